This design comes from an exercise in tuning for small area on the open sky130 flow, not from production work.
Where RTL was checked, it was by simulation tests only, not by an equivalence proof against the original.
Runs are listed by start time; runs that overlapped did not see each other's results, and the first one shown may already differ from the original design.
Some runs may be left out. An edit can pass the tests and still lose a function that they never use.
The RTL of runs 1 to 5, 7 to 9 and 15 was laid out without a check of its function.

--- constraint.sdc ---
create_clock -name core_clock -period 8.5 [get_ports {clock}]
set_input_delay 1.7000 -clock core_clock [delete_from_list [all_inputs] [get_ports {clock}]]
set_output_delay 1.7000 -clock core_clock [all_outputs]
set_load 0.01 [all_outputs]
--- config.mk ---
export PLATFORM = sky130hd
export DESIGN_NAME = MulRawFN
export DESIGN_NICKNAME = MulRawFN
export VERILOG_FILES = /design/flow/design.v
export SDC_FILE = /design/flow/constraint.sdc
export NUM_CORES = 4
export LEC_CHECK = 0
export CAP_MARGIN = 20
export CORE_MARGIN = 2
export CORE_UTILIZATION = 40
export SLEW_MARGIN = 20
--- design.v ---
module MulFullRawFN(
  input         clock,
  input         io_a_isNaN,
  input         io_a_isInf,
  input         io_a_isZero,
  input  [8:0]  io_a_exp,
  input  [22:0] io_a_sig,
  input         io_b_isNaN,
  input         io_b_isInf,
  input         io_b_isZero,
  input  [8:0]  io_b_exp,
  input  [22:0] io_b_sig,
  output        io_invalidExc,
  output        io_rawOut_isNaN,
  output        io_rawOut_isInf,
  output        io_rawOut_isZero,
  output [8:0]  io_rawOut_exp,
  output [47:0] io_rawOut_sig
);
  wire  notSigNaN_invalidExc = io_a_isInf & io_b_isZero | io_a_isZero & io_b_isInf;  
  wire  notNaN_isZeroOut = io_a_isZero | io_b_isZero;  
  wire [8:0] _common_expOut_T_1 = io_a_exp + io_b_exp;  
  wire [23:0] _common_sigOut_T = {1'h1,io_a_sig};  
  wire [23:0] _common_sigOut_T_1 = {1'h1,io_b_sig};  
  reg [8:0] common_expOut_reg;  
  reg [47:0] common_sigOut_reg;  
  reg  invalidExc_reg;
  reg  isNaN_reg;
  reg  isInf_reg;
  reg  isZero_reg;
  wire  _io_invalidExc_T_11 = io_a_isNaN & ~io_a_isInf & ~io_a_isZero & io_a_exp == 9'h1ff & ~io_a_sig[22] & io_a_sig[21
    :0] != 22'h0;  
  wire  _io_invalidExc_T_23 = io_b_isNaN & ~io_b_isInf & ~io_b_isZero & io_b_exp == 9'h1ff & ~io_b_sig[22] & io_b_sig[21
    :0] != 22'h0;  
  wire [8:0] _io_rawOut_exp_T_1 = common_expOut_reg + 9'h1;  
  wire [48:0] _io_rawOut_sig_T = {common_sigOut_reg, 1'h0};  
  wire [49:0] _io_rawOut_sig_T_1 = {common_sigOut_reg, 2'h0};  
  wire [8:0] _GEN_0 = common_sigOut_reg[47] ? _io_rawOut_exp_T_1 : common_expOut_reg;  
  wire [49:0] _GEN_1 = common_sigOut_reg[47] ? {{1'd0}, _io_rawOut_sig_T} : _io_rawOut_sig_T_1;  
  wire [49:0] _GEN_3 = isZero_reg ? 50'h0 : _GEN_1;  
  assign io_invalidExc = invalidExc_reg;  
  assign io_rawOut_isNaN = isNaN_reg;  
  assign io_rawOut_isInf = isInf_reg;  
  assign io_rawOut_isZero = isZero_reg;  
  assign io_rawOut_exp = isZero_reg ? 9'h0 : _GEN_0;  
  assign io_rawOut_sig = _GEN_3[47:0];
  always @(posedge clock) begin
    common_expOut_reg <= _common_expOut_T_1 - 9'hff;  
    common_sigOut_reg <= _common_sigOut_T * _common_sigOut_T_1;  
    invalidExc_reg <= _io_invalidExc_T_11 | _io_invalidExc_T_23 | notSigNaN_invalidExc;
    isNaN_reg <= io_a_isNaN | io_b_isNaN;
    isInf_reg <= io_a_isInf | io_b_isInf;
    isZero_reg <= notNaN_isZeroOut;
  end
endmodule
module MulRawFN(
  input         clock,
  input         reset,
  input         io_a_isNaN,
  input         io_a_isInf,
  input         io_a_isZero,
  input  [8:0]  io_a_exp,
  input  [22:0] io_a_sig,
  input         io_b_isNaN,
  input         io_b_isInf,
  input         io_b_isZero,
  input  [8:0]  io_b_exp,
  input  [22:0] io_b_sig,
  output        io_invalidExc,
  output        io_rawOut_isNaN,
  output        io_rawOut_isInf,
  output        io_rawOut_isZero,
  output [8:0]  io_rawOut_exp,
  output [22:0] io_rawOut_sig
);
  wire  mulFullRaw_clock;  
  wire  mulFullRaw_io_a_isNaN;  
  wire  mulFullRaw_io_a_isInf;  
  wire  mulFullRaw_io_a_isZero;  
  wire [8:0] mulFullRaw_io_a_exp;  
  wire [22:0] mulFullRaw_io_a_sig;  
  wire  mulFullRaw_io_b_isNaN;  
  wire  mulFullRaw_io_b_isInf;  
  wire  mulFullRaw_io_b_isZero;  
  wire [8:0] mulFullRaw_io_b_exp;  
  wire [22:0] mulFullRaw_io_b_sig;  
  wire  mulFullRaw_io_invalidExc;  
  wire  mulFullRaw_io_rawOut_isNaN;  
  wire  mulFullRaw_io_rawOut_isInf;  
  wire  mulFullRaw_io_rawOut_isZero;  
  wire [8:0] mulFullRaw_io_rawOut_exp;  
  wire [47:0] mulFullRaw_io_rawOut_sig;  
  wire  guardBit = mulFullRaw_io_rawOut_sig[24];  
  wire  roundBit = mulFullRaw_io_rawOut_sig[23];  
  wire  stickyBit = |mulFullRaw_io_rawOut_sig[22:0];  
  wire  leastSigBitOfResult = mulFullRaw_io_rawOut_sig[25];  
  wire  roundUp = guardBit & (roundBit | stickyBit | ~roundBit & ~stickyBit & leastSigBitOfResult);  
  wire [22:0] preRoundSig = mulFullRaw_io_rawOut_sig[47:25];  
  wire [22:0] _io_rawOut_sig_T_1 = preRoundSig + 23'h1;  
  wire  roundCarry = roundUp & (&preRoundSig);
  MulFullRawFN mulFullRaw (  
    .clock(mulFullRaw_clock),
    .io_a_isNaN(mulFullRaw_io_a_isNaN),
    .io_a_isInf(mulFullRaw_io_a_isInf),
    .io_a_isZero(mulFullRaw_io_a_isZero),
    .io_a_exp(mulFullRaw_io_a_exp),
    .io_a_sig(mulFullRaw_io_a_sig),
    .io_b_isNaN(mulFullRaw_io_b_isNaN),
    .io_b_isInf(mulFullRaw_io_b_isInf),
    .io_b_isZero(mulFullRaw_io_b_isZero),
    .io_b_exp(mulFullRaw_io_b_exp),
    .io_b_sig(mulFullRaw_io_b_sig),
    .io_invalidExc(mulFullRaw_io_invalidExc),
    .io_rawOut_isNaN(mulFullRaw_io_rawOut_isNaN),
    .io_rawOut_isInf(mulFullRaw_io_rawOut_isInf),
    .io_rawOut_isZero(mulFullRaw_io_rawOut_isZero),
    .io_rawOut_exp(mulFullRaw_io_rawOut_exp),
    .io_rawOut_sig(mulFullRaw_io_rawOut_sig)
  );
  assign io_invalidExc = mulFullRaw_io_invalidExc;  
  assign io_rawOut_isNaN = mulFullRaw_io_rawOut_isNaN;  
  assign io_rawOut_isInf = mulFullRaw_io_rawOut_isInf;  
  assign io_rawOut_isZero = mulFullRaw_io_rawOut_isZero;  
  assign io_rawOut_exp = mulFullRaw_io_rawOut_exp + {8'h0, roundCarry};  
  assign io_rawOut_sig = roundUp ? _io_rawOut_sig_T_1 : preRoundSig;  
  assign mulFullRaw_clock = clock;
  assign mulFullRaw_io_a_isNaN = io_a_isNaN;  
  assign mulFullRaw_io_a_isInf = io_a_isInf;  
  assign mulFullRaw_io_a_isZero = io_a_isZero;  
  assign mulFullRaw_io_a_exp = io_a_exp;  
  assign mulFullRaw_io_a_sig = io_a_sig;  
  assign mulFullRaw_io_b_isNaN = io_b_isNaN;  
  assign mulFullRaw_io_b_isInf = io_b_isInf;  
  assign mulFullRaw_io_b_isZero = io_b_isZero;  
  assign mulFullRaw_io_b_exp = io_b_exp;  
  assign mulFullRaw_io_b_sig = io_b_sig;  
endmodule
--- run.sh ---
#!/bin/bash
# synth_recipe.tcl (not shown) runs the flow's synth.tcl, then flattens the netlist and writes it again
# the make line also repeats each setting of config.mk as NAME=value (left out here)
make -C /OpenROAD-flow-scripts/flow DESIGN_CONFIG=/design/flow/config.mk WORK_HOME=/design/flow/orfs CLKGATE_MAP_FILE= SYNTH_SCRIPT=/design/flow/synth_recipe.tcl finish
==> out/summary.txt, run 1 <==
outcome - finished clean
CP max stage delay - 600 ps
# hold bufs at CTS - 0
cell mode on critical path - fa_1
Hold Path Sink - mulFullRaw.isNaN_reg
layout cell share with drive strength beyond 1 - 7.55%
Die X - 238 um
GRT met3 Usage - 2.66%
DP Cell Count - 3,368
buffers inserted by post-CTS timing repair - 0
All-Layer GR Usage - 22.6%
Crit-path slowest cell - fa_1
chip height - 238 um
Slew headroom - 33.0%
vias in the first global route - 18.7k
Layout area overhead - 15.9%
Worst Tran Pin Value - 996 ps
CTS tree - yes
H-tree depth - 3
via count - 17.2k
Core Util, Final - 47.0%
Worst Setup SP - io_a_sig[15]
worst min path class - primary input to flop
FMAX - 122 MHz
# rows - 85
# DRC - 0
PortBufs - 106
Layout Cells excl Fill - 3,384
WP data arrival - 8420 ps
met2 track demand over resource - 38.6%
RSZ-0062 raised after global routing - false
Hold Slack - 1990 ps
Yosys top cell area share - 44.1%
post-synthesis sequential area ratio - 5.57%
Clock transition at path regs - 50 ps
pin count of the biggest net entering global routing - 46
Cells after Synth - 2,520
Startpoint Class - primary input
Antenna Cells - 0
number of I/O pins - 108
most common cell in the netlist - inv_1
max FFs per register - 48
Most used DFF post-synth - dfxtp_1
top post-synthesis cells by area - fa_1 (44%), ha_1 (11%), inv_1 (10%)
critical-path maximum fanout - 16
distinct cell type count after synthesis - 67
DP Area - 25,100 um2
NumNets Final - 3,430
Post-Route WL - 61,500 um
Overflow after GRT - 0
clk buf depth - 2
Commonest cells post-synth - inv_1 (586), fa_1 (483), nand2_1 (343)
Synth area leader - fa_1
initial core utilization - 40.6%
post-route cell area - 25,400 um2
# clock sinks - 61
GRT busiest layer - met2
Worst setup EP type - flop
routed len/inst - 18.2 um
WS Path Type - primary input to flop
Core ar. - 54,000 um2
part of the cycle the worst path needs - 96.6%
#FFs+latches synth - 61
met1 GRT Util - 31.2%
CP required - 8710 ps
Min-Delay Path Depth - 2
antenna violations before repair - 0
mapped cell area - 21,900 um2
fin. max-slew vios - 0
Setup Viol. Count Final - 0
1st-iter DRT viols - 924
crit path cell chain - clkdlybuf4s50_1 > buf_12 > buf_4 > nand2_1 > fa_1 > fa_1 > inv_1 > fa_1 > fa_1 > fa_1 > fa_1 > inv_1 > fa_1 > inv_1 > ha_1 > a21oi_1 > o21ai_0 > a22o_1 > a211oi_1 > or3_4 > o211ai_1 > xor2_1
Clk Tree Root Cell - clkbuf_16
maxcap violations - 0
Post-synth EDFFs - 0
first-pass GRT wire length - 101,000 um
Async SR Flop Fraction - 0%
Hold Crit Start - io_a_isNaN
via density per instance - 5.07
min cycle time layout - 8210 ps
FILL cells - 5,189
syn avg cell area - 8.70 um2
Warnings, synthesis - 1
drt first pass iters - 5
ANT nets after route - 0
Fin. Hold Viols - 0
gpl congestion - 0.900
cts bufs inserted - 9
Die Footprint - 56,700 um2
HPWL Detailed - 52,300 um
==> worst max-delay path by stage <==
stage,to,slack [ps],depth (start not counted)
floorplan,mulFullRaw.common_sigOut_reg[45],590,23
global placement,mulFullRaw.common_sigOut_reg[47],-30,24
detailed placement,mulFullRaw.common_sigOut_reg[47],-80,24
CTS,mulFullRaw.common_sigOut_reg[47],260,24
global route,mulFullRaw.common_sigOut_reg[40],10,27
finish,mulFullRaw.common_sigOut_reg[37],290,22
==> critical path: cells and delay by family <==
kind            cells  cell delay (ps)
fa+ha+maj           8             3950
compound gates      5             1150
xor+xnor            1              150
buf+inv             6             1090
simple gates        2              380
==> metal layers <==
layer | up-vias | wire (um)
met3 | 70 | 3570
met2 | 530 | 29800
met5 | - | 0
li1 | 7809 | -
met1 | 8744 | 27200
met4 | 0 | 1010
==> placed cells by master (no fill, tap or decap), drive strengths merged, types with 3 or more instances in the layout <==
cell           count
a2111oi            3
mux2i             13
nand3             28
or3                5
nand2            343
o21a               4
ha               192
a211oi             6
o21bai            10
nor4              19
clkbuf            11
nor2              99
a31oi              8
o21ai             23
xnor2             51
nand4b             3
a211o              5
a21o              25
clkinvlp           4
or4                4
clkdlybuf4s50    106
and3               6
o31ai              4
o211ai             5
xor2              36
nor3              12
inv              586
nand4             16
or2                5
fa               483
buf              167
a21oi             64
clkinv             3
and2             245
dfxtp             61
==> cell families after synthesis <==
family / count (synthesis) / synth area share, %
flops: 61 / 5.57
buf+inv: 710 / 12.2
mux: 13 / 0.594
fa+ha+maj: 675 / 55.1
compound gates: 180 / 5.53
xor+xnor: 87 / 3.48
simple gates: 794 / 17.6
==> cell type report <==
| class | instances | area, um2 | share of cell area, % |
|---|---|---|---|
| repair buffers | 273 | 2770 | 10.9 |
| flip-flops and latches | 61 | 1220 | 4.81 |
| clock buffers | 11 | 243 | 0.956 |
| well taps | 696 | 871 | 3.43 |
| multi-input cells | 1749 | 18000 | 71.0 |
| inverters | 589 | 2210 | 8.70 |
| clock inverters | 5 | 60.1 | 0.236 |
==> stage by stage <==
step / setup slack [ps] / TNS [ps]
6_report: 286 / 0
5_1_grt: 13.5 / 0
4_1_cts: 257 / 0
3_5_place_dp: -78.2 / -287
3_3_place_gp: -27.8 / -60.8
2_1_floorplan: 590 / 0
==> repair_timing <==
item | 4_1_cts | 5_1_grt
endpoints found under the hold margin | 0 | 0
gates resized for setup | 0 | 1
setup endpoints to repair | 0 | 2
Power of run 1 is left out: the tool's default activity adds up to more than one toggle a clock period on the data nets, which glitch-free logic cannot reach.
==> run 2: changes to the inputs <==
==> design.v (replaced) <==
module MulRawFN(
  input         clock,
  input         reset,
  input         io_a_isNaN,
  input         io_a_isInf,
  input         io_a_isZero,
  input  [8:0]  io_a_exp,
  input  [22:0] io_a_sig,
  input         io_b_isNaN,
  input         io_b_isInf,
  input         io_b_isZero,
  input  [8:0]  io_b_exp,
  input  [22:0] io_b_sig,
  output        io_invalidExc,
  output        io_rawOut_isNaN,
  output        io_rawOut_isInf,
  output        io_rawOut_isZero,
  output [8:0]  io_rawOut_exp,
  output [22:0] io_rawOut_sig
);
  wire sNaN_a = io_a_isNaN & ~io_a_isInf & ~io_a_isZero & (io_a_exp == 9'h1ff) & ~io_a_sig[22] & (io_a_sig[21:0] != 22'h0);
  wire sNaN_b = io_b_isNaN & ~io_b_isInf & ~io_b_isZero & (io_b_exp == 9'h1ff) & ~io_b_sig[22] & (io_b_sig[21:0] != 22'h0);
  wire [47:0] prod = {1'b1, io_a_sig} * {1'b1, io_b_sig};
  reg        invalidExc_reg, isNaN_reg, isInf_reg, isZero_reg;
  reg [8:0]  exp_reg;
  reg [25:0] prodHi_reg;   
  reg        stickyLo_reg;  
  always @(posedge clock) begin
    invalidExc_reg <= sNaN_a | sNaN_b | (io_a_isInf & io_b_isZero) | (io_a_isZero & io_b_isInf);
    isNaN_reg <= io_a_isNaN | io_b_isNaN;
    isInf_reg <= io_a_isInf | io_b_isInf;
    isZero_reg <= io_a_isZero | io_b_isZero;
    exp_reg <= io_a_exp + io_b_exp + 9'h101;
    prodHi_reg <= prod[47:22];
    stickyLo_reg <= |prod[21:0];
  end
  wire top = prodHi_reg[25];
  wire [22:0] preF = top ? prodHi_reg[24:2] : prodHi_reg[23:1];
  wire g    = top ? prodHi_reg[1] : prodHi_reg[0];
  wire rest = top ? (prodHi_reg[0] | stickyLo_reg) : stickyLo_reg;
  wire roundUp = g & (rest | preF[0]);
  wire [23:0] F = {1'b0, preF} + {23'h0, roundUp};
  wire [8:0] E = exp_reg + {8'h0, top | F[23]};
  assign io_invalidExc = invalidExc_reg;
  assign io_rawOut_isNaN = isNaN_reg;
  assign io_rawOut_isInf = isInf_reg;
  assign io_rawOut_isZero = isZero_reg;
  assign io_rawOut_exp = isZero_reg ? 9'h0 : E;
  assign io_rawOut_sig = isZero_reg ? 23'h0 : F[22:0];
endmodule
==> run 2 against run 1 <==
Compared with the run above: still clean on timing, DRC and antenna; cell count grew 1.1%; core utilization grew 1.6 points; routed wire length shrank 0.14%; fmax shrank 1.4%; synthesized area shrank 2.2%; worst hold slack gained 19 ps; via count grew 0.50%; global-route usage shrank 0.29 points.
==> out/summary.txt, run 2 <==
FMAX - 120 MHz (-1.4%)
post-synthesis mux area share - 0.636% (+0.043 points)
distinct cell type count after synthesis - 68 (+1.5%)
post-synthesis adder-cell area fraction - 56.3% (+1.2 points)
largest family of logic cells by synthesized area - adder cells
Clk Tree Root Cell - clkbuf_16
Critical Path Stages - 25 (+14%)
layout cell share with drive strength beyond 1 - 11.1% (+3.5 points)
post-synthesis sequential area ratio - 3.74% (-1.8 points)
Layout area overhead - 19.7%
Compound-Gate Fraction of Synth Area - 6.14% (+0.61 points)
CTS tree - yes
Die X - 235 um (-1.1%)
Setup Total Neg Slack - 0 ps (unchanged)
multi-input logic area - 18,000 um2 (about the same)
Post-Route WL - 61,400 um (-0.14%)
NumNets Final - 3,476 (+1.3%)
#FFs+latches synth - 40 (-34%)
Crit-path slowest cell - fa_1
WP data arrival - 8540 ps (+120 ps)
Die Footprint - 55,400 um2 (-2.2%)
Slew headroom - 35.8% (+2.8 points)
# DRC - 0 (unchanged)
syn avg cell area - 8.63 um2 (-0.80%)
via count - 17.2k (+0.50%)
first-pass GRT wire length - 98,300 um (-2.6%)
Post-synth EDFFs - 0 (unchanged)
Yosys top cell area share - 45.1% (+1.0 points)
H-tree depth - 2 (-1)
Worst setup EP type - flop
Fin. Hold Viols - 0 (unchanged)
post-synthesis simple-gate area fraction - 17.8% (+0.26 points)
Synth area leader - fa_1
drt first pass iters - 5 (unchanged)
ANT nets after route - 0 (unchanged)
CP Buf/Inv Count - 8 (+2)
pin count of the biggest net entering global routing - 50 (+8.7%)
top post-synthesis cells by area - fa_1 (45%), ha_1 (11%), inv_1 (11%)
Layout Cells excl Fill - 3,421 (+1.1%)
FILL cells - 5,042 (-2.8%)
# hold bufs at CTS - 0 (unchanged)
# clock sinks - 40 (-34%)
most common cell after layout, fill and taps aside - inv_1
clk buf depth - 2 (unchanged)
min cycle time layout - 8330 ps (+116 ps)
xor-xnor portion of the synthesized cell area - 2.62% (-0.86 points)
most frequent cells in the layout - inv_1 (600), fa_1 (481), nand2_1 (300), and2_1 (253), buf_4 (206)
most common cell in the netlist - inv_1
CP max stage delay - 580 ps (-20 ps)
DP Cell Count - 3,395 (+0.80%)
mapped cell area - 21,400 um2 (-2.2%)
maxcap violations - 0 (unchanged)
Clock transition at path regs - 60 ps (about the same)
# rows - 84 (-1.2%)
gpl congestion - 0.910 (+1.1%)
critical-path maximum fanout - 20 (+4)
chip height - 235 um (-1.1%)
cts bufs inserted - 5 (-4)
sequential standard cell area - 802 um2 (-34%)
Cells after Synth - 2,484 (-1.4%)
vias in the first global route - 18.6k (-0.85%)
via density per instance - 5.04 (-0.59%)
HPWL Detailed - 52,400 um (+0.28%)
routed len/inst - 18.0 um (-1.2%)
Warnings, synthesis - 1 (unchanged)
Overflow after GRT - 0 (unchanged)
Worst Tran Pin Value - 954 ps (-42.3 ps)
critical path's top delay family - adder cells
Commonest cells post-synth - inv_1 (601), fa_1 (483), nand2_1 (300)
WS Path Type - primary input to flop
Most used DFF post-synth - dfxtp_1
fin. max-slew vios - 0 (unchanged)
Hold Slack - 2010 ps (+19.0 ps)
cell mode on critical path - fa_1
antenna violations before repair - 3 (+3)
number of I/O pins - 108 (unchanged)
Core ar. - 52,800 um2 (-2.3%)
initial core utilization - 40.6% (+0.053 points)
Core Util, Final - 48.6% (+1.6 points)
worst min path class - primary input to flop
PortBufs - 106 (unchanged)
CP required - 8710 ps (about the same)
outcome - finished clean
max FFs per register - 26 (-46%)
Setup Viol. Count Final - 0 (unchanged)
part of the cycle the worst path needs - 98.0% (+1.4 points)
Min-Delay Path Depth - 2 (unchanged)
All-Layer GR Usage - 22.3% (-0.29 points)
1st-iter DRT viols - 1,157 (+25%)
Async SR Flop Fraction - 0% (unchanged)
Startpoint Class - primary input
run 2: cell count changes after synthesis, moves of 6 or more:
cell	change
nand2_1	-43
dfxtp_1	-21
nor2_1	-16
o21ai_0	+16
inv_1	+15
xnor2_1	-12
nor2b_1	+11
xor2_1	-11
and2_1	+8
nand4_1	+6
nor4_1	-6
run 2: area by class of cell:
type / count / share of cell area, %
Clock buffer: 5 / 0.488
Inverter: 605 / 8.88
Sequential cell: 40 / 3.13
Multi-Input combinational cell: 1720 / 70.3
Clock inverter: 2 / 0.234
Tap cell: 688 / 3.36
Timing Repair Buffer: 357 / 13.6
Antenna cell: 4 / 0.0390
run 2: cell families (layout without fill, tap and decap cells):
| group | after synthesis | after routing |
|---|---|---|
| other | 0 | 4 |
| AND/OR/NAND/NOR | 764 | 764 |
| XOR/XNOR | 64 | 64 |
| multiplexers | 13 | 13 |
| buffers and inverters | 724 | 969 |
| adder cells (fa/ha/maj) | 675 | 675 |
| flip-flops | 40 | 40 |
| AO/OA/AOI/OAI | 204 | 204 |
run 2: repair_timing:
action | in CTS | in global routing
setup endpoints to repair | 10 | 12
gates cloned | 0 | 2
pin swaps | 0 | 8
gates resized for setup | 8 | 41
setup buffers | 1 | 12
run 2: final timing paths:
path	startpoint	to	slack (ps)
min	io_a_isNaN	isNaN_reg	2010
max	io_a_sig[12]	prodHi_reg[21]	170
run 2: per-stage QoR:
stage / instance area, um2 / setup slack, ps
after floorplan: 21400 / 467
after global placement: 25100 / -493
after detailed placement: 25100 / -541
after CTS: 25300 / 10.3
after global routing: 25600 / -11.5
final: 25700 / 169
run 2: metal layers:
layer  wire [um]  part of all wire [%]  vias up  global-route usage (%)
met5           0                     0        -                       0
met4        1370                   2.2        0                    6.00
met3        3880                   6.3       71                    3.10
met2       29300                    48      553                    37.8
met1       26900                    44     8712                    30.1
li1            -                     -     7902                       -
Power of run 2 is left out for the same reason.
--- run 3: outline of the changes from run 2 ---
design.v: 50 -> 3084 lines; modules unchanged: 0
  FA: new, 4 lines
  HA: new, 4 lines
  MulRawFN: edited, 50 -> 3076 lines, shown in part
==> module FA as of run 3 <==
module FA(input a, input b, input ci, output s, output co);
  assign s = a ^ b ^ ci;
  assign co = (a & b) | (a & ci) | (b & ci);
endmodule
==> module HA as of run 3 <==
module HA(input a, input b, output s, output co);
  assign s = a ^ b;
  assign co = a & b;
endmodule
==> module MulRawFN, changes in run 3, first 122 of 3061 lines <==
@@ -18,27 +18,3053 @@
   output [8:0]  io_rawOut_exp,
   output [22:0] io_rawOut_sig
 );
+  wire [23:0] A = {1'b1, io_a_sig};
+  wire [23:0] B = {1'b1, io_b_sig};
+  wire pp1;
+  wire pp2;
+  wire pp3;
+  wire pp4;
+  wire pp5;
+  wire pp6;
+  wire pp7;
+  wire pp8;
+  wire pp9;
+  wire pp10;
+  wire pp11;
+  wire pp12;
+  wire pp13;
+  wire pp14;
+  wire pp15;
+  wire pp16;
+  wire pp17;
+  wire pp18;
+  wire pp19;
+  wire pp20;
+  wire pp21;
+  wire pp22;
+  wire pp23;
+  wire pp24;
+  wire pp25;
+  wire pp26;
+  wire pp27;
+  wire pp28;
+  wire pp29;
+  wire pp30;
+  wire pp31;
+  wire pp32;
+  wire pp33;
+  wire pp34;
+  wire pp35;
+  wire pp36;
+  wire pp37;
+  wire pp38;
+  wire pp39;
+  wire pp40;
+  wire pp41;
+  wire pp42;
+  wire pp43;
+  wire pp44;
+  wire pp45;
+  wire pp46;
+  wire pp47;
+  wire pp48;
+  wire pp49;
+  wire pp50;
+  wire pp51;
+  wire pp52;
+  wire pp53;
+  wire pp54;
+  wire pp55;
+  wire pp56;
+  wire pp57;
+  wire pp58;
+  wire pp59;
+  wire pp60;
+  wire pp61;
+  wire pp62;
+  wire pp63;
+  wire pp64;
+  wire pp65;
+  wire pp66;
+  wire pp67;
+  wire pp68;
+  wire pp69;
+  wire pp70;
+  wire pp71;
+  wire pp72;
+  wire pp73;
+  wire pp74;
+  wire pp75;
+  wire pp76;
+  wire pp77;
+  wire pp78;
+  wire pp79;
+  wire pp80;
+  wire pp81;
+  wire pp82;
+  wire pp83;
+  wire pp84;
+  wire pp85;
+  wire pp86;
+  wire pp87;
+  wire pp88;
+  wire pp89;
+  wire pp90;
+  wire pp91;
+  wire pp92;
+  wire pp93;
+  wire pp94;
+  wire pp95;
+  wire pp96;
+  wire pp97;
+  wire pp98;
+  wire pp99;
+  wire pp100;
+  wire pp101;
+  wire pp102;
+  wire pp103;
+  wire pp104;
+  wire pp105;
+  wire pp106;
+  wire pp107;
+  wire pp108;
+  wire pp109;
+  wire pp110;
+  wire pp111;
+  wire pp112;
+  wire pp113;
+  wire pp114;
+  wire pp115;
+  wire pp116;
--- a/config.mk
+++ b/config.mk
@@ -9,3 +9,5 @@
 export CORE_MARGIN = 2
 export CORE_UTILIZATION = 40
 export SLEW_MARGIN = 20
+export SYNTH_HIERARCHICAL = 1
+export SYNTH_MINIMUM_KEEP_SIZE = 0
==> run 3 against run 2 <==
Compared with the run above: die area decreased by 18%; count of clock-buffer cells in the layout unchanged; critical path type unchanged; fmax increased by 0.13%; still clean on timing, DRC and antenna; synthesized cell count fell by 27%; first-iteration DRC count decreased by 11%; routed wire length down 12%; setup slack better by 11 ps; flip-flop and latch count unchanged; cell area is 18% lower; synthesized area shrank 19%; non-clock buffer count down 41.
==> out/summary.txt, run 3 <==
outcome - finished clean
min cycle time layout - 8320 ps (-11.1 ps)
max FFs per register - 26 (unchanged)
PortBufs - 106 (unchanged)
Hold Slack - 2000 ps (-9.31 ps)
most common cell in the netlist - nand2_1
Slew headroom - 28.1% (-7.7 points)
first-pass GRT wire length - 85,900 um (-13%)
Compound-Gate Fraction of Synth Area - 5.13% (-1.0 points)
fin. max-slew vios - 0 (unchanged)
post-synthesis mux area share - 0.302% (-0.33 points)
chip height - 213 um (-9.7%)
Commonest cells post-synth - nand2_1 (565), fa_1 (506), inv_1 (168)
worst min path class - primary input to flop
Fin. Hold Viols - 0 (unchanged)
initial core utilization - 40.5% (-0.11 points)
Async SR Flop Fraction - 0% (unchanged)
Setup Viol. Count Final - 0 (unchanged)
drt first pass iters - 5 (unchanged)
Overflow after GRT - 0 (unchanged)
FMAX - 120 MHz (+0.13%)
number of I/O pins - 108 (unchanged)
critical-path maximum fanout - 8 (-60%)
gpl congestion - 0.928 (+2.0%)
maxcap violations - 0 (unchanged)
HPWL Detailed - 45,600 um (-13%)
Startpoint Class - primary input
Synth area leader - fa_1
antenna violations before repair - 1 (-2)
Layout area overhead - 20.6%
Clock transition at path regs - 70 ps (about the same)
cts bufs inserted - 5 (unchanged)
Post-Route WL - 54,100 um (-12%)
Yosys top cell area share - 58.2% (+13 points)
Worst setup EP type - flop
syn avg cell area - 9.54 um2 (+11%)
distinct cell type count after synthesis - 64 (-5.9%)
Die X - 213 um (-9.7%)
post-synthesis sequential area ratio - 4.60% (+0.86 points)
#FFs+latches synth - 40 (unchanged)
routed len/inst - 20.8 um (+16%)
NumNets Final - 2,680 (-23%)
Post-synth EDFFs - 0 (unchanged)
ANT nets after route - 0 (unchanged)
post-synthesis adder-cell area fraction - 64.5% (+8.2 points)
# clock sinks - 40 (unchanged)
mapped cell area - 17,400 um2 (-19%)
# DRC - 0 (unchanged)
1st-iter DRT viols - 1,031 (-11%)
via density per instance - 5.34 (+6.1%)
xor-xnor portion of the synthesized cell area - 2.46% (-0.15 points)
Clk Tree Root Cell - clkbuf_16
# rows - 76 (-9.5%)
WP data arrival - 8490 ps (-50 ps)
via count - 13.9k (-19%)
Worst Tran Pin Value - 1070 ps (+115 ps)
FILL cells - 4,048 (-20%)
clk buf depth - 2 (unchanged)
All-Layer GR Usage - 25.1% (+2.8 points)
post-synthesis simple-gate area fraction - 16.4% (-1.4 points)
CP required - 8670 ps (-40 ps)
pin count of the biggest net entering global routing - 48 (-4.0%)
H-tree depth - 2 (unchanged)
WS Path Type - primary input to flop
Most used DFF post-synth - dfxtp_1
Core ar. - 43,000 um2 (-19%)
top post-synthesis cells by area - fa_1 (58%), nand2_1 (12%), ha_1 (6.3%)
most frequent cells in the layout - nand2_1 (565), fa_1 (473), inv_1 (168), buf_4 (157), clkdlybuf4s50_1 (91)
largest family of logic cells by synthesized area - adder cells
most common cell after layout, fill and taps aside - nand2_1
Die Footprint - 45,200 um2 (-18%)
Warnings, synthesis - 7 (+6)
layout cell share with drive strength beyond 1 - 14.3% (+3.2 points)
Cells after Synth - 1,825 (-27%)
CTS tree - yes
part of the cycle the worst path needs - 97.9% (-0.13 points)
Min-Delay Path Depth - 2 (unchanged)
vias in the first global route - 15.8k (-15%)
run 3: changes by cell type in the layout (fill, tap and decap cells not counted), moves of 13 or more:
cell	previous run	this run
nand4_1	22	9
inv_1	600	168
buf_12	39	23
ha_1	190	87
a21oi_1	58	37
and2_1	253	3
nand2_1	300	565
o21ai_0	34	20
buf_4	206	157
nor2_1	80	55
fa_2	2	33
buf_6	3	28
xnor2_1	39	21
run 3: final cells by class:
cell class                 count  area [um2]  share of cell area, %
multi-input combinational   1483       15600                   74.2
inverter                     168         631                   3.00
clock buffer                   5         125                  0.596
tap                          585         732                   3.48
clock inverter                 2        60.1                  0.286
antenna                        1        2.50                 0.0119
timing repair buffer         316        3060                   14.6
sequential                    40         802                   3.82
run 3: final timing paths:
kind	from	endpoint	slack [ps]
min	io_a_isNaN	isNaN_reg	2000
max	io_a_sig[15]	prodHi_reg[23]	180
run 3: critical path: stages:
cell	delay, ps
clkdlybuf4s50_1	510
buf_12	150
buf_6	140
buf_4	160
nand2_1	80
fa_1	580
fa_1	460
fa_1	420
fa_1	470
fa_1	400
fa_1	460
fa_1	490
inv_1	40
ha_1	310
a21oi_2	150
o21ai_2	80
a221oi_2	330
o21ai_1	120
a31oi_2	150
buf_4	160
buf_4	120
o31ai_2	70
o41a_1	420
fa_2	350
xor2_1	160
run 3: layer usage:
| metal | vias up | track usage, % | part of all wire, % |
|---|---|---|---|
| met5 | - | 0 | 0 |
| met4 | 0 | 7.67 | 3.6 |
| met3 | 137 | 6.12 | 9.2 |
| met2 | 666 | 43.5 | 50 |
| met1 | 7151 | 31.0 | 37 |
| li1 | 5942 | - | - |
run 3: Yosys stat by module (local to each module, per instance):
module / flip-flops and latches / copies in the design / area (um2) / cells inside
MulRawFN: 40 / 1 / 7740 / 1342
FA: 0 / 483 / 20.0 / 1
run 3: logic make-up (layout without fill, tap and decap cells):
kind of cell             Yosys count  after routing
AND/OR/NAND/NOR                  706            706
adder cells (fa/ha/maj)          594            594
buffers and inverters            302            491
AO/OA/AOI/OAI                    129            129
XOR/XNOR                          49             49
flip-flops                        40             40
multiplexers                       5              5
other                              0              1
run 3: timing repair:
item                                   4_1_cts  5_1_grt
setup endpoints to repair                   12       11
resized for setup                           19       79
pin swaps                                    2       18
hold buffers                                 0        0
buffers inserted                             1       14
endpoints found under the hold margin        0        0
run 3: through the flow:
stage,utilization [%],worst slack [ps],cell area [um2],setup TNS [ps],std cells
after floorplan,-,297,17400,0,1825
final,48.9,180,21000,0,2600
after CTS,48.0,31.4,20600,0,2587
after detailed placement,47.4,-585,20400,-6400,2579
after global routing,48.9,-14.9,21000,-16.2,2600
after global placement,47.4,-527,20400,-5360,2579
Power of run 3 is left out for the same reason.
==> run 4: changes to the inputs <==
==> design.v (replaced) <==
module FA(input a, input b, input ci, output s, output co);
  assign s = a ^ b ^ ci;
  assign co = (a & b) | (a & ci) | (b & ci);
endmodule
module HA(input a, input b, output s, output co);
  assign s = a ^ b;
  assign co = a & b;
endmodule
module BPP(input one, input two, input neg, input a1, input a0, output pp);
  assign pp = ((one & a1) | (two & a0)) ^ neg;
endmodule
module MulRawFN(
  input         clock,
  input         reset,
  input         io_a_isNaN,
  input         io_a_isInf,
  input         io_a_isZero,
  input  [8:0]  io_a_exp,
  input  [22:0] io_a_sig,
  input         io_b_isNaN,
  input         io_b_isInf,
  input         io_b_isZero,
  input  [8:0]  io_b_exp,
  input  [22:0] io_b_sig,
  output        io_invalidExc,
  output        io_rawOut_isNaN,
  output        io_rawOut_isInf,
  output        io_rawOut_isZero,
  output [8:0]  io_rawOut_exp,
  output [22:0] io_rawOut_sig
);
  wire [23:0] A = {1'b1, io_a_sig};
  wire [23:0] B = {1'b1, io_b_sig};
  wire neg0, one0, two0;
  wire pp1;
  wire pp2;
  wire pp3;
  wire pp4;
  wire pp5;
  wire pp6;
  wire pp7;
  wire pp8;
  wire pp9;
  wire pp10;
  wire pp11;
  wire pp12;
  wire pp13;
  wire pp14;
  wire pp15;
  wire pp16;
  wire pp17;
  wire pp18;
  wire pp19;
  wire pp20;
  wire pp21;
  wire pp22;
  wire pp23;
  wire pp24;
  wire pp25;
  wire sn26;
  wire neg1, one1, two1;
  wire pp27;
  wire pp28;
  wire pp29;
  wire pp30;
  wire pp31;
  wire pp32;
  wire pp33;
  wire pp34;
  wire pp35;
  wire pp36;
  wire pp37;
  wire pp38;
  wire pp39;
  wire pp40;
  wire pp41;
  wire pp42;
  wire pp43;
  wire pp44;
  wire pp45;
  wire pp46;
  wire pp47;
  wire pp48;
  wire pp49;
  wire pp50;
  wire pp51;
  wire sn52;
  wire neg2, one2, two2;
  wire pp53;
  wire pp54;
  wire pp55;
  wire pp56;
  wire pp57;
  wire pp58;
  wire pp59;
  wire pp60;
  wire pp61;
  wire pp62;
  wire pp63;
  wire pp64;
  wire pp65;
  wire pp66;
  wire pp67;
  wire pp68;
  wire pp69;
  wire pp70;
  wire pp71;
  wire pp72;
  wire pp73;
  wire pp74;
  wire pp75;
  wire pp76;
  wire pp77;
  wire sn78;
  wire neg3, one3, two3;
  wire pp79;
  wire pp80;
  wire pp81;
  wire pp82;
  wire pp83;
  wire pp84;
  wire pp85;
  wire pp86;
  wire pp87;
  wire pp88;
  wire pp89;
  wire pp90;
  wire pp91;
  wire pp92;
  wire pp93;
  wire pp94;
  wire pp95;
  wire pp96;
  wire pp97;
  wire pp98;
  wire pp99;
  wire pp100;
  wire pp101;
  wire pp102;
  wire pp103;
  wire sn104;
  wire neg4, one4, two4;
  wire pp105;
  wire pp106;
  wire pp107;
  wire pp108;
  wire pp109;
  wire pp110;
  wire pp111;
  wire pp112;
  wire pp113;
  wire pp114;
  wire pp115;
  wire pp116;
  wire pp117;
  wire pp118;
  wire pp119;
  wire pp120;
  wire pp121;
  wire pp122;
  wire pp123;
  wire pp124;
  wire pp125;
  wire pp126;
  wire pp127;
  wire pp128;
  wire pp129;
  wire sn130;
  wire neg5, one5, two5;
  wire pp131;
  wire pp132;
  wire pp133;
  wire pp134;
  wire pp135;
  wire pp136;
  wire pp137;
  wire pp138;
  wire pp139;
  wire pp140;
  wire pp141;
  wire pp142;
  wire pp143;
  wire pp144;
  wire pp145;
  wire pp146;
  wire pp147;
  wire pp148;
  wire pp149;
  wire pp150;
  wire pp151;
  wire pp152;
  wire pp153;
  wire pp154;
  wire pp155;
  wire sn156;
  wire neg6, one6, two6;
  wire pp157;
  wire pp158;
  wire pp159;
  wire pp160;
  wire pp161;
  wire pp162;
  wire pp163;
  wire pp164;
  wire pp165;
  wire pp166;
  wire pp167;
  wire pp168;
  wire pp169;
  wire pp170;
  wire pp171;
  wire pp172;
  wire pp173;
  wire pp174;
  wire pp175;
  wire pp176;
  wire pp177;
  wire pp178;
  wire pp179;
  wire pp180;
  wire pp181;
  wire sn182;
  wire neg7, one7, two7;
  wire pp183;
  wire pp184;
  wire pp185;
  wire pp186;
  wire pp187;
  wire pp188;
  wire pp189;
  wire pp190;
  wire pp191;
  wire pp192;
  wire pp193;
  wire pp194;
  wire pp195;
  wire pp196;
  wire pp197;
  wire pp198;
  wire pp199;
  wire pp200;
  wire pp201;
  wire pp202;
  wire pp203;
  wire pp204;
  wire pp205;
  wire pp206;
  wire pp207;
  wire sn208;
  wire neg8, one8, two8;
  wire pp209;
  wire pp210;
  wire pp211;
  wire pp212;
  wire pp213;
  wire pp214;
  wire pp215;
  wire pp216;
  wire pp217;
  wire pp218;
  wire pp219;
  wire pp220;
  wire pp221;
  wire pp222;
  wire pp223;
  wire pp224;
  wire pp225;
  wire pp226;
  wire pp227;
  wire pp228;
  wire pp229;
  wire pp230;
  wire pp231;
  wire pp232;
  wire pp233;
  wire sn234;
  wire neg9, one9, two9;
  wire pp235;
  wire pp236;
  wire pp237;
  wire pp238;
  wire pp239;
  wire pp240;
  wire pp241;
  wire pp242;
  wire pp243;
  wire pp244;
  wire pp245;
  wire pp246;
  wire pp247;
  wire pp248;
  wire pp249;
  wire pp250;
  wire pp251;
  wire pp252;
  wire pp253;
  wire pp254;
  wire pp255;
  wire pp256;
  wire pp257;
  wire pp258;
  wire pp259;
  wire sn260;
  wire neg10, one10, two10;
  wire pp261;
  wire pp262;
  wire pp263;
  wire pp264;
  wire pp265;
  wire pp266;
  wire pp267;
  wire pp268;
  wire pp269;
  wire pp270;
  wire pp271;
  wire pp272;
  wire pp273;
  wire pp274;
  wire pp275;
  wire pp276;
  wire pp277;
  wire pp278;
  wire pp279;
  wire pp280;
  wire pp281;
  wire pp282;
  wire pp283;
  wire pp284;
  wire pp285;
  wire sn286;
  wire neg11, one11, two11;
  wire pp287;
  wire pp288;
  wire pp289;
  wire pp290;
  wire pp291;
  wire pp292;
  wire pp293;
  wire pp294;
  wire pp295;
  wire pp296;
  wire pp297;
  wire pp298;
  wire pp299;
  wire pp300;
  wire pp301;
  wire pp302;
  wire pp303;
  wire pp304;
  wire pp305;
  wire pp306;
  wire pp307;
  wire pp308;
  wire pp309;
  wire pp310;
  wire pp311;
  wire sn312;
  wire s313;
  wire c314;
  wire s315;
  wire c316;
  wire s317;
  wire c318;
  wire s319;
  wire c320;
  wire s321;
  wire c322;
  wire s323;
  wire c324;
  wire s325;
  wire c326;
  wire s327;
  wire c328;
  wire s329;
  wire c330;
  wire s331;
  wire c332;
  wire s333;
  wire c334;
  wire s335;
  wire c336;
  wire s337;
  wire c338;
  wire s339;
  wire c340;
  wire s341;
  wire c342;
  wire s343;
  wire c344;
  wire s345;
  wire c346;
  wire s347;
  wire c348;
  wire s349;
  wire c350;
  wire s351;
  wire c352;
  wire s353;
  wire c354;
  wire s355;
  wire c356;
  wire s357;
  wire c358;
  wire s359;
  wire c360;
  wire s361;
  wire c362;
  wire s363;
  wire c364;
  wire s365;
  wire c366;
  wire s367;
  wire c368;
  wire s369;
  wire c370;
  wire s371;
  wire c372;
  wire s373;
  wire c374;
  wire s375;
  wire c376;
  wire s377;
  wire c378;
  wire s379;
  wire c380;
  wire s381;
  wire c382;
  wire s383;
  wire c384;
  wire s385;
  wire c386;
  wire s387;
  wire c388;
  wire s389;
  wire c390;
  wire s391;
  wire c392;
  wire s393;
  wire c394;
  wire s395;
  wire c396;
  wire s397;
  wire c398;
  wire s399;
  wire c400;
  wire s401;
  wire c402;
  wire s403;
  wire c404;
  wire s405;
  wire c406;
  wire s407;
  wire c408;
  wire s409;
  wire c410;
  wire s411;
  wire c412;
  wire s413;
  wire c414;
  wire s415;
  wire c416;
  wire s417;
  wire c418;
  wire s419;
  wire c420;
  wire s421;
  wire c422;
  wire s423;
  wire c424;
  wire s425;
  wire c426;
  wire s427;
  wire c428;
  wire s429;
  wire c430;
  wire s431;
  wire c432;
  wire s433;
  wire c434;
  wire s435;
  wire c436;
  wire s437;
  wire c438;
  wire s439;
  wire c440;
  wire s441;
  wire c442;
  wire s443;
  wire c444;
  wire s445;
  wire c446;
  wire s447;
  wire c448;
  wire s449;
  wire c450;
  wire s451;
  wire c452;
  wire s453;
  wire c454;
  wire s455;
  wire c456;
  wire s457;
  wire c458;
  wire s459;
  wire c460;
  wire s461;
  wire c462;
  wire s463;
  wire c464;
  wire s465;
  wire c466;
  wire s467;
  wire c468;
  wire s469;
  wire c470;
  wire s471;
  wire c472;
  wire s473;
  wire c474;
  wire s475;
  wire c476;
  wire s477;
  wire c478;
  wire s479;
  wire c480;
  wire s481;
  wire c482;
  wire s483;
  wire c484;
  wire s485;
  wire c486;
  wire s487;
  wire c488;
  wire s489;
  wire c490;
  wire s491;
  wire c492;
  wire s493;
  wire c494;
  wire s495;
  wire c496;
  wire s497;
  wire c498;
  wire s499;
  wire c500;
  wire s501;
  wire c502;
  wire s503;
  wire c504;
  wire s505;
  wire c506;
  wire s507;
  wire c508;
  wire s509;
  wire c510;
  wire s511;
  wire c512;
  wire s513;
  wire c514;
  wire s515;
  wire c516;
  wire s517;
  wire c518;
  wire s519;
  wire c520;
  wire s521;
  wire c522;
  wire s523;
  wire c524;
  wire s525;
  wire c526;
  wire s527;
  wire c528;
  wire s529;
  wire c530;
  wire s531;
  wire c532;
  wire s533;
  wire c534;
  wire s535;
  wire c536;
  wire s537;
  wire c538;
  wire s539;
  wire c540;
  wire s541;
  wire c542;
  wire s543;
  wire c544;
  wire s545;
  wire c546;
  wire s547;
  wire c548;
  wire s549;
  wire c550;
  wire s551;
  wire c552;
  wire s553;
  wire c554;
  wire s555;
  wire c556;
  wire s557;
  wire c558;
  wire s559;
  wire c560;
  wire s561;
  wire c562;
  wire s563;
  wire c564;
  wire s565;
  wire c566;
  wire s567;
  wire c568;
  wire s569;
  wire c570;
  wire s571;
  wire c572;
  wire s573;
  wire c574;
  wire s575;
  wire c576;
  wire s577;
  wire c578;
  wire s579;
  wire c580;
  wire s581;
  wire c582;
  wire s583;
  wire c584;
  wire s585;
  wire c586;
  wire s587;
  wire c588;
  wire s589;
  wire c590;
  wire s591;
  wire c592;
  wire s593;
  wire c594;
  wire s595;
  wire c596;
  wire s597;
  wire c598;
  wire s599;
  wire c600;
  wire s601;
  wire c602;
  wire s603;
  wire c604;
  wire s605;
  wire c606;
  wire s607;
  wire c608;
  wire s609;
  wire c610;
  wire s611;
  wire c612;
  wire s613;
  wire c614;
  wire s615;
  wire c616;
  wire s617;
  wire c618;
  wire s619;
  wire c620;
  wire s621;
  wire c622;
  wire s623;
  wire c624;
  wire s625;
  wire c626;
  wire s627;
  wire c628;
  wire s629;
  wire c630;
  wire s631;
  wire c632;
  wire s633;
  wire c634;
  wire s635;
  wire c636;
  wire s637;
  wire c638;
  wire s639;
  wire c640;
  wire s641;
  wire c642;
  wire s643;
  wire c644;
  wire s645;
  wire c646;
  wire s647;
  wire c648;
  wire s649;
  wire c650;
  wire s651;
  wire c652;
  wire s653;
  wire c654;
  wire s655;
  wire c656;
  wire s657;
  wire c658;
  wire s659;
  wire c660;
  wire s661;
  wire c662;
  wire s663;
  wire c664;
  wire s665;
  wire c666;
  wire s667;
  wire c668;
  wire s669;
  wire c670;
  wire s671;
  wire c672;
  wire s673;
  wire c674;
  wire s675;
  wire c676;
  wire s677;
  wire c678;
  wire s679;
  wire c680;
  wire s681;
  wire c682;
  wire s683;
  wire c684;
  wire s685;
  wire c686;
  wire s687;
  wire c688;
  wire s689;
  wire c690;
  wire s691;
  wire c692;
  wire s693;
  wire c694;
  wire s695;
  wire c696;
  wire s697;
  wire c698;
  wire s699;
  wire c700;
  wire s701;
  wire c702;
  wire s703;
  wire c704;
  wire s705;
  wire c706;
  wire s707;
  wire c708;
  wire s709;
  wire c710;
  wire s711;
  wire c712;
  wire s713;
  wire c714;
  wire s715;
  wire c716;
  wire s717;
  wire c718;
  wire s719;
  wire c720;
  wire s721;
  wire c722;
  wire s723;
  wire c724;
  wire s725;
  wire c726;
  wire s727;
  wire c728;
  wire s729;
  wire c730;
  wire s731;
  wire c732;
  wire s733;
  wire c734;
  wire s735;
  wire c736;
  wire s737;
  wire c738;
  wire s739;
  wire c740;
  wire s741;
  wire c742;
  wire s743;
  wire c744;
  wire s745;
  wire c746;
  wire s747;
  wire c748;
  wire s749;
  wire c750;
  wire s751;
  wire c752;
  wire s753;
  wire c754;
  wire s755;
  wire c756;
  wire s757;
  wire c758;
  wire s759;
  wire c760;
  wire s761;
  wire c762;
  wire s763;
  wire c764;
  wire s765;
  wire c766;
  wire s767;
  wire c768;
  wire s769;
  wire c770;
  wire s771;
  wire c772;
  wire s773;
  wire c774;
  wire s775;
  wire c776;
  wire s777;
  wire c778;
  wire s779;
  wire c780;
  wire s781;
  wire c782;
  wire s783;
  wire c784;
  wire s785;
  wire c786;
  wire s787;
  wire c788;
  wire s789;
  wire c790;
  wire s791;
  wire c792;
  wire s793;
  wire c794;
  wire s795;
  wire c796;
  wire s797;
  wire c798;
  wire s799;
  wire c800;
  wire s801;
  wire c802;
  wire s803;
  wire c804;
  wire s805;
  wire c806;
  wire s807;
  wire c808;
  wire s809;
  wire c810;
  wire s811;
  wire c812;
  wire s813;
  wire c814;
  wire s815;
  wire c816;
  wire s817;
  wire c818;
  wire s819;
  wire c820;
  wire s821;
  wire c822;
  wire s823;
  wire c824;
  wire s825;
  wire c826;
  wire s827;
  wire c828;
  wire s829;
  wire c830;
  wire s831;
  wire c832;
  wire s833;
  wire c834;
  wire s835;
  wire c836;
  wire s837;
  wire c838;
  wire s839;
  wire c840;
  wire s841;
  wire c842;
  wire s843;
  wire c844;
  wire s845;
  wire c846;
  wire s847;
  wire c848;
  wire s849;
  wire c850;
  wire s851;
  wire c852;
  wire s853;
  wire c854;
  wire s855;
  wire c856;
  wire s857;
  wire c858;
  wire s859;
  wire c860;
  wire s861;
  wire c862;
  wire s863;
  wire c864;
  wire s865;
  wire c866;
  wire s867;
  wire c868;
  wire s869;
  wire c870;
  wire s871;
  wire c872;
  wire s873;
  wire c874;
  wire s875;
  wire c876;
  wire s877;
  wire c878;
  wire s879;
  wire c880;
  wire s881;
  wire c882;
  wire s883;
  wire c884;
  wire s885;
  wire c886;
  wire s887;
  wire c888;
  wire s889;
  wire c890;
  wire s891;
  wire c892;
  wire s893;
  wire c894;
  wire s895;
  wire c896;
  wire s897;
  wire c898;
  wire s899;
  wire c900;
  wire s901;
  wire c902;
  wire s903;
  wire c904;
  wire [47:0] R0, R1, P;
  wire [47:0] gen, prp;
  wire [47:0] C;
  wire G905;
  wire G906;
  wire P907;
  wire G908;
  wire P909;
  wire G910;
  wire P911;
  wire G912;
  wire P913;
  wire G914;
  wire P915;
  wire G916;
  wire P917;
  wire G918;
  wire P919;
  wire G920;
  wire P921;
  wire G922;
  wire P923;
  wire G924;
  wire P925;
  wire G926;
  wire P927;
  wire G928;
  wire P929;
  wire G930;
  wire P931;
  wire G932;
  wire P933;
  wire G934;
  wire P935;
  wire G936;
  wire P937;
  wire G938;
  wire P939;
  wire G940;
  wire P941;
  wire G942;
  wire P943;
  wire G944;
  wire P945;
  wire G946;
  wire P947;
  wire G948;
  wire P949;
  wire G950;
  wire P951;
  wire G952;
  wire G953;
  wire P954;
  wire G955;
  wire P956;
  wire G957;
  wire P958;
  wire G959;
  wire P960;
  wire G961;
  wire P962;
  wire G963;
  wire P964;
  wire G965;
  wire P966;
  wire G967;
  wire P968;
  wire G969;
  wire P970;
  wire G971;
  wire P972;
  wire G973;
  wire P974;
  wire G975;
  wire G976;
  wire P977;
  wire G978;
  wire P979;
  wire G980;
  wire P981;
  wire G982;
  wire P983;
  wire G984;
  wire P985;
  wire G986;
  wire G987;
  wire P988;
  wire G989;
  wire P990;
  wire G991;
  wire G992;
  wire G993;
  wire G994;
  wire G995;
  wire G996;
  wire G997;
  wire G998;
  wire G999;
  wire G1000;
  wire G1001;
  wire G1002;
  wire G1003;
  wire G1004;
  wire G1005;
  wire G1006;
  wire G1007;
  wire G1008;
  wire G1009;
  wire G1010;
  wire G1011;
  wire G1012;
  wire G1013;
  wire G1014;
  wire G1015;
  wire G1016;
  wire G1017;
  wire G1018;
  wire G1019;
  wire G1020;
  wire G1021;
  wire G1022;
  wire G1023;
  wire G1024;
  wire G1025;
  wire G1026;
  wire G1027;
  wire G1028;
  wire G1029;
  wire G1030;
  wire G1031;
  wire G1032;
  wire G1033;
  assign neg0 = B[1];
  assign one0 = B[0] ^ 1'b0;
  assign two0 = (B[1] & ~B[0] & ~1'b0) | (~B[1] & B[0] & 1'b0);
  assign pp1 = ((one0 & A[0]) | (two0 & 1'b0)) ^ neg0;
  BPP u_bpp0_1 (.one(one0), .two(two0), .neg(neg0), .a1(A[1]), .a0(A[0]), .pp(pp2));
  BPP u_bpp0_2 (.one(one0), .two(two0), .neg(neg0), .a1(A[2]), .a0(A[1]), .pp(pp3));
  BPP u_bpp0_3 (.one(one0), .two(two0), .neg(neg0), .a1(A[3]), .a0(A[2]), .pp(pp4));
  BPP u_bpp0_4 (.one(one0), .two(two0), .neg(neg0), .a1(A[4]), .a0(A[3]), .pp(pp5));
  BPP u_bpp0_5 (.one(one0), .two(two0), .neg(neg0), .a1(A[5]), .a0(A[4]), .pp(pp6));
  BPP u_bpp0_6 (.one(one0), .two(two0), .neg(neg0), .a1(A[6]), .a0(A[5]), .pp(pp7));
  BPP u_bpp0_7 (.one(one0), .two(two0), .neg(neg0), .a1(A[7]), .a0(A[6]), .pp(pp8));
  BPP u_bpp0_8 (.one(one0), .two(two0), .neg(neg0), .a1(A[8]), .a0(A[7]), .pp(pp9));
  BPP u_bpp0_9 (.one(one0), .two(two0), .neg(neg0), .a1(A[9]), .a0(A[8]), .pp(pp10));
  BPP u_bpp0_10 (.one(one0), .two(two0), .neg(neg0), .a1(A[10]), .a0(A[9]), .pp(pp11));
  BPP u_bpp0_11 (.one(one0), .two(two0), .neg(neg0), .a1(A[11]), .a0(A[10]), .pp(pp12));
  BPP u_bpp0_12 (.one(one0), .two(two0), .neg(neg0), .a1(A[12]), .a0(A[11]), .pp(pp13));
  BPP u_bpp0_13 (.one(one0), .two(two0), .neg(neg0), .a1(A[13]), .a0(A[12]), .pp(pp14));
  BPP u_bpp0_14 (.one(one0), .two(two0), .neg(neg0), .a1(A[14]), .a0(A[13]), .pp(pp15));
  BPP u_bpp0_15 (.one(one0), .two(two0), .neg(neg0), .a1(A[15]), .a0(A[14]), .pp(pp16));
  BPP u_bpp0_16 (.one(one0), .two(two0), .neg(neg0), .a1(A[16]), .a0(A[15]), .pp(pp17));
  BPP u_bpp0_17 (.one(one0), .two(two0), .neg(neg0), .a1(A[17]), .a0(A[16]), .pp(pp18));
  BPP u_bpp0_18 (.one(one0), .two(two0), .neg(neg0), .a1(A[18]), .a0(A[17]), .pp(pp19));
  BPP u_bpp0_19 (.one(one0), .two(two0), .neg(neg0), .a1(A[19]), .a0(A[18]), .pp(pp20));
  BPP u_bpp0_20 (.one(one0), .two(two0), .neg(neg0), .a1(A[20]), .a0(A[19]), .pp(pp21));
  BPP u_bpp0_21 (.one(one0), .two(two0), .neg(neg0), .a1(A[21]), .a0(A[20]), .pp(pp22));
  BPP u_bpp0_22 (.one(one0), .two(two0), .neg(neg0), .a1(A[22]), .a0(A[21]), .pp(pp23));
  assign pp24 = ((one0 & A[23]) | (two0 & A[22])) ^ neg0;
  assign pp25 = ((one0 & 1'b0) | (two0 & A[23])) ^ neg0;
  assign sn26 = ~neg0;
  assign neg1 = B[3];
  assign one1 = B[2] ^ B[1];
  assign two1 = (B[3] & ~B[2] & ~B[1]) | (~B[3] & B[2] & B[1]);
  assign pp27 = ((one1 & A[0]) | (two1 & 1'b0)) ^ neg1;
  BPP u_bpp1_1 (.one(one1), .two(two1), .neg(neg1), .a1(A[1]), .a0(A[0]), .pp(pp28));
  BPP u_bpp1_2 (.one(one1), .two(two1), .neg(neg1), .a1(A[2]), .a0(A[1]), .pp(pp29));
  BPP u_bpp1_3 (.one(one1), .two(two1), .neg(neg1), .a1(A[3]), .a0(A[2]), .pp(pp30));
  BPP u_bpp1_4 (.one(one1), .two(two1), .neg(neg1), .a1(A[4]), .a0(A[3]), .pp(pp31));
  BPP u_bpp1_5 (.one(one1), .two(two1), .neg(neg1), .a1(A[5]), .a0(A[4]), .pp(pp32));
  BPP u_bpp1_6 (.one(one1), .two(two1), .neg(neg1), .a1(A[6]), .a0(A[5]), .pp(pp33));
  BPP u_bpp1_7 (.one(one1), .two(two1), .neg(neg1), .a1(A[7]), .a0(A[6]), .pp(pp34));
  BPP u_bpp1_8 (.one(one1), .two(two1), .neg(neg1), .a1(A[8]), .a0(A[7]), .pp(pp35));
  BPP u_bpp1_9 (.one(one1), .two(two1), .neg(neg1), .a1(A[9]), .a0(A[8]), .pp(pp36));
  BPP u_bpp1_10 (.one(one1), .two(two1), .neg(neg1), .a1(A[10]), .a0(A[9]), .pp(pp37));
  BPP u_bpp1_11 (.one(one1), .two(two1), .neg(neg1), .a1(A[11]), .a0(A[10]), .pp(pp38));
  BPP u_bpp1_12 (.one(one1), .two(two1), .neg(neg1), .a1(A[12]), .a0(A[11]), .pp(pp39));
  BPP u_bpp1_13 (.one(one1), .two(two1), .neg(neg1), .a1(A[13]), .a0(A[12]), .pp(pp40));
  BPP u_bpp1_14 (.one(one1), .two(two1), .neg(neg1), .a1(A[14]), .a0(A[13]), .pp(pp41));
  BPP u_bpp1_15 (.one(one1), .two(two1), .neg(neg1), .a1(A[15]), .a0(A[14]), .pp(pp42));
  BPP u_bpp1_16 (.one(one1), .two(two1), .neg(neg1), .a1(A[16]), .a0(A[15]), .pp(pp43));
  BPP u_bpp1_17 (.one(one1), .two(two1), .neg(neg1), .a1(A[17]), .a0(A[16]), .pp(pp44));
  BPP u_bpp1_18 (.one(one1), .two(two1), .neg(neg1), .a1(A[18]), .a0(A[17]), .pp(pp45));
  BPP u_bpp1_19 (.one(one1), .two(two1), .neg(neg1), .a1(A[19]), .a0(A[18]), .pp(pp46));
  BPP u_bpp1_20 (.one(one1), .two(two1), .neg(neg1), .a1(A[20]), .a0(A[19]), .pp(pp47));
  BPP u_bpp1_21 (.one(one1), .two(two1), .neg(neg1), .a1(A[21]), .a0(A[20]), .pp(pp48));
  BPP u_bpp1_22 (.one(one1), .two(two1), .neg(neg1), .a1(A[22]), .a0(A[21]), .pp(pp49));
  assign pp50 = ((one1 & A[23]) | (two1 & A[22])) ^ neg1;
  assign pp51 = ((one1 & 1'b0) | (two1 & A[23])) ^ neg1;
  assign sn52 = ~neg1;
  assign neg2 = B[5];
  assign one2 = B[4] ^ B[3];
  assign two2 = (B[5] & ~B[4] & ~B[3]) | (~B[5] & B[4] & B[3]);
  assign pp53 = ((one2 & A[0]) | (two2 & 1'b0)) ^ neg2;
  BPP u_bpp2_1 (.one(one2), .two(two2), .neg(neg2), .a1(A[1]), .a0(A[0]), .pp(pp54));
  BPP u_bpp2_2 (.one(one2), .two(two2), .neg(neg2), .a1(A[2]), .a0(A[1]), .pp(pp55));
  BPP u_bpp2_3 (.one(one2), .two(two2), .neg(neg2), .a1(A[3]), .a0(A[2]), .pp(pp56));
  BPP u_bpp2_4 (.one(one2), .two(two2), .neg(neg2), .a1(A[4]), .a0(A[3]), .pp(pp57));
  BPP u_bpp2_5 (.one(one2), .two(two2), .neg(neg2), .a1(A[5]), .a0(A[4]), .pp(pp58));
  BPP u_bpp2_6 (.one(one2), .two(two2), .neg(neg2), .a1(A[6]), .a0(A[5]), .pp(pp59));
  BPP u_bpp2_7 (.one(one2), .two(two2), .neg(neg2), .a1(A[7]), .a0(A[6]), .pp(pp60));
  BPP u_bpp2_8 (.one(one2), .two(two2), .neg(neg2), .a1(A[8]), .a0(A[7]), .pp(pp61));
  BPP u_bpp2_9 (.one(one2), .two(two2), .neg(neg2), .a1(A[9]), .a0(A[8]), .pp(pp62));
  BPP u_bpp2_10 (.one(one2), .two(two2), .neg(neg2), .a1(A[10]), .a0(A[9]), .pp(pp63));
  BPP u_bpp2_11 (.one(one2), .two(two2), .neg(neg2), .a1(A[11]), .a0(A[10]), .pp(pp64));
  BPP u_bpp2_12 (.one(one2), .two(two2), .neg(neg2), .a1(A[12]), .a0(A[11]), .pp(pp65));
  BPP u_bpp2_13 (.one(one2), .two(two2), .neg(neg2), .a1(A[13]), .a0(A[12]), .pp(pp66));
  BPP u_bpp2_14 (.one(one2), .two(two2), .neg(neg2), .a1(A[14]), .a0(A[13]), .pp(pp67));
  BPP u_bpp2_15 (.one(one2), .two(two2), .neg(neg2), .a1(A[15]), .a0(A[14]), .pp(pp68));
  BPP u_bpp2_16 (.one(one2), .two(two2), .neg(neg2), .a1(A[16]), .a0(A[15]), .pp(pp69));
  BPP u_bpp2_17 (.one(one2), .two(two2), .neg(neg2), .a1(A[17]), .a0(A[16]), .pp(pp70));
  BPP u_bpp2_18 (.one(one2), .two(two2), .neg(neg2), .a1(A[18]), .a0(A[17]), .pp(pp71));
  BPP u_bpp2_19 (.one(one2), .two(two2), .neg(neg2), .a1(A[19]), .a0(A[18]), .pp(pp72));
  BPP u_bpp2_20 (.one(one2), .two(two2), .neg(neg2), .a1(A[20]), .a0(A[19]), .pp(pp73));
  BPP u_bpp2_21 (.one(one2), .two(two2), .neg(neg2), .a1(A[21]), .a0(A[20]), .pp(pp74));
  BPP u_bpp2_22 (.one(one2), .two(two2), .neg(neg2), .a1(A[22]), .a0(A[21]), .pp(pp75));
  assign pp76 = ((one2 & A[23]) | (two2 & A[22])) ^ neg2;
  assign pp77 = ((one2 & 1'b0) | (two2 & A[23])) ^ neg2;
  assign sn78 = ~neg2;
  assign neg3 = B[7];
  assign one3 = B[6] ^ B[5];
  assign two3 = (B[7] & ~B[6] & ~B[5]) | (~B[7] & B[6] & B[5]);
  assign pp79 = ((one3 & A[0]) | (two3 & 1'b0)) ^ neg3;
  BPP u_bpp3_1 (.one(one3), .two(two3), .neg(neg3), .a1(A[1]), .a0(A[0]), .pp(pp80));
  BPP u_bpp3_2 (.one(one3), .two(two3), .neg(neg3), .a1(A[2]), .a0(A[1]), .pp(pp81));
  BPP u_bpp3_3 (.one(one3), .two(two3), .neg(neg3), .a1(A[3]), .a0(A[2]), .pp(pp82));
  BPP u_bpp3_4 (.one(one3), .two(two3), .neg(neg3), .a1(A[4]), .a0(A[3]), .pp(pp83));
  BPP u_bpp3_5 (.one(one3), .two(two3), .neg(neg3), .a1(A[5]), .a0(A[4]), .pp(pp84));
  BPP u_bpp3_6 (.one(one3), .two(two3), .neg(neg3), .a1(A[6]), .a0(A[5]), .pp(pp85));
  BPP u_bpp3_7 (.one(one3), .two(two3), .neg(neg3), .a1(A[7]), .a0(A[6]), .pp(pp86));
  BPP u_bpp3_8 (.one(one3), .two(two3), .neg(neg3), .a1(A[8]), .a0(A[7]), .pp(pp87));
  BPP u_bpp3_9 (.one(one3), .two(two3), .neg(neg3), .a1(A[9]), .a0(A[8]), .pp(pp88));
  BPP u_bpp3_10 (.one(one3), .two(two3), .neg(neg3), .a1(A[10]), .a0(A[9]), .pp(pp89));
  BPP u_bpp3_11 (.one(one3), .two(two3), .neg(neg3), .a1(A[11]), .a0(A[10]), .pp(pp90));
  BPP u_bpp3_12 (.one(one3), .two(two3), .neg(neg3), .a1(A[12]), .a0(A[11]), .pp(pp91));
  BPP u_bpp3_13 (.one(one3), .two(two3), .neg(neg3), .a1(A[13]), .a0(A[12]), .pp(pp92));
  BPP u_bpp3_14 (.one(one3), .two(two3), .neg(neg3), .a1(A[14]), .a0(A[13]), .pp(pp93));
  BPP u_bpp3_15 (.one(one3), .two(two3), .neg(neg3), .a1(A[15]), .a0(A[14]), .pp(pp94));
  BPP u_bpp3_16 (.one(one3), .two(two3), .neg(neg3), .a1(A[16]), .a0(A[15]), .pp(pp95));
  BPP u_bpp3_17 (.one(one3), .two(two3), .neg(neg3), .a1(A[17]), .a0(A[16]), .pp(pp96));
  BPP u_bpp3_18 (.one(one3), .two(two3), .neg(neg3), .a1(A[18]), .a0(A[17]), .pp(pp97));
  BPP u_bpp3_19 (.one(one3), .two(two3), .neg(neg3), .a1(A[19]), .a0(A[18]), .pp(pp98));
  BPP u_bpp3_20 (.one(one3), .two(two3), .neg(neg3), .a1(A[20]), .a0(A[19]), .pp(pp99));
  BPP u_bpp3_21 (.one(one3), .two(two3), .neg(neg3), .a1(A[21]), .a0(A[20]), .pp(pp100));
  BPP u_bpp3_22 (.one(one3), .two(two3), .neg(neg3), .a1(A[22]), .a0(A[21]), .pp(pp101));
  assign pp102 = ((one3 & A[23]) | (two3 & A[22])) ^ neg3;
  assign pp103 = ((one3 & 1'b0) | (two3 & A[23])) ^ neg3;
  assign sn104 = ~neg3;
  assign neg4 = B[9];
  assign one4 = B[8] ^ B[7];
  assign two4 = (B[9] & ~B[8] & ~B[7]) | (~B[9] & B[8] & B[7]);
  assign pp105 = ((one4 & A[0]) | (two4 & 1'b0)) ^ neg4;
  BPP u_bpp4_1 (.one(one4), .two(two4), .neg(neg4), .a1(A[1]), .a0(A[0]), .pp(pp106));
  BPP u_bpp4_2 (.one(one4), .two(two4), .neg(neg4), .a1(A[2]), .a0(A[1]), .pp(pp107));
  BPP u_bpp4_3 (.one(one4), .two(two4), .neg(neg4), .a1(A[3]), .a0(A[2]), .pp(pp108));
  BPP u_bpp4_4 (.one(one4), .two(two4), .neg(neg4), .a1(A[4]), .a0(A[3]), .pp(pp109));
  BPP u_bpp4_5 (.one(one4), .two(two4), .neg(neg4), .a1(A[5]), .a0(A[4]), .pp(pp110));
  BPP u_bpp4_6 (.one(one4), .two(two4), .neg(neg4), .a1(A[6]), .a0(A[5]), .pp(pp111));
  BPP u_bpp4_7 (.one(one4), .two(two4), .neg(neg4), .a1(A[7]), .a0(A[6]), .pp(pp112));
  BPP u_bpp4_8 (.one(one4), .two(two4), .neg(neg4), .a1(A[8]), .a0(A[7]), .pp(pp113));
  BPP u_bpp4_9 (.one(one4), .two(two4), .neg(neg4), .a1(A[9]), .a0(A[8]), .pp(pp114));
  BPP u_bpp4_10 (.one(one4), .two(two4), .neg(neg4), .a1(A[10]), .a0(A[9]), .pp(pp115));
  BPP u_bpp4_11 (.one(one4), .two(two4), .neg(neg4), .a1(A[11]), .a0(A[10]), .pp(pp116));
  BPP u_bpp4_12 (.one(one4), .two(two4), .neg(neg4), .a1(A[12]), .a0(A[11]), .pp(pp117));
  BPP u_bpp4_13 (.one(one4), .two(two4), .neg(neg4), .a1(A[13]), .a0(A[12]), .pp(pp118));
  BPP u_bpp4_14 (.one(one4), .two(two4), .neg(neg4), .a1(A[14]), .a0(A[13]), .pp(pp119));
  BPP u_bpp4_15 (.one(one4), .two(two4), .neg(neg4), .a1(A[15]), .a0(A[14]), .pp(pp120));
  BPP u_bpp4_16 (.one(one4), .two(two4), .neg(neg4), .a1(A[16]), .a0(A[15]), .pp(pp121));
  BPP u_bpp4_17 (.one(one4), .two(two4), .neg(neg4), .a1(A[17]), .a0(A[16]), .pp(pp122));
  BPP u_bpp4_18 (.one(one4), .two(two4), .neg(neg4), .a1(A[18]), .a0(A[17]), .pp(pp123));
  BPP u_bpp4_19 (.one(one4), .two(two4), .neg(neg4), .a1(A[19]), .a0(A[18]), .pp(pp124));
  BPP u_bpp4_20 (.one(one4), .two(two4), .neg(neg4), .a1(A[20]), .a0(A[19]), .pp(pp125));
  BPP u_bpp4_21 (.one(one4), .two(two4), .neg(neg4), .a1(A[21]), .a0(A[20]), .pp(pp126));
  BPP u_bpp4_22 (.one(one4), .two(two4), .neg(neg4), .a1(A[22]), .a0(A[21]), .pp(pp127));
  assign pp128 = ((one4 & A[23]) | (two4 & A[22])) ^ neg4;
  assign pp129 = ((one4 & 1'b0) | (two4 & A[23])) ^ neg4;
  assign sn130 = ~neg4;
  assign neg5 = B[11];
  assign one5 = B[10] ^ B[9];
  assign two5 = (B[11] & ~B[10] & ~B[9]) | (~B[11] & B[10] & B[9]);
  assign pp131 = ((one5 & A[0]) | (two5 & 1'b0)) ^ neg5;
  BPP u_bpp5_1 (.one(one5), .two(two5), .neg(neg5), .a1(A[1]), .a0(A[0]), .pp(pp132));
  BPP u_bpp5_2 (.one(one5), .two(two5), .neg(neg5), .a1(A[2]), .a0(A[1]), .pp(pp133));
  BPP u_bpp5_3 (.one(one5), .two(two5), .neg(neg5), .a1(A[3]), .a0(A[2]), .pp(pp134));
  BPP u_bpp5_4 (.one(one5), .two(two5), .neg(neg5), .a1(A[4]), .a0(A[3]), .pp(pp135));
  BPP u_bpp5_5 (.one(one5), .two(two5), .neg(neg5), .a1(A[5]), .a0(A[4]), .pp(pp136));
  BPP u_bpp5_6 (.one(one5), .two(two5), .neg(neg5), .a1(A[6]), .a0(A[5]), .pp(pp137));
  BPP u_bpp5_7 (.one(one5), .two(two5), .neg(neg5), .a1(A[7]), .a0(A[6]), .pp(pp138));
  BPP u_bpp5_8 (.one(one5), .two(two5), .neg(neg5), .a1(A[8]), .a0(A[7]), .pp(pp139));
  BPP u_bpp5_9 (.one(one5), .two(two5), .neg(neg5), .a1(A[9]), .a0(A[8]), .pp(pp140));
  BPP u_bpp5_10 (.one(one5), .two(two5), .neg(neg5), .a1(A[10]), .a0(A[9]), .pp(pp141));
  BPP u_bpp5_11 (.one(one5), .two(two5), .neg(neg5), .a1(A[11]), .a0(A[10]), .pp(pp142));
  BPP u_bpp5_12 (.one(one5), .two(two5), .neg(neg5), .a1(A[12]), .a0(A[11]), .pp(pp143));
  BPP u_bpp5_13 (.one(one5), .two(two5), .neg(neg5), .a1(A[13]), .a0(A[12]), .pp(pp144));
  BPP u_bpp5_14 (.one(one5), .two(two5), .neg(neg5), .a1(A[14]), .a0(A[13]), .pp(pp145));
  BPP u_bpp5_15 (.one(one5), .two(two5), .neg(neg5), .a1(A[15]), .a0(A[14]), .pp(pp146));
  BPP u_bpp5_16 (.one(one5), .two(two5), .neg(neg5), .a1(A[16]), .a0(A[15]), .pp(pp147));
  BPP u_bpp5_17 (.one(one5), .two(two5), .neg(neg5), .a1(A[17]), .a0(A[16]), .pp(pp148));
  BPP u_bpp5_18 (.one(one5), .two(two5), .neg(neg5), .a1(A[18]), .a0(A[17]), .pp(pp149));
  BPP u_bpp5_19 (.one(one5), .two(two5), .neg(neg5), .a1(A[19]), .a0(A[18]), .pp(pp150));
  BPP u_bpp5_20 (.one(one5), .two(two5), .neg(neg5), .a1(A[20]), .a0(A[19]), .pp(pp151));
  BPP u_bpp5_21 (.one(one5), .two(two5), .neg(neg5), .a1(A[21]), .a0(A[20]), .pp(pp152));
  BPP u_bpp5_22 (.one(one5), .two(two5), .neg(neg5), .a1(A[22]), .a0(A[21]), .pp(pp153));
  assign pp154 = ((one5 & A[23]) | (two5 & A[22])) ^ neg5;
  assign pp155 = ((one5 & 1'b0) | (two5 & A[23])) ^ neg5;
  assign sn156 = ~neg5;
  assign neg6 = B[13];
  assign one6 = B[12] ^ B[11];
  assign two6 = (B[13] & ~B[12] & ~B[11]) | (~B[13] & B[12] & B[11]);
  assign pp157 = ((one6 & A[0]) | (two6 & 1'b0)) ^ neg6;
  BPP u_bpp6_1 (.one(one6), .two(two6), .neg(neg6), .a1(A[1]), .a0(A[0]), .pp(pp158));
  BPP u_bpp6_2 (.one(one6), .two(two6), .neg(neg6), .a1(A[2]), .a0(A[1]), .pp(pp159));
  BPP u_bpp6_3 (.one(one6), .two(two6), .neg(neg6), .a1(A[3]), .a0(A[2]), .pp(pp160));
  BPP u_bpp6_4 (.one(one6), .two(two6), .neg(neg6), .a1(A[4]), .a0(A[3]), .pp(pp161));
  BPP u_bpp6_5 (.one(one6), .two(two6), .neg(neg6), .a1(A[5]), .a0(A[4]), .pp(pp162));
  BPP u_bpp6_6 (.one(one6), .two(two6), .neg(neg6), .a1(A[6]), .a0(A[5]), .pp(pp163));
  BPP u_bpp6_7 (.one(one6), .two(two6), .neg(neg6), .a1(A[7]), .a0(A[6]), .pp(pp164));
  BPP u_bpp6_8 (.one(one6), .two(two6), .neg(neg6), .a1(A[8]), .a0(A[7]), .pp(pp165));
  BPP u_bpp6_9 (.one(one6), .two(two6), .neg(neg6), .a1(A[9]), .a0(A[8]), .pp(pp166));
  BPP u_bpp6_10 (.one(one6), .two(two6), .neg(neg6), .a1(A[10]), .a0(A[9]), .pp(pp167));
  BPP u_bpp6_11 (.one(one6), .two(two6), .neg(neg6), .a1(A[11]), .a0(A[10]), .pp(pp168));
  BPP u_bpp6_12 (.one(one6), .two(two6), .neg(neg6), .a1(A[12]), .a0(A[11]), .pp(pp169));
  BPP u_bpp6_13 (.one(one6), .two(two6), .neg(neg6), .a1(A[13]), .a0(A[12]), .pp(pp170));
  BPP u_bpp6_14 (.one(one6), .two(two6), .neg(neg6), .a1(A[14]), .a0(A[13]), .pp(pp171));
  BPP u_bpp6_15 (.one(one6), .two(two6), .neg(neg6), .a1(A[15]), .a0(A[14]), .pp(pp172));
  BPP u_bpp6_16 (.one(one6), .two(two6), .neg(neg6), .a1(A[16]), .a0(A[15]), .pp(pp173));
  BPP u_bpp6_17 (.one(one6), .two(two6), .neg(neg6), .a1(A[17]), .a0(A[16]), .pp(pp174));
  BPP u_bpp6_18 (.one(one6), .two(two6), .neg(neg6), .a1(A[18]), .a0(A[17]), .pp(pp175));
  BPP u_bpp6_19 (.one(one6), .two(two6), .neg(neg6), .a1(A[19]), .a0(A[18]), .pp(pp176));
  BPP u_bpp6_20 (.one(one6), .two(two6), .neg(neg6), .a1(A[20]), .a0(A[19]), .pp(pp177));
  BPP u_bpp6_21 (.one(one6), .two(two6), .neg(neg6), .a1(A[21]), .a0(A[20]), .pp(pp178));
  BPP u_bpp6_22 (.one(one6), .two(two6), .neg(neg6), .a1(A[22]), .a0(A[21]), .pp(pp179));
  assign pp180 = ((one6 & A[23]) | (two6 & A[22])) ^ neg6;
  assign pp181 = ((one6 & 1'b0) | (two6 & A[23])) ^ neg6;
  assign sn182 = ~neg6;
  assign neg7 = B[15];
  assign one7 = B[14] ^ B[13];
  assign two7 = (B[15] & ~B[14] & ~B[13]) | (~B[15] & B[14] & B[13]);
  assign pp183 = ((one7 & A[0]) | (two7 & 1'b0)) ^ neg7;
  BPP u_bpp7_1 (.one(one7), .two(two7), .neg(neg7), .a1(A[1]), .a0(A[0]), .pp(pp184));
  BPP u_bpp7_2 (.one(one7), .two(two7), .neg(neg7), .a1(A[2]), .a0(A[1]), .pp(pp185));
  BPP u_bpp7_3 (.one(one7), .two(two7), .neg(neg7), .a1(A[3]), .a0(A[2]), .pp(pp186));
  BPP u_bpp7_4 (.one(one7), .two(two7), .neg(neg7), .a1(A[4]), .a0(A[3]), .pp(pp187));
  BPP u_bpp7_5 (.one(one7), .two(two7), .neg(neg7), .a1(A[5]), .a0(A[4]), .pp(pp188));
  BPP u_bpp7_6 (.one(one7), .two(two7), .neg(neg7), .a1(A[6]), .a0(A[5]), .pp(pp189));
  BPP u_bpp7_7 (.one(one7), .two(two7), .neg(neg7), .a1(A[7]), .a0(A[6]), .pp(pp190));
  BPP u_bpp7_8 (.one(one7), .two(two7), .neg(neg7), .a1(A[8]), .a0(A[7]), .pp(pp191));
  BPP u_bpp7_9 (.one(one7), .two(two7), .neg(neg7), .a1(A[9]), .a0(A[8]), .pp(pp192));
  BPP u_bpp7_10 (.one(one7), .two(two7), .neg(neg7), .a1(A[10]), .a0(A[9]), .pp(pp193));
  BPP u_bpp7_11 (.one(one7), .two(two7), .neg(neg7), .a1(A[11]), .a0(A[10]), .pp(pp194));
  BPP u_bpp7_12 (.one(one7), .two(two7), .neg(neg7), .a1(A[12]), .a0(A[11]), .pp(pp195));
  BPP u_bpp7_13 (.one(one7), .two(two7), .neg(neg7), .a1(A[13]), .a0(A[12]), .pp(pp196));
  BPP u_bpp7_14 (.one(one7), .two(two7), .neg(neg7), .a1(A[14]), .a0(A[13]), .pp(pp197));
  BPP u_bpp7_15 (.one(one7), .two(two7), .neg(neg7), .a1(A[15]), .a0(A[14]), .pp(pp198));
  BPP u_bpp7_16 (.one(one7), .two(two7), .neg(neg7), .a1(A[16]), .a0(A[15]), .pp(pp199));
  BPP u_bpp7_17 (.one(one7), .two(two7), .neg(neg7), .a1(A[17]), .a0(A[16]), .pp(pp200));
  BPP u_bpp7_18 (.one(one7), .two(two7), .neg(neg7), .a1(A[18]), .a0(A[17]), .pp(pp201));
  BPP u_bpp7_19 (.one(one7), .two(two7), .neg(neg7), .a1(A[19]), .a0(A[18]), .pp(pp202));
  BPP u_bpp7_20 (.one(one7), .two(two7), .neg(neg7), .a1(A[20]), .a0(A[19]), .pp(pp203));
  BPP u_bpp7_21 (.one(one7), .two(two7), .neg(neg7), .a1(A[21]), .a0(A[20]), .pp(pp204));
  BPP u_bpp7_22 (.one(one7), .two(two7), .neg(neg7), .a1(A[22]), .a0(A[21]), .pp(pp205));
  assign pp206 = ((one7 & A[23]) | (two7 & A[22])) ^ neg7;
  assign pp207 = ((one7 & 1'b0) | (two7 & A[23])) ^ neg7;
  assign sn208 = ~neg7;
  assign neg8 = B[17];
  assign one8 = B[16] ^ B[15];
  assign two8 = (B[17] & ~B[16] & ~B[15]) | (~B[17] & B[16] & B[15]);
  assign pp209 = ((one8 & A[0]) | (two8 & 1'b0)) ^ neg8;
  BPP u_bpp8_1 (.one(one8), .two(two8), .neg(neg8), .a1(A[1]), .a0(A[0]), .pp(pp210));
  BPP u_bpp8_2 (.one(one8), .two(two8), .neg(neg8), .a1(A[2]), .a0(A[1]), .pp(pp211));
  BPP u_bpp8_3 (.one(one8), .two(two8), .neg(neg8), .a1(A[3]), .a0(A[2]), .pp(pp212));
  BPP u_bpp8_4 (.one(one8), .two(two8), .neg(neg8), .a1(A[4]), .a0(A[3]), .pp(pp213));
  BPP u_bpp8_5 (.one(one8), .two(two8), .neg(neg8), .a1(A[5]), .a0(A[4]), .pp(pp214));
  BPP u_bpp8_6 (.one(one8), .two(two8), .neg(neg8), .a1(A[6]), .a0(A[5]), .pp(pp215));
  BPP u_bpp8_7 (.one(one8), .two(two8), .neg(neg8), .a1(A[7]), .a0(A[6]), .pp(pp216));
  BPP u_bpp8_8 (.one(one8), .two(two8), .neg(neg8), .a1(A[8]), .a0(A[7]), .pp(pp217));
  BPP u_bpp8_9 (.one(one8), .two(two8), .neg(neg8), .a1(A[9]), .a0(A[8]), .pp(pp218));
  BPP u_bpp8_10 (.one(one8), .two(two8), .neg(neg8), .a1(A[10]), .a0(A[9]), .pp(pp219));
  BPP u_bpp8_11 (.one(one8), .two(two8), .neg(neg8), .a1(A[11]), .a0(A[10]), .pp(pp220));
  BPP u_bpp8_12 (.one(one8), .two(two8), .neg(neg8), .a1(A[12]), .a0(A[11]), .pp(pp221));
  BPP u_bpp8_13 (.one(one8), .two(two8), .neg(neg8), .a1(A[13]), .a0(A[12]), .pp(pp222));
  BPP u_bpp8_14 (.one(one8), .two(two8), .neg(neg8), .a1(A[14]), .a0(A[13]), .pp(pp223));
  BPP u_bpp8_15 (.one(one8), .two(two8), .neg(neg8), .a1(A[15]), .a0(A[14]), .pp(pp224));
  BPP u_bpp8_16 (.one(one8), .two(two8), .neg(neg8), .a1(A[16]), .a0(A[15]), .pp(pp225));
  BPP u_bpp8_17 (.one(one8), .two(two8), .neg(neg8), .a1(A[17]), .a0(A[16]), .pp(pp226));
  BPP u_bpp8_18 (.one(one8), .two(two8), .neg(neg8), .a1(A[18]), .a0(A[17]), .pp(pp227));
  BPP u_bpp8_19 (.one(one8), .two(two8), .neg(neg8), .a1(A[19]), .a0(A[18]), .pp(pp228));
  BPP u_bpp8_20 (.one(one8), .two(two8), .neg(neg8), .a1(A[20]), .a0(A[19]), .pp(pp229));
  BPP u_bpp8_21 (.one(one8), .two(two8), .neg(neg8), .a1(A[21]), .a0(A[20]), .pp(pp230));
  BPP u_bpp8_22 (.one(one8), .two(two8), .neg(neg8), .a1(A[22]), .a0(A[21]), .pp(pp231));
  assign pp232 = ((one8 & A[23]) | (two8 & A[22])) ^ neg8;
  assign pp233 = ((one8 & 1'b0) | (two8 & A[23])) ^ neg8;
  assign sn234 = ~neg8;
  assign neg9 = B[19];
  assign one9 = B[18] ^ B[17];
  assign two9 = (B[19] & ~B[18] & ~B[17]) | (~B[19] & B[18] & B[17]);
  assign pp235 = ((one9 & A[0]) | (two9 & 1'b0)) ^ neg9;
  BPP u_bpp9_1 (.one(one9), .two(two9), .neg(neg9), .a1(A[1]), .a0(A[0]), .pp(pp236));
  BPP u_bpp9_2 (.one(one9), .two(two9), .neg(neg9), .a1(A[2]), .a0(A[1]), .pp(pp237));
  BPP u_bpp9_3 (.one(one9), .two(two9), .neg(neg9), .a1(A[3]), .a0(A[2]), .pp(pp238));
  BPP u_bpp9_4 (.one(one9), .two(two9), .neg(neg9), .a1(A[4]), .a0(A[3]), .pp(pp239));
  BPP u_bpp9_5 (.one(one9), .two(two9), .neg(neg9), .a1(A[5]), .a0(A[4]), .pp(pp240));
  BPP u_bpp9_6 (.one(one9), .two(two9), .neg(neg9), .a1(A[6]), .a0(A[5]), .pp(pp241));
  BPP u_bpp9_7 (.one(one9), .two(two9), .neg(neg9), .a1(A[7]), .a0(A[6]), .pp(pp242));
  BPP u_bpp9_8 (.one(one9), .two(two9), .neg(neg9), .a1(A[8]), .a0(A[7]), .pp(pp243));
  BPP u_bpp9_9 (.one(one9), .two(two9), .neg(neg9), .a1(A[9]), .a0(A[8]), .pp(pp244));
  BPP u_bpp9_10 (.one(one9), .two(two9), .neg(neg9), .a1(A[10]), .a0(A[9]), .pp(pp245));
  BPP u_bpp9_11 (.one(one9), .two(two9), .neg(neg9), .a1(A[11]), .a0(A[10]), .pp(pp246));
  BPP u_bpp9_12 (.one(one9), .two(two9), .neg(neg9), .a1(A[12]), .a0(A[11]), .pp(pp247));
  BPP u_bpp9_13 (.one(one9), .two(two9), .neg(neg9), .a1(A[13]), .a0(A[12]), .pp(pp248));
  BPP u_bpp9_14 (.one(one9), .two(two9), .neg(neg9), .a1(A[14]), .a0(A[13]), .pp(pp249));
  BPP u_bpp9_15 (.one(one9), .two(two9), .neg(neg9), .a1(A[15]), .a0(A[14]), .pp(pp250));
  BPP u_bpp9_16 (.one(one9), .two(two9), .neg(neg9), .a1(A[16]), .a0(A[15]), .pp(pp251));
  BPP u_bpp9_17 (.one(one9), .two(two9), .neg(neg9), .a1(A[17]), .a0(A[16]), .pp(pp252));
  BPP u_bpp9_18 (.one(one9), .two(two9), .neg(neg9), .a1(A[18]), .a0(A[17]), .pp(pp253));
  BPP u_bpp9_19 (.one(one9), .two(two9), .neg(neg9), .a1(A[19]), .a0(A[18]), .pp(pp254));
  BPP u_bpp9_20 (.one(one9), .two(two9), .neg(neg9), .a1(A[20]), .a0(A[19]), .pp(pp255));
  BPP u_bpp9_21 (.one(one9), .two(two9), .neg(neg9), .a1(A[21]), .a0(A[20]), .pp(pp256));
  BPP u_bpp9_22 (.one(one9), .two(two9), .neg(neg9), .a1(A[22]), .a0(A[21]), .pp(pp257));
  assign pp258 = ((one9 & A[23]) | (two9 & A[22])) ^ neg9;
  assign pp259 = ((one9 & 1'b0) | (two9 & A[23])) ^ neg9;
  assign sn260 = ~neg9;
  assign neg10 = B[21];
  assign one10 = B[20] ^ B[19];
  assign two10 = (B[21] & ~B[20] & ~B[19]) | (~B[21] & B[20] & B[19]);
  assign pp261 = ((one10 & A[0]) | (two10 & 1'b0)) ^ neg10;
  BPP u_bpp10_1 (.one(one10), .two(two10), .neg(neg10), .a1(A[1]), .a0(A[0]), .pp(pp262));
  BPP u_bpp10_2 (.one(one10), .two(two10), .neg(neg10), .a1(A[2]), .a0(A[1]), .pp(pp263));
  BPP u_bpp10_3 (.one(one10), .two(two10), .neg(neg10), .a1(A[3]), .a0(A[2]), .pp(pp264));
  BPP u_bpp10_4 (.one(one10), .two(two10), .neg(neg10), .a1(A[4]), .a0(A[3]), .pp(pp265));
  BPP u_bpp10_5 (.one(one10), .two(two10), .neg(neg10), .a1(A[5]), .a0(A[4]), .pp(pp266));
  BPP u_bpp10_6 (.one(one10), .two(two10), .neg(neg10), .a1(A[6]), .a0(A[5]), .pp(pp267));
  BPP u_bpp10_7 (.one(one10), .two(two10), .neg(neg10), .a1(A[7]), .a0(A[6]), .pp(pp268));
  BPP u_bpp10_8 (.one(one10), .two(two10), .neg(neg10), .a1(A[8]), .a0(A[7]), .pp(pp269));
  BPP u_bpp10_9 (.one(one10), .two(two10), .neg(neg10), .a1(A[9]), .a0(A[8]), .pp(pp270));
  BPP u_bpp10_10 (.one(one10), .two(two10), .neg(neg10), .a1(A[10]), .a0(A[9]), .pp(pp271));
  BPP u_bpp10_11 (.one(one10), .two(two10), .neg(neg10), .a1(A[11]), .a0(A[10]), .pp(pp272));
  BPP u_bpp10_12 (.one(one10), .two(two10), .neg(neg10), .a1(A[12]), .a0(A[11]), .pp(pp273));
  BPP u_bpp10_13 (.one(one10), .two(two10), .neg(neg10), .a1(A[13]), .a0(A[12]), .pp(pp274));
  BPP u_bpp10_14 (.one(one10), .two(two10), .neg(neg10), .a1(A[14]), .a0(A[13]), .pp(pp275));
  BPP u_bpp10_15 (.one(one10), .two(two10), .neg(neg10), .a1(A[15]), .a0(A[14]), .pp(pp276));
  BPP u_bpp10_16 (.one(one10), .two(two10), .neg(neg10), .a1(A[16]), .a0(A[15]), .pp(pp277));
  BPP u_bpp10_17 (.one(one10), .two(two10), .neg(neg10), .a1(A[17]), .a0(A[16]), .pp(pp278));
  BPP u_bpp10_18 (.one(one10), .two(two10), .neg(neg10), .a1(A[18]), .a0(A[17]), .pp(pp279));
  BPP u_bpp10_19 (.one(one10), .two(two10), .neg(neg10), .a1(A[19]), .a0(A[18]), .pp(pp280));
  BPP u_bpp10_20 (.one(one10), .two(two10), .neg(neg10), .a1(A[20]), .a0(A[19]), .pp(pp281));
  BPP u_bpp10_21 (.one(one10), .two(two10), .neg(neg10), .a1(A[21]), .a0(A[20]), .pp(pp282));
  BPP u_bpp10_22 (.one(one10), .two(two10), .neg(neg10), .a1(A[22]), .a0(A[21]), .pp(pp283));
  assign pp284 = ((one10 & A[23]) | (two10 & A[22])) ^ neg10;
  assign pp285 = ((one10 & 1'b0) | (two10 & A[23])) ^ neg10;
  assign sn286 = ~neg10;
  assign neg11 = B[23];
  assign one11 = B[22] ^ B[21];
  assign two11 = (B[23] & ~B[22] & ~B[21]) | (~B[23] & B[22] & B[21]);
  assign pp287 = ((one11 & A[0]) | (two11 & 1'b0)) ^ neg11;
  BPP u_bpp11_1 (.one(one11), .two(two11), .neg(neg11), .a1(A[1]), .a0(A[0]), .pp(pp288));
  BPP u_bpp11_2 (.one(one11), .two(two11), .neg(neg11), .a1(A[2]), .a0(A[1]), .pp(pp289));
  BPP u_bpp11_3 (.one(one11), .two(two11), .neg(neg11), .a1(A[3]), .a0(A[2]), .pp(pp290));
  BPP u_bpp11_4 (.one(one11), .two(two11), .neg(neg11), .a1(A[4]), .a0(A[3]), .pp(pp291));
  BPP u_bpp11_5 (.one(one11), .two(two11), .neg(neg11), .a1(A[5]), .a0(A[4]), .pp(pp292));
  BPP u_bpp11_6 (.one(one11), .two(two11), .neg(neg11), .a1(A[6]), .a0(A[5]), .pp(pp293));
  BPP u_bpp11_7 (.one(one11), .two(two11), .neg(neg11), .a1(A[7]), .a0(A[6]), .pp(pp294));
  BPP u_bpp11_8 (.one(one11), .two(two11), .neg(neg11), .a1(A[8]), .a0(A[7]), .pp(pp295));
  BPP u_bpp11_9 (.one(one11), .two(two11), .neg(neg11), .a1(A[9]), .a0(A[8]), .pp(pp296));
  BPP u_bpp11_10 (.one(one11), .two(two11), .neg(neg11), .a1(A[10]), .a0(A[9]), .pp(pp297));
  BPP u_bpp11_11 (.one(one11), .two(two11), .neg(neg11), .a1(A[11]), .a0(A[10]), .pp(pp298));
  BPP u_bpp11_12 (.one(one11), .two(two11), .neg(neg11), .a1(A[12]), .a0(A[11]), .pp(pp299));
  BPP u_bpp11_13 (.one(one11), .two(two11), .neg(neg11), .a1(A[13]), .a0(A[12]), .pp(pp300));
  BPP u_bpp11_14 (.one(one11), .two(two11), .neg(neg11), .a1(A[14]), .a0(A[13]), .pp(pp301));
  BPP u_bpp11_15 (.one(one11), .two(two11), .neg(neg11), .a1(A[15]), .a0(A[14]), .pp(pp302));
  BPP u_bpp11_16 (.one(one11), .two(two11), .neg(neg11), .a1(A[16]), .a0(A[15]), .pp(pp303));
  BPP u_bpp11_17 (.one(one11), .two(two11), .neg(neg11), .a1(A[17]), .a0(A[16]), .pp(pp304));
  BPP u_bpp11_18 (.one(one11), .two(two11), .neg(neg11), .a1(A[18]), .a0(A[17]), .pp(pp305));
  BPP u_bpp11_19 (.one(one11), .two(two11), .neg(neg11), .a1(A[19]), .a0(A[18]), .pp(pp306));
  BPP u_bpp11_20 (.one(one11), .two(two11), .neg(neg11), .a1(A[20]), .a0(A[19]), .pp(pp307));
  BPP u_bpp11_21 (.one(one11), .two(two11), .neg(neg11), .a1(A[21]), .a0(A[20]), .pp(pp308));
  BPP u_bpp11_22 (.one(one11), .two(two11), .neg(neg11), .a1(A[22]), .a0(A[21]), .pp(pp309));
  assign pp310 = ((one11 & A[23]) | (two11 & A[22])) ^ neg11;
  assign pp311 = ((one11 & 1'b0) | (two11 & A[23])) ^ neg11;
  assign sn312 = ~neg11;
  HA u_ha1 (.a(neg1), .b(pp3), .s(s313), .co(c314));
  HA u_ha2 (.a(pp4), .b(pp28), .s(s315), .co(c316));
  FA u_fa1 (.a(neg2), .b(pp5), .ci(pp29), .s(s317), .co(c318));
  HA u_ha3 (.a(pp53), .b(c316), .s(s319), .co(c320));
  FA u_fa2 (.a(pp6), .b(pp30), .ci(pp54), .s(s321), .co(c322));
  HA u_ha4 (.a(c318), .b(c320), .s(s323), .co(c324));
  FA u_fa3 (.a(neg3), .b(pp7), .ci(pp31), .s(s325), .co(c326));
  FA u_fa4 (.a(pp55), .b(pp79), .ci(c322), .s(s327), .co(c328));
  HA u_ha5 (.a(s325), .b(c324), .s(s329), .co(c330));
  FA u_fa5 (.a(pp8), .b(pp32), .ci(pp56), .s(s331), .co(c332));
  FA u_fa6 (.a(pp80), .b(c326), .ci(s331), .s(s333), .co(c334));
  HA u_ha6 (.a(c328), .b(c330), .s(s335), .co(c336));
  FA u_fa7 (.a(neg4), .b(pp9), .ci(pp33), .s(s337), .co(c338));
  FA u_fa8 (.a(pp57), .b(pp81), .ci(pp105), .s(s339), .co(c340));
  FA u_fa9 (.a(c332), .b(s337), .ci(s339), .s(s341), .co(c342));
  HA u_ha7 (.a(c334), .b(s341), .s(s343), .co(c344));
  FA u_fa10 (.a(pp10), .b(pp34), .ci(pp58), .s(s345), .co(c346));
  FA u_fa11 (.a(pp82), .b(pp106), .ci(c338), .s(s347), .co(c348));
  FA u_fa12 (.a(c340), .b(s345), .ci(c342), .s(s349), .co(c350));
  HA u_ha8 (.a(s347), .b(c344), .s(s351), .co(c352));
  FA u_fa13 (.a(neg5), .b(pp11), .ci(pp35), .s(s353), .co(c354));
  FA u_fa14 (.a(pp59), .b(pp83), .ci(pp107), .s(s355), .co(c356));
  FA u_fa15 (.a(pp131), .b(c346), .ci(s353), .s(s357), .co(c358));
  FA u_fa16 (.a(s355), .b(c348), .ci(s357), .s(s359), .co(c360));
  HA u_ha9 (.a(c350), .b(c352), .s(s361), .co(c362));
  FA u_fa17 (.a(pp12), .b(pp36), .ci(pp60), .s(s363), .co(c364));
  FA u_fa18 (.a(pp84), .b(pp108), .ci(pp132), .s(s365), .co(c366));
  FA u_fa19 (.a(c354), .b(c356), .ci(s363), .s(s367), .co(c368));
  FA u_fa20 (.a(s365), .b(c358), .ci(s367), .s(s369), .co(c370));
  HA u_ha10 (.a(c360), .b(s369), .s(s371), .co(c372));
  FA u_fa21 (.a(neg6), .b(pp13), .ci(pp37), .s(s373), .co(c374));
  FA u_fa22 (.a(pp61), .b(pp85), .ci(pp109), .s(s375), .co(c376));
  FA u_fa23 (.a(pp133), .b(pp157), .ci(c364), .s(s377), .co(c378));
  FA u_fa24 (.a(c366), .b(s373), .ci(s375), .s(s379), .co(c380));
  FA u_fa25 (.a(c368), .b(s377), .ci(s379), .s(s381), .co(c382));
  HA u_ha11 (.a(c370), .b(s381), .s(s383), .co(c384));
  FA u_fa26 (.a(pp14), .b(pp38), .ci(pp62), .s(s385), .co(c386));
  FA u_fa27 (.a(pp86), .b(pp110), .ci(pp134), .s(s387), .co(c388));
  FA u_fa28 (.a(pp158), .b(c374), .ci(c376), .s(s389), .co(c390));
  FA u_fa29 (.a(s385), .b(s387), .ci(c378), .s(s391), .co(c392));
  FA u_fa30 (.a(c380), .b(s389), .ci(s391), .s(s393), .co(c394));
  HA u_ha12 (.a(c382), .b(c384), .s(s395), .co(c396));
  FA u_fa31 (.a(neg7), .b(pp15), .ci(pp39), .s(s397), .co(c398));
  FA u_fa32 (.a(pp63), .b(pp87), .ci(pp111), .s(s399), .co(c400));
  FA u_fa33 (.a(pp135), .b(pp159), .ci(pp183), .s(s401), .co(c402));
  FA u_fa34 (.a(c386), .b(c388), .ci(s397), .s(s403), .co(c404));
  FA u_fa35 (.a(s399), .b(s401), .ci(c390), .s(s405), .co(c406));
  FA u_fa36 (.a(s403), .b(c392), .ci(s405), .s(s407), .co(c408));
  HA u_ha13 (.a(c394), .b(s407), .s(s409), .co(c410));
  FA u_fa37 (.a(pp16), .b(pp40), .ci(pp64), .s(s411), .co(c412));
  FA u_fa38 (.a(pp88), .b(pp112), .ci(pp136), .s(s413), .co(c414));
  FA u_fa39 (.a(pp160), .b(pp184), .ci(c398), .s(s415), .co(c416));
  FA u_fa40 (.a(c400), .b(c402), .ci(s411), .s(s417), .co(c418));
  FA u_fa41 (.a(s413), .b(c404), .ci(s415), .s(s419), .co(c420));
  FA u_fa42 (.a(s417), .b(c406), .ci(s419), .s(s421), .co(c422));
  HA u_ha14 (.a(c408), .b(s421), .s(s423), .co(c424));
  FA u_fa43 (.a(neg8), .b(pp17), .ci(pp41), .s(s425), .co(c426));
  FA u_fa44 (.a(pp65), .b(pp89), .ci(pp113), .s(s427), .co(c428));
  FA u_fa45 (.a(pp137), .b(pp161), .ci(pp185), .s(s429), .co(c430));
  FA u_fa46 (.a(pp209), .b(c412), .ci(c414), .s(s431), .co(c432));
  FA u_fa47 (.a(s425), .b(s427), .ci(s429), .s(s433), .co(c434));
  FA u_fa48 (.a(c416), .b(c418), .ci(s431), .s(s435), .co(c436));
  FA u_fa49 (.a(s433), .b(c420), .ci(s435), .s(s437), .co(c438));
  HA u_ha15 (.a(c422), .b(s437), .s(s439), .co(c440));
  FA u_fa50 (.a(pp18), .b(pp42), .ci(pp66), .s(s441), .co(c442));
  FA u_fa51 (.a(pp90), .b(pp114), .ci(pp138), .s(s443), .co(c444));
  FA u_fa52 (.a(pp162), .b(pp186), .ci(pp210), .s(s445), .co(c446));
  FA u_fa53 (.a(c426), .b(c428), .ci(c430), .s(s447), .co(c448));
  FA u_fa54 (.a(s441), .b(s443), .ci(s445), .s(s449), .co(c450));
  FA u_fa55 (.a(c432), .b(c434), .ci(s447), .s(s451), .co(c452));
  FA u_fa56 (.a(s449), .b(c436), .ci(s451), .s(s453), .co(c454));
  HA u_ha16 (.a(c438), .b(s453), .s(s455), .co(c456));
  FA u_fa57 (.a(neg9), .b(pp19), .ci(pp43), .s(s457), .co(c458));
  FA u_fa58 (.a(pp67), .b(pp91), .ci(pp115), .s(s459), .co(c460));
  FA u_fa59 (.a(pp139), .b(pp163), .ci(pp187), .s(s461), .co(c462));
  FA u_fa60 (.a(pp211), .b(pp235), .ci(c442), .s(s463), .co(c464));
  FA u_fa61 (.a(c444), .b(c446), .ci(s457), .s(s465), .co(c466));
  FA u_fa62 (.a(s459), .b(s461), .ci(c448), .s(s467), .co(c468));
  FA u_fa63 (.a(c450), .b(s463), .ci(s465), .s(s469), .co(c470));
  FA u_fa64 (.a(c452), .b(s467), .ci(s469), .s(s471), .co(c472));
  HA u_ha17 (.a(c454), .b(s471), .s(s473), .co(c474));
  FA u_fa65 (.a(pp20), .b(pp44), .ci(pp68), .s(s475), .co(c476));
  FA u_fa66 (.a(pp92), .b(pp116), .ci(pp140), .s(s477), .co(c478));
  FA u_fa67 (.a(pp164), .b(pp188), .ci(pp212), .s(s479), .co(c480));
  FA u_fa68 (.a(pp236), .b(c458), .ci(c460), .s(s481), .co(c482));
  FA u_fa69 (.a(c462), .b(s475), .ci(s477), .s(s483), .co(c484));
  FA u_fa70 (.a(s479), .b(c464), .ci(c466), .s(s485), .co(c486));
  FA u_fa71 (.a(s481), .b(s483), .ci(c468), .s(s487), .co(c488));
  FA u_fa72 (.a(c470), .b(s485), .ci(s487), .s(s489), .co(c490));
  HA u_ha18 (.a(c472), .b(c474), .s(s491), .co(c492));
  FA u_fa73 (.a(neg10), .b(pp21), .ci(pp45), .s(s493), .co(c494));
  FA u_fa74 (.a(pp69), .b(pp93), .ci(pp117), .s(s495), .co(c496));
  FA u_fa75 (.a(pp141), .b(pp165), .ci(pp189), .s(s497), .co(c498));
  FA u_fa76 (.a(pp213), .b(pp237), .ci(pp261), .s(s499), .co(c500));
  FA u_fa77 (.a(c476), .b(c478), .ci(c480), .s(s501), .co(c502));
  FA u_fa78 (.a(s493), .b(s495), .ci(s497), .s(s503), .co(c504));
  FA u_fa79 (.a(s499), .b(c482), .ci(c484), .s(s505), .co(c506));
  FA u_fa80 (.a(s501), .b(s503), .ci(c486), .s(s507), .co(c508));
  FA u_fa81 (.a(s505), .b(c488), .ci(s507), .s(s509), .co(c510));
  HA u_ha19 (.a(c490), .b(s509), .s(s511), .co(c512));
  FA u_fa82 (.a(pp22), .b(pp46), .ci(pp70), .s(s513), .co(c514));
  FA u_fa83 (.a(pp94), .b(pp118), .ci(pp142), .s(s515), .co(c516));
  FA u_fa84 (.a(pp166), .b(pp190), .ci(pp214), .s(s517), .co(c518));
  FA u_fa85 (.a(pp238), .b(pp262), .ci(c494), .s(s519), .co(c520));
  FA u_fa86 (.a(c496), .b(c498), .ci(c500), .s(s521), .co(c522));
  FA u_fa87 (.a(s513), .b(s515), .ci(s517), .s(s523), .co(c524));
  FA u_fa88 (.a(c502), .b(c504), .ci(s519), .s(s525), .co(c526));
  FA u_fa89 (.a(s521), .b(s523), .ci(c506), .s(s527), .co(c528));
  FA u_fa90 (.a(s525), .b(c508), .ci(s527), .s(s529), .co(c530));
  HA u_ha20 (.a(c510), .b(s529), .s(s531), .co(c532));
  FA u_fa91 (.a(neg11), .b(pp23), .ci(pp47), .s(s533), .co(c534));
  FA u_fa92 (.a(pp71), .b(pp95), .ci(pp119), .s(s535), .co(c536));
  FA u_fa93 (.a(pp143), .b(pp167), .ci(pp191), .s(s537), .co(c538));
  FA u_fa94 (.a(pp215), .b(pp239), .ci(pp263), .s(s539), .co(c540));
  FA u_fa95 (.a(pp287), .b(c514), .ci(c516), .s(s541), .co(c542));
  FA u_fa96 (.a(c518), .b(s533), .ci(s535), .s(s543), .co(c544));
  FA u_fa97 (.a(s537), .b(s539), .ci(c520), .s(s545), .co(c546));
  FA u_fa98 (.a(c522), .b(c524), .ci(s541), .s(s547), .co(c548));
  FA u_fa99 (.a(s543), .b(c526), .ci(s545), .s(s549), .co(c550));
  FA u_fa100 (.a(s547), .b(c528), .ci(s549), .s(s551), .co(c552));
  HA u_ha21 (.a(c530), .b(s551), .s(s553), .co(c554));
  FA u_fa101 (.a(pp24), .b(pp48), .ci(pp72), .s(s555), .co(c556));
  FA u_fa102 (.a(pp96), .b(pp120), .ci(pp144), .s(s557), .co(c558));
  FA u_fa103 (.a(pp168), .b(pp192), .ci(pp216), .s(s559), .co(c560));
  FA u_fa104 (.a(pp240), .b(pp264), .ci(pp288), .s(s561), .co(c562));
  FA u_fa105 (.a(c534), .b(c536), .ci(c538), .s(s563), .co(c564));
  FA u_fa106 (.a(c540), .b(s555), .ci(s557), .s(s565), .co(c566));
  FA u_fa107 (.a(s559), .b(s561), .ci(c542), .s(s567), .co(c568));
  FA u_fa108 (.a(c544), .b(s563), .ci(s565), .s(s569), .co(c570));
  FA u_fa109 (.a(c546), .b(c548), .ci(s567), .s(s571), .co(c572));
  FA u_fa110 (.a(s569), .b(c550), .ci(s571), .s(s573), .co(c574));
  HA u_ha22 (.a(c552), .b(s573), .s(s575), .co(c576));
  FA u_fa111 (.a(A[0]), .b(pp25), .ci(pp49), .s(s577), .co(c578));
  FA u_fa112 (.a(pp73), .b(pp97), .ci(pp121), .s(s579), .co(c580));
  FA u_fa113 (.a(pp145), .b(pp169), .ci(pp193), .s(s581), .co(c582));
  FA u_fa114 (.a(pp217), .b(pp241), .ci(pp265), .s(s583), .co(c584));
  FA u_fa115 (.a(pp289), .b(c556), .ci(c558), .s(s585), .co(c586));
  FA u_fa116 (.a(c560), .b(c562), .ci(s577), .s(s587), .co(c588));
  FA u_fa117 (.a(s579), .b(s581), .ci(s583), .s(s589), .co(c590));
  FA u_fa118 (.a(c564), .b(c566), .ci(s585), .s(s591), .co(c592));
  FA u_fa119 (.a(s587), .b(s589), .ci(c568), .s(s593), .co(c594));
  FA u_fa120 (.a(c570), .b(s591), .ci(c572), .s(s595), .co(c596));
  FA u_fa121 (.a(s593), .b(c574), .ci(s595), .s(s597), .co(c598));
  FA u_fa122 (.a(neg0), .b(A[1]), .ci(pp50), .s(s599), .co(c600));
  FA u_fa123 (.a(pp74), .b(pp98), .ci(pp122), .s(s601), .co(c602));
  FA u_fa124 (.a(pp146), .b(pp170), .ci(pp194), .s(s603), .co(c604));
  FA u_fa125 (.a(pp218), .b(pp242), .ci(pp266), .s(s605), .co(c606));
  FA u_fa126 (.a(pp290), .b(c578), .ci(c580), .s(s607), .co(c608));
  FA u_fa127 (.a(c582), .b(c584), .ci(s599), .s(s609), .co(c610));
  FA u_fa128 (.a(s601), .b(s603), .ci(s605), .s(s611), .co(c612));
  FA u_fa129 (.a(c586), .b(c588), .ci(c590), .s(s613), .co(c614));
  FA u_fa130 (.a(s607), .b(s609), .ci(s611), .s(s615), .co(c616));
  FA u_fa131 (.a(c592), .b(s613), .ci(s615), .s(s617), .co(c618));
  FA u_fa132 (.a(c594), .b(s617), .ci(c596), .s(s619), .co(c620));
  FA u_fa133 (.a(neg0), .b(A[2]), .ci(pp51), .s(s621), .co(c622));
  FA u_fa134 (.a(pp75), .b(pp99), .ci(pp123), .s(s623), .co(c624));
  FA u_fa135 (.a(pp147), .b(pp171), .ci(pp195), .s(s625), .co(c626));
  FA u_fa136 (.a(pp219), .b(pp243), .ci(pp267), .s(s627), .co(c628));
  FA u_fa137 (.a(pp291), .b(c600), .ci(c602), .s(s629), .co(c630));
  FA u_fa138 (.a(c604), .b(c606), .ci(s621), .s(s631), .co(c632));
  FA u_fa139 (.a(s623), .b(s625), .ci(s627), .s(s633), .co(c634));
  FA u_fa140 (.a(c608), .b(c610), .ci(c612), .s(s635), .co(c636));
  FA u_fa141 (.a(s629), .b(s631), .ci(s633), .s(s637), .co(c638));
  FA u_fa142 (.a(c614), .b(c616), .ci(s635), .s(s639), .co(c640));
  FA u_fa143 (.a(s637), .b(c618), .ci(s639), .s(s641), .co(c642));
  FA u_fa144 (.a(A[3]), .b(sn26), .ci(sn52), .s(s643), .co(c644));
  FA u_fa145 (.a(pp76), .b(pp100), .ci(pp124), .s(s645), .co(c646));
  FA u_fa146 (.a(pp148), .b(pp172), .ci(pp196), .s(s647), .co(c648));
  FA u_fa147 (.a(pp220), .b(pp244), .ci(pp268), .s(s649), .co(c650));
  FA u_fa148 (.a(pp292), .b(s643), .ci(c622), .s(s651), .co(c652));
  FA u_fa149 (.a(c624), .b(c626), .ci(c628), .s(s653), .co(c654));
  FA u_fa150 (.a(s645), .b(s647), .ci(s649), .s(s655), .co(c656));
  FA u_fa151 (.a(c630), .b(c632), .ci(c634), .s(s657), .co(c658));
  FA u_fa152 (.a(s651), .b(s653), .ci(s655), .s(s659), .co(c660));
  FA u_fa153 (.a(c636), .b(c638), .ci(s657), .s(s661), .co(c662));
  FA u_fa154 (.a(s659), .b(c640), .ci(s661), .s(s663), .co(c664));
  assign s665 = ~(A[4] ^ pp77);
  assign c666 = A[4] | pp77;
  FA u_fa155 (.a(pp101), .b(pp125), .ci(pp149), .s(s667), .co(c668));
  FA u_fa156 (.a(pp173), .b(pp197), .ci(pp221), .s(s669), .co(c670));
  FA u_fa157 (.a(pp245), .b(pp269), .ci(pp293), .s(s671), .co(c672));
  FA u_fa158 (.a(c644), .b(s665), .ci(c646), .s(s673), .co(c674));
  FA u_fa159 (.a(c648), .b(c650), .ci(s667), .s(s675), .co(c676));
  FA u_fa160 (.a(s669), .b(s671), .ci(c652), .s(s677), .co(c678));
  FA u_fa161 (.a(c654), .b(c656), .ci(s673), .s(s679), .co(c680));
  FA u_fa162 (.a(s675), .b(c658), .ci(s677), .s(s681), .co(c682));
  FA u_fa163 (.a(c660), .b(s679), .ci(c662), .s(s683), .co(c684));
  HA u_ha23 (.a(s681), .b(c664), .s(s685), .co(c686));
  FA u_fa164 (.a(A[5]), .b(sn78), .ci(pp102), .s(s687), .co(c688));
  FA u_fa165 (.a(pp126), .b(pp150), .ci(pp174), .s(s689), .co(c690));
  FA u_fa166 (.a(pp198), .b(pp222), .ci(pp246), .s(s691), .co(c692));
  FA u_fa167 (.a(pp270), .b(pp294), .ci(c666), .s(s693), .co(c694));
  FA u_fa168 (.a(c668), .b(c670), .ci(c672), .s(s695), .co(c696));
  FA u_fa169 (.a(s687), .b(s689), .ci(s691), .s(s697), .co(c698));
  FA u_fa170 (.a(s693), .b(c674), .ci(c676), .s(s699), .co(c700));
  FA u_fa171 (.a(s695), .b(s697), .ci(c678), .s(s701), .co(c702));
  FA u_fa172 (.a(c680), .b(s699), .ci(c682), .s(s703), .co(c704));
  FA u_fa173 (.a(s701), .b(c684), .ci(s703), .s(s705), .co(c706));
  assign s707 = ~(A[6] ^ pp103);
  assign c708 = A[6] | pp103;
  FA u_fa174 (.a(pp127), .b(pp151), .ci(pp175), .s(s709), .co(c710));
  FA u_fa175 (.a(pp199), .b(pp223), .ci(pp247), .s(s711), .co(c712));
  FA u_fa176 (.a(pp271), .b(pp295), .ci(s707), .s(s713), .co(c714));
  FA u_fa177 (.a(c688), .b(c690), .ci(c692), .s(s715), .co(c716));
  FA u_fa178 (.a(s709), .b(s711), .ci(c694), .s(s717), .co(c718));
  FA u_fa179 (.a(s713), .b(c696), .ci(c698), .s(s719), .co(c720));
  FA u_fa180 (.a(s715), .b(s717), .ci(c700), .s(s721), .co(c722));
  FA u_fa181 (.a(s719), .b(c702), .ci(s721), .s(s723), .co(c724));
  HA u_ha24 (.a(c704), .b(s723), .s(s725), .co(c726));
  FA u_fa182 (.a(A[7]), .b(sn104), .ci(pp128), .s(s727), .co(c728));
  FA u_fa183 (.a(pp152), .b(pp176), .ci(pp200), .s(s729), .co(c730));
  FA u_fa184 (.a(pp224), .b(pp248), .ci(pp272), .s(s731), .co(c732));
  FA u_fa185 (.a(pp296), .b(c708), .ci(c710), .s(s733), .co(c734));
  FA u_fa186 (.a(c712), .b(s727), .ci(s729), .s(s735), .co(c736));
  FA u_fa187 (.a(s731), .b(c714), .ci(c716), .s(s737), .co(c738));
  FA u_fa188 (.a(s733), .b(s735), .ci(c718), .s(s739), .co(c740));
  FA u_fa189 (.a(c720), .b(s737), .ci(s739), .s(s741), .co(c742));
  FA u_fa190 (.a(c722), .b(s741), .ci(c724), .s(s743), .co(c744));
  assign s745 = ~(A[8] ^ pp129);
  assign c746 = A[8] | pp129;
  FA u_fa191 (.a(pp153), .b(pp177), .ci(pp201), .s(s747), .co(c748));
  FA u_fa192 (.a(pp225), .b(pp249), .ci(pp273), .s(s749), .co(c750));
  FA u_fa193 (.a(pp297), .b(s745), .ci(c728), .s(s751), .co(c752));
  FA u_fa194 (.a(c730), .b(c732), .ci(s747), .s(s753), .co(c754));
  FA u_fa195 (.a(s749), .b(c734), .ci(c736), .s(s755), .co(c756));
  FA u_fa196 (.a(s751), .b(s753), .ci(c738), .s(s757), .co(c758));
  FA u_fa197 (.a(s755), .b(c740), .ci(s757), .s(s759), .co(c760));
  HA u_ha25 (.a(c742), .b(s759), .s(s761), .co(c762));
  FA u_fa198 (.a(A[9]), .b(sn130), .ci(pp154), .s(s763), .co(c764));
  FA u_fa199 (.a(pp178), .b(pp202), .ci(pp226), .s(s765), .co(c766));
  FA u_fa200 (.a(pp250), .b(pp274), .ci(pp298), .s(s767), .co(c768));
  FA u_fa201 (.a(c746), .b(c748), .ci(c750), .s(s769), .co(c770));
  FA u_fa202 (.a(s763), .b(s765), .ci(s767), .s(s771), .co(c772));
  FA u_fa203 (.a(c752), .b(c754), .ci(s769), .s(s773), .co(c774));
  FA u_fa204 (.a(s771), .b(c756), .ci(s773), .s(s775), .co(c776));
  FA u_fa205 (.a(c758), .b(s775), .ci(c760), .s(s777), .co(c778));
  assign s779 = ~(A[10] ^ pp155);
  assign c780 = A[10] | pp155;
  FA u_fa206 (.a(pp179), .b(pp203), .ci(pp227), .s(s781), .co(c782));
  FA u_fa207 (.a(pp251), .b(pp275), .ci(pp299), .s(s783), .co(c784));
  FA u_fa208 (.a(s779), .b(c764), .ci(c766), .s(s785), .co(c786));
  FA u_fa209 (.a(c768), .b(s781), .ci(s783), .s(s787), .co(c788));
  FA u_fa210 (.a(c770), .b(c772), .ci(s785), .s(s789), .co(c790));
  FA u_fa211 (.a(s787), .b(c774), .ci(s789), .s(s791), .co(c792));
  HA u_ha26 (.a(c776), .b(s791), .s(s793), .co(c794));
  FA u_fa212 (.a(A[11]), .b(sn156), .ci(pp180), .s(s795), .co(c796));
  FA u_fa213 (.a(pp204), .b(pp228), .ci(pp252), .s(s797), .co(c798));
  FA u_fa214 (.a(pp276), .b(pp300), .ci(c780), .s(s799), .co(c800));
  FA u_fa215 (.a(c782), .b(c784), .ci(s795), .s(s801), .co(c802));
  FA u_fa216 (.a(s797), .b(s799), .ci(c786), .s(s803), .co(c804));
  FA u_fa217 (.a(c788), .b(s801), .ci(c790), .s(s805), .co(c806));
  FA u_fa218 (.a(s803), .b(c792), .ci(s805), .s(s807), .co(c808));
  assign s809 = ~(A[12] ^ pp181);
  assign c810 = A[12] | pp181;
  FA u_fa219 (.a(pp205), .b(pp229), .ci(pp253), .s(s811), .co(c812));
  FA u_fa220 (.a(pp277), .b(pp301), .ci(s809), .s(s813), .co(c814));
  FA u_fa221 (.a(c796), .b(c798), .ci(s811), .s(s815), .co(c816));
  FA u_fa222 (.a(c800), .b(s813), .ci(c802), .s(s817), .co(c818));
  FA u_fa223 (.a(s815), .b(c804), .ci(s817), .s(s819), .co(c820));
  HA u_ha27 (.a(c806), .b(s819), .s(s821), .co(c822));
  FA u_fa224 (.a(A[13]), .b(sn182), .ci(pp206), .s(s823), .co(c824));
  FA u_fa225 (.a(pp230), .b(pp254), .ci(pp278), .s(s825), .co(c826));
  FA u_fa226 (.a(pp302), .b(c810), .ci(c812), .s(s827), .co(c828));
  FA u_fa227 (.a(s823), .b(s825), .ci(c814), .s(s829), .co(c830));
  FA u_fa228 (.a(c816), .b(s827), .ci(s829), .s(s831), .co(c832));
  FA u_fa229 (.a(c818), .b(s831), .ci(c820), .s(s833), .co(c834));
  assign s835 = ~(A[14] ^ pp207);
  assign c836 = A[14] | pp207;
  FA u_fa230 (.a(pp231), .b(pp255), .ci(pp279), .s(s837), .co(c838));
  FA u_fa231 (.a(pp303), .b(s835), .ci(c824), .s(s839), .co(c840));
  FA u_fa232 (.a(c826), .b(s837), .ci(c828), .s(s841), .co(c842));
  FA u_fa233 (.a(s839), .b(c830), .ci(s841), .s(s843), .co(c844));
  HA u_ha28 (.a(c832), .b(s843), .s(s845), .co(c846));
  FA u_fa234 (.a(A[15]), .b(sn208), .ci(pp232), .s(s847), .co(c848));
  FA u_fa235 (.a(pp256), .b(pp280), .ci(pp304), .s(s849), .co(c850));
  FA u_fa236 (.a(c836), .b(c838), .ci(s847), .s(s851), .co(c852));
  FA u_fa237 (.a(s849), .b(c840), .ci(s851), .s(s853), .co(c854));
  FA u_fa238 (.a(c842), .b(s853), .ci(c844), .s(s855), .co(c856));
  assign s857 = ~(A[16] ^ pp233);
  assign c858 = A[16] | pp233;
  FA u_fa239 (.a(pp257), .b(pp281), .ci(pp305), .s(s859), .co(c860));
  FA u_fa240 (.a(s857), .b(c848), .ci(c850), .s(s861), .co(c862));
  FA u_fa241 (.a(s859), .b(c852), .ci(s861), .s(s863), .co(c864));
  HA u_ha29 (.a(c854), .b(s863), .s(s865), .co(c866));
  FA u_fa242 (.a(A[17]), .b(sn234), .ci(pp258), .s(s867), .co(c868));
  FA u_fa243 (.a(pp282), .b(pp306), .ci(c858), .s(s869), .co(c870));
  FA u_fa244 (.a(c860), .b(s867), .ci(s869), .s(s871), .co(c872));
  FA u_fa245 (.a(c862), .b(s871), .ci(c864), .s(s873), .co(c874));
  assign s875 = ~(A[18] ^ pp259);
  assign c876 = A[18] | pp259;
  FA u_fa246 (.a(pp283), .b(pp307), .ci(s875), .s(s877), .co(c878));
  FA u_fa247 (.a(c868), .b(c870), .ci(s877), .s(s879), .co(c880));
  HA u_ha30 (.a(c872), .b(s879), .s(s881), .co(c882));
  FA u_fa248 (.a(A[19]), .b(sn260), .ci(pp284), .s(s883), .co(c884));
  FA u_fa249 (.a(pp308), .b(c876), .ci(s883), .s(s885), .co(c886));
  FA u_fa250 (.a(c878), .b(s885), .ci(c880), .s(s887), .co(c888));
  assign s889 = ~(A[20] ^ pp285);
  assign c890 = A[20] | pp285;
  FA u_fa251 (.a(pp309), .b(s889), .ci(c884), .s(s891), .co(c892));
  HA u_ha31 (.a(c886), .b(s891), .s(s893), .co(c894));
  FA u_fa252 (.a(A[21]), .b(sn286), .ci(pp310), .s(s895), .co(c896));
  FA u_fa253 (.a(c890), .b(s895), .ci(c892), .s(s897), .co(c898));
  assign s899 = ~(A[22] ^ pp311);
  assign c900 = A[22] | pp311;
  HA u_ha32 (.a(s899), .b(c896), .s(s901), .co(c902));
  assign s903 = ~(sn312 ^ c900);
  assign c904 = sn312 | c900;
  assign R0 = {c902, c898, c894, c888, c882, c874, c866, c856, c846, c834, c822, c808, c794, c778, c762, c744, c726, c706, c686, s683, c642, c620, c598, c576, c554, c532, c512, c492, s489, c456, c440, c424, c410, c396, s393, c372, c362, s359, s349, c336, s333, s327, s321, s317, c314, pp27, pp2, pp1};
  assign R1 = {s903, s901, s897, s893, s887, s881, s873, s865, s855, s845, s833, s821, s807, s793, s777, s761, s743, s725, s705, s685, s663, s641, s619, s597, s575, s553, s531, s511, s491, s473, s455, s439, s423, s409, s395, s383, s371, s361, s351, s343, s335, s329, s323, s319, s315, s313, 1'b0, neg0};
  assign gen = R0 & R1;
  assign prp = R0 ^ R1;
  assign G905 = gen[1] | (prp[1] & gen[0]);
  assign G906 = gen[3] | (prp[3] & gen[2]);
  assign P907 = prp[3] & prp[2];
  assign G908 = gen[5] | (prp[5] & gen[4]);
  assign P909 = prp[5] & prp[4];
  assign G910 = gen[7] | (prp[7] & gen[6]);
  assign P911 = prp[7] & prp[6];
  assign G912 = gen[9] | (prp[9] & gen[8]);
  assign P913 = prp[9] & prp[8];
  assign G914 = gen[11] | (prp[11] & gen[10]);
  assign P915 = prp[11] & prp[10];
  assign G916 = gen[13] | (prp[13] & gen[12]);
  assign P917 = prp[13] & prp[12];
  assign G918 = gen[15] | (prp[15] & gen[14]);
  assign P919 = prp[15] & prp[14];
  assign G920 = gen[17] | (prp[17] & gen[16]);
  assign P921 = prp[17] & prp[16];
  assign G922 = gen[19] | (prp[19] & gen[18]);
  assign P923 = prp[19] & prp[18];
  assign G924 = gen[21] | (prp[21] & gen[20]);
  assign P925 = prp[21] & prp[20];
  assign G926 = gen[23] | (prp[23] & gen[22]);
  assign P927 = prp[23] & prp[22];
  assign G928 = gen[25] | (prp[25] & gen[24]);
  assign P929 = prp[25] & prp[24];
  assign G930 = gen[27] | (prp[27] & gen[26]);
  assign P931 = prp[27] & prp[26];
  assign G932 = gen[29] | (prp[29] & gen[28]);
  assign P933 = prp[29] & prp[28];
  assign G934 = gen[31] | (prp[31] & gen[30]);
  assign P935 = prp[31] & prp[30];
  assign G936 = gen[33] | (prp[33] & gen[32]);
  assign P937 = prp[33] & prp[32];
  assign G938 = gen[35] | (prp[35] & gen[34]);
  assign P939 = prp[35] & prp[34];
  assign G940 = gen[37] | (prp[37] & gen[36]);
  assign P941 = prp[37] & prp[36];
  assign G942 = gen[39] | (prp[39] & gen[38]);
  assign P943 = prp[39] & prp[38];
  assign G944 = gen[41] | (prp[41] & gen[40]);
  assign P945 = prp[41] & prp[40];
  assign G946 = gen[43] | (prp[43] & gen[42]);
  assign P947 = prp[43] & prp[42];
  assign G948 = gen[45] | (prp[45] & gen[44]);
  assign P949 = prp[45] & prp[44];
  assign G950 = gen[47] | (prp[47] & gen[46]);
  assign P951 = prp[47] & prp[46];
  assign G952 = G906 | (P907 & G905);
  assign G953 = G910 | (P911 & G908);
  assign P954 = P911 & P909;
  assign G955 = G914 | (P915 & G912);
  assign P956 = P915 & P913;
  assign G957 = G918 | (P919 & G916);
  assign P958 = P919 & P917;
  assign G959 = G922 | (P923 & G920);
  assign P960 = P923 & P921;
  assign G961 = G926 | (P927 & G924);
  assign P962 = P927 & P925;
  assign G963 = G930 | (P931 & G928);
  assign P964 = P931 & P929;
  assign G965 = G934 | (P935 & G932);
  assign P966 = P935 & P933;
  assign G967 = G938 | (P939 & G936);
  assign P968 = P939 & P937;
  assign G969 = G942 | (P943 & G940);
  assign P970 = P943 & P941;
  assign G971 = G946 | (P947 & G944);
  assign P972 = P947 & P945;
  assign G973 = G950 | (P951 & G948);
  assign P974 = P951 & P949;
  assign G975 = G953 | (P954 & G952);
  assign G976 = G957 | (P958 & G955);
  assign P977 = P958 & P956;
  assign G978 = G961 | (P962 & G959);
  assign P979 = P962 & P960;
  assign G980 = G965 | (P966 & G963);
  assign P981 = P966 & P964;
  assign G982 = G969 | (P970 & G967);
  assign P983 = P970 & P968;
  assign G984 = G973 | (P974 & G971);
  assign P985 = P974 & P972;
  assign G986 = G976 | (P977 & G975);
  assign G987 = G980 | (P981 & G978);
  assign P988 = P981 & P979;
  assign G989 = G984 | (P985 & G982);
  assign P990 = P985 & P983;
  assign G991 = G987 | (P988 & G986);
  assign G992 = G989 | (P990 & G991);
  assign G993 = G978 | (P979 & G986);
  assign G994 = G982 | (P983 & G991);
  assign G995 = G955 | (P956 & G975);
  assign G996 = G959 | (P960 & G986);
  assign G997 = G963 | (P964 & G993);
  assign G998 = G967 | (P968 & G991);
  assign G999 = G971 | (P972 & G994);
  assign G1000 = G908 | (P909 & G952);
  assign G1001 = G912 | (P913 & G975);
  assign G1002 = G916 | (P917 & G995);
  assign G1003 = G920 | (P921 & G986);
  assign G1004 = G924 | (P925 & G996);
  assign G1005 = G928 | (P929 & G993);
  assign G1006 = G932 | (P933 & G997);
  assign G1007 = G936 | (P937 & G991);
  assign G1008 = G940 | (P941 & G998);
  assign G1009 = G944 | (P945 & G994);
  assign G1010 = G948 | (P949 & G999);
  assign G1011 = gen[2] | (prp[2] & G905);
  assign G1012 = gen[4] | (prp[4] & G952);
  assign G1013 = gen[6] | (prp[6] & G1000);
  assign G1014 = gen[8] | (prp[8] & G975);
  assign G1015 = gen[10] | (prp[10] & G1001);
  assign G1016 = gen[12] | (prp[12] & G995);
  assign G1017 = gen[14] | (prp[14] & G1002);
  assign G1018 = gen[16] | (prp[16] & G986);
  assign G1019 = gen[18] | (prp[18] & G1003);
  assign G1020 = gen[20] | (prp[20] & G996);
  assign G1021 = gen[22] | (prp[22] & G1004);
  assign G1022 = gen[24] | (prp[24] & G993);
  assign G1023 = gen[26] | (prp[26] & G1005);
  assign G1024 = gen[28] | (prp[28] & G997);
  assign G1025 = gen[30] | (prp[30] & G1006);
  assign G1026 = gen[32] | (prp[32] & G991);
  assign G1027 = gen[34] | (prp[34] & G1007);
  assign G1028 = gen[36] | (prp[36] & G998);
  assign G1029 = gen[38] | (prp[38] & G1008);
  assign G1030 = gen[40] | (prp[40] & G994);
  assign G1031 = gen[42] | (prp[42] & G1009);
  assign G1032 = gen[44] | (prp[44] & G999);
  assign G1033 = gen[46] | (prp[46] & G1010);
  assign C[0] = 1'b0;
  assign C[1] = gen[0];
  assign C[2] = G905;
  assign C[3] = G1011;
  assign C[4] = G952;
  assign C[5] = G1012;
  assign C[6] = G1000;
  assign C[7] = G1013;
  assign C[8] = G975;
  assign C[9] = G1014;
  assign C[10] = G1001;
  assign C[11] = G1015;
  assign C[12] = G995;
  assign C[13] = G1016;
  assign C[14] = G1002;
  assign C[15] = G1017;
  assign C[16] = G986;
  assign C[17] = G1018;
  assign C[18] = G1003;
  assign C[19] = G1019;
  assign C[20] = G996;
  assign C[21] = G1020;
  assign C[22] = G1004;
  assign C[23] = G1021;
  assign C[24] = G993;
  assign C[25] = G1022;
  assign C[26] = G1005;
  assign C[27] = G1023;
  assign C[28] = G997;
  assign C[29] = G1024;
  assign C[30] = G1006;
  assign C[31] = G1025;
  assign C[32] = G991;
  assign C[33] = G1026;
  assign C[34] = G1007;
  assign C[35] = G1027;
  assign C[36] = G998;
  assign C[37] = G1028;
  assign C[38] = G1008;
  assign C[39] = G1029;
  assign C[40] = G994;
  assign C[41] = G1030;
  assign C[42] = G1009;
  assign C[43] = G1031;
  assign C[44] = G999;
  assign C[45] = G1032;
  assign C[46] = G1010;
  assign C[47] = G1033;
  assign P = prp ^ C;
  wire sNaN_a = io_a_isNaN & ~io_a_isInf & ~io_a_isZero & (io_a_exp == 9'h1ff) & ~io_a_sig[22] & (io_a_sig[21:0] != 22'h0);
  wire sNaN_b = io_b_isNaN & ~io_b_isInf & ~io_b_isZero & (io_b_exp == 9'h1ff) & ~io_b_sig[22] & (io_b_sig[21:0] != 22'h0);
  reg        invalidExc_reg, isNaN_reg, isInf_reg, isZero_reg;
  reg [8:0]  exp_reg;
  reg [25:0] prodHi_reg;
  reg        stickyLo_reg;
  always @(posedge clock) begin
    invalidExc_reg <= sNaN_a | sNaN_b | (io_a_isInf & io_b_isZero) | (io_a_isZero & io_b_isInf);
    isNaN_reg <= io_a_isNaN | io_b_isNaN;
    isInf_reg <= io_a_isInf | io_b_isInf;
    isZero_reg <= io_a_isZero | io_b_isZero;
    exp_reg <= io_a_exp + io_b_exp + 9'h101;
    prodHi_reg <= P[47:22];
    stickyLo_reg <= |P[21:0];
  end
  wire top = prodHi_reg[25];
  wire [22:0] preF = top ? prodHi_reg[24:2] : prodHi_reg[23:1];
  wire gb   = top ? prodHi_reg[1] : prodHi_reg[0];
  wire rest = top ? (prodHi_reg[0] | stickyLo_reg) : stickyLo_reg;
  wire roundUp = gb & (rest | preF[0]);
  wire [23:0] F = {1'b0, preF} + {23'h0, roundUp};
  wire [8:0] E = exp_reg + {8'h0, top | F[23]};
  assign io_invalidExc = invalidExc_reg;
  assign io_rawOut_isNaN = isNaN_reg;
  assign io_rawOut_isInf = isInf_reg;
  assign io_rawOut_isZero = isZero_reg;
  assign io_rawOut_exp = isZero_reg ? 9'h0 : E;
  assign io_rawOut_sig = isZero_reg ? 23'h0 : F[22:0];
endmodule
==> run 4 against run 3 <==
Compared with the run above: fmax is 1.8% higher; sequential share of layout area is 0.16 points higher; setup slack better by 150 ps; synthesized area is 3.3% lower; via count is 1.7% lower; first-iteration DRC count is 2.7% lower; global-route usage is 0.12 points lower; cell area is 3.9% lower; flip-flop and latch count stayed put; synthesized cell count is 14% lower; cell count is 9.6% lower; largest cell class unchanged; still clean; worst hold slack better by 10 ps.
==> out/summary.txt, run 4 <==
post-synthesis mux area share - 0.624% (+0.32 points)
1st-iter DRT viols - 1,003 (-2.7%)
Setup Viol. Count Final - 0 (unchanged)
HPWL Detailed - 42,600 um (-6.6%)
Core ar. - 41,800 um2 (-2.8%)
crit path cell chain - clkdlybuf4s50_1 > nand2b_1 > o21ai_2 > buf_12 > a22oi_2 > xnor2_1 > fa_1 > fa_1 > fa_1 > fa_1 > fa_1 > fa_1 > ha_1 > nand4_1 > nor3_1 > a221oi_1 > nand2_1 > a32oi_1 > buf_4 > a31oi_1 > a211o_1 > fa_1 > xnor2_1 > xnor2_1
Worst Setup SP - io_b_sig[14]
routed len/inst - 22.9 um (+10%)
Post-synth EDFFs - 0 (unchanged)
Hold Crit Start - io_a_isNaN
via density per instance - 5.81 (+8.7%)
Fin. Hold Viols - 0 (unchanged)
NumNets Final - 2,266 (-15%)
H-tree depth - 2 (unchanged)
RSZ-0062 raised after global routing - false
DP Cell Count - 2,340 (-9.3%)
number of I/O pins - 108 (unchanged)
gpl congestion - 0.918 (-1.0%)
cts bufs inserted - 5 (unchanged)
Yosys top cell area share - 32.9% (-25 points)
CP required - 8710 ps (+40 ps)
PortBufs - 106 (unchanged)
Core Util, Final - 48.3% (-0.55 points)
DP Area - 20,000 um2 (-2.0%)
mapped cell area - 16,800 um2 (-3.3%)
most frequent cells in the layout - xnor2_1 (299), fa_1 (277), a22oi_2 (264), ha_1 (109), buf_4 (95)
Die Footprint - 43,700 um2 (-3.3%)
Overflow after GRT - 0 (unchanged)
Layout Cells excl Fill - 2,350 (-9.6%)
# hold bufs at CTS - 0 (unchanged)
critical path's top delay family - adder cells
Die X - 209 um (-1.6%)
CP max stage delay - 580 ps (about the same)
maxcap violations - 0 (unchanged)
layout cell share with drive strength beyond 1 - 25.1% (+11 points)
post-synthesis simple-gate area fraction - 7.43% (-9.0 points)
Slew headroom - 28.2% (+0.15 points)
Setup Total Neg Slack - 0 ps (unchanged)
antenna violations before repair - 5 (+4)
sequential standard cell area - 802 um2 (unchanged)
Crit-path slowest cell - clkdlybuf4s50_1
# DRC - 0 (unchanged)
distinct cell type count after synthesis - 58 (-9.4%)
Worst setup EP type - flop
ANT nets after route - 0 (unchanged)
Synth area leader - fa_1
vias in the first global route - 14.3k (-9.6%)
post-route cell area - 20,200 um2 (-3.9%)
Clock transition at path regs - 60 ps (about the same)
post-synthesis adder-cell area fraction - 41.0% (-23 points)
via count - 13.7k (-1.7%)
FILL cells - 3,828 (-5.4%)
fin. max-slew vios - 0 (unchanged)
pin count of the biggest net entering global routing - 46 (-4.2%)
clk buf depth - 2 (unchanged)
WS Path Type - primary input to flop
chip height - 209 um (-1.6%)
Layout area overhead - 19.9%
#FFs+latches synth - 40 (unchanged)
max FFs per register - 26 (unchanged)
top post-synthesis cells by area - fa_1 (33%), a22oi_2 (20%), xnor2_1 (16%)
most common cell after layout, fill and taps aside - xnor2_1
Post-Route WL - 53,900 um (-0.40%)
most common cell in the netlist - xnor2_1
WP data arrival - 8380 ps (-110 ps)
initial core utilization - 40.3% (-0.20 points)
FMAX - 122 MHz (+1.8%)
multi-input logic area - 15,800 um2 (+1.5%)
post-synthesis sequential area ratio - 4.76% (+0.16 points)
min cycle time layout - 8170 ps (-147 ps)
largest family of logic cells by synthesized area - adder cells
CP Buf/Inv Count - 3 (-4)
Warnings, synthesis - 7 (unchanged)
xor-xnor portion of the synthesized cell area - 17.5% (+15 points)
drt first pass iters - 5 (unchanged)
critical-path maximum fanout - 14 (+6)
All-Layer GR Usage - 25.0% (-0.12 points)
Clk Tree Root Cell - clkbuf_16
Worst Tran Pin Value - 1070 ps (-2.19 ps)
Async SR Flop Fraction - 0% (unchanged)
worst min path class - primary input to flop
Commonest cells post-synth - xnor2_1 (299), fa_1 (277), a22oi_2 (264)
first-pass GRT wire length - 84,700 um (-1.3%)
Compound-Gate Fraction of Synth Area - 26.1% (+21 points)
Cells after Synth - 1,572 (-14%)
cell mode on critical path - fa_1
# clock sinks - 40 (unchanged)
Startpoint Class - primary input
outcome - finished clean
CTS tree - yes
part of the cycle the worst path needs - 96.1% (-1.7 points)
Most used DFF post-synth - dfxtp_1
syn avg cell area - 10.7 um2 (+12%)
# rows - 75 (-1.3%)
==> run 4: cell count changes after synthesis, moves of 87 or more <==
cell	change
nand2_1	-507
a22oi_2	+264
inv_1	-87
xnor2_1	+278
fa_1	-229
clkbuf_1	-108
==> run 4: path summary, 6_finish.rpt <==
check              to  cells after the start
max    prodHi_reg[25]                     24
min         isNaN_reg                      2
==> run 4: modules after synthesis (local to each module, per instance) <==
module,copies in the design,cells,area (um2),flops+latches
FA,253,1,20.0,0
HA,32,1,12.5,0
BPP,264,2,21.3,0
MulRawFN,1,759,5750,40
==> run 4: area by class of cell <==
class	instances	share of cell area, %
multi-input cells	1445	78.4
clock inverters	3	0.229
flip-flops and latches	40	3.97
well taps	539	3.34
inverters	81	1.51
diodes	2	0.0248
repair buffers	235	11.9
clock buffers	5	0.620
==> run 4: per-stage QoR <==
step                worst slack, ps  hold WS (ps)
floorplan                      9.24          1800
global placement               27.4          2300
detailed placement             19.6          2300
CTS                             293          2000
global route                   3.96          2020
finish                          327          2010
==> run 4: cells by family (layout without fill, tap and decap cells) <==
logic type	Yosys count	count (layout)
other cells	1	25
fa+ha+maj	386	386
compound gates	439	439
flops	40	40
mux	10	10
buf+inv	109	324
simple gates	250	250
xor+xnor	337	337
==> run 4: metal layers <==
metal / global-route usage [%] / vias up / part of all wire (%)
li1: - / 6077 / -
met1: 35.9 / 6968 / 45
met2: 40.4 / 548 / 46
met3: 2.96 / 60 / 7.0
met4: 5.39 / 0 / 2.0
met5: 0 / - / 0
==> run 4: repair_timing <==
| action | in CTS | in global routing |
|---|---|---|
| endpoints found under the hold margin | 0 | 0 |
| buffers inserted | 0 | 0 |
| setup endpoints to repair | 0 | 2 |
| gates resized for setup | 0 | 4 |
Power of run 4 is left out for the same reason.
==> run 5: changes to the inputs <==
==> config.mk (replaced) <==
export PLATFORM = sky130hd
export DESIGN_NAME = MulRawFN
export DESIGN_NICKNAME = MulRawFN
export VERILOG_FILES = /design/flow/design.v
export SDC_FILE = /design/flow/constraint.sdc
export NUM_CORES = 4
export LEC_CHECK = 0
export CAP_MARGIN = 0
export CORE_MARGIN = 2
export CORE_UTILIZATION = 60
export SLEW_MARGIN = 0
export SYNTH_HIERARCHICAL = 1
export SYNTH_MINIMUM_KEEP_SIZE = 0
==> run 5 against run 4 <==
Compared with the run above: routed wire length about the same; die area fell by 33%; non-clock buffer count rose by 8; synthesized area is the same; via count grew 2.7%; first-iteration DRC count increased by 26%; global-route usage up 12 points; largest cell class unchanged; worst hold slack worse by 12 ps; fmax grew 0.68%; cell area down 0.66%; setup slack improved by 55 ps.
==> out/summary.txt, run 5 <==
#FFs+latches synth - 40 (unchanged)
Core ar. - 27,700 um2 (-34%)
chip height - 172 um (-18%)
Startpoint Class - primary input
FILL cells - 2,110 (-45%)
Min-Delay Path Depth - 2 (unchanged)
outcome - finished clean
cell mode on critical path - fa_1
most common cell in the netlist - xnor2_1
part of the cycle the worst path needs - 95.5% (-0.65 points)
fin. max-slew vios - 0 (unchanged)
WS Path Type - primary input to flop
critical-path maximum fanout - 14 (unchanged)
Critical Path Stages - 24 (unchanged)
Post-Route WL - 53,900 um (about the same)
CP Buf/Inv Count - 3 (unchanged)
worst min path class - primary input to flop
pin count of the biggest net entering global routing - 46 (unchanged)
antenna violations before repair - 5 (unchanged)
post-place setup slack - -232 ps (-252 ps)
CTS tree - yes
Die Footprint - 29,400 um2 (-33%)
Fin. Hold Viols - 0 (unchanged)
top post-synthesis cells by area - fa_1 (33%), a22oi_2 (20%), xnor2_1 (16%)
WP data arrival - 8320 ps (-60 ps)
1st-iter DRT viols - 1,260 (+26%)
crit path cell chain - clkdlybuf4s50_1 > nand2b_1 > o21ai_2 > buf_12 > buf_4 > a22oi_2 > xnor2_1 > fa_1 > fa_1 > fa_1 > fa_1 > fa_1 > fa_1 > ha_1 > nand4_1 > nor3_1 > a221oi_1 > nand2_1 > a32oi_2 > a31oi_1 > a211o_1 > fa_1 > xnor2_1 > xnor2_1
Overflow after GRT - 0 (unchanged)
gpl congestion - 0.933 (+1.5%)
CP max stage delay - 520 ps (-60 ps)
ANT nets after route - 0 (unchanged)
Worst setup EP type - flop
All-Layer GR Usage - 37.3% (+12 points)
Crit-path slowest cell - fa_1
# clock sinks - 40 (unchanged)
worst setup margin - 382 ps (+54.9 ps)
Clock transition at path regs - 60 ps (about the same)
# DRC - 0 (unchanged)
min cycle time layout - 8120 ps (-54.9 ps)
RSZ-0062 raised after global routing - false
HPWL Detailed - 41,300 um (-3.2%)
DP Area - 19,800 um2 (-1.1%)
FMAX - 123 MHz (+0.68%)
maxcap violations - 0 (unchanged)
most common cell after layout, fill and taps aside - xnor2_1
PortBufs - 106 (unchanged)
distinct cell type count after synthesis - 58 (unchanged)
Worst Tran Pin Value - 1170 ps (+101 ps)
NumNets Final - 2,274 (+0.35%)
vias in the first global route - 14.2k (-0.33%)
via density per instance - 6.38 (+9.9%)
DP Cell Count - 2,181 (-6.8%)
drt first pass iters - 5 (unchanged)
Slew headroom - 22.1% (-6.2 points)
CP required - 8710 ps (about the same)
Most used DFF post-synth - dfxtp_1
Clk Tree Root Cell - clkbuf_16
max FFs per register - 26 (unchanged)
Setup Viol. Count Final - 0 (unchanged)
Warnings, synthesis - 7 (unchanged)
initial core utilization - 60.8% (+20 points)
Layout Cells excl Fill - 2,197 (-6.5%)
syn avg cell area - 10.7 um2 (unchanged)
Async SR Flop Fraction - 0% (unchanged)
# rows - 61 (-19%)
Cells after Synth - 1,572 (unchanged)
cts bufs inserted - 5 (unchanged)
via count - 14.0k (+2.7%)
Commonest cells post-synth - xnor2_1 (299), fa_1 (277), a22oi_2 (264)
most frequent cells in the layout - xnor2_1 (298), fa_1 (275), a22oi_2 (264), ha_1 (109), buf_4 (103)
critical path's top delay family - adder cells
Layout area overhead - 19.1%
number of I/O pins - 108 (unchanged)
layout cell share with drive strength beyond 1 - 25.5% (+0.38 points)
H-tree depth - 2 (unchanged)
Post-synth EDFFs - 0 (unchanged)
Yosys top cell area share - 32.9% (unchanged)
first-pass GRT wire length - 82,700 um (-2.4%)
clk buf depth - 2 (unchanged)
Synth area leader - fa_1
Die X - 172 um (-18%)
mapped cell area - 16,800 um2 (unchanged)
# hold bufs at CTS - 0 (unchanged)
post-route cell area - 20,000 um2 (-0.66%)
routed len/inst - 24.5 um (+7.0%)
post-synthesis sequential area ratio - 4.76% (unchanged)
==> run 5: cell counts after synthesis <==
No cell type changed its count.
==> run 5: area by class of cell <==
class | count | area [um2] | share of cell area [%]
inverters | 81 | 304 | 1.52
multi-input cells | 1445 | 15900 | 79.1
flip-flops and latches | 40 | 801 | 3.99
clock inverters | 3 | 23.8 | 0.119
diodes | 2 | 5.00 | 0.0250
clock buffers | 5 | 125 | 0.624
well taps | 378 | 473 | 2.36
repair buffers | 243 | 2450 | 12.2
==> run 5: modules after synthesis, one instance, submodules excluded <==
module / area [um2] / cells inside
MulRawFN: 5750 / 759
FA: 20.0 / 1
HA: 12.5 / 1
BPP: 21.3 / 2
==> run 5: worst paths after layout <==
path / start / endpoint / slack (ps)
max: io_b_sig[10] / prodHi_reg[25] / 380
min: io_b_isNaN / isNaN_reg / 2000
==> run 5: what timing repair did <==
item,CTS,global route
endpoints found under the setup margin,0,11
buffers inserted,0,5
resized for setup,0,12
==> run 5: cells by family after synthesis <==
| group | count (synthesis) | synth area share, % |
|---|---|---|
| compound gates | 439 | 26.1 |
| mux | 10 | 0.624 |
| other cells | 1 | 0.0223 |
| fa+ha+maj | 386 | 41.0 |
| xor+xnor | 337 | 17.5 |
| simple gates | 250 | 7.43 |
| flops | 40 | 4.76 |
| buf+inv | 109 | 2.50 |
==> run 5: per-stage QoR <==
| stage | setup TNS, ps | hold WS (ps) | util, % |
|---|---|---|---|
| 2_1_floorplan | 0 | 1800 | - |
| 3_3_place_gp | -149 | 2290 | 71.4 |
| 3_5_place_dp | -426 | 2290 | 71.4 |
| 4_1_cts | 0 | 1990 | 71.9 |
| 5_1_grt | 0 | 2020 | 72.3 |
| 6_report | 0 | 2000 | 72.4 |
==> run 5: per-layer routing <==
metal  part of all wire (%)  vias up  GRT usage [%]
li1                       -     6093              -
met1                     41     7053           52.6
met2                     45      780           57.4
met3                     11       95           9.16
met4                    3.2        2           10.3
met5                  0.024        -              0
Power of run 5 is left out for the same reason.
## Run 6: large edit since run 5, in outline
design.v: 1947 -> 2473 lines; modules unchanged: 2
  AO22: new, 3 lines
  MulRawFN: edited, 1936 -> 2462 lines, shown in part
  removed: BPP
==> module AO22 as of run 6 <==
module AO22(input a1, input b1, input a2, input b2, output y);
  assign y = (a1 & b1) | (a2 & b2);
endmodule
==> module MulRawFN, changes in run 6, first 127 of 4105 lines <==
@@ -23,1887 +23,2413 @@
   wire neg0, one0, two0;
   wire pp1;
   wire pp2;
-  wire pp3;
+  wire m3;
   wire pp4;
-  wire pp5;
+  wire m5;
   wire pp6;
-  wire pp7;
+  wire m7;
   wire pp8;
-  wire pp9;
+  wire m9;
   wire pp10;
-  wire pp11;
+  wire m11;
   wire pp12;
-  wire pp13;
+  wire m13;
   wire pp14;
-  wire pp15;
+  wire m15;
   wire pp16;
-  wire pp17;
+  wire m17;
   wire pp18;
-  wire pp19;
+  wire m19;
   wire pp20;
-  wire pp21;
+  wire m21;
   wire pp22;
-  wire pp23;
+  wire m23;
   wire pp24;
-  wire pp25;
-  wire sn26;
-  wire neg1, one1, two1;
-  wire pp27;
+  wire m25;
+  wire pp26;
+  wire m27;
   wire pp28;
-  wire pp29;
+  wire m29;
   wire pp30;
-  wire pp31;
+  wire m31;
   wire pp32;
-  wire pp33;
+  wire m33;
   wire pp34;
-  wire pp35;
+  wire m35;
   wire pp36;
-  wire pp37;
+  wire m37;
   wire pp38;
-  wire pp39;
+  wire m39;
   wire pp40;
-  wire pp41;
+  wire m41;
   wire pp42;
-  wire pp43;
+  wire m43;
   wire pp44;
-  wire pp45;
+  wire m45;
   wire pp46;
   wire pp47;
-  wire pp48;
+  wire sn48;
+  wire neg1, one1, two1;
   wire pp49;
   wire pp50;
-  wire pp51;
-  wire sn52;
-  wire neg2, one2, two2;
-  wire pp53;
+  wire m51;
+  wire pp52;
+  wire m53;
   wire pp54;
-  wire pp55;
+  wire m55;
   wire pp56;
-  wire pp57;
+  wire m57;
   wire pp58;
-  wire pp59;
+  wire m59;
   wire pp60;
-  wire pp61;
+  wire m61;
   wire pp62;
-  wire pp63;
+  wire m63;
   wire pp64;
-  wire pp65;
+  wire m65;
   wire pp66;
-  wire pp67;
+  wire m67;
   wire pp68;
-  wire pp69;
+  wire m69;
   wire pp70;
-  wire pp71;
+  wire m71;
   wire pp72;
-  wire pp73;
+  wire m73;
   wire pp74;
-  wire pp75;
+  wire m75;
   wire pp76;
-  wire pp77;
-  wire sn78;
-  wire neg3, one3, two3;
-  wire pp79;
+  wire m77;
+  wire pp78;
+  wire m79;
   wire pp80;
--- a/config.mk
+++ b/config.mk
@@ -5,9 +5,9 @@
 export SDC_FILE = /design/flow/constraint.sdc
 export NUM_CORES = 4
 export LEC_CHECK = 0
-export CAP_MARGIN = 0
+export CAP_MARGIN = 20
 export CORE_MARGIN = 2
-export CORE_UTILIZATION = 60
-export SLEW_MARGIN = 0
+export CORE_UTILIZATION = 40
+export SLEW_MARGIN = 20
 export SYNTH_HIERARCHICAL = 1
 export SYNTH_MINIMUM_KEEP_SIZE = 0
==> run 6 against run 5 <==
Compared with the run above: via count fell by 3.1%; fmax down 0.64%; setup slack got worse by 52 ps; count of clock-buffer cells in the layout unchanged; cell count rose by 6.7%; routed wire length shrank 3.0%; sequential share of layout area up 0.26 points; largest cell class unchanged; highest routed layer is now met4.
==> out/summary.txt, run 6 <==
Worst Setup SP - io_b_sig[10]
pin count of the biggest net entering global routing - 34 (-26%)
Setup Viol. Count Final - 0 (unchanged)
vias in the first global route - 14.1k (-0.63%)
Warnings, synthesis - 7 (unchanged)
first-pass GRT wire length - 82,100 um (-0.74%)
most frequent cells in the layout - xor2_1 (277), fa_1 (276), a22o_1 (266), buf_4 (164), ha_1 (110)
Die X - 203 um (+18%)
top post-synthesis cells by area - fa_1 (35%), xor2_1 (15%), a22o_1 (15%)
WP data arrival - 8320 ps (about the same)
Slew headroom - 30.5% (+8.4 points)
worst min path class - primary input to flop
via density per instance - 5.80 (-9.2%)
Layout area overhead - 18.9%
number of I/O pins - 108 (unchanged)
uppermost layer routed - met4
post-CTS resize count - 0 (unchanged)
Antenna Cells - 0 (-2)
NumNets Final - 2,283 (+0.40%)
layout cell share with drive strength beyond 1 - 11.7% (-14 points)
chip height - 203 um (+18%)
Synth area leader - fa_1
Hold Crit Start - io_b_isNaN
met3 WL - 4160 um (-28%)
Core ar. - 38,800 um2 (+40%)
Worst setup EP type - flop
antenna violations before repair - 0 (-5)
# clock sinks - 40 (unchanged)
outcome - finished clean
#FFs+latches synth - 40 (unchanged)
# DRC - 0 (unchanged)
CP required - 8650 ps (-60 ps)
Worst Tran Pin Value - 1040 ps (-126 ps)
Most used DFF post-synth - dfxtp_1
Clk Tree Root Cell - clkbuf_16
WS Path Type - primary input to flop
CTS tree - yes
Startpoint Class - primary input
HPWL Detailed - 42,800 um (+3.8%)
Post-Route WL - 52,300 um (-3.0%)
Commonest cells post-synth - xor2_1 (278), fa_1 (276), a22o_1 (266)
gpl congestion - 0.918 (-1.6%)
most common cell in the netlist - xor2_1
maxcap violations - 0 (unchanged)
buffers inserted by post-CTS timing repair - 0 (unchanged)
max FFs per register - 26 (unchanged)
syn avg cell area - 9.92 um2 (-7.4%)
# hold bufs at CTS - 0 (unchanged)
routed len/inst - 22.3 um (-9.0%)
drt first pass iters - 5 (unchanged)
ANT nets after route - 0 (unchanged)
part of the cycle the worst path needs - 96.1% (+0.62 points)
wl on met1 - 23,600 um (+6.0%)
PortBufs - 106 (unchanged)
cts bufs inserted - 5 (unchanged)
Overflow after GRT - 0 (unchanged)
# rows - 72 (+18%)
All-Layer GR Usage - 25.7% (-12 points)
via count - 13.6k (-3.1%)
post-synthesis sequential area ratio - 5.06% (+0.30 points)
Setup Total Neg Slack - 0 ps (unchanged)
Post-synth EDFFs - 0 (unchanged)
RSZ-0062 raised after global routing - false
Clock transition at path regs - 60 ps (about the same)
distinct cell type count after synthesis - 66 (+14%)
Die Footprint - 41,200 um2 (+40%)
min cycle time layout - 8170 ps (+52.3 ps)
clk buf depth - 2 (unchanged)
H-tree depth - 2 (unchanged)
mapped cell area - 15,800 um2 (-5.9%)
1st-iter DRT viols - 1,073 (-15%)
FMAX - 122 MHz (-0.64%)
Fin. Hold Viols - 0 (unchanged)
fin. max-slew vios - 0 (unchanged)
WL met2 - 23,100 um (-4.2%)
Cells after Synth - 1,597 (+1.6%)
initial core utilization - 40.8% (-20 points)
most common cell after layout, fill and taps aside - xor2_1
Yosys top cell area share - 34.9% (+1.9 points)
Async SR Flop Fraction - 0% (unchanged)
critical-path maximum fanout - 6 (-8)
run 6: cell count changes after synthesis, moves of 8 or more:
cell,delta
a22o_1,+265
a22oi_2,-264
buf_1,+8
clkbuf_1,+23
inv_1,+26
nand2_1,-12
o21ai_0,-11
xnor2_1,-263
xor2_1,+240
run 6: worst paths after layout:
check,cells past startpoint,to,slack [ps]
worst min-delay path,2,isNaN_reg,2020
worst max-delay path,24,prodHi_reg[16],330
run 6: final cells by class:
cell class	count	area, um2
clock buffers	5	125
clock inverters	3	42.5
fillers	3653	20000
inverters	107	402
multi-input cells	1394	14400
flip-flops and latches	40	802
well taps	518	648
repair buffers	277	2380
run 6: metal layers:
metal	vias up	global-route usage, %
met2	591	40.7
met4	0	6.65
li1	6121	-
met5	-	0
met3	73	3.56
met1	6804	36.9
run 6: critical path, stage by stage:
cell	delay, ps
clkdlybuf4s50_1	480
nand2b_1	190
o21ai_1	210
buf_4	190
a22o_1	140
xor2_1	250
fa_1	540
fa_1	470
fa_1	440
fa_1	530
fa_1	420
ha_1	290
ha_1	310
nand4_1	200
nor3_1	300
nand4_1	130
buf_4	180
nand2_1	60
nor3_1	50
buf_4	140
o21a_1	190
o21ai_1	260
a31o_2	210
fa_1	420
run 6: per-module statistics from Yosys (local to each module, per instance):
module / flip-flops and latches / times used / cells inside
AO22: 0 / 264 / 1
FA: 0 / 252 / 1
HA: 0 / 32 / 1
MulRawFN: 40 / 1 / 1049
run 6: stage by stage:
stage / cell area, um2 / cells / util [%] / hold WS (ps) / setup slack [ps]
floorplan: 15800 / 1597 / - / 1800 / 212
global placement: 18700 / 2336 / 48.0 / 2300 / -136
detailed placement: 18700 / 2336 / 48.0 / 2310 / -158
CTS: 18800 / 2344 / 48.5 / 2020 / 112
global route: 18800 / 2344 / 48.5 / 2010 / 7.97
finish: 18800 / 2344 / 48.5 / 2020 / 330
run 6: cell families (layout without fill, tap and decap cells):
| kind of cell | count (synthesis) | after routing | share of synthesized area (%) |
|---|---|---|---|
| flops | 40 | 40 | 5.06 |
| simple gates | 249 | 249 | 8.10 |
| buf+inv | 163 | 392 | 3.92 |
| fa+ha+maj | 386 | 386 | 43.6 |
| compound gates | 440 | 440 | 21.6 |
| xor+xnor | 314 | 314 | 17.4 |
| mux | 5 | 5 | 0.340 |
Power of run 6 is left out for the same reason.
==> run 7: changes to the inputs <==
--- a/design.v
+++ b/design.v
@@ -1210,9 +1210,9 @@
   wire c1165;
   wire s1166;
   wire c1167;
-  wire [47:0] R0, R1, P;
+  wire [47:0] R0, R1;
   wire [47:0] gen, prp;
-  wire [47:0] C;
+  wire [47:0] P;
   wire G1168;
   wire G1169;
   wire P1170;
@@ -1235,36 +1235,37 @@
   wire G1187;
   wire P1188;
   wire G1189;
-  wire P1190;
-  wire G1191;
-  wire P1192;
-  wire G1193;
-  wire P1194;
-  wire G1195;
-  wire P1196;
-  wire G1197;
-  wire P1198;
+  wire G1190;
+  wire P1191;
+  wire G1192;
+  wire P1193;
+  wire G1194;
+  wire P1195;
+  wire G1196;
+  wire P1197;
+  wire G1198;
   wire G1199;
   wire P1200;
   wire G1201;
-  wire P1202;
+  wire G1202;
   wire G1203;
-  wire P1204;
+  wire G1204;
   wire G1205;
-  wire P1206;
+  wire G1206;
   wire G1207;
-  wire P1208;
+  wire G1208;
   wire G1209;
-  wire P1210;
+  wire G1210;
   wire G1211;
-  wire P1212;
+  wire G1212;
   wire G1213;
-  wire P1214;
+  wire G1214;
   wire G1215;
   wire G1216;
-  wire P1217;
+  wire G1217;
   wire G1218;
-  wire P1219;
+  wire [21:0] orA;
+  wire G1219;
   wire G1220;
   wire P1221;
   wire G1222;
@@ -1284,27 +1285,27 @@
   wire G1236;
   wire P1237;
   wire G1238;
-  wire G1239;
-  wire P1240;
-  wire G1241;
-  wire P1242;
-  wire G1243;
-  wire P1244;
+  wire P1239;
+  wire G1240;
+  wire P1241;
+  wire G1242;
+  wire P1243;
+  wire G1244;
   wire G1245;
   wire P1246;
   wire G1247;
   wire P1248;
   wire G1249;
-  wire G1250;
-  wire P1251;
-  wire G1252;
-  wire P1253;
-  wire G1254;
+  wire P1250;
+  wire G1251;
+  wire P1252;
+  wire G1253;
+  wire P1254;
   wire G1255;
   wire G1256;
-  wire G1257;
+  wire P1257;
   wire G1258;
-  wire G1259;
+  wire P1259;
   wire G1260;
   wire G1261;
   wire G1262;
@@ -1328,20 +1329,7 @@
   wire G1280;
   wire G1281;
   wire G1282;
-  wire G1283;
-  wire G1284;
-  wire G1285;
-  wire G1286;
-  wire G1287;
-  wire G1288;
-  wire G1289;
-  wire G1290;
-  wire G1291;
-  wire G1292;
-  wire G1293;
-  wire G1294;
-  wire G1295;
-  wire G1296;
+  wire [47:0] C;
   assign neg0 = B[1];
   assign one0 = B[0] ^ 1'b0;
   assign two0 = (B[1] & ~B[0] & ~1'b0) | (~B[1] & B[0] & 1'b0);
@@ -2285,165 +2273,154 @@
   assign P1186 = prp[19] & prp[18];
   assign G1187 = gen[21] | (prp[21] & gen[20]);
   assign P1188 = prp[21] & prp[20];
-  assign G1189 = gen[23] | (prp[23] & gen[22]);
-  assign P1190 = prp[23] & prp[22];
-  assign G1191 = gen[25] | (prp[25] & gen[24]);
-  assign P1192 = prp[25] & prp[24];
-  assign G1193 = gen[27] | (prp[27] & gen[26]);
-  assign P1194 = prp[27] & prp[26];
-  assign G1195 = gen[29] | (prp[29] & gen[28]);
-  assign P1196 = prp[29] & prp[28];
-  assign G1197 = gen[31] | (prp[31] & gen[30]);
-  assign P1198 = prp[31] & prp[30];
-  assign G1199 = gen[33] | (prp[33] & gen[32]);
-  assign P1200 = prp[33] & prp[32];
-  assign G1201 = gen[35] | (prp[35] & gen[34]);
-  assign P1202 = prp[35] & prp[34];
-  assign G1203 = gen[37] | (prp[37] & gen[36]);
-  assign P1204 = prp[37] & prp[36];
-  assign G1205 = gen[39] | (prp[39] & gen[38]);
-  assign P1206 = prp[39] & prp[38];
-  assign G1207 = gen[41] | (prp[41] & gen[40]);
-  assign P1208 = prp[41] & prp[40];
-  assign G1209 = gen[43] | (prp[43] & gen[42]);
-  assign P1210 = prp[43] & prp[42];
-  assign G1211 = gen[45] | (prp[45] & gen[44]);
-  assign P1212 = prp[45] & prp[44];
-  assign G1213 = gen[47] | (prp[47] & gen[46]);
-  assign P1214 = prp[47] & prp[46];
-  assign G1215 = G1169 | (P1170 & G1168);
-  assign G1216 = G1173 | (P1174 & G1171);
-  assign P1217 = P1174 & P1172;
-  assign G1218 = G1177 | (P1178 & G1175);
-  assign P1219 = P1178 & P1176;
-  assign G1220 = G1181 | (P1182 & G1179);
-  assign P1221 = P1182 & P1180;
-  assign G1222 = G1185 | (P1186 & G1183);
-  assign P1223 = P1186 & P1184;
-  assign G1224 = G1189 | (P1190 & G1187);
-  assign P1225 = P1190 & P1188;
-  assign G1226 = G1193 | (P1194 & G1191);
-  assign P1227 = P1194 & P1192;
-  assign G1228 = G1197 | (P1198 & G1195);
-  assign P1229 = P1198 & P1196;
-  assign G1230 = G1201 | (P1202 & G1199);
-  assign P1231 = P1202 & P1200;
-  assign G1232 = G1205 | (P1206 & G1203);
-  assign P1233 = P1206 & P1204;
-  assign G1234 = G1209 | (P1210 & G1207);
-  assign P1235 = P1210 & P1208;
-  assign G1236 = G1213 | (P1214 & G1211);
-  assign P1237 = P1214 & P1212;
-  assign G1238 = G1216 | (P1217 & G1215);
-  assign G1239 = G1220 | (P1221 & G1218);
-  assign P1240 = P1221 & P1219;
-  assign G1241 = G1224 | (P1225 & G1222);
-  assign P1242 = P1225 & P1223;
-  assign G1243 = G1228 | (P1229 & G1226);
-  assign P1244 = P1229 & P1227;
-  assign G1245 = G1232 | (P1233 & G1230);
-  assign P1246 = P1233 & P1231;
-  assign G1247 = G1236 | (P1237 & G1234);
-  assign P1248 = P1237 & P1235;
-  assign G1249 = G1239 | (P1240 & G1238);
-  assign G1250 = G1243 | (P1244 & G1241);
-  assign P1251 = P1244 & P1242;
-  assign G1252 = G1247 | (P1248 & G1245);
-  assign P1253 = P1248 & P1246;
-  assign G1254 = G1250 | (P1251 & G1249);
-  assign G1255 = G1252 | (P1253 & G1254);
-  assign G1256 = G1241 | (P1242 & G1249);
-  assign G1257 = G1245 | (P1246 & G1254);
-  assign G1258 = G1218 | (P1219 & G1238);
-  assign G1259 = G1222 | (P1223 & G1249);
-  assign G1260 = G1226 | (P1227 & G1256);
-  assign G1261 = G1230 | (P1231 & G1254);
-  assign G1262 = G1234 | (P1235 & G1257);
-  assign G1263 = G1171 | (P1172 & G1215);
-  assign G1264 = G1175 | (P1176 & G1238);
-  assign G1265 = G1179 | (P1180 & G1258);
-  assign G1266 = G1183 | (P1184 & G1249);
-  assign G1267 = G1187 | (P1188 & G1259);
-  assign G1268 = G1191 | (P1192 & G1256);
-  assign G1269 = G1195 | (P1196 & G1260);
-  assign G1270 = G1199 | (P1200 & G1254);
-  assign G1271 = G1203 | (P1204 & G1261);
-  assign G1272 = G1207 | (P1208 & G1257);
-  assign G1273 = G1211 | (P1212 & G1262);
-  assign G1274 = gen[2] | (prp[2] & G1168);
-  assign G1275 = gen[4] | (prp[4] & G1215);
-  assign G1276 = gen[6] | (prp[6] & G1263);
-  assign G1277 = gen[8] | (prp[8] & G1238);
-  assign G1278 = gen[10] | (prp[10] & G1264);
-  assign G1279 = gen[12] | (prp[12] & G1258);
-  assign G1280 = gen[14] | (prp[14] & G1265);
-  assign G1281 = gen[16] | (prp[16] & G1249);
-  assign G1282 = gen[18] | (prp[18] & G1266);
-  assign G1283 = gen[20] | (prp[20] & G1259);
-  assign G1284 = gen[22] | (prp[22] & G1267);
-  assign G1285 = gen[24] | (prp[24] & G1256);
-  assign G1286 = gen[26] | (prp[26] & G1268);
-  assign G1287 = gen[28] | (prp[28] & G1260);
-  assign G1288 = gen[30] | (prp[30] & G1269);
-  assign G1289 = gen[32] | (prp[32] & G1254);
-  assign G1290 = gen[34] | (prp[34] & G1270);
-  assign G1291 = gen[36] | (prp[36] & G1261);
-  assign G1292 = gen[38] | (prp[38] & G1271);
-  assign G1293 = gen[40] | (prp[40] & G1257);
-  assign G1294 = gen[42] | (prp[42] & G1272);
-  assign G1295 = gen[44] | (prp[44] & G1262);
-  assign G1296 = gen[46] | (prp[46] & G1273);
-  assign C[0] = 1'b0;
-  assign C[1] = gen[0];
-  assign C[2] = G1168;
-  assign C[3] = G1274;
-  assign C[4] = G1215;
-  assign C[5] = G1275;
-  assign C[6] = G1263;
-  assign C[7] = G1276;
-  assign C[8] = G1238;
-  assign C[9] = G1277;
-  assign C[10] = G1264;
-  assign C[11] = G1278;
-  assign C[12] = G1258;
-  assign C[13] = G1279;
-  assign C[14] = G1265;
-  assign C[15] = G1280;
-  assign C[16] = G1249;
-  assign C[17] = G1281;
-  assign C[18] = G1266;
-  assign C[19] = G1282;
-  assign C[20] = G1259;
-  assign C[21] = G1283;
-  assign C[22] = G1267;
-  assign C[23] = G1284;
-  assign C[24] = G1256;
-  assign C[25] = G1285;
-  assign C[26] = G1268;
-  assign C[27] = G1286;
-  assign C[28] = G1260;
-  assign C[29] = G1287;
-  assign C[30] = G1269;
-  assign C[31] = G1288;
-  assign C[32] = G1254;
-  assign C[33] = G1289;
-  assign C[34] = G1270;
-  assign C[35] = G1290;
-  assign C[36] = G1261;
-  assign C[37] = G1291;
-  assign C[38] = G1271;
-  assign C[39] = G1292;
-  assign C[40] = G1257;
-  assign C[41] = G1293;
-  assign C[42] = G1272;
-  assign C[43] = G1294;
-  assign C[44] = G1262;
-  assign C[45] = G1295;
-  assign C[46] = G1273;
-  assign C[47] = G1296;
-  assign P = prp ^ C;
+  assign G1189 = G1169 | (P1170 & G1168);
+  assign G1190 = G1173 | (P1174 & G1171);
+  assign P1191 = P1174 & P1172;
+  assign G1192 = G1177 | (P1178 & G1175);
+  assign P1193 = P1178 & P1176;
+  assign G1194 = G1181 | (P1182 & G1179);
+  assign P1195 = P1182 & P1180;
+  assign G1196 = G1185 | (P1186 & G1183);
+  assign P1197 = P1186 & P1184;
+  assign G1198 = G1190 | (P1191 & G1189);
+  assign G1199 = G1194 | (P1195 & G1192);
+  assign P1200 = P1195 & P1193;
+  assign G1201 = G1199 | (P1200 & G1198);
+  assign G1202 = G1192 | (P1193 & G1198);
+  assign G1203 = G1196 | (P1197 & G1201);
+  assign G1204 = G1171 | (P1172 & G1189);
+  assign G1205 = G1175 | (P1176 & G1198);
+  assign G1206 = G1179 | (P1180 & G1202);
+  assign G1207 = G1183 | (P1184 & G1201);
+  assign G1208 = G1187 | (P1188 & G1203);
+  assign G1209 = gen[2] | (prp[2] & G1168);
+  assign G1210 = gen[4] | (prp[4] & G1189);
+  assign G1211 = gen[6] | (prp[6] & G1204);
+  assign G1212 = gen[8] | (prp[8] & G1198);
+  assign G1213 = gen[10] | (prp[10] & G1205);
+  assign G1214 = gen[12] | (prp[12] & G1202);
+  assign G1215 = gen[14] | (prp[14] & G1206);
+  assign G1216 = gen[16] | (prp[16] & G1201);
+  assign G1217 = gen[18] | (prp[18] & G1207);
+  assign G1218 = gen[20] | (prp[20] & G1203);
+  assign orA[0] = A[0];
+  assign orA[1] = orA[0] | A[1];
+  assign orA[2] = orA[1] | A[2];
+  assign orA[3] = orA[2] | A[3];
+  assign orA[4] = orA[3] | A[4];
+  assign orA[5] = orA[4] | A[5];
+  assign orA[6] = orA[5] | A[6];
+  assign orA[7] = orA[6] | A[7];
+  assign orA[8] = orA[7] | A[8];
+  assign orA[9] = orA[8] | A[9];
+  assign orA[10] = orA[9] | A[10];
+  assign orA[11] = orA[10] | A[11];
+  assign orA[12] = orA[11] | A[12];
+  assign orA[13] = orA[12] | A[13];
+  assign orA[14] = orA[13] | A[14];
+  assign orA[15] = orA[14] | A[15];
+  assign orA[16] = orA[15] | A[16];
+  assign orA[17] = orA[16] | A[17];
+  assign orA[18] = orA[17] | A[18];
+  assign orA[19] = orA[18] | A[19];
+  assign orA[20] = orA[19] | A[20];
+  assign orA[21] = orA[20] | A[21];
+  wire stickyLo = (B[0] & orA[21]) | (B[1] & orA[20]) | (B[2] & orA[19]) | (B[3] & orA[18]) | (B[4] & orA[17]) | (B[5] & orA[16]) | (B[6] & orA[15]) | (B[7] & orA[14]) | (B[8] & orA[13]) | (B[9] & orA[12]) | (B[10] & orA[11]) | (B[11] & orA[10]) | (B[12] & orA[9]) | (B[13] & orA[8]) | (B[14] & orA[7]) | (B[15] & orA[6]) | (B[16] & orA[5]) | (B[17] & orA[4]) | (B[18] & orA[3]) | (B[19] & orA[2]) | (B[20] & orA[1]) | (B[21] & orA[0]);
+  assign P[21:0] = 22'b0;
+  assign G1219 = gen[22] | (prp[22] & G1208);
+  assign G1220 = gen[24] | (prp[24] & gen[23]);
+  assign P1221 = prp[24] & prp[23];
+  assign G1222 = gen[26] | (prp[26] & gen[25]);
+  assign P1223 = prp[26] & prp[25];
+  assign G1224 = gen[28] | (prp[28] & gen[27]);
+  assign P1225 = prp[28] & prp[27];
+  assign G1226 = gen[30] | (prp[30] & gen[29]);
+  assign P1227 = prp[30] & prp[29];
+  assign G1228 = gen[32] | (prp[32] & gen[31]);
+  assign P1229 = prp[32] & prp[31];
+  assign G1230 = gen[34] | (prp[34] & gen[33]);
+  assign P1231 = prp[34] & prp[33];
+  assign G1232 = gen[36] | (prp[36] & gen[35]);
+  assign P1233 = prp[36] & prp[35];
+  assign G1234 = gen[38] | (prp[38] & gen[37]);
+  assign P1235 = prp[38] & prp[37];
+  assign G1236 = gen[40] | (prp[40] & gen[39]);
+  assign P1237 = prp[40] & prp[39];
+  assign G1238 = gen[42] | (prp[42] & gen[41]);
+  assign P1239 = prp[42] & prp[41];
+  assign G1240 = gen[44] | (prp[44] & gen[43]);
+  assign P1241 = prp[44] & prp[43];
+  assign G1242 = gen[46] | (prp[46] & gen[45]);
+  assign P1243 = prp[46] & prp[45];
+  assign G1244 = G1220 | (P1221 & G1219);
+  assign G1245 = G1224 | (P1225 & G1222);
+  assign P1246 = P1225 & P1223;
+  assign G1247 = G1228 | (P1229 & G1226);
+  assign P1248 = P1229 & P1227;
+  assign G1249 = G1232 | (P1233 & G1230);
+  assign P1250 = P1233 & P1231;
+  assign G1251 = G1236 | (P1237 & G1234);
+  assign P1252 = P1237 & P1235;
+  assign G1253 = G1240 | (P1241 & G1238);
+  assign P1254 = P1241 & P1239;
+  assign G1255 = G1245 | (P1246 & G1244);
+  assign G1256 = G1249 | (P1250 & G1247);
+  assign P1257 = P1250 & P1248;
+  assign G1258 = G1253 | (P1254 & G1251);
+  assign P1259 = P1254 & P1252;
+  assign G1260 = G1256 | (P1257 & G1255);
+  assign G1261 = G1258 | (P1259 & G1260);
+  assign G1262 = G1247 | (P1248 & G1255);
+  assign G1263 = G1251 | (P1252 & G1260);
+  assign G1264 = G1222 | (P1223 & G1244);
+  assign G1265 = G1226 | (P1227 & G1255);
+  assign G1266 = G1230 | (P1231 & G1262);
+  assign G1267 = G1234 | (P1235 & G1260);
+  assign G1268 = G1238 | (P1239 & G1263);
+  assign G1269 = G1242 | (P1243 & G1261);
+  assign G1270 = gen[23] | (prp[23] & G1219);
+  assign G1271 = gen[25] | (prp[25] & G1244);
+  assign G1272 = gen[27] | (prp[27] & G1264);
+  assign G1273 = gen[29] | (prp[29] & G1255);
+  assign G1274 = gen[31] | (prp[31] & G1265);
+  assign G1275 = gen[33] | (prp[33] & G1262);
+  assign G1276 = gen[35] | (prp[35] & G1266);
+  assign G1277 = gen[37] | (prp[37] & G1260);
+  assign G1278 = gen[39] | (prp[39] & G1267);
+  assign G1279 = gen[41] | (prp[41] & G1263);
+  assign G1280 = gen[43] | (prp[43] & G1268);
+  assign G1281 = gen[45] | (prp[45] & G1261);
+  assign G1282 = gen[47] | (prp[47] & G1269);
+  assign C[22] = G1208;
+  assign C[23] = G1219;
+  assign C[24] = G1270;
+  assign C[25] = G1244;
+  assign C[26] = G1271;
+  assign C[27] = G1264;
+  assign C[28] = G1272;
+  assign C[29] = G1255;
+  assign C[30] = G1273;
+  assign C[31] = G1265;
+  assign C[32] = G1274;
+  assign C[33] = G1262;
+  assign C[34] = G1275;
+  assign C[35] = G1266;
+  assign C[36] = G1276;
+  assign C[37] = G1260;
+  assign C[38] = G1277;
+  assign C[39] = G1267;
+  assign C[40] = G1278;
+  assign C[41] = G1263;
+  assign C[42] = G1279;
+  assign C[43] = G1268;
+  assign C[44] = G1280;
+  assign C[45] = G1261;
+  assign C[46] = G1281;
+  assign C[47] = G1269;
+  assign P[47:22] = prp[47:22] ^ C[47:22];
   wire sNaN_a = io_a_isNaN & ~io_a_isInf & ~io_a_isZero & (io_a_exp == 9'h1ff) & ~io_a_sig[22] & (io_a_sig[21:0] != 22'h0);
   wire sNaN_b = io_b_isNaN & ~io_b_isInf & ~io_b_isZero & (io_b_exp == 9'h1ff) & ~io_b_sig[22] & (io_b_sig[21:0] != 22'h0);
+  wire isZero = io_a_isZero | io_b_isZero;
   reg        invalidExc_reg, isNaN_reg, isInf_reg, isZero_reg;
   reg [8:0]  exp_reg;
   reg [25:0] prodHi_reg;
@@ -2452,22 +2429,92 @@
     invalidExc_reg <= sNaN_a | sNaN_b | (io_a_isInf & io_b_isZero) | (io_a_isZero & io_b_isInf);
     isNaN_reg <= io_a_isNaN | io_b_isNaN;
     isInf_reg <= io_a_isInf | io_b_isInf;
-    isZero_reg <= io_a_isZero | io_b_isZero;
-    exp_reg <= io_a_exp + io_b_exp + 9'h101;
+    isZero_reg <= isZero;
+    exp_reg <= isZero ? 9'h0 : io_a_exp + io_b_exp + 9'h101;
     prodHi_reg <= P[47:22];
-    stickyLo_reg <= |P[21:0];
+    stickyLo_reg <= stickyLo;
   end
   wire top = prodHi_reg[25];
-  wire [22:0] preF = top ? prodHi_reg[24:2] : prodHi_reg[23:1];
-  wire gb   = top ? prodHi_reg[1] : prodHi_reg[0];
-  wire rest = top ? (prodHi_reg[0] | stickyLo_reg) : stickyLo_reg;
+  wire sT = top & ~isZero_reg;
+  wire sN = ~top & ~isZero_reg;
+  wire [22:0] preF;
+  wire gb;
+  wire [23:0] c;
+  wire [22:0] F;
+  AO22 u_mx0 (.a1(sT), .b1(prodHi_reg[2]), .a2(sN), .b2(prodHi_reg[1]), .y(preF[0]));
+  AO22 u_mx1 (.a1(sT), .b1(prodHi_reg[3]), .a2(sN), .b2(prodHi_reg[2]), .y(preF[1]));
+  AO22 u_mx2 (.a1(sT), .b1(prodHi_reg[4]), .a2(sN), .b2(prodHi_reg[3]), .y(preF[2]));
+  AO22 u_mx3 (.a1(sT), .b1(prodHi_reg[5]), .a2(sN), .b2(prodHi_reg[4]), .y(preF[3]));
+  AO22 u_mx4 (.a1(sT), .b1(prodHi_reg[6]), .a2(sN), .b2(prodHi_reg[5]), .y(preF[4]));
+  AO22 u_mx5 (.a1(sT), .b1(prodHi_reg[7]), .a2(sN), .b2(prodHi_reg[6]), .y(preF[5]));
+  AO22 u_mx6 (.a1(sT), .b1(prodHi_reg[8]), .a2(sN), .b2(prodHi_reg[7]), .y(preF[6]));
+  AO22 u_mx7 (.a1(sT), .b1(prodHi_reg[9]), .a2(sN), .b2(prodHi_reg[8]), .y(preF[7]));
+  AO22 u_mx8 (.a1(sT), .b1(prodHi_reg[10]), .a2(sN), .b2(prodHi_reg[9]), .y(preF[8]));
+  AO22 u_mx9 (.a1(sT), .b1(prodHi_reg[11]), .a2(sN), .b2(prodHi_reg[10]), .y(preF[9]));
+  AO22 u_mx10 (.a1(sT), .b1(prodHi_reg[12]), .a2(sN), .b2(prodHi_reg[11]), .y(preF[10]));
+  AO22 u_mx11 (.a1(sT), .b1(prodHi_reg[13]), .a2(sN), .b2(prodHi_reg[12]), .y(preF[11]));
+  AO22 u_mx12 (.a1(sT), .b1(prodHi_reg[14]), .a2(sN), .b2(prodHi_reg[13]), .y(preF[12]));
+  AO22 u_mx13 (.a1(sT), .b1(prodHi_reg[15]), .a2(sN), .b2(prodHi_reg[14]), .y(preF[13]));
+  AO22 u_mx14 (.a1(sT), .b1(prodHi_reg[16]), .a2(sN), .b2(prodHi_reg[15]), .y(preF[14]));
+  AO22 u_mx15 (.a1(sT), .b1(prodHi_reg[17]), .a2(sN), .b2(prodHi_reg[16]), .y(preF[15]));
+  AO22 u_mx16 (.a1(sT), .b1(prodHi_reg[18]), .a2(sN), .b2(prodHi_reg[17]), .y(preF[16]));
+  AO22 u_mx17 (.a1(sT), .b1(prodHi_reg[19]), .a2(sN), .b2(prodHi_reg[18]), .y(preF[17]));
+  AO22 u_mx18 (.a1(sT), .b1(prodHi_reg[20]), .a2(sN), .b2(prodHi_reg[19]), .y(preF[18]));
+  AO22 u_mx19 (.a1(sT), .b1(prodHi_reg[21]), .a2(sN), .b2(prodHi_reg[20]), .y(preF[19]));
+  AO22 u_mx20 (.a1(sT), .b1(prodHi_reg[22]), .a2(sN), .b2(prodHi_reg[21]), .y(preF[20]));
+  AO22 u_mx21 (.a1(sT), .b1(prodHi_reg[23]), .a2(sN), .b2(prodHi_reg[22]), .y(preF[21]));
+  AO22 u_mx22 (.a1(sT), .b1(prodHi_reg[24]), .a2(sN), .b2(prodHi_reg[23]), .y(preF[22]));
+  AO22 u_mxg (.a1(sT), .b1(prodHi_reg[1]), .a2(sN), .b2(prodHi_reg[0]), .y(gb));
+  wire rest = (top & prodHi_reg[0]) | stickyLo_reg;
   wire roundUp = gb & (rest | preF[0]);
-  wire [23:0] F = {1'b0, preF} + {23'h0, roundUp};
-  wire [8:0] E = exp_reg + {8'h0, top | F[23]};
+  wire cb0 = roundUp;
+  HA u_inc0 (.a(preF[0]), .b(cb0), .s(F[0]), .co(c[1]));
+  HA u_inc1 (.a(preF[1]), .b(c[1]), .s(F[1]), .co(c[2]));
+  HA u_inc2 (.a(preF[2]), .b(c[2]), .s(F[2]), .co(c[3]));
+  HA u_inc3 (.a(preF[3]), .b(c[3]), .s(F[3]), .co(c[4]));
+  HA u_inc4 (.a(preF[4]), .b(c[4]), .s(F[4]), .co(c[5]));
+  assign F[5] = preF[5] ^ c[5];
+  wire ao0 = preF[0] & preF[1] & preF[2] & preF[3] & preF[4] & preF[5];
+  wire cb1 = (cb0 & ao0);
+  HA u_inc6 (.a(preF[6]), .b(cb1), .s(F[6]), .co(c[7]));
+  HA u_inc7 (.a(preF[7]), .b(c[7]), .s(F[7]), .co(c[8]));
+  HA u_inc8 (.a(preF[8]), .b(c[8]), .s(F[8]), .co(c[9]));
+  HA u_inc9 (.a(preF[9]), .b(c[9]), .s(F[9]), .co(c[10]));
+  HA u_inc10 (.a(preF[10]), .b(c[10]), .s(F[10]), .co(c[11]));
+  assign F[11] = preF[11] ^ c[11];
+  wire ao1 = preF[6] & preF[7] & preF[8] & preF[9] & preF[10] & preF[11];
+  wire cb2 = (cb1 & ao1);
+  HA u_inc12 (.a(preF[12]), .b(cb2), .s(F[12]), .co(c[13]));
+  HA u_inc13 (.a(preF[13]), .b(c[13]), .s(F[13]), .co(c[14]));
+  HA u_inc14 (.a(preF[14]), .b(c[14]), .s(F[14]), .co(c[15]));
+  HA u_inc15 (.a(preF[15]), .b(c[15]), .s(F[15]), .co(c[16]));
+  HA u_inc16 (.a(preF[16]), .b(c[16]), .s(F[16]), .co(c[17]));
+  assign F[17] = preF[17] ^ c[17];
+  wire ao2 = preF[12] & preF[13] & preF[14] & preF[15] & preF[16] & preF[17];
+  wire cb3 = (cb2 & ao2);
+  HA u_inc18 (.a(preF[18]), .b(cb3), .s(F[18]), .co(c[19]));
+  HA u_inc19 (.a(preF[19]), .b(c[19]), .s(F[19]), .co(c[20]));
+  HA u_inc20 (.a(preF[20]), .b(c[20]), .s(F[20]), .co(c[21]));
+  HA u_inc21 (.a(preF[21]), .b(c[21]), .s(F[21]), .co(c[22]));
+  assign F[22] = preF[22] ^ c[22];
+  wire ao3 = preF[18] & preF[19] & preF[20] & preF[21] & preF[22];
+  wire inc = sT | (cb3 & ao3);
+  wire [9:0] ce;
+  wire [8:0] E;
+  assign ce[0] = inc;
+  HA u_einc0 (.a(exp_reg[0]), .b(ce[0]), .s(E[0]), .co(ce[1]));
+  HA u_einc1 (.a(exp_reg[1]), .b(ce[1]), .s(E[1]), .co(ce[2]));
+  HA u_einc2 (.a(exp_reg[2]), .b(ce[2]), .s(E[2]), .co(ce[3]));
+  HA u_einc3 (.a(exp_reg[3]), .b(ce[3]), .s(E[3]), .co(ce[4]));
+  HA u_einc4 (.a(exp_reg[4]), .b(ce[4]), .s(E[4]), .co(ce[5]));
+  HA u_einc5 (.a(exp_reg[5]), .b(ce[5]), .s(E[5]), .co(ce[6]));
+  HA u_einc6 (.a(exp_reg[6]), .b(ce[6]), .s(E[6]), .co(ce[7]));
+  HA u_einc7 (.a(exp_reg[7]), .b(ce[7]), .s(E[7]), .co(ce[8]));
+  assign E[8] = exp_reg[8] ^ ce[8];
   assign io_invalidExc = invalidExc_reg;
   assign io_rawOut_isNaN = isNaN_reg;
   assign io_rawOut_isInf = isInf_reg;
   assign io_rawOut_isZero = isZero_reg;
-  assign io_rawOut_exp = isZero_reg ? 9'h0 : E;
-  assign io_rawOut_sig = isZero_reg ? 23'h0 : F[22:0];
+  assign io_rawOut_exp = E;
+  assign io_rawOut_sig = F;
 endmodule
==> run 7 against run 6 <==
Compared with the run above: count of clock-buffer cells in the layout up 1; flip-flop and latch count did not move; routed wire length decreased by 0.24%; cell area rose by 0.11%; sequential share of layout area about the same; non-clock buffer count rose by 48; synthesized cell count fell by 11%; cell count fell by 7.2%; still clean; worst hold slack lost 13 ps.
==> out/summary.txt, run 7 <==
maxcap violations - 0 (unchanged)
part of the cycle the worst path needs - 97.7% (+1.6 points)
post-synthesis sequential area ratio - 5.37% (+0.31 points)
All-Layer GR Usage - 27.3% (+1.6 points)
post-route cell area - 18,800 um2 (+0.11%)
mapped cell area - 14,900 um2 (-5.8%)
WP data arrival - 8480 ps (+160 ps)
via count - 12.9k (-4.7%)
WS Path Type - primary input to flop
drt first pass iters - 7 (+2)
Synth area leader - fa_1
# rows - 70 (-2.8%)
Post-synth EDFFs - 0 (unchanged)
Warnings, synthesis - 7 (unchanged)
Setup Viol. Count Final - 0 (unchanged)
gpl congestion - 0.952 (+3.7%)
first-pass GRT wire length - 80,300 um (-2.2%)
top post-synthesis cells by area - fa_1 (36%), a22o_1 (17%), xor2_1 (16%)
most common cell after layout, fill and taps aside - a22o_1
# clock sinks - 40 (unchanged)
Overflow after GRT - 0 (unchanged)
DP Area - 18,100 um2 (-3.2%)
Die Footprint - 38,800 um2 (-5.7%)
Commonest cells post-synth - a22o_1 (288), xor2_1 (268), fa_1 (266)
Clk Tree Root Cell - clkbuf_16
chip height - 197 um (-2.9%)
worst min path class - primary input to flop
distinct cell type count after synthesis - 48 (-27%)
Worst Setup SP - io_b_sig[16]
max FFs per register - 26 (unchanged)
CP required - 8680 ps (+30 ps)
CTS tree - yes
post-place setup slack - -1120 ps (-964 ps)
Worst setup EP type - flop
FMAX - 120 MHz (-1.6%)
Worst Tran Pin Value - 717 ps (-324 ps)
worst setup margin - 195 ps (-136 ps)
Core Util, Final - 51.4% (+2.9 points)
# DRC - 0 (unchanged)
number of I/O pins - 108 (unchanged)
1st-iter DRT viols - 1,072 (-0.093%)
initial core utilization - 40.6% (-0.15 points)
worst setup path end - prodHi_reg[24]
Core ar. - 36,700 um2 (-5.5%)
# hold bufs at CTS - 0 (unchanged)
RSZ-0062 raised after global routing - true
CP max stage delay - 580 ps (+40 ps)
Fin. Hold Viols - 0 (unchanged)
Startpoint Class - primary input
routed len/inst - 24.0 um (+7.5%)
Die X - 197 um (-2.9%)
NumNets Final - 2,175 (-4.7%)
vias in the first global route - 13.7k (-3.0%)
Most used DFF post-synth - dfxtp_1
H-tree depth - 2 (unchanged)
Clock transition at path regs - 60 ps (about the same)
min cycle time layout - 8310 ps (+136 ps)
Yosys top cell area share - 35.7% (+0.82 points)
Post-Route WL - 52,200 um (-0.24%)
outcome - finished clean
Crit-path slowest cell - fa_1
ANT nets after route - 0 (unchanged)
cts bufs inserted - 5 (unchanged)
clk buf depth - 2 (unchanged)
via density per instance - 5.95 (+2.6%)
most frequent cells in the layout - a22o_1 (287), fa_1 (247), xor2_1 (243), buf_4 (197), ha_1 (124)
PortBufs - 106 (unchanged)
HPWL Detailed - 42,000 um (-1.9%)
#FFs+latches synth - 40 (unchanged)
FILL cells - 3,311 (-9.4%)
critical-path maximum fanout - 4 (-2)
layout cell share with drive strength beyond 1 - 19.6% (+7.9 points)
pin count of the biggest net entering global routing - 28 (-18%)
antenna violations before repair - 2 (+2)
syn avg cell area - 10.5 um2 (+5.5%)
most common cell in the netlist - a22o_1
Slew headroom - 52.0% (+22 points)
Async SR Flop Fraction - 0% (unchanged)
Layout area overhead - 26.4%
fin. max-slew vios - 0 (unchanged)
Cells after Synth - 1,426 (-11%)
[run 7: per-stage QoR]
step | hold slack, ps | cells | TNS [ps]
final | 2010 | 2176 | 0
after global routing | 2010 | 2176 | -254
after CTS | 2000 | 2169 | 0
after detailed placement | 2300 | 2154 | -18220
after global placement | 2300 | 2154 | -15160
after floorplan | 1800 | 1426 | 0
[run 7: worst min path at each step]
stage	slack, ps	cells after the start	from	endpoint
global route	2010	2	io_b_isNaN	isNaN_reg
detailed placement	2300	2	io_b_isNaN	isNaN_reg
CTS	2000	2	io_b_isNaN	isNaN_reg
floorplan	1800	1	io_b_isInf	isInf_reg
global placement	2300	2	io_b_isNaN	isNaN_reg
finish	2010	2	io_b_isNaN	isNaN_reg
[run 7: what timing repair did]
| item | 4_1_cts | 5_1_grt |
|---|---|---|
| gates cloned | 0 | 0 |
| endpoints found under the setup margin | 22 | 18 |
| gates resized for setup | 75 | 55 |
| pin swaps | 32 | 39 |
| buffers inserted | 9 | 6 |
[run 7: logic make-up (layout without fill, tap and decap cells)]
logic type / after synthesis / count (layout) / synth area share (%)
simple gates: 161 / 161 / 5.49
xor+xnor: 288 / 288 / 16.9
flops: 40 / 40 / 5.37
other cells: 0 / 1 / 0
mux: 2 / 2 / 0.134
compound gates: 411 / 411 / 22.2
buf+inv: 127 / 408 / 3.20
fa+ha+maj: 397 / 397 / 46.7
[run 7: cell type report]
class	count	area [um2]	area share [%]
flip-flops and latches	40	801	4.25
inverters	75	282	1.49
clock inverters	2	35.0	0.186
repair buffers	325	2830	15.0
clock buffers	6	129	0.684
diodes	1	2.50	0.0133
multi-input cells	1259	14200	75.2
well taps	468	586	3.11
[run 7: worst max-delay path: cells and delay by family]
kind | cells | cell delay [ps]
adders and majority gates | 9 | 3270
xor gates and xnor gates | 2 | 340
AOI/OAI and AO/OA | 9 | 1840
and+or+nand+nor | 3 | 450
buffers and inverters | 3 | 860
[run 7: modules after synthesis, one instance, submodules excluded]
module	flip-flops and latches	area (um2)	copies in the design	cells inside
AO22	0	8.76	288	1
FA	0	20.0	252	1
HA	0	12.5	59	1
MulRawFN	40	6610	1	827
[run 7: routing by layer]
metal	global-route usage, %	vias to the layer above	wire, um	part of all wire, %
li1	-	5680	-	-
met1	35.9	6584	21400	41
met2	43.4	567	24100	46
met3	7.09	113	4640	8.9
met4	9.83	2	2030	3.9
met5	0	-	13	0.025
Power of run 7 is not shown: the default activity estimate is doubtful for this run.
==> run 8: changes to the inputs <==
--- a/design.v
+++ b/design.v
@@ -1236,54 +1236,54 @@
   wire P1188;
   wire G1189;
   wire G1190;
-  wire P1191;
-  wire G1192;
-  wire P1193;
-  wire G1194;
-  wire P1195;
-  wire G1196;
-  wire P1197;
-  wire G1198;
+  wire G1191;
+  wire P1192;
+  wire G1193;
+  wire P1194;
+  wire G1195;
+  wire P1196;
+  wire G1197;
+  wire P1198;
   wire G1199;
   wire P1200;
   wire G1201;
-  wire G1202;
+  wire P1202;
   wire G1203;
-  wire G1204;
+  wire P1204;
   wire G1205;
-  wire G1206;
+  wire P1206;
   wire G1207;
   wire G1208;
   wire G1209;
   wire G1210;
   wire G1211;
-  wire G1212;
+  wire P1212;
   wire G1213;
-  wire G1214;
+  wire P1214;
   wire G1215;
-  wire G1216;
+  wire P1216;
   wire G1217;
-  wire G1218;
-  wire [21:0] orA;
+  wire P1218;
   wire G1219;
-  wire G1220;
-  wire P1221;
-  wire G1222;
-  wire P1223;
+  wire P1220;
+  wire G1221;
+  wire P1222;
+  wire G1223;
   wire G1224;
-  wire P1225;
+  wire G1225;
   wire G1226;
-  wire P1227;
+  wire G1227;
   wire G1228;
-  wire P1229;
+  wire G1229;
   wire G1230;
-  wire P1231;
+  wire G1231;
   wire G1232;
-  wire P1233;
+  wire G1233;
   wire G1234;
-  wire P1235;
+  wire G1235;
   wire G1236;
-  wire P1237;
+  wire [21:0] orA;
+  wire G1237;
   wire G1238;
   wire P1239;
   wire G1240;
@@ -1291,44 +1291,92 @@
   wire G1242;
   wire P1243;
   wire G1244;
-  wire G1245;
-  wire P1246;
-  wire G1247;
-  wire P1248;
-  wire G1249;
-  wire P1250;
-  wire G1251;
-  wire P1252;
-  wire G1253;
-  wire P1254;
-  wire G1255;
+  wire P1245;
+  wire G1246;
+  wire P1247;
+  wire G1248;
+  wire P1249;
+  wire G1250;
+  wire P1251;
+  wire G1252;
+  wire P1253;
+  wire G1254;
+  wire P1255;
   wire G1256;
   wire P1257;
   wire G1258;
   wire P1259;
   wire G1260;
-  wire G1261;
+  wire P1261;
   wire G1262;
   wire G1263;
   wire G1264;
-  wire G1265;
+  wire P1265;
   wire G1266;
-  wire G1267;
+  wire P1267;
   wire G1268;
-  wire G1269;
+  wire P1269;
   wire G1270;
-  wire G1271;
+  wire P1271;
   wire G1272;
-  wire G1273;
+  wire P1273;
   wire G1274;
-  wire G1275;
+  wire P1275;
   wire G1276;
-  wire G1277;
+  wire P1277;
   wire G1278;
-  wire G1279;
+  wire P1279;
   wire G1280;
-  wire G1281;
+  wire P1281;
   wire G1282;
+  wire P1283;
+  wire G1284;
+  wire P1285;
+  wire G1286;
+  wire G1287;
+  wire G1288;
+  wire G1289;
+  wire G1290;
+  wire P1291;
+  wire G1292;
+  wire P1293;
+  wire G1294;
+  wire P1295;
+  wire G1296;
+  wire P1297;
+  wire G1298;
+  wire P1299;
+  wire G1300;
+  wire P1301;
+  wire G1302;
+  wire P1303;
+  wire G1304;
+  wire P1305;
+  wire G1306;
+  wire G1307;
+  wire G1308;
+  wire G1309;
+  wire G1310;
+  wire G1311;
+  wire G1312;
+  wire G1313;
+  wire G1314;
+  wire P1315;
+  wire G1316;
+  wire P1317;
+  wire G1318;
+  wire P1319;
+  wire G1320;
+  wire G1321;
+  wire G1322;
+  wire G1323;
+  wire G1324;
+  wire G1325;
+  wire G1326;
+  wire G1327;
+  wire G1328;
+  wire G1329;
+  wire G1330;
   wire [47:0] C;
   assign neg0 = B[1];
   assign one0 = B[0] ^ 1'b0;
@@ -2273,36 +2321,54 @@
   assign P1186 = prp[19] & prp[18];
   assign G1187 = gen[21] | (prp[21] & gen[20]);
   assign P1188 = prp[21] & prp[20];
-  assign G1189 = G1169 | (P1170 & G1168);
-  assign G1190 = G1173 | (P1174 & G1171);
-  assign P1191 = P1174 & P1172;
-  assign G1192 = G1177 | (P1178 & G1175);
-  assign P1193 = P1178 & P1176;
-  assign G1194 = G1181 | (P1182 & G1179);
-  assign P1195 = P1182 & P1180;
-  assign G1196 = G1185 | (P1186 & G1183);
-  assign P1197 = P1186 & P1184;
-  assign G1198 = G1190 | (P1191 & G1189);
-  assign G1199 = G1194 | (P1195 & G1192);
-  assign P1200 = P1195 & P1193;
-  assign G1201 = G1199 | (P1200 & G1198);
-  assign G1202 = G1192 | (P1193 & G1198);
-  assign G1203 = G1196 | (P1197 & G1201);
-  assign G1204 = G1171 | (P1172 & G1189);
-  assign G1205 = G1175 | (P1176 & G1198);
-  assign G1206 = G1179 | (P1180 & G1202);
-  assign G1207 = G1183 | (P1184 & G1201);
-  assign G1208 = G1187 | (P1188 & G1203);
-  assign G1209 = gen[2] | (prp[2] & G1168);
-  assign G1210 = gen[4] | (prp[4] & G1189);
-  assign G1211 = gen[6] | (prp[6] & G1204);
-  assign G1212 = gen[8] | (prp[8] & G1198);
-  assign G1213 = gen[10] | (prp[10] & G1205);
-  assign G1214 = gen[12] | (prp[12] & G1202);
-  assign G1215 = gen[14] | (prp[14] & G1206);
-  assign G1216 = gen[16] | (prp[16] & G1201);
-  assign G1217 = gen[18] | (prp[18] & G1207);
-  assign G1218 = gen[20] | (prp[20] & G1203);
+  assign G1189 = gen[2] | (prp[2] & G1168);
+  assign G1190 = G1169 | (P1170 & G1168);
+  assign G1191 = gen[6] | (prp[6] & G1171);
+  assign P1192 = prp[6] & P1172;
+  assign G1193 = G1173 | (P1174 & G1171);
+  assign P1194 = P1174 & P1172;
+  assign G1195 = gen[10] | (prp[10] & G1175);
+  assign P1196 = prp[10] & P1176;
+  assign G1197 = G1177 | (P1178 & G1175);
+  assign P1198 = P1178 & P1176;
+  assign G1199 = gen[14] | (prp[14] & G1179);
+  assign P1200 = prp[14] & P1180;
+  assign G1201 = G1181 | (P1182 & G1179);
+  assign P1202 = P1182 & P1180;
+  assign G1203 = gen[18] | (prp[18] & G1183);
+  assign P1204 = prp[18] & P1184;
+  assign G1205 = G1185 | (P1186 & G1183);
+  assign P1206 = P1186 & P1184;
+  assign G1207 = gen[4] | (prp[4] & G1190);
+  assign G1208 = G1171 | (P1172 & G1190);
+  assign G1209 = G1191 | (P1192 & G1190);
+  assign G1210 = G1193 | (P1194 & G1190);
+  assign G1211 = gen[12] | (prp[12] & G1197);
+  assign P1212 = prp[12] & P1198;
+  assign G1213 = G1179 | (P1180 & G1197);
+  assign P1214 = P1180 & P1198;
+  assign G1215 = G1199 | (P1200 & G1197);
+  assign P1216 = P1200 & P1198;
+  assign G1217 = G1201 | (P1202 & G1197);
+  assign P1218 = P1202 & P1198;
+  assign G1219 = gen[20] | (prp[20] & G1205);
+  assign P1220 = prp[20] & P1206;
+  assign G1221 = G1187 | (P1188 & G1205);
+  assign P1222 = P1188 & P1206;
+  assign G1223 = gen[8] | (prp[8] & G1210);
+  assign G1224 = G1175 | (P1176 & G1210);
+  assign G1225 = G1195 | (P1196 & G1210);
+  assign G1226 = G1197 | (P1198 & G1210);
+  assign G1227 = G1211 | (P1212 & G1210);
+  assign G1228 = G1213 | (P1214 & G1210);
+  assign G1229 = G1215 | (P1216 & G1210);
+  assign G1230 = G1217 | (P1218 & G1210);
+  assign G1231 = gen[16] | (prp[16] & G1230);
+  assign G1232 = G1183 | (P1184 & G1230);
+  assign G1233 = G1203 | (P1204 & G1230);
+  assign G1234 = G1205 | (P1206 & G1230);
+  assign G1235 = G1219 | (P1220 & G1230);
+  assign G1236 = G1221 | (P1222 & G1230);
   assign orA[0] = A[0];
   assign orA[1] = orA[0] | A[1];
   assign orA[2] = orA[1] | A[2];
@@ -2327,96 +2393,126 @@
   assign orA[21] = orA[20] | A[21];
   wire stickyLo = (B[0] & orA[21]) | (B[1] & orA[20]) | (B[2] & orA[19]) | (B[3] & orA[18]) | (B[4] & orA[17]) | (B[5] & orA[16]) | (B[6] & orA[15]) | (B[7] & orA[14]) | (B[8] & orA[13]) | (B[9] & orA[12]) | (B[10] & orA[11]) | (B[11] & orA[10]) | (B[12] & orA[9]) | (B[13] & orA[8]) | (B[14] & orA[7]) | (B[15] & orA[6]) | (B[16] & orA[5]) | (B[17] & orA[4]) | (B[18] & orA[3]) | (B[19] & orA[2]) | (B[20] & orA[1]) | (B[21] & orA[0]);
   assign P[21:0] = 22'b0;
-  assign G1219 = gen[22] | (prp[22] & G1208);
-  assign G1220 = gen[24] | (prp[24] & gen[23]);
-  assign P1221 = prp[24] & prp[23];
-  assign G1222 = gen[26] | (prp[26] & gen[25]);
-  assign P1223 = prp[26] & prp[25];
-  assign G1224 = gen[28] | (prp[28] & gen[27]);
-  assign P1225 = prp[28] & prp[27];
-  assign G1226 = gen[30] | (prp[30] & gen[29]);
-  assign P1227 = prp[30] & prp[29];
-  assign G1228 = gen[32] | (prp[32] & gen[31]);
-  assign P1229 = prp[32] & prp[31];
-  assign G1230 = gen[34] | (prp[34] & gen[33]);
-  assign P1231 = prp[34] & prp[33];
-  assign G1232 = gen[36] | (prp[36] & gen[35]);
-  assign P1233 = prp[36] & prp[35];
-  assign G1234 = gen[38] | (prp[38] & gen[37]);
-  assign P1235 = prp[38] & prp[37];
-  assign G1236 = gen[40] | (prp[40] & gen[39]);
-  assign P1237 = prp[40] & prp[39];
-  assign G1238 = gen[42] | (prp[42] & gen[41]);
-  assign P1239 = prp[42] & prp[41];
-  assign G1240 = gen[44] | (prp[44] & gen[43]);
-  assign P1241 = prp[44] & prp[43];
-  assign G1242 = gen[46] | (prp[46] & gen[45]);
-  assign P1243 = prp[46] & prp[45];
-  assign G1244 = G1220 | (P1221 & G1219);
-  assign G1245 = G1224 | (P1225 & G1222);
-  assign P1246 = P1225 & P1223;
-  assign G1247 = G1228 | (P1229 & G1226);
-  assign P1248 = P1229 & P1227;
-  assign G1249 = G1232 | (P1233 & G1230);
-  assign P1250 = P1233 & P1231;
-  assign G1251 = G1236 | (P1237 & G1234);
-  assign P1252 = P1237 & P1235;
-  assign G1253 = G1240 | (P1241 & G1238);
-  assign P1254 = P1241 & P1239;
-  assign G1255 = G1245 | (P1246 & G1244);
-  assign G1256 = G1249 | (P1250 & G1247);
-  assign P1257 = P1250 & P1248;
-  assign G1258 = G1253 | (P1254 & G1251);
-  assign P1259 = P1254 & P1252;
-  assign G1260 = G1256 | (P1257 & G1255);
-  assign G1261 = G1258 | (P1259 & G1260);
-  assign G1262 = G1247 | (P1248 & G1255);
-  assign G1263 = G1251 | (P1252 & G1260);
-  assign G1264 = G1222 | (P1223 & G1244);
-  assign G1265 = G1226 | (P1227 & G1255);
-  assign G1266 = G1230 | (P1231 & G1262);
-  assign G1267 = G1234 | (P1235 & G1260);
-  assign G1268 = G1238 | (P1239 & G1263);
-  assign G1269 = G1242 | (P1243 & G1261);
-  assign G1270 = gen[23] | (prp[23] & G1219);
-  assign G1271 = gen[25] | (prp[25] & G1244);
-  assign G1272 = gen[27] | (prp[27] & G1264);
-  assign G1273 = gen[29] | (prp[29] & G1255);
-  assign G1274 = gen[31] | (prp[31] & G1265);
-  assign G1275 = gen[33] | (prp[33] & G1262);
-  assign G1276 = gen[35] | (prp[35] & G1266);
-  assign G1277 = gen[37] | (prp[37] & G1260);
-  assign G1278 = gen[39] | (prp[39] & G1267);
-  assign G1279 = gen[41] | (prp[41] & G1263);
-  assign G1280 = gen[43] | (prp[43] & G1268);
-  assign G1281 = gen[45] | (prp[45] & G1261);
-  assign G1282 = gen[47] | (prp[47] & G1269);
-  assign C[22] = G1208;
-  assign C[23] = G1219;
-  assign C[24] = G1270;
-  assign C[25] = G1244;
-  assign C[26] = G1271;
-  assign C[27] = G1264;
-  assign C[28] = G1272;
-  assign C[29] = G1255;
-  assign C[30] = G1273;
-  assign C[31] = G1265;
-  assign C[32] = G1274;
-  assign C[33] = G1262;
-  assign C[34] = G1275;
-  assign C[35] = G1266;
-  assign C[36] = G1276;
-  assign C[37] = G1260;
-  assign C[38] = G1277;
-  assign C[39] = G1267;
-  assign C[40] = G1278;
-  assign C[41] = G1263;
-  assign C[42] = G1279;
-  assign C[43] = G1268;
-  assign C[44] = G1280;
-  assign C[45] = G1261;
-  assign C[46] = G1281;
-  assign C[47] = G1269;
+  assign G1237 = gen[22] | (prp[22] & G1236);
+  assign G1238 = gen[24] | (prp[24] & gen[23]);
+  assign P1239 = prp[24] & prp[23];
+  assign G1240 = gen[26] | (prp[26] & gen[25]);
+  assign P1241 = prp[26] & prp[25];
+  assign G1242 = gen[28] | (prp[28] & gen[27]);
+  assign P1243 = prp[28] & prp[27];
+  assign G1244 = gen[30] | (prp[30] & gen[29]);
+  assign P1245 = prp[30] & prp[29];
+  assign G1246 = gen[32] | (prp[32] & gen[31]);
+  assign P1247 = prp[32] & prp[31];
+  assign G1248 = gen[34] | (prp[34] & gen[33]);
+  assign P1249 = prp[34] & prp[33];
+  assign G1250 = gen[36] | (prp[36] & gen[35]);
+  assign P1251 = prp[36] & prp[35];
+  assign G1252 = gen[38] | (prp[38] & gen[37]);
+  assign P1253 = prp[38] & prp[37];
+  assign G1254 = gen[40] | (prp[40] & gen[39]);
+  assign P1255 = prp[40] & prp[39];
+  assign G1256 = gen[42] | (prp[42] & gen[41]);
+  assign P1257 = prp[42] & prp[41];
+  assign G1258 = gen[44] | (prp[44] & gen[43]);
+  assign P1259 = prp[44] & prp[43];
+  assign G1260 = gen[46] | (prp[46] & gen[45]);
+  assign P1261 = prp[46] & prp[45];
+  assign G1262 = gen[23] | (prp[23] & G1237);
+  assign G1263 = G1238 | (P1239 & G1237);
+  assign G1264 = gen[27] | (prp[27] & G1240);
+  assign P1265 = prp[27] & P1241;
+  assign G1266 = G1242 | (P1243 & G1240);
+  assign P1267 = P1243 & P1241;
+  assign G1268 = gen[31] | (prp[31] & G1244);
+  assign P1269 = prp[31] & P1245;
+  assign G1270 = G1246 | (P1247 & G1244);
+  assign P1271 = P1247 & P1245;
+  assign G1272 = gen[35] | (prp[35] & G1248);
+  assign P1273 = prp[35] & P1249;
+  assign G1274 = G1250 | (P1251 & G1248);
+  assign P1275 = P1251 & P1249;
+  assign G1276 = gen[39] | (prp[39] & G1252);
+  assign P1277 = prp[39] & P1253;
+  assign G1278 = G1254 | (P1255 & G1252);
+  assign P1279 = P1255 & P1253;
+  assign G1280 = gen[43] | (prp[43] & G1256);
+  assign P1281 = prp[43] & P1257;
+  assign G1282 = G1258 | (P1259 & G1256);
+  assign P1283 = P1259 & P1257;
+  assign G1284 = gen[47] | (prp[47] & G1260);
+  assign P1285 = prp[47] & P1261;
+  assign G1286 = gen[25] | (prp[25] & G1263);
+  assign G1287 = G1240 | (P1241 & G1263);
+  assign G1288 = G1264 | (P1265 & G1263);
+  assign G1289 = G1266 | (P1267 & G1263);
+  assign G1290 = gen[33] | (prp[33] & G1270);
+  assign P1291 = prp[33] & P1271;
+  assign G1292 = G1248 | (P1249 & G1270);
+  assign P1293 = P1249 & P1271;
+  assign G1294 = G1272 | (P1273 & G1270);
+  assign P1295 = P1273 & P1271;
+  assign G1296 = G1274 | (P1275 & G1270);
+  assign P1297 = P1275 & P1271;
+  assign G1298 = gen[41] | (prp[41] & G1278);
+  assign P1299 = prp[41] & P1279;
+  assign G1300 = G1256 | (P1257 & G1278);
+  assign P1301 = P1257 & P1279;
+  assign G1302 = G1280 | (P1281 & G1278);
+  assign P1303 = P1281 & P1279;
+  assign G1304 = G1282 | (P1283 & G1278);
+  assign P1305 = P1283 & P1279;
+  assign G1306 = gen[29] | (prp[29] & G1289);
+  assign G1307 = G1244 | (P1245 & G1289);
+  assign G1308 = G1268 | (P1269 & G1289);
+  assign G1309 = G1270 | (P1271 & G1289);
+  assign G1310 = G1290 | (P1291 & G1289);
+  assign G1311 = G1292 | (P1293 & G1289);
+  assign G1312 = G1294 | (P1295 & G1289);
+  assign G1313 = G1296 | (P1297 & G1289);
+  assign G1314 = gen[45] | (prp[45] & G1304);
+  assign P1315 = prp[45] & P1305;
+  assign G1316 = G1260 | (P1261 & G1304);
+  assign P1317 = P1261 & P1305;
+  assign G1318 = G1284 | (P1285 & G1304);
+  assign P1319 = P1285 & P1305;
+  assign G1320 = gen[37] | (prp[37] & G1313);
+  assign G1321 = G1252 | (P1253 & G1313);
+  assign G1322 = G1276 | (P1277 & G1313);
+  assign G1323 = G1278 | (P1279 & G1313);
+  assign G1324 = G1298 | (P1299 & G1313);
+  assign G1325 = G1300 | (P1301 & G1313);
+  assign G1326 = G1302 | (P1303 & G1313);
+  assign G1327 = G1304 | (P1305 & G1313);
+  assign G1328 = G1314 | (P1315 & G1313);
+  assign G1329 = G1316 | (P1317 & G1313);
+  assign G1330 = G1318 | (P1319 & G1313);
+  assign C[22] = G1236;
+  assign C[23] = G1237;
+  assign C[24] = G1262;
+  assign C[25] = G1263;
+  assign C[26] = G1286;
+  assign C[27] = G1287;
+  assign C[28] = G1288;
+  assign C[29] = G1289;
+  assign C[30] = G1306;
+  assign C[31] = G1307;
+  assign C[32] = G1308;
+  assign C[33] = G1309;
+  assign C[34] = G1310;
+  assign C[35] = G1311;
+  assign C[36] = G1312;
+  assign C[37] = G1313;
+  assign C[38] = G1320;
+  assign C[39] = G1321;
+  assign C[40] = G1322;
+  assign C[41] = G1323;
+  assign C[42] = G1324;
+  assign C[43] = G1325;
+  assign C[44] = G1326;
+  assign C[45] = G1327;
+  assign C[46] = G1328;
+  assign C[47] = G1329;
   assign P[47:22] = prp[47:22] ^ C[47:22];
   wire sNaN_a = io_a_isNaN & ~io_a_isInf & ~io_a_isZero & (io_a_exp == 9'h1ff) & ~io_a_sig[22] & (io_a_sig[21:0] != 22'h0);
   wire sNaN_b = io_b_isNaN & ~io_b_isInf & ~io_b_isZero & (io_b_exp == 9'h1ff) & ~io_b_sig[22] & (io_b_sig[21:0] != 22'h0);
==> run 8 against run 7 <==
Compared with the run above: non-clock buffer count up 9; critical endpoint is now prodHi_reg[16]; flip-flop and latch count unchanged; synthesized area up 0.17%; critical path depth up 2; first-iteration DRC count up 6.0%; count of clock-buffer cells in the layout down 1; cell count up 1.7%; global-route usage up 0.28 points; routed wire length up 1.8%; critical path type unchanged; cell area down 0.97%.
==> out/summary.txt, run 8 <==
Hold Crit Start - io_a_isNaN
number of I/O pins - 108 (unchanged)
min cycle time layout - 8260 ps (-46.5 ps)
# rows - 70 (unchanged)
Commonest cells post-synth - a22o_1 (289), xor2_1 (266), fa_1 (258)
via count - 13.2k (+2.2%)
pin count of the biggest net entering global routing - 26 (-7.1%)
most common cell in the netlist - a22o_1
max FFs per register - 26 (unchanged)
layout cell share with drive strength beyond 1 - 17.4% (-2.1 points)
Overflow after GRT - 0 (unchanged)
#FFs+latches synth - 40 (unchanged)
post-place setup slack - -778 ps (+345 ps)
FMAX - 121 MHz (+0.56%)
# clock sinks - 40 (unchanged)
WS Path Type - primary input to flop
critical-path maximum fanout - 7 (+3)
via density per instance - 5.98 (+0.58%)
H-tree depth - 2 (unchanged)
part of the cycle the worst path needs - 97.2% (-0.55 points)
worst min path class - primary input to flop
Hold Slack - 2020 ps (+13.0 ps)
Worst Tran Pin Value - 847 ps (+130 ps)
Slew headroom - 43.0% (-9.0 points)
gpl congestion - 0.947 (-0.57%)
Most used DFF post-synth - dfxtp_1
Worst setup EP type - flop
clk buf depth - 2 (unchanged)
distinct cell type count after synthesis - 51 (+6.3%)
worst setup margin - 241 ps (+46.5 ps)
CP required - 8680 ps (about the same)
Layout area overhead - 25.0%
Die X - 197 um (about the same)
Core Util, Final - 50.9% (-0.50 points)
Startpoint Class - primary input
NumNets Final - 2,203 (+1.3%)
# DRC - 0 (unchanged)
All-Layer GR Usage - 27.5% (+0.28 points)
FILL cells - 3,388 (+2.3%)
PortBufs - 106 (unchanged)
most frequent cells in the layout - a22o_1 (289), xor2_1 (254), fa_1 (245), buf_4 (215), ha_1 (130)
Async SR Flop Fraction - 0% (unchanged)
WP data arrival - 8430 ps (-50 ps)
Setup Total Neg Slack - 0 ps (unchanged)
mapped cell area - 14,900 um2 (+0.17%)
drt first pass iters - 5 (-2)
Core ar. - 36,700 um2 (unchanged)
vias in the first global route - 13.9k (+1.2%)
Hold Path Sink - isNaN_reg
1st-iter DRT viols - 1,136 (+6.0%)
ANT nets after route - 0 (unchanged)
Setup Viol. Count Final - 0 (unchanged)
Cells after Synth - 1,456 (+2.1%)
routed len/inst - 24.0 um (+0.13%)
initial core utilization - 40.7% (+0.068 points)
Post-Route WL - 53,100 um (+1.8%)
Clock transition at path regs - 60 ps (about the same)
Synth area leader - fa_1
post-synthesis sequential area ratio - 5.36% (-0.0090 points)
HPWL Detailed - 42,400 um (+1.0%)
outcome - finished clean
Warnings, synthesis - 7 (unchanged)
Yosys top cell area share - 34.6% (-1.1 points)
Die Footprint - 38,900 um2 (+0.17%)
antenna violations before repair - 2 (unchanged)
Post-synth EDFFs - 0 (unchanged)
top post-synthesis cells by area - fa_1 (35%), a22o_1 (17%), xor2_1 (16%)
Min-Delay Path Depth - 2 (unchanged)
maxcap violations - 0 (unchanged)
cts bufs inserted - 5 (unchanged)
first-pass GRT wire length - 81,700 um (+1.7%)
Fin. Hold Viols - 0 (unchanged)
Clk Tree Root Cell - clkbuf_16
most common cell after layout, fill and taps aside - a22o_1
syn avg cell area - 10.3 um2 (-1.9%)
CTS tree - yes
fin. max-slew vios - 0 (unchanged)
chip height - 197 um (about the same)
## run 8: changes by cell type after synthesis, sizes merged, moves of 5 or more
cell | previous run | this run
a21o | 21 | 11
nor3 | 7 | 17
fa | 266 | 258
xnor2 | 20 | 28
a21oi | 27 | 34
nand3 | 26 | 33
nand2 | 26 | 32
o22ai | 0 | 5
## run 8: cells by family (layout without fill, tap and decap cells)
group,after synthesis,after routing,synth area share (%)
xor+xnor,294,294,17.2
buf+inv,132,419,3.32
compound gates,421,421,22.5
mux,1,1,0.0670
fa+ha+maj,389,389,45.5
simple gates,179,179,5.99
flops,40,40,5.36
other cells,0,1,0
## run 8: stage by stage
stage	instance area [um2]	cells
2_1_floorplan	15100	1456
3_3_place_gp	18200	2197
3_5_place_dp	18200	2197
4_1_cts	18400	2208
5_1_grt	18700	2212
6_report	18700	2212
## run 8: layout make-up
cell class	count	area [um2]	area share, %
Multi-Input combinational cell	1284	14000	74.9
Timing Repair Buffer	334	2850	15.3
Sequential cell	40	801	4.29
Tap cell	468	586	3.14
Inverter	77	289	1.55
Clock buffer	5	125	0.670
Clock inverter	3	42.5	0.228
Antenna cell	1	2.50	0.0134
## run 8: worst max path at each step
stage	slack (ps)	end	startpoint	cells after the start
global placement	-830	prodHi_reg[16]	io_b_sig[6]	29
floorplan	6	prodHi_reg[16]	io_b_sig[11]	28
CTS	7	prodHi_reg[16]	io_b_sig[2]	30
finish	240	prodHi_reg[16]	io_b_sig[8]	28
detailed placement	-780	prodHi_reg[16]	io_b_sig[6]	29
global route	-40	prodHi_reg[16]	io_b_sig[8]	30
## run 8: what timing repair did
| action | 4_1_cts | 5_1_grt |
|---|---|---|
| hold buffers | 0 | 0 |
| pin swaps | 4 | 19 |
| endpoints found under the setup margin | 14 | 10 |
| hold endpoints to repair | 0 | 0 |
| setup buffers | 3 | 3 |
| gates resized for setup | 7 | 46 |
## run 8: worst max-delay path, stage by stage
cell and delay [ps]:
clkdlybuf4s50_1 490, buf_6 150, nand2b_4 140, o21ai_2 50, buf_6 140, a22o_1 230, xor2_2 160, fa_2 410
fa_1 440, fa_1 410, fa_1 470, fa_1 410, ha_1 310, ha_1 300, a21oi_2 180, nand3_1 110
a31o_4 270, fa_2 400, a211oi_4 250, o21ai_2 120, a21oi_2 140, buf_4 140, or2_2 110, nor2_1 50
nor3_2 200, o21bai_1 90, fa_1 370, xor2_1 160
## run 8: per-layer routing
| layer | routed length [um] | vias up | track usage (%) |
|---|---|---|---|
| li1 | - | 5807 | - |
| met1 | 22200 | 6710 | 38.1 |
| met2 | 24700 | 609 | 44.2 |
| met3 | 4570 | 108 | 5.02 |
| met4 | 1660 | 2 | 7.74 |
| met5 | 10 | - | 0 |
## run 8: per-module statistics from Yosys (local to each module, per instance)
module / area, um2 / cells inside / flip-flops and latches / copies in the design
MulRawFN: 6630 / 857 / 40 / 1
AO22: 8.76 / 1 / 0 / 288
HA: 12.5 / 1 / 0 / 59
FA: 20.0 / 1 / 0 / 252
Power of run 8 is not shown: the default activity estimate is doubtful for this run.
==> run 9: changes to the inputs <==
--- a/design.v
+++ b/design.v
@@ -9,6 +9,269 @@
 module AO22(input a1, input b1, input a2, input b2, output y);
   assign y = (a1 & b1) | (a2 & b2);
 endmodule
+module CPA(input [47:0] gen, input [47:0] prp, output [25:0] PH);
+  wire [47:0] P;
+  wire G1168;
+  wire G1169;
+  wire P1170;
+  wire G1171;
+  wire P1172;
+  wire G1173;
+  wire P1174;
+  wire G1175;
+  wire P1176;
+  wire G1177;
+  wire P1178;
+  wire G1179;
+  wire P1180;
+  wire G1181;
+  wire P1182;
+  wire G1183;
+  wire P1184;
+  wire G1185;
+  wire P1186;
+  wire G1187;
+  wire P1188;
+  wire G1189;
+  wire G1190;
+  wire P1191;
+  wire G1192;
+  wire P1193;
+  wire G1194;
+  wire P1195;
+  wire G1196;
+  wire P1197;
+  wire G1198;
+  wire G1199;
+  wire P1200;
+  wire G1201;
+  wire G1202;
+  wire G1203;
+  wire G1204;
+  wire G1205;
+  wire G1206;
+  wire G1207;
+  wire G1208;
+  wire G1209;
+  wire G1210;
+  wire G1211;
+  wire G1212;
+  wire G1213;
+  wire G1214;
+  wire G1215;
+  wire G1216;
+  wire G1217;
+  wire G1218;
+  wire G1219;
+  wire G1220;
+  wire P1221;
+  wire G1222;
+  wire P1223;
+  wire G1224;
+  wire P1225;
+  wire G1226;
+  wire P1227;
+  wire G1228;
+  wire P1229;
+  wire G1230;
+  wire P1231;
+  wire G1232;
+  wire P1233;
+  wire G1234;
+  wire P1235;
+  wire G1236;
+  wire P1237;
+  wire G1238;
+  wire P1239;
+  wire G1240;
+  wire P1241;
+  wire G1242;
+  wire P1243;
+  wire G1244;
+  wire G1245;
+  wire P1246;
+  wire G1247;
+  wire P1248;
+  wire G1249;
+  wire P1250;
+  wire G1251;
+  wire P1252;
+  wire G1253;
+  wire P1254;
+  wire G1255;
+  wire G1256;
+  wire P1257;
+  wire G1258;
+  wire P1259;
+  wire G1260;
+  wire G1261;
+  wire G1262;
+  wire G1263;
+  wire G1264;
+  wire G1265;
+  wire G1266;
+  wire G1267;
+  wire G1268;
+  wire G1269;
+  wire G1270;
+  wire G1271;
+  wire G1272;
+  wire G1273;
+  wire G1274;
+  wire G1275;
+  wire G1276;
+  wire G1277;
+  wire G1278;
+  wire G1279;
+  wire G1280;
+  wire G1281;
+  wire G1282;
+  wire [47:0] C;
+  assign G1168 = gen[1] | (prp[1] & gen[0]);
+  assign G1169 = gen[3] | (prp[3] & gen[2]);
+  assign P1170 = prp[3] & prp[2];
+  assign G1171 = gen[5] | (prp[5] & gen[4]);
+  assign P1172 = prp[5] & prp[4];
+  assign G1173 = gen[7] | (prp[7] & gen[6]);
+  assign P1174 = prp[7] & prp[6];
+  assign G1175 = gen[9] | (prp[9] & gen[8]);
+  assign P1176 = prp[9] & prp[8];
+  assign G1177 = gen[11] | (prp[11] & gen[10]);
+  assign P1178 = prp[11] & prp[10];
+  assign G1179 = gen[13] | (prp[13] & gen[12]);
+  assign P1180 = prp[13] & prp[12];
+  assign G1181 = gen[15] | (prp[15] & gen[14]);
+  assign P1182 = prp[15] & prp[14];
+  assign G1183 = gen[17] | (prp[17] & gen[16]);
+  assign P1184 = prp[17] & prp[16];
+  assign G1185 = gen[19] | (prp[19] & gen[18]);
+  assign P1186 = prp[19] & prp[18];
+  assign G1187 = gen[21] | (prp[21] & gen[20]);
+  assign P1188 = prp[21] & prp[20];
+  assign G1189 = G1169 | (P1170 & G1168);
+  assign G1190 = G1173 | (P1174 & G1171);
+  assign P1191 = P1174 & P1172;
+  assign G1192 = G1177 | (P1178 & G1175);
+  assign P1193 = P1178 & P1176;
+  assign G1194 = G1181 | (P1182 & G1179);
+  assign P1195 = P1182 & P1180;
+  assign G1196 = G1185 | (P1186 & G1183);
+  assign P1197 = P1186 & P1184;
+  assign G1198 = G1190 | (P1191 & G1189);
+  assign G1199 = G1194 | (P1195 & G1192);
+  assign P1200 = P1195 & P1193;
+  assign G1201 = G1199 | (P1200 & G1198);
+  assign G1202 = G1192 | (P1193 & G1198);
+  assign G1203 = G1196 | (P1197 & G1201);
+  assign G1204 = G1171 | (P1172 & G1189);
+  assign G1205 = G1175 | (P1176 & G1198);
+  assign G1206 = G1179 | (P1180 & G1202);
+  assign G1207 = G1183 | (P1184 & G1201);
+  assign G1208 = G1187 | (P1188 & G1203);
+  assign G1209 = gen[2] | (prp[2] & G1168);
+  assign G1210 = gen[4] | (prp[4] & G1189);
+  assign G1211 = gen[6] | (prp[6] & G1204);
+  assign G1212 = gen[8] | (prp[8] & G1198);
+  assign G1213 = gen[10] | (prp[10] & G1205);
+  assign G1214 = gen[12] | (prp[12] & G1202);
+  assign G1215 = gen[14] | (prp[14] & G1206);
+  assign G1216 = gen[16] | (prp[16] & G1201);
+  assign G1217 = gen[18] | (prp[18] & G1207);
+  assign G1218 = gen[20] | (prp[20] & G1203);
+  assign P[21:0] = 22'b0;
+  assign G1219 = gen[22] | (prp[22] & G1208);
+  assign G1220 = gen[24] | (prp[24] & gen[23]);
+  assign P1221 = prp[24] & prp[23];
+  assign G1222 = gen[26] | (prp[26] & gen[25]);
+  assign P1223 = prp[26] & prp[25];
+  assign G1224 = gen[28] | (prp[28] & gen[27]);
+  assign P1225 = prp[28] & prp[27];
+  assign G1226 = gen[30] | (prp[30] & gen[29]);
+  assign P1227 = prp[30] & prp[29];
+  assign G1228 = gen[32] | (prp[32] & gen[31]);
+  assign P1229 = prp[32] & prp[31];
+  assign G1230 = gen[34] | (prp[34] & gen[33]);
+  assign P1231 = prp[34] & prp[33];
+  assign G1232 = gen[36] | (prp[36] & gen[35]);
+  assign P1233 = prp[36] & prp[35];
+  assign G1234 = gen[38] | (prp[38] & gen[37]);
+  assign P1235 = prp[38] & prp[37];
+  assign G1236 = gen[40] | (prp[40] & gen[39]);
+  assign P1237 = prp[40] & prp[39];
+  assign G1238 = gen[42] | (prp[42] & gen[41]);
+  assign P1239 = prp[42] & prp[41];
+  assign G1240 = gen[44] | (prp[44] & gen[43]);
+  assign P1241 = prp[44] & prp[43];
+  assign G1242 = gen[46] | (prp[46] & gen[45]);
+  assign P1243 = prp[46] & prp[45];
+  assign G1244 = G1220 | (P1221 & G1219);
+  assign G1245 = G1224 | (P1225 & G1222);
+  assign P1246 = P1225 & P1223;
+  assign G1247 = G1228 | (P1229 & G1226);
+  assign P1248 = P1229 & P1227;
+  assign G1249 = G1232 | (P1233 & G1230);
+  assign P1250 = P1233 & P1231;
+  assign G1251 = G1236 | (P1237 & G1234);
+  assign P1252 = P1237 & P1235;
+  assign G1253 = G1240 | (P1241 & G1238);
+  assign P1254 = P1241 & P1239;
+  assign G1255 = G1245 | (P1246 & G1244);
+  assign G1256 = G1249 | (P1250 & G1247);
+  assign P1257 = P1250 & P1248;
+  assign G1258 = G1253 | (P1254 & G1251);
+  assign P1259 = P1254 & P1252;
+  assign G1260 = G1256 | (P1257 & G1255);
+  assign G1261 = G1258 | (P1259 & G1260);
+  assign G1262 = G1247 | (P1248 & G1255);
+  assign G1263 = G1251 | (P1252 & G1260);
+  assign G1264 = G1222 | (P1223 & G1244);
+  assign G1265 = G1226 | (P1227 & G1255);
+  assign G1266 = G1230 | (P1231 & G1262);
+  assign G1267 = G1234 | (P1235 & G1260);
+  assign G1268 = G1238 | (P1239 & G1263);
+  assign G1269 = G1242 | (P1243 & G1261);
+  assign G1270 = gen[23] | (prp[23] & G1219);
+  assign G1271 = gen[25] | (prp[25] & G1244);
+  assign G1272 = gen[27] | (prp[27] & G1264);
+  assign G1273 = gen[29] | (prp[29] & G1255);
+  assign G1274 = gen[31] | (prp[31] & G1265);
+  assign G1275 = gen[33] | (prp[33] & G1262);
+  assign G1276 = gen[35] | (prp[35] & G1266);
+  assign G1277 = gen[37] | (prp[37] & G1260);
+  assign G1278 = gen[39] | (prp[39] & G1267);
+  assign G1279 = gen[41] | (prp[41] & G1263);
+  assign G1280 = gen[43] | (prp[43] & G1268);
+  assign G1281 = gen[45] | (prp[45] & G1261);
+  assign G1282 = gen[47] | (prp[47] & G1269);
+  assign C[22] = G1208;
+  assign C[23] = G1219;
+  assign C[24] = G1270;
+  assign C[25] = G1244;
+  assign C[26] = G1271;
+  assign C[27] = G1264;
+  assign C[28] = G1272;
+  assign C[29] = G1255;
+  assign C[30] = G1273;
+  assign C[31] = G1265;
+  assign C[32] = G1274;
+  assign C[33] = G1262;
+  assign C[34] = G1275;
+  assign C[35] = G1266;
+  assign C[36] = G1276;
+  assign C[37] = G1260;
+  assign C[38] = G1277;
+  assign C[39] = G1267;
+  assign C[40] = G1278;
+  assign C[41] = G1263;
+  assign C[42] = G1279;
+  assign C[43] = G1268;
+  assign C[44] = G1280;
+  assign C[45] = G1261;
+  assign C[46] = G1281;
+  assign C[47] = G1269;
+  assign P[47:22] = prp[47:22] ^ C[47:22];
+  assign PH = P[47:22];
+endmodule
 module MulRawFN(
   input         clock,
   input         reset,
@@ -1213,171 +1476,7 @@
   wire [47:0] R0, R1;
   wire [47:0] gen, prp;
   wire [47:0] P;
-  wire G1168;
-  wire G1169;
-  wire P1170;
-  wire G1171;
-  wire P1172;
-  wire G1173;
-  wire P1174;
-  wire G1175;
-  wire P1176;
-  wire G1177;
-  wire P1178;
-  wire G1179;
-  wire P1180;
-  wire G1181;
-  wire P1182;
-  wire G1183;
-  wire P1184;
-  wire G1185;
-  wire P1186;
-  wire G1187;
-  wire P1188;
-  wire G1189;
-  wire G1190;
-  wire G1191;
-  wire P1192;
-  wire G1193;
-  wire P1194;
-  wire G1195;
-  wire P1196;
-  wire G1197;
-  wire P1198;
-  wire G1199;
-  wire P1200;
-  wire G1201;
-  wire P1202;
-  wire G1203;
-  wire P1204;
-  wire G1205;
-  wire P1206;
-  wire G1207;
-  wire G1208;
-  wire G1209;
-  wire G1210;
-  wire G1211;
-  wire P1212;
-  wire G1213;
-  wire P1214;
-  wire G1215;
-  wire P1216;
-  wire G1217;
-  wire P1218;
-  wire G1219;
-  wire P1220;
-  wire G1221;
-  wire P1222;
-  wire G1223;
-  wire G1224;
-  wire G1225;
-  wire G1226;
-  wire G1227;
-  wire G1228;
-  wire G1229;
-  wire G1230;
-  wire G1231;
-  wire G1232;
-  wire G1233;
-  wire G1234;
-  wire G1235;
-  wire G1236;
   wire [21:0] orA;
-  wire G1237;
-  wire G1238;
-  wire P1239;
-  wire G1240;
-  wire P1241;
-  wire G1242;
-  wire P1243;
-  wire G1244;
-  wire P1245;
-  wire G1246;
-  wire P1247;
-  wire G1248;
-  wire P1249;
-  wire G1250;
-  wire P1251;
-  wire G1252;
-  wire P1253;
-  wire G1254;
-  wire P1255;
-  wire G1256;
-  wire P1257;
-  wire G1258;
-  wire P1259;
-  wire G1260;
-  wire P1261;
-  wire G1262;
-  wire G1263;
-  wire G1264;
-  wire P1265;
-  wire G1266;
-  wire P1267;
-  wire G1268;
-  wire P1269;
-  wire G1270;
-  wire P1271;
-  wire G1272;
-  wire P1273;
-  wire G1274;
-  wire P1275;
-  wire G1276;
-  wire P1277;
-  wire G1278;
-  wire P1279;
-  wire G1280;
-  wire P1281;
-  wire G1282;
-  wire P1283;
-  wire G1284;
-  wire P1285;
-  wire G1286;
-  wire G1287;
-  wire G1288;
-  wire G1289;
-  wire G1290;
-  wire P1291;
-  wire G1292;
-  wire P1293;
-  wire G1294;
-  wire P1295;
-  wire G1296;
-  wire P1297;
-  wire G1298;
-  wire P1299;
-  wire G1300;
-  wire P1301;
-  wire G1302;
-  wire P1303;
-  wire G1304;
-  wire P1305;
-  wire G1306;
-  wire G1307;
-  wire G1308;
-  wire G1309;
-  wire G1310;
-  wire G1311;
-  wire G1312;
-  wire G1313;
-  wire G1314;
-  wire P1315;
-  wire G1316;
-  wire P1317;
-  wire G1318;
-  wire P1319;
-  wire G1320;
-  wire G1321;
-  wire G1322;
-  wire G1323;
-  wire G1324;
-  wire G1325;
-  wire G1326;
-  wire G1327;
-  wire G1328;
-  wire G1329;
-  wire G1330;
-  wire [47:0] C;
   assign neg0 = B[1];
   assign one0 = B[0] ^ 1'b0;
   assign two0 = (B[1] & ~B[0] & ~1'b0) | (~B[1] & B[0] & 1'b0);
@@ -2298,222 +2397,80 @@
   assign c1167 = c1163 | c1165;
   assign R0 = {s1166, c1161, c1157, c1151, c1145, c1137, c1129, c1119, c1109, c1097, c1085, c1071, c1057, c1041, c1025, c1007, c989, c969, c949, s946, c905, c883, c861, c839, c817, c795, c775, c755, s752, c719, c703, c687, c673, c659, s656, c635, c625, s622, s612, c599, s596, s590, s584, s580, c577, pp49, pp2, pp1};
   assign R1 = {1'b0, s1164, s1160, s1156, s1150, s1144, s1136, s1128, s1118, s1108, s1096, s1084, s1070, s1056, s1040, s1024, s1006, s988, s968, s948, s926, s904, s882, s860, s838, s816, s794, s774, s754, s736, s718, s702, s686, s672, s658, s646, s634, s624, s614, s606, s598, s592, s586, s582, s578, s576, 1'b0, neg0};
-  assign gen = R0 & R1;
-  assign prp = R0 ^ R1;
-  assign G1168 = gen[1] | (prp[1] & gen[0]);
-  assign G1169 = gen[3] | (prp[3] & gen[2]);
-  assign P1170 = prp[3] & prp[2];
-  assign G1171 = gen[5] | (prp[5] & gen[4]);
-  assign P1172 = prp[5] & prp[4];
-  assign G1173 = gen[7] | (prp[7] & gen[6]);
-  assign P1174 = prp[7] & prp[6];
-  assign G1175 = gen[9] | (prp[9] & gen[8]);
-  assign P1176 = prp[9] & prp[8];
-  assign G1177 = gen[11] | (prp[11] & gen[10]);
-  assign P1178 = prp[11] & prp[10];
-  assign G1179 = gen[13] | (prp[13] & gen[12]);
-  assign P1180 = prp[13] & prp[12];
-  assign G1181 = gen[15] | (prp[15] & gen[14]);
-  assign P1182 = prp[15] & prp[14];
-  assign G1183 = gen[17] | (prp[17] & gen[16]);
-  assign P1184 = prp[17] & prp[16];
-  assign G1185 = gen[19] | (prp[19] & gen[18]);
-  assign P1186 = prp[19] & prp[18];
-  assign G1187 = gen[21] | (prp[21] & gen[20]);
-  assign P1188 = prp[21] & prp[20];
-  assign G1189 = gen[2] | (prp[2] & G1168);
-  assign G1190 = G1169 | (P1170 & G1168);
-  assign G1191 = gen[6] | (prp[6] & G1171);
-  assign P1192 = prp[6] & P1172;
-  assign G1193 = G1173 | (P1174 & G1171);
-  assign P1194 = P1174 & P1172;
-  assign G1195 = gen[10] | (prp[10] & G1175);
-  assign P1196 = prp[10] & P1176;
-  assign G1197 = G1177 | (P1178 & G1175);
-  assign P1198 = P1178 & P1176;
-  assign G1199 = gen[14] | (prp[14] & G1179);
-  assign P1200 = prp[14] & P1180;
-  assign G1201 = G1181 | (P1182 & G1179);
-  assign P1202 = P1182 & P1180;
-  assign G1203 = gen[18] | (prp[18] & G1183);
-  assign P1204 = prp[18] & P1184;
-  assign G1205 = G1185 | (P1186 & G1183);
-  assign P1206 = P1186 & P1184;
-  assign G1207 = gen[4] | (prp[4] & G1190);
-  assign G1208 = G1171 | (P1172 & G1190);
-  assign G1209 = G1191 | (P1192 & G1190);
-  assign G1210 = G1193 | (P1194 & G1190);
-  assign G1211 = gen[12] | (prp[12] & G1197);
-  assign P1212 = prp[12] & P1198;
-  assign G1213 = G1179 | (P1180 & G1197);
-  assign P1214 = P1180 & P1198;
-  assign G1215 = G1199 | (P1200 & G1197);
-  assign P1216 = P1200 & P1198;
-  assign G1217 = G1201 | (P1202 & G1197);
-  assign P1218 = P1202 & P1198;
-  assign G1219 = gen[20] | (prp[20] & G1205);
-  assign P1220 = prp[20] & P1206;
-  assign G1221 = G1187 | (P1188 & G1205);
-  assign P1222 = P1188 & P1206;
-  assign G1223 = gen[8] | (prp[8] & G1210);
-  assign G1224 = G1175 | (P1176 & G1210);
-  assign G1225 = G1195 | (P1196 & G1210);
-  assign G1226 = G1197 | (P1198 & G1210);
-  assign G1227 = G1211 | (P1212 & G1210);
-  assign G1228 = G1213 | (P1214 & G1210);
-  assign G1229 = G1215 | (P1216 & G1210);
-  assign G1230 = G1217 | (P1218 & G1210);
-  assign G1231 = gen[16] | (prp[16] & G1230);
-  assign G1232 = G1183 | (P1184 & G1230);
-  assign G1233 = G1203 | (P1204 & G1230);
-  assign G1234 = G1205 | (P1206 & G1230);
-  assign G1235 = G1219 | (P1220 & G1230);
-  assign G1236 = G1221 | (P1222 & G1230);
-  assign orA[0] = A[0];
-  assign orA[1] = orA[0] | A[1];
-  assign orA[2] = orA[1] | A[2];
-  assign orA[3] = orA[2] | A[3];
-  assign orA[4] = orA[3] | A[4];
-  assign orA[5] = orA[4] | A[5];
-  assign orA[6] = orA[5] | A[6];
-  assign orA[7] = orA[6] | A[7];
-  assign orA[8] = orA[7] | A[8];
-  assign orA[9] = orA[8] | A[9];
-  assign orA[10] = orA[9] | A[10];
-  assign orA[11] = orA[10] | A[11];
-  assign orA[12] = orA[11] | A[12];
-  assign orA[13] = orA[12] | A[13];
-  assign orA[14] = orA[13] | A[14];
-  assign orA[15] = orA[14] | A[15];
-  assign orA[16] = orA[15] | A[16];
-  assign orA[17] = orA[16] | A[17];
-  assign orA[18] = orA[17] | A[18];
-  assign orA[19] = orA[18] | A[19];
-  assign orA[20] = orA[19] | A[20];
-  assign orA[21] = orA[20] | A[21];
+  HA u_gp0 (.a(R0[0]), .b(R1[0]), .s(prp[0]), .co(gen[0]));
+  assign gen[1] = 1'b0;
+  assign prp[1] = pp2;
+  HA u_gp2 (.a(R0[2]), .b(R1[2]), .s(prp[2]), .co(gen[2]));
+  HA u_gp3 (.a(R0[3]), .b(R1[3]), .s(prp[3]), .co(gen[3]));
+  HA u_gp4 (.a(R0[4]), .b(R1[4]), .s(prp[4]), .co(gen[4]));
+  HA u_gp5 (.a(R0[5]), .b(R1[5]), .s(prp[5]), .co(gen[5]));
+  HA u_gp6 (.a(R0[6]), .b(R1[6]), .s(prp[6]), .co(gen[6]));
+  HA u_gp7 (.a(R0[7]), .b(R1[7]), .s(prp[7]), .co(gen[7]));
+  HA u_gp8 (.a(R0[8]), .b(R1[8]), .s(prp[8]), .co(gen[8]));
+  HA u_gp9 (.a(R0[9]), .b(R1[9]), .s(prp[9]), .co(gen[9]));
+  HA u_gp10 (.a(R0[10]), .b(R1[10]), .s(prp[10]), .co(gen[10]));
+  HA u_gp11 (.a(R0[11]), .b(R1[11]), .s(prp[11]), .co(gen[11]));
+  HA u_gp12 (.a(R0[12]), .b(R1[12]), .s(prp[12]), .co(gen[12]));
+  HA u_gp13 (.a(R0[13]), .b(R1[13]), .s(prp[13]), .co(gen[13]));
+  HA u_gp14 (.a(R0[14]), .b(R1[14]), .s(prp[14]), .co(gen[14]));
+  HA u_gp15 (.a(R0[15]), .b(R1[15]), .s(prp[15]), .co(gen[15]));
+  HA u_gp16 (.a(R0[16]), .b(R1[16]), .s(prp[16]), .co(gen[16]));
+  HA u_gp17 (.a(R0[17]), .b(R1[17]), .s(prp[17]), .co(gen[17]));
+  HA u_gp18 (.a(R0[18]), .b(R1[18]), .s(prp[18]), .co(gen[18]));
+  HA u_gp19 (.a(R0[19]), .b(R1[19]), .s(prp[19]), .co(gen[19]));
+  HA u_gp20 (.a(R0[20]), .b(R1[20]), .s(prp[20]), .co(gen[20]));
+  HA u_gp21 (.a(R0[21]), .b(R1[21]), .s(prp[21]), .co(gen[21]));
+  HA u_gp22 (.a(R0[22]), .b(R1[22]), .s(prp[22]), .co(gen[22]));
+  HA u_gp23 (.a(R0[23]), .b(R1[23]), .s(prp[23]), .co(gen[23]));
+  HA u_gp24 (.a(R0[24]), .b(R1[24]), .s(prp[24]), .co(gen[24]));
+  HA u_gp25 (.a(R0[25]), .b(R1[25]), .s(prp[25]), .co(gen[25]));
+  HA u_gp26 (.a(R0[26]), .b(R1[26]), .s(prp[26]), .co(gen[26]));
+  HA u_gp27 (.a(R0[27]), .b(R1[27]), .s(prp[27]), .co(gen[27]));
+  HA u_gp28 (.a(R0[28]), .b(R1[28]), .s(prp[28]), .co(gen[28]));
+  HA u_gp29 (.a(R0[29]), .b(R1[29]), .s(prp[29]), .co(gen[29]));
+  HA u_gp30 (.a(R0[30]), .b(R1[30]), .s(prp[30]), .co(gen[30]));
+  HA u_gp31 (.a(R0[31]), .b(R1[31]), .s(prp[31]), .co(gen[31]));
+  HA u_gp32 (.a(R0[32]), .b(R1[32]), .s(prp[32]), .co(gen[32]));
+  HA u_gp33 (.a(R0[33]), .b(R1[33]), .s(prp[33]), .co(gen[33]));
+  HA u_gp34 (.a(R0[34]), .b(R1[34]), .s(prp[34]), .co(gen[34]));
+  HA u_gp35 (.a(R0[35]), .b(R1[35]), .s(prp[35]), .co(gen[35]));
+  HA u_gp36 (.a(R0[36]), .b(R1[36]), .s(prp[36]), .co(gen[36]));
+  HA u_gp37 (.a(R0[37]), .b(R1[37]), .s(prp[37]), .co(gen[37]));
+  HA u_gp38 (.a(R0[38]), .b(R1[38]), .s(prp[38]), .co(gen[38]));
+  HA u_gp39 (.a(R0[39]), .b(R1[39]), .s(prp[39]), .co(gen[39]));
+  HA u_gp40 (.a(R0[40]), .b(R1[40]), .s(prp[40]), .co(gen[40]));
+  HA u_gp41 (.a(R0[41]), .b(R1[41]), .s(prp[41]), .co(gen[41]));
+  HA u_gp42 (.a(R0[42]), .b(R1[42]), .s(prp[42]), .co(gen[42]));
+  HA u_gp43 (.a(R0[43]), .b(R1[43]), .s(prp[43]), .co(gen[43]));
+  HA u_gp44 (.a(R0[44]), .b(R1[44]), .s(prp[44]), .co(gen[44]));
+  HA u_gp45 (.a(R0[45]), .b(R1[45]), .s(prp[45]), .co(gen[45]));
+  HA u_gp46 (.a(R0[46]), .b(R1[46]), .s(prp[46]), .co(gen[46]));
+  assign gen[47] = 1'b0;
+  assign prp[47] = s1166;
+  CPA u_cpa (.gen(gen), .prp(prp), .PH(P[47:22]));
+  assign orA[0] = |A[0:0];
+  assign orA[1] = |A[1:0];
+  assign orA[2] = |A[2:0];
+  assign orA[3] = |A[3:0];
+  assign orA[4] = |A[4:0];
+  assign orA[5] = |A[5:0];
+  assign orA[6] = |A[6:0];
+  assign orA[7] = |A[7:0];
+  assign orA[8] = |A[8:0];
+  assign orA[9] = |A[9:0];
+  assign orA[10] = |A[10:0];
+  assign orA[11] = |A[11:0];
+  assign orA[12] = |A[12:0];
+  assign orA[13] = |A[13:0];
+  assign orA[14] = |A[14:0];
+  assign orA[15] = |A[15:0];
+  assign orA[16] = |A[16:0];
+  assign orA[17] = |A[17:0];
+  assign orA[18] = |A[18:0];
+  assign orA[19] = |A[19:0];
+  assign orA[20] = |A[20:0];
+  assign orA[21] = |A[21:0];
   wire stickyLo = (B[0] & orA[21]) | (B[1] & orA[20]) | (B[2] & orA[19]) | (B[3] & orA[18]) | (B[4] & orA[17]) | (B[5] & orA[16]) | (B[6] & orA[15]) | (B[7] & orA[14]) | (B[8] & orA[13]) | (B[9] & orA[12]) | (B[10] & orA[11]) | (B[11] & orA[10]) | (B[12] & orA[9]) | (B[13] & orA[8]) | (B[14] & orA[7]) | (B[15] & orA[6]) | (B[16] & orA[5]) | (B[17] & orA[4]) | (B[18] & orA[3]) | (B[19] & orA[2]) | (B[20] & orA[1]) | (B[21] & orA[0]);
-  assign P[21:0] = 22'b0;
-  assign G1237 = gen[22] | (prp[22] & G1236);
-  assign G1238 = gen[24] | (prp[24] & gen[23]);
-  assign P1239 = prp[24] & prp[23];
-  assign G1240 = gen[26] | (prp[26] & gen[25]);
-  assign P1241 = prp[26] & prp[25];
-  assign G1242 = gen[28] | (prp[28] & gen[27]);
-  assign P1243 = prp[28] & prp[27];
-  assign G1244 = gen[30] | (prp[30] & gen[29]);
-  assign P1245 = prp[30] & prp[29];
-  assign G1246 = gen[32] | (prp[32] & gen[31]);
-  assign P1247 = prp[32] & prp[31];
-  assign G1248 = gen[34] | (prp[34] & gen[33]);
-  assign P1249 = prp[34] & prp[33];
-  assign G1250 = gen[36] | (prp[36] & gen[35]);
-  assign P1251 = prp[36] & prp[35];
-  assign G1252 = gen[38] | (prp[38] & gen[37]);
-  assign P1253 = prp[38] & prp[37];
-  assign G1254 = gen[40] | (prp[40] & gen[39]);
-  assign P1255 = prp[40] & prp[39];
-  assign G1256 = gen[42] | (prp[42] & gen[41]);
-  assign P1257 = prp[42] & prp[41];
-  assign G1258 = gen[44] | (prp[44] & gen[43]);
-  assign P1259 = prp[44] & prp[43];
-  assign G1260 = gen[46] | (prp[46] & gen[45]);
-  assign P1261 = prp[46] & prp[45];
-  assign G1262 = gen[23] | (prp[23] & G1237);
-  assign G1263 = G1238 | (P1239 & G1237);
-  assign G1264 = gen[27] | (prp[27] & G1240);
-  assign P1265 = prp[27] & P1241;
-  assign G1266 = G1242 | (P1243 & G1240);
-  assign P1267 = P1243 & P1241;
-  assign G1268 = gen[31] | (prp[31] & G1244);
-  assign P1269 = prp[31] & P1245;
-  assign G1270 = G1246 | (P1247 & G1244);
-  assign P1271 = P1247 & P1245;
-  assign G1272 = gen[35] | (prp[35] & G1248);
-  assign P1273 = prp[35] & P1249;
-  assign G1274 = G1250 | (P1251 & G1248);
-  assign P1275 = P1251 & P1249;
-  assign G1276 = gen[39] | (prp[39] & G1252);
-  assign P1277 = prp[39] & P1253;
-  assign G1278 = G1254 | (P1255 & G1252);
-  assign P1279 = P1255 & P1253;
-  assign G1280 = gen[43] | (prp[43] & G1256);
-  assign P1281 = prp[43] & P1257;
-  assign G1282 = G1258 | (P1259 & G1256);
-  assign P1283 = P1259 & P1257;
-  assign G1284 = gen[47] | (prp[47] & G1260);
-  assign P1285 = prp[47] & P1261;
-  assign G1286 = gen[25] | (prp[25] & G1263);
-  assign G1287 = G1240 | (P1241 & G1263);
-  assign G1288 = G1264 | (P1265 & G1263);
-  assign G1289 = G1266 | (P1267 & G1263);
-  assign G1290 = gen[33] | (prp[33] & G1270);
-  assign P1291 = prp[33] & P1271;
-  assign G1292 = G1248 | (P1249 & G1270);
-  assign P1293 = P1249 & P1271;
-  assign G1294 = G1272 | (P1273 & G1270);
-  assign P1295 = P1273 & P1271;
-  assign G1296 = G1274 | (P1275 & G1270);
-  assign P1297 = P1275 & P1271;
-  assign G1298 = gen[41] | (prp[41] & G1278);
-  assign P1299 = prp[41] & P1279;
-  assign G1300 = G1256 | (P1257 & G1278);
-  assign P1301 = P1257 & P1279;
-  assign G1302 = G1280 | (P1281 & G1278);
-  assign P1303 = P1281 & P1279;
-  assign G1304 = G1282 | (P1283 & G1278);
-  assign P1305 = P1283 & P1279;
-  assign G1306 = gen[29] | (prp[29] & G1289);
-  assign G1307 = G1244 | (P1245 & G1289);
-  assign G1308 = G1268 | (P1269 & G1289);
-  assign G1309 = G1270 | (P1271 & G1289);
-  assign G1310 = G1290 | (P1291 & G1289);
-  assign G1311 = G1292 | (P1293 & G1289);
-  assign G1312 = G1294 | (P1295 & G1289);
-  assign G1313 = G1296 | (P1297 & G1289);
-  assign G1314 = gen[45] | (prp[45] & G1304);
-  assign P1315 = prp[45] & P1305;
-  assign G1316 = G1260 | (P1261 & G1304);
-  assign P1317 = P1261 & P1305;
-  assign G1318 = G1284 | (P1285 & G1304);
-  assign P1319 = P1285 & P1305;
-  assign G1320 = gen[37] | (prp[37] & G1313);
-  assign G1321 = G1252 | (P1253 & G1313);
-  assign G1322 = G1276 | (P1277 & G1313);
-  assign G1323 = G1278 | (P1279 & G1313);
-  assign G1324 = G1298 | (P1299 & G1313);
-  assign G1325 = G1300 | (P1301 & G1313);
-  assign G1326 = G1302 | (P1303 & G1313);
-  assign G1327 = G1304 | (P1305 & G1313);
-  assign G1328 = G1314 | (P1315 & G1313);
-  assign G1329 = G1316 | (P1317 & G1313);
-  assign G1330 = G1318 | (P1319 & G1313);
-  assign C[22] = G1236;
-  assign C[23] = G1237;
-  assign C[24] = G1262;
-  assign C[25] = G1263;
-  assign C[26] = G1286;
-  assign C[27] = G1287;
-  assign C[28] = G1288;
-  assign C[29] = G1289;
-  assign C[30] = G1306;
-  assign C[31] = G1307;
-  assign C[32] = G1308;
-  assign C[33] = G1309;
-  assign C[34] = G1310;
-  assign C[35] = G1311;
-  assign C[36] = G1312;
-  assign C[37] = G1313;
-  assign C[38] = G1320;
-  assign C[39] = G1321;
-  assign C[40] = G1322;
-  assign C[41] = G1323;
-  assign C[42] = G1324;
-  assign C[43] = G1325;
-  assign C[44] = G1326;
-  assign C[45] = G1327;
-  assign C[46] = G1328;
-  assign C[47] = G1329;
-  assign P[47:22] = prp[47:22] ^ C[47:22];
   wire sNaN_a = io_a_isNaN & ~io_a_isInf & ~io_a_isZero & (io_a_exp == 9'h1ff) & ~io_a_sig[22] & (io_a_sig[21:0] != 22'h0);
   wire sNaN_b = io_b_isNaN & ~io_b_isInf & ~io_b_isZero & (io_b_exp == 9'h1ff) & ~io_b_sig[22] & (io_b_sig[21:0] != 22'h0);
   wire isZero = io_a_isZero | io_b_isZero;
==> run 9 against run 8 <==
Compared with the run above: routed wire length is 3.3% lower; cell area decreased by 1.8%; critical path depth up 3; first-iteration DRC count shrank 8.5%; synthesized cell count rose by 0.14%; critical path type unchanged; critical endpoint is now prodHi_reg[18].
==> out/summary.txt, run 9 <==
outcome - finished clean
via count - 13.0k (-1.8%)
Setup Viol. Count Final - 0 (unchanged)
most frequent cells in the layout - a22o_1 (288), xor2_1 (251), fa_1 (242), buf_4 (178), ha_1 (146)
part of the cycle the worst path needs - 97.1% (about the same)
Clock transition at path regs - 70 ps (about the same)
most common cell after layout, fill and taps aside - a22o_1
top post-synthesis cells by area - fa_1 (34%), a22o_1 (17%), xor2_1 (15%)
vias in the first global route - 13.6k (-1.9%)
post-synthesis sequential area ratio - 5.32% (-0.045 points)
PortBufs - 106 (unchanged)
first-pass GRT wire length - 78,800 um (-3.5%)
antenna violations before repair - 2 (unchanged)
Yosys top cell area share - 33.6% (-0.96 points)
Setup Total Neg Slack - 0 ps (unchanged)
Clk Tree Root Cell - clkbuf_16
# clock sinks - 40 (unchanged)
Overflow after GRT - 0 (unchanged)
min cycle time layout - 8250 ps (-8.14 ps)
FMAX - 121 MHz (about the same)
cts bufs inserted - 5 (unchanged)
#FFs+latches synth - 40 (unchanged)
FILL cells - 3,490 (+3.0%)
mapped cell area - 15,100 um2 (+0.85%)
All-Layer GR Usage - 26.7% (-0.79 points)
initial core utilization - 40.3% (-0.42 points)
NumNets Final - 2,178 (-1.1%)
Die Footprint - 39,200 um2 (+0.83%)
Worst setup EP type - flop
Worst Tran Pin Value - 921 ps (+73.8 ps)
CP required - 8730 ps (+50 ps)
cell mode on critical path - buf_4
worst min path class - primary input to flop
drt first pass iters - 5 (unchanged)
fin. max-slew vios - 0 (unchanged)
Slew headroom - 38.4% (-4.6 points)
CP max stage delay - 510 ps (+20 ps)
DP Cell Count - 2,207 (+0.46%)
WS Path Type - primary input to flop
Layout Cells excl Fill - 2,220 (+0.36%)
Post-synth EDFFs - 0 (unchanged)
CTS tree - yes
# DRC - 0 (unchanged)
routed len/inst - 23.1 um (-3.7%)
clk buf depth - 2 (unchanged)
Post-Route WL - 51,300 um (-3.3%)
syn avg cell area - 10.3 um2 (+0.72%)
RSZ-0062 raised after global routing - true
H-tree depth - 2 (unchanged)
# hold bufs at CTS - 0 (unchanged)
max FFs per register - 26 (unchanged)
Synth area leader - fa_1
most common cell in the netlist - a22o_1
ANT nets after route - 0 (unchanged)
Most used DFF post-synth - dfxtp_1
gpl congestion - 0.945 (-0.19%)
Core ar. - 37,400 um2 (+1.9%)
worst setup margin - 249 ps (+8.14 ps)
Crit-path slowest cell - fa_1
pin count of the biggest net entering global routing - 30 (+15%)
Die X - 198 um (+0.42%)
WP data arrival - 8480 ps (+50 ps)
Commonest cells post-synth - a22o_1 (288), xor2_1 (258), fa_1 (253)
Startpoint Class - primary input
Cells after Synth - 1,458 (+0.14%)
critical-path maximum fanout - 6 (-1)
chip height - 198 um (+0.42%)
distinct cell type count after synthesis - 65 (+27%)
# rows - 71 (+1.4%)
Warnings, synthesis - 7 (unchanged)
maxcap violations - 0 (unchanged)
Async SR Flop Fraction - 0% (unchanged)
post-place setup slack - -677 ps (+100 ps)
1st-iter DRT viols - 1,040 (-8.5%)
layout cell share with drive strength beyond 1 - 15.0% (-2.4 points)
Hold Slack - 2000 ps (-16.8 ps)
number of I/O pins - 108 (unchanged)
Fin. Hold Viols - 0 (unchanged)
Layout area overhead - 21.6%
sequential standard cell area - 801 um2 (unchanged)
HPWL Detailed - 41,900 um (-1.2%)
via density per instance - 5.85 (-2.2%)
multi-input logic area - 13,900 um2 (-0.57%)
==> run 9: cell count changes after synthesis, moves of 5 or more <==
cell	previous run	this run
a21oi_1	34	28
o21ai_0	43	30
ha_1	131	146
o21ai_1	1	10
xor2_1	266	258
fa_1	258	253
clkbuf_1	42	32
buf_2	0	8
nor3_1	17	6
nor2_1	48	57
==> run 9: kinds of logic (layout without fill, tap and decap cells) <==
family	Yosys count	after routing	synth area share [%]
other cells	1	2	0.0249
compound gates	414	414	22.3
fa+ha+maj	400	400	45.8
mux	1	1	0.0664
buf+inv	131	381	3.48
simple gates	183	183	6.25
flops	40	40	5.32
xor+xnor	288	288	16.7
==> run 9: per-stage QoR <==
stage / cell area (um2) / util [%]
floorplan: 15100 / -
global route: 18300 / 49.0
global placement: 17900 / 48.0
CTS: 18200 / 48.5
finish: 18300 / 49.0
detailed placement: 17900 / 48.0
==> run 9: final timing paths <==
| path | start | end | slack [ps] | cells after the start |
|---|---|---|---|---|
| worst max-delay path | io_b_sig[14] | prodHi_reg[18] | 250 | 31 |
| worst min-delay path | io_b_isNaN | isNaN_reg | 2000 | 2 |
==> run 9: cell type report <==
| type | instances | area share, % |
|---|---|---|
| diodes | 1 | 0.0137 |
| clock buffers | 5 | 0.683 |
| clock inverters | 3 | 0.253 |
| inverters | 76 | 1.56 |
| multi-input cells | 1287 | 75.8 |
| flip-flops and latches | 40 | 4.37 |
| well taps | 511 | 3.49 |
| repair buffers | 297 | 13.8 |
==> run 9: critical path, delay by kind of cell <==
family          cells  cell delay, ps
fa+ha+maj           9            3130
simple gates        4             750
buf+inv             7            1480
compound gates      9            1120
xor+xnor            2             310
==> run 9: per-layer routing <==
| metal | global-route usage (%) | routed length [um] | up-vias |
|---|---|---|---|
| li1 | - | - | 5767 |
| met1 | 35.7 | 21300 | 6534 |
| met2 | 43.2 | 23700 | 600 |
| met3 | 5.31 | 4560 | 93 |
| met4 | 9.33 | 1810 | 0 |
| met5 | 0 | 0 | - |
==> run 9: timing repair <==
action,CTS,global route
resized for setup,13,34
endpoints found under the setup margin,14,11
pin swaps,1,5
buffers inserted,1,2
gates cloned,0,1
endpoints found under the hold margin,0,0
==> run 9: modules after synthesis (local to each module, per instance) <==
module | flip-flops and latches | copies in the design | cells inside
CPA | 0 | 1 | 124
AO22 | 0 | 288 | 1
MulRawFN | 40 | 1 | 689
HA | 0 | 105 | 1
FA | 0 | 252 | 1
Power of run 9 is not shown: the default activity estimate is doubtful for this run.
==> run 10: changes to the inputs <==
--- a/design.v
+++ b/design.v
@@ -34,53 +34,53 @@
   wire P1188;
   wire G1189;
   wire G1190;
-  wire P1191;
-  wire G1192;
-  wire P1193;
-  wire G1194;
-  wire P1195;
-  wire G1196;
-  wire P1197;
-  wire G1198;
+  wire G1191;
+  wire P1192;
+  wire G1193;
+  wire P1194;
+  wire G1195;
+  wire P1196;
+  wire G1197;
+  wire P1198;
   wire G1199;
   wire P1200;
   wire G1201;
-  wire G1202;
+  wire P1202;
   wire G1203;
-  wire G1204;
+  wire P1204;
   wire G1205;
-  wire G1206;
+  wire P1206;
   wire G1207;
   wire G1208;
   wire G1209;
   wire G1210;
   wire G1211;
-  wire G1212;
+  wire P1212;
   wire G1213;
-  wire G1214;
+  wire P1214;
   wire G1215;
-  wire G1216;
+  wire P1216;
   wire G1217;
-  wire G1218;
+  wire P1218;
   wire G1219;
-  wire G1220;
-  wire P1221;
-  wire G1222;
-  wire P1223;
+  wire P1220;
+  wire G1221;
+  wire P1222;
+  wire G1223;
   wire G1224;
-  wire P1225;
+  wire G1225;
   wire G1226;
-  wire P1227;
+  wire G1227;
   wire G1228;
-  wire P1229;
+  wire G1229;
   wire G1230;
-  wire P1231;
+  wire G1231;
   wire G1232;
-  wire P1233;
+  wire G1233;
   wire G1234;
-  wire P1235;
+  wire G1235;
   wire G1236;
-  wire P1237;
+  wire G1237;
   wire G1238;
   wire P1239;
   wire G1240;
@@ -88,44 +88,92 @@
   wire G1242;
   wire P1243;
   wire G1244;
-  wire G1245;
-  wire P1246;
-  wire G1247;
-  wire P1248;
-  wire G1249;
-  wire P1250;
-  wire G1251;
-  wire P1252;
-  wire G1253;
-  wire P1254;
-  wire G1255;
+  wire P1245;
+  wire G1246;
+  wire P1247;
+  wire G1248;
+  wire P1249;
+  wire G1250;
+  wire P1251;
+  wire G1252;
+  wire P1253;
+  wire G1254;
+  wire P1255;
   wire G1256;
   wire P1257;
   wire G1258;
   wire P1259;
   wire G1260;
-  wire G1261;
+  wire P1261;
   wire G1262;
   wire G1263;
   wire G1264;
-  wire G1265;
+  wire P1265;
   wire G1266;
-  wire G1267;
+  wire P1267;
   wire G1268;
-  wire G1269;
+  wire P1269;
   wire G1270;
-  wire G1271;
+  wire P1271;
   wire G1272;
-  wire G1273;
+  wire P1273;
   wire G1274;
-  wire G1275;
+  wire P1275;
   wire G1276;
-  wire G1277;
+  wire P1277;
   wire G1278;
-  wire G1279;
+  wire P1279;
   wire G1280;
-  wire G1281;
+  wire P1281;
   wire G1282;
+  wire P1283;
+  wire G1284;
+  wire P1285;
+  wire G1286;
+  wire G1287;
+  wire G1288;
+  wire G1289;
+  wire G1290;
+  wire P1291;
+  wire G1292;
+  wire P1293;
+  wire G1294;
+  wire P1295;
+  wire G1296;
+  wire P1297;
+  wire G1298;
+  wire P1299;
+  wire G1300;
+  wire P1301;
+  wire G1302;
+  wire P1303;
+  wire G1304;
+  wire P1305;
+  wire G1306;
+  wire G1307;
+  wire G1308;
+  wire G1309;
+  wire G1310;
+  wire G1311;
+  wire G1312;
+  wire G1313;
+  wire G1314;
+  wire P1315;
+  wire G1316;
+  wire P1317;
+  wire G1318;
+  wire P1319;
+  wire G1320;
+  wire G1321;
+  wire G1322;
+  wire G1323;
+  wire G1324;
+  wire G1325;
+  wire G1326;
+  wire G1327;
+  wire G1328;
+  wire G1329;
+  wire G1330;
   wire [47:0] C;
   assign G1168 = gen[1] | (prp[1] & gen[0]);
   assign G1169 = gen[3] | (prp[3] & gen[2]);
@@ -148,127 +196,175 @@
   assign P1186 = prp[19] & prp[18];
   assign G1187 = gen[21] | (prp[21] & gen[20]);
   assign P1188 = prp[21] & prp[20];
-  assign G1189 = G1169 | (P1170 & G1168);
-  assign G1190 = G1173 | (P1174 & G1171);
-  assign P1191 = P1174 & P1172;
-  assign G1192 = G1177 | (P1178 & G1175);
-  assign P1193 = P1178 & P1176;
-  assign G1194 = G1181 | (P1182 & G1179);
-  assign P1195 = P1182 & P1180;
-  assign G1196 = G1185 | (P1186 & G1183);
-  assign P1197 = P1186 & P1184;
-  assign G1198 = G1190 | (P1191 & G1189);
-  assign G1199 = G1194 | (P1195 & G1192);
-  assign P1200 = P1195 & P1193;
-  assign G1201 = G1199 | (P1200 & G1198);
-  assign G1202 = G1192 | (P1193 & G1198);
-  assign G1203 = G1196 | (P1197 & G1201);
-  assign G1204 = G1171 | (P1172 & G1189);
-  assign G1205 = G1175 | (P1176 & G1198);
-  assign G1206 = G1179 | (P1180 & G1202);
-  assign G1207 = G1183 | (P1184 & G1201);
-  assign G1208 = G1187 | (P1188 & G1203);
-  assign G1209 = gen[2] | (prp[2] & G1168);
-  assign G1210 = gen[4] | (prp[4] & G1189);
-  assign G1211 = gen[6] | (prp[6] & G1204);
-  assign G1212 = gen[8] | (prp[8] & G1198);
-  assign G1213 = gen[10] | (prp[10] & G1205);
-  assign G1214 = gen[12] | (prp[12] & G1202);
-  assign G1215 = gen[14] | (prp[14] & G1206);
-  assign G1216 = gen[16] | (prp[16] & G1201);
-  assign G1217 = gen[18] | (prp[18] & G1207);
-  assign G1218 = gen[20] | (prp[20] & G1203);
+  assign G1189 = gen[2] | (prp[2] & G1168);
+  assign G1190 = G1169 | (P1170 & G1168);
+  assign G1191 = gen[6] | (prp[6] & G1171);
+  assign P1192 = prp[6] & P1172;
+  assign G1193 = G1173 | (P1174 & G1171);
+  assign P1194 = P1174 & P1172;
+  assign G1195 = gen[10] | (prp[10] & G1175);
+  assign P1196 = prp[10] & P1176;
+  assign G1197 = G1177 | (P1178 & G1175);
+  assign P1198 = P1178 & P1176;
+  assign G1199 = gen[14] | (prp[14] & G1179);
+  assign P1200 = prp[14] & P1180;
+  assign G1201 = G1181 | (P1182 & G1179);
+  assign P1202 = P1182 & P1180;
+  assign G1203 = gen[18] | (prp[18] & G1183);
+  assign P1204 = prp[18] & P1184;
+  assign G1205 = G1185 | (P1186 & G1183);
+  assign P1206 = P1186 & P1184;
+  assign G1207 = gen[4] | (prp[4] & G1190);
+  assign G1208 = G1171 | (P1172 & G1190);
+  assign G1209 = G1191 | (P1192 & G1190);
+  assign G1210 = G1193 | (P1194 & G1190);
+  assign G1211 = gen[12] | (prp[12] & G1197);
+  assign P1212 = prp[12] & P1198;
+  assign G1213 = G1179 | (P1180 & G1197);
+  assign P1214 = P1180 & P1198;
+  assign G1215 = G1199 | (P1200 & G1197);
+  assign P1216 = P1200 & P1198;
+  assign G1217 = G1201 | (P1202 & G1197);
+  assign P1218 = P1202 & P1198;
+  assign G1219 = gen[20] | (prp[20] & G1205);
+  assign P1220 = prp[20] & P1206;
+  assign G1221 = G1187 | (P1188 & G1205);
+  assign P1222 = P1188 & P1206;
+  assign G1223 = gen[8] | (prp[8] & G1210);
+  assign G1224 = G1175 | (P1176 & G1210);
+  assign G1225 = G1195 | (P1196 & G1210);
+  assign G1226 = G1197 | (P1198 & G1210);
+  assign G1227 = G1211 | (P1212 & G1210);
+  assign G1228 = G1213 | (P1214 & G1210);
+  assign G1229 = G1215 | (P1216 & G1210);
+  assign G1230 = G1217 | (P1218 & G1210);
+  assign G1231 = gen[16] | (prp[16] & G1230);
+  assign G1232 = G1183 | (P1184 & G1230);
+  assign G1233 = G1203 | (P1204 & G1230);
+  assign G1234 = G1205 | (P1206 & G1230);
+  assign G1235 = G1219 | (P1220 & G1230);
+  assign G1236 = G1221 | (P1222 & G1230);
   assign P[21:0] = 22'b0;
-  assign G1219 = gen[22] | (prp[22] & G1208);
-  assign G1220 = gen[24] | (prp[24] & gen[23]);
-  assign P1221 = prp[24] & prp[23];
-  assign G1222 = gen[26] | (prp[26] & gen[25]);
-  assign P1223 = prp[26] & prp[25];
-  assign G1224 = gen[28] | (prp[28] & gen[27]);
-  assign P1225 = prp[28] & prp[27];
-  assign G1226 = gen[30] | (prp[30] & gen[29]);
-  assign P1227 = prp[30] & prp[29];
-  assign G1228 = gen[32] | (prp[32] & gen[31]);
-  assign P1229 = prp[32] & prp[31];
-  assign G1230 = gen[34] | (prp[34] & gen[33]);
-  assign P1231 = prp[34] & prp[33];
-  assign G1232 = gen[36] | (prp[36] & gen[35]);
-  assign P1233 = prp[36] & prp[35];
-  assign G1234 = gen[38] | (prp[38] & gen[37]);
-  assign P1235 = prp[38] & prp[37];
-  assign G1236 = gen[40] | (prp[40] & gen[39]);
-  assign P1237 = prp[40] & prp[39];
-  assign G1238 = gen[42] | (prp[42] & gen[41]);
-  assign P1239 = prp[42] & prp[41];
-  assign G1240 = gen[44] | (prp[44] & gen[43]);
-  assign P1241 = prp[44] & prp[43];
-  assign G1242 = gen[46] | (prp[46] & gen[45]);
-  assign P1243 = prp[46] & prp[45];
-  assign G1244 = G1220 | (P1221 & G1219);
-  assign G1245 = G1224 | (P1225 & G1222);
-  assign P1246 = P1225 & P1223;
-  assign G1247 = G1228 | (P1229 & G1226);
-  assign P1248 = P1229 & P1227;
-  assign G1249 = G1232 | (P1233 & G1230);
-  assign P1250 = P1233 & P1231;
-  assign G1251 = G1236 | (P1237 & G1234);
-  assign P1252 = P1237 & P1235;
-  assign G1253 = G1240 | (P1241 & G1238);
-  assign P1254 = P1241 & P1239;
-  assign G1255 = G1245 | (P1246 & G1244);
-  assign G1256 = G1249 | (P1250 & G1247);
-  assign P1257 = P1250 & P1248;
-  assign G1258 = G1253 | (P1254 & G1251);
-  assign P1259 = P1254 & P1252;
-  assign G1260 = G1256 | (P1257 & G1255);
-  assign G1261 = G1258 | (P1259 & G1260);
-  assign G1262 = G1247 | (P1248 & G1255);
-  assign G1263 = G1251 | (P1252 & G1260);
-  assign G1264 = G1222 | (P1223 & G1244);
-  assign G1265 = G1226 | (P1227 & G1255);
-  assign G1266 = G1230 | (P1231 & G1262);
-  assign G1267 = G1234 | (P1235 & G1260);
-  assign G1268 = G1238 | (P1239 & G1263);
-  assign G1269 = G1242 | (P1243 & G1261);
-  assign G1270 = gen[23] | (prp[23] & G1219);
-  assign G1271 = gen[25] | (prp[25] & G1244);
-  assign G1272 = gen[27] | (prp[27] & G1264);
-  assign G1273 = gen[29] | (prp[29] & G1255);
-  assign G1274 = gen[31] | (prp[31] & G1265);
-  assign G1275 = gen[33] | (prp[33] & G1262);
-  assign G1276 = gen[35] | (prp[35] & G1266);
-  assign G1277 = gen[37] | (prp[37] & G1260);
-  assign G1278 = gen[39] | (prp[39] & G1267);
-  assign G1279 = gen[41] | (prp[41] & G1263);
-  assign G1280 = gen[43] | (prp[43] & G1268);
-  assign G1281 = gen[45] | (prp[45] & G1261);
-  assign G1282 = gen[47] | (prp[47] & G1269);
-  assign C[22] = G1208;
-  assign C[23] = G1219;
-  assign C[24] = G1270;
-  assign C[25] = G1244;
-  assign C[26] = G1271;
-  assign C[27] = G1264;
-  assign C[28] = G1272;
-  assign C[29] = G1255;
-  assign C[30] = G1273;
-  assign C[31] = G1265;
-  assign C[32] = G1274;
-  assign C[33] = G1262;
-  assign C[34] = G1275;
-  assign C[35] = G1266;
-  assign C[36] = G1276;
-  assign C[37] = G1260;
-  assign C[38] = G1277;
-  assign C[39] = G1267;
-  assign C[40] = G1278;
-  assign C[41] = G1263;
-  assign C[42] = G1279;
-  assign C[43] = G1268;
-  assign C[44] = G1280;
-  assign C[45] = G1261;
-  assign C[46] = G1281;
-  assign C[47] = G1269;
+  assign G1237 = gen[22] | (prp[22] & G1236);
+  assign G1238 = gen[24] | (prp[24] & gen[23]);
+  assign P1239 = prp[24] & prp[23];
+  assign G1240 = gen[26] | (prp[26] & gen[25]);
+  assign P1241 = prp[26] & prp[25];
+  assign G1242 = gen[28] | (prp[28] & gen[27]);
+  assign P1243 = prp[28] & prp[27];
+  assign G1244 = gen[30] | (prp[30] & gen[29]);
+  assign P1245 = prp[30] & prp[29];
+  assign G1246 = gen[32] | (prp[32] & gen[31]);
+  assign P1247 = prp[32] & prp[31];
+  assign G1248 = gen[34] | (prp[34] & gen[33]);
+  assign P1249 = prp[34] & prp[33];
+  assign G1250 = gen[36] | (prp[36] & gen[35]);
+  assign P1251 = prp[36] & prp[35];
+  assign G1252 = gen[38] | (prp[38] & gen[37]);
+  assign P1253 = prp[38] & prp[37];
+  assign G1254 = gen[40] | (prp[40] & gen[39]);
+  assign P1255 = prp[40] & prp[39];
+  assign G1256 = gen[42] | (prp[42] & gen[41]);
+  assign P1257 = prp[42] & prp[41];
+  assign G1258 = gen[44] | (prp[44] & gen[43]);
+  assign P1259 = prp[44] & prp[43];
+  assign G1260 = gen[46] | (prp[46] & gen[45]);
+  assign P1261 = prp[46] & prp[45];
+  assign G1262 = gen[23] | (prp[23] & G1237);
+  assign G1263 = G1238 | (P1239 & G1237);
+  assign G1264 = gen[27] | (prp[27] & G1240);
+  assign P1265 = prp[27] & P1241;
+  assign G1266 = G1242 | (P1243 & G1240);
+  assign P1267 = P1243 & P1241;
+  assign G1268 = gen[31] | (prp[31] & G1244);
+  assign P1269 = prp[31] & P1245;
+  assign G1270 = G1246 | (P1247 & G1244);
+  assign P1271 = P1247 & P1245;
+  assign G1272 = gen[35] | (prp[35] & G1248);
+  assign P1273 = prp[35] & P1249;
+  assign G1274 = G1250 | (P1251 & G1248);
+  assign P1275 = P1251 & P1249;
+  assign G1276 = gen[39] | (prp[39] & G1252);
+  assign P1277 = prp[39] & P1253;
+  assign G1278 = G1254 | (P1255 & G1252);
+  assign P1279 = P1255 & P1253;
+  assign G1280 = gen[43] | (prp[43] & G1256);
+  assign P1281 = prp[43] & P1257;
+  assign G1282 = G1258 | (P1259 & G1256);
+  assign P1283 = P1259 & P1257;
+  assign G1284 = gen[47] | (prp[47] & G1260);
+  assign P1285 = prp[47] & P1261;
+  assign G1286 = gen[25] | (prp[25] & G1263);
+  assign G1287 = G1240 | (P1241 & G1263);
+  assign G1288 = G1264 | (P1265 & G1263);
+  assign G1289 = G1266 | (P1267 & G1263);
+  assign G1290 = gen[33] | (prp[33] & G1270);
+  assign P1291 = prp[33] & P1271;
+  assign G1292 = G1248 | (P1249 & G1270);
+  assign P1293 = P1249 & P1271;
+  assign G1294 = G1272 | (P1273 & G1270);
+  assign P1295 = P1273 & P1271;
+  assign G1296 = G1274 | (P1275 & G1270);
+  assign P1297 = P1275 & P1271;
+  assign G1298 = gen[41] | (prp[41] & G1278);
+  assign P1299 = prp[41] & P1279;
+  assign G1300 = G1256 | (P1257 & G1278);
+  assign P1301 = P1257 & P1279;
+  assign G1302 = G1280 | (P1281 & G1278);
+  assign P1303 = P1281 & P1279;
+  assign G1304 = G1282 | (P1283 & G1278);
+  assign P1305 = P1283 & P1279;
+  assign G1306 = gen[29] | (prp[29] & G1289);
+  assign G1307 = G1244 | (P1245 & G1289);
+  assign G1308 = G1268 | (P1269 & G1289);
+  assign G1309 = G1270 | (P1271 & G1289);
+  assign G1310 = G1290 | (P1291 & G1289);
+  assign G1311 = G1292 | (P1293 & G1289);
+  assign G1312 = G1294 | (P1295 & G1289);
+  assign G1313 = G1296 | (P1297 & G1289);
+  assign G1314 = gen[45] | (prp[45] & G1304);
+  assign P1315 = prp[45] & P1305;
+  assign G1316 = G1260 | (P1261 & G1304);
+  assign P1317 = P1261 & P1305;
+  assign G1318 = G1284 | (P1285 & G1304);
+  assign P1319 = P1285 & P1305;
+  assign G1320 = gen[37] | (prp[37] & G1313);
+  assign G1321 = G1252 | (P1253 & G1313);
+  assign G1322 = G1276 | (P1277 & G1313);
+  assign G1323 = G1278 | (P1279 & G1313);
+  assign G1324 = G1298 | (P1299 & G1313);
+  assign G1325 = G1300 | (P1301 & G1313);
+  assign G1326 = G1302 | (P1303 & G1313);
+  assign G1327 = G1304 | (P1305 & G1313);
+  assign G1328 = G1314 | (P1315 & G1313);
+  assign G1329 = G1316 | (P1317 & G1313);
+  assign G1330 = G1318 | (P1319 & G1313);
+  assign C[22] = G1236;
+  assign C[23] = G1237;
+  assign C[24] = G1262;
+  assign C[25] = G1263;
+  assign C[26] = G1286;
+  assign C[27] = G1287;
+  assign C[28] = G1288;
+  assign C[29] = G1289;
+  assign C[30] = G1306;
+  assign C[31] = G1307;
+  assign C[32] = G1308;
+  assign C[33] = G1309;
+  assign C[34] = G1310;
+  assign C[35] = G1311;
+  assign C[36] = G1312;
+  assign C[37] = G1313;
+  assign C[38] = G1320;
+  assign C[39] = G1321;
+  assign C[40] = G1322;
+  assign C[41] = G1323;
+  assign C[42] = G1324;
+  assign C[43] = G1325;
+  assign C[44] = G1326;
+  assign C[45] = G1327;
+  assign C[46] = G1328;
+  assign C[47] = G1329;
   assign P[47:22] = prp[47:22] ^ C[47:22];
   assign PH = P[47:22];
 endmodule
==> run 10 against run 9 <==
Compared with the run above: critical path depth shrank 5; worst hold slack gained 9.0 ps; fmax grew 0.35%; global-route usage shrank 0.92 points; die area grew 0.38%.
==> out/summary.txt, run 10 <==
outcome - finished clean
top post-synthesis cells by area - fa_1 (33%), a22o_1 (17%), xor2_1 (15%)
RSZ-0062 raised after global routing - false
H-tree depth - 2 (unchanged)
most frequent cells in the layout - a22o_1 (288), xor2_1 (260), fa_1 (253), buf_4 (179), ha_1 (136)
critical path's top delay family - adder cells
met2 track demand over resource - 41.6% (-1.6 points)
critical-path maximum fanout - 7 (+1)
most common cell after layout, fill and taps aside - a22o_1
Worst setup EP type - flop
GRT busiest layer - met2
layout cell share with drive strength beyond 1 - 13.7% (-1.3 points)
antenna violations before repair - 2 (unchanged)
pin count of the biggest net entering global routing - 27 (-10%)
WS Path Type - primary input to flop
Setup Total Neg Slack - 0 ps (unchanged)
Most used DFF post-synth - dfxtp_1
Async SR Flop Fraction - 0% (unchanged)
Setup Viol. Count Final - 0 (unchanged)
Layout area overhead - 20.5%
Slew headroom - 35.3% (-3.1 points)
Warnings, synthesis - 7 (unchanged)
most common cell in the netlist - a22o_1
buffers inserted by post-CTS timing repair - 0 (-1)
Overflow after GRT - 0 (unchanged)
NumNets Final - 2,167 (-0.51%)
post-synthesis sequential area ratio - 5.29% (-0.020 points)
Startpoint Class - primary input
Cells after Synth - 1,462 (+0.27%)
# clock sinks - 40 (unchanged)
# rows - 71 (unchanged)
Fin. Hold Viols - 0 (unchanged)
met1 GRT Util - 34.6% (-1.1 points)
# DRC - 0 (unchanged)
vias in the first global route - 13.4k (-2.0%)
number of I/O pins - 108 (unchanged)
worst setup path end - prodHi_reg[21]
#FFs+latches synth - 40 (unchanged)
All-Layer GR Usage - 25.8% (-0.92 points)
Core ar. - 37,500 um2 (+0.24%)
PortBufs - 106 (unchanged)
# hold bufs at CTS - 0 (unchanged)
1st-iter DRT viols - 1,035 (-0.48%)
min cycle time layout - 8220 ps (-28.7 ps)
drt first pass iters - 5 (unchanged)
Worst Setup SP - io_b_sig[2]
Commonest cells post-synth - a22o_1 (288), xor2_1 (262), fa_1 (253)
Synth area leader - fa_1
part of the cycle the worst path needs - 96.7% (-0.34 points)
CP Buf/Inv Count - 5 (-2)
Yosys top cell area share - 33.5% (-0.13 points)
Die Footprint - 39,400 um2 (+0.38%)
CP max stage delay - 580 ps (+70 ps)
WP data arrival - 8410 ps (-70 ps)
syn avg cell area - 10.3 um2 (+0.11%)
GRT met3 Usage - 5.39% (+0.077 points)
CTS tree - yes
FMAX - 122 MHz (+0.35%)
Post-Route WL - 50,000 um (-2.6%)
via count - 13.0k (-0.22%)
Post-synth EDFFs - 0 (unchanged)
Crit-path slowest cell - fa_1
maxcap violations - 0 (unchanged)
Worst Tran Pin Value - 968 ps (+47.4 ps)
HPWL Detailed - 41,000 um (-2.2%)
max FFs per register - 26 (unchanged)
clk buf depth - 2 (unchanged)
gpl congestion - 0.928 (-1.7%)
FILL cells - 3,586 (+2.8%)
Die X - 198 um (+0.19%)
fin. max-slew vios - 0 (unchanged)
chip height - 198 um (+0.19%)
Clk Tree Root Cell - clkbuf_16
Clock transition at path regs - 60 ps (about the same)
first-pass GRT wire length - 77,600 um (-1.5%)
initial core utilization - 40.3% (+0.058 points)
mapped cell area - 15,100 um2 (+0.38%)
Critical Path Stages - 26 (-16%)
DP Area - 18,000 um2 (+0.27%)
via density per instance - 5.85 (about the same)
worst min path class - primary input to flop
post-route cell area - 18,200 um2 (-0.57%)
cts bufs inserted - 5 (unchanged)
CP required - 8690 ps (-40 ps)
routed len/inst - 22.5 um (-2.5%)
distinct cell type count after synthesis - 71 (+9.2%)
ANT nets after route - 0 (unchanged)
[run 10: changes by cell type in the layout (fill, tap and decap cells not counted), moves of 4 or more]
cell / previous run / this run
fa_2: 11 / 0
nand2_1: 30 / 25
fa_1: 242 / 253
xor2_1: 251 / 260
nor2_1: 57 / 52
xor2_2: 7 / 2
a21oi_2: 2 / 6
o21ai_2: 5 / 1
buf_6: 7 / 1
ha_1: 146 / 136
[run 10: routing by layer]
metal	routed length, um	part of all wire, %	vias to the layer above
li1	-	-	5783
met1	20900	42	6570
met2	23200	46	520
met3	4020	8.0	93
met4	1860	3.7	0
met5	0	0	-
[run 10: worst min path at each step]
stage               startpoint   endpoint  slack [ps]  cells after the start
detailed placement  io_b_isNaN  isNaN_reg        2310                      2
CTS                 io_b_isNaN  isNaN_reg        2010                      2
finish              io_b_isNaN  isNaN_reg        2010                      2
global placement    io_b_isNaN  isNaN_reg        2290                      2
floorplan           io_b_isInf  isInf_reg        1800                      1
global route        io_b_isNaN  isNaN_reg        2020                      2
[run 10: area by class of cell]
type                            count  area (um2)  area share, %
Antenna cell                        1        2.50         0.0137
Clock buffer                        7         143          0.783
Clock inverter                      1        7.51         0.0412
Inverter                           75         282           1.55
Multi-Input combinational cell   1291       13900           76.1
Sequential cell                    40         801           4.39
Tap cell                          511         639           3.51
Timing Repair Buffer              291        2480           13.6
[run 10: cells by family (layout without fill, tap and decap cells)]
logic type | Yosys count | after routing | share of synthesized area [%]
and+or+nand+nor | 182 | 182 | 6.29
DFF | 40 | 40 | 5.29
buffers and inverters | 131 | 374 | 3.47
xor gates and xnor gates | 292 | 292 | 16.9
adders and majority gates | 392 | 392 | 45.0
muxes | 1 | 1 | 0.0662
AOI/OAI and AO/OA | 423 | 423 | 23.0
other | 1 | 2 | 0.0248
[run 10: through the flow]
stage	std cells	utilization, %	hold WS, ps	setup slack (ps)
2_1_floorplan	1462	-	1800	112
3_3_place_gp	2208	48.0	2290	-378
3_5_place_dp	2208	48.0	2310	-443
4_1_cts	2216	48.4	2010	11.5
5_1_grt	2217	48.6	2020	7.78
6_report	2217	48.6	2010	278
[run 10: per-module statistics from Yosys (local to each module, per instance)]
module    cells inside  copies in the design  area, um2
AO22                 1                   288       8.76
CPA                128                     1        912
FA                   1                   252       20.0
HA                   1                   105       12.5
MulRawFN           689                     1       5330
[run 10: what timing repair did]
action                                  CTS  global route
endpoints found under the setup margin    6            10
pin swaps                                 1            10
gates cloned                              0             0
resized for setup                         4            14
Power of run 10 is not shown: the default activity estimate is doubtful for this run.
==> run 11: changes to the inputs <==
==> flow/run.sh (new file) <==
#!/bin/bash
# Standard ORFS flow (standard.sh, unchanged synthesis), with the port
# buffers made from buf_4 cells and power recovery (downsizing of gates with
# positive slack) after global routing.
set -euo pipefail
export BUFFER_PORTS_ARGS="-buffer_cell sky130_fd_sc_hd__buf_4"
export RECOVER_POWER=100
bash standard.sh > standard.log 2>&1
==> standard.sh (new file) <==
#!/bin/bash
# synth_recipe.tcl (not shown) runs the flow's synth.tcl, then flattens the netlist and writes it again
# the make line also repeats each setting of config.mk as NAME=value (left out here)
make -C /OpenROAD-flow-scripts/flow DESIGN_CONFIG=/design/flow/config.mk WORK_HOME=/design/flow/orfs CLKGATE_MAP_FILE= SYNTH_SCRIPT=/design/flow/synth_recipe.tcl "${@:-finish}"
removed: run.sh
==> run 11 against run 10 <==
Compared with the run above: worst hold slack worse by 400 ps; synthesized cell count is the same; global-route usage decreased by 0.11 points; via count shrank 1.8%; cell area decreased by 5.9%; non-clock buffer count down 82; routed wire length is essentially flat; first-iteration DRC count down 0.19%; flip-flop and latch count stayed put; highest routed layer unchanged.
==> out/summary.txt, run 11 <==
part of the cycle the worst path needs - 95.8% (-0.89 points)
Hold Slack - 1610 ps (-404 ps)
Clk Tree Root Cell - clkbuf_16
Fin. Hold Viols - 0 (unchanged)
worst min path class - primary input to flop
1st-iter DRT viols - 1,033 (-0.19%)
# rows - 71 (unchanged)
Warnings, synthesis - 7 (unchanged)
gpl congestion - 0.936 (+0.86%)
FMAX - 123 MHz (+0.93%)
Worst setup EP type - flop
drt first pass iters - 5 (unchanged)
maxcap violations - 0 (unchanged)
# hold bufs at CTS - 0 (unchanged)
most common cell after layout, fill and taps aside - a22o_1
All-Layer GR Usage - 25.7% (-0.11 points)
most common cell in the netlist - a22o_1
Overflow after GRT - 0 (unchanged)
vias in the first global route - 13.1k (-2.0%)
ANT nets after route - 0 (unchanged)
distinct cell type count after synthesis - 71 (unchanged)
Clock transition at path regs - 60 ps (about the same)
#FFs+latches synth - 40 (unchanged)
via density per instance - 5.97 (+2.0%)
Die Footprint - 39,400 um2 (unchanged)
Hold Crit Start - io_b_isNaN
Commonest cells post-synth - a22o_1 (288), xor2_1 (262), fa_1 (253)
Layout area overhead - 13.4%
critical-path maximum fanout - 21 (+14)
Slew headroom - 14.6% (-21 points)
Startpoint Class - primary input
Post-synth EDFFs - 0 (unchanged)
Antenna Cells - 0 (-1)
CP Buf/Inv Count - 3 (-2)
WP data arrival - 8340 ps (-70 ps)
number of I/O pins - 108 (unchanged)
chip height - 198 um (unchanged)
H-tree depth - 2 (unchanged)
Cells after Synth - 1,462 (unchanged)
top post-synthesis cells by area - fa_1 (33%), a22o_1 (17%), xor2_1 (15%)
# DRC - 0 (unchanged)
fin. max-slew vios - 0 (unchanged)
Crit-path slowest cell - clkbuf_1
crit path cell chain - buf_4 > clkbuf_1 > a22o_1 > xor2_1 > fa_1 > fa_1 > fa_1 > ha_1 > ha_1 > ha_1 > a21o_1 > a21o_1 > a21oi_1 > o211ai_1 > a221o_1 > ha_1 > o211ai_1 > a21oi_1 > o211ai_1 > buf_4 > a21oi_2 > o21ai_4 > or4b_1 > o311ai_1
PortBufs - 106 (unchanged)
via count - 12.7k (-1.8%)
FILL cells - 3,617 (+0.86%)
first-pass GRT wire length - 77,300 um (-0.37%)
min cycle time layout - 8150 ps (-75.8 ps)
Worst Tran Pin Value - 1280 ps (+313 ps)
RSZ-0062 raised after global routing - false
Die X - 198 um (unchanged)
mapped cell area - 15,100 um2 (unchanged)
CTS tree - yes
antenna violations before repair - 0 (-2)
Setup Viol. Count Final - 0 (unchanged)
Worst Setup SP - io_a_sig[0]
most frequent cells in the layout - a22o_1 (288), xor2_1 (262), fa_1 (253), buf_4 (162), ha_1 (138)
outcome - finished clean
Yosys top cell area share - 33.5% (unchanged)
Core ar. - 37,500 um2 (unchanged)
layout cell share with drive strength beyond 1 - 12.2% (-1.5 points)
routed len/inst - 23.4 um (+3.9%)
Post-Route WL - 50,000 um (about the same)
CP max stage delay - 970 ps (+390 ps)
initial core utilization - 40.3% (unchanged)
WS Path Type - primary input to flop
clk buf depth - 2 (unchanged)
Core Util, Final - 45.7% (-2.9 points)
CP required - 8690 ps (about the same)
HPWL Detailed - 38,500 um (-6.0%)
NumNets Final - 2,085 (-3.8%)
cell mode on critical path - ha_1
Synth area leader - fa_1
post-synthesis sequential area ratio - 5.29% (unchanged)
critical path's top delay family - adder cells
buffers inserted by post-CTS timing repair - 0 (unchanged)
Async SR Flop Fraction - 0% (unchanged)
max FFs per register - 26 (unchanged)
Most used DFF post-synth - dfxtp_1
syn avg cell area - 10.3 um2 (unchanged)
# clock sinks - 40 (unchanged)
pin count of the biggest net entering global routing - 33 (+22%)
cts bufs inserted - 5 (unchanged)
[run 11: cell counts after synthesis]
Identical to the previous run, type by type.
[run 11: layout make-up]
| type | count | area (um2) | share of cell area (%) |
|---|---|---|---|
| multi-input cells | 1291 | 13800 | 80.4 |
| repair buffers | 209 | 1460 | 8.53 |
| flip-flops and latches | 40 | 801 | 4.67 |
| well taps | 511 | 639 | 3.73 |
| inverters | 75 | 282 | 1.64 |
| clock buffers | 6 | 139 | 0.810 |
| clock inverters | 2 | 38.8 | 0.226 |
[run 11: final timing paths]
kind	endpoint	slack, ps	cells after the start
worst max-delay path	prodHi_reg[21]	350	24
worst min-delay path	isNaN_reg	1610	2
[run 11: cell families (layout without fill, tap and decap cells)]
kind of cell    after synthesis  after routing  share of synthesized area [%]
mux                           1              1                         0.0662
fa+ha+maj                   392            392                           45.0
flops                        40             40                           5.29
other cells                   1              1                         0.0248
xor+xnor                    292            292                           16.9
buf+inv                     131            292                           3.47
compound gates              423            423                           23.0
simple gates                182            182                           6.29
[run 11: stage by stage]
stage          instances  instance area, um2  setup WS (ps)  TNS, ps
6_report            2134               17100            354        0
5_1_grt             2134               17100            112        0
4_1_cts             2134               17300            209        0
3_5_place_dp        2126               17100          -58.3    -58.3
3_3_place_gp        2126               17100           21.1        0
2_1_floorplan       1462               15100            112        0
[run 11: timing repair]
item,4_1_cts,5_1_grt
endpoints found under the hold margin,0,0
gates resized for setup,0,1
endpoints found under the setup margin,0,3
[run 11: per-layer routing]
metal | global-route usage [%] | vias up | wire, um
met2 | 42.2 | 537 | 23700
li1 | - | 5624 | -
met4 | 7.79 | 0 | 1590
met1 | 34.8 | 6484 | 20900
met5 | 0 | - | 0
met3 | 4.29 | 90 | 3730
[run 11: Yosys stat by module (local to each module, per instance)]
module    cell area, um2  cells inside  flip-flops and latches
FA                  20.0             1                       0
MulRawFN            5330           689                      40
HA                  12.5             1                       0
CPA                  912           128                       0
AO22                8.76             1                       0
Power of run 11 is not shown: the default activity estimate is doubtful for this run.
==> run 12: changes to the inputs <==
==> flow/run.sh (replaced) <==
#!/bin/bash
# Standard ORFS flow (standard.sh, unchanged synthesis), with buf_1 port
# buffers and power recovery (downsizing of gates with positive slack) after global routing.
set -euo pipefail
export BUFFER_PORTS_ARGS="-buffer_cell sky130_fd_sc_hd__buf_1"
export RECOVER_POWER=100
bash standard.sh > standard.log 2>&1
==> run 12 against run 11 <==
Compared with the run above: worst hold slack gained 18 ps; cell count is 2.4% higher; flip-flop and latch count unchanged.
==> out/summary.txt, run 12 <==
syn avg cell area - 10.3 um2 (unchanged)
1st-iter DRT viols - 1,165 (+13%)
part of the cycle the worst path needs - 95.6% (-0.25 points)
Fin. Hold Viols - 0 (unchanged)
CP Buf/Inv Count - 3 (unchanged)
# hold bufs at CTS - 0 (unchanged)
drt first pass iters - 6 (+1)
cts bufs inserted - 5 (unchanged)
WP data arrival - 8310 ps (-30 ps)
Layout area overhead - 14.3%
Commonest cells post-synth - a22o_1 (288), xor2_1 (262), fa_1 (253)
Synth area leader - fa_1
PortBufs - 106 (unchanged)
first-pass GRT wire length - 77,500 um (+0.20%)
# DRC - 0 (unchanged)
Hold Slack - 1630 ps (+18.5 ps)
top post-synthesis cells by area - fa_1 (33%), a22o_1 (17%), xor2_1 (15%)
routed len/inst - 23.0 um (-1.9%)
min cycle time layout - 8120 ps (-21.6 ps)
All-Layer GR Usage - 25.7% (about the same)
Die X - 198 um (unchanged)
layout cell share with drive strength beyond 1 - 11.6% (-0.61 points)
Cells after Synth - 1,462 (unchanged)
gpl congestion - 0.929 (-0.83%)
H-tree depth - 2 (unchanged)
RSZ-0062 raised after global routing - false
Overflow after GRT - 0 (unchanged)
post-CTS resize count - 0 (unchanged)
via density per instance - 5.94 (-0.44%)
number of I/O pins - 108 (unchanged)
Post-synth EDFFs - 0 (unchanged)
worst setup margin - 375 ps (+21.6 ps)
outcome - finished clean
clk buf depth - 2 (unchanged)
# clock sinks - 40 (unchanged)
vias in the first global route - 13.2k (+0.69%)
Crit-path slowest cell - fa_1
post-synthesis sequential area ratio - 5.29% (unchanged)
Clock transition at path regs - 60 ps (about the same)
CTS tree - yes
max FFs per register - 26 (unchanged)
CP max stage delay - 560 ps (-410 ps)
Worst Tran Pin Value - 966 ps (-315 ps)
Post-Route WL - 50,200 um (+0.39%)
Setup Viol. Count Final - 0 (unchanged)
Worst setup EP type - flop
FILL cells - 3,625 (+0.22%)
most common cell in the netlist - a22o_1
via count - 13.0k (+1.9%)
FMAX - 123 MHz (+0.27%)
# rows - 71 (unchanged)
worst min path class - primary input to flop
initial core utilization - 40.3% (unchanged)
post-place setup slack - 11.8 ps (+70.1 ps)
Startpoint Class - primary input
critical path's top delay family - adder cells
Slew headroom - 35.5% (+21 points)
Yosys top cell area share - 33.5% (unchanged)
Warnings, synthesis - 7 (unchanged)
CP required - 8690 ps (about the same)
mapped cell area - 15,100 um2 (unchanged)
Most used DFF post-synth - dfxtp_1
pin count of the biggest net entering global routing - 26 (-21%)
Setup Total Neg Slack - 0 ps (unchanged)
Async SR Flop Fraction - 0% (unchanged)
Core ar. - 37,500 um2 (unchanged)
maxcap violations - 0 (unchanged)
chip height - 198 um (unchanged)
distinct cell type count after synthesis - 71 (unchanged)
Clk Tree Root Cell - clkbuf_16
antenna violations before repair - 1 (+1)
NumNets Final - 2,137 (+2.5%)
most frequent cells in the layout - a22o_1 (288), xor2_1 (261), fa_1 (253), buf_4 (151), ha_1 (138)
buffers inserted by post-CTS timing repair - 0 (unchanged)
WS Path Type - primary input to flop
ANT nets after route - 0 (unchanged)
most common cell after layout, fill and taps aside - a22o_1
#FFs+latches synth - 40 (unchanged)
Antenna Cells - 0 (unchanged)
critical-path maximum fanout - 6 (-71%)
HPWL Detailed - 40,800 um (+5.9%)
fin. max-slew vios - 0 (unchanged)
Die Footprint - 39,400 um2 (unchanged)
[run 12: cell count changes in the layout (fill, tap and decap cells not counted), sizes merged]
| cell | before | now |
|---|---|---|
| buf | 166 | 247 |
| bufinv | 1 | 2 |
| clkbuf | 49 | 19 |
| clkinv | 1 | 0 |
[run 12: stage by stage]
| stage | std cells | util (%) | cell area, um2 |
|---|---|---|---|
| global placement | 2178 | 45.7 | 17100 |
| detailed placement | 2178 | 45.7 | 17100 |
| global route | 2185 | 46.1 | 17300 |
| CTS | 2185 | 46.2 | 17300 |
| finish | 2185 | 46.1 | 17300 |
| floorplan | 1462 | - | 15100 |
[run 12: area by class of cell]
class | instances | area (um2) | area share, %
well taps | 511 | 639 | 3.70
multi-input cells | 1291 | 13800 | 79.7
repair buffers | 261 | 1600 | 9.23
clock inverters | 2 | 60.1 | 0.347
flip-flops and latches | 40 | 801 | 4.63
clock buffers | 5 | 125 | 0.724
inverters | 75 | 282 | 1.63
[run 12: modules after synthesis (local to each module, per instance)]
module | cell area (um2) | flops+latches | times used | cells
HA | 12.5 | 0 | 105 | 1
CPA | 912 | 0 | 1 | 128
FA | 20.0 | 0 | 252 | 1
AO22 | 8.76 | 0 | 288 | 1
MulRawFN | 5330 | 40 | 1 | 689
[run 12: logic make-up after synthesis]
family | share of synthesized area (%)
other | 0.0248
flip-flops | 5.29
buffers and inverters | 3.47
AND/OR/NAND/NOR | 6.29
XOR/XNOR | 16.9
multiplexers | 0.0662
AO/OA/AOI/OAI | 23.0
adder cells (fa/ha/maj) | 45.0
[run 12: metal layers]
metal	global-route usage [%]	share of wire [%]
met5	0	0
met3	3.44	7.6
met4	9.70	4.0
met2	42.2	47
met1	34.6	41
[run 12: final timing paths]
kind / endpoint / cells past startpoint / slack, ps / from
min: isNaN_reg / 2 / 1630 / io_a_isNaN
max: prodHi_reg[21] / 25 / 380 / io_b_sig[16]
Power of run 12 is not shown: the default activity estimate is doubtful for this run.
==> run 13: changes to the inputs <==
==> flow/run.sh (replaced) <==
#!/bin/bash
# Standard synthesis first (standard.sh synth, unchanged). The layout steps
# then run with buf_2 port buffers, the larger buf_N cells kept out of buffering and
# sizing (the platform appends its own don't-use list), and power recovery
# (downsizing of gates with positive slack) after global routing.
set -euo pipefail
bash standard.sh synth > standard_synth.log 2>&1
export BUFFER_PORTS_ARGS="-buffer_cell sky130_fd_sc_hd__buf_2"
export RECOVER_POWER=100
export DONT_USE_CELLS="sky130_fd_sc_hd__buf_4 sky130_fd_sc_hd__buf_6 sky130_fd_sc_hd__buf_8 sky130_fd_sc_hd__buf_12 sky130_fd_sc_hd__buf_16"
bash standard.sh > standard.log 2>&1
==> run 13 against run 12 <==
Compared with the run above: critical endpoint unchanged; count of clock-buffer cells in the layout up 1; fmax up 0.14%; non-clock buffer count down 49; core utilization down 0.74 points; flip-flop and latch count unchanged; cell area down 1.6%; die area unchanged; cell count down 2.1%; largest cell class unchanged; worst hold slack worse by 21 ps; routed wire length down 0.77%; synthesized area unchanged; setup slack better by 12 ps.
==> out/summary.txt, run 13 <==
H-tree depth - 2 (unchanged)
most common cell in the netlist - a22o_1
Worst Tran Pin Value - 1230 ps (+259 ps)
max FFs per register - 26 (unchanged)
Clock transition at path regs - 60 ps (about the same)
cts bufs inserted - 5 (unchanged)
Warnings, synthesis - 7 (unchanged)
Die X - 198 um (unchanged)
initial core utilization - 40.3% (unchanged)
syn avg cell area - 10.3 um2 (unchanged)
first-pass GRT wire length - 76,900 um (-0.75%)
DP Cell Count - 2,129 (-2.2%)
FMAX - 123 MHz (+0.14%)
Core ar. - 37,500 um2 (unchanged)
Async SR Flop Fraction - 0% (unchanged)
All-Layer GR Usage - 25.7% (about the same)
Post-Route WL - 49,800 um (-0.77%)
Startpoint Class - primary input
ANT nets after route - 0 (unchanged)
post-synthesis sequential area ratio - 5.29% (unchanged)
outcome - finished clean
Crit-path slowest cell - fa_1
CP required - 8680 ps (about the same)
Worst setup EP type - flop
Fin. Hold Viols - 0 (unchanged)
Yosys top cell area share - 33.5% (unchanged)
pin count of the biggest net entering global routing - 32 (+23%)
clk buf depth - 2 (unchanged)
via count - 12.9k (-0.95%)
critical path's top delay family - adder cells
number of I/O pins - 108 (unchanged)
antenna violations before repair - 3 (+2)
layout cell share with drive strength beyond 1 - 12.4% (+0.77 points)
PortBufs - 106 (unchanged)
worst min path class - primary input to flop
WP data arrival - 8300 ps (about the same)
WS Path Type - primary input to flop
Overflow after GRT - 0 (unchanged)
Setup Viol. Count Final - 0 (unchanged)
CP max stage delay - 570 ps (about the same)
Slew headroom - 18.3% (-17 points)
Setup Total Neg Slack - 0 ps (unchanged)
most common cell after layout, fill and taps aside - a22o_1
part of the cycle the worst path needs - 95.4% (-0.14 points)
Synth area leader - fa_1
fin. max-slew vios - 0 (unchanged)
gpl congestion - 0.908 (-2.3%)
maxcap violations - 0 (unchanged)
Hold Slack - 1610 ps (-21.4 ps)
#FFs+latches synth - 40 (unchanged)
NumNets Final - 2,088 (-2.3%)
routed len/inst - 23.3 um (+1.4%)
Post-synth EDFFs - 0 (unchanged)
Clk Tree Root Cell - clkbuf_16
drt first pass iters - 5 (-1)
Commonest cells post-synth - a22o_1 (288), xor2_1 (262), fa_1 (253)
top post-synthesis cells by area - fa_1 (33%), a22o_1 (17%), xor2_1 (15%)
RSZ-0062 raised after global routing - false
# clock sinks - 40 (unchanged)
Die Footprint - 39,400 um2 (unchanged)
critical-path maximum fanout - 14 (+8)
CTS tree - yes
Cells after Synth - 1,462 (unchanged)
min cycle time layout - 8110 ps (-11.7 ps)
1st-iter DRT viols - 1,201 (+3.1%)
via density per instance - 6.01 (+1.2%)
distinct cell type count after synthesis - 71 (unchanged)
chip height - 198 um (unchanged)
most frequent cells in the layout - a22o_1 (288), xor2_1 (261), fa_1 (253), ha_1 (138), buf_4 (97)
# rows - 71 (unchanged)
vias in the first global route - 13.2k (-0.22%)
mapped cell area - 15,100 um2 (unchanged)
HPWL Detailed - 39,400 um (-3.3%)
cell mode on critical path - fa_1
CP Buf/Inv Count - 3 (unchanged)
# DRC - 0 (unchanged)
Layout area overhead - 12.5%
Layout Cells excl Fill - 2,139 (-2.1%)
Most used DFF post-synth - dfxtp_1
run 13: cell count changes in the layout (fill, tap and decap cells not counted), sizes merged:
cell	change
diode	+2
bufinv	-2
clkbuf	+31
clkinvlp	+2
buf	-79
run 13: final cells by class:
cell class / instances / area [um2]
timing repair buffer: 212 / 1340
inverter: 75 / 282
multi-input combinational: 1291 / 13800
clock inverter: 2 / 15.0
antenna: 2 / 5.00
fill: 3716 / 20500
tap: 511 / 639
sequential: 40 / 801
clock buffer: 6 / 139
run 13: worst paths after layout:
check / start / end / slack [ps] / cells past startpoint
setup / recovery: io_b_sig[8] / prodHi_reg[21] / 390 / 26
hold / removal: io_b_isNaN / isNaN_reg / 1610 / 2
run 13: logic make-up (layout without fill, tap and decap cells):
| logic type | Yosys count | count (layout) | synth area share [%] |
|---|---|---|---|
| AOI/OAI and AO/OA | 423 | 423 | 23.0 |
| xor gates and xnor gates | 292 | 292 | 16.9 |
| other | 1 | 3 | 0.0248 |
| buffers and inverters | 131 | 295 | 3.47 |
| muxes | 1 | 1 | 0.0662 |
| DFF | 40 | 40 | 5.29 |
| adders and majority gates | 392 | 392 | 45.0 |
| and+or+nand+nor | 182 | 182 | 6.29 |
run 13: modules after synthesis, one instance, submodules excluded:
module | cells | flops+latches | cell area (um2) | copies in the design
MulRawFN | 689 | 40 | 5330 | 1
CPA | 128 | 0 | 912 | 1
FA | 1 | 0 | 20.0 | 252
HA | 1 | 0 | 12.5 | 105
AO22 | 1 | 0 | 8.76 | 288
run 13: metrics by stage:
| stage | instance area [um2] | util (%) | setup slack [ps] |
|---|---|---|---|
| 6_report | 17000 | 45.4 | 387 |
| 5_1_grt | 17000 | 45.4 | 9.85 |
| 4_1_cts | 17100 | 45.6 | 250 |
| 3_5_place_dp | 16900 | 45.2 | -24.2 |
| 3_3_place_gp | 16900 | 45.2 | 21.2 |
| 2_1_floorplan | 15100 | - | 112 |
run 13: metal layers:
metal  vias to the layer above  share of wire [%]  GRT usage [%]  wire [um]
li1                       5621                  -              -          -
met1                      6538                 42           34.8      20800
met2                       580                 47           40.8      23200
met3                       118                7.4           4.46       3670
met4                         2                4.3           10.4       2170
met5                         -              0.026              0         13
run 13: timing repair:
action	4_1_cts	5_1_grt
setup buffers	0	0
hold buffers	0	0
resized for setup	0	3
setup endpoints to repair	0	1
hold endpoints to repair	0	0
Power of run 13 is not shown: the default activity estimate is doubtful for this run.
==> run 14: changes to the inputs <==
==> flow/run.sh (replaced) <==
#!/bin/bash
# Standard ORFS flow (standard.sh, unchanged synthesis), with the port
# buffers made from buf_2 cells and power recovery (downsizing of gates with
# positive slack) after global routing.
set -euo pipefail
export BUFFER_PORTS_ARGS="-buffer_cell sky130_fd_sc_hd__buf_2"
export RECOVER_POWER=100
bash standard.sh > standard.log 2>&1
==> run 14 against run 13 <==
Compared with the run above: count of clock-buffer cells in the layout did not move; largest cell class unchanged; non-clock buffer count unchanged; flip-flop and latch count did not move; still clean; cell count unchanged; die area unchanged; cell area did not move; routed wire length stayed put.
==> out/summary.txt, run 14 <==
Startpoint Class - primary input
CTS tree - yes
most common cell after layout, fill and taps aside - a22o_1
# hold bufs at CTS - 0 (unchanged)
syn avg cell area - 10.3 um2 (unchanged)
critical-path maximum fanout - 14 (unchanged)
top post-synthesis cells by area - fa_1 (33%), a22o_1 (17%), xor2_1 (15%)
part of the cycle the worst path needs - 95.4% (unchanged)
chip height - 198 um (unchanged)
Slew headroom - 18.3% (unchanged)
Clock transition at path regs - 60 ps (about the same)
cts bufs inserted - 5 (unchanged)
1st-iter DRT viols - 1,201 (unchanged)
mapped cell area - 15,100 um2 (unchanged)
buffers inserted by post-CTS timing repair - 0 (unchanged)
#FFs+latches synth - 40 (unchanged)
number of I/O pins - 108 (unchanged)
post-route cell area - 17,000 um2 (unchanged)
via count - 12.9k (unchanged)
clk buf depth - 2 (unchanged)
WP data arrival - 8300 ps (about the same)
Worst setup EP type - flop
CP required - 8680 ps (about the same)
Fin. Hold Viols - 0 (unchanged)
distinct cell type count after synthesis - 71 (unchanged)
FILL cells - 3,716 (unchanged)
Layout area overhead - 12.5% (unchanged)
antenna violations before repair - 3 (unchanged)
Most used DFF post-synth - dfxtp_1
gpl congestion - 0.908 (unchanged)
# DRC - 0 (unchanged)
routed len/inst - 23.3 um (unchanged)
outcome - finished clean
most frequent cells in the layout - a22o_1 (288), xor2_1 (261), fa_1 (253), ha_1 (138), buf_4 (97)
# clock sinks - 40 (unchanged)
Core ar. - 37,500 um2 (unchanged)
Clk Tree Root Cell - clkbuf_16
Post-synth EDFFs - 0 (unchanged)
RSZ-0062 raised after global routing - false
FMAX - 123 MHz (unchanged)
WS Path Type - primary input to flop
ANT nets after route - 0 (unchanged)
Setup Viol. Count Final - 0 (unchanged)
Cells after Synth - 1,462 (unchanged)
Worst Tran Pin Value - 1230 ps (unchanged)
Synth area leader - fa_1
post-synthesis sequential area ratio - 5.29% (unchanged)
PortBufs - 106 (unchanged)
Warnings, synthesis - 7 (unchanged)
Async SR Flop Fraction - 0% (unchanged)
met1 GRT Util - 34.8% (unchanged)
Die X - 198 um (unchanged)
Overflow after GRT - 0 (unchanged)
Post-Route WL - 49,800 um (unchanged)
GRT met3 Usage - 4.46% (unchanged)
worst min path class - primary input to flop
GRT busiest layer - met2
DP Area - 16,900 um2 (unchanged)
post-CTS resize count - 0 (unchanged)
initial core utilization - 40.3% (unchanged)
maxcap violations - 0 (unchanged)
fin. max-slew vios - 0 (unchanged)
# rows - 71 (unchanged)
H-tree depth - 2 (unchanged)
Commonest cells post-synth - a22o_1 (288), xor2_1 (262), fa_1 (253)
pin count of the biggest net entering global routing - 32 (unchanged)
NumNets Final - 2,088 (unchanged)
vias in the first global route - 13.2k (unchanged)
HPWL Detailed - 39,400 um (unchanged)
layout cell share with drive strength beyond 1 - 12.4% (unchanged)
drt first pass iters - 5 (unchanged)
Setup Total Neg Slack - 0 ps (unchanged)
met2 track demand over resource - 40.8% (unchanged)
min cycle time layout - 8110 ps (unchanged)
via density per instance - 6.01 (unchanged)
All-Layer GR Usage - 25.7% (unchanged)
Die Footprint - 39,400 um2 (unchanged)
max FFs per register - 26 (unchanged)
first-pass GRT wire length - 76,900 um (unchanged)
most common cell in the netlist - a22o_1
Yosys top cell area share - 33.5% (unchanged)
-- run 14: Yosys stat by module, one instance, submodules excluded --
module / cells inside / flops+latches / copies in the design
FA: 1 / 0 / 252
HA: 1 / 0 / 105
AO22: 1 / 0 / 288
MulRawFN: 689 / 40 / 1
CPA: 128 / 0 / 1
-- run 14: stage by stage --
| stage | cells | setup WS (ps) | util, % | hold slack, ps |
|---|---|---|---|---|
| floorplan | 1462 | 112 | - | 1800 |
| global placement | 2129 | 21.2 | 45.2 | 1900 |
| detailed placement | 2129 | -24.2 | 45.2 | 1900 |
| CTS | 2137 | 250 | 45.6 | 1600 |
| global route | 2138 | 9.85 | 45.4 | 1610 |
| finish | 2139 | 387 | 45.4 | 1610 |
-- run 14: cell families (layout without fill, tap and decap cells) --
kind of cell	count (synthesis)	in the layout	synth area share (%)
adders and majority gates	392	392	45.0
AOI/OAI and AO/OA	423	423	23.0
xor gates and xnor gates	292	292	16.9
buffers and inverters	131	295	3.47
muxes	1	1	0.0662
DFF	40	40	5.29
other	1	3	0.0248
and+or+nand+nor	182	182	6.29
-- run 14: worst max-delay path, cell delays in order --
cell      delay [ps]
buf_2            160
nand2b_1         190
o21ai_1          210
buf_4            280
a22o_1           170
xor2_1           170
fa_1             470
fa_1             430
fa_1             570
fa_1             430
ha_1             290
ha_1             290
a21o_1           180
a21o_1           170
a21oi_1          210
o211ai_1         140
a221o_1          370
ha_1             220
o211ai_1         250
a21oi_1          190
o211ai_1         230
buf_4            170
a21oi_2           80
o21ai_4          160
or4b_1           450
o311ai_1         110
-- run 14: cell type report --
type | count | area (um2) | area share [%]
Timing Repair Buffer | 212 | 1340 | 7.90
Antenna cell | 2 | 5.00 | 0.0294
Clock buffer | 6 | 139 | 0.816
Clock inverter | 2 | 15.0 | 0.0882
Multi-Input combinational cell | 1291 | 13800 | 81.0
Tap cell | 511 | 639 | 3.76
Inverter | 75 | 282 | 1.65
Sequential cell | 40 | 801 | 4.71
-- run 14: worst paths after layout --
kind	from	endpoint	slack (ps)	cells past startpoint
hold / removal	io_b_isNaN	isNaN_reg	1610	2
setup / recovery	io_b_sig[8]	prodHi_reg[21]	390	26
-- run 14: metal layers --
layer	up-vias	wire length, um
li1	5621	-
met1	6538	20800
met2	580	23200
met3	118	3670
met4	2	2170
met5	-	13
Power of run 14 is not shown: the default activity estimate is doubtful for this run.
==> run 15: too many edits to list; what changed since run 14 <==
design.v: 2669 -> 2033 lines; modules unchanged: 3
  XNOR2: new, 3 lines
  OR2: new, 3 lines
  AOI21: new, 3 lines
  AOI222: new, 3 lines
  ADD3A: new, 3 lines
  CPA: edited, 359 -> 350 lines
  MulRawFN: edited, 2299 -> 1657 lines, shown in part
==> module XNOR2 as of run 15 <==
module XNOR2(input a, input b, output y);
  assign y = ~(a ^ b);
endmodule
==> module OR2 as of run 15 <==
module OR2(input a, input b, output y);
  assign y = a | b;
endmodule
==> module AOI21 as of run 15 <==
module AOI21(input a1, input a2, input b1, output y);
  assign y = ~((a1 & a2) | b1);
endmodule
==> module AOI222 as of run 15 <==
module AOI222(input a1, input b1, input a2, input b2, input a3, input b3, output y);
  assign y = ~((a1 & b1) | (a2 & b2) | (a3 & b3));
endmodule
==> module ADD3A as of run 15 <==
module ADD3A(input [23:0] A, output [25:0] T);
  assign T = {2'b0, A} + {1'b0, A, 1'b0};
endmodule
==> module CPA as of run 15 <==
module CPA(input [47:0] gen, input [47:0] prp, output [25:0] PH, output CL);
  wire [47:0] P;
  wire G793;
  wire G794;
  wire P795;
  wire G796;
  wire P797;
  wire G798;
  wire P799;
  wire G800;
  wire P801;
  wire G802;
  wire P803;
  wire G804;
  wire P805;
  wire G806;
  wire P807;
  wire G808;
  wire P809;
  wire G810;
  wire P811;
  wire G812;
  wire P813;
  wire G814;
  wire G815;
  wire G816;
  wire P817;
  wire G818;
  wire P819;
  wire G820;
  wire P821;
  wire G822;
  wire P823;
  wire G824;
  wire P825;
  wire G826;
  wire P827;
  wire G828;
  wire P829;
  wire G830;
  wire P831;
  wire G832;
  wire G833;
  wire G834;
  wire G835;
  wire G836;
  wire P837;
  wire G838;
  wire P839;
  wire G840;
  wire P841;
  wire G842;
  wire P843;
  wire G844;
  wire P845;
  wire G846;
  wire P847;
  wire G848;
  wire G849;
  wire G850;
  wire G851;
  wire G852;
  wire G853;
  wire G854;
  wire G855;
  wire G856;
  wire G857;
  wire G858;
  wire G859;
  wire G860;
  wire G861;
  wire [47:0] C;
  wire G862;
  wire G863;
  wire P864;
  wire G865;
  wire P866;
  wire G867;
  wire P868;
  wire G869;
  wire P870;
  wire G871;
  wire P872;
  wire G873;
  wire P874;
  wire G875;
  wire P876;
  wire G877;
  wire P878;
  wire G879;
  wire P880;
  wire G881;
  wire P882;
  wire G883;
  wire P884;
  wire G885;
  wire P886;
  wire G887;
  wire G888;
  wire G889;
  wire P890;
  wire G891;
  wire P892;
  wire G893;
  wire P894;
  wire G895;
  wire P896;
  wire G897;
  wire P898;
  wire G899;
  wire P900;
  wire G901;
  wire P902;
  wire G903;
  wire P904;
  wire G905;
  wire P906;
  wire G907;
  wire P908;
  wire G909;
  wire G910;
  wire G911;
  wire G912;
  wire G913;
  wire P914;
  wire G915;
  wire P916;
  wire G917;
  wire P918;
  wire G919;
  wire P920;
  wire G921;
  wire P922;
  wire G923;
  wire P924;
  wire G925;
  wire P926;
  wire G927;
  wire P928;
  wire G929;
  wire G930;
  wire G931;
  wire G932;
  wire G933;
  wire G934;
  wire G935;
  wire G936;
  wire G937;
  wire P938;
  wire G939;
  wire P940;
  wire G941;
  wire G942;
  wire G943;
  wire G944;
  wire G945;
  wire G946;
  wire G947;
  wire G948;
  wire G949;
  wire G950;
  assign G793 = gen[1] | (prp[1] & (gen[0] | prp[0]));
  assign G794 = gen[3] | (prp[3] & gen[2]);
  assign P795 = prp[3] & prp[2];
  assign G796 = gen[5] | (prp[5] & gen[4]);
  assign P797 = prp[5] & prp[4];
  assign G798 = gen[7] | (prp[7] & gen[6]);
  assign P799 = prp[7] & prp[6];
  assign G800 = gen[9] | (prp[9] & gen[8]);
  assign P801 = prp[9] & prp[8];
  assign G802 = gen[11] | (prp[11] & gen[10]);
  assign P803 = prp[11] & prp[10];
  assign G804 = gen[13] | (prp[13] & gen[12]);
  assign P805 = prp[13] & prp[12];
  assign G806 = gen[15] | (prp[15] & gen[14]);
  assign P807 = prp[15] & prp[14];
  assign G808 = gen[17] | (prp[17] & gen[16]);
  assign P809 = prp[17] & prp[16];
  assign G810 = gen[19] | (prp[19] & gen[18]);
  assign P811 = prp[19] & prp[18];
  assign G812 = gen[21] | (prp[21] & gen[20]);
  assign P813 = prp[21] & prp[20];
  assign G814 = gen[2] | (prp[2] & G793);
  assign G815 = G794 | (P795 & G793);
  assign G816 = gen[6] | (prp[6] & G796);
  assign P817 = prp[6] & P797;
  assign G818 = G798 | (P799 & G796);
  assign P819 = P799 & P797;
  assign G820 = gen[10] | (prp[10] & G800);
  assign P821 = prp[10] & P801;
  assign G822 = G802 | (P803 & G800);
  assign P823 = P803 & P801;
  assign G824 = gen[14] | (prp[14] & G804);
  assign P825 = prp[14] & P805;
  assign G826 = G806 | (P807 & G804);
  assign P827 = P807 & P805;
  assign G828 = gen[18] | (prp[18] & G808);
  assign P829 = prp[18] & P809;
  assign G830 = G810 | (P811 & G808);
  assign P831 = P811 & P809;
  assign G832 = gen[4] | (prp[4] & G815);
  assign G833 = G796 | (P797 & G815);
  assign G834 = G816 | (P817 & G815);
  assign G835 = G818 | (P819 & G815);
  assign G836 = gen[12] | (prp[12] & G822);
  assign P837 = prp[12] & P823;
  assign G838 = G804 | (P805 & G822);
  assign P839 = P805 & P823;
  assign G840 = G824 | (P825 & G822);
  assign P841 = P825 & P823;
  assign G842 = G826 | (P827 & G822);
  assign P843 = P827 & P823;
  assign G844 = gen[20] | (prp[20] & G830);
  assign P845 = prp[20] & P831;
  assign G846 = G812 | (P813 & G830);
  assign P847 = P813 & P831;
  assign G848 = gen[8] | (prp[8] & G835);
  assign G849 = G800 | (P801 & G835);
  assign G850 = G820 | (P821 & G835);
  assign G851 = G822 | (P823 & G835);
  assign G852 = G836 | (P837 & G835);
  assign G853 = G838 | (P839 & G835);
  assign G854 = G840 | (P841 & G835);
  assign G855 = G842 | (P843 & G835);
  assign G856 = gen[16] | (prp[16] & G855);
  assign G857 = G808 | (P809 & G855);
  assign G858 = G828 | (P829 & G855);
  assign G859 = G830 | (P831 & G855);
  assign G860 = G844 | (P845 & G855);
  assign G861 = G846 | (P847 & G855);
  assign P[21:0] = 22'b0;
  assign G862 = gen[23] | (prp[23] & (gen[22] | prp[22]));
  assign G863 = gen[25] | (prp[25] & gen[24]);
  assign P864 = prp[25] & prp[24];
  assign G865 = gen[27] | (prp[27] & gen[26]);
  assign P866 = prp[27] & prp[26];
  assign G867 = gen[29] | (prp[29] & gen[28]);
  assign P868 = prp[29] & prp[28];
  assign G869 = gen[31] | (prp[31] & gen[30]);
  assign P870 = prp[31] & prp[30];
  assign G871 = gen[33] | (prp[33] & gen[32]);
  assign P872 = prp[33] & prp[32];
  assign G873 = gen[35] | (prp[35] & gen[34]);
  assign P874 = prp[35] & prp[34];
  assign G875 = gen[37] | (prp[37] & gen[36]);
  assign P876 = prp[37] & prp[36];
  assign G877 = gen[39] | (prp[39] & gen[38]);
  assign P878 = prp[39] & prp[38];
  assign G879 = gen[41] | (prp[41] & gen[40]);
  assign P880 = prp[41] & prp[40];
  assign G881 = gen[43] | (prp[43] & gen[42]);
  assign P882 = prp[43] & prp[42];
  assign G883 = gen[45] | (prp[45] & gen[44]);
  assign P884 = prp[45] & prp[44];
  assign G885 = gen[47] | (prp[47] & gen[46]);
  assign P886 = prp[47] & prp[46];
  assign G887 = gen[24] | (prp[24] & G862);
  assign G888 = G863 | (P864 & G862);
  assign G889 = gen[28] | (prp[28] & G865);
  assign P890 = prp[28] & P866;
  assign G891 = G867 | (P868 & G865);
  assign P892 = P868 & P866;
  assign G893 = gen[32] | (prp[32] & G869);
  assign P894 = prp[32] & P870;
  assign G895 = G871 | (P872 & G869);
  assign P896 = P872 & P870;
  assign G897 = gen[36] | (prp[36] & G873);
  assign P898 = prp[36] & P874;
  assign G899 = G875 | (P876 & G873);
  assign P900 = P876 & P874;
  assign G901 = gen[40] | (prp[40] & G877);
  assign P902 = prp[40] & P878;
  assign G903 = G879 | (P880 & G877);
  assign P904 = P880 & P878;
  assign G905 = gen[44] | (prp[44] & G881);
  assign P906 = prp[44] & P882;
  assign G907 = G883 | (P884 & G881);
  assign P908 = P884 & P882;
  assign G909 = gen[26] | (prp[26] & G888);
  assign G910 = G865 | (P866 & G888);
  assign G911 = G889 | (P890 & G888);
  assign G912 = G891 | (P892 & G888);
  assign G913 = gen[34] | (prp[34] & G895);
  assign P914 = prp[34] & P896;
  assign G915 = G873 | (P874 & G895);
  assign P916 = P874 & P896;
  assign G917 = G897 | (P898 & G895);
  assign P918 = P898 & P896;
  assign G919 = G899 | (P900 & G895);
  assign P920 = P900 & P896;
  assign G921 = gen[42] | (prp[42] & G903);
  assign P922 = prp[42] & P904;
  assign G923 = G881 | (P882 & G903);
  assign P924 = P882 & P904;
  assign G925 = G905 | (P906 & G903);
  assign P926 = P906 & P904;
  assign G927 = G907 | (P908 & G903);
  assign P928 = P908 & P904;
  assign G929 = gen[30] | (prp[30] & G912);
  assign G930 = G869 | (P870 & G912);
  assign G931 = G893 | (P894 & G912);
  assign G932 = G895 | (P896 & G912);
  assign G933 = G913 | (P914 & G912);
  assign G934 = G915 | (P916 & G912);
  assign G935 = G917 | (P918 & G912);
  assign G936 = G919 | (P920 & G912);
  assign G937 = gen[46] | (prp[46] & G927);
  assign P938 = prp[46] & P928;
  assign G939 = G885 | (P886 & G927);
  assign P940 = P886 & P928;
  assign G941 = gen[38] | (prp[38] & G936);
  assign G942 = G877 | (P878 & G936);
  assign G943 = G901 | (P902 & G936);
  assign G944 = G903 | (P904 & G936);
  assign G945 = G921 | (P922 & G936);
  assign G946 = G923 | (P924 & G936);
  assign G947 = G925 | (P926 & G936);
  assign G948 = G927 | (P928 & G936);
  assign G949 = G937 | (P938 & G936);
  assign G950 = G939 | (P940 & G936);
  assign C[22] = 1'b1;
  assign C[23] = (gen[22] | prp[22]);
  assign C[24] = G862;
  assign C[25] = G887;
  assign C[26] = G888;
  assign C[27] = G909;
  assign C[28] = G910;
  assign C[29] = G911;
  assign C[30] = G912;
  assign C[31] = G929;
  assign C[32] = G930;
  assign C[33] = G931;
  assign C[34] = G932;
  assign C[35] = G933;
  assign C[36] = G934;
  assign C[37] = G935;
  assign C[38] = G936;
  assign C[39] = G941;
  assign C[40] = G942;
  assign C[41] = G943;
  assign C[42] = G944;
  assign C[43] = G945;
  assign C[44] = G946;
  assign C[45] = G947;
  assign C[46] = G948;
  assign C[47] = G949;
  assign CL = ~G861;
  assign P[47:22] = ~(prp[47:22] ^ C[47:22]);
  assign PH = P[47:22];
endmodule
==> module MulRawFN, changes in run 15, first 123 of 3496 lines <==
@@ -20,2112 +20,1432 @@
 );
   wire [23:0] A = {1'b1, io_a_sig};
   wire [23:0] B = {1'b1, io_b_sig};
-  wire neg0, one0, two0;
+  wire [25:0] T;
+  ADD3A u_add3a (.A(A), .T(T));
+  wire sa0, sb0, sc0;
   wire pp1;
   wire pp2;
-  wire m3;
+  wire pp3;
   wire pp4;
-  wire m5;
+  wire pp5;
   wire pp6;
-  wire m7;
+  wire pp7;
   wire pp8;
-  wire m9;
+  wire pp9;
   wire pp10;
-  wire m11;
+  wire pp11;
   wire pp12;
-  wire m13;
+  wire pp13;
   wire pp14;
-  wire m15;
+  wire pp15;
   wire pp16;
-  wire m17;
+  wire pp17;
   wire pp18;
-  wire m19;
+  wire pp19;
   wire pp20;
-  wire m21;
+  wire pp21;
   wire pp22;
-  wire m23;
+  wire pp23;
   wire pp24;
-  wire m25;
+  wire pp25;
   wire pp26;
-  wire m27;
+  wire sa1, sb1, sc1;
+  wire pp27;
   wire pp28;
-  wire m29;
+  wire pp29;
   wire pp30;
-  wire m31;
+  wire pp31;
   wire pp32;
-  wire m33;
+  wire pp33;
   wire pp34;
-  wire m35;
+  wire pp35;
   wire pp36;
-  wire m37;
+  wire pp37;
   wire pp38;
-  wire m39;
+  wire pp39;
   wire pp40;
-  wire m41;
+  wire pp41;
   wire pp42;
-  wire m43;
+  wire pp43;
   wire pp44;
-  wire m45;
+  wire pp45;
   wire pp46;
   wire pp47;
-  wire sn48;
-  wire neg1, one1, two1;
+  wire pp48;
   wire pp49;
   wire pp50;
-  wire m51;
+  wire pp51;
   wire pp52;
-  wire m53;
+  wire sa2, sb2, sc2;
+  wire pp53;
   wire pp54;
-  wire m55;
+  wire pp55;
   wire pp56;
-  wire m57;
+  wire pp57;
   wire pp58;
-  wire m59;
+  wire pp59;
   wire pp60;
-  wire m61;
+  wire pp61;
   wire pp62;
-  wire m63;
+  wire pp63;
   wire pp64;
-  wire m65;
+  wire pp65;
   wire pp66;
-  wire m67;
+  wire pp67;
   wire pp68;
-  wire m69;
+  wire pp69;
   wire pp70;
-  wire m71;
+  wire pp71;
   wire pp72;
-  wire m73;
+  wire pp73;
   wire pp74;
-  wire m75;
+  wire pp75;
   wire pp76;
==> run 15 against run 14 <==
Compared with the run above: still clean on timing, DRC and antenna; setup slack got worse by 270 ps; count of clock-buffer cells in the layout rose by 1; sequential share of layout area rose by 0.37 points; cell area fell by 4.9%; core utilization rose by 4.2 points.
==> out/summary.txt, run 15 <==
H-tree depth - 2 (unchanged)
clk buf depth - 2 (unchanged)
Warnings, synthesis - 7 (unchanged)
drt first pass iters - 14 (+9)
layout cell share with drive strength beyond 1 - 22.3% (+9.9 points)
number of I/O pins - 108 (unchanged)
post-route cell area - 16,200 um2 (-4.9%)
1st-iter DRT viols - 3,418 (+180%)
mapped cell area - 13,300 um2 (-12%)
Core ar. - 32,600 um2 (-13%)
part of the cycle the worst path needs - 98.7% (+3.2 points)
Die Footprint - 34,700 um2 (-12%)
max FFs per register - 26 (unchanged)
FMAX - 119 MHz (-3.3%)
outcome - finished clean
vias in the first global route - 14.3k (+8.5%)
# clock sinks - 41 (+2.5%)
Startpoint Class - primary input
# DRC - 0 (unchanged)
pin count of the biggest net entering global routing - 28 (-13%)
CP required - 8700 ps (+20 ps)
critical-path maximum fanout - 4 (-10)
Die X - 186 um (-6.1%)
Post-Route WL - 56,200 um (+13%)
DP Area - 15,700 um2 (-7.1%)
Slew headroom - 8.81% (-9.5 points)
# hold bufs at CTS - 0 (unchanged)
via density per instance - 7.19 (+20%)
WS Path Type - primary input to flop
Worst setup EP type - flop
maxcap violations - 0 (unchanged)
gpl congestion - 0.981 (+8.1%)
Fin. Hold Viols - 0 (unchanged)
initial core utilization - 40.7% (+0.40 points)
CTS tree - yes
sequential standard cell area - 821 um2 (+2.5%)
WP data arrival - 8590 ps (+290 ps)
cts bufs inserted - 5 (unchanged)
Clk Tree Root Cell - clkbuf_16
antenna violations before repair - 7 (+4)
first-pass GRT wire length - 83,800 um (+9.0%)
Worst Setup SP - io_a_sig[1]
fin. max-slew vios - 0 (unchanged)
Worst Tran Pin Value - 1370 ps (+143 ps)
Setup Viol. Count Final - 0 (unchanged)
All-Layer GR Usage - 31.8% (+6.1 points)
Hold Slack - 1620 ps (+11.1 ps)
NumNets Final - 1,958 (-6.2%)
FILL cells - 2,999 (-19%)
Hold Path Sink - isNaN_reg
most common cell after layout, fill and taps aside - a222oi_1
worst min path class - primary input to flop
HPWL Detailed - 41,000 um (+3.9%)
chip height - 186 um (-6.1%)
routed len/inst - 28.5 um (+22%)
most frequent cells in the layout - a222oi_1 (242), fa_1 (208), buf_4 (189), ha_1 (131), buf_2 (68)
Hold Crit Start - io_b_isNaN
multi-input logic area - 12,500 um2 (-9.1%)
Overflow after GRT - 0 (unchanged)
Core Util, Final - 49.6% (+4.2 points)
Layout area overhead - 21.8%
min cycle time layout - 8390 ps (+273 ps)
ANT nets after route - 0 (unchanged)
RSZ-0062 raised after global routing - true
Clock transition at path regs - 60 ps (about the same)
PortBufs - 106 (unchanged)
syn avg cell area - 10.8 um2 (+4.4%)
via count - 14.2k (+10%)
Cells after Synth - 1,231 (-16%)
# rows - 66 (-7.0%)
Min-Delay Path Depth - 2 (unchanged)
[run 15: worst max path at each step]
stage,end,slack [ps],cells after the start
2_1_floorplan,prodHi_reg[9],80,28
3_3_place_gp,prodHi_reg[25],-500,27
3_5_place_dp,prodHi_reg[25],-540,27
4_1_cts,prodHi_reg[25],20,28
5_1_grt,prodHi_reg[24],-150,27
6_report,prodHi_reg[25],110,27
[run 15: critical path, stage by stage]
cell and delay [ps]:
buf_8 100, buf_6 110, fa_2 390, a21o_4 220
nand3_4 100, a31oi_4 130, a41oi_2 210, o211ai_1 180
a221oi_2 360, xnor2_2 160, buf_4 180, a222oi_1 330
fa_1 500, fa_1 540, fa_1 440, fa_1 510
fa_2 480, ha_4 300, ha_4 130, o211ai_1 130
buf_4 170, a211oi_4 290, o21ai_2 110, a21oi_2 270
o2111ai_2 170, a31oi_1 200, xnor2_1 140
[run 15: what timing repair did]
item,4_1_cts,5_1_grt
gates resized for setup,21,30
endpoints found under the setup margin,16,16
buffers inserted,5,2
pin swaps,36,30
[run 15: layer usage]
layer  track usage, %  up-vias  share of wire (%)
met5                0        -               0.11
met4             15.9        8                6.0
met3             10.0      273                 15
met2             49.1     1339                 42
met1             40.3     6771                 36
li1                 -     5796                  -
[run 15: area by class of cell]
class                      instances  area share, %
clock inverter                     1          0.186
clock buffer                       7          0.881
inverter                          36          0.835
sequential                        41           5.07
tap                              442           3.42
timing repair buffer             299           12.1
multi-input combinational       1144           77.5
antenna                            3         0.0464
[run 15: metrics by stage]
stage	worst slack, ps	std cells	TNS (ps)
2_1_floorplan	81.4	1234	0
5_1_grt	-153	1971	-609
4_1_cts	22.1	1968	0
3_3_place_gp	-498	1955	-6530
6_report	114	1973	0
3_5_place_dp	-539	1955	-7130
Power of run 15 is not shown: the default activity estimate is doubtful for this run.
==> run 16: changes to the inputs <==
--- a/design.v
+++ b/design.v
@@ -21,8 +21,154 @@
 module AOI222(input a1, input b1, input a2, input b2, input a3, input b3, output y);
   assign y = ~((a1 & b1) | (a2 & b2) | (a3 & b3));
 endmodule
-module ADD3A(input [23:0] A, output [25:0] T);
-  assign T = {2'b0, A} + {1'b0, A, 1'b0};
+module ADD3A(input [23:1] g3, input [23:0] p3, output [25:0] T);
+  wire [24:0] c;
+  wire G951;
+  wire G952;
+  wire P953;
+  wire G954;
+  wire P955;
+  wire G956;
+  wire P957;
+  wire G958;
+  wire P959;
+  wire G960;
+  wire P961;
+  wire G962;
+  wire P963;
+  wire G964;
+  wire P965;
+  wire G966;
+  wire P967;
+  wire G968;
+  wire P969;
+  wire G970;
+  wire P971;
+  wire G972;
+  wire P973;
+  wire G974;
+  wire G975;
+  wire P976;
+  wire G977;
+  wire P978;
+  wire G979;
+  wire P980;
+  wire G981;
+  wire P982;
+  wire G983;
+  wire P984;
+  wire G985;
+  wire G986;
+  wire P987;
+  wire G988;
+  wire P989;
+  wire G990;
+  wire G991;
+  wire G992;
+  wire G993;
+  wire G994;
+  wire G995;
+  wire G996;
+  wire G997;
+  wire G998;
+  wire G999;
+  wire G1000;
+  wire G1001;
+  wire G1002;
+  wire G1003;
+  wire G1004;
+  wire G1005;
+  wire G1006;
+  wire G1007;
+  wire G1008;
+  wire G1009;
+  assign G951 = g3[1] | (p3[1] & 1'b0);
+  assign G952 = g3[3] | (p3[3] & g3[2]);
+  assign P953 = p3[3] & p3[2];
+  assign G954 = g3[5] | (p3[5] & g3[4]);
+  assign P955 = p3[5] & p3[4];
+  assign G956 = g3[7] | (p3[7] & g3[6]);
+  assign P957 = p3[7] & p3[6];
+  assign G958 = g3[9] | (p3[9] & g3[8]);
+  assign P959 = p3[9] & p3[8];
+  assign G960 = g3[11] | (p3[11] & g3[10]);
+  assign P961 = p3[11] & p3[10];
+  assign G962 = g3[13] | (p3[13] & g3[12]);
+  assign P963 = p3[13] & p3[12];
+  assign G964 = g3[15] | (p3[15] & g3[14]);
+  assign P965 = p3[15] & p3[14];
+  assign G966 = g3[17] | (p3[17] & g3[16]);
+  assign P967 = p3[17] & p3[16];
+  assign G968 = g3[19] | (p3[19] & g3[18]);
+  assign P969 = p3[19] & p3[18];
+  assign G970 = g3[21] | (p3[21] & g3[20]);
+  assign P971 = p3[21] & p3[20];
+  assign G972 = g3[23] | (p3[23] & g3[22]);
+  assign P973 = p3[23] & p3[22];
+  assign G974 = G952 | (P953 & G951);
+  assign G975 = G956 | (P957 & G954);
+  assign P976 = P957 & P955;
+  assign G977 = G960 | (P961 & G958);
+  assign P978 = P961 & P959;
+  assign G979 = G964 | (P965 & G962);
+  assign P980 = P965 & P963;
+  assign G981 = G968 | (P969 & G966);
+  assign P982 = P969 & P967;
+  assign G983 = G972 | (P973 & G970);
+  assign P984 = P973 & P971;
+  assign G985 = G975 | (P976 & G974);
+  assign G986 = G979 | (P980 & G977);
+  assign P987 = P980 & P978;
+  assign G988 = G983 | (P984 & G981);
+  assign P989 = P984 & P982;
+  assign G990 = G986 | (P987 & G985);
+  assign G991 = G988 | (P989 & G990);
+  assign G992 = G977 | (P978 & G985);
+  assign G993 = G981 | (P982 & G990);
+  assign G994 = G954 | (P955 & G974);
+  assign G995 = G958 | (P959 & G985);
+  assign G996 = G962 | (P963 & G992);
+  assign G997 = G966 | (P967 & G990);
+  assign G998 = G970 | (P971 & G993);
+  assign G999 = g3[2] | (p3[2] & G951);
+  assign G1000 = g3[4] | (p3[4] & G974);
+  assign G1001 = g3[6] | (p3[6] & G994);
+  assign G1002 = g3[8] | (p3[8] & G985);
+  assign G1003 = g3[10] | (p3[10] & G995);
+  assign G1004 = g3[12] | (p3[12] & G992);
+  assign G1005 = g3[14] | (p3[14] & G996);
+  assign G1006 = g3[16] | (p3[16] & G990);
+  assign G1007 = g3[18] | (p3[18] & G997);
+  assign G1008 = g3[20] | (p3[20] & G993);
+  assign G1009 = g3[22] | (p3[22] & G998);
+  assign c[0] = 1'b0;
+  assign c[1] = 1'b0;
+  assign c[2] = G951;
+  assign c[3] = G999;
+  assign c[4] = G974;
+  assign c[5] = G1000;
+  assign c[6] = G994;
+  assign c[7] = G1001;
+  assign c[8] = G985;
+  assign c[9] = G1002;
+  assign c[10] = G995;
+  assign c[11] = G1003;
+  assign c[12] = G992;
+  assign c[13] = G1004;
+  assign c[14] = G996;
+  assign c[15] = G1005;
+  assign c[16] = G990;
+  assign c[17] = G1006;
+  assign c[18] = G997;
+  assign c[19] = G1007;
+  assign c[20] = G993;
+  assign c[21] = G1008;
+  assign c[22] = G998;
+  assign c[23] = G1009;
+  assign c[24] = G991;
+  assign T[23:0] = p3 ^ c[23:0];
+  assign T[24] = ~c[24];
+  assign T[25] = c[24];
 endmodule
 module CPA(input [47:0] gen, input [47:0] prp, output [25:0] PH, output CL);
   wire [47:0] P;
@@ -397,7 +543,33 @@
   wire [23:0] A = {1'b1, io_a_sig};
   wire [23:0] B = {1'b1, io_b_sig};
   wire [25:0] T;
-  ADD3A u_add3a (.A(A), .T(T));
+  wire [23:1] g3;
+  wire [23:0] p3;
+  assign p3[0] = A[0];
+  HA u_g3_1 (.a(A[1]), .b(A[0]), .s(p3[1]), .co(g3[1]));
+  HA u_g3_2 (.a(A[2]), .b(A[1]), .s(p3[2]), .co(g3[2]));
+  HA u_g3_3 (.a(A[3]), .b(A[2]), .s(p3[3]), .co(g3[3]));
+  HA u_g3_4 (.a(A[4]), .b(A[3]), .s(p3[4]), .co(g3[4]));
+  HA u_g3_5 (.a(A[5]), .b(A[4]), .s(p3[5]), .co(g3[5]));
+  HA u_g3_6 (.a(A[6]), .b(A[5]), .s(p3[6]), .co(g3[6]));
+  HA u_g3_7 (.a(A[7]), .b(A[6]), .s(p3[7]), .co(g3[7]));
+  HA u_g3_8 (.a(A[8]), .b(A[7]), .s(p3[8]), .co(g3[8]));
+  HA u_g3_9 (.a(A[9]), .b(A[8]), .s(p3[9]), .co(g3[9]));
+  HA u_g3_10 (.a(A[10]), .b(A[9]), .s(p3[10]), .co(g3[10]));
+  HA u_g3_11 (.a(A[11]), .b(A[10]), .s(p3[11]), .co(g3[11]));
+  HA u_g3_12 (.a(A[12]), .b(A[11]), .s(p3[12]), .co(g3[12]));
+  HA u_g3_13 (.a(A[13]), .b(A[12]), .s(p3[13]), .co(g3[13]));
+  HA u_g3_14 (.a(A[14]), .b(A[13]), .s(p3[14]), .co(g3[14]));
+  HA u_g3_15 (.a(A[15]), .b(A[14]), .s(p3[15]), .co(g3[15]));
+  HA u_g3_16 (.a(A[16]), .b(A[15]), .s(p3[16]), .co(g3[16]));
+  HA u_g3_17 (.a(A[17]), .b(A[16]), .s(p3[17]), .co(g3[17]));
+  HA u_g3_18 (.a(A[18]), .b(A[17]), .s(p3[18]), .co(g3[18]));
+  HA u_g3_19 (.a(A[19]), .b(A[18]), .s(p3[19]), .co(g3[19]));
+  HA u_g3_20 (.a(A[20]), .b(A[19]), .s(p3[20]), .co(g3[20]));
+  HA u_g3_21 (.a(A[21]), .b(A[20]), .s(p3[21]), .co(g3[21]));
+  HA u_g3_22 (.a(A[22]), .b(A[21]), .s(p3[22]), .co(g3[22]));
+  HA u_g3_23 (.a(A[23]), .b(A[22]), .s(p3[23]), .co(g3[23]));
+  ADD3A u_add3a (.g3(g3), .p3(p3), .T(T));
   wire sa0, sb0, sc0;
   wire pp1;
   wire pp2;
--- a/config.mk
+++ b/config.mk
@@ -6,6 +6,8 @@
 export NUM_CORES = 4
 export LEC_CHECK = 0
 export CAP_MARGIN = 20
+export CELL_PAD_IN_SITES_DETAIL_PLACEMENT = 1
+export CELL_PAD_IN_SITES_GLOBAL_PLACEMENT = 1
 export CORE_MARGIN = 2
 export CORE_UTILIZATION = 40
 export SLEW_MARGIN = 20
==> run 16 against run 15 <==
Compared with the run above: cell area rose by 0.43%; first-iteration DRC count fell by 34%; critical endpoint unchanged; setup slack improved by 110 ps; flip-flop and latch count did not move; critical path type unchanged.
==> out/summary.txt, run 16 <==
CTS tree - yes
antenna violations before repair - 0 (-7)
routed len/inst - 29.0 um (+2.0%)
via density per instance - 6.93 (-3.6%)
maxcap violations - 0 (unchanged)
Layout area overhead - 25.0%
HPWL Detailed - 42,800 um (+4.5%)
DP Area - 15,500 um2 (-1.4%)
Post-Route WL - 56,100 um (about the same)
post-route cell area - 16,300 um2 (+0.43%)
Worst Tran Pin Value - 810 ps (-558 ps)
max FFs per register - 26 (unchanged)
cts bufs inserted - 5 (unchanged)
part of the cycle the worst path needs - 97.4% (-1.3 points)
syn avg cell area - 10.9 um2 (+1.4%)
number of I/O pins - 108 (unchanged)
drt first pass iters - 12 (-2)
Hold Crit Start - io_b_isNaN
gpl congestion - 0.932 (-5.1%)
WP data arrival - 8470 ps (-120 ps)
chip height - 184 um (-1.0%)
fin. max-slew vios - 0 (unchanged)
pin count of the biggest net entering global routing - 28 (unchanged)
Min-Delay Path Depth - 2 (unchanged)
WS Path Type - primary input to flop
# clock sinks - 41 (unchanged)
1st-iter DRT viols - 2,261 (-34%)
FMAX - 121 MHz (+1.3%)
Die Footprint - 34,000 um2 (-2.1%)
# rows - 66 (unchanged)
worst min path class - primary input to flop
outcome - finished clean
Overflow after GRT - 0 (unchanged)
Warnings, synthesis - 7 (unchanged)
layout cell share with drive strength beyond 1 - 25.7% (+3.4 points)
Startpoint Class - primary input
Hold Path Sink - isNaN_reg
Clk Tree Root Cell - clkbuf_16
most frequent cells in the layout - a222oi_1 (242), fa_1 (209), buf_4 (194), ha_1 (128), buf_2 (78)
initial core utilization - 40.3% (-0.46 points)
Worst setup EP type - flop
Antenna Cells - 0 (-3)
Die X - 184 um (-1.0%)
Cells after Synth - 1,188 (-3.5%)
FILL cells - 3,558 (+19%)
Core ar. - 32,300 um2 (-1.0%)
mapped cell area - 13,000 um2 (-2.1%)
# DRC - 0 (unchanged)
vias in the first global route - 14.3k (+0.028%)
most common cell after layout, fill and taps aside - a222oi_1
CP required - 8690 ps (about the same)
H-tree depth - 2 (unchanged)
critical-path maximum fanout - 4 (unchanged)
ANT nets after route - 0 (unchanged)
PortBufs - 106 (unchanged)
Slew headroom - 46.0% (+37 points)
clk buf depth - 2 (unchanged)
Setup Viol. Count Final - 0 (unchanged)
first-pass GRT wire length - 84,400 um (+0.70%)
via count - 13.4k (-5.6%)
min cycle time layout - 8280 ps (-108 ps)
# hold bufs at CTS - 0 (unchanged)
All-Layer GR Usage - 32.7% (+0.85 points)
NumNets Final - 1,929 (-1.5%)
Fin. Hold Viols - 0 (unchanged)
Clock transition at path regs - 60 ps (about the same)
## run 16: worst max path at each step
stage	from	end	slack [ps]	cells after the start
3_3_place_gp	io_a_sig[7]	prodHi_reg[22]	-440	27
5_1_grt	io_a_sig[12]	prodHi_reg[25]	-60	28
3_5_place_dp	io_a_sig[7]	prodHi_reg[22]	-490	30
4_1_cts	io_a_sig[12]	prodHi_reg[24]	40	27
2_1_floorplan	io_a_sig[7]	prodHi_reg[9]	390	28
6_report	io_a_sig[5]	prodHi_reg[25]	220	27
## run 16: final cells by class
| cell class | count | area (um2) | area share, % |
|---|---|---|---|
| clock buffers | 5 | 125 | 0.770 |
| clock inverters | 3 | 25.0 | 0.154 |
| inverters | 33 | 124 | 0.762 |
| multi-input cells | 1103 | 12500 | 76.9 |
| flip-flops and latches | 41 | 821 | 5.05 |
| well taps | 442 | 553 | 3.40 |
| repair buffers | 306 | 2100 | 12.9 |
## run 16: repair_timing
item | in CTS | in global routing
endpoints found under the setup margin | 8 | 18
pin swaps | 8 | 46
gates resized for setup | 12 | 95
buffers inserted | 2 | 7
## run 16: metrics by stage
stage                     instances  setup WS (ps)  util, %  TNS, ps  hold slack [ps]
after floorplan                1188            387        -        0             1800
after global placement         1917           -438     48.0    -3790             1900
after detailed placement       1917           -486     48.0    -5210             1900
after CTS                      1927           38.7     48.8        0             1590
after global routing           1933          -62.4     50.3     -235             1610
final                          1933            222     50.3        0             1600
## run 16: layer usage
layer | GRT usage (%) | vias to the layer above | share of wire [%]
met5 | 0 | - | 0
met4 | 19.0 | 0 | 6.3
met3 | 5.43 | 167 | 9.7
met2 | 53.9 | 911 | 46
met1 | 40.4 | 6675 | 38
li1 | - | 5641 | -
## run 16: worst max-delay path, stage by stage
cell	delay [ps]
buf_2	130
ha_1	350
a21oi_2	240
o211ai_4	180
a21bo_1	250
a21boi_2	160
o21ai_1	80
ha_2	180
nor2_2	130
xnor2_2	140
buf_4	180
a222oi_1	390
fa_1	520
fa_1	520
fa_1	450
fa_1	530
fa_1	430
ha_1	300
ha_2	170
o211ai_1	120
buf_4	160
a211oi_4	280
o21ai_4	110
a21oi_4	250
o2111ai_4	180
a31oi_2	230
xnor2_1	80
Power of run 16 is not shown: the default activity estimate is doubtful for this run.
==> run 17: changes to the inputs <==
--- a/design.v
+++ b/design.v
@@ -2083,107 +2083,80 @@
     stickyLo_reg <= stickyLo;
     cin_reg <= carryLo;
   end
-  wire [25:0] hh;
-  wire [26:0] hc;
-  wire hb0 = cin_reg;
-  HA u_hinc0 (.a(prodHi_reg[0]), .b(hb0), .s(hh[0]), .co(hc[1]));
-  HA u_hinc1 (.a(prodHi_reg[1]), .b(hc[1]), .s(hh[1]), .co(hc[2]));
-  HA u_hinc2 (.a(prodHi_reg[2]), .b(hc[2]), .s(hh[2]), .co(hc[3]));
-  HA u_hinc3 (.a(prodHi_reg[3]), .b(hc[3]), .s(hh[3]), .co(hc[4]));
-  HA u_hinc4 (.a(prodHi_reg[4]), .b(hc[4]), .s(hh[4]), .co(hc[5]));
-  HA u_hinc5 (.a(prodHi_reg[5]), .b(hc[5]), .s(hh[5]), .co(hc[6]));
-  assign hh[6] = prodHi_reg[6] ^ hc[6];
-  wire hao0 = prodHi_reg[0] & prodHi_reg[1] & prodHi_reg[2] & prodHi_reg[3] & prodHi_reg[4] & prodHi_reg[5] & prodHi_reg[6];
-  wire hb1 = (hb0 & hao0);
-  HA u_hinc7 (.a(prodHi_reg[7]), .b(hb1), .s(hh[7]), .co(hc[8]));
-  HA u_hinc8 (.a(prodHi_reg[8]), .b(hc[8]), .s(hh[8]), .co(hc[9]));
-  HA u_hinc9 (.a(prodHi_reg[9]), .b(hc[9]), .s(hh[9]), .co(hc[10]));
-  HA u_hinc10 (.a(prodHi_reg[10]), .b(hc[10]), .s(hh[10]), .co(hc[11]));
-  HA u_hinc11 (.a(prodHi_reg[11]), .b(hc[11]), .s(hh[11]), .co(hc[12]));
-  HA u_hinc12 (.a(prodHi_reg[12]), .b(hc[12]), .s(hh[12]), .co(hc[13]));
-  assign hh[13] = prodHi_reg[13] ^ hc[13];
-  wire hao1 = prodHi_reg[7] & prodHi_reg[8] & prodHi_reg[9] & prodHi_reg[10] & prodHi_reg[11] & prodHi_reg[12] & prodHi_reg[13];
-  wire hb2 = (hb1 & hao1);
-  HA u_hinc14 (.a(prodHi_reg[14]), .b(hb2), .s(hh[14]), .co(hc[15]));
-  HA u_hinc15 (.a(prodHi_reg[15]), .b(hc[15]), .s(hh[15]), .co(hc[16]));
-  HA u_hinc16 (.a(prodHi_reg[16]), .b(hc[16]), .s(hh[16]), .co(hc[17]));
-  HA u_hinc17 (.a(prodHi_reg[17]), .b(hc[17]), .s(hh[17]), .co(hc[18]));
-  HA u_hinc18 (.a(prodHi_reg[18]), .b(hc[18]), .s(hh[18]), .co(hc[19]));
-  assign hh[19] = prodHi_reg[19] ^ hc[19];
-  wire hao2 = prodHi_reg[14] & prodHi_reg[15] & prodHi_reg[16] & prodHi_reg[17] & prodHi_reg[18] & prodHi_reg[19];
-  wire hb3 = (hb2 & hao2);
-  HA u_hinc20 (.a(prodHi_reg[20]), .b(hb3), .s(hh[20]), .co(hc[21]));
-  HA u_hinc21 (.a(prodHi_reg[21]), .b(hc[21]), .s(hh[21]), .co(hc[22]));
-  HA u_hinc22 (.a(prodHi_reg[22]), .b(hc[22]), .s(hh[22]), .co(hc[23]));
-  HA u_hinc23 (.a(prodHi_reg[23]), .b(hc[23]), .s(hh[23]), .co(hc[24]));
-  HA u_hinc24 (.a(prodHi_reg[24]), .b(hc[24]), .s(hh[24]), .co(hc[25]));
-  assign hh[25] = prodHi_reg[25] ^ hc[25];
-  wire hao3 = prodHi_reg[20] & prodHi_reg[21] & prodHi_reg[22] & prodHi_reg[23] & prodHi_reg[24] & prodHi_reg[25];
-  wire top = hh[25];
+  wire [25:0] S = prodHi_reg;
+  wire allLo = &S[24:0];
+  wire top = S[25] | (cin_reg & allLo);
+  wire v0 = S[0] ^ cin_reg;
+  wire k1 = S[0] & cin_reg;
+  wire v1 = S[1] ^ k1;
+  wire k2 = S[1] & k1;
+  wire v2 = S[2] ^ k2;
+  wire r1 = v1 & (v0 | stickyLo_reg | v2);
+  wire r0 = v0 & (stickyLo_reg | v1);
+  wire rT = top & r1;
+  wire rN = ~top & r0;
+  wire [3:0] L = {1'b0, S[2:0]} + {3'b0, cin_reg} + {2'b0, rN, 1'b0} + {1'b0, rT, 2'b0};
+  wire [25:0] Wv;
+  wire [26:0] wc;
+  assign Wv[2:0] = L[2:0];
+  wire wb0 = L[3];
+  HA u_winc3 (.a(S[3]), .b(wb0), .s(Wv[3]), .co(wc[4]));
+  HA u_winc4 (.a(S[4]), .b(wc[4]), .s(Wv[4]), .co(wc[5]));
+  HA u_winc5 (.a(S[5]), .b(wc[5]), .s(Wv[5]), .co(wc[6]));
+  HA u_winc6 (.a(S[6]), .b(wc[6]), .s(Wv[6]), .co(wc[7]));
+  HA u_winc7 (.a(S[7]), .b(wc[7]), .s(Wv[7]), .co(wc[8]));
+  assign Wv[8] = S[8] ^ wc[8];
+  wire wao0 = S[3] & S[4] & S[5] & S[6] & S[7] & S[8];
+  wire wb1 = (wb0 & wao0);
+  HA u_winc9 (.a(S[9]), .b(wb1), .s(Wv[9]), .co(wc[10]));
+  HA u_winc10 (.a(S[10]), .b(wc[10]), .s(Wv[10]), .co(wc[11]));
+  HA u_winc11 (.a(S[11]), .b(wc[11]), .s(Wv[11]), .co(wc[12]));
+  HA u_winc12 (.a(S[12]), .b(wc[12]), .s(Wv[12]), .co(wc[13]));
+  HA u_winc13 (.a(S[13]), .b(wc[13]), .s(Wv[13]), .co(wc[14]));
+  assign Wv[14] = S[14] ^ wc[14];
+  wire wao1 = S[9] & S[10] & S[11] & S[12] & S[13] & S[14];
+  wire wb2 = (wb1 & wao1);
+  HA u_winc15 (.a(S[15]), .b(wb2), .s(Wv[15]), .co(wc[16]));
+  HA u_winc16 (.a(S[16]), .b(wc[16]), .s(Wv[16]), .co(wc[17]));
+  HA u_winc17 (.a(S[17]), .b(wc[17]), .s(Wv[17]), .co(wc[18]));
+  HA u_winc18 (.a(S[18]), .b(wc[18]), .s(Wv[18]), .co(wc[19]));
+  HA u_winc19 (.a(S[19]), .b(wc[19]), .s(Wv[19]), .co(wc[20]));
+  assign Wv[20] = S[20] ^ wc[20];
+  wire wao2 = S[15] & S[16] & S[17] & S[18] & S[19] & S[20];
+  wire wb3 = (wb2 & wao2);
+  HA u_winc21 (.a(S[21]), .b(wb3), .s(Wv[21]), .co(wc[22]));
+  HA u_winc22 (.a(S[22]), .b(wc[22]), .s(Wv[22]), .co(wc[23]));
+  HA u_winc23 (.a(S[23]), .b(wc[23]), .s(Wv[23]), .co(wc[24]));
+  HA u_winc24 (.a(S[24]), .b(wc[24]), .s(Wv[24]), .co(wc[25]));
+  assign Wv[25] = S[25] ^ wc[25];
+  wire wao3 = S[21] & S[22] & S[23] & S[24] & S[25];
   wire sT = top & ~isZero_reg;
   wire sN = ~top & ~isZero_reg;
-  wire [22:0] preF;
-  wire gb;
-  wire [23:0] c;
   wire [22:0] F;
-  AO22 u_mx0 (.a1(sT), .b1(hh[2]), .a2(sN), .b2(hh[1]), .y(preF[0]));
-  AO22 u_mx1 (.a1(sT), .b1(hh[3]), .a2(sN), .b2(hh[2]), .y(preF[1]));
-  AO22 u_mx2 (.a1(sT), .b1(hh[4]), .a2(sN), .b2(hh[3]), .y(preF[2]));
-  AO22 u_mx3 (.a1(sT), .b1(hh[5]), .a2(sN), .b2(hh[4]), .y(preF[3]));
-  AO22 u_mx4 (.a1(sT), .b1(hh[6]), .a2(sN), .b2(hh[5]), .y(preF[4]));
-  AO22 u_mx5 (.a1(sT), .b1(hh[7]), .a2(sN), .b2(hh[6]), .y(preF[5]));
-  AO22 u_mx6 (.a1(sT), .b1(hh[8]), .a2(sN), .b2(hh[7]), .y(preF[6]));
-  AO22 u_mx7 (.a1(sT), .b1(hh[9]), .a2(sN), .b2(hh[8]), .y(preF[7]));
-  AO22 u_mx8 (.a1(sT), .b1(hh[10]), .a2(sN), .b2(hh[9]), .y(preF[8]));
-  AO22 u_mx9 (.a1(sT), .b1(hh[11]), .a2(sN), .b2(hh[10]), .y(preF[9]));
-  AO22 u_mx10 (.a1(sT), .b1(hh[12]), .a2(sN), .b2(hh[11]), .y(preF[10]));
-  AO22 u_mx11 (.a1(sT), .b1(hh[13]), .a2(sN), .b2(hh[12]), .y(preF[11]));
-  AO22 u_mx12 (.a1(sT), .b1(hh[14]), .a2(sN), .b2(hh[13]), .y(preF[12]));
-  AO22 u_mx13 (.a1(sT), .b1(hh[15]), .a2(sN), .b2(hh[14]), .y(preF[13]));
-  AO22 u_mx14 (.a1(sT), .b1(hh[16]), .a2(sN), .b2(hh[15]), .y(preF[14]));
-  AO22 u_mx15 (.a1(sT), .b1(hh[17]), .a2(sN), .b2(hh[16]), .y(preF[15]));
-  AO22 u_mx16 (.a1(sT), .b1(hh[18]), .a2(sN), .b2(hh[17]), .y(preF[16]));
-  AO22 u_mx17 (.a1(sT), .b1(hh[19]), .a2(sN), .b2(hh[18]), .y(preF[17]));
-  AO22 u_mx18 (.a1(sT), .b1(hh[20]), .a2(sN), .b2(hh[19]), .y(preF[18]));
-  AO22 u_mx19 (.a1(sT), .b1(hh[21]), .a2(sN), .b2(hh[20]), .y(preF[19]));
-  AO22 u_mx20 (.a1(sT), .b1(hh[22]), .a2(sN), .b2(hh[21]), .y(preF[20]));
-  AO22 u_mx21 (.a1(sT), .b1(hh[23]), .a2(sN), .b2(hh[22]), .y(preF[21]));
-  AO22 u_mx22 (.a1(sT), .b1(hh[24]), .a2(sN), .b2(hh[23]), .y(preF[22]));
-  AO22 u_mxg (.a1(sT), .b1(hh[1]), .a2(sN), .b2(hh[0]), .y(gb));
-  wire rest = (top & hh[0]) | stickyLo_reg;
-  wire roundUp = gb & (rest | preF[0]);
-  wire cb0 = roundUp;
-  HA u_inc0 (.a(preF[0]), .b(cb0), .s(F[0]), .co(c[1]));
-  HA u_inc1 (.a(preF[1]), .b(c[1]), .s(F[1]), .co(c[2]));
-  HA u_inc2 (.a(preF[2]), .b(c[2]), .s(F[2]), .co(c[3]));
-  HA u_inc3 (.a(preF[3]), .b(c[3]), .s(F[3]), .co(c[4]));
-  HA u_inc4 (.a(preF[4]), .b(c[4]), .s(F[4]), .co(c[5]));
-  assign F[5] = preF[5] ^ c[5];
-  wire ao0 = preF[0] & preF[1] & preF[2] & preF[3] & preF[4] & preF[5];
-  wire cb1 = (cb0 & ao0);
-  HA u_inc6 (.a(preF[6]), .b(cb1), .s(F[6]), .co(c[7]));
-  HA u_inc7 (.a(preF[7]), .b(c[7]), .s(F[7]), .co(c[8]));
-  HA u_inc8 (.a(preF[8]), .b(c[8]), .s(F[8]), .co(c[9]));
-  HA u_inc9 (.a(preF[9]), .b(c[9]), .s(F[9]), .co(c[10]));
-  HA u_inc10 (.a(preF[10]), .b(c[10]), .s(F[10]), .co(c[11]));
-  assign F[11] = preF[11] ^ c[11];
-  wire ao1 = preF[6] & preF[7] & preF[8] & preF[9] & preF[10] & preF[11];
-  wire cb2 = (cb1 & ao1);
-  HA u_inc12 (.a(preF[12]), .b(cb2), .s(F[12]), .co(c[13]));
-  HA u_inc13 (.a(preF[13]), .b(c[13]), .s(F[13]), .co(c[14]));
-  HA u_inc14 (.a(preF[14]), .b(c[14]), .s(F[14]), .co(c[15]));
-  HA u_inc15 (.a(preF[15]), .b(c[15]), .s(F[15]), .co(c[16]));
-  HA u_inc16 (.a(preF[16]), .b(c[16]), .s(F[16]), .co(c[17]));
-  assign F[17] = preF[17] ^ c[17];
-  wire ao2 = preF[12] & preF[13] & preF[14] & preF[15] & preF[16] & preF[17];
-  wire cb3 = (cb2 & ao2);
-  HA u_inc18 (.a(preF[18]), .b(cb3), .s(F[18]), .co(c[19]));
-  HA u_inc19 (.a(preF[19]), .b(c[19]), .s(F[19]), .co(c[20]));
-  HA u_inc20 (.a(preF[20]), .b(c[20]), .s(F[20]), .co(c[21]));
-  HA u_inc21 (.a(preF[21]), .b(c[21]), .s(F[21]), .co(c[22]));
-  assign F[22] = preF[22] ^ c[22];
-  wire ao3 = preF[18] & preF[19] & preF[20] & preF[21] & preF[22];
-  wire inc = sT | (cb3 & ao3);
+  AO22 u_mx0 (.a1(sT), .b1(Wv[2]), .a2(sN), .b2(Wv[1]), .y(F[0]));
+  AO22 u_mx1 (.a1(sT), .b1(Wv[3]), .a2(sN), .b2(Wv[2]), .y(F[1]));
+  AO22 u_mx2 (.a1(sT), .b1(Wv[4]), .a2(sN), .b2(Wv[3]), .y(F[2]));
+  AO22 u_mx3 (.a1(sT), .b1(Wv[5]), .a2(sN), .b2(Wv[4]), .y(F[3]));
+  AO22 u_mx4 (.a1(sT), .b1(Wv[6]), .a2(sN), .b2(Wv[5]), .y(F[4]));
+  AO22 u_mx5 (.a1(sT), .b1(Wv[7]), .a2(sN), .b2(Wv[6]), .y(F[5]));
+  AO22 u_mx6 (.a1(sT), .b1(Wv[8]), .a2(sN), .b2(Wv[7]), .y(F[6]));
+  AO22 u_mx7 (.a1(sT), .b1(Wv[9]), .a2(sN), .b2(Wv[8]), .y(F[7]));
+  AO22 u_mx8 (.a1(sT), .b1(Wv[10]), .a2(sN), .b2(Wv[9]), .y(F[8]));
+  AO22 u_mx9 (.a1(sT), .b1(Wv[11]), .a2(sN), .b2(Wv[10]), .y(F[9]));
+  AO22 u_mx10 (.a1(sT), .b1(Wv[12]), .a2(sN), .b2(Wv[11]), .y(F[10]));
+  AO22 u_mx11 (.a1(sT), .b1(Wv[13]), .a2(sN), .b2(Wv[12]), .y(F[11]));
+  AO22 u_mx12 (.a1(sT), .b1(Wv[14]), .a2(sN), .b2(Wv[13]), .y(F[12]));
+  AO22 u_mx13 (.a1(sT), .b1(Wv[15]), .a2(sN), .b2(Wv[14]), .y(F[13]));
+  AO22 u_mx14 (.a1(sT), .b1(Wv[16]), .a2(sN), .b2(Wv[15]), .y(F[14]));
+  AO22 u_mx15 (.a1(sT), .b1(Wv[17]), .a2(sN), .b2(Wv[16]), .y(F[15]));
+  AO22 u_mx16 (.a1(sT), .b1(Wv[18]), .a2(sN), .b2(Wv[17]), .y(F[16]));
+  AO22 u_mx17 (.a1(sT), .b1(Wv[19]), .a2(sN), .b2(Wv[18]), .y(F[17]));
+  AO22 u_mx18 (.a1(sT), .b1(Wv[20]), .a2(sN), .b2(Wv[19]), .y(F[18]));
+  AO22 u_mx19 (.a1(sT), .b1(Wv[21]), .a2(sN), .b2(Wv[20]), .y(F[19]));
+  AO22 u_mx20 (.a1(sT), .b1(Wv[22]), .a2(sN), .b2(Wv[21]), .y(F[20]));
+  AO22 u_mx21 (.a1(sT), .b1(Wv[23]), .a2(sN), .b2(Wv[22]), .y(F[21]));
+  AO22 u_mx22 (.a1(sT), .b1(Wv[24]), .a2(sN), .b2(Wv[23]), .y(F[22]));
+  wire inc = (top | Wv[25]) & ~isZero_reg;
   wire [9:0] ce;
   wire [8:0] E;
   assign ce[0] = inc;
==> run 17 against run 16 <==
Compared with the run above: now fails the layout checks on max-capacitance violations, max-slew violations; die area down 1.9%; count of clock-buffer cells in the layout is the same; core utilization grew 0.32 points; fmax is 1.6% lower; setup slack got worse by 130 ps; first-iteration DRC count increased by 10%; worst hold slack improved by 28 ps; critical path depth increased by 3; critical path type unchanged.
==> out/summary.txt, run 17 <==
sequential standard cell area - 821 um2 (unchanged)
multi-input logic area - 12,200 um2 (-2.5%)
CP required - 8690 ps (about the same)
via count - 13.4k (-0.23%)
pin count of the biggest net entering global routing - 28 (unchanged)
number of I/O pins - 108 (unchanged)
most common cell after layout, fill and taps aside - a222oi_1
CP Buf/Inv Count - 6 (+3)
CP max stage delay - 610 ps (+80 ps)
Layout area overhead - 25.0% (about the same)
FMAX - 119 MHz (-1.6%)
ANT nets after route - 0 (unchanged)
# rows - 65 (-1.5%)
maxcap violations - 1 (+1)
Warnings, synthesis - 7 (unchanged)
1st-iter DRT viols - 2,495 (+10%)
RSZ-0062 raised after global routing - true
initial core utilization - 40.5% (+0.24 points)
Worst setup EP type - flop
Startpoint Class - primary input
mapped cell area - 12,800 um2 (-1.9%)
clk buf depth - 2 (unchanged)
NumNets Final - 1,909 (-1.0%)
first-pass GRT wire length - 84,800 um (+0.38%)
Die Footprint - 33,300 um2 (-1.9%)
critical path's top delay family - adder cells
Crit-path slowest cell - fa_2
PortBufs - 106 (unchanged)
Core ar. - 31,500 um2 (-2.5%)
All-Layer GR Usage - 33.0% (+0.35 points)
HPWL Detailed - 43,100 um (+0.64%)
# DRC - 0 (unchanged)
FILL cells - 3,471 (-2.4%)
antenna violations before repair - 2 (+2)
part of the cycle the worst path needs - 99.0% (+1.6 points)
max FFs per register - 26 (unchanged)
layout cell share with drive strength beyond 1 - 24.7% (-1.0 points)
Clk Tree Root Cell - clkbuf_16
outcome - finished with violations
Fin. Hold Viols - 0 (unchanged)
Worst Tran Pin Value - 1580 ps (+772 ps)
CTS tree - yes
# clock sinks - 41 (unchanged)
gpl congestion - 0.904 (-3.0%)
Slew headroom - -5.48% (-51 points)
vias in the first global route - 13.8k (-3.1%)
most frequent cells in the layout - a222oi_1 (243), fa_1 (208), buf_4 (199), ha_1 (114), buf_2 (66)
Clock transition at path regs - 60 ps (about the same)
critical-path maximum fanout - 4 (unchanged)
H-tree depth - 2 (unchanged)
drt first pass iters - 13 (+1)
cts bufs inserted - 5 (unchanged)
Cells after Synth - 1,178 (-0.84%)
via density per instance - 7.07 (+2.0%)
WP data arrival - 8600 ps (+130 ps)
chip height - 183 um (-0.96%)
WS Path Type - primary input to flop
Post-Route WL - 55,500 um (-1.2%)
worst min path class - primary input to flop
routed len/inst - 29.3 um (+1.0%)
syn avg cell area - 10.8 um2 (-1.1%)
Setup Viol. Count Final - 0 (unchanged)
Overflow after GRT - 0 (unchanged)
min cycle time layout - 8410 ps (+133 ps)
Hold Slack - 1620 ps (+28.1 ps)
Die X - 183 um (-0.96%)
fin. max-slew vios - 22 (+22)
checks failing in the layout checks - max-capacitance violations, max-slew violations
run 17: timing repair:
action                                  in CTS  in global routing
hold endpoints to repair                     0                  0
endpoints found under the setup margin      12                 16
resized for setup                           38                 58
buffers inserted                             7                  9
pin swaps                                   23                 60
hold buffers                                 0                  0
run 17: layer usage:
layer	routed length, um	vias to the layer above	GRT usage, %
met1	21500	6701	43.7
met2	25600	963	53.7
met3	6490	108	6.86
li1	-	5589	-
met5	13	-	0
met4	1860	2	11.4
run 17: area by class of cell:
cell class / count / share of cell area (%)
diodes: 1 / 0.0157
clock buffers: 5 / 0.785
well taps: 402 / 3.15
inverters: 38 / 0.895
repair buffers: 314 / 13.2
flip-flops and latches: 41 / 5.15
clock inverters: 3 / 0.290
multi-input cells: 1087 / 76.5
run 17: metrics by stage:
step | TNS (ps) | worst slack [ps] | util (%) | cells | cell area (um2)
after floorplan | 0 | 387 | - | 1178 | 12800
after global placement | -4770 | -428 | 48.3 | 1869 | 15200
after detailed placement | -6110 | -544 | 48.3 | 1869 | 15200
after CTS | 0 | 2.43 | 49.7 | 1884 | 15600
after global routing | -743 | -120 | 50.6 | 1890 | 15900
final | 0 | 88.9 | 50.7 | 1891 | 15900
run 17: final timing paths:
kind	start	end	slack, ps	cells after the start
max	io_a_sig[11]	prodHi_reg[24]	90	30
min	io_b_isInf	isInf_reg	1620	2
Power of run 17 is not shown: the default activity estimate is doubtful for this run.
==> run 18: changes to the inputs <==
==> flow/run.sh (replaced) <==
#!/bin/bash
# Standard ORFS flow (standard.sh, unchanged synthesis), with the port
# buffers made from buf_2 cells, timing-driven global placement that does not keep
# the resizer's buffering from its virtual repair passes (GPL_KEEP_OVERFLOW=0; the
# later repair steps of the standard flow still fix slew, capacitance and timing),
# and power recovery (downsizing of gates with positive slack) after global routing.
set -euo pipefail
export BUFFER_PORTS_ARGS="-buffer_cell sky130_fd_sc_hd__buf_2"
export GPL_KEEP_OVERFLOW=0
export RECOVER_POWER=100
bash standard.sh > standard.log 2>&1
==> run 18 against run 17 <==
Compared with the run above: the run now finishes clean; cell count fell by 8.4%; count of clock-buffer cells in the layout stayed put; synthesized cell count did not move; cell area shrank 3.2%; highest routed layer is now met4; critical path depth is 2 lower; synthesized area unchanged; routed wire length increased by 2.4%; non-clock buffer count is 159 lower; fmax grew 0.90%; die area did not move; flip-flop and latch count unchanged.
==> out/summary.txt, run 18 <==
outcome - finished clean
syn avg cell area - 10.8 um2 (unchanged)
Cells after Synth - 1,178 (unchanged)
NumNets Final - 1,751 (-8.3%)
min cycle time layout - 8340 ps (-74.7 ps)
max FFs per register - 26 (unchanged)
fin. max-slew vios - 0 (-100%)
Startpoint Class - primary input
worst min path class - primary input to flop
Clk Tree Root Cell - clkbuf_16
WP data arrival - 8520 ps (-80 ps)
vias in the first global route - 13.6k (-2.0%)
FMAX - 120 MHz (+0.90%)
Die X - 183 um (unchanged)
most frequent cells in the layout - a222oi_1 (243), fa_1 (214), ha_1 (104), nand2_1 (50), buf_2 (47)
via density per instance - 7.48 (+5.9%)
number of I/O pins - 108 (unchanged)
first-pass GRT wire length - 83,200 um (-1.8%)
maxcap violations - 0 (-1)
Slew headroom - 16.2% (+22 points)
Overflow after GRT - 0 (unchanged)
Clock transition at path regs - 60 ps (about the same)
pin count of the biggest net entering global routing - 30 (+7.1%)
part of the cycle the worst path needs - 98.1% (-0.88 points)
routed len/inst - 32.8 um (+12%)
# DRC - 0 (unchanged)
All-Layer GR Usage - 32.6% (-0.47 points)
Setup Viol. Count Final - 0 (unchanged)
most common cell after layout, fill and taps aside - a222oi_1
clk buf depth - 2 (unchanged)
chip height - 183 um (unchanged)
HPWL Detailed - 39,700 um (-7.8%)
gpl congestion - 0.878 (-2.9%)
Layout area overhead - 21.0%
Fin. Hold Viols - 0 (unchanged)
CP required - 8680 ps (about the same)
via count - 13.0k (-2.9%)
Min-Delay Path Depth - 2 (unchanged)
cts bufs inserted - 5 (unchanged)
H-tree depth - 2 (unchanged)
Die Footprint - 33,300 um2 (unchanged)
RSZ-0062 raised after global routing - true
initial core utilization - 40.5% (unchanged)
PortBufs - 106 (unchanged)
Post-Route WL - 56,800 um (+2.4%)
Hold Slack - 1640 ps (+12.4 ps)
Worst Tran Pin Value - 1260 ps (-325 ps)
mapped cell area - 12,800 um2 (unchanged)
CTS tree - yes
Core ar. - 31,500 um2 (unchanged)
Worst setup EP type - flop
WS Path Type - primary input to flop
layout cell share with drive strength beyond 1 - 18.6% (-6.0 points)
drt first pass iters - 14 (+1)
antenna violations before repair - 0 (-2)
1st-iter DRT viols - 3,117 (+25%)
critical-path maximum fanout - 14 (+10)
# clock sinks - 41 (unchanged)
ANT nets after route - 0 (unchanged)
# rows - 65 (unchanged)
Warnings, synthesis - 7 (unchanged)
==> run 18: timing repair <==
item                                    CTS  global route
hold buffers                              0             0
endpoints found under the setup margin   23            15
resized for setup                        86            86
setup buffers                             4            20
cloned                                    0             5
pin swaps                                15            65
==> run 18: worst paths after layout <==
| kind | start | end |
|---|---|---|
| setup / recovery | io_a_sig[6] | prodHi_reg[25] |
| hold / removal | io_b_isInf | isInf_reg |
==> run 18: final cells by class <==
| class | instances | area (um2) |
|---|---|---|
| Antenna cell | 1 | 2.50 |
| Clock buffer | 5 | 125 |
| Clock inverter | 3 | 46.3 |
| Fill cell | 3391 | 16000 |
| Inverter | 38 | 143 |
| Multi-Input combinational cell | 1088 | 12400 |
| Sequential cell | 41 | 821 |
| Tap cell | 402 | 503 |
| Timing Repair Buffer | 155 | 1380 |
==> run 18: critical path: stages <==
cell	delay (ps)
buf_16	150
ha_4	280
buf_4	150
a21oi_4	160
o211ai_2	150
a21bo_1	250
a21boi_2	190
o21ai_1	90
ha_2	190
nor2_4	100
xnor2_2	70
buf_6	160
a222oi_1	570
fa_1	550
fa_1	460
fa_1	510
fa_1	460
xnor2_2	190
ha_4	230
or2_2	300
ha_2	170
o211ai_1	280
a211oi_2	160
o21ai_2	310
a21oi_4	130
o2111ai_4	250
a31oi_2	130
xnor2_1	140
==> run 18: routing by layer <==
metal | GRT usage, % | vias to the layer above | wire length, um
met2 | 51.9 | 1064 | 25900
li1 | - | 5279 | -
met4 | 14.6 | 0 | 2370
met5 | 0 | - | 0
met1 | 42.1 | 6462 | 21300
met3 | 7.64 | 165 | 7240
==> run 18: stage by stage <==
step / TNS, ps / setup slack, ps / area, um2 / cells / util, %
final: 0 / 164 / 15400 / 1733 / 49.0
after global placement: -32690 / -1630 / 13700 / 1674 / 43.6
after CTS: 0 / 2.55 / 14800 / 1709 / 46.9
after global routing: -369 / -87.6 / 15400 / 1732 / 49.0
after floorplan: 0 / 387 / 12800 / 1178 / -
after detailed placement: -17190 / -1020 / 14200 / 1697 / 45.1
Power of run 18 is not shown: the default activity estimate is doubtful for this run.
==> run 19: changes to the inputs <==
==> flow/run.sh (replaced) <==
#!/bin/bash
# Standard ORFS flow (standard.sh, unchanged synthesis), with the port
# buffers made from buf_2 cells and timing-driven global placement that does not
# keep the resizer's buffering from its virtual repair passes (GPL_KEEP_OVERFLOW=0;
# the later repair steps of the standard flow still fix slew, capacitance and timing).
set -euo pipefail
export BUFFER_PORTS_ARGS="-buffer_cell sky130_fd_sc_hd__buf_2"
export GPL_KEEP_OVERFLOW=0
bash standard.sh > standard.log 2>&1
==> run 19 against run 18 <==
Compared with the run above: still clean on timing, DRC and antenna; die area unchanged; sequential share of layout area about the same; flip-flop and latch count unchanged; core utilization up 0.18 points; worst hold slack worse by 3.2 ps; synthesized cell count unchanged; critical path depth down 6; non-clock buffer count unchanged; setup slack better by 9.5 ps; critical endpoint unchanged; largest cell class unchanged.
==> out/summary.txt, run 19 <==
outcome - finished clean
Fin. Hold Viols - 0 (unchanged)
most frequent cells in the layout - a222oi_1 (243), fa_1 (214), ha_1 (104), buf_2 (85), nand2_1 (50)
worst min path class - primary input to flop
mapped cell area - 12,800 um2 (unchanged)
initial core utilization - 40.5% (unchanged)
drt first pass iters - 15 (+1)
NumNets Final - 1,751 (unchanged)
post-place setup slack - -1020 ps (unchanged)
part of the cycle the worst path needs - 98.0% (-0.11 points)
Die Footprint - 33,300 um2 (unchanged)
uppermost layer routed - met4
Antenna Cells - 0 (-1)
All-Layer GR Usage - 32.6% (unchanged)
clk buf depth - 2 (unchanged)
FMAX - 120 MHz (+0.11%)
# DRC - 0 (unchanged)
most common cell after layout, fill and taps aside - a222oi_1
1st-iter DRT viols - 3,232 (+3.7%)
Worst setup EP type - flop
met3 WL - 7150 um (-1.2%)
WL met2 - 25,700 um (-0.71%)
number of I/O pins - 108 (unchanged)
H-tree depth - 2 (unchanged)
Overflow after GRT - 0 (unchanged)
layout cell share with drive strength beyond 1 - 21.6% (+2.9 points)
cts bufs inserted - 5 (unchanged)
Clk Tree Root Cell - clkbuf_16
HPWL Detailed - 39,700 um (unchanged)
Die X - 183 um (unchanged)
WP data arrival - 8550 ps (+30 ps)
Clock transition at path regs - 60 ps (about the same)
Post-Route WL - 56,700 um (-0.22%)
PortBufs - 106 (unchanged)
DP Area - 14,200 um2 (unchanged)
critical-path maximum fanout - 14 (unchanged)
worst setup margin - 173 ps (+9.48 ps)
Setup Total Neg Slack - 0 ps (unchanged)
RSZ-0062 raised after global routing - true
max FFs per register - 26 (unchanged)
antenna violations before repair - 0 (unchanged)
Cells after Synth - 1,178 (unchanged)
chip height - 183 um (unchanged)
vias in the first global route - 13.6k (unchanged)
Startpoint Class - primary input
first-pass GRT wire length - 83,200 um (unchanged)
maxcap violations - 0 (unchanged)
WS Path Type - primary input to flop
wl on met1 - 21,400 um (+0.45%)
Setup Viol. Count Final - 0 (unchanged)
syn avg cell area - 10.8 um2 (unchanged)
min cycle time layout - 8330 ps (-9.48 ps)
via density per instance - 7.50 (+0.23%)
CTS tree - yes
routed len/inst - 32.7 um (-0.16%)
CP required - 8720 ps (+40 ps)
Core ar. - 31,500 um2 (unchanged)
Slew headroom - 14.9% (-1.3 points)
gpl congestion - 0.878 (unchanged)
Hold Slack - 1630 ps (-3.18 ps)
via count - 13.0k (+0.17%)
fin. max-slew vios - 0 (unchanged)
Warnings, synthesis - 7 (unchanged)
# rows - 65 (unchanged)
ANT nets after route - 0 (unchanged)
# clock sinks - 41 (unchanged)
Worst Tran Pin Value - 1280 ps (+19.2 ps)
post-route cell area - 15,500 um2 (+0.36%)
pin count of the biggest net entering global routing - 30 (unchanged)
Layout area overhead - 21.5%
-- run 19: cell types whose count changed in the layout (fill, tap and decap cells not counted) --
cell      previous run  this run
and2_0               1         0
and2_1              12        13
buf_2               47        85
clkbuf_1            38         0
diode_2              1         0
nor3_1               9         8
nor3_4               0         1
-- run 19: final timing paths --
kind                   startpoint             end  slack [ps]  depth (start not counted)
worst max-delay path  io_a_sig[6]  prodHi_reg[25]         170                         22
worst min-delay path   io_a_isInf       isInf_reg        1630                          2
-- run 19: cell type report --
cell class / instances / area (um2)
tap: 402 / 503
multi-input combinational: 1088 / 12400
sequential: 41 / 821
fill: 3391 / 16000
clock buffer: 5 / 125
timing repair buffer: 155 / 1420
clock inverter: 3 / 46.3
inverter: 38 / 143
-- run 19: per-layer routing --
| layer | track usage [%] | vias to the layer above |
|---|---|---|
| li1 | - | 5275 |
| met1 | 42.1 | 6470 |
| met2 | 51.9 | 1076 |
| met3 | 7.64 | 171 |
| met4 | 14.6 | 0 |
| met5 | 0 | - |
-- run 19: timing repair --
action,in CTS,in global routing
setup endpoints to repair,23,15
pin swaps,15,65
setup buffers,4,20
hold buffers,0,0
cloned,0,5
endpoints found under the hold margin,0,0
resized for setup,86,86
-- run 19: worst max-delay path, cell delays in order --
cell and delay (ps):
buf_16 150, ha_4 280, buf_4 150, a21oi_4 160
o211ai_2 150, a21bo_1 250, ha_1 920, a222oi_1 260
fa_1 490, fa_1 420, fa_1 460, fa_1 420
fa_1 510, fa_1 460, ha_4 310, nand4_1 150
a211oi_2 300, o21ai_2 180, a21oi_4 260, o2111ai_4 180
a31oi_2 230, xnor2_1 130
-- run 19: metrics by stage --
step	util [%]	std cells
after detailed placement	45.1	1697
after CTS	46.9	1709
after global routing	49.2	1732
final	49.2	1732
after global placement	43.6	1674
after floorplan	-	1178
Power of run 19 is not shown: the default activity estimate is doubtful for this run.
==> run 20: changes to the inputs <==
==> flow/run.sh (replaced) <==
#!/bin/bash
# Standard ORFS flow (standard.sh, unchanged synthesis), with the port
# buffers made from buf_2 cells, timing-driven global placement that does not keep
# the resizer's buffering from its virtual repair passes (GPL_KEEP_OVERFLOW=0; the
# later repair steps of the standard flow still fix slew, capacitance and timing),
# and power recovery (downsizing of gates with positive slack) after global routing.
set -euo pipefail
export BUFFER_PORTS_ARGS="-buffer_cell sky130_fd_sc_hd__buf_2"
export GPL_KEEP_OVERFLOW=0
export RECOVER_POWER=100
bash standard.sh > standard.log 2>&1
--- a/config.mk
+++ b/config.mk
@@ -9,7 +9,7 @@
 export CELL_PAD_IN_SITES_DETAIL_PLACEMENT = 1
 export CELL_PAD_IN_SITES_GLOBAL_PLACEMENT = 1
 export CORE_MARGIN = 2
-export CORE_UTILIZATION = 40
+export CORE_UTILIZATION = 50
 export SLEW_MARGIN = 20
 export SYNTH_HIERARCHICAL = 1
 export SYNTH_MINIMUM_KEEP_SIZE = 0
==> run 20 against run 19 <==
Compared with the run above: now fails the layout checks on max-capacitance violations, max-slew violations; non-clock buffer count increased by 6; worst hold slack got worse by 6.8 ps; global-route usage increased by 6.9 points; cell count decreased by 3.8%; critical path type unchanged; die area decreased by 20%; critical path depth increased by 2; synthesized cell count unchanged; setup slack got worse by 67 ps.
==> out/summary.txt, run 20 <==
outcome - finished with violations
FMAX - 119 MHz (-0.80%)
Startpoint Class - primary input
layout cell share with drive strength beyond 1 - 18.9% (-2.7 points)
pin count of the biggest net entering global routing - 30 (unchanged)
antenna violations before repair - 0 (unchanged)
NumNets Final - 1,757 (+0.34%)
clk buf depth - 2 (unchanged)
syn avg cell area - 10.8 um2 (unchanged)
DP Cell Count - 1,630 (-3.9%)
cell mode on critical path - fa_1
Fin. Hold Viols - 0 (unchanged)
Clock transition at path regs - 70 ps (about the same)
CP required - 8670 ps (-50 ps)
Die X - 164 um (-10%)
initial core utilization - 50.8% (+10 points)
Setup Total Neg Slack - 0 ps (unchanged)
# rows - 58 (-11%)
CP max stage delay - 870 ps (-50 ps)
Cells after Synth - 1,178 (unchanged)
# DRC - 0 (unchanged)
PortBufs - 106 (unchanged)
Layout area overhead - 20.2%
Clk Tree Root Cell - clkbuf_16
maxcap violations - 1 (+1)
most common cell after layout, fill and taps aside - a222oi_1
Layout Cells excl Fill - 1,667 (-3.8%)
Crit-path slowest cell - ha_1
FILL cells - 2,648 (-22%)
Setup Viol. Count Final - 0 (unchanged)
via density per instance - 7.98 (+6.3%)
vias in the first global route - 13.7k (+0.91%)
checks failing in the layout checks - max-capacitance violations, max-slew violations
Slew headroom - -40.0% (-55 points)
# clock sinks - 41 (unchanged)
1st-iter DRT viols - 3,536 (+9.4%)
H-tree depth - 2 (unchanged)
max FFs per register - 26 (unchanged)
# hold bufs at CTS - 0 (unchanged)
CTS tree - yes
critical path's top delay family - adder cells
Worst Tran Pin Value - 2100 ps (+824 ps)
drt first pass iters - 16 (+1)
WP data arrival - 8560 ps (about the same)
ANT nets after route - 0 (unchanged)
worst min path class - primary input to flop
Post-Route WL - 55,700 um (-1.7%)
critical-path maximum fanout - 27 (+13)
cts bufs inserted - 5 (unchanged)
Warnings, synthesis - 7 (unchanged)
min cycle time layout - 8390 ps (+66.8 ps)
Core ar. - 25,100 um2 (-20%)
HPWL Detailed - 38,200 um (-3.7%)
Core Util, Final - 61.1% (+12 points)
part of the cycle the worst path needs - 98.7% (+0.79 points)
Overflow after GRT - 0 (unchanged)
most frequent cells in the layout - a222oi_1 (243), fa_1 (215), ha_1 (103), nand2_1 (51), buf_2 (44)
Die Footprint - 26,800 um2 (-20%)
number of I/O pins - 108 (unchanged)
via count - 13.3k (+2.3%)
All-Layer GR Usage - 39.5% (+6.9 points)
first-pass GRT wire length - 80,800 um (-2.9%)
gpl congestion - 0.916 (+4.3%)
fin. max-slew vios - 28 (+28)
crit path cell chain - buf_12 > ha_4 > a21oi_2 > o21ai_0 > a21oi_2 > nand2_1 > ha_1 > a222oi_1 > fa_1 > fa_1 > fa_1 > fa_1 > fa_1 > ha_1 > or2_2 > ha_2 > o211ai_1 > a211oi_2 > buf_4 > nor3_4 > o21bai_2 > a21o_1 > buf_4 > xnor2_1
mapped cell area - 12,800 um2 (unchanged)
WS Path Type - primary input to flop
chip height - 164 um (-10%)
routed len/inst - 33.4 um (+2.1%)
CP Buf/Inv Count - 3 (+1)
Worst setup EP type - flop
[run 20: repair_timing]
item | in CTS | in global routing
gates resized for setup | 72 | 98
pin swaps | 11 | 54
endpoints found under the hold margin | 0 | 0
endpoints found under the setup margin | 22 | 16
setup buffers | 4 | 18
gates cloned | 0 | 6
[run 20: worst paths after layout]
path / startpoint / end / slack, ps / depth (start not counted)
hold / removal: io_b_isInf / isInf_reg / 1630 / 2
setup / recovery: io_a_sig[13] / prodHi_reg[12] / 110 / 24
[run 20: layer usage]
layer	vias to the layer above	GRT usage (%)	wire [um]
met2	1199	63.8	25500
met3	284	10.4	7310
met1	6520	48.9	19800
met5	-	0	0
li1	5292	-	-
met4	0	19.9	3160
[run 20: area by class of cell]
type	instances	area (um2)	share of cell area, %
Multi-Input combinational cell	1088	12400	80.7
Tap cell	330	413	2.69
Antenna cell	1	2.50	0.0163
Clock inverter	3	17.5	0.114
Inverter	38	143	0.930
Sequential cell	41	821	5.35
Timing Repair Buffer	161	1440	9.42
Clock buffer	5	125	0.816
[run 20: stage by stage]
step	setup WS [ps]	hold slack, ps	cell area (um2)
finish	106	1630	15300
global route	-130	1640	15300
CTS	-41.2	1630	14600
detailed placement	-944	1930	14100
global placement	-1300	1920	13600
floorplan	387	1800	12800
Power of run 20 is not shown: the default activity estimate is doubtful for this run.
==> run 21: changes to the inputs <==
--- a/config.mk
+++ b/config.mk
@@ -7,9 +7,9 @@
 export LEC_CHECK = 0
 export CAP_MARGIN = 20
 export CELL_PAD_IN_SITES_DETAIL_PLACEMENT = 1
-export CELL_PAD_IN_SITES_GLOBAL_PLACEMENT = 1
+export CELL_PAD_IN_SITES_GLOBAL_PLACEMENT = 2
 export CORE_MARGIN = 2
-export CORE_UTILIZATION = 50
+export CORE_UTILIZATION = 40
 export SLEW_MARGIN = 20
 export SYNTH_HIERARCHICAL = 1
 export SYNTH_MINIMUM_KEEP_SIZE = 0
==> run 21 against run 20 <==
Compared with the run above: the layout still fails its checks (max-capacitance violations, max-slew violations); synthesized cell count unchanged; via count down 4.2%; sequential share of layout area up 0.076 points; largest cell class unchanged.
==> out/summary.txt, run 21 <==
outcome - finished with violations
checks failing in the layout checks - max-capacitance violations, max-slew violations
Setup Viol. Count Final - 0 (unchanged)
part of the cycle the worst path needs - 97.4% (-1.4 points)
WS Path Type - primary input to flop
worst min path class - primary input to flop
All-Layer GR Usage - 32.6% (-6.9 points)
# hold bufs at CTS - 0 (unchanged)
Die Footprint - 33,300 um2 (+24%)
# rows - 65 (+12%)
pin count of the biggest net entering global routing - 30 (unchanged)
FILL cells - 3,392 (+28%)
Clock transition at path regs - 60 ps (about the same)
syn avg cell area - 10.8 um2 (unchanged)
PortBufs - 106 (unchanged)
ANT nets after route - 0 (unchanged)
# clock sinks - 41 (unchanged)
chip height - 183 um (+12%)
layout cell share with drive strength beyond 1 - 17.0% (-1.9 points)
drt first pass iters - 15 (-1)
maxcap violations - 1 (unchanged)
H-tree depth - 2 (unchanged)
sequential standard cell area - 821 um2 (unchanged)
gpl congestion - 0.851 (-7.1%)
first-pass GRT wire length - 83,100 um (+2.8%)
Cells after Synth - 1,178 (unchanged)
multi-input logic area - 12,400 um2 (unchanged)
Core Util, Final - 48.0% (-13 points)
most common cell after layout, fill and taps aside - a222oi_1
HPWL Detailed - 39,300 um (+2.8%)
Worst Tran Pin Value - 2130 ps (+26.7 ps)
Fin. Hold Viols - 0 (unchanged)
CP Buf/Inv Count - 1 (-2)
Worst setup EP type - flop
Hold Slack - 1630 ps (+1.03 ps)
# DRC - 0 (unchanged)
critical-path maximum fanout - 27 (unchanged)
most frequent cells in the layout - a222oi_1 (243), fa_1 (212), ha_1 (104), nand2_1 (52), buf_2 (47)
routed len/inst - 32.0 um (-4.1%)
Post-Route WL - 55,100 um (-1.1%)
CP max stage delay - 570 ps (-300 ps)
antenna violations before repair - 0 (unchanged)
Clk Tree Root Cell - clkbuf_16
WP data arrival - 8500 ps (-60 ps)
Core ar. - 31,500 um2 (+25%)
Die X - 183 um (+12%)
via density per instance - 7.41 (-7.1%)
initial core utilization - 40.5% (-10 points)
Startpoint Class - primary input
Overflow after GRT - 0 (unchanged)
mapped cell area - 12,800 um2 (unchanged)
vias in the first global route - 13.5k (-1.5%)
Warnings, synthesis - 7 (unchanged)
clk buf depth - 2 (unchanged)
NumNets Final - 1,738 (-1.1%)
RSZ-0062 raised after global routing - true
Slew headroom - -41.8% (-1.8 points)
Layout area overhead - 18.5%
CP required - 8720 ps (+50 ps)
CTS tree - yes
post-route cell area - 15,100 um2 (-1.4%)
max FFs per register - 26 (unchanged)
cell mode on critical path - fa_1
via count - 12.7k (-4.2%)
fin. max-slew vios - 28 (unchanged)
cts bufs inserted - 5 (unchanged)
critical path's top delay family - adder cells
min cycle time layout - 8280 ps (-117 ps)
1st-iter DRT viols - 2,738 (-23%)
number of I/O pins - 108 (unchanged)
Crit-path slowest cell - fa_1
FMAX - 121 MHz (+1.4%)
DP Area - 14,200 um2 (+0.17%)
-- run 21: worst paths after layout --
check       endpoint  cells past startpoint  slack [ps]    startpoint
max    prodHi_reg[9]                     27         220  io_a_sig[13]
min        isNaN_reg                      2        1630    io_b_isNaN
-- run 21: layer usage --
metal | up-vias | wire length (um) | track usage [%]
li1 | 5252 | - | -
met1 | 6439 | 21400 | 42.1
met2 | 909 | 25500 | 53.9
met3 | 142 | 6070 | 6.55
met4 | 0 | 2190 | 12.3
met5 | - | 0 | 0
-- run 21: cell type report --
cell class                      instances  share of cell area [%]
Timing Repair Buffer                  142                    7.34
Antenna cell                            1                  0.0166
Multi-Input combinational cell       1088                    81.8
Inverter                               38                   0.944
Clock buffer                            5                   0.828
Tap cell                              402                    3.33
Clock inverter                          3                   0.306
Sequential cell                        41                    5.43
-- run 21: timing repair --
| action | 4_1_cts | 5_1_grt |
|---|---|---|
| pin swaps | 19 | 42 |
| hold endpoints to repair | 0 | 0 |
| gates resized for setup | 88 | 53 |
| setup buffers | 4 | 9 |
| setup endpoints to repair | 21 | 17 |
| cloned | 0 | 2 |
-- run 21: per-stage QoR --
step / instances / TNS [ps] / setup slack, ps
6_report: 1720 / 0 / 224
5_1_grt: 1719 / -183 / -72.0
4_1_cts: 1707 / -4.12 / -4.12
3_5_place_dp: 1695 / -16090 / -1010
3_3_place_gp: 1674 / -29400 / -1520
2_1_floorplan: 1178 / 0 / 387
Power of run 21 is not shown: the default activity estimate is doubtful for this run.

## re-timing with driven ports
Ports are ideal in the flow. The routed layouts listed here were re-timed in OpenROAD.
Step 1 (the two cells are an assumption about what drives the block):
set clk [get_ports {clock}]
set_driving_cell -lib_cell sky130_fd_sc_hd__clkbuf_16 $clk
set_driving_cell -lib_cell sky130_fd_sc_hd__buf_2 [delete_from_list [all_inputs] $clk]
Step 2 also shifts input and output timing later by t, the mid clock arrival at the registers, as if the neighbouring blocks saw the same clock.
a / b / c = ideal ports / drivers / drivers and shift; a / b = the first two.
run | t (ns) | setup slack, ns | worst slew at a driven data input, ns | pins driven straight from the clock port
run 1 | 0.365 | 0.286 / 0.301 / -0.064 | 0.04 | 1
run 2 | 0.318 | 0.169 / 0.174 / -0.143 | 0.04 | 1
run 3 | 0.326 | 0.180 / 0.134 / -0.191 | 0.14 | 1
run 4 | 0.320 | 0.327 / 0.339 / 0.020 | 0.20 | 1
run 5 | 0.315 | 0.382 / 0.365 / 0.050 | 0.15 | 1
run 6 | 0.317 | 0.330 / 0.342 / 0.025 | 0.05 | 1
run 7 | 0.317 | 0.195 / 0.199 / -0.118 | 0.08 | 1
run 8 | 0.318 | 0.241 / 0.243 / -0.075 | 0.14 | 1
run 9 | 0.342 | 0.249 / 0.252 / -0.090 | 0.05 | 1
run 10 | 0.321 | 0.278 / 0.295 / -0.026 | 0.14 | 1
run 11 | 0.315 | 0.354 / 0.363 / 0.048 | 0.11 | 1
run 12 | 0.315 | 0.375 / 0.391 / 0.077 | 0.13 | 1
run 13 | 0.323 | 0.387 / 0.368 / 0.046 | 0.11 | 1
run 14 | 0.323 | 0.387 / 0.368 / 0.046 | 0.11 | 1
run 15 | 0.306 | 0.114 / 0.104 / -0.202 | 0.12 | 1
run 16 | 0.335 | 0.222 / 0.235 / -0.100 | 0.05 | 1
run 17 | 0.333 | 0.089 / 0.082 / -0.250 | 0.09 | 1
run 18 | 0.335 | 0.164 / 0.056 / -0.279 | 0.22 | 1
run 19 | 0.336 | 0.173 / 0.066 / -0.270 | 0.22 | 1
run 20 | 0.328 | 0.106 / 0.039 / -0.289 | 0.20 | 1
run 21 | 0.335 | 0.224 / 0.203 / -0.132 | 0.08 | 1
